Background: an optimization exercise with open tools, aiming at small area and a short achievable clock period. Do not read the settings as production practice. RTL that was checked went through simulation tests only; none was proved equivalent to the original. The runs stand in the order in which they began. Some may have run side by side, so a run need not build on the results above it, and the first need not be the original design. Not every run is shown, and edits may drop behaviour that the tests do not exercise. For runs 1 to 7, 14, 30, 31 and 35, only the layout was checked, not whether the RTL still works. In runs 29 to 35 the design's own scripts or RTL, not TritonCTS, make the clock network. No driver is modelled on the clock port, so clock power and skew are understated where the tree is cut down; a real chip needs a root buffer or a tree. Power figures rest on the tool's default switching activity, not on a simulated workload.

### flow/config.mk
export PLATFORM = sky130hd
export DESIGN_NAME = edge_detection_top
export DESIGN_NICKNAME = edge_detection_top
export VERILOG_FILES = /design/flow/design.v
export SDC_FILE = /design/flow/constraint.sdc
export NUM_CORES = 4
export LEC_CHECK = 0
export CAP_MARGIN = 35
export CORE_MARGIN = 2
export CORE_UTILIZATION = 40
export SLEW_MARGIN = 30
### flow/run.sh
#!/bin/bash
# synth_recipe.tcl (not shown) runs the flow's synth.tcl, then flattens the netlist and writes it again
# the make line also repeats each setting of config.mk as NAME=value (left out here)
make -C /OpenROAD-flow-scripts/flow DESIGN_CONFIG=/design/flow/config.mk WORK_HOME=/design/flow/orfs CLKGATE_MAP_FILE= SYNTH_SCRIPT=/design/flow/synth_recipe.tcl finish
### flow/design.v
module image_buffer #(
    parameter IMAGE_WIDTH = 128
)(
    input  wire        clk,
    input  wire        reset,
    input  wire [7:0]  pixel_in,
    input  wire        pixel_valid,
    output wire [71:0] pixel_window,  
    output wire        window_valid
);
    reg [8*IMAGE_WIDTH-1:0] line_buffer_1;
    reg [8*IMAGE_WIDTH-1:0] line_buffer_2;
    reg [7:0] win [0:8];
    reg [15:0] x_count, y_count;
    reg window_valid_reg;
    reg [7:0] lb1_rd, lb2_rd;
    always @(*) begin
        lb1_rd = 8'h00;
        lb2_rd = 8'h00;
        for (integer k=0; k<IMAGE_WIDTH; k=k+1) begin
            lb1_rd = lb1_rd | ({8{x_count == k}} & line_buffer_1[8*k +: 8]);
            lb2_rd = lb2_rd | ({8{x_count == k}} & line_buffer_2[8*k +: 8]);
        end
    end
    genvar g;
    generate
        for (g=0; g<9; g=g+1) begin : g_win
            assign pixel_window[8*g +: 8] = win[g];
        end
    endgenerate
    assign window_valid = window_valid_reg;
    generate
        for (g=0; g<IMAGE_WIDTH; g=g+1) begin : g_col
            always @(posedge clk or posedge reset) begin
                if (reset) begin
                    line_buffer_1[8*g +: 8] <= 8'h00;
                    line_buffer_2[8*g +: 8] <= 8'h00;
                end else if (pixel_valid && x_count == g) begin
                    line_buffer_2[8*g +: 8] <= line_buffer_1[8*g +: 8];
                    line_buffer_1[8*g +: 8] <= pixel_in;
                end
            end
        end
    endgenerate
    always @(posedge clk or posedge reset) begin
        if (reset) begin
            x_count <= 0;
            y_count <= 0;
            window_valid_reg <= 1'b0;
            for (integer i=0; i<9; i=i+1) begin
                win[i] <= 8'h00;
            end
        end else if (pixel_valid) begin
            win[0] <= win[1]; win[1] <= win[2]; win[2] <= lb2_rd;
            win[3] <= win[4]; win[4] <= win[5]; win[5] <= lb1_rd;
            win[6] <= win[7]; win[7] <= win[8]; win[8] <= pixel_in;
            x_count <= x_count + 1;
            if (x_count == IMAGE_WIDTH - 1) begin
                x_count <= 0;
                if (y_count < 2)
                    y_count <= y_count + 1;
            end
            if (y_count >= 2 && x_count >= 2) begin
                window_valid_reg <= 1'b1;
            end else begin
                window_valid_reg <= 1'b0;
            end
        end else begin
            window_valid_reg <= 1'b0;
        end
    end
endmodule
module sobel_core (
    input  wire        clk,
    input  wire        reset,
    input  wire [71:0] pixel_window,  
    input  wire        window_valid,
    output reg  [7:0]  edge_magnitude,
    output reg         magnitude_valid
);
    wire signed [15:0] Gx, Gy;
    wire signed [15:0] Gx_abs, Gy_abs;
    assign Gx = ( $signed({1'b0, pixel_window[16 +: 8]}) + 
                 ($signed({1'b0, pixel_window[40 +: 8]}) * 2) + 
                  $signed({1'b0, pixel_window[64 +: 8]}) ) -
                ( $signed({1'b0, pixel_window[0 +: 8]}) + 
                 ($signed({1'b0, pixel_window[24 +: 8]}) * 2) + 
                  $signed({1'b0, pixel_window[48 +: 8]}) );
    assign Gy = ( $signed({1'b0, pixel_window[48 +: 8]}) + 
                 ($signed({1'b0, pixel_window[56 +: 8]}) * 2) + 
                  $signed({1'b0, pixel_window[64 +: 8]}) ) -
                ( $signed({1'b0, pixel_window[0 +: 8]}) + 
                 ($signed({1'b0, pixel_window[8 +: 8]}) * 2) + 
                  $signed({1'b0, pixel_window[16 +: 8]}) );
    assign Gx_abs = (Gx < 0) ? -Gx : Gx;
    assign Gy_abs = (Gy < 0) ? -Gy : Gy;
    always @(posedge clk or posedge reset) begin
        if (reset) begin
            edge_magnitude <= 8'h00;
            magnitude_valid <= 1'b0;
        end else begin
            if (window_valid) begin
                if ((Gx_abs + Gy_abs) > 255) begin
                    edge_magnitude <= 8'hff;
                end else begin
                    edge_magnitude <= (Gx_abs + Gy_abs);
                end
                magnitude_valid <= 1'b1;
            end else begin
                magnitude_valid <= 1'b0;
            end
        end
    end
endmodule
module edge_detection_top #(
    parameter IMAGE_WIDTH = 128
)(
    input  wire        clk,
    input  wire        reset,
    input  wire [7:0]  image_data,
    input  wire        data_valid,
    output wire [7:0]  edge_output,
    output wire        edge_valid
);
    wire [71:0] sobel_window;
    wire       window_valid_sig;
    image_buffer #(
        .IMAGE_WIDTH(IMAGE_WIDTH)
    ) image_buffer_inst (
        .clk(clk),
        .reset(reset),
        .pixel_in(image_data),
        .pixel_valid(data_valid),
        .pixel_window(sobel_window),
        .window_valid(window_valid_sig)
    );
    sobel_core sobel_core_inst (
        .clk(clk),
        .reset(reset),
        .pixel_window(sobel_window),
        .window_valid(window_valid_sig),
        .edge_magnitude(edge_output),
        .magnitude_valid(edge_valid)
    );
endmodule
### flow/constraint.sdc
create_clock -name core_clock -period 7.5 [get_ports {clk}]
set_input_delay 1.5000 -clock core_clock [delete_from_list [all_inputs] [get_ports {clk}]]
set_output_delay 1.5000 -clock core_clock [all_outputs]
set_load 0.01 [all_outputs]
==> results.py, run 1 <==
metrics = {
    "layout": {
        "synthToLayoutAreaGrowth_pct": 17.62,
        "drive_gt1_frac": 0.4304,
        "layout_commonest_cell": "dfrtp_1",
        "nets": 7715,
        "final_design_area_no_fill_um2": 115400,
        "final_cell_mix": "dfrtp_1, mux2_2, buf_4, a22o_1, a221oi_1",
        "instances_no_fill": 11146,
        "largestRegisters": "image_buffer_inst.line_buffer_1: 1024 flops, image_buffer_inst.line_buffer_2: 1024 flops, image_buffer_inst.win: 72 flops",
        "post-route-util": 0.4737,
    },
    "logic_synthesis": {
        "ys_seq_area_frac": 0.5513,
        "yosysWarnings": 3,
        "ys_types": 82,
        "avgSynthCellArea_um2": 13.47,
        "synth-edff-count": 0,
        "synth_flop_cell": "dfrtp_1",
        "ys_seq_elements": 2162,
        "ys_async_sr_fraction": 1.000,
        "syn_area_um2": 98130,
        "synthCells": 7287,
    },
    "critical_path": {
        "reg2reg_from": "image_buffer_inst.win[6][1]$_DFFE_PP0P_",
        "rr_worst_depth": 31,
        "crit_buf_inv": 4,
        "path_depth": 31,
        "path_class": "reg -> reg",
        "worstPathRequired_ps": 8250,
        "cp_top_family": "adder cells",
        "slowest_stage": "fa_1",
        "reg2reg_to": "sobel_core_inst.edge_magnitude[3]$_DFFE_PP0P_",
        "max_stage_delay_ps": 460,
        "reg2reg_slack_ps": 550,
        "cp_common_cell": "a21oi_1",
        "cp-start-kind": "flop",
        "worstPathMaxFanout": 8,
        "cp-end-kind": "flop",
        "cp.arrival_ps": 7700,
    },
    "placement": {
        "placed_area_um2": 106400,
        "io_buffers": 19,
        "hpwl_mm": 503.3,
        "dpl.cell_count": 10518,
        "routabilityCongestion": 1.159,
    },
    "routing": {
        "antenna_left": 0,
        "routed_wl_mm": 696.5,
        "vias_per_cell": 7.746,
        "drc": 0,
        "drt_iter0_drc": 15156,
        "vias": 86338,
        "wl_per_cell_um": 62.49,
        "drt-pass1-iter-count": 10,
    },
    "floorplan": {
        "die_w_um": 499.3,
        "initial_core_util": 0.4027,
        "dieArea_um2": 249300,
        "placementRows": 181,
        "core-area_um2": 243700,
        "pin_count": 20,
        "die_h_um": 499.3,
    },
    "power": {
        "switchingPower_uw": 27170,
        "switching_share": 0.4369,
        "leakagePower_uw": 0.05477,
        "power_uw": 62190,
        "power.density_nw_per_um2": 538.8,
        "seqPwrFrac": 0.242,
        "internal-power_uw": 35020,
        "ir_drop_uv": 2634,
        "p_comb_frac": 0.558,
        "p_clk_frac": 0.200,
    },
    "status": {
        "status": "complete, no violations",
    },
    "sta": {
        "slew_headroom": 0.1555,
        "fmax_mhz": 143.8,
        "period_needed_ps": 6953,
        "fin_skew_ps": 100.7,
        "finalCritPeriodShare": 0.9270,
        "worst_pin_slew_ps": 1267,
        "final-setup-viol-count": 0,
        "drv_slew": 0,
        "finalHoldViolCount": 0,
    },
    "clock_tree": {
        "clk_pin_slew_ps": 60,
        "numCtsBuffers": 239,
        "tritoncts": "done",
        "clock_latency_ps": 970,
        "cts-root-buf": "clkbuf_16",
        "clock_sinks": 2162,
        "clockBufferDepth": 3,
        "ctsHtreeMaxLevel": 4,
        "cts_hold_buffers": 0,
    },
    "worst_hold_path": {
        "hold_class": "reg -> reg",
        "hold_depth": 0,
        "hold_end": "image_buffer_inst.y_count[8]$_DFFE_PP0P_",
        "hold_start": "image_buffer_inst.y_count[8]$_DFFE_PP0P_",
    },
    "grt": {
        "grt_usage": 0.5499,
        "grt_max_degree": 161,
        "antenna_found_initial": 160,
        "grt_pass1_wl_mm": 875.3,
        "grt-ovfl-total": 0,
        "grt_pass1_vias": 77942,
    },
    "flow_run": {
        "maxCapViolCount": 0,
    },
}
## Yosys cell counts, types with 7 or more instances
cell	n	share of area
dfrtp_1	2162	0.55
mux2_2	2081	0.24
clkbuf_1	394	0.015
a22o_1	305	0.027
a221oi_1	296	0.026
nand2_1	264	0.010
a22oi_1	255	0.020
nor3_1	179	0.0091
nand4_1	127	0.0081
nor2_1	116	0.0044
nand3_1	108	0.0055
buf_2	90	0.0046
ha_1	82	0.010
nor4_1	69	0.0044
a21oi_1	66	0.0034
inv_1	66	0.0025
xnor2_1	58	0.0052
o21ai_0	50	0.0026
a222oi_1	41	0.0042
fa_1	37	0.0075
nor4_2	32	0.0041
a32oi_1	28	0.0025
xor2_1	26	0.0023
a31oi_1	24	0.0015
buf_1	22	0.00084
a32o_1	21	0.0021
a221o_1	16	0.0016
nor4_4	16	0.0035
buf_4	15	0.0011
a21o_1	14	0.0011
o21bai_1	13	0.00099
and3_1	12	0.00076
nor2b_1	12	0.00076
and2_1	11	0.00070
buf_6	11	0.0013
nand2b_1	11	0.00070
a211oi_1	10	0.00076
or4_1	10	0.00076
mux2i_1	8	0.00082
o31ai_1	7	0.00054
## kinds of logic after synthesis
kind of cell    synth area share
xor+xnor                0.007497
other cells           0.00003821
simple gates             0.05957
compound gates           0.09825
buf+inv                  0.02559
mux                       0.2397
fa+ha+maj                0.01800
flops                     0.5513
## repair_timing
item	CTS	global route
endpoints found under the hold margin	0	0
endpoints found under the setup margin	0	8
gates resized for setup	0	4
buffers inserted	0	0
## per-layer routing
metal  up-vias  GRT usage  wire (µm)
li1      28537          -          -
met1     44872     0.6005     235600
met2      9444     0.7005     262500
met3      3419     0.3458     109700
met4        66     0.5430      87370
met5         -    0.04959       1352
## area by class of cell
type,count,area (µm²)
fill,21493,128300
sequential,2162,54110
multi-input combinational,4529,43050
clock buffer,349,6965
timing repair buffer,587,5505
tap,3202,4006
clock inverter,90,1134
antenna,161,402.9
inverter,66,251.5
## worst max path at each step
stage	from	to	slack (ps)
after detailed placement	image_buffer_inst.win[0][1]$_DFFE_PP0P_	sobel_core_inst.edge_magnitude[3]$_DFFE_PP0P_	500
final	image_buffer_inst.win[6][1]$_DFFE_PP0P_	sobel_core_inst.edge_magnitude[3]$_DFFE_PP0P_	550
after floorplan	reset	image_buffer_inst.line_buffer_1[0]$_DFFE_PP0P_	-24030
after global placement	image_buffer_inst.win[0][1]$_DFFE_PP0P_	sobel_core_inst.edge_magnitude[5]$_DFFE_PP0P_	270
after CTS	image_buffer_inst.win[0][1]$_DFFE_PP0P_	sobel_core_inst.edge_magnitude[3]$_DFFE_PP0P_	440
after global routing	image_buffer_inst.win[0][1]$_DFFE_PP0P_	sobel_core_inst.edge_magnitude[3]$_DFFE_PP0P_	-10
## power groups by stage
stage / combinational, µW / sequential (µW) / clock, µW
2_1_floorplan: 21500 / 14000 / 0
3_3_place_gp: 33800 / 15000 / 0
3_5_place_dp: 33500 / 15100 / 0
4_1_cts: 33700 / 14900 / 12300
5_1_grt: 36900 / 15000 / 12900
6_report: 34700 / 15100 / 12400
## per-stage QoR
stage / setup slack (ps) / hold slack (ps) / setup TNS [ps]
3_3_place_gp: 267.0 / 364.9 / 0
5_1_grt: -12.34 / 386.3 / -14.64
6_report: 547.2 / 375.0 / 0
3_5_place_dp: 495.8 / 367.9 / 0
2_1_floorplan: -24030 / 429.4 / -
4_1_cts: 439.6 / 380.2 / 0
==> inputs of run 2 (changes only) <==
==> flow/design.v (replaced) <==
module image_buffer #(
    parameter IMAGE_WIDTH = 128
)(
    input  wire        clk,
    input  wire        reset,
    input  wire [7:0]  pixel_in,
    input  wire        pixel_valid,
    output wire [23:0] column,
    output wire        column_valid,   
    output wire        column_window   
);
    localparam N = 2 * IMAGE_WIDTH;
    reg  [7:0]     pix_r;
    reg            pix_v;
    reg  [8*N-1:0] chain;    
    reg  [6:0]     x_count;
    reg  [1:0]     y_count;  
    always @(posedge clk)
        pix_r <= pixel_in;
    always @(posedge clk or posedge reset) begin
        if (reset)
            pix_v <= 1'b0;
        else
            pix_v <= pixel_valid;
    end
    always @(posedge clk) begin
        if (pix_v)
            chain <= {chain[8*N-9:0], pix_r};
    end
    always @(posedge clk or posedge reset) begin
        if (reset) begin
            x_count <= 7'd0;
            y_count <= 2'd0;
        end else if (pix_v) begin
            x_count <= x_count + 7'd1;
            if (x_count == 7'd127 && !y_count[1])
                y_count <= y_count + 2'd1;
        end
    end
    assign column        = {pix_r, chain[8*(IMAGE_WIDTH-1) +: 8], chain[8*(N-1) +: 8]};
    assign column_valid  = pix_v;
    assign column_window = pix_v && y_count[1] && (x_count[6:1] != 6'd0);
endmodule
module sobel_core (
    input  wire        clk,
    input  wire        reset,
    input  wire [23:0] column,         
    input  wire        column_valid,
    input  wire        column_window,
    output reg  [7:0]  edge_magnitude,
    output reg         magnitude_valid
);
    wire [7:0] c = column[23:16];
    wire [7:0] b = column[15:8];
    wire [7:0] a = column[7:0];
    reg        [9:0] u1;
    reg signed [8:0] d1;
    reg              v1, w1;
    always @(posedge clk) begin
        u1 <= {2'b00, a} + {1'b0, b, 1'b0} + {2'b00, c};
        d1 <= $signed({1'b0, c}) - $signed({1'b0, a});
    end
    reg        [9:0]  uh0, uh1;
    reg signed [8:0]  dh0, dh1;
    reg signed [10:0] gx2, gy2;
    reg               w2;
    always @(posedge clk) begin
        if (v1) begin
            uh0 <= u1;  uh1 <= uh0;
            dh0 <= d1;  dh1 <= dh0;
        end
        gx2 <= $signed({1'b0, u1}) - $signed({1'b0, uh1});
        gy2 <= d1 + (dh0 <<< 1) + dh1;
    end
    wire [10:0] ax = gx2[10] ? -gx2 : gx2;
    wire [10:0] ay = gy2[10] ? -gy2 : gy2;
    reg  [11:0] s3;
    reg         w3;
    always @(posedge clk)
        s3 <= {1'b0, ax} + {1'b0, ay};
    always @(posedge clk)
        edge_magnitude <= (s3[11:8] != 4'd0) ? 8'hff : s3[7:0];
    always @(posedge clk or posedge reset) begin
        if (reset) begin
            v1 <= 1'b0; w1 <= 1'b0; w2 <= 1'b0; w3 <= 1'b0;
            magnitude_valid <= 1'b0;
        end else begin
            v1 <= column_valid;
            w1 <= column_window;
            w2 <= w1;
            w3 <= w2;
            magnitude_valid <= w3;
        end
    end
endmodule
module edge_detection_top #(
    parameter IMAGE_WIDTH = 128
)(
    input  wire        clk,
    input  wire        reset,
    input  wire [7:0]  image_data,
    input  wire        data_valid,
    output wire [7:0]  edge_output,
    output wire        edge_valid
);
    wire [23:0] column;
    wire        column_valid, column_window;
    image_buffer #(
        .IMAGE_WIDTH(IMAGE_WIDTH)
    ) image_buffer_inst (
        .clk(clk),
        .reset(reset),
        .pixel_in(image_data),
        .pixel_valid(data_valid),
        .column(column),
        .column_valid(column_valid),
        .column_window(column_window)
    );
    sobel_core sobel_core_inst (
        .clk(clk),
        .reset(reset),
        .column(column),
        .column_valid(column_valid),
        .column_window(column_window),
        .edge_magnitude(edge_output),
        .magnitude_valid(edge_valid)
    );
endmodule
==> run 2 against run 1 <==
Highest routed layer is now met4. Critical endpoint is now edge_output[1]. Sequential share of layout area up 37 points. Worst setup slack better by 3800 ps. Count of clock-buffer cells in the layout down 102. Critical path depth down 30.
==> results.py, run 2 <==
metrics = {
    "layout": {
        "layout_commonest_cell": "edfxtp_1",
        "drive_gt1_frac": 0.1140,
        "largestRegisters": "image_buffer_inst.chain: 2048 flops, sobel_core_inst.gy2: 11 flops, sobel_core_inst.s3: 11 flops",
        "synthToLayoutAreaGrowth_pct": 14.90,
        "top_register": "image_buffer_inst.chain",
        "final_cell_mix": "edfxtp_1, clkbuf_16, dfxtp_1, ha_1, xnor2_1",
        "nets": 2847,
        "fillers": 13231,
        "largest_reg_flops": 2048,
    },
    "critical_path": {
        "worstPathRequired_ps": 6000,
        "cp_top_family": "buffers and inverters",
        "cp-start-kind": "flop",
        "worstPathMaxFanout": 1,
        "slowest_stage": "clkdlybuf4s50_1",
        "path_class": "reg -> out",
        "max_stage_delay_ps": 530,
        "crit_buf_inv": 1,
        "critical_path.startpoint": "sobel_core_inst.edge_magnitude[1]$_SDFF_PP1_",
        "reg2reg_from": "image_buffer_inst.pix_v$_DFF_PP0_",
        "cp-end-kind": "output pin",
        "crit_chain": "clkdlybuf4s50_1",
        "cp.arrival_ps": 1640,
    },
    "routing": {
        "drt-pass1-iter-count": 5,
        "antenna_left": 0,
        "wl_per_cell_um": 15.99,
        "routed_wl_mm": 82.23,
        "wl_met1_mm": 42.91,
        "drt_iter0_drc": 2332,
        "vias": 23040,
        "drc": 0,
        "wl_met3_mm": 3.722,
        "wl_met2_mm": 33.20,
        "highest_layer": "met4",
        "vias_per_cell": 4.479,
    },
    "power": {
        "power_uw": 26460,
        "switchingPower_uw": 5717,
        "power.density_nw_per_um2": 343.3,
        "p_comb_frac": 0.068,
        "p_clk_frac": 0.382,
        "leakagePower_uw": 0.02600,
        "seqPwrFrac": 0.550,
        "switching_share": 0.2161,
        "internal-power_uw": 20740,
        "ir_drop_uv": 284.7,
    },
    "sta": {
        "finalHoldViolCount": 0,
        "worst_pin_slew_ps": 991.8,
        "drv_slew": 0,
        "fmax_mhz": 318.6,
        "grt_setup_unrepaired": "false",
        "slew_headroom": 0.3388,
        "fin_skew_ps": 37.72,
        "finalCritPeriodShare": 0.4185,
        "period_needed_ps": 3139,
        "worst_slack_ps": 4361,
        "final-setup-viol-count": 0,
        "setup_tns_ps": 0,
    },
    "grt": {
        "grt_max_degree": 199,
        "grt_pass1_vias": 22732,
        "grt_usage": 0.09519,
        "antenna_found_initial": 3,
        "grt-ovfl-total": 0,
        "grt_pass1_wl_mm": 129.0,
    },
    "floorplan": {
        "pin_count": 20,
        "dieArea_um2": 171000,
        "core-area_um2": 166800,
        "placementRows": 150,
        "initial_core_util": 0.4021,
        "die_h_um": 413.5,
        "die_w_um": 413.5,
    },
    "logic_synthesis": {
        "synth.top_cell.area_share": 0.9328,
        "synthCells": 2522,
        "avgSynthCellArea_um2": 26.60,
        "synth.most_common_cell": "edfxtp_1",
        "synth-edff-count": 2084,
        "ys_types": 49,
        "synth_commonest_cells": "edfxtp_1, dfxtp_1, ha_1",
        "ys_seq_elements": 2165,
        "synth_flop_cell": "edfxtp_1",
        "synth_top_cell_by_area": "edfxtp_1",
        "yosys-top-cells-area": "edfxtp_1, dfxtp_1, ha_1",
        "ys_seq_area_frac": 0.9581,
        "yosysWarnings": 2,
        "syn_area_um2": 67090,
        "ys_async_sr_fraction": 0.006928,
    },
    "clock_tree": {
        "clock_sinks": 2165,
        "clockBufferDepth": 3,
        "ctsHtreeMaxLevel": 4,
        "clock_latency_ps": 810,
        "cts_hold_buffers": 0,
        "tritoncts": "done",
        "clk_pin_slew_ps": 60,
        "cts_resized": 0,
        "numCtsBuffers": 201,
        "cts-root-buf": "clkbuf_16",
        "postCtsSetupBuffers": 0,
    },
    "placement": {
        "routabilityCongestion": 0.7946,
        "io_buffers": 19,
        "hpwl_mm": 37.54,
        "post-place-ws_ps": 4690,
    },
    "worst_hold_path": {
        "hold_start": "sobel_core_inst.w3$_DFF_PP0_",
        "hold_class": "reg -> reg",
    },
    "status": {
        "status": "complete, no violations",
    },
    "flow_run": {
        "maxCapViolCount": 0,
    },
}
[run 2: cell count changes in the layout (fill, tap and decap cells not counted), moves of 123 or more]
cell / delta
nand2_1: -158
buf_4: -452
nor3_1: -130
nand4_1: -123
a22o_1: -305
dfrtp_1: -2145
a22oi_1: -252
mux2_2: -2080
edfxtp_1: +2084
diode_2: -160
a221oi_1: -280
[run 2: cell families (layout without fill, tap and decap cells)]
kind of cell	Yosys count	in the layout	share of synthesized area
buffers and inverters	46	463	0.002574
and+or+nand+nor	89	89	0.006956
DFF	2165	2165	0.9581
xor gates and xnor gates	57	57	0.007441
AOI/OAI and AO/OA	93	93	0.009213
muxes	1	1	0.0001678
other	0	1	0
adders and majority gates	71	71	0.01559
[run 2: cell type report]
cell class	count	area, µm²	area share
antenna	1	2.502	0.00003246
clock buffer	247	5253	0.06814
clock inverter	130	1464	0.01899
inverter	44	165.2	0.002143
multi-input combinational	311	2641	0.03427
sequential	2165	64280	0.8339
tap	2204	2758	0.03577
timing repair buffer	42	520.5	0.006752
[run 2: power by group through the flow]
stage	registers, µW	clock network, µW	logic (µW)
2_1_floorplan	15000	0	1150
3_3_place_gp	14800	0	1670
3_5_place_dp	14800	0	1770
4_1_cts	14600	10500	1780
5_1_grt	14600	10900	1980
6_report	14500	10100	1800
[run 2: worst paths after layout]
| path | depth (start not counted) | slack [ps] | endpoint |
|---|---|---|---|
| setup / recovery | 1 | 4360 | edge_output[1] |
| hold / removal | 0 | 350 | sobel_core_inst.magnitude_valid$_DFF_PP0_ |
| setup reg to reg | 3 | 4560 | image_buffer_inst.chain[1028]$_DFFE_PP_ |
| hold reg to reg | 0 | 350 | sobel_core_inst.magnitude_valid$_DFF_PP0_ |
| max in group asynchronous | 2 | 5960 | image_buffer_inst.pix_v$_DFF_PP0_ |
| min in group asynchronous | 2 | 1060 | sobel_core_inst.w1$_DFF_PP0_ |
[run 2: metal layers]
metal  track usage  vias to the layer above
met3       0.02582                      218
met2        0.1205                      429
met4       0.03781                        0
met5             0                        -
met1        0.1532                    11835
li1              -                    10558
[run 2: per-stage QoR]
step / cells / util / instance area [µm²] / hold WS [ps]
6_report: 5144 / 0.4620 / 77080 / 347.6
5_1_grt: 5143 / 0.4620 / 77080 / 362.3
4_1_cts: 5141 / 0.4617 / 77030 / 350.8
3_5_place_dp: 4764 / 0.4214 / 70320 / 337.8
3_3_place_gp: 4763 / 0.4213 / 70300 / 344.9
2_1_floorplan: 2522 / - / 67090 / 331.2
==> inputs of run 3 (changes only) <==
--- a/flow/config.mk
+++ b/flow/config.mk
@@ -8,4 +8,5 @@
 export CAP_MARGIN = 35
 export CORE_MARGIN = 2
-export CORE_UTILIZATION = 40
+export CORE_UTILIZATION = 65
+export SETUP_SLACK_MARGIN = 5
 export SLEW_MARGIN = 30
==> run 3 against run 2 <==
Routed wire length shrank 3.2%. Non-clock buffer count is 27 higher. First-iteration DRC count decreased by 6.9%. Via count shrank 0.72%. Fmax is 15% higher. Flip-flop and latch count did not move.
==> results.py, run 3 <==
metrics = {
    "logic_synthesis": {
        "synth_commonest_cells": "edfxtp_1, dfxtp_1, ha_1",
        "yosys-top-cells-area": "edfxtp_1, dfxtp_1, ha_1",
        "synth-edff-count": 2084,
        "ys_seq_area_frac": 0.9581,
        "synth_flop_cell": "edfxtp_1",
        "ys_async_sr_fraction": 0.006928,
        "yosysWarnings": 2,
        "synthCells": 2522,
        "synth_top_cell_by_area": "edfxtp_1",
        "synth.top_cell.area_share": 0.9328,
        "synth.most_common_cell": "edfxtp_1",
        "syn_area_um2": 67090,
        "avgSynthCellArea_um2": 26.60,
        "ys_types": 49,
        "ys_seq_elements": 2165,
    },
    "critical_path": {
        "slowest_stage": "dfrtp_1",
        "crit_buf_inv": 1,
        "path_class": "reg -> out",
        "crit_chain": "buf_2",
        "max_stage_delay_ps": 350,
        "reg2reg_slack_ps": 4780,
        "cp_top_family": "flip-flops",
        "rr_worst_depth": 12,
        "cp-start-kind": "flop",
        "reg2reg_to": "sobel_core_inst.s3[9]$_DFF_P_",
        "cp.arrival_ps": 1240,
        "reg2reg_from": "sobel_core_inst.gy2[0]$_DFF_P_",
        "cp-end-kind": "output pin",
        "worstPathRequired_ps": 6000,
        "worstPathMaxFanout": 1,
    },
    "placement": {
        "routabilityCongestion": 0.7881,
        "io_buffers": 19,
        "hpwl_mm": 35.98,
    },
    "routing": {
        "drt-pass1-iter-count": 5,
        "wl_per_cell_um": 18.40,
        "vias_per_cell": 5.290,
        "drc": 0,
        "antenna_left": 0,
        "vias": 22874,
        "routed_wl_mm": 79.57,
        "drt_iter0_drc": 2171,
    },
    "sta": {
        "period_needed_ps": 2741,
        "fin_skew_ps": 19.23,
        "finalCritPeriodShare": 0.3655,
        "setup_tns_ps": 0,
        "drv_slew": 0,
        "slew_headroom": 0.4053,
        "worst_pin_slew_ps": 892.0,
        "finalHoldViolCount": 0,
        "final-setup-viol-count": 0,
        "fmax_mhz": 364.8,
        "grt_setup_unrepaired": "true",
    },
    "power": {
        "leakagePower_uw": 0.02606,
        "ir_drop_uv": 237.6,
        "power.density_nw_per_um2": 347.5,
    },
    "worst_hold_path": {
        "hold_class": "reg -> reg",
        "hold_start": "sobel_core_inst.w1$_DFF_PP0_",
        "hold_end": "sobel_core_inst.w2$_DFF_PP0_",
        "hold_depth": 0,
    },
    "grt": {
        "grt-ovfl-total": 0,
        "grt_pass1_vias": 22424,
        "grt_usage": 0.1510,
        "grt_max_degree": 215,
        "antenna_found_initial": 4,
        "grt_pass1_wl_mm": 124.4,
    },
    "floorplan": {
        "core-area_um2": 102000,
        "die_w_um": 325.3,
        "pin_count": 20,
        "initial_core_util": 0.6575,
        "dieArea_um2": 105800,
        "die_h_um": 325.3,
        "placementRows": 117,
    },
    "clock_tree": {
        "ctsHtreeMaxLevel": 4,
        "cts-root-buf": "clkbuf_16",
        "clockBufferDepth": 3,
        "clock_sinks": 2165,
        "numCtsBuffers": 193,
        "clk_pin_slew_ps": 60,
        "cts_hold_buffers": 0,
        "clock_latency_ps": 770,
        "tritoncts": "done",
    },
    "layout": {
        "largest_reg_flops": 2048,
        "synthToLayoutAreaGrowth_pct": 13.65,
        "fillers": 5486,
        "num_antenna_cells": 0,
        "final_cell_mix": "edfxtp_1, clkbuf_16, dfxtp_1, ha_1, xnor2_1",
        "layout_commonest_cell": "edfxtp_1",
        "largestRegisters": "image_buffer_inst.chain: 2048 flops, sobel_core_inst.gy2: 11 flops, sobel_core_inst.s3: 11 flops",
        "top_register": "image_buffer_inst.chain",
        "drive_gt1_frac": 0.1357,
        "post-route-util": 0.7473,
        "nets": 2866,
    },
    "status": {
        "status": "complete, no violations",
    },
    "flow_run": {
        "maxCapViolCount": 0,
    },
}
[run 3: cell types whose count changed in the layout (fill, tap and decap cells not counted), moves of 8 or more]
cell / before / now
dfxtp_1: 66 / 54
dfxtp_2: 0 / 11
buf_4: 11 / 24
clkdlybuf4s50_1: 19 / 10
clkinv_1: 35 / 43
buf_6: 0 / 15
[run 3: where the power goes]
group	switching [µW]	internal [µW]
clock network	4060	5600
registers	352	14200
logic	1250	1030
total	5660	20800
[run 3: stage by stage]
step | power (µW) | hold slack [ps] | instances | worst slack, ps | cell area (µm²)
6_report | 26490 | 348.7 | 4324 | 4759 | 76250
3_5_place_dp | 16500 | 336.2 | 3929 | 4477 | 69270
4_1_cts | 26490 | 349.6 | 4312 | 4695 | 75840
2_1_floorplan | 16200 | 331.2 | 2522 | -8331 | 67090
3_3_place_gp | 16400 | 339.1 | 3929 | 4593 | 69270
5_1_grt | 27570 | 355.8 | 4324 | 4694 | 76250
[run 3: final cells by class]
class                   count  area, µm²  area share
inverters                  44      167.7    0.002199
flip-flops and latches   2165      64300      0.8433
repair buffers             69      824.5     0.01081
well taps                1368       1712     0.02245
clock buffers             246       5195     0.06813
multi-input cells         311       2887     0.03786
clock inverters           121       1164     0.01526
[run 3: per-layer routing]
metal | vias to the layer above | global-route usage | wire length, µm
met5 | - | 0 | 0
met4 | 0 | 0.05988 | 1972
met1 | 11693 | 0.2644 | 42160
met2 | 418 | 0.1844 | 31980
li1 | 10595 | - | -
met3 | 168 | 0.03445 | 3461
[run 3: repair_timing]
item / CTS / global route
gates resized for setup: 68 / 50
setup buffers: 16 / 8
setup endpoints to repair: 1188 / 835
cloned: 0 / 2
pin swaps: 18 / 28
endpoints found under the hold margin: 0 / 0
[run 3: cell families after synthesis]
kind of cell | Yosys count | synth area share
buffers and inverters | 46 | 0.002574
adder cells (fa/ha/maj) | 71 | 0.01559
multiplexers | 1 | 0.0001678
AO/OA/AOI/OAI | 93 | 0.009213
XOR/XNOR | 57 | 0.007441
AND/OR/NAND/NOR | 89 | 0.006956
flip-flops | 2165 | 0.9581
[run 3: worst max path at each step]
stage	from	end	slack, ps	depth (start not counted)
3_5_place_dp	image_buffer_inst.pix_v$_DFF_PP0_	image_buffer_inst.chain[363]$_DFFE_PP_	4480	2
2_1_floorplan	image_buffer_inst.pix_v$_DFF_PP0_	image_buffer_inst.y_count[0]$_DFFE_PP0P_	-8330	5
3_3_place_gp	image_buffer_inst.pix_v$_DFF_PP0_	image_buffer_inst.chain[363]$_DFFE_PP_	4590	2
4_1_cts	sobel_core_inst.magnitude_valid$_DFF_PP0_	edge_valid	4690	1
5_1_grt	sobel_core_inst.magnitude_valid$_DFF_PP0_	edge_valid	4690	1
6_report	sobel_core_inst.magnitude_valid$_DFF_PP0_	edge_valid	4760	1
==> inputs of run 4 (changes only) <==
--- a/flow/config.mk
+++ b/flow/config.mk
@@ -8,5 +8,5 @@
 export CAP_MARGIN = 35
 export CORE_MARGIN = 2
-export CORE_UTILIZATION = 65
+export CORE_UTILIZATION = 40
 export SETUP_SLACK_MARGIN = 5
 export SLEW_MARGIN = 30
==> run 4 against run 3 <==
Register-to-register slack about the same. Final area up 1.9%. Still clean on timing, DRC and antenna. Clock power up 5%. Largest cell class unchanged. Global-route usage down 5.5 points. Highest routed layer unchanged. Non-clock buffer count down 1. Sequential power about the same. Utilization down 28 points. Worst setup slack worse by 35 ps. Combinational power down 2%. Clock skew up 18 ps.
==> results.py, run 4 <==
metrics = {
    "status": {
        "status": "complete, no violations",
    },
    "routing": {
        "wl_met1_mm": 43.69,
        "routed_wl_mm": 84.13,
        "drt-pass1-iter-count": 5,
        "drc": 0,
        "highest_layer": "met4",
        "vias": 23255,
        "antenna_left": 0,
        "drt_iter0_drc": 2364,
        "wl_per_cell_um": 16.28,
        "wl_met3_mm": 3.642,
        "wl_met2_mm": 34.31,
        "vias_per_cell": 4.499,
    },
    "layout": {
        "instances_no_fill": 5169,
        "nets": 2873,
        "synthToLayoutAreaGrowth_pct": 15.81,
        "num_antenna_cells": 0,
        "layout_commonest_cell": "edfxtp_1",
        "final_cell_mix": "edfxtp_1, clkbuf_16, dfxtp_1, ha_1, xnor2_1",
        "largestRegisters": "image_buffer_inst.chain: 2048 flops, sobel_core_inst.gy2: 11 flops, sobel_core_inst.s3: 11 flops",
        "drive_gt1_frac": 0.1433,
        "top_register": "image_buffer_inst.chain",
        "largest_reg_flops": 2048,
    },
    "critical_path": {
        "cp-end-kind": "output pin",
        "worstPathMaxFanout": 1,
        "slowest_stage": "dfrtp_1",
        "path_class": "reg -> out",
        "crit_chain": "buf_2",
        "cp.arrival_ps": 1280,
        "crit_buf_inv": 1,
        "cp_top_family": "flip-flops",
        "cp-start-kind": "flop",
        "max_stage_delay_ps": 350,
        "worstPathRequired_ps": 6000,
    },
    "logic_synthesis": {
        "synth_simple_gate_area_frac": 0.006956,
        "ys_async_sr_fraction": 0.006928,
        "synth_top_cell_by_area": "edfxtp_1",
        "synth-edff-count": 2084,
        "synth_flop_cell": "edfxtp_1",
        "synth_compound_area_frac": 0.009213,
        "yosysWarnings": 2,
        "synthAdderAreaFrac": 0.01559,
        "synthCells": 2522,
        "yosys-top-cells-area": "edfxtp_1, dfxtp_1, ha_1",
        "synthMuxAreaShare": 0.0001678,
        "ys_seq_elements": 2165,
        "synth.top_cell.area_share": 0.9328,
        "syn_area_um2": 67090,
        "ys_seq_area_frac": 0.9581,
        "ys_types": 49,
        "synth_top_family_by_area": "adder cells",
        "avgSynthCellArea_um2": 26.60,
        "synth.most_common_cell": "edfxtp_1",
        "synth_commonest_cells": "edfxtp_1, dfxtp_1, ha_1",
        "synthXorXnorAreaFrac": 0.007441,
    },
    "grt": {
        "grt_pass1_vias": 22896,
        "grt_max_degree": 180,
        "grt-ovfl-total": 0,
        "antenna_found_initial": 3,
        "grt_usage": 0.09623,
        "grt_pass1_wl_mm": 130.4,
    },
    "sta": {
        "hold_slack_ps": 347.6,
        "grt_setup_unrepaired": "true",
        "setup_tns_ps": 0,
        "period_needed_ps": 2776,
        "fin_skew_ps": 37.42,
        "slew_headroom": 0.3361,
        "fmax_mhz": 360.2,
        "worst_pin_slew_ps": 995.9,
        "finalCritPeriodShare": 0.3701,
        "finalHoldViolCount": 0,
        "drv_slew": 0,
        "final-setup-viol-count": 0,
    },
    "clock_tree": {
        "tritoncts": "done",
        "clk_pin_slew_ps": 50,
        "clock_latency_ps": 810,
        "ctsHtreeMaxLevel": 4,
        "cts_hold_buffers": 0,
        "clock_sinks": 2165,
        "cts-root-buf": "clkbuf_16",
        "clockBufferDepth": 3,
        "numCtsBuffers": 201,
    },
    "floorplan": {
        "die_w_um": 413.5,
        "dieArea_um2": 171000,
        "core-area_um2": 166800,
        "pin_count": 20,
        "initial_core_util": 0.4021,
        "die_h_um": 413.5,
        "placementRows": 150,
    },
    "placement": {
        "io_buffers": 19,
        "dpl.cell_count": 4764,
        "hpwl_mm": 37.54,
        "routabilityCongestion": 0.7946,
    },
    "power": {
        "power.density_nw_per_um2": 346.5,
        "power_uw": 26920,
        "leakagePower_uw": 0.02625,
        "ir_drop_uv": 285.8,
    },
    "flow_run": {
        "maxCapViolCount": 0,
    },
    "worst_hold_path": {
        "hold_class": "reg -> reg",
    },
}
run 4: repair_timing:
action / 4_1_cts / 5_1_grt
pin swaps: 21 / 25
cloned: 1 / 5
setup buffers: 13 / 8
resized for setup: 69 / 50
endpoints found under the setup margin: 1171 / 853
run 4: worst paths after layout:
path | startpoint | endpoint | slack, ps | cells past startpoint
max | sobel_core_inst.magnitude_valid$_DFF_PP0_ | edge_valid | 4720 | 1
min | sobel_core_inst.w3$_DFF_PP0_ | sobel_core_inst.magnitude_valid$_DFF_PP0_ | 350 | 0
max reg2reg | sobel_core_inst.gy2[0]$_DFF_P_ | sobel_core_inst.s3[9]$_DFF_P_ | 4770 | 12
min reg2reg | sobel_core_inst.w3$_DFF_PP0_ | sobel_core_inst.magnitude_valid$_DFF_PP0_ | 350 | 0
max in group asynchronous | reset | image_buffer_inst.pix_v$_DFF_PP0_ | 5970 | 2
min in group asynchronous | reset | sobel_core_inst.w1$_DFF_PP0_ | 1060 | 2
run 4: through the flow:
stage,setup WS [ps],util,area [µm²]
floorplan,-8331,-,67090
global placement,4764,0.4213,70300
detailed placement,4690,0.4214,70320
CTS,4632,0.4632,77280
global route,4645,0.4657,77700
finish,4724,0.4657,77700
run 4: routing by layer:
| metal | track usage | up-vias |
|---|---|---|
| met2 | 0.1220 | 394 |
| met3 | 0.02601 | 222 |
| met1 | 0.1544 | 12017 |
| li1 | - | 10622 |
| met4 | 0.03900 | 0 |
| met5 | 0 | - |
run 4: final cells by class:
cell class	count	area, µm²
multi-input cells	311	2878
repair buffers	68	882.1
clock buffers	247	5253
inverters	44	170.2
flip-flops and latches	2165	64300
well taps	2204	2758
fillers	13156	89150
clock inverters	130	1464
run 4: cells by family after synthesis:
logic type                 after synthesis
DFF                                   2165
AOI/OAI and AO/OA                       93
and+or+nand+nor                         89
adders and majority gates               71
xor gates and xnor gates                57
buffers and inverters                   46
muxes                                    1
run 4: report_power, final:
group	switching [µW]	internal (µW)	leakage, µW
combinational	1250	985	0.00185
sequential	373	14200	0.0211
clock	4300	5820	0.00326
==> inputs of run 5 (changes only) <==
--- a/flow/design.v
+++ b/flow/design.v
@@ -73,15 +73,25 @@
         gy2 <= d1 + (dh0 <<< 1) + dh1;
     end
-    wire [10:0] ax = gx2[10] ? -gx2 : gx2;
-    wire [10:0] ay = gy2[10] ? -gy2 : gy2;
-    reg  [11:0] s3;
+    wire [10:0] gx_neg = -gx2;
+    wire [10:0] gy_neg = -gy2;
+    reg  [9:0]  ax3, ay3;
     reg         w3;
+    always @(posedge clk) begin
+        ax3 <= gx2[10] ? gx_neg[9:0] : gx2[9:0];
+        ay3 <= gy2[10] ? gy_neg[9:0] : gy2[9:0];
+    end
+    wire [10:0] sum = {1'b0, ax3} + {1'b0, ay3};
+    reg  [7:0]  s4;
+    reg         big4;
+    reg         w4;
+    always @(posedge clk) begin
+        s4   <= sum[7:0];
+        big4 <= sum[10:8] != 3'd0;
+    end
     always @(posedge clk)
-        s3 <= {1'b0, ax} + {1'b0, ay};
-    always @(posedge clk)
-        edge_magnitude <= (s3[11:8] != 4'd0) ? 8'hff : s3[7:0];
+        edge_magnitude <= s4 | {8{big4}};
     always @(posedge clk or posedge reset) begin
         if (reset) begin
-            v1 <= 1'b0; w1 <= 1'b0; w2 <= 1'b0; w3 <= 1'b0;
+            v1 <= 1'b0; w1 <= 1'b0; w2 <= 1'b0; w3 <= 1'b0; w4 <= 1'b0;
             magnitude_valid <= 1'b0;
         end else begin
@@ -90,5 +100,6 @@
             w2 <= w1;
             w3 <= w2;
-            magnitude_valid <= w3;
+            w4 <= w3;
+            magnitude_valid <= w4;
         end
     end
--- a/flow/config.mk
+++ b/flow/config.mk
@@ -8,5 +8,5 @@
 export CAP_MARGIN = 35
 export CORE_MARGIN = 2
-export CORE_UTILIZATION = 40
+export CORE_UTILIZATION = 65
 export SETUP_SLACK_MARGIN = 5
 export SLEW_MARGIN = 30
==> run 5 against run 4 <==
Largest cell class unchanged. Worst hold slack improved by 13 ps. Synthesized cell count is 0.32% higher. Combinational power decreased by 42%. Flip-flop and latch count increased by 17. Non-clock buffer count decreased by 16.
==> results.py, run 5 <==
metrics = {
    "status": {
        "status": "complete, no violations",
    },
    "worst_hold_path": {
        "hold_class": "reg -> reg",
        "hold_start": "sobel_core_inst.w2$_DFF_PP0_",
    },
    "logic_synthesis": {
        "synthCells": 2530,
        "avgSynthCellArea_um2": 26.63,
        "synth.top_cell.area_share": 0.9290,
        "synth.most_common_cell": "edfxtp_1",
        "yosys-top-cells-area": "edfxtp_1, dfxtp_1, ha_1",
        "ys_async_sr_fraction": 0.007333,
        "yosysWarnings": 2,
        "synth_commonest_cells": "edfxtp_1, dfxtp_1, ha_1",
        "synth-edff-count": 2084,
        "synth_flop_cell": "edfxtp_1",
        "ys_types": 49,
        "ys_seq_area_frac": 0.9593,
        "ys_seq_elements": 2182,
        "syn_area_um2": 67360,
        "synth_top_cell_by_area": "edfxtp_1",
    },
    "floorplan": {
        "die_w_um": 325.9,
        "initial_core_util": 0.6527,
        "pin_count": 20,
        "core-area_um2": 103200,
        "die_h_um": 325.9,
        "placementRows": 118,
        "dieArea_um2": 106200,
    },
    "routing": {
        "vias": 22836,
        "wl_per_cell_um": 18.77,
        "drt-pass1-iter-count": 5,
        "drt_iter0_drc": 2133,
        "routed_wl_mm": 81.00,
        "drc": 0,
        "antenna_left": 0,
        "vias_per_cell": 5.291,
    },
    "critical_path": {
        "cp.arrival_ps": 1260,
        "cp-end-kind": "output pin",
        "critical_path.startpoint": "sobel_core_inst.magnitude_valid$_DFF_PP0_",
        "cp-start-kind": "flop",
        "slowest_stage": "dfrtp_1",
        "worstPathRequired_ps": 6000,
        "crit_buf_inv": 1,
        "cp_top_family": "flip-flops",
        "reg2reg_from": "sobel_core_inst.dh1[1]$_DFFE_PP_",
        "crit_chain": "buf_2",
        "worstPathMaxFanout": 1,
        "path_class": "reg -> out",
        "max_stage_delay_ps": 360,
    },
    "placement": {
        "routabilityCongestion": 0.7643,
        "hpwl_mm": 36.95,
        "io_buffers": 19,
        "placed_area_um2": 69550,
    },
    "grt": {
        "grt_usage": 0.1539,
        "antenna_found_initial": 4,
        "grt-ovfl-total": 0,
        "grt_pass1_vias": 22327,
        "grt_max_degree": 212,
        "grt_pass1_wl_mm": 125.6,
    },
    "flow_run": {
        "maxCapViolCount": 0,
    },
    "layout": {
        "multi_input_area_um2": 2605,
        "largestRegisters": "image_buffer_inst.chain: 2048 flops, sobel_core_inst.gy2: 11 flops",
        "synthToLayoutAreaGrowth_pct": 12.88,
        "fillers": 5586,
        "final-seq-area_um2": 64630,
        "layout_commonest_cell": "edfxtp_1",
        "final_cell_mix": "edfxtp_1, clkbuf_16, dfxtp_1, ha_1, xnor2_1",
        "top_register": "image_buffer_inst.chain",
        "largest_reg_flops": 2048,
        "drive_gt1_frac": 0.1165,
        "nets": 2859,
        "final_design_area_no_fill_um2": 76040,
    },
    "sta": {
        "drv_slew": 0,
        "slew_headroom": 0.5320,
        "final-setup-viol-count": 0,
        "finalHoldViolCount": 0,
        "period_needed_ps": 2759,
        "fin_skew_ps": 17.33,
        "grt_setup_unrepaired": "true",
        "worst_pin_slew_ps": 702.0,
        "fmax_mhz": 362.4,
        "setup_tns_ps": 0,
        "finalCritPeriodShare": 0.3679,
    },
    "clock_tree": {
        "ctsHtreeMaxLevel": 4,
        "clockBufferDepth": 3,
        "clock_latency_ps": 770,
        "clock_sinks": 2182,
        "clk_pin_slew_ps": 60,
        "numCtsBuffers": 197,
        "cts-root-buf": "clkbuf_16",
        "tritoncts": "done",
    },
    "power": {
        "power.density_nw_per_um2": 335.7,
        "ir_drop_uv": 252.8,
        "leakagePower_uw": 0.02595,
    },
}
-- run 5: per-layer routing --
layer	vias up	track usage	part of all wire
li1	10577	-	-
met1	11753	0.2637	0.52
met2	375	0.1951	0.41
met3	131	0.03702	0.044
met4	0	0.05630	0.022
met5	-	0	0
-- run 5: layout make-up --
type	count	share of cell area
Antenna cell	1	0.00003291
Clock buffer	249	0.06973
Tap cell	1380	0.02271
Clock inverter	107	0.01232
Multi-Input combinational cell	306	0.03426
Timing Repair Buffer	52	0.009115
Inverter	39	0.001925
Sequential cell	2182	0.8499
-- run 5: final timing paths --
kind / endpoint / slack (ps) / depth (start not counted)
setup reg to reg: sobel_core_inst.gy2[9]$_DFF_P_ / 5110 / 9
max in group asynchronous: image_buffer_inst.pix_v$_DFF_PP0_ / 5940 / 2
setup / recovery: edge_valid / 4740 / 1
hold / removal: sobel_core_inst.w3$_DFF_PP0_ / 360 / 0
min in group asynchronous: image_buffer_inst.x_count[3]$_DFFE_PP0P_ / 1110 / 2
hold reg to reg: sobel_core_inst.w3$_DFF_PP0_ / 360 / 0
-- run 5: what timing repair did --
item | in CTS | in global routing
endpoints found under the setup margin | 1210 | 386
hold buffers | 0 | 0
buffers inserted | 2 | 2
resized for setup | 49 | 10
gates cloned | 3 | 1
pin swaps | 1 | 2
-- run 5: power by group --
part           leakage [µW]  total [µW]  internal [µW]  switching [µW]
registers            0.0213       14700          14300             352
clock network       0.00304        9560           5530            4030
logic               0.00162        1300            514             787
-- run 5: metrics by stage --
step,total power (µW),std cells,hold slack [ps],util,setup slack [ps]
floorplan,15960,2530,331.2,-,-7546
global placement,16140,3950,339.4,0.6740,4670
detailed placement,16180,3950,338.6,0.6740,4533
CTS,25850,4311,360.8,0.7358,4654
global route,26560,4315,368.4,0.7368,4657
finish,25530,4316,360.2,0.7368,4741
-- run 5: logic make-up (layout without fill, tap and decap cells) --
family	after synthesis	count (layout)	share of synthesized area
other	0	1	0
AOI/OAI and AO/OA	69	69	0.007430
and+or+nand+nor	110	110	0.008098
adders and majority gates	70	70	0.01534
buffers and inverters	42	447	0.002340
DFF	2182	2182	0.9593
muxes	2	2	0.0003343
xor gates and xnor gates	55	55	0.007151
==> inputs of run 6 (changes only) <==
--- a/flow/config.mk
+++ b/flow/config.mk
@@ -9,4 +9,6 @@
 export CORE_MARGIN = 2
 export CORE_UTILIZATION = 65
+export CTS_CLUSTER_DIAMETER = 100
+export CTS_CLUSTER_SIZE = 30
 export SETUP_SLACK_MARGIN = 5
 export SLEW_MARGIN = 30
==> run 6 against run 5 <==
Still clean on timing, DRC and antenna. Worst hold slack better by 4.2 ps. Power down 17%. Worst setup slack better by 69 ps. Clock power down 45%. Clock skew up 9.2 ps. Utilization down 3.9 points. Count of clock-buffer cells in the layout down 137. Via count down 3.8%. Sequential share of layout area up 4.7 points. Combinational power about the same. Highest routed layer unchanged.
==> results.py, run 6 <==
metrics = {
    "status": {
        "status": "complete, no violations",
    },
    "layout": {
        "nets": 2745,
        "drive_gt1_frac": 0.05714,
        "fillers": 5996,
        "largest_reg_flops": 2048,
        "num_antenna_cells": 0,
        "largestRegisters": "image_buffer_inst.chain: 2048 flops, sobel_core_inst.gy2: 11 flops",
        "synthToLayoutAreaGrowth_pct": 6.976,
        "layout_commonest_cell": "edfxtp_1",
        "top_register": "image_buffer_inst.chain",
        "final_cell_mix": "edfxtp_1, clkbuf_16, dfxtp_1, ha_1, xnor2_1",
    },
    "clock_tree": {
        "clockBufferDepth": 3,
        "clk_pin_slew_ps": 110,
        "clock_latency_ps": 680,
        "ctsHtreeMaxLevel": 3,
        "numCtsBuffers": 82,
        "clock_sinks": 2182,
        "cts_hold_buffers": 0,
        "tritoncts": "done",
        "cts-root-buf": "clkbuf_16",
    },
    "flow_run": {
        "maxCapViolCount": 0,
    },
    "logic_synthesis": {
        "avgSynthCellArea_um2": 26.63,
        "ys_async_sr_fraction": 0.007333,
        "synth_flop_cell": "edfxtp_1",
        "synthCells": 2530,
        "synth.most_common_cell": "edfxtp_1",
        "ys_seq_area_frac": 0.9593,
        "yosysWarnings": 2,
        "ys_types": 49,
        "ys_seq_elements": 2182,
        "synth_commonest_cells": "edfxtp_1, dfxtp_1, ha_1",
        "synth_top_cell_by_area": "edfxtp_1",
        "yosys-top-cells-area": "edfxtp_1, dfxtp_1, ha_1",
        "syn_area_um2": 67360,
        "synth.top_cell.area_share": 0.9290,
        "synth-edff-count": 2084,
    },
    "floorplan": {
        "dieArea_um2": 106200,
        "initial_core_util": 0.6527,
        "pin_count": 20,
        "die_h_um": 325.9,
        "die_w_um": 325.9,
        "core-area_um2": 103200,
        "placementRows": 118,
    },
    "critical_path": {
        "cp-end-kind": "output pin",
        "slowest_stage": "dfrtp_1",
        "path_class": "reg -> out",
        "cp.arrival_ps": 1190,
        "reg2reg_from": "sobel_core_inst.dh1[1]$_DFFE_PP_",
        "cp-start-kind": "flop",
        "reg2reg_slack_ps": 5120,
        "cp_top_family": "flip-flops",
        "crit_buf_inv": 1,
        "crit_chain": "buf_2",
        "max_stage_delay_ps": 380,
        "worstPathMaxFanout": 1,
        "path_depth": 1,
        "worstPathRequired_ps": 6000,
        "reg2reg_to": "sobel_core_inst.gy2[9]$_DFF_P_",
        "rr_worst_depth": 9,
    },
    "grt": {
        "grt_pass1_wl_mm": 118.9,
        "grt_max_degree": 212,
        "grt_pass1_vias": 20850,
        "grt_usage": 0.1442,
        "antenna_found_initial": 4,
        "grt-ovfl-total": 0,
    },
    "sta": {
        "finalCritPeriodShare": 0.3588,
        "grt_setup_unrepaired": "true",
        "worst_slack_ps": 4809,
        "drv_slew": 0,
        "finalHoldViolCount": 0,
        "worst_pin_slew_ps": 806.7,
        "hold_slack_ps": 364.5,
        "final-setup-viol-count": 0,
        "period_needed_ps": 2691,
        "fin_skew_ps": 26.55,
        "setup_tns_ps": 0,
        "slew_headroom": 0.4622,
        "fmax_mhz": 371.6,
    },
    "power": {
        "p_clk_frac": 0.248,
        "leakagePower_uw": 0.02401,
        "power_uw": 21200,
        "switchingPower_uw": 4288,
        "p_comb_frac": 0.061,
        "internal-power_uw": 16910,
        "power.density_nw_per_um2": 294.2,
        "ir_drop_uv": 229.4,
        "seqPwrFrac": 0.690,
        "switching_share": 0.2023,
    },
    "worst_hold_path": {
        "hold_start": "sobel_core_inst.w3$_DFF_PP0_",
        "hold_class": "reg -> reg",
        "hold_end": "sobel_core_inst.w4$_DFF_PP0_",
        "hold_depth": 0,
    },
    "placement": {
        "post-place-ws_ps": 4533,
        "hpwl_mm": 36.95,
        "routabilityCongestion": 0.7643,
        "io_buffers": 19,
    },
    "routing": {
        "antenna_left": 0,
        "drc": 0,
        "drt_iter0_drc": 2240,
        "routed_wl_mm": 76.80,
        "drt-pass1-iter-count": 5,
        "wl_per_cell_um": 18.85,
        "vias_per_cell": 5.393,
        "vias": 21977,
    },
}
==> run 6: cell counts after synthesis <==
Identical to the previous run, type by type.
==> run 6: repair_timing <==
action | CTS | global route
gates resized for setup | 50 | 3
buffers inserted | 3 | 2
cloned | 3 | 0
endpoints found under the setup margin | 1210 | 13
pin swaps | 1 | 2
hold endpoints to repair | 0 | 0
==> run 6: logic make-up (layout without fill, tap and decap cells) <==
logic type / Yosys count / after routing / share of synthesized area
buf+inv: 42 / 207 / 0.002340
mux: 2 / 2 / 0.0003343
compound gates: 69 / 69 / 0.007430
xor+xnor: 55 / 55 / 0.007151
flops: 2182 / 2182 / 0.9593
fa+ha+maj: 70 / 70 / 0.01534
simple gates: 110 / 110 / 0.008098
==> run 6: layout make-up <==
class                      count  area (µm²)  area share
multi-input combinational    306        2605     0.03615
clock buffer                 112        2228     0.03092
sequential                  2182       64630      0.8968
inverter                      39       146.4    0.002031
tap                         1380        1727     0.02396
timing repair buffer          53       701.9    0.009740
clock inverter                 3       26.28   0.0003646
==> run 6: how the worst max path moves through the flow <==
stage / endpoint / slack (ps) / from
final: edge_valid / 4810 / sobel_core_inst.magnitude_valid$_DFF_PP0_
after global routing: edge_valid / 4720 / sobel_core_inst.magnitude_valid$_DFF_PP0_
after detailed placement: image_buffer_inst.chain[184]$_DFFE_PP_ / 4530 / image_buffer_inst.pix_v$_DFF_PP0_
after global placement: image_buffer_inst.chain[1160]$_DFFE_PP_ / 4670 / image_buffer_inst.pix_v$_DFF_PP0_
after CTS: edge_valid / 4740 / sobel_core_inst.magnitude_valid$_DFF_PP0_
after floorplan: sobel_core_inst.v1$_DFF_PP0_ / -7550 / image_buffer_inst.pix_v$_DFF_PP0_
==> run 6: power by group through the flow <==
stage	registers (µW)	clock network [µW]	logic (µW)
6_report	14600	5260	1300
5_1_grt	14700	5920	1450
2_1_floorplan	15200	0	783
3_3_place_gp	14900	0	1230
4_1_cts	14700	5520	1290
3_5_place_dp	14900	0	1270
==> run 6: routing by layer <==
layer / up-vias / GRT usage / wire (µm)
met5: - / 0 / 0
met4: 0 / 0.04077 / 1399
met3: 86 / 0.02387 / 2848
met2: 255 / 0.1871 / 31580
met1: 11440 / 0.2564 / 40980
li1: 10196 / - / -
==> run 6: per-stage QoR <==
| stage | utilization | std cells | cell area (µm²) |
|---|---|---|---|
| floorplan | - | 2530 | 67370 |
| global placement | 0.6740 | 3950 | 69550 |
| detailed placement | 0.6740 | 3950 | 69550 |
| CTS | 0.6974 | 4071 | 71980 |
| global route | 0.6983 | 4075 | 72060 |
| finish | 0.6983 | 4075 | 72060 |
==> inputs of run 7 (changes only) <==
--- a/flow/design.v
+++ b/flow/design.v
@@ -11,20 +11,10 @@
 );
     localparam N = 2 * IMAGE_WIDTH;
-    reg  [7:0]     pix_r;
-    reg            pix_v;
     reg  [8*N-1:0] chain;    
     reg  [6:0]     x_count;
     reg  [1:0]     y_count;  
-    always @(posedge clk)
-        pix_r <= pixel_in;
-    always @(posedge clk or posedge reset) begin
-        if (reset)
-            pix_v <= 1'b0;
-        else
-            pix_v <= pixel_valid;
-    end
     always @(posedge clk) begin
-        if (pix_v)
-            chain <= {chain[8*N-9:0], pix_r};
+        if (pixel_valid)
+            chain <= {chain[8*N-9:0], pixel_in};
     end
     always @(posedge clk or posedge reset) begin
@@ -32,5 +22,5 @@
             x_count <= 7'd0;
             y_count <= 2'd0;
-        end else if (pix_v) begin
+        end else if (pixel_valid) begin
             x_count <= x_count + 7'd1;
             if (x_count == 7'd127 && !y_count[1])
@@ -38,7 +28,7 @@
         end
     end
-    assign column        = {pix_r, chain[8*(IMAGE_WIDTH-1) +: 8], chain[8*(N-1) +: 8]};
-    assign column_valid  = pix_v;
-    assign column_window = pix_v && y_count[1] && (x_count[6:1] != 6'd0);
+    assign column        = {pixel_in, chain[8*(IMAGE_WIDTH-1) +: 8], chain[8*(N-1) +: 8]};
+    assign column_valid  = pixel_valid;
+    assign column_window = pixel_valid && y_count[1] && (x_count[6:1] != 6'd0);
 endmodule
 module sobel_core (
@@ -73,26 +63,21 @@
         gy2 <= d1 + (dh0 <<< 1) + dh1;
     end
-    wire [10:0] gx_neg = -gx2;
-    wire [10:0] gy_neg = -gy2;
-    reg  [9:0]  ax3, ay3;
+    wire        sx = gx2[10];
+    wire        sy = gy2[10];
+    wire [9:0]  ox = gx2[9:0] ^ {10{sx}};
+    wire [9:0]  oy = gy2[9:0] ^ {10{sy}};
+    wire [10:0] sum = {1'b0, ox} + {1'b0, oy} + {10'd0, sx} + {10'd0, sy};
+    reg  [7:0]  s3;
+    reg         big3;
     reg         w3;
     always @(posedge clk) begin
-        ax3 <= gx2[10] ? gx_neg[9:0] : gx2[9:0];
-        ay3 <= gy2[10] ? gy_neg[9:0] : gy2[9:0];
-    end
-    wire [10:0] sum = {1'b0, ax3} + {1'b0, ay3};
-    reg  [7:0]  s4;
-    reg         big4;
-    reg         w4;
-    always @(posedge clk) begin
-        s4   <= sum[7:0];
-        big4 <= sum[10:8] != 3'd0;
+        s3   <= sum[7:0];
+        big3 <= sum[10:8] != 3'd0;
     end
     always @(posedge clk)
-        edge_magnitude <= s4 | {8{big4}};
+        edge_magnitude <= s3 | {8{big3}};
     always @(posedge clk or posedge reset) begin
         if (reset) begin
-            v1 <= 1'b0; w1 <= 1'b0; w2 <= 1'b0; w3 <= 1'b0; w4 <= 1'b0;
-            magnitude_valid <= 1'b0;
+            v1 <= 1'b0; w1 <= 1'b0; w2 <= 1'b0; w3 <= 1'b0;
         end else begin
             v1 <= column_valid;
@@ -100,8 +85,8 @@
             w2 <= w1;
             w3 <= w2;
-            w4 <= w3;
-            magnitude_valid <= w4;
         end
     end
+    always @(posedge clk)
+        magnitude_valid <= w3;
 endmodule
 module edge_detection_top #(
==> run 7 against run 6 <==
Combinational power is 87% higher. Fmax is 0.96% lower. Non-clock buffer count is 8 higher. First-iteration DRC count is 1.7% lower. Count of clock-buffer cells in the layout is 29 higher. Final area is 0.29% lower. Flip-flop and latch count is 28 lower. Power is 4.6% higher. Via count is 1.2% lower. Utilization is 0.80 points higher. Synthesized cell count is 1.8% lower. Largest power group unchanged.
==> results.py, run 7 <==
metrics = {
    "layout": {
        "synthToLayoutAreaGrowth_pct": 7.652,
        "drive_gt1_frac": 0.07930,
        "largest_reg_flops": 2048,
        "nets": 2714,
        "top_register": "image_buffer_inst.chain",
        "largestRegisters": "image_buffer_inst.chain: 2048 flops, sobel_core_inst.gy2: 11 flops",
        "final_cell_mix": "edfxtp_1, clkbuf_16, clkbuf_1, dfxtp_1, ha_1",
        "layout_commonest_cell": "edfxtp_1",
    },
    "placement": {
        "routabilityCongestion": 0.7302,
        "hpwl_mm": 36.11,
        "post-place-ws_ps": 3423,
        "io_buffers": 19,
    },
    "routing": {
        "drt_iter0_drc": 2203,
        "vias_per_cell": 5.357,
        "wl_per_cell_um": 18.87,
        "routed_wl_mm": 76.52,
        "drc": 0,
        "vias": 21722,
        "drt-pass1-iter-count": 5,
        "antenna_left": 0,
    },
    "sta": {
        "worst_slack_ps": 4783,
        "grt_setup_unrepaired": "true",
        "period_needed_ps": 2717,
        "finalCritPeriodShare": 0.3622,
        "hold_slack_ps": 351.9,
        "fin_skew_ps": 16.83,
        "finalHoldViolCount": 0,
        "drv_slew": 0,
        "fmax_mhz": 368.1,
        "slew_headroom": 0.3402,
        "setup_tns_ps": 0,
        "final-setup-viol-count": 0,
        "worst_pin_slew_ps": 989.7,
    },
    "clock_tree": {
        "clock_sinks": 2154,
        "tritoncts": "done",
        "clk_pin_slew_ps": 110,
        "cts_hold_buffers": 0,
        "ctsHtreeMaxLevel": 3,
        "clock_latency_ps": 690,
        "numCtsBuffers": 81,
        "cts-root-buf": "clkbuf_16",
        "clockBufferDepth": 3,
    },
    "floorplan": {
        "dieArea_um2": 105300,
        "die_w_um": 324.5,
        "initial_core_util": 0.6561,
        "core-area_um2": 101700,
        "placementRows": 117,
        "die_h_um": 324.5,
        "pin_count": 20,
    },
    "logic_synthesis": {
        "yosysWarnings": 2,
        "synth_commonest_cells": "edfxtp_1, dfxtp_1, ha_1",
        "synth.top_cell.area_share": 0.9375,
        "ys_seq_area_frac": 0.9595,
        "ys_types": 49,
        "ys_async_sr_fraction": 0.006035,
        "synth_top_cell_by_area": "edfxtp_1",
        "avgSynthCellArea_um2": 26.87,
        "synthCells": 2484,
        "syn_area_um2": 66750,
        "synth.most_common_cell": "edfxtp_1",
        "ys_seq_elements": 2154,
        "synth-edff-count": 2084,
        "yosys-top-cells-area": "edfxtp_1, dfxtp_1, ha_1",
        "synth_flop_cell": "edfxtp_1",
    },
    "critical_path": {
        "worstPathRequired_ps": 8090,
        "path_class": "in -> reg",
        "cp-end-kind": "flop",
        "cp-start-kind": "input pin",
        "reg2reg_slack_ps": 5070,
        "rr_worst_depth": 10,
        "cp.arrival_ps": 3300,
        "reg2reg_from": "sobel_core_inst.gx2[10]$_DFF_P_",
        "reg2reg_to": "sobel_core_inst.big3$_DFF_P_",
        "worstPathMaxFanout": 3,
    },
    "grt": {
        "antenna_found_initial": 0,
        "grt_usage": 0.1440,
        "grt_max_degree": 187,
        "grt_pass1_vias": 20644,
        "grt-ovfl-total": 0,
        "grt_pass1_wl_mm": 118.3,
    },
    "status": {
        "status": "complete, no violations",
    },
    "worst_hold_path": {
        "hold_start": "sobel_core_inst.w3$_DFF_PP0_",
        "hold_class": "reg -> reg",
        "hold_end": "sobel_core_inst.magnitude_valid$_DFF_P_",
        "hold_depth": 0,
    },
    "power": {
        "leakagePower_uw": 0.02395,
        "ir_drop_uv": 293.7,
        "power.density_nw_per_um2": 308.7,
    },
    "flow_run": {
        "maxCapViolCount": 0,
    },
}
-- run 7: cell types whose count changed after synthesis, sizes merged, moves of 9 or more --
cell,previous run,this run
a21oi,10,19
dfxtp,82,57
nand2,22,13
nand3,12,2
xnor2,44,26
xor2,11,30
-- run 7: metal layers --
| layer | global-route usage | wire length (µm) |
|---|---|---|
| met1 | 0.2617 | 41560 |
| met2 | 0.1808 | 30880 |
| met3 | 0.02577 | 2478 |
| met4 | 0.03794 | 1609 |
| met5 | 0 | 0 |
-- run 7: critical path, cell delays in order --
cell	delay, ps
buf_12	110
fa_1	480
ha_2	190
inv_2	40
fa_2	330
nor2b_1	120
o21ai_1	70
nand2b_1	110
a21o_1	140
a21oi_2	80
xnor2_1	120
-- run 7: final cells by class --
class | count | area [µm²]
sequential | 2154 | 64060
inverter | 42 | 165.2
fill | 5927 | 29880
multi-input combinational | 285 | 2783
clock inverter | 3 | 18.77
tap | 1368 | 1712
antenna | 1 | 2.502
timing repair buffer | 61 | 735.7
clock buffer | 141 | 2380
-- run 7: how the worst max path moves through the flow --
stage                     slack, ps  cells past startpoint                             to                                       from
after global routing           4750                     11  sobel_core_inst.u1[7]$_DFF_P_                              image_data[1]
after global placement         3460                     11  sobel_core_inst.u1[7]$_DFF_P_                              image_data[1]
final                          4780                     11  sobel_core_inst.u1[7]$_DFF_P_                              image_data[1]
after floorplan                4290                     10  sobel_core_inst.u1[7]$_DFF_P_                              image_data[1]
after detailed placement       3420                     11  sobel_core_inst.u1[9]$_DFF_P_                              image_data[1]
after CTS                      4790                      1                 edge_output[7]  sobel_core_inst.edge_magnitude[7]$_DFF_P_
-- run 7: repair_timing --
action / 4_1_cts / 5_1_grt
setup endpoints to repair: 1111 / 291
gates cloned: 1 / 1
hold endpoints to repair: 0 / 0
pin swaps: 19 / 28
gates resized for setup: 95 / 34
buffers inserted: 8 / 10
-- run 7: cell families (layout without fill, tap and decap cells) --
group / Yosys count / in the layout / share of synthesized area
multiplexers: 3 / 3 / 0.0004686
XOR/XNOR: 56 / 56 / 0.007348
buffers and inverters: 45 / 247 / 0.002531
adder cells (fa/ha/maj): 78 / 78 / 0.01698
flip-flops: 2154 / 2154 / 0.9595
other: 0 / 1 / 0
AO/OA/AOI/OAI: 74 / 74 / 0.007498
AND/OR/NAND/NOR: 74 / 74 / 0.005661
-- run 7: power breakdown --
group,internal [µW],switching (µW),leakage [µW]
registers,14100,294,0.0210
clock network,2200,3150,0.00114
logic,1140,1290,0.00177
total,17400,4740,0.0240
-- run 7: stage by stage --
stage | power (µW) | area [µm²] | std cells | util
6_report | 22180 | 71860 | 4055 | 0.7063
5_1_grt | 23150 | 71850 | 4054 | 0.7062
4_1_cts | 22150 | 71640 | 4043 | 0.7041
3_5_place_dp | 16610 | 69050 | 3890 | 0.6786
3_3_place_gp | 16500 | 69020 | 3889 | 0.6784
2_1_floorplan | 15910 | 66820 | 2484 | -
==> inputs of run 8 (changes only) <==
--- a/flow/design.v
+++ b/flow/design.v
@@ -11,10 +11,20 @@
 );
     localparam N = 2 * IMAGE_WIDTH;
+    reg  [7:0]     pix_r;
+    reg            pix_v;
     reg  [8*N-1:0] chain;    
     reg  [6:0]     x_count;
     reg  [1:0]     y_count;  
+    always @(posedge clk)
+        pix_r <= pixel_in;
+    always @(posedge clk or posedge reset) begin
+        if (reset)
+            pix_v <= 1'b0;
+        else
+            pix_v <= pixel_valid;
+    end
     always @(posedge clk) begin
-        if (pixel_valid)
-            chain <= {chain[8*N-9:0], pixel_in};
+        if (pix_v)
+            chain <= {chain[8*N-9:0], pix_r};
     end
     always @(posedge clk or posedge reset) begin
@@ -22,5 +32,5 @@
             x_count <= 7'd0;
             y_count <= 2'd0;
-        end else if (pixel_valid) begin
+        end else if (pix_v) begin
             x_count <= x_count + 7'd1;
             if (x_count == 7'd127 && !y_count[1])
@@ -28,7 +38,7 @@
         end
     end
-    assign column        = {pixel_in, chain[8*(IMAGE_WIDTH-1) +: 8], chain[8*(N-1) +: 8]};
-    assign column_valid  = pixel_valid;
-    assign column_window = pixel_valid && y_count[1] && (x_count[6:1] != 6'd0);
+    assign column        = {pix_r, chain[8*(IMAGE_WIDTH-1) +: 8], chain[8*(N-1) +: 8]};
+    assign column_valid  = pix_v;
+    assign column_window = pix_v && y_count[1] && (x_count[6:1] != 6'd0);
 endmodule
 module sobel_core (
--- a/flow/config.mk
+++ b/flow/config.mk
@@ -8,7 +8,7 @@
 export CAP_MARGIN = 35
 export CORE_MARGIN = 2
-export CORE_UTILIZATION = 65
-export CTS_CLUSTER_DIAMETER = 100
-export CTS_CLUSTER_SIZE = 30
+export CORE_UTILIZATION = 80
+export CTS_CLUSTER_DIAMETER = 70
+export CTS_CLUSTER_SIZE = 36
 export SETUP_SLACK_MARGIN = 5
 export SLEW_MARGIN = 30
==> run 8 against run 7 <==
The run now fails in 3_5_place_dp. Synthesized cell count increased by 0.36%. Synthesized area is 0.28% higher.
==> results.py, run 8 <==
metrics = {
    "status": {
        "status": "did not finish",
        "error": "[ERROR DPL-0033] detailed placement checks failed during check placement.",
        "failing_step": "3_5_place_dp",
    },
    "logic_synthesis": {
        "synth-edff-count": 2084,
        "synthCells": 2493,
        "syn_area_um2": 66930,
        "avgSynthCellArea_um2": 26.85,
        "ys_seq_area_frac": 0.9596,
        "synth_flop_cell": "edfxtp_1",
        "ys_async_sr_fraction": 0.006472,
        "synth_top_cell_by_area": "edfxtp_1",
        "synth.top_cell.area_share": 0.9349,
        "synth_commonest_cells": "edfxtp_1, dfxtp_1, ha_1",
        "synth.most_common_cell": "edfxtp_1",
        "yosysWarnings": 2,
        "ys_types": 49,
        "yosys-top-cells-area": "edfxtp_1, dfxtp_1, ha_1",
        "ys_seq_elements": 2163,
    },
    "placement": {
        "routabilityCongestion": 0.7582,
        "io_buffers": 19,
        "hpwl_mm": 47.85,
    },
    "floorplan": {
        "die_w_um": 293.3,
        "pin_count": 20,
        "initial_core_util": 0.8036,
        "die_h_um": 293.3,
        "placementRows": 106,
    },
}
## run 8: cell count changes after synthesis, sizes merged
cell,before,now
dfxtp,57,65
dfrtp,13,14
## run 8: cells by family after synthesis
group	count (synthesis)	share of synthesized area
compound gates	74	0.007478
simple gates	74	0.005646
fa+ha+maj	78	0.01694
buf+inv	45	0.002524
xor+xnor	56	0.007328
mux	3	0.0004673
flops	2163	0.9596
## run 8: power by group through the flow
stage | Combinational [µW] | Clock (µW) | Sequential, µW
floorplan | 1370 | 0 | 15000
global placement | 1830 | 0 | 14700
## run 8: metrics by stage
| step | hold WS, ps | std cells | area (µm²) | setup WS (ps) |
|---|---|---|---|---|
| floorplan | 324.2 | 2493 | 66940 | -8458 |
| global placement | 337.8 | 3611 | 68720 | 4562 |
## run 8: worst max path at each step
stage / endpoint / slack, ps / cells past startpoint
after floorplan: image_buffer_inst.y_count[0]$_DFFE_PP0P_ / -8460 / 5
after global placement: image_buffer_inst.chain[536]$_DFFE_PP_ / 4560 / 2
==> inputs of run 9 (changes only) <==
--- a/flow/config.mk
+++ b/flow/config.mk
@@ -9,6 +9,6 @@
 export CORE_MARGIN = 2
 export CORE_UTILIZATION = 80
-export CTS_CLUSTER_DIAMETER = 70
-export CTS_CLUSTER_SIZE = 36
+export CTS_CLUSTER_DIAMETER = 100
+export CTS_CLUSTER_SIZE = 30
 export SETUP_SLACK_MARGIN = 5
 export SLEW_MARGIN = 30
==> run 9 against run 8 <==
The run again fails in 3_5_place_dp. Synthesized area did not move. Synthesized cell count is the same.
==> results.py, run 9 <==
metrics = {
    "placement": {
        "hpwl_mm": 47.85,
        "routabilityCongestion": 0.7582,
        "io_buffers": 19,
    },
    "logic_synthesis": {
        "yosysWarnings": 2,
        "synth.most_common_cell": "edfxtp_1",
        "synth_commonest_cells": "edfxtp_1, dfxtp_1, ha_1",
        "ys_types": 49,
        "synth_top_cell_by_area": "edfxtp_1",
        "syn_area_um2": 66930,
        "synth.top_cell.area_share": 0.9349,
        "synth_flop_cell": "edfxtp_1",
        "avgSynthCellArea_um2": 26.85,
        "ys_seq_area_frac": 0.9596,
        "ys_async_sr_fraction": 0.006472,
        "synth-edff-count": 2084,
        "yosys-top-cells-area": "edfxtp_1, dfxtp_1, ha_1",
        "ys_seq_elements": 2163,
        "synthCells": 2493,
    },
    "status": {
        "failing_step": "3_5_place_dp",
        "status": "did not finish",
        "error": "[ERROR DPL-0033] detailed placement checks failed during check placement.",
    },
    "floorplan": {
        "initial_core_util": 0.8036,
        "pin_count": 20,
        "die_w_um": 293.3,
        "placementRows": 106,
        "die_h_um": 293.3,
    },
}
## run 9: cell counts after synthesis
Identical to the previous run, type by type.
## run 9: power by group through the flow
stage	clock network (µW)	registers [µW]	logic, µW
3_3_place_gp	0	14700	1830
2_1_floorplan	0	15000	1370
## run 9: worst min path at each step
| stage | start | endpoint | slack, ps | depth (start not counted) |
|---|---|---|---|---|
| floorplan | sobel_core_inst.w3$_DFF_PP0_ | sobel_core_inst.magnitude_valid$_DFF_P_ | 320 | 0 |
| global placement | sobel_core_inst.w3$_DFF_PP0_ | sobel_core_inst.magnitude_valid$_DFF_P_ | 340 | 0 |
## run 9: kinds of logic after synthesis
| logic type | after synthesis | share of synthesized area |
|---|---|---|
| adders and majority gates | 78 | 0.01694 |
| and+or+nand+nor | 74 | 0.005646 |
| muxes | 3 | 0.0004673 |
| DFF | 2163 | 0.9596 |
| AOI/OAI and AO/OA | 74 | 0.007478 |
| buffers and inverters | 45 | 0.002524 |
| xor gates and xnor gates | 56 | 0.007328 |
## run 9: stage by stage
step / instances / area [µm²] / hold WS [ps] / setup slack [ps] / power [µW]
after floorplan: 2493 / 66940 / 324.2 / -8458 / 16380
after global placement: 3611 / 68720 / 337.8 / 4562 / 16550
==> inputs of run 10 (changes only) <==
--- a/flow/config.mk
+++ b/flow/config.mk
@@ -8,5 +8,5 @@
 export CAP_MARGIN = 35
 export CORE_MARGIN = 2
-export CORE_UTILIZATION = 80
+export CORE_UTILIZATION = 72
 export CTS_CLUSTER_DIAMETER = 100
 export CTS_CLUSTER_SIZE = 30
==> run 10 against run 9 <==
The run now finishes clean. Synthesized area did not move. Synthesized cell count is the same.
==> results.py, run 10 <==
metrics = {
    "status": {
        "status": "complete, no violations",
    },
    "routing": {
        "routed_wl_mm": 74.74,
        "vias_per_cell": 5.512,
        "drc": 0,
        "drt_iter0_drc": 2336,
        "antenna_left": 0,
        "wl_per_cell_um": 19.03,
        "vias": 21644,
        "drt-pass1-iter-count": 5,
    },
    "worst_hold_path": {
        "hold_class": "reg -> reg",
    },
    "layout": {
        "largestRegisters": "image_buffer_inst.chain: 2048 flops, sobel_core_inst.gy2: 11 flops",
        "largest_reg_flops": 2048,
        "final-seq-area_um2": 64250,
        "synthToLayoutAreaGrowth_pct": 7.214,
        "post-route-util": 0.7805,
        "fillers": 4634,
        "multi_input_area_um2": 2656,
        "top_register": "image_buffer_inst.chain",
        "layout_commonest_cell": "edfxtp_1",
        "drive_gt1_frac": 0.06483,
        "final_cell_mix": "edfxtp_1, clkbuf_16, dfxtp_1, clkbuf_1, ha_1",
        "num_antenna_cells": 0,
        "nets": 2714,
    },
    "sta": {
        "period_needed_ps": 2610,
        "drv_slew": 0,
        "fin_skew_ps": 24.46,
        "grt_setup_unrepaired": "true",
        "slew_headroom": 0.3799,
        "setup_tns_ps": 0,
        "finalHoldViolCount": 0,
        "worst_pin_slew_ps": 930.1,
        "final-setup-viol-count": 0,
        "finalCritPeriodShare": 0.3480,
        "fmax_mhz": 383.1,
    },
    "critical_path": {
        "path_class": "reg -> out",
        "worstPathRequired_ps": 6000,
        "crit_buf_inv": 1,
        "crit_chain": "buf_2",
        "slowest_stage": "dfxtp_1",
        "max_stage_delay_ps": 320,
        "cp_top_family": "flip-flops",
        "worstPathMaxFanout": 1,
        "cp.arrival_ps": 1110,
        "cp-start-kind": "flop",
        "cp-end-kind": "output pin",
    },
    "clock_tree": {
        "clk_pin_slew_ps": 100,
        "tritoncts": "done",
        "clockBufferDepth": 3,
        "ctsHtreeMaxLevel": 3,
        "cts_hold_buffers": 0,
        "clock_latency_ps": 670,
        "clock_sinks": 2163,
        "numCtsBuffers": 82,
        "cts-root-buf": "clkbuf_16",
    },
    "logic_synthesis": {
        "synth_commonest_cells": "edfxtp_1, dfxtp_1, ha_1",
        "ys_seq_area_frac": 0.9596,
        "synth.top_cell.area_share": 0.9349,
        "synth_top_cell_by_area": "edfxtp_1",
        "synthCells": 2493,
        "synth.most_common_cell": "edfxtp_1",
        "syn_area_um2": 66930,
        "yosysWarnings": 2,
        "avgSynthCellArea_um2": 26.85,
        "yosys-top-cells-area": "edfxtp_1, dfxtp_1, ha_1",
        "ys_types": 49,
        "synth-edff-count": 2084,
        "ys_seq_elements": 2163,
        "ys_async_sr_fraction": 0.006472,
        "synth_flop_cell": "edfxtp_1",
    },
    "floorplan": {
        "die_h_um": 308.9,
        "dieArea_um2": 95420,
        "pin_count": 20,
        "initial_core_util": 0.7280,
        "core-area_um2": 91940,
        "placementRows": 111,
        "die_w_um": 308.9,
    },
    "grt": {
        "grt-ovfl-total": 0,
        "grt_pass1_vias": 20294,
        "grt_usage": 0.1558,
        "grt_pass1_wl_mm": 113.6,
        "grt_max_degree": 202,
        "antenna_found_initial": 4,
    },
    "placement": {
        "routabilityCongestion": 0.7752,
        "hpwl_mm": 35.56,
        "io_buffers": 19,
    },
    "power": {
        "ir_drop_uv": 278.9,
        "power.density_nw_per_um2": 307.5,
        "leakagePower_uw": 0.02397,
    },
    "flow_run": {
        "maxCapViolCount": 0,
    },
}
==> run 10: metrics by stage <==
stage | setup slack (ps) | area [µm²] | power (µW) | hold WS, ps | cells
final | 4890 | 71760 | 22060 | 354.3 | 3927
after detailed placement | 4412 | 68960 | 16670 | 334.0 | 3770
after CTS | 4836 | 71480 | 22230 | 355.5 | 3918
after global routing | 4820 | 71760 | 22950 | 373.3 | 3927
after global placement | 4588 | 68940 | 16550 | 330.0 | 3769
after floorplan | -8458 | 66940 | 16380 | 324.2 | 2493
==> run 10: layout make-up <==
| type | instances | share of cell area |
|---|---|---|
| Multi-Input combinational cell | 285 | 0.03702 |
| Sequential cell | 2163 | 0.8953 |
| Clock buffer | 139 | 0.03246 |
| Clock inverter | 4 | 0.0007497 |
| Tap cell | 1243 | 0.02167 |
| Timing Repair Buffer | 51 | 0.01060 |
| Inverter | 42 | 0.002197 |
==> run 10: logic make-up (layout without fill, tap and decap cells) <==
family | after synthesis | count (layout) | share of synthesized area
flip-flops | 2163 | 2163 | 0.9596
adder cells (fa/ha/maj) | 78 | 78 | 0.01694
AO/OA/AOI/OAI | 74 | 74 | 0.007478
AND/OR/NAND/NOR | 74 | 74 | 0.005646
XOR/XNOR | 56 | 56 | 0.007328
buffers and inverters | 45 | 236 | 0.002524
multiplexers | 3 | 3 | 0.0004673
==> run 10: where the power goes <==
group          switching, µW  internal (µW)  total, µW
combinational           1260           1050       2310
clock                   3140           2170       5310
sequential               298          14200      14400
==> run 10: what timing repair did <==
item | 4_1_cts | 5_1_grt
pin swaps | 3 | 3
buffers inserted | 5 | 2
resized for setup | 59 | 20
setup endpoints to repair | 1144 | 852
cloned | 0 | 5
==> run 10: final timing paths <==
check,cells past startpoint,from,slack (ps),end
worst max-delay path,1,sobel_core_inst.edge_magnitude[2]$_DFF_P_,4890,edge_output[2]
worst min-delay path,0,sobel_core_inst.w3$_DFF_PP0_,350,sobel_core_inst.magnitude_valid$_DFF_P_
worst max register to register,9,sobel_core_inst.gy2[10]$_DFF_P_,4950,sobel_core_inst.big3$_DFF_P_
worst min register to register,0,sobel_core_inst.w3$_DFF_PP0_,350,sobel_core_inst.magnitude_valid$_DFF_P_
max in group asynchronous,2,reset,5950,image_buffer_inst.pix_v$_DFF_PP0_
min in group asynchronous,2,reset,1160,image_buffer_inst.y_count[1]$_DFFE_PP0P_
==> run 10: routing by layer <==
metal | up-vias | part of all wire | track usage
met5 | - | 0 | 0
met4 | 0 | 0.020 | 0.03951
met3 | 98 | 0.037 | 0.02761
met2 | 312 | 0.42 | 0.2061
met1 | 11152 | 0.52 | 0.2766
li1 | 10082 | - | -
==> inputs of run 11 (changes only) <==
--- a/flow/config.mk
+++ b/flow/config.mk
@@ -9,6 +9,6 @@
 export CORE_MARGIN = 2
 export CORE_UTILIZATION = 72
-export CTS_CLUSTER_DIAMETER = 100
-export CTS_CLUSTER_SIZE = 30
+export CTS_CLUSTER_DIAMETER = 70
+export CTS_CLUSTER_SIZE = 36
 export SETUP_SLACK_MARGIN = 5
 export SLEW_MARGIN = 30
==> run 11 against run 10 <==
Still clean on timing, DRC and antenna. Worst hold slack improved by 8.0 ps. Combinational power increased by 12%. Count of clock-buffer cells in the layout decreased by 36. Sequential power about the same. Global-route usage increased by 0.19 points. Synthesized cell count unchanged. Routed wire length increased by 1.8%. First-iteration DRC count increased by 0.21%. Sequential share of layout area decreased by 0.40 points. Critical endpoint is now edge_output[4]. Largest cell class unchanged. Largest power group unchanged.
==> results.py, run 11 <==
metrics = {
    "critical_path": {
        "path_class": "reg -> out",
        "max_stage_delay_ps": 330,
        "worstPathRequired_ps": 6000,
        "crit_chain": "buf_2",
        "worstPathMaxFanout": 1,
        "rr_worst_depth": 11,
        "reg2reg_slack_ps": 4970,
        "slowest_stage": "dfxtp_2",
        "cp.arrival_ps": 1130,
        "cp-start-kind": "flop",
        "cp_top_family": "flip-flops",
        "reg2reg_from": "sobel_core_inst.gy2[10]$_DFF_P_",
        "crit_buf_inv": 1,
        "reg2reg_to": "sobel_core_inst.s3[7]$_DFF_P_",
        "cp-end-kind": "output pin",
    },
    "sta": {
        "setup_tns_ps": 0,
        "fin_skew_ps": 29.81,
        "grt_setup_unrepaired": "true",
        "finalHoldViolCount": 0,
        "worst_pin_slew_ps": 1049,
        "drv_slew": 0,
        "final-setup-viol-count": 0,
        "worst_slack_ps": 4874,
        "fmax_mhz": 380.8,
        "finalCritPeriodShare": 0.3501,
        "period_needed_ps": 2626,
        "slew_headroom": 0.3007,
    },
    "layout": {
        "drive_gt1_frac": 0.08088,
        "synthToLayoutAreaGrowth_pct": 7.690,
        "multi_input_area_um2": 2751,
        "largestRegisters": "image_buffer_inst.chain: 2048 flops, sobel_core_inst.gy2: 11 flops",
        "layout_commonest_cell": "edfxtp_1",
        "final_design_area_no_fill_um2": 72080,
        "largest_reg_flops": 2048,
        "final_cell_mix": "edfxtp_1, clkbuf_16, dfxtp_1, ha_1, inv_1",
        "final-seq-area_um2": 64250,
        "fillers": 4566,
        "top_register": "image_buffer_inst.chain",
        "nets": 2715,
    },
    "power": {
        "internal-power_uw": 17570,
        "power.density_nw_per_um2": 313.4,
        "leakagePower_uw": 0.02413,
        "power_uw": 22590,
        "ir_drop_uv": 312.4,
        "seqPwrFrac": 0.640,
        "switching_share": 0.2225,
        "p_clk_frac": 0.246,
        "p_comb_frac": 0.114,
        "switchingPower_uw": 5026,
    },
    "logic_synthesis": {
        "synth.most_common_cell": "edfxtp_1",
        "avgSynthCellArea_um2": 26.85,
        "synthCells": 2493,
        "ys_seq_elements": 2163,
        "syn_area_um2": 66930,
        "synth-edff-count": 2084,
        "yosysWarnings": 2,
        "ys_seq_area_frac": 0.9596,
        "ys_async_sr_fraction": 0.006472,
        "synth.top_cell.area_share": 0.9349,
        "ys_types": 49,
        "synth_commonest_cells": "edfxtp_1, dfxtp_1, ha_1",
        "synth_flop_cell": "edfxtp_1",
        "synth_top_cell_by_area": "edfxtp_1",
        "yosys-top-cells-area": "edfxtp_1, dfxtp_1, ha_1",
    },
    "clock_tree": {
        "tritoncts": "done",
        "clock_sinks": 2163,
        "cts-root-buf": "clkbuf_16",
        "clockBufferDepth": 3,
        "clk_pin_slew_ps": 110,
        "cts_hold_buffers": 0,
        "numCtsBuffers": 78,
        "ctsHtreeMaxLevel": 3,
        "clock_latency_ps": 680,
    },
    "floorplan": {
        "initial_core_util": 0.7280,
        "core-area_um2": 91940,
        "die_w_um": 308.9,
        "placementRows": 111,
        "die_h_um": 308.9,
        "dieArea_um2": 95420,
        "pin_count": 20,
    },
    "routing": {
        "drt-pass1-iter-count": 5,
        "vias": 21659,
        "vias_per_cell": 5.515,
        "routed_wl_mm": 76.10,
        "antenna_left": 0,
        "wl_per_cell_um": 19.38,
        "drt_iter0_drc": 2341,
        "drc": 0,
    },
    "placement": {
        "placed_area_um2": 68960,
        "io_buffers": 19,
        "hpwl_mm": 35.56,
        "routabilityCongestion": 0.7752,
        "post-place-ws_ps": 4412,
    },
    "flow_run": {
        "maxCapViolCount": 0,
    },
    "worst_hold_path": {
        "hold_end": "sobel_core_inst.magnitude_valid$_DFF_P_",
        "hold_depth": 0,
        "hold_start": "sobel_core_inst.w3$_DFF_PP0_",
        "hold_class": "reg -> reg",
    },
    "grt": {
        "antenna_found_initial": 3,
        "grt_usage": 0.1576,
        "grt-ovfl-total": 0,
        "grt_max_degree": 202,
        "grt_pass1_vias": 20369,
        "grt_pass1_wl_mm": 114.6,
    },
    "status": {
        "status": "complete, no violations",
    },
}
[run 11: cell types whose count changed in the layout (fill, tap and decap cells not counted), moves of 4 or more]
| cell | previous run | this run |
|---|---|---|
| clkbuf_1 | 54 | 18 |
| clkinv_2 | 0 | 5 |
| inv_16 | 0 | 4 |
| inv_8 | 0 | 4 |
| inv_12 | 0 | 7 |
| buf_4 | 8 | 14 |
| inv_6 | 2 | 6 |
[run 11: power groups by stage]
stage,Sequential [µW],Clock (µW),Combinational [µW]
3_5_place_dp,14700,0,1950
6_report,14500,5550,2580
2_1_floorplan,15000,0,1370
4_1_cts,14500,5780,2200
5_1_grt,14500,6110,2810
3_3_place_gp,14700,0,1830
[run 11: worst reg2reg max path: cells and delay by family (launching register included)]
kind                     cells  cell delay (ps)
AND/OR/NAND/NOR              2              280
XOR/XNOR                     1              160
buffers and inverters        3              460
flip-flops                   1              390
multiplexers                 1              200
adder cells (fa/ha/maj)      1              200
AO/OA/AOI/OAI                3              770
[run 11: layout make-up]
| class | count | area share |
|---|---|---|
| flip-flops and latches | 2163 | 0.8913 |
| clock buffers | 103 | 0.02998 |
| repair buffers | 56 | 0.01068 |
| inverters | 42 | 0.002187 |
| multi-input cells | 285 | 0.03817 |
| diodes | 1 | 0.00003472 |
| well taps | 1243 | 0.02158 |
| clock inverters | 34 | 0.006041 |
[run 11: how the worst max path moves through the flow]
stage | start | to | slack, ps | depth (start not counted)
floorplan | image_buffer_inst.pix_v$_DFF_PP0_ | image_buffer_inst.y_count[0]$_DFFE_PP0P_ | -8460 | 5
global placement | image_buffer_inst.pix_v$_DFF_PP0_ | image_buffer_inst.chain[1856]$_DFFE_PP_ | 4590 | 2
detailed placement | image_buffer_inst.pix_v$_DFF_PP0_ | image_buffer_inst.chain[488]$_DFFE_PP_ | 4410 | 2
CTS | sobel_core_inst.edge_magnitude[4]$_DFF_P_ | edge_output[4] | 4810 | 1
global route | sobel_core_inst.edge_magnitude[2]$_DFF_P_ | edge_output[2] | 4800 | 1
finish | sobel_core_inst.edge_magnitude[4]$_DFF_P_ | edge_output[4] | 4870 | 1
[run 11: what timing repair did]
action                                  CTS  global route
setup endpoints to repair              1144           920
gates cloned                              0             5
resized for setup                        61            34
buffers inserted                          6             7
pin swaps                                 1            19
endpoints found under the hold margin     0             0
[run 11: stage by stage]
step | instances | util | hold slack (ps)
after global routing | 3926 | 0.7840 | 373.2
final | 3927 | 0.7840 | 362.3
after global placement | 3769 | 0.7498 | 330.0
after floorplan | 2493 | - | 324.2
after CTS | 3913 | 0.7798 | 361.3
after detailed placement | 3770 | 0.7500 | 334.0
[run 11: layer usage]
layer  track usage  vias to the layer above  part of all wire
met5             0                        -                 0
met4       0.04233                        0             0.022
li1              -                    10106                 -
met1        0.2743                    11129              0.51
met2        0.2142                      323              0.43
met3       0.02624                      101             0.037
[run 11: logic make-up (layout without fill, tap and decap cells)]
kind of cell / after synthesis / count (layout) / share of synthesized area
flops: 2163 / 2163 / 0.9596
compound gates: 74 / 74 / 0.007478
fa+ha+maj: 78 / 78 / 0.01694
simple gates: 74 / 74 / 0.005646
mux: 3 / 3 / 0.0004673
buf+inv: 45 / 235 / 0.002524
other cells: 0 / 1 / 0
xor+xnor: 56 / 56 / 0.007328
==> inputs of run 12 (changes only) <==
--- a/flow/config.mk
+++ b/flow/config.mk
@@ -8,7 +8,7 @@
 export CAP_MARGIN = 35
 export CORE_MARGIN = 2
-export CORE_UTILIZATION = 72
-export CTS_CLUSTER_DIAMETER = 70
-export CTS_CLUSTER_SIZE = 36
+export CORE_UTILIZATION = 65
+export CTS_CLUSTER_DIAMETER = 100
+export CTS_CLUSTER_SIZE = 30
 export SETUP_SLACK_MARGIN = 5
 export SLEW_MARGIN = 30
==> run 12 against run 11 <==
Sequential power is essentially flat. Sequential share of layout area shrank 0.15 points. Routed wire length shrank 0.33%. Register-to-register slack gained 20 ps. Via count grew 0.81%.
==> results.py, run 12 <==
metrics = {
    "clock_tree": {
        "tritoncts": "done",
        "ctsHtreeMaxLevel": 3,
        "clock_latency_ps": 670,
        "cts-root-buf": "clkbuf_16",
        "clockBufferDepth": 3,
        "numCtsBuffers": 82,
        "clk_pin_slew_ps": 100,
        "clock_sinks": 2163,
    },
    "grt": {
        "grt_usage": 0.1424,
        "grt_pass1_wl_mm": 117.9,
        "grt_pass1_vias": 20913,
        "antenna_found_initial": 3,
        "grt_max_degree": 183,
        "grt-ovfl-total": 0,
    },
    "logic_synthesis": {
        "synth_commonest_cells": "edfxtp_1, dfxtp_1, ha_1",
        "synth.most_common_cell": "edfxtp_1",
        "ys_types": 49,
        "synth.top_cell.area_share": 0.9349,
        "synthCells": 2493,
        "avgSynthCellArea_um2": 26.85,
        "synth_top_cell_by_area": "edfxtp_1",
        "syn_area_um2": 66930,
        "yosysWarnings": 2,
        "synth-edff-count": 2084,
        "ys_async_sr_fraction": 0.006472,
        "synth_flop_cell": "edfxtp_1",
        "ys_seq_area_frac": 0.9596,
        "yosys-top-cells-area": "edfxtp_1, dfxtp_1, ha_1",
        "ys_seq_elements": 2163,
    },
    "power": {
        "switchingPower_uw": 4862,
        "seqPwrFrac": 0.642,
        "p_clk_frac": 0.237,
        "p_comb_frac": 0.121,
        "internal-power_uw": 17660,
        "ir_drop_uv": 256.2,
        "power.density_nw_per_um2": 311.9,
        "switching_share": 0.2159,
        "leakagePower_uw": 0.02412,
    },
    "layout": {
        "final_design_area_no_fill_um2": 72210,
        "post-route-util": 0.7087,
        "instances_no_fill": 4060,
        "synthToLayoutAreaGrowth_pct": 7.875,
        "layout_commonest_cell": "edfxtp_1",
        "largestRegisters": "image_buffer_inst.chain: 2048 flops, sobel_core_inst.gy2: 11 flops",
        "top_register": "image_buffer_inst.chain",
        "drive_gt1_frac": 0.07652,
        "fillers": 5903,
        "nets": 2732,
        "num_antenna_cells": 0,
        "largest_reg_flops": 2048,
        "final_cell_mix": "edfxtp_1, clkbuf_16, dfxtp_1, ha_1, clkbuf_1",
    },
    "placement": {
        "routabilityCongestion": 0.7572,
        "placed_area_um2": 69100,
        "io_buffers": 19,
        "hpwl_mm": 35.87,
        "post-place-ws_ps": 4429,
        "dpl.cell_count": 3897,
    },
    "status": {
        "status": "complete, no violations",
    },
    "routing": {
        "routed_wl_mm": 75.85,
        "drc": 0,
        "vias": 21835,
        "drt-pass1-iter-count": 5,
        "wl_per_cell_um": 18.68,
        "vias_per_cell": 5.378,
        "drt_iter0_drc": 2052,
        "antenna_left": 0,
    },
    "critical_path": {
        "cp-end-kind": "output pin",
        "worstPathRequired_ps": 6000,
        "worstPathMaxFanout": 1,
        "max_stage_delay_ps": 340,
        "cp-start-kind": "flop",
        "path_class": "reg -> out",
        "cp.arrival_ps": 1120,
        "cp_top_family": "flip-flops",
        "slowest_stage": "dfxtp_2",
        "crit_buf_inv": 1,
        "crit_chain": "buf_6",
    },
    "worst_hold_path": {
        "hold_class": "reg -> reg",
    },
    "flow_run": {
        "maxCapViolCount": 0,
    },
    "sta": {
        "worst_slack_ps": 4884,
        "slew_headroom": 0.3343,
        "grt_setup_unrepaired": "true",
        "setup_tns_ps": 0,
        "fin_skew_ps": 29.38,
        "period_needed_ps": 2616,
        "finalHoldViolCount": 0,
        "drv_slew": 0,
        "worst_pin_slew_ps": 998.5,
        "finalCritPeriodShare": 0.3487,
        "fmax_mhz": 382.3,
        "final-setup-viol-count": 0,
    },
    "floorplan": {
        "initial_core_util": 0.6569,
        "die_w_um": 324.9,
        "dieArea_um2": 105600,
        "pin_count": 20,
        "placementRows": 117,
        "die_h_um": 324.9,
        "core-area_um2": 101900,
    },
}
[run 12: cell count changes in the layout (fill, tap and decap cells not counted), moves of 5 or more]
cell / delta
clkbuf_1: +26
buf_4: +11
buf_6: +7
inv_12: -7
buf_2: -5
clkinv_2: -5
inv_6: -5
[run 12: layout make-up]
type                            count  area [µm²]  area share
Multi-Input combinational cell    285        2771     0.03838
Inverter                           42       157.7    0.002183
Tap cell                         1368        1712     0.02371
Clock inverter                      2       38.79   0.0005372
Timing Repair Buffer               69       930.9     0.01289
Clock buffer                      131        2342     0.03244
Sequential cell                  2163       64250      0.8899
[run 12: per-stage QoR]
step,hold WS [ps],total power [µW]
after floorplan,324.2,16380
after global placement,336.0,16580
after detailed placement,334.7,16700
after CTS,358.9,22320
after global routing,380.1,23510
final,357.5,22520
[run 12: power by group through the flow]
stage / registers, µW / logic [µW] / clock network [µW]
detailed placement: 14700 / 1970 / 0
finish: 14500 / 2730 / 5340
global placement: 14700 / 1860 / 0
CTS: 14500 / 2250 / 5600
global route: 14500 / 2970 / 5990
floorplan: 15000 / 1370 / 0
[run 12: logic make-up (layout without fill, tap and decap cells)]
family                     count (synthesis)  after routing  share of synthesized area
AOI/OAI and AO/OA                         74             74                   0.007478
DFF                                     2163           2163                     0.9596
muxes                                      3              3                  0.0004673
adders and majority gates                 78             78                    0.01694
and+or+nand+nor                           74             74                   0.005646
xor gates and xnor gates                  56             56                   0.007328
buffers and inverters                     45            244                   0.002524
[run 12: timing repair]
action,in CTS,in global routing
pin swaps,8,25
cloned,3,3
gates resized for setup,75,39
endpoints found under the hold margin,0,0
endpoints found under the setup margin,1324,635
hold buffers,0,0
buffers inserted,8,16
[run 12: per-layer routing]
| metal | vias up | wire (µm) | track usage |
|---|---|---|---|
| met5 | - | 0 | 0 |
| met4 | 0 | 1689 | 0.03784 |
| met3 | 113 | 2141 | 0.02348 |
| met1 | 11368 | 41200 | 0.2564 |
| met2 | 229 | 30830 | 0.1828 |
| li1 | 10125 | - | - |
[run 12: path summary, 6_finish.rpt]
kind,start,endpoint,slack (ps),cells past startpoint
setup / recovery,sobel_core_inst.edge_magnitude[4]$_DFF_P_,edge_output[4],4880,1
hold / removal,sobel_core_inst.w1$_DFF_PP0_,sobel_core_inst.w2$_DFF_PP0_,360,0
setup reg to reg,sobel_core_inst.gx2[10]$_DFF_P_,sobel_core_inst.big3$_DFF_P_,4990,10
hold reg to reg,sobel_core_inst.w1$_DFF_PP0_,sobel_core_inst.w2$_DFF_PP0_,360,0
max in group asynchronous,reset,image_buffer_inst.pix_v$_DFF_PP0_,5920,2
min in group asynchronous,reset,image_buffer_inst.x_count[5]$_DFFE_PP0P_,1180,2
==> inputs of run 13 (changes only) <==
==> flow/flow/run.sh (new file) <==
#!/bin/bash
# The standard layout, with clock tree synthesis told not to add dummy
# load cells. Each tool's output goes to ORFS's own logs; make's output to
# make.log here.
set -euo pipefail
export CTS_ARGS="-sink_clustering_enable -repair_clock_nets -dont_use_dummy_load -sink_clustering_size 30 -sink_clustering_max_diameter 100"
bash standard.sh > make.log 2>&1
==> flow/standard.sh (new file) <==
#!/bin/bash
# synth_recipe.tcl (not shown) runs the flow's synth.tcl, then flattens the netlist and writes it again
# the make line also repeats each setting of config.mk as NAME=value (left out here)
make -C /OpenROAD-flow-scripts/flow DESIGN_CONFIG=/design/flow/config.mk WORK_HOME=/design/flow/orfs CLKGATE_MAP_FILE= SYNTH_SCRIPT=/design/flow/synth_recipe.tcl "${@:-finish}"
removed: flow/run.sh
==> run 13 against run 12 <==
Global-route usage is 0.14 points lower. Critical path type unchanged. Count of clock-buffer cells in the layout is 49 lower. Fmax is 0.20% higher. Die area unchanged. Still clean on timing, DRC and antenna. Clock power decreased by 5.6%. First-iteration DRC count up 5.5%.
==> results.py, run 13 <==
metrics = {
    "clock_tree": {
        "cts_hold_buffers": 0,
        "clock_latency_ps": 670,
        "cts-root-buf": "clkbuf_16",
        "clockBufferDepth": 3,
        "ctsHtreeMaxLevel": 3,
        "clock_sinks": 2163,
        "clk_pin_slew_ps": 100,
        "tritoncts": "done",
        "numCtsBuffers": 82,
    },
    "grt": {
        "grt_max_degree": 213,
        "grt-ovfl-total": 0,
        "antenna_found_initial": 5,
        "grt_usage": 0.1411,
        "grt_pass1_wl_mm": 116.9,
        "grt_pass1_vias": 20773,
    },
    "critical_path": {
        "cp.arrival_ps": 1110,
        "worstPathRequired_ps": 6000,
        "cp-start-kind": "flop",
        "worstPathMaxFanout": 1,
        "crit_buf_inv": 1,
        "slowest_stage": "dfxtp_2",
        "crit_chain": "buf_6",
        "cp_top_family": "flip-flops",
        "path_class": "reg -> out",
        "cp-end-kind": "output pin",
        "max_stage_delay_ps": 340,
    },
    "floorplan": {
        "dieArea_um2": 105600,
        "pin_count": 20,
        "core-area_um2": 101900,
        "die_w_um": 324.9,
        "initial_core_util": 0.6569,
        "placementRows": 117,
        "die_h_um": 324.9,
    },
    "layout": {
        "top_register": "image_buffer_inst.chain",
        "final-seq-area_um2": 64250,
        "nets": 2727,
        "largest_reg_flops": 2048,
        "layout_commonest_cell": "edfxtp_1",
        "synthToLayoutAreaGrowth_pct": 7.176,
        "post-route-util": 0.7041,
        "drive_gt1_frac": 0.07284,
        "fillers": 5924,
        "multi_input_area_um2": 2748,
        "final_cell_mix": "edfxtp_1, clkbuf_16, dfxtp_1, ha_1, inv_1",
        "largestRegisters": "image_buffer_inst.chain: 2048 flops, sobel_core_inst.gy2: 11 flops",
        "num_antenna_cells": 0,
    },
    "power": {
        "ir_drop_uv": 263.0,
        "power.density_nw_per_um2": 309.1,
        "leakagePower_uw": 0.02392,
    },
    "sta": {
        "fmax_mhz": 383.1,
        "grt_setup_unrepaired": "true",
        "worst_pin_slew_ps": 1106,
        "fin_skew_ps": 62.78,
        "drv_slew": 0,
        "period_needed_ps": 2610,
        "final-setup-viol-count": 0,
        "slew_headroom": 0.2628,
        "worst_slack_ps": 4890,
        "setup_tns_ps": 0,
        "finalCritPeriodShare": 0.3481,
        "finalHoldViolCount": 0,
    },
    "routing": {
        "routed_wl_mm": 74.95,
        "drt-pass1-iter-count": 5,
        "drc": 0,
        "vias_per_cell": 5.427,
        "vias": 21729,
        "drt_iter0_drc": 2164,
        "wl_per_cell_um": 18.72,
        "antenna_left": 0,
    },
    "status": {
        "status": "complete, no violations",
    },
    "logic_synthesis": {
        "synth_flop_cell": "edfxtp_1",
        "synth_top_cell_by_area": "edfxtp_1",
        "synth_commonest_cells": "edfxtp_1, dfxtp_1, ha_1",
        "yosysWarnings": 2,
        "synthCells": 2493,
        "avgSynthCellArea_um2": 26.85,
        "ys_async_sr_fraction": 0.006472,
        "yosys-top-cells-area": "edfxtp_1, dfxtp_1, ha_1",
        "ys_seq_elements": 2163,
        "ys_types": 49,
        "synth-edff-count": 2084,
        "synth.most_common_cell": "edfxtp_1",
        "synth.top_cell.area_share": 0.9349,
        "ys_seq_area_frac": 0.9596,
        "syn_area_um2": 66930,
    },
    "flow_run": {
        "maxCapViolCount": 0,
    },
    "placement": {
        "io_buffers": 19,
        "post-place-ws_ps": 4429,
        "hpwl_mm": 35.87,
        "routabilityCongestion": 0.7572,
    },
    "worst_hold_path": {
        "hold_class": "reg -> reg",
    },
}
run 13: cell counts after synthesis:
No cell type changed its count.
run 13: path summary, 6_finish.rpt:
kind / start / slack (ps) / endpoint / cells after the start
setup / recovery: sobel_core_inst.edge_magnitude[4]$_DFF_P_ / 4890 / edge_output[4] / 1
hold / removal: image_buffer_inst.chain[206]$_DFFE_PP_ / 350 / image_buffer_inst.chain[214]$_DFFE_PP_ / 0
setup reg to reg: sobel_core_inst.gx2[10]$_DFF_P_ / 4990 / sobel_core_inst.big3$_DFF_P_ / 10
hold reg to reg: image_buffer_inst.chain[206]$_DFFE_PP_ / 350 / image_buffer_inst.chain[214]$_DFFE_PP_ / 0
max in group asynchronous: reset / 5900 / image_buffer_inst.pix_v$_DFF_PP0_ / 2
min in group asynchronous: reset / 1200 / image_buffer_inst.x_count[5]$_DFFE_PP0P_ / 2
run 13: what timing repair did:
item / in CTS / in global routing
setup buffers: 7 / 13
gates cloned: 1 / 2
endpoints found under the setup margin: 1324 / 1025
resized for setup: 69 / 32
pin swaps: 6 / 22
run 13: metrics by stage:
stage / hold WS, ps / total power [µW] / cells / area [µm²]
floorplan: 324.2 / 16380 / 2493 / 66940
global placement: 336.0 / 16580 / 3896 / 69070
detailed placement: 334.7 / 16700 / 3897 / 69100
CTS: 340.9 / 21990 / 3987 / 71340
global route: 335.6 / 23140 / 4004 / 71740
finish: 345.7 / 22170 / 4004 / 71740
run 13: layout make-up:
cell class              count  area share
clock buffers              82     0.02860
inverters                  42    0.002198
multi-input cells         285     0.03830
flip-flops and latches   2163      0.8957
well taps                1368     0.02386
repair buffers             64     0.01137
run 13: report_power, final:
group | switching [µW] | internal (µW) | total (µW)
Sequential | 300 | 14200 | 14500
Combinational | 1400 | 1280 | 2680
Clock | 3060 | 1980 | 5040
Total | 4760 | 17400 | 22200
run 13: logic make-up (layout without fill, tap and decap cells):
kind of cell	Yosys count	count (layout)	share of synthesized area
xor+xnor	56	56	0.007328
fa+ha+maj	78	78	0.01694
compound gates	74	74	0.007478
mux	3	3	0.0004673
buf+inv	45	188	0.002524
simple gates	74	74	0.005646
flops	2163	2163	0.9596
run 13: layer usage:
metal	GRT usage	vias to the layer above	part of all wire
met2	0.1793	234	0.40
met5	0	-	0
li1	-	10064	-
met1	0.2554	11308	0.54
met4	0.03824	0	0.025
met3	0.02311	123	0.028
==> inputs of run 14 (changes only) <==
--- a/flow/design.v
+++ b/flow/design.v
@@ -78,25 +78,17 @@
     wire [9:0]  oy = gy2[9:0] ^ {10{sy}};
     wire [10:0] sum = {1'b0, ox} + {1'b0, oy} + {10'd0, sx} + {10'd0, sy};
-    reg  [7:0]  s3;
-    reg         big3;
-    reg         w3;
-    always @(posedge clk) begin
-        s3   <= sum[7:0];
-        big3 <= sum[10:8] != 3'd0;
-    end
     always @(posedge clk)
-        edge_magnitude <= s3 | {8{big3}};
+        edge_magnitude <= sum[7:0] | {8{sum[10:8] != 3'd0}};
     always @(posedge clk or posedge reset) begin
         if (reset) begin
-            v1 <= 1'b0; w1 <= 1'b0; w2 <= 1'b0; w3 <= 1'b0;
+            v1 <= 1'b0; w1 <= 1'b0; w2 <= 1'b0;
         end else begin
             v1 <= column_valid;
             w1 <= column_window;
             w2 <= w1;
-            w3 <= w2;
         end
     end
     always @(posedge clk)
-        magnitude_valid <= w3;
+        magnitude_valid <= w2;
 endmodule
 module edge_detection_top #(
==> flow/run.sh (new file) <==
#!/bin/bash
# synth_recipe.tcl (not shown) runs the flow's synth.tcl, then flattens the netlist and writes it again
# the make line also repeats each setting of config.mk as NAME=value (left out here)
make -C /OpenROAD-flow-scripts/flow DESIGN_CONFIG=/design/flow/config.mk WORK_HOME=/design/flow/orfs CLKGATE_MAP_FILE= SYNTH_SCRIPT=/design/flow/synth_recipe.tcl finish
removed: flow/flow/run.sh
removed: flow/standard.sh
==> run 14 against run 13 <==
Register-to-register slack lost 100 ps. Utilization grew 0.17 points. Sequential power is essentially flat. Power grew 1.6%. Final cell count grew 1.4%. Worst setup slack lost 4.6 ps. Largest power group unchanged. Highest routed layer unchanged.
==> results.py, run 14 <==
metrics = {
    "status": {
        "status": "complete, no violations",
    },
    "grt": {
        "antenna_found_initial": 0,
        "grt-ovfl-total": 0,
        "grt_pass1_vias": 20464,
        "grt_usage": 0.1396,
        "grt_pass1_wl_mm": 116.2,
        "grt_max_degree": 217,
    },
    "critical_path": {
        "slowest_stage": "dfxtp_4",
        "max_stage_delay_ps": 390,
        "crit_chain": "buf_4 > xor2_2 > ha_1 > ha_4 > o21ai_4 > nor4_4 > o211ai_1 > o41a_1 > nand4_4 > or2_1",
        "crit_buf_inv": 1,
        "worstPathMaxFanout": 8,
        "path_class": "reg -> reg",
        "cp_top_family": "compound AO/OA/AOI/OAI gates",
        "cp.arrival_ps": 3170,
        "critical_path.startpoint": "sobel_core_inst.gy2[10]$_DFF_P_",
        "worstPathRequired_ps": 8060,
        "cp-end-kind": "flop",
        "cp-start-kind": "flop",
        "reg2reg_from": "sobel_core_inst.gy2[10]$_DFF_P_",
    },
    "logic_synthesis": {
        "synth_top_family_by_area": "adder cells",
        "ys_seq_elements": 2153,
        "ys_async_sr_fraction": 0.006038,
        "avgSynthCellArea_um2": 26.73,
        "syn_area_um2": 66780,
        "synthCells": 2498,
        "synthAdderAreaFrac": 0.01697,
        "synth.most_common_cell": "edfxtp_1",
        "ys_seq_area_frac": 0.9587,
        "synth-edff-count": 2084,
        "synth_simple_gate_area_frac": 0.006670,
        "synth_compound_area_frac": 0.007082,
        "yosys-top-cells-area": "edfxtp_1, dfxtp_1, ha_1",
        "synth_flop_cell": "edfxtp_1",
        "synthXorXnorAreaFrac": 0.007082,
        "synth.top_cell.area_share": 0.9371,
        "ys_types": 51,
        "synthMuxAreaShare": 0.0006370,
        "yosysWarnings": 2,
        "synth_commonest_cells": "edfxtp_1, ha_1, dfxtp_1",
        "synth_top_cell_by_area": "edfxtp_1",
    },
    "sta": {
        "period_needed_ps": 2615,
        "slew_headroom": 0.5491,
        "hold_slack_ps": 360.9,
        "finalCritPeriodShare": 0.3487,
        "setup_tns_ps": 0,
        "worst_pin_slew_ps": 676.3,
        "fin_skew_ps": 22.38,
        "final-setup-viol-count": 0,
        "grt_setup_unrepaired": "true",
        "fmax_mhz": 382.4,
        "drv_slew": 0,
        "finalHoldViolCount": 0,
    },
    "placement": {
        "routabilityCongestion": 0.7795,
        "hpwl_mm": 33.75,
        "io_buffers": 19,
    },
    "clock_tree": {
        "clockBufferDepth": 3,
        "cts-root-buf": "clkbuf_16",
        "cts_hold_buffers": 0,
        "tritoncts": "done",
        "clk_pin_slew_ps": 110,
        "numCtsBuffers": 81,
        "ctsHtreeMaxLevel": 3,
        "clock_latency_ps": 680,
        "clock_sinks": 2153,
    },
    "layout": {
        "synthToLayoutAreaGrowth_pct": 7.678,
        "top_register": "image_buffer_inst.chain",
        "layout_commonest_cell": "edfxtp_1",
        "largestRegisters": "image_buffer_inst.chain: 2048 flops, sobel_core_inst.gy2: 11 flops",
        "post-route-util": 0.7058,
        "drive_gt1_frac": 0.07244,
        "largest_reg_flops": 2048,
        "num_antenna_cells": 0,
        "fillers": 5986,
        "nets": 2730,
        "final_cell_mix": "edfxtp_1, clkbuf_16, ha_1, clkbuf_1, dfxtp_1",
        "final-seq-area_um2": 64050,
        "multi_input_area_um2": 2801,
    },
    "routing": {
        "wl_met2_mm": 29.24,
        "vias_per_cell": 5.339,
        "wl_met1_mm": 40.11,
        "drt_iter0_drc": 2152,
        "wl_per_cell_um": 18.11,
        "wl_met3_mm": 2.416,
        "antenna_left": 0,
        "vias": 21678,
        "drc": 0,
        "highest_layer": "met4",
        "routed_wl_mm": 73.52,
        "drt-pass1-iter-count": 4,
    },
    "floorplan": {
        "die_h_um": 324.5,
        "pin_count": 20,
        "placementRows": 117,
        "initial_core_util": 0.6554,
        "dieArea_um2": 105300,
        "core-area_um2": 101900,
        "die_w_um": 324.5,
    },
    "worst_hold_path": {
        "hold_start": "sobel_core_inst.w1$_DFF_PP0_",
        "hold_class": "reg -> reg",
    },
    "power": {
        "leakagePower_uw": 0.02399,
        "power.density_nw_per_um2": 313.3,
        "ir_drop_uv": 298.0,
    },
    "flow_run": {
        "maxCapViolCount": 0,
    },
}
[run 14: changes by cell type after synthesis, sizes merged, moves of 3 or more]
| cell | delta |
|---|---|
| inv | +5 |
| nor2 | +4 |
| o21a | -3 |
| a21oi | +3 |
| dfxtp | -9 |
| nand2b | +8 |
| nand2 | +6 |
| or2 | -5 |
[run 14: logic make-up (layout without fill, tap and decap cells)]
group,after synthesis,count (layout)
and+or+nand+nor,88,88
xor gates and xnor gates,54,54
DFF,2153,2153
AOI/OAI and AO/OA,71,71
adders and majority gates,78,78
muxes,4,4
buffers and inverters,50,244
[run 14: power breakdown]
part	internal [µW]	leakage, µW	switching (µW)
Clock	2160	0.00113	3130
Combinational	1270	0.00183	1610
Sequential	14100	0.0210	284
Total	17500	0.0240	5030
[run 14: layer usage]
layer | track usage | up-vias
met5 | 0 | -
met4 | 0.03774 | 0
met3 | 0.02491 | 115
met2 | 0.1728 | 274
met1 | 0.2558 | 11193
li1 | - | 10096
[run 14: cell type report]
cell class	instances	area share
Tap cell	1368	0.02380
Multi-Input combinational cell	295	0.03896
Inverter	47	0.002453
Clock inverter	2	0.0003480
Clock buffer	132	0.03233
Sequential cell	2153	0.8907
Timing Repair Buffer	63	0.01141
[run 14: per-stage QoR]
stage	instances	worst slack (ps)	instance area (µm²)	power, µW
floorplan	2498	-8458	66790	16410
global placement	3903	4604	68920	16610
detailed placement	3906	4505	69000	16710
CTS	4053	4811	71650	22520
global route	4060	4814	71910	23500
finish	4060	4885	71910	22530
[run 14: worst register-to-register path, stage by stage, from the launching register on]
cell	delay [ps]
dfxtp_4	390
buf_4	150
xor2_2	180
ha_1	330
ha_4	260
o21ai_4	190
nor4_4	80
o211ai_1	250
o41a_1	280
nand4_4	140
or2_1	260
[run 14: final timing paths]
check | to | slack (ps) | depth (start not counted)
worst max register to register | sobel_core_inst.edge_magnitude[0]$_DFF_P_ | 4890 | 10
max in group asynchronous | image_buffer_inst.pix_v$_DFF_PP0_ | 5960 | 2
worst max-delay path | sobel_core_inst.edge_magnitude[0]$_DFF_P_ | 4890 | 10
min in group asynchronous | image_buffer_inst.x_count[2]$_DFFE_PP0P_ | 1160 | 2
worst min register to register | sobel_core_inst.w2$_DFF_PP0_ | 360 | 0
worst min-delay path | sobel_core_inst.w2$_DFF_PP0_ | 360 | 0
[run 14: what timing repair did]
| action | 4_1_cts | 5_1_grt |
|---|---|---|
| resized for setup | 76 | 26 |
| cloned | 1 | 0 |
| setup buffers | 12 | 3 |
| pin swaps | 15 | 22 |
| endpoints found under the setup margin | 649 | 142 |
==> inputs of run 15 (changes only) <==
--- a/flow/design.v
+++ b/flow/design.v
@@ -78,17 +78,25 @@
     wire [9:0]  oy = gy2[9:0] ^ {10{sy}};
     wire [10:0] sum = {1'b0, ox} + {1'b0, oy} + {10'd0, sx} + {10'd0, sy};
+    reg  [7:0]  s3;
+    reg         big3;
+    reg         w3;
+    always @(posedge clk) begin
+        s3   <= sum[7:0];
+        big3 <= sum[10:8] != 3'd0;
+    end
     always @(posedge clk)
-        edge_magnitude <= sum[7:0] | {8{sum[10:8] != 3'd0}};
+        edge_magnitude <= s3 | {8{big3}};
     always @(posedge clk or posedge reset) begin
         if (reset) begin
-            v1 <= 1'b0; w1 <= 1'b0; w2 <= 1'b0;
+            v1 <= 1'b0; w1 <= 1'b0; w2 <= 1'b0; w3 <= 1'b0;
         end else begin
             v1 <= column_valid;
             w1 <= column_window;
             w2 <= w1;
+            w3 <= w2;
         end
     end
     always @(posedge clk)
-        magnitude_valid <= w2;
+        magnitude_valid <= w3;
 endmodule
 module edge_detection_top #(
==> flow/flow/run.sh (new file) <==
#!/bin/bash
# The standard layout, with clock tree synthesis told not to add dummy
# load cells. Each tool's output goes to ORFS's own logs; make's output to
# make.log here.
set -euo pipefail
export CTS_ARGS="-sink_clustering_enable -repair_clock_nets -dont_use_dummy_load -sink_clustering_size 20 -sink_clustering_max_diameter 60 -buf_list {sky130_fd_sc_hd__clkbuf_8 sky130_fd_sc_hd__clkbuf_16} -root_buf sky130_fd_sc_hd__clkbuf_16 -tree_buf sky130_fd_sc_hd__clkbuf_16 -sink_clustering_buffer sky130_fd_sc_hd__clkbuf_8"
bash standard.sh > make.log 2>&1
==> flow/standard.sh (new file) <==
#!/bin/bash
# synth_recipe.tcl (not shown) runs the flow's synth.tcl, then flattens the netlist and writes it again
# the make line also repeats each setting of config.mk as NAME=value (left out here)
make -C /OpenROAD-flow-scripts/flow DESIGN_CONFIG=/design/flow/config.mk WORK_HOME=/design/flow/orfs CLKGATE_MAP_FILE= SYNTH_SCRIPT=/design/flow/synth_recipe.tcl "${@:-finish}"
removed: flow/run.sh
==> run 15 against run 14 <==
Still clean on timing, DRC and antenna. Worst hold slack got worse by 2.3 ps. Synthesized cell count is 0.20% lower. Combinational power shrank 13%. Sequential share of layout area rose by 0.57 points. Via count rose by 0.94%. Routed wire length increased by 4.5%. Die area increased by 0.23%. Worst setup slack got worse by 38 ps. Critical endpoint is now edge_output[5].
==> results.py, run 15 <==
metrics = {
    "grt": {
        "grt_pass1_vias": 21381,
        "grt_usage": 0.1467,
        "grt_pass1_wl_mm": 120.0,
        "grt_max_degree": 183,
        "antenna_found_initial": 2,
        "grt-ovfl-total": 0,
    },
    "routing": {
        "antenna_left": 0,
        "drt_iter0_drc": 2252,
        "drc": 0,
        "vias": 21881,
        "vias_per_cell": 5.401,
        "routed_wl_mm": 76.82,
        "drt-pass1-iter-count": 5,
        "wl_per_cell_um": 18.96,
    },
    "sta": {
        "worst_pin_slew_ps": 1022,
        "finalCritPeriodShare": 0.3537,
        "fmax_mhz": 376.9,
        "setup_tns_ps": 0,
        "slew_headroom": 0.3190,
        "period_needed_ps": 2653,
        "worst_slack_ps": 4847,
        "finalHoldViolCount": 0,
        "grt_setup_unrepaired": "true",
        "final-setup-viol-count": 0,
        "drv_slew": 0,
        "fin_skew_ps": 33.21,
    },
    "floorplan": {
        "die_h_um": 324.9,
        "placementRows": 117,
        "initial_core_util": 0.6569,
        "dieArea_um2": 105600,
        "pin_count": 20,
        "die_w_um": 324.9,
        "core-area_um2": 101900,
    },
    "layout": {
        "largest_reg_flops": 2048,
        "num_antenna_cells": 0,
        "largestRegisters": "image_buffer_inst.chain: 2048 flops, sobel_core_inst.gy2: 11 flops",
        "synthToLayoutAreaGrowth_pct": 7.087,
        "nets": 2774,
        "layout_commonest_cell": "edfxtp_1",
        "top_register": "image_buffer_inst.chain",
        "final_cell_mix": "edfxtp_1, clkbuf_8, dfxtp_1, ha_1, inv_1",
        "drive_gt1_frac": 0.08796,
        "instances_no_fill": 4051,
    },
    "critical_path": {
        "slowest_stage": "dfxtp_2",
        "reg2reg_to": "sobel_core_inst.big3$_DFF_P_",
        "cp-end-kind": "output pin",
        "critPathCapture": "edge_output[5]",
        "worstPathMaxFanout": 1,
        "crit_buf_inv": 1,
        "cp_top_family": "flip-flops",
        "cp-start-kind": "flop",
        "reg2reg_slack_ps": 4980,
        "max_stage_delay_ps": 340,
        "critical_path.startpoint": "sobel_core_inst.edge_magnitude[5]$_DFF_P_",
        "worstPathRequired_ps": 6000,
        "path_class": "reg -> out",
        "cp.arrival_ps": 1150,
        "path_depth": 1,
        "crit_chain": "buf_6",
        "rr_worst_depth": 10,
        "reg2reg_from": "sobel_core_inst.gy2[10]$_DFF_P_",
    },
    "logic_synthesis": {
        "yosys-top-cells-area": "edfxtp_1, dfxtp_1, ha_1",
        "ys_types": 49,
        "yosysWarnings": 2,
        "synth-edff-count": 2084,
        "synth_commonest_cells": "edfxtp_1, dfxtp_1, ha_1",
        "avgSynthCellArea_um2": 26.85,
        "ys_seq_area_frac": 0.9596,
        "syn_area_um2": 66930,
        "synth.top_cell.area_share": 0.9349,
        "synth_top_cell_by_area": "edfxtp_1",
        "synth.most_common_cell": "edfxtp_1",
        "synthCells": 2493,
        "ys_async_sr_fraction": 0.006472,
        "synth_flop_cell": "edfxtp_1",
        "ys_seq_elements": 2163,
    },
    "clock_tree": {
        "tritoncts": "done",
        "clock_sinks": 2163,
        "clk_pin_slew_ps": 110,
        "cts-root-buf": "clkbuf_16",
        "clockBufferDepth": 3,
        "ctsHtreeMaxLevel": 4,
        "clock_latency_ps": 710,
        "numCtsBuffers": 132,
        "cts_hold_buffers": 0,
    },
    "power": {
        "power.density_nw_per_um2": 305.1,
        "switchingPower_uw": 4740,
        "leakagePower_uw": 0.02397,
        "internal-power_uw": 17130,
        "ir_drop_uv": 259.2,
        "seqPwrFrac": 0.661,
        "p_comb_frac": 0.114,
        "switching_share": 0.2168,
        "p_clk_frac": 0.225,
        "power_uw": 21870,
    },
    "placement": {
        "routabilityCongestion": 0.7572,
        "dpl.cell_count": 3897,
        "io_buffers": 19,
        "hpwl_mm": 35.87,
        "post-place-ws_ps": 4429,
    },
    "flow_run": {
        "maxCapViolCount": 0,
    },
    "worst_hold_path": {
        "hold_class": "reg -> reg",
        "hold_depth": 0,
    },
    "status": {
        "status": "complete, no violations",
    },
}
==> run 15: changes by cell type after synthesis, sizes merged, moves of 4 or more <==
cell / delta
nand2: -6
nand2b: -8
inv: -5
dfxtp: +9
nor2: -4
or2: +5
==> run 15: worst min path at each step <==
stage / start / to
after CTS: sobel_core_inst.w1$_DFF_PP0_ / sobel_core_inst.w2$_DFF_PP0_
after floorplan: sobel_core_inst.w3$_DFF_PP0_ / sobel_core_inst.magnitude_valid$_DFF_P_
after global routing: sobel_core_inst.w1$_DFF_PP0_ / sobel_core_inst.w2$_DFF_PP0_
final: sobel_core_inst.w1$_DFF_PP0_ / sobel_core_inst.w2$_DFF_PP0_
after detailed placement: sobel_core_inst.w1$_DFF_PP0_ / sobel_core_inst.w2$_DFF_PP0_
after global placement: sobel_core_inst.w3$_DFF_PP0_ / sobel_core_inst.magnitude_valid$_DFF_P_
==> run 15: cell type report <==
class / instances / area, µm²
clock buffers: 132 / 2008
fillers: 5920 / 30210
inverters: 42 / 157.7
multi-input cells: 285 / 2684
flip-flops and latches: 2163 / 64250
well taps: 1368 / 1712
repair buffers: 61 / 863.3
==> run 15: cells by family after synthesis <==
logic type               after synthesis  synth area share
AND/OR/NAND/NOR                       74          0.005646
multiplexers                           3         0.0004673
adder cells (fa/ha/maj)               78           0.01694
AO/OA/AOI/OAI                         74          0.007478
buffers and inverters                 45          0.002524
flip-flops                          2163            0.9596
XOR/XNOR                              56          0.007328
==> run 15: power groups by stage <==
stage                     logic, µW  clock network [µW]  registers (µW)
after floorplan                1370                   0           15000
after CTS                      2210                5200           14500
after global routing           2750                5610           14500
after detailed placement       1970                   0           14700
after global placement         1860                   0           14700
final                          2500                4920           14400
==> run 15: routing by layer <==
metal | share of wire | GRT usage | wire [µm] | up-vias
met5 | 0 | 0 | 0 | -
met4 | 0.025 | 0.05435 | 1884 | 0
met3 | 0.033 | 0.02683 | 2538 | 131
met2 | 0.40 | 0.1846 | 31000 | 297
met1 | 0.54 | 0.2587 | 41390 | 11315
li1 | - | - | - | 10138
==> run 15: repair_timing <==
action / CTS / global route
endpoints found under the setup margin: 1326 / 467
pin swaps: 9 / 20
gates resized for setup: 73 / 28
cloned: 4 / 2
buffers inserted: 8 / 8
==> run 15: per-stage QoR <==
stage                     hold WS [ps]    util  cell area (µm²)
after CTS                        360.8  0.7011            71430
after floorplan                  324.2       -            66940
final                            358.6  0.7035            71680
after global placement           336.0  0.6779            69070
after detailed placement         334.7  0.6782            69100
after global routing             382.1  0.7035            71680
==> inputs of run 16 (changes only) <==
==> flow/flow/run.sh (replaced) <==
#!/bin/bash
# The standard layout, with clock tree synthesis told not to add dummy
# load cells. Each tool's output goes to ORFS's own logs; make's output to
# make.log here.
set -euo pipefail
export CTS_ARGS="-sink_clustering_enable -repair_clock_nets -dont_use_dummy_load -sink_clustering_size 36 -sink_clustering_max_diameter 80"
bash standard.sh > make.log 2>&1
==> run 16 against run 15 <==
Count of clock-buffer cells in the layout shrank 62. Final area shrank 0.52%. Still clean. Largest power group unchanged. Fmax grew 1.9%. Synthesized area is the same.
==> results.py, run 16 <==
metrics = {
    "grt": {
        "antenna_found_initial": 3,
        "grt-ovfl-total": 0,
        "grt_pass1_vias": 20598,
        "grt_usage": 0.1412,
        "grt_max_degree": 183,
        "grt_pass1_wl_mm": 116.8,
    },
    "critical_path": {
        "worstPathMaxFanout": 1,
        "slowest_stage": "dfxtp_2",
        "crit_chain": "buf_6",
        "max_stage_delay_ps": 340,
        "reg2reg_from": "sobel_core_inst.gy2[10]$_DFF_P_",
        "cp-end-kind": "output pin",
        "crit_buf_inv": 1,
        "cp-start-kind": "flop",
        "path_class": "reg -> out",
        "critical_path.startpoint": "sobel_core_inst.edge_magnitude[5]$_DFF_P_",
        "worstPathRequired_ps": 6000,
        "rr_worst_depth": 10,
        "cp_top_family": "flip-flops",
        "path_depth": 1,
        "cp.arrival_ps": 1100,
    },
    "placement": {
        "routabilityCongestion": 0.7572,
        "hpwl_mm": 35.87,
        "io_buffers": 19,
    },
    "sta": {
        "finalHoldViolCount": 0,
        "setup_tns_ps": 0,
        "fin_skew_ps": 48.97,
        "hold_slack_ps": 367.4,
        "fmax_mhz": 384.0,
        "period_needed_ps": 2604,
        "slew_headroom": 0.3055,
        "drv_slew": 0,
        "finalCritPeriodShare": 0.3472,
        "worst_pin_slew_ps": 1042,
        "grt_setup_unrepaired": "true",
        "final-setup-viol-count": 0,
    },
    "routing": {
        "vias": 21477,
        "routed_wl_mm": 74.78,
        "wl_per_cell_um": 18.78,
        "vias_per_cell": 5.395,
        "drt-pass1-iter-count": 5,
        "drc": 0,
        "drt_iter0_drc": 2194,
        "antenna_left": 0,
    },
    "logic_synthesis": {
        "synthAdderAreaFrac": 0.01694,
        "ys_types": 49,
        "ys_seq_area_frac": 0.9596,
        "synthCells": 2493,
        "synth_top_family_by_area": "adder cells",
        "ys_seq_elements": 2163,
        "syn_area_um2": 66930,
        "synth_flop_cell": "edfxtp_1",
        "synth.most_common_cell": "edfxtp_1",
        "synthMuxAreaShare": 0.0004673,
        "synth_commonest_cells": "edfxtp_1, dfxtp_1, ha_1",
        "synthXorXnorAreaFrac": 0.007328,
        "yosysWarnings": 2,
        "synth_top_cell_by_area": "edfxtp_1",
        "synth-edff-count": 2084,
        "yosys-top-cells-area": "edfxtp_1, dfxtp_1, ha_1",
        "synth_simple_gate_area_frac": 0.005645,
        "synth.top_cell.area_share": 0.9349,
        "ys_async_sr_fraction": 0.006472,
        "synth_compound_area_frac": 0.007477,
        "avgSynthCellArea_um2": 26.85,
    },
    "worst_hold_path": {
        "hold_class": "reg -> reg",
        "hold_start": "sobel_core_inst.w1$_DFF_PP0_",
        "hold_depth": 0,
    },
    "floorplan": {
        "pin_count": 20,
        "core-area_um2": 101900,
        "die_h_um": 324.9,
        "die_w_um": 324.9,
        "placementRows": 117,
        "initial_core_util": 0.6569,
        "dieArea_um2": 105600,
    },
    "layout": {
        "synthToLayoutAreaGrowth_pct": 6.528,
        "layout_commonest_cell": "edfxtp_1",
        "num_antenna_cells": 0,
        "largestRegisters": "image_buffer_inst.chain: 2048 flops, sobel_core_inst.gy2: 11 flops",
        "multi_input_area_um2": 2638,
        "final-seq-area_um2": 64250,
        "drive_gt1_frac": 0.06123,
        "fillers": 5980,
        "largest_reg_flops": 2048,
        "nets": 2704,
        "top_register": "image_buffer_inst.chain",
        "final_cell_mix": "edfxtp_1, clkbuf_16, dfxtp_1, ha_1, inv_1",
    },
    "power": {
        "ir_drop_uv": 228.8,
        "leakagePower_uw": 0.02374,
        "power.density_nw_per_um2": 300.2,
        "power_uw": 21400,
    },
    "clock_tree": {
        "ctsHtreeMaxLevel": 3,
        "tritoncts": "done",
        "clock_latency_ps": 680,
        "cts-root-buf": "clkbuf_16",
        "clk_pin_slew_ps": 110,
        "clock_sinks": 2163,
        "numCtsBuffers": 70,
        "clockBufferDepth": 3,
    },
    "status": {
        "status": "complete, no violations",
    },
    "flow_run": {
        "maxCapViolCount": 0,
    },
}
-- run 16: worst paths after layout --
| check | endpoint | slack [ps] |
|---|---|---|
| worst max register to register | sobel_core_inst.big3$_DFF_P_ | 4920 |
| max in group asynchronous | image_buffer_inst.pix_v$_DFF_PP0_ | 5900 |
| min in group asynchronous | image_buffer_inst.pix_v$_DFF_PP0_ | 1210 |
| worst max-delay path | edge_output[5] | 4900 |
| worst min-delay path | sobel_core_inst.w2$_DFF_PP0_ | 370 |
| worst min register to register | sobel_core_inst.w2$_DFF_PP0_ | 370 |
-- run 16: timing repair --
action / CTS / global route
hold buffers: 0 / 0
cloned: 3 / 3
pin swaps: 5 / 3
setup buffers: 5 / 3
resized for setup: 75 / 17
endpoints found under the setup margin: 1325 / 622
-- run 16: area by class of cell --
type / instances / area share
multi-input cells: 285 / 0.03699
inverters: 42 / 0.002211
clock buffers: 70 / 0.02457
repair buffers: 53 / 0.01111
flip-flops and latches: 2163 / 0.9011
well taps: 1368 / 0.02401
-- run 16: per-stage QoR --
step / setup slack [ps] / cells / instance area [µm²] / utilization
2_1_floorplan: -8458 / 2493 / 66940 / -
3_3_place_gp: 4548 / 3896 / 69070 / 0.6779
3_5_place_dp: 4429 / 3897 / 69100 / 0.6782
4_1_cts: 4827 / 3975 / 71120 / 0.6980
5_1_grt: 4821 / 3981 / 71300 / 0.6998
6_report: 4896 / 3981 / 71300 / 0.6998
-- run 16: where the power goes --
group          switching [µW]  total, µW  internal (µW)
Sequential                298      14400          14200
Clock                    2990       4700           1710
Combinational            1260       2260            999
Total                    4550      21400          16900
-- run 16: routing by layer --
| layer | track usage | wire length (µm) | share of wire | vias up |
|---|---|---|---|---|
| met5 | 0 | 0 | 0 | - |
| met3 | 0.02299 | 1874 | 0.025 | 94 |
| met1 | 0.2572 | 40990 | 0.55 | 11189 |
| li1 | - | - | - | 10006 |
| met4 | 0.03543 | 1670 | 0.022 | 0 |
| met2 | 0.1794 | 30240 | 0.40 | 188 |
-- run 16: cell families (layout without fill, tap and decap cells) --
family / count (synthesis) / in the layout
DFF: 2163 / 2163
adders and majority gates: 78 / 78
AOI/OAI and AO/OA: 74 / 74
and+or+nand+nor: 74 / 74
xor gates and xnor gates: 56 / 56
buffers and inverters: 45 / 165
muxes: 3 / 3
==> inputs of run 17 (changes only) <==
==> flow/flow/run.sh (replaced) <==
#!/bin/bash
# The standard layout, with clock tree synthesis told not to add dummy
# load cells. Each tool's output goes to ORFS's own logs; make's output to
# make.log here.
set -euo pipefail
export CTS_ARGS="-sink_clustering_enable -repair_clock_nets -dont_use_dummy_load -sink_clustering_size 30 -sink_clustering_max_diameter 100"
bash standard.sh > make.log 2>&1
--- a/flow/config.mk
+++ b/flow/config.mk
@@ -6,4 +6,5 @@
 export NUM_CORES = 4
 export LEC_CHECK = 0
+export ABC_AREA = 1
 export CAP_MARGIN = 35
 export CORE_MARGIN = 2
==> run 17 against run 16 <==
Global-route usage is 0.31 points higher. Worst hold slack worse by 11 ps. Via count increased by 2.6%. Final cell count is 2.8% higher. Fmax decreased by 0.43%. Sequential share of layout area is 0.49 points lower. Critical path type unchanged. Routed wire length up 2.3%. Flip-flop and latch count unchanged. Still clean. Synthesized area grew 0.37%. Clock skew increased by 7.6 ps.
==> results.py, run 17 <==
metrics = {
    "sta": {
        "slew_headroom": 0.4465,
        "fmax_mhz": 382.3,
        "final-setup-viol-count": 0,
        "worst_pin_slew_ps": 830.2,
        "drv_slew": 0,
        "grt_setup_unrepaired": "true",
        "setup_tns_ps": 0,
        "fin_skew_ps": 56.56,
        "finalCritPeriodShare": 0.3487,
        "finalHoldViolCount": 0,
        "period_needed_ps": 2616,
        "worst_slack_ps": 4884,
    },
    "clock_tree": {
        "clock_latency_ps": 670,
        "cts_hold_buffers": 0,
        "clk_pin_slew_ps": 100,
        "clock_sinks": 2163,
        "clockBufferDepth": 3,
        "ctsHtreeMaxLevel": 3,
        "tritoncts": "done",
        "cts-root-buf": "clkbuf_16",
        "numCtsBuffers": 82,
    },
    "layout": {
        "fillers": 6055,
        "top_register": "image_buffer_inst.chain",
        "drive_gt1_frac": 0.05507,
        "num_antenna_cells": 0,
        "final_cell_mix": "edfxtp_1, nand2_1, clkbuf_16, inv_1",
        "largest_reg_flops": 2048,
        "largestRegisters": "image_buffer_inst.chain: 2048 flops, sobel_core_inst.gy2: 11 flops",
        "layout_commonest_cell": "edfxtp_1",
        "synthToLayoutAreaGrowth_pct": 6.697,
        "nets": 2815,
    },
    "floorplan": {
        "pin_count": 20,
        "initial_core_util": 0.6575,
        "dieArea_um2": 105900,
        "core-area_um2": 102200,
        "die_h_um": 325.5,
        "placementRows": 117,
        "die_w_um": 325.5,
    },
    "logic_synthesis": {
        "synth.most_common_cell": "edfxtp_1",
        "avgSynthCellArea_um2": 25.89,
        "syn_area_um2": 67180,
        "ys_seq_area_frac": 0.9561,
        "synth.top_cell.area_share": 0.9315,
        "ys_seq_elements": 2163,
        "ys_async_sr_fraction": 0.006472,
        "yosysWarnings": 2,
        "synth-edff-count": 2084,
        "yosys-top-cells-area": "edfxtp_1, dfxtp_1, ha_1",
        "synthCells": 2595,
        "ys_types": 32,
        "synth_flop_cell": "edfxtp_1",
        "synth_top_cell_by_area": "edfxtp_1",
        "synth_commonest_cells": "edfxtp_1, nand2_1, inv_1",
    },
    "critical_path": {
        "cp.arrival_ps": 1120,
        "crit_buf_inv": 1,
        "cp_top_family": "flip-flops",
        "worstPathRequired_ps": 6000,
        "worstPathMaxFanout": 1,
        "cp-end-kind": "output pin",
        "crit_chain": "buf_6",
        "path_class": "reg -> out",
        "cp-start-kind": "flop",
        "max_stage_delay_ps": 330,
        "slowest_stage": "dfxtp_2",
    },
    "power": {
        "internal-power_uw": 16880,
        "p_clk_frac": 0.234,
        "switchingPower_uw": 4684,
        "ir_drop_uv": 239.2,
        "power.density_nw_per_um2": 300.8,
        "switching_share": 0.2172,
        "seqPwrFrac": 0.671,
        "leakagePower_uw": 0.02418,
        "p_comb_frac": 0.095,
    },
    "routing": {
        "vias_per_cell": 5.384,
        "drt_iter0_drc": 2507,
        "drc": 0,
        "wl_per_cell_um": 18.70,
        "antenna_left": 0,
        "vias": 22033,
        "routed_wl_mm": 76.53,
        "drt-pass1-iter-count": 7,
    },
    "placement": {
        "hpwl_mm": 36.79,
        "io_buffers": 19,
        "post-place-ws_ps": 4640,
        "routabilityCongestion": 0.8020,
    },
    "grt": {
        "grt_pass1_wl_mm": 119.6,
        "met2_usage": 0.1887,
        "antenna_found_initial": 1,
        "grt_usage": 0.1443,
        "grt_pass1_vias": 21154,
        "use_met1": 0.2544,
        "use_met3": 0.02579,
        "grt_max_degree": 198,
        "grt-ovfl-total": 0,
        "top_usage_layer": "met1",
    },
    "worst_hold_path": {
        "hold_class": "reg -> reg",
    },
    "status": {
        "status": "complete, no violations",
    },
    "flow_run": {
        "maxCapViolCount": 0,
    },
}
-- run 17: power groups by stage --
stage / logic, µW / registers [µW] / clock network [µW]
after global routing: 2320 / 14600 / 5680
after global placement: 1900 / 14700 / 0
after CTS: 1990 / 14500 / 5310
after floorplan: 1370 / 15000 / 0
after detailed placement: 1980 / 14700 / 0
final: 2050 / 14500 / 5050
-- run 17: metal layers --
metal | wire length (µm) | share of wire | up-vias
li1 | - | - | 10281
met1 | 40670 | 0.53 | 11358
met2 | 31710 | 0.41 | 277
met3 | 2427 | 0.032 | 117
met4 | 1726 | 0.023 | 0
met5 | 0 | 0 | -
-- run 17: what timing repair did --
action                                   CTS  global route
cloned                                     1             4
resized for setup                         48            11
buffers inserted                           1             2
hold endpoints to repair                   0             0
endpoints found under the setup margin  1243           875
-- run 17: layout make-up --
cell class,count,area (µm²),share of cell area
inverters,75,281.5,0.003927
flip-flops and latches,2163,64250,0.8962
repair buffers,50,728.2,0.01016
multi-input cells,354,2664,0.03716
well taps,1368,1712,0.02388
clock buffers,82,2052,0.02863
-- run 17: worst paths after layout --
path / start / end / slack (ps) / depth (start not counted)
setup / recovery: sobel_core_inst.edge_magnitude[6]$_DFF_P_ / edge_output[6] / 4880 / 1
setup reg to reg: sobel_core_inst.gy2[10]$_DFF_P_ / sobel_core_inst.big3$_DFF_P_ / 5120 / 11
max in group asynchronous: reset / image_buffer_inst.pix_v$_DFF_PP0_ / 5790 / 2
min in group asynchronous: reset / sobel_core_inst.v1$_DFF_PP0_ / 1230 / 2
hold / removal: image_buffer_inst.chain[115]$_DFFE_PP_ / image_buffer_inst.chain[123]$_DFFE_PP_ / 360 / 0
hold reg to reg: image_buffer_inst.chain[115]$_DFFE_PP_ / image_buffer_inst.chain[123]$_DFFE_PP_ / 360 / 0
-- run 17: through the flow --
step | instances | total power (µW) | instance area (µm²) | utilization | hold slack (ps)
after floorplan | 2595 | 16380 | 67190 | - | 324.2
after global placement | 4000 | 16630 | 69350 | 0.6787 | 337.3
after detailed placement | 4001 | 16720 | 69370 | 0.6789 | 340.3
after CTS | 4085 | 21800 | 71480 | 0.6996 | 352.8
after global routing | 4092 | 22560 | 71680 | 0.7015 | 354.4
final | 4092 | 21560 | 71680 | 0.7015 | 356.8
-- run 17: cells by family after synthesis --
family | synth area share
adder cells (fa/ha/maj) | 0.01687
buffers and inverters | 0.004395
AND/OR/NAND/NOR | 0.01073
XOR/XNOR | 0.006909
flip-flops | 0.9561
AO/OA/AOI/OAI | 0.005028
==> inputs of run 18 (changes only) <==
--- a/flow/design.v
+++ b/flow/design.v
@@ -61,21 +61,23 @@
         d1 <= $signed({1'b0, c}) - $signed({1'b0, a});
     end
-    reg        [9:0]  uh0, uh1;
-    reg signed [8:0]  dh0, dh1;
-    reg signed [10:0] gx2, gy2;
+    reg        [9:0]  uh0, uh1;    
+    reg signed [8:0]  dh0;         
+    reg signed [10:0] eh0;         
+    wire signed [10:0] gx = $signed({1'b0, u1}) - $signed({1'b0, uh1});
+    wire signed [10:0] gy = d1 + eh0;
+    reg        [9:0]  ox2, oy2;
+    reg               sx2, sy2;
     reg               w2;
     always @(posedge clk) begin
         if (v1) begin
             uh0 <= u1;  uh1 <= uh0;
-            dh0 <= d1;  dh1 <= dh0;
+            dh0 <= d1;  eh0 <= (d1 <<< 1) + dh0;
         end
-        gx2 <= $signed({1'b0, u1}) - $signed({1'b0, uh1});
-        gy2 <= d1 + (dh0 <<< 1) + dh1;
+        ox2 <= gx[9:0] ^ {10{gx[10]}};
+        oy2 <= gy[9:0] ^ {10{gy[10]}};
+        sx2 <= gx[10];
+        sy2 <= gy[10];
     end
-    wire        sx = gx2[10];
-    wire        sy = gy2[10];
-    wire [9:0]  ox = gx2[9:0] ^ {10{sx}};
-    wire [9:0]  oy = gy2[9:0] ^ {10{sy}};
-    wire [10:0] sum = {1'b0, ox} + {1'b0, oy} + {10'd0, sx} + {10'd0, sy};
+    wire [10:0] sum = {1'b0, ox2} + {1'b0, oy2} + {10'd0, sx2} + {10'd0, sy2};
     reg  [7:0]  s3;
     reg         big3;
==> flow/flow/run.sh (replaced) <==
#!/bin/bash
# The standard layout, with clock tree synthesis told not to add dummy
# load cells. Each tool's output goes to ORFS's own logs; make's output to
# make.log here.
set -euo pipefail
export CTS_ARGS="-sink_clustering_enable -repair_clock_nets -dont_use_dummy_load -sink_clustering_size 30 -sink_clustering_max_diameter 80"
bash standard.sh > make.log 2>&1
--- a/flow/config.mk
+++ b/flow/config.mk
@@ -6,5 +6,4 @@
 export NUM_CORES = 4
 export LEC_CHECK = 0
-export ABC_AREA = 1
 export CAP_MARGIN = 35
 export CORE_MARGIN = 2
==> run 18 against run 17 <==
Power down 1.1%. Final area rose by 0.31%. First-iteration DRC count down 6.6%. Flip-flop and latch count up 3. Via count down 1.0%. Global-route usage shrank 0.31 points. Synthesized area up 0.20%. Worst setup slack improved by 6.8 ps. Critical path type unchanged.
==> results.py, run 18 <==
metrics = {
    "status": {
        "status": "complete, no violations",
    },
    "routing": {
        "drc": 0,
        "antenna_left": 0,
        "drt_iter0_drc": 2342,
        "vias_per_cell": 5.393,
        "wl_per_cell_um": 18.65,
        "drt-pass1-iter-count": 5,
        "vias": 21803,
        "routed_wl_mm": 75.40,
    },
    "placement": {
        "hpwl_mm": 36.59,
        "io_buffers": 19,
        "routabilityCongestion": 0.7484,
    },
    "layout": {
        "nets": 2756,
        "largestRegisters": "image_buffer_inst.chain: 2048 flops, sobel_core_inst.eh0: 11 flops",
        "final_cell_mix": "edfxtp_1, clkbuf_16, ha_1, dfxtp_1, inv_1",
        "top_register": "image_buffer_inst.chain",
        "layout_commonest_cell": "edfxtp_1",
        "num_antenna_cells": 0,
        "drive_gt1_frac": 0.06309,
        "largest_reg_flops": 2048,
        "synthToLayoutAreaGrowth_pct": 6.814,
    },
    "clock_tree": {
        "clockBufferDepth": 3,
        "clock_sinks": 2166,
        "ctsHtreeMaxLevel": 3,
        "cts-root-buf": "clkbuf_16",
        "numCtsBuffers": 82,
        "clk_pin_slew_ps": 100,
        "clock_latency_ps": 680,
        "tritoncts": "done",
    },
    "power": {
        "ir_drop_uv": 228.3,
        "p_clk_frac": 0.237,
        "p_comb_frac": 0.084,
        "switching_share": 0.2038,
        "leakagePower_uw": 0.02403,
        "seqPwrFrac": 0.679,
        "switchingPower_uw": 4345,
        "power.density_nw_per_um2": 296.5,
        "internal-power_uw": 16970,
    },
    "logic_synthesis": {
        "syn_area_um2": 67320,
        "synth-edff-count": 2086,
        "synth.most_common_cell": "edfxtp_1",
        "ys_types": 52,
        "synth_commonest_cells": "edfxtp_1, dfxtp_1, ha_1",
        "synth_flop_cell": "edfxtp_1",
        "avgSynthCellArea_um2": 26.60,
        "yosys-top-cells-area": "edfxtp_1, dfxtp_1, ha_1",
        "yosysWarnings": 2,
        "ys_seq_area_frac": 0.9554,
        "ys_async_sr_fraction": 0.006464,
        "ys_seq_elements": 2166,
        "synthCells": 2531,
        "synth.top_cell.area_share": 0.9305,
        "synth_top_cell_by_area": "edfxtp_1",
    },
    "floorplan": {
        "core-area_um2": 103100,
        "initial_core_util": 0.6532,
        "pin_count": 20,
        "placementRows": 118,
        "die_h_um": 325.8,
        "die_w_um": 325.8,
        "dieArea_um2": 106200,
    },
    "sta": {
        "grt_setup_unrepaired": "true",
        "fmax_mhz": 383.3,
        "fin_skew_ps": 36.13,
        "period_needed_ps": 2609,
        "hold_slack_ps": 366.3,
        "finalHoldViolCount": 0,
        "drv_slew": 0,
        "final-setup-viol-count": 0,
        "slew_headroom": 0.3831,
        "finalCritPeriodShare": 0.3478,
        "worst_pin_slew_ps": 925.4,
        "setup_tns_ps": 0,
    },
    "critical_path": {
        "worstPathRequired_ps": 6000,
        "path_depth": 1,
        "cp.arrival_ps": 1110,
        "crit_buf_inv": 1,
        "cp-start-kind": "flop",
        "max_stage_delay_ps": 320,
        "path_class": "reg -> out",
        "rr_worst_depth": 8,
        "cp-end-kind": "output pin",
        "slowest_stage": "dfxtp_1",
        "worstPathMaxFanout": 1,
        "cp_top_family": "flip-flops",
        "crit_chain": "buf_2",
    },
    "grt": {
        "grt_pass1_wl_mm": 116.7,
        "antenna_found_initial": 2,
        "grt_pass1_vias": 20653,
        "grt_max_degree": 206,
        "grt_usage": 0.1412,
        "grt-ovfl-total": 0,
    },
    "flow_run": {
        "maxCapViolCount": 0,
    },
    "worst_hold_path": {
        "hold_class": "reg -> reg",
        "hold_depth": 0,
    },
}
==> run 18: cell types whose count changed after synthesis, sizes merged, moves of 6 or more <==
cell   previous run  this run
nand2            93        18
xor2             48        21
fa               21        14
a21o              2        13
xnor2             5        43
nand3            27         3
inv              75        40
nor2b             0        12
ha               57        66
o21a              1         7
==> run 18: area by class of cell <==
cell class                 count  area, µm²
fill                        6074      31150
multi-input combinational    323       2918
sequential                  2166      64320
inverter                      41      155.1
clock buffer                  82       2052
timing repair buffer          51      732.0
tap                         1380       1727
==> run 18: what timing repair did <==
| item | CTS | global route |
|---|---|---|
| resized for setup | 50 | 21 |
| gates cloned | 1 | 3 |
| hold buffers | 0 | 0 |
| setup buffers | 4 | 4 |
| pin swaps | 3 | 7 |
| endpoints found under the setup margin | 375 | 773 |
==> run 18: kinds of logic (layout without fill, tap and decap cells) <==
| family | after synthesis | after routing | synth area share |
|---|---|---|---|
| flops | 2166 | 2166 | 0.9554 |
| buf+inv | 42 | 174 | 0.002528 |
| compound gates | 94 | 94 | 0.009572 |
| xor+xnor | 64 | 64 | 0.009609 |
| simple gates | 82 | 82 | 0.006040 |
| fa+ha+maj | 80 | 80 | 0.01643 |
| mux | 3 | 3 | 0.0004647 |
==> run 18: path summary, 6_finish.rpt <==
kind / startpoint / end / slack (ps)
worst max-delay path: sobel_core_inst.edge_magnitude[1]$_DFF_P_ / edge_output[1] / 4890
worst min-delay path: sobel_core_inst.w2$_DFF_PP0_ / sobel_core_inst.w3$_DFF_PP0_ / 370
worst max register to register: sobel_core_inst.oy2[7]$_DFF_P_ / sobel_core_inst.big3$_DFF_P_ / 5070
worst min register to register: sobel_core_inst.w2$_DFF_PP0_ / sobel_core_inst.w3$_DFF_PP0_ / 370
max in group asynchronous: reset / image_buffer_inst.pix_v$_DFF_PP0_ / 5900
min in group asynchronous: reset / image_buffer_inst.x_count[2]$_DFFE_PP0P_ / 1180
==> run 18: per-layer routing <==
metal  wire length (µm)  up-vias  share of wire  GRT usage
met5                  0        -              0          0
met4               1350        0          0.018    0.03827
met3               2622       84          0.035    0.02332
met2              31100      227           0.41     0.1813
met1              40330    11315           0.53     0.2539
li1                   -    10177              -          -
==> run 18: power groups by stage <==
stage          combinational, µW  sequential, µW  clock [µW]
2_1_floorplan               1160           15100           0
3_3_place_gp                1580           14800           0
3_5_place_dp                1640           14800           0
4_1_cts                     1700           14500        5320
5_1_grt                     2000           14600        5670
6_report                    1790           14500        5050
==> run 18: per-stage QoR <==
| stage | util | setup slack (ps) | total power [µW] | instances | cell area, µm² |
|---|---|---|---|---|---|
| 2_1_floorplan | - | -8458 | 16210 | 2531 | 67320 |
| 3_3_place_gp | 0.6742 | 4481 | 16330 | 3947 | 69480 |
| 3_5_place_dp | 0.6746 | 4540 | 16400 | 3948 | 69520 |
| 4_1_cts | 0.6954 | 4821 | 21540 | 4035 | 71660 |
| 5_1_grt | 0.6977 | 4821 | 22250 | 4043 | 71900 |
| 6_report | 0.6977 | 4891 | 21320 | 4043 | 71900 |
==> inputs of run 19 (changes only) <==
==> flow/flow/run.sh (replaced) <==
#!/bin/bash
# The standard layout, except for the clock tree: CTS builds the leaf
# clusters without dummy loads, then flow/post_cts.tcl drives the leaf buffers
# from four root buffers on the clock port (two buffer levels instead of
# three). make's output goes to make.log here; each ORFS step keeps its own
# log under orfs/logs.
set -euo pipefail
HERE=$(cd "$(dirname "${BASH_SOURCE[0]}")" && pwd)
export CTS_ARGS="-sink_clustering_enable -repair_clock_nets -dont_use_dummy_load -sink_clustering_size 30 -sink_clustering_max_diameter 80"
export POST_CTS_TCL="$HERE/post_cts.tcl"
bash standard.sh > make.log 2>&1
==> flow/flow/post_cts.tcl (new file) <==
# Run by ORFS's CTS step after its clock tree and timing repair (POST_CTS_TCL):
# replace the tree above the leaf buffers with four root buffers fed by the
# clock port, then legalise the new buffers.
source [file join [file dirname [info script]] retree.tcl]
retree 4
detailed_placement
check_placement -verbose
estimate_parasitics -placement
report_clock_latency
==> flow/flow/retree.tcl (new file) <==
# Rebuild the clock tree above the leaf buffers: the clock port drives
# NROOT clkbuf_16 buffers, each driving the leaf buffers nearest to it.
proc retree { nroot } {
  set block [ord::get_db_block]
  set clkport [$block findBTerm clk]
  set clknet [$clkport getNet]
  # walk the tree: buffers whose output net has a flip-flop clock pin are leaves
  set leaves {}
  set upper {}
  set todo [list $clknet]
  while {[llength $todo]} {
    set net [lindex $todo 0]; set todo [lrange $todo 1 end]
    foreach it [$net getITerms] {
      if {![$it isInputSignal]} continue
      set inst [$it getInst]
      set m [[$inst getMaster] getName]
      if {[string match "*clkbuf*" $m] || [string match "*clkinv*" $m]} {
        if {[string match "*clkinv*" $m]} { error "inverter in clock tree" }
        set out [[$inst findITerm X] getNet]
        set isleaf 0
        foreach it2 [$out getITerms] {
          if {[$it2 isInputSignal] && [[$it2 getMTerm] getName] eq "CLK"} { set isleaf 1 }
        }
        if {$isleaf} { lappend leaves $inst } else { lappend upper $inst; lappend todo $out }
      } elseif {[[$it getMTerm] getName] ne "CLK"} {
        error "clock net drives [$inst getName]/[[$it getMTerm] getName]"
      }
    }
  }
  puts "retree: [llength $leaves] leaves, [llength $upper] upper buffers"
  # remove the upper buffers and their output nets
  foreach inst $upper {
    set out [[$inst findITerm X] getNet]
    foreach it [$out getITerms] { $it disconnect }
    odb::dbNet_destroy $out
    foreach it [$inst getITerms] { $it disconnect }
    odb::dbInst_destroy $inst
  }
  # k-means of the leaves into nroot groups
  set pts {}
  foreach l $leaves { set b [$l getBBox]; lappend pts [list [expr {([$b xMin]+[$b xMax])/2.0}] [expr {([$b yMin]+[$b yMax])/2.0}]] }
  set n [llength $pts]
  set cs {}
  for {set k 0} {$k < $nroot} {incr k} { lappend cs [lindex $pts [expr {int(($k + 0.5) * $n / $nroot)}]] }
  # seed along a sorted order for determinism
  set sorted [lsort -real -index 0 $pts]
  set cs {}
  for {set k 0} {$k < $nroot} {incr k} { lappend cs [lindex $sorted [expr {int(($k + 0.5) * $n / $nroot)}]] }
  for {set iter 0} {$iter < 50} {incr iter} {
    set asg {}
    foreach p $pts {
      set best 0; set bd 1e30
      for {set k 0} {$k < $nroot} {incr k} {
        set c [lindex $cs $k]
        set d [expr {abs([lindex $p 0]-[lindex $c 0]) + abs([lindex $p 1]-[lindex $c 1])}]
        if {$d < $bd} { set bd $d; set best $k }
      }
      lappend asg $best
    }
    set ncs {}
    for {set k 0} {$k < $nroot} {incr k} {
      set sx 0; set sy 0; set cnt 0
      foreach p $pts a $asg { if {$a == $k} { set sx [expr {$sx + [lindex $p 0]}]; set sy [expr {$sy + [lindex $p 1]}]; incr cnt } }
      if {$cnt} { lappend ncs [list [expr {$sx/$cnt}] [expr {$sy/$cnt}]] } else { lappend ncs [lindex $cs $k] }
    }
    set cs $ncs
  }
  set master [[ord::get_db] findMaster sky130_fd_sc_hd__clkbuf_16]
  for {set k 0} {$k < $nroot} {incr k} {
    set inst [odb::dbInst_create $block $master "clkroot_$k"]
    set net [odb::dbNet_create $block "clknet_root_$k"]
    $net setSigType CLOCK
    [$inst findITerm A] connect $clknet
    [$inst findITerm X] connect $net
    set c [lindex $cs $k]
    $inst setLocation [expr {int([lindex $c 0])}] [expr {int([lindex $c 1])}]
    $inst setPlacementStatus PLACED
    set cnt 0
    foreach l $leaves a $asg { if {$a == $k} { [$l findITerm A] disconnect; [$l findITerm A] connect $net; incr cnt } }
    puts "retree: root $k at [lindex $c 0] [lindex $c 1] drives $cnt leaves"
  }
}
==> run 19 against run 18 <==
Still clean on timing, DRC and antenna. Die area did not move. Final area fell by 0.18%. Worst hold slack got worse by 6.6 ps. Fmax rose by 5.9%. Clock skew rose by 33 ps. Sequential share of layout area rose by 0.16 points. Flip-flop and latch count did not move. Clock power fell by 4.2%. Largest power group unchanged. Highest routed layer unchanged.
==> results.py, run 19 <==
metrics = {
    "logic_synthesis": {
        "synth_top_cell_by_area": "edfxtp_1",
        "yosys-top-cells-area": "edfxtp_1, dfxtp_1, ha_1",
        "syn_area_um2": 67320,
        "synth.top_cell.area_share": 0.9305,
        "ys_types": 52,
        "synthCells": 2531,
        "synth.most_common_cell": "edfxtp_1",
        "ys_async_sr_fraction": 0.006464,
        "ys_seq_area_frac": 0.9554,
        "synth-edff-count": 2086,
        "yosysWarnings": 2,
        "avgSynthCellArea_um2": 26.60,
        "synth_commonest_cells": "edfxtp_1, dfxtp_1, ha_1",
        "synth_flop_cell": "edfxtp_1",
        "ys_seq_elements": 2166,
    },
    "routing": {
        "drt-pass1-iter-count": 5,
        "vias_per_cell": 5.387,
        "antenna_left": 0,
        "vias": 21762,
        "wl_per_cell_um": 18.69,
        "drc": 0,
        "drt_iter0_drc": 2319,
        "routed_wl_mm": 75.49,
    },
    "critical_path": {
        "crit_chain": "buf_2",
        "crit_buf_inv": 1,
        "max_stage_delay_ps": 320,
        "cp_top_family": "flip-flops",
        "worstPathRequired_ps": 6000,
        "rr_worst_depth": 2,
        "cp-end-kind": "output pin",
        "reg2reg_from": "image_buffer_inst.pix_v$_DFF_PP0_",
        "reg2reg_to": "image_buffer_inst.chain[1860]$_DFFE_PP_",
        "critical_path.startpoint": "sobel_core_inst.edge_magnitude[1]$_DFF_P_",
        "path_depth": 1,
        "path_class": "reg -> out",
        "cp.arrival_ps": 960,
        "cp-start-kind": "flop",
        "slowest_stage": "dfxtp_1",
        "critPathCapture": "edge_output[1]",
        "reg2reg_slack_ps": 5130,
        "worstPathMaxFanout": 1,
    },
    "placement": {
        "routabilityCongestion": 0.7484,
        "io_buffers": 19,
        "dpl.cell_count": 3948,
        "hpwl_mm": 36.59,
    },
    "worst_hold_path": {
        "hold_class": "reg -> reg",
        "hold_start": "sobel_core_inst.w3$_DFF_PP0_",
    },
    "clock_tree": {
        "clock_sinks": 2166,
        "clk_pin_slew_ps": 100,
        "clock_latency_ps": 520,
    },
    "power": {
        "internal-power_uw": 16820,
        "power_uw": 21090,
        "leakagePower_uw": 0.02397,
        "switching_share": 0.2025,
        "power.density_nw_per_um2": 293.8,
        "ir_drop_uv": 253.9,
        "switchingPower_uw": 4270,
        "seqPwrFrac": 0.687,
        "p_comb_frac": 0.084,
        "p_clk_frac": 0.229,
    },
    "sta": {
        "final-setup-viol-count": 0,
        "fin_skew_ps": 69.55,
        "slew_headroom": 0.3800,
        "setup_tns_ps": 0,
        "finalCritPeriodShare": 0.3286,
        "grt_setup_unrepaired": "true",
        "finalHoldViolCount": 0,
        "fmax_mhz": 405.8,
        "worst_pin_slew_ps": 930.0,
        "period_needed_ps": 2464,
        "drv_slew": 0,
    },
    "floorplan": {
        "core-area_um2": 103100,
        "die_h_um": 325.8,
        "placementRows": 118,
        "initial_core_util": 0.6532,
        "die_w_um": 325.8,
        "dieArea_um2": 106200,
        "pin_count": 20,
    },
    "layout": {
        "final_cell_mix": "edfxtp_1, clkbuf_16, ha_1, dfxtp_1, inv_1",
        "largestRegisters": "image_buffer_inst.chain: 2048 flops, sobel_core_inst.eh0: 11 flops",
        "largest_reg_flops": 2048,
        "nets": 2752,
        "drive_gt1_frac": 0.06168,
        "top_register": "image_buffer_inst.chain",
        "instances_no_fill": 4040,
        "layout_commonest_cell": "edfxtp_1",
        "synthToLayoutAreaGrowth_pct": 6.617,
    },
    "grt": {
        "grt_pass1_wl_mm": 116.5,
        "grt_usage": 0.1397,
        "antenna_found_initial": 3,
        "grt_pass1_vias": 20614,
        "grt-ovfl-total": 0,
        "grt_max_degree": 206,
    },
    "status": {
        "status": "complete, no violations",
    },
    "flow_run": {
        "maxCapViolCount": 0,
    },
}
run 19: how the worst min path moves through the flow:
stage	endpoint	depth (start not counted)	slack, ps
after floorplan	sobel_core_inst.magnitude_valid$_DFF_P_	0	320
after global placement	sobel_core_inst.magnitude_valid$_DFF_P_	0	330
after detailed placement	sobel_core_inst.w3$_DFF_PP0_	0	340
after global routing	sobel_core_inst.magnitude_valid$_DFF_P_	0	360
final	sobel_core_inst.magnitude_valid$_DFF_P_	0	360
run 19: cells by family (layout without fill, tap and decap cells):
family / after synthesis / in the layout / synth area share
flip-flops: 2166 / 2166 / 0.9554
AO/OA/AOI/OAI: 94 / 94 / 0.009572
AND/OR/NAND/NOR: 82 / 82 / 0.006040
adder cells (fa/ha/maj): 80 / 80 / 0.01643
XOR/XNOR: 64 / 64 / 0.009609
buffers and inverters: 42 / 170 / 0.002528
multiplexers: 3 / 3 / 0.0004647
other: 0 / 1 / 0
run 19: through the flow:
step	setup WS, ps	hold WS [ps]	utilization	area, µm²
6_report	5036	359.7	0.6964	71770
5_1_grt	4946	359.6	0.6964	71770
3_5_place_dp	4540	342.6	0.6746	69520
3_3_place_gp	4481	329.6	0.6742	69480
2_1_floorplan	-8458	324.2	-	67320
run 19: layout make-up, clock buffers not listed:
type                       instances  area [µm²]
sequential                      2166       64320
fill                            6086       31280
multi-input combinational        323        2902
tap                             1380        1727
timing repair buffer              52       739.5
inverter                          41       155.1
buffer                             4       100.1
antenna                            1       2.502
run 19: power groups by stage:
stage / Sequential (µW) / Combinational, µW / Clock [µW]
detailed placement: 14800 / 1640 / 0
finish: 14500 / 1770 / 4840
global placement: 14800 / 1580 / 0
global route: 14600 / 1980 / 5450
floorplan: 15100 / 1160 / 0
run 19: routing by layer:
metal / global-route usage / up-vias / share of wire
met5: 0 / - / 0
met4: 0.02525 / 0 / 0.015
met3: 0.02442 / 74 / 0.038
met2: 0.1813 / 241 / 0.41
met1: 0.2539 / 11281 / 0.54
li1: - / 10166 / -
==> inputs of run 20 (changes only) <==
--- a/flow/flow/run.sh
+++ b/flow/flow/run.sh
@@ -7,5 +7,5 @@
 set -euo pipefail
 HERE=$(cd "$(dirname "${BASH_SOURCE[0]}")" && pwd)
-export CTS_ARGS="-sink_clustering_enable -repair_clock_nets -dont_use_dummy_load -sink_clustering_size 30 -sink_clustering_max_diameter 80"
+export CTS_ARGS="-sink_clustering_enable -repair_clock_nets -dont_use_dummy_load -sink_clustering_size 33 -sink_clustering_max_diameter 80"
 export POST_CTS_TCL="$HERE/post_cts.tcl"
 bash standard.sh > make.log 2>&1
==> run 20 against run 19 <==
Still clean. Flip-flop and latch count did not move. Final cell count fell by 0.27%. Final area fell by 0.33%. First-iteration DRC count down 6.4%. Synthesized area is the same. Die area unchanged. Sequential share of layout area is 0.30 points higher. Utilization fell by 0.23 points. Sequential power barely moved. Largest cell class unchanged.
==> results.py, run 20 <==
metrics = {
    "worst_hold_path": {
        "hold_end": "sobel_core_inst.w3$_DFF_PP0_",
        "hold_class": "reg -> reg",
        "hold_depth": 0,
        "hold_start": "sobel_core_inst.w2$_DFF_PP0_",
    },
    "logic_synthesis": {
        "avgSynthCellArea_um2": 26.60,
        "synth.top_cell.area_share": 0.9305,
        "yosys-top-cells-area": "edfxtp_1, dfxtp_1, ha_1",
        "synth-edff-count": 2086,
        "yosysWarnings": 2,
        "synthXorXnorAreaFrac": 0.009609,
        "syn_area_um2": 67320,
        "synthAdderAreaFrac": 0.01643,
        "ys_seq_elements": 2166,
        "synthMuxAreaShare": 0.0004647,
        "synth_top_cell_by_area": "edfxtp_1",
        "synth_top_family_by_area": "adder cells",
        "synth.most_common_cell": "edfxtp_1",
        "synth_commonest_cells": "edfxtp_1, dfxtp_1, ha_1",
        "ys_seq_area_frac": 0.9554,
        "ys_async_sr_fraction": 0.006464,
        "synth_simple_gate_area_frac": 0.006041,
        "ys_types": 52,
        "synth_flop_cell": "edfxtp_1",
        "synthCells": 2531,
        "synth_compound_area_frac": 0.009572,
    },
    "grt": {
        "grt_pass1_wl_mm": 116.0,
        "antenna_found_initial": 3,
        "grt_pass1_vias": 20597,
        "grt_max_degree": 206,
        "grt_usage": 0.1391,
        "grt-ovfl-total": 0,
    },
    "sta": {
        "final-setup-viol-count": 0,
        "hold_slack_ps": 366.4,
        "grt_setup_unrepaired": "true",
        "fmax_mhz": 404.4,
        "slew_headroom": 0.3710,
        "worst_pin_slew_ps": 943.5,
        "worst_slack_ps": 5027,
        "finalCritPeriodShare": 0.3297,
        "finalHoldViolCount": 0,
        "setup_tns_ps": 0,
        "fin_skew_ps": 54.97,
        "drv_slew": 0,
        "period_needed_ps": 2473,
    },
    "critical_path": {
        "reg2reg_from": "sobel_core_inst.sy2$_DFF_P_",
        "rr_worst_depth": 10,
        "path_class": "reg -> out",
        "cp-start-kind": "flop",
        "cp.arrival_ps": 970,
        "crit_buf_inv": 1,
        "slowest_stage": "dfxtp_1",
        "critical_path.startpoint": "sobel_core_inst.edge_magnitude[1]$_DFF_P_",
        "reg2reg_slack_ps": 5060,
        "worstPathRequired_ps": 6000,
        "cp-end-kind": "output pin",
        "reg2reg_to": "sobel_core_inst.big3$_DFF_P_",
        "max_stage_delay_ps": 330,
        "crit_chain": "buf_2",
        "cp_top_family": "flip-flops",
        "worstPathMaxFanout": 1,
    },
    "layout": {
        "synthToLayoutAreaGrowth_pct": 6.262,
        "num_antenna_cells": 0,
        "largestRegisters": "image_buffer_inst.chain: 2048 flops, sobel_core_inst.eh0: 11 flops",
        "largest_reg_flops": 2048,
        "final_cell_mix": "edfxtp_1, clkbuf_16, ha_1, dfxtp_1, inv_1",
        "drive_gt1_frac": 0.05738,
        "layout_commonest_cell": "edfxtp_1",
        "fillers": 6127,
        "instances_no_fill": 4029,
        "nets": 2742,
        "top_register": "image_buffer_inst.chain",
    },
    "floorplan": {
        "die_w_um": 325.8,
        "placementRows": 118,
        "initial_core_util": 0.6532,
        "die_h_um": 325.8,
        "core-area_um2": 103100,
        "pin_count": 20,
        "dieArea_um2": 106200,
    },
    "clock_tree": {
        "clk_pin_slew_ps": 110,
        "clock_latency_ps": 530,
        "clock_sinks": 2166,
    },
    "power": {
        "power_uw": 20870,
        "seqPwrFrac": 0.694,
        "p_comb_frac": 0.082,
        "p_clk_frac": 0.224,
        "leakagePower_uw": 0.02386,
        "internal-power_uw": 16650,
        "switching_share": 0.2021,
        "ir_drop_uv": 223.6,
        "power.density_nw_per_um2": 291.7,
        "switchingPower_uw": 4217,
    },
    "flow_run": {
        "maxCapViolCount": 0,
    },
    "status": {
        "status": "complete, no violations",
    },
    "routing": {
        "routed_wl_mm": 74.75,
        "vias": 21795,
        "vias_per_cell": 5.410,
        "drc": 0,
        "drt-pass1-iter-count": 5,
        "antenna_left": 0,
        "drt_iter0_drc": 2171,
        "wl_per_cell_um": 18.55,
    },
    "placement": {
        "hpwl_mm": 36.59,
        "io_buffers": 19,
        "post-place-ws_ps": 4540,
        "dpl.cell_count": 3948,
        "routabilityCongestion": 0.7484,
    },
}
[run 20: cell type report, clock buffers not listed]
type | instances | area, µm² | area share
multi-input combinational | 324 | 2910 | 0.04068
tap | 1380 | 1727 | 0.02414
sequential | 2166 | 64320 | 0.8992
inverter | 41 | 155.1 | 0.002169
timing repair buffer | 47 | 643.1 | 0.008991
buffer | 4 | 100.1 | 0.001399
[run 20: power by group through the flow]
stage,Sequential (µW),Clock [µW],Combinational [µW]
after floorplan,15100,0,1160
after global routing,14600,5260,1910
after detailed placement,14800,0,1640
final,14500,4670,1710
after global placement,14800,0,1580
[run 20: worst max path at each step]
stage                                                    end  slack (ps)  cells after the start
finish                                        edge_output[1]        5030                      1
global route                    sobel_core_inst.big3$_DFF_P_        4920                     10
detailed placement   image_buffer_inst.chain[1853]$_DFFE_PP_        4540                      3
global placement     image_buffer_inst.chain[1903]$_DFFE_PP_        4480                      2
floorplan           image_buffer_inst.y_count[0]$_DFFE_PP0P_       -8460                      5
[run 20: metrics by stage]
stage          utilization  instance area [µm²]
2_1_floorplan            -                67320
3_3_place_gp        0.6742                69480
3_5_place_dp        0.6746                69520
5_1_grt             0.6941                71530
6_report            0.6941                71530
[run 20: cells by family (layout without fill, tap and decap cells)]
logic type               after synthesis  after routing
buffers and inverters                 42            159
flip-flops                          2166           2166
AND/OR/NAND/NOR                       82             82
AO/OA/AOI/OAI                         94             94
adder cells (fa/ha/maj)               80             80
multiplexers                           3              3
XOR/XNOR                              64             65
[run 20: per-layer routing]
layer  wire (µm)  track usage  up-vias
li1            -            -    10153
met1       40120       0.2525    11308
met2       30870       0.1818      241
met3        2490      0.02143       93
met4        1269      0.02835        0
met5           0            0        -
==> inputs of run 21 (changes only) <==
==> flow/flow/run.sh (replaced) <==
#!/bin/bash
# The standard layout, except for the clock tree: CTS builds the leaf
# clusters without dummy loads, then flow/post_cts.tcl drives the leaf buffers
# from four buf_16 root buffers on the clock port, and makes the leaves buf_12 (two buffer levels instead of
# three). make's output goes to make.log here; each ORFS step keeps its own
# log under orfs/logs.
set -euo pipefail
HERE=$(cd "$(dirname "${BASH_SOURCE[0]}")" && pwd)
export CTS_ARGS="-sink_clustering_enable -repair_clock_nets -dont_use_dummy_load -sink_clustering_size 30 -sink_clustering_max_diameter 80"
export POST_CTS_TCL="$HERE/post_cts.tcl"
bash standard.sh > make.log 2>&1
==> flow/flow/post_cts.tcl (replaced) <==
# Run by ORFS's CTS step after its clock tree and timing repair (POST_CTS_TCL):
# replace the tree above the leaf buffers with four root buffers fed by the
# clock port, make the leaf buffers buf_12, then legalise.
source [file join [file dirname [info script]] retree.tcl]
retree 4 sky130_fd_sc_hd__buf_16
swap_leaves sky130_fd_sc_hd__buf_12
detailed_placement
check_placement -verbose
estimate_parasitics -placement
report_clock_latency
--- a/flow/flow/retree.tcl
+++ b/flow/flow/retree.tcl
@@ -1,5 +1,5 @@
 # Rebuild the clock tree above the leaf buffers: the clock port drives
-# NROOT clkbuf_16 buffers, each driving the leaf buffers nearest to it.
-proc retree { nroot } {
+# nroot buffers of type rootcell, each driving the leaf buffers nearest to it.
+proc retree { nroot rootcell } {
   set block [ord::get_db_block]
   set clkport [$block findBTerm clk]
@@ -41,7 +41,5 @@
   foreach l $leaves { set b [$l getBBox]; lappend pts [list [expr {([$b xMin]+[$b xMax])/2.0}] [expr {([$b yMin]+[$b yMax])/2.0}]] }
   set n [llength $pts]
-  set cs {}
-  for {set k 0} {$k < $nroot} {incr k} { lappend cs [lindex $pts [expr {int(($k + 0.5) * $n / $nroot)}]] }
-  # seed along a sorted order for determinism
+  # seed along x order
   set sorted [lsort -real -index 0 $pts]
   set cs {}
@@ -66,5 +64,5 @@
     set cs $ncs
   }
-  set master [[ord::get_db] findMaster sky130_fd_sc_hd__clkbuf_16]
+  set master [[ord::get_db] findMaster $rootcell]
   for {set k 0} {$k < $nroot} {incr k} {
     set inst [odb::dbInst_create $block $master "clkroot_$k"]
@@ -81,2 +79,9 @@
   }
 }
+# Give every leaf buffer of the tree the cell type cell.
+proc swap_leaves { cell } {
+  set master [[ord::get_db] findMaster $cell]
+  foreach inst [[ord::get_db_block] getInsts] {
+    if {[string match "clkbuf_leaf_*" [$inst getName]]} { $inst swapMaster $master }
+  }
+}
==> run 21 against run 20 <==
Synthesized cell count stayed put. Global-route usage hardly changed. Via count is 0.28% lower. Register-to-register slack better by 80 ps. First-iteration DRC count is 9.2% higher. Clock skew is 11 ps higher. Utilization is 0.11 points lower. Largest cell class unchanged. Critical path depth stayed put. Flip-flop and latch count stayed put. Synthesized area stayed put.
==> results.py, run 21 <==
metrics = {
    "status": {
        "status": "complete, no violations",
    },
    "sta": {
        "setup_tns_ps": 0,
        "drv_slew": 0,
        "hold_slack_ps": 364.1,
        "fmax_mhz": 413.0,
        "worst_slack_ps": 5078,
        "final-setup-viol-count": 0,
        "grt_setup_unrepaired": "true",
        "fin_skew_ps": 65.62,
        "worst_pin_slew_ps": 913.8,
        "period_needed_ps": 2422,
        "finalCritPeriodShare": 0.3229,
        "finalHoldViolCount": 0,
        "slew_headroom": 0.3908,
    },
    "logic_synthesis": {
        "synth_flop_cell": "edfxtp_1",
        "ys_async_sr_fraction": 0.006464,
        "synth-edff-count": 2086,
        "yosys-top-cells-area": "edfxtp_1, dfxtp_1, ha_1",
        "avgSynthCellArea_um2": 26.60,
        "synth_top_cell_by_area": "edfxtp_1",
        "synth_commonest_cells": "edfxtp_1, dfxtp_1, ha_1",
        "synth.top_cell.area_share": 0.9305,
        "syn_area_um2": 67320,
        "ys_seq_area_frac": 0.9554,
        "yosysWarnings": 2,
        "synth.most_common_cell": "edfxtp_1",
        "ys_seq_elements": 2166,
        "synthCells": 2531,
        "ys_types": 52,
    },
    "floorplan": {
        "pin_count": 20,
        "core-area_um2": 103100,
        "dieArea_um2": 106200,
        "die_h_um": 325.8,
        "placementRows": 118,
        "initial_core_util": 0.6532,
        "die_w_um": 325.8,
    },
    "routing": {
        "wl_per_cell_um": 18.58,
        "vias": 21733,
        "antenna_left": 0,
        "routed_wl_mm": 75.06,
        "drc": 0,
        "drt-pass1-iter-count": 4,
        "vias_per_cell": 5.379,
        "drt_iter0_drc": 2370,
    },
    "placement": {
        "io_buffers": 19,
        "post-place-ws_ps": 4540,
        "hpwl_mm": 36.59,
        "routabilityCongestion": 0.7484,
    },
    "critical_path": {
        "critical_path.startpoint": "sobel_core_inst.edge_magnitude[1]$_DFF_P_",
        "crit_buf_inv": 1,
        "worstPathRequired_ps": 6000,
        "worstPathMaxFanout": 1,
        "rr_worst_depth": 10,
        "critPathCapture": "edge_output[1]",
        "cp.arrival_ps": 920,
        "reg2reg_slack_ps": 5140,
        "path_class": "reg -> out",
        "path_depth": 1,
        "max_stage_delay_ps": 330,
        "reg2reg_from": "sobel_core_inst.sy2$_DFF_P_",
        "cp-start-kind": "flop",
        "cp-end-kind": "output pin",
        "reg2reg_to": "sobel_core_inst.big3$_DFF_P_",
        "crit_chain": "buf_2",
        "slowest_stage": "dfxtp_1",
        "cp_top_family": "flip-flops",
    },
    "power": {
        "seqPwrFrac": 0.692,
        "p_comb_frac": 0.084,
        "switchingPower_uw": 4306,
        "leakagePower_uw": 0.02376,
        "ir_drop_uv": 268.7,
        "switching_share": 0.2058,
        "power.density_nw_per_um2": 292.9,
        "internal-power_uw": 16610,
        "p_clk_frac": 0.223,
    },
    "layout": {
        "largestRegisters": "image_buffer_inst.chain: 2048 flops, sobel_core_inst.eh0: 11 flops",
        "largest_reg_flops": 2048,
        "drive_gt1_frac": 0.06168,
        "synthToLayoutAreaGrowth_pct": 6.089,
        "top_register": "image_buffer_inst.chain",
        "nets": 2752,
        "layout_commonest_cell": "edfxtp_1",
        "final_cell_mix": "edfxtp_1, buf_12, ha_1, dfxtp_1, inv_1",
        "post-route-util": 0.6930,
        "fillers": 6140,
    },
    "clock_tree": {
        "clock_sinks": 2166,
        "clock_latency_ps": 480,
        "clk_pin_slew_ps": 110,
    },
    "grt": {
        "grt_pass1_vias": 20613,
        "grt-ovfl-total": 0,
        "grt_max_degree": 206,
        "antenna_found_initial": 3,
        "grt_usage": 0.1396,
        "grt_pass1_wl_mm": 116.5,
    },
    "flow_run": {
        "maxCapViolCount": 0,
    },
    "worst_hold_path": {
        "hold_class": "reg -> reg",
    },
}
## run 21: stage by stage
stage | cell area (µm²) | total power [µW] | instances
6_report | 71420 | 20920 | 4040
5_1_grt | 71410 | 21840 | 4039
3_5_place_dp | 69520 | 16400 | 3948
2_1_floorplan | 67320 | 16210 | 2531
3_3_place_gp | 69480 | 16330 | 3947
## run 21: cell families after synthesis
kind of cell | share of synthesized area
flops | 0.9554
compound gates | 0.009572
simple gates | 0.006040
fa+ha+maj | 0.01643
xor+xnor | 0.009609
buf+inv | 0.002528
mux | 0.0004647
## run 21: power by group through the flow
stage                     Sequential [µW]  Combinational (µW)  Clock [µW]
after floorplan                     15100                1160           0
after global placement              14800                1580           0
after detailed placement            14800                1640           0
after global routing                14600                1980        5280
final                               14500                1770        4670
## run 21: worst min-delay path by stage
stage / start / end / slack (ps) / cells past startpoint
2_1_floorplan: sobel_core_inst.w3$_DFF_PP0_ / sobel_core_inst.magnitude_valid$_DFF_P_ / 320 / 0
6_report: sobel_core_inst.w3$_DFF_PP0_ / sobel_core_inst.magnitude_valid$_DFF_P_ / 360 / 0
3_3_place_gp: sobel_core_inst.w3$_DFF_PP0_ / sobel_core_inst.magnitude_valid$_DFF_P_ / 330 / 0
5_1_grt: sobel_core_inst.w3$_DFF_PP0_ / sobel_core_inst.magnitude_valid$_DFF_P_ / 370 / 0
3_5_place_dp: sobel_core_inst.w2$_DFF_PP0_ / sobel_core_inst.w3$_DFF_PP0_ / 340 / 0
## run 21: layout make-up, clock buffers not listed
class	instances	area [µm²]	share of cell area
antenna	1	2.502	0.00003504
inverter	41	155.1	0.002172
sequential	2166	64320	0.9006
multi-input combinational	323	2902	0.04063
tap	1380	1727	0.02418
timing repair buffer	52	739.5	0.01035
buffer	4	110.1	0.001542
## run 21: routing by layer
metal,global-route usage,part of all wire,up-vias
met5,0,0,-
met4,0.02565,0.015,0
met3,0.02375,0.037,76
met2,0.1811,0.42,255
met1,0.2542,0.53,11235
li1,-,-,10167
==> inputs of run 22 (changes only) <==
==> flow/flow/run.sh (replaced) <==
#!/bin/bash
# The standard layout, except for the clock tree: CTS builds the leaf
# clusters without dummy loads, then flow/post_cts.tcl drives the leaf buffers
# from four buf_16 root buffers on the clock port, and makes the leaves buf_12 (two buffer levels instead of
# three). Ports are buffered with buf_2. make's output goes to make.log here; each ORFS step keeps its own
# log under orfs/logs.
set -euo pipefail
HERE=$(cd "$(dirname "${BASH_SOURCE[0]}")" && pwd)
export CTS_ARGS="-sink_clustering_enable -repair_clock_nets -dont_use_dummy_load -sink_clustering_size 33 -sink_clustering_max_diameter 80"
export BUFFER_PORTS_ARGS="-buffer_cell sky130_fd_sc_hd__buf_2"
export POST_CTS_TCL="$HERE/post_cts.tcl"
bash standard.sh > make.log 2>&1
==> run 22 against run 21 <==
Still clean on timing, DRC and antenna. Final cell count decreased by 0.17%. Register-to-register slack got worse by 40 ps. Flip-flop and latch count unchanged. Critical endpoint is now edge_valid. Largest power group unchanged. Highest routed layer unchanged.
==> results.py, run 22 <==
metrics = {
    "status": {
        "status": "complete, no violations",
    },
    "logic_synthesis": {
        "ys_seq_area_frac": 0.9554,
        "synthXorXnorAreaFrac": 0.009609,
        "synthMuxAreaShare": 0.0004647,
        "synth_commonest_cells": "edfxtp_1, dfxtp_1, ha_1",
        "yosysWarnings": 2,
        "synth-edff-count": 2086,
        "yosys-top-cells-area": "edfxtp_1, dfxtp_1, ha_1",
        "ys_seq_elements": 2166,
        "synth.top_cell.area_share": 0.9305,
        "syn_area_um2": 67320,
        "synthCells": 2531,
        "avgSynthCellArea_um2": 26.60,
        "synth_simple_gate_area_frac": 0.006041,
        "synth.most_common_cell": "edfxtp_1",
        "synth_top_cell_by_area": "edfxtp_1",
        "synthAdderAreaFrac": 0.01643,
        "ys_async_sr_fraction": 0.006464,
        "synth_compound_area_frac": 0.009572,
        "ys_types": 52,
        "synth_flop_cell": "edfxtp_1",
        "synth_top_family_by_area": "adder cells",
    },
    "critical_path": {
        "slowest_stage": "dfxtp_2",
        "worstPathRequired_ps": 6000,
        "path_class": "reg -> out",
        "worstPathMaxFanout": 1,
        "cp-start-kind": "flop",
        "reg2reg_from": "sobel_core_inst.eh0[0]$_DFFE_PP_",
        "critical_path.startpoint": "sobel_core_inst.magnitude_valid$_DFF_P_",
        "max_stage_delay_ps": 350,
        "cp.arrival_ps": 930,
        "cp-end-kind": "output pin",
        "crit_buf_inv": 1,
        "cp_top_family": "flip-flops",
        "crit_chain": "buf_6",
    },
    "sta": {
        "fin_skew_ps": 45.58,
        "finalCritPeriodShare": 0.3243,
        "slew_headroom": 0.4237,
        "finalHoldViolCount": 0,
        "final-setup-viol-count": 0,
        "drv_slew": 0,
        "worst_slack_ps": 5068,
        "worst_pin_slew_ps": 864.4,
        "setup_tns_ps": 0,
        "fmax_mhz": 411.2,
        "grt_setup_unrepaired": "false",
        "period_needed_ps": 2432,
    },
    "power": {
        "ir_drop_uv": 289.5,
        "power_uw": 20720,
        "leakagePower_uw": 0.02375,
        "power.density_nw_per_um2": 290.6,
    },
    "floorplan": {
        "die_h_um": 325.8,
        "pin_count": 20,
        "initial_core_util": 0.6532,
        "die_w_um": 325.8,
        "dieArea_um2": 106200,
        "core-area_um2": 103100,
        "placementRows": 118,
    },
    "routing": {
        "drc": 0,
        "wl_per_cell_um": 18.72,
        "vias": 21791,
        "vias_per_cell": 5.403,
        "drt_iter0_drc": 2151,
        "routed_wl_mm": 75.50,
        "antenna_left": 0,
        "drt-pass1-iter-count": 5,
    },
    "layout": {
        "largest_reg_flops": 2048,
        "top_register": "image_buffer_inst.chain",
        "layout_commonest_cell": "edfxtp_1",
        "synthToLayoutAreaGrowth_pct": 5.957,
        "final_cell_mix": "edfxtp_1, buf_12, ha_1, dfxtp_1, inv_1",
        "fillers": 6214,
        "largestRegisters": "image_buffer_inst.chain: 2048 flops, sobel_core_inst.eh0: 11 flops",
        "post-route-util": 0.6921,
        "final-seq-area_um2": 64330,
        "final_design_area_no_fill_um2": 71330,
        "multi_input_area_um2": 2903,
        "nets": 2744,
        "drive_gt1_frac": 0.06375,
    },
    "flow_run": {
        "maxCapViolCount": 0,
    },
    "clock_tree": {
        "clock_latency_ps": 490,
        "clock_sinks": 2166,
        "clk_pin_slew_ps": 120,
    },
    "grt": {
        "grt_max_degree": 178,
        "antenna_found_initial": 0,
        "grt-ovfl-total": 0,
        "grt_usage": 0.1415,
        "grt_pass1_wl_mm": 118.4,
        "grt_pass1_vias": 20691,
    },
    "placement": {
        "placed_area_um2": 69460,
        "routabilityCongestion": 0.7334,
        "hpwl_mm": 36.63,
        "io_buffers": 19,
        "post-place-ws_ps": 4513,
    },
    "worst_hold_path": {
        "hold_class": "reg -> reg",
        "hold_start": "sobel_core_inst.w3$_DFF_PP0_",
    },
}
-- run 22: worst paths after layout --
path	endpoint	slack, ps	depth (start not counted)
setup / recovery	edge_valid	5070	1
hold / removal	sobel_core_inst.magnitude_valid$_DFF_P_	360	0
setup reg to reg	sobel_core_inst.oy2[0]$_DFF_P_	5100	9
hold reg to reg	sobel_core_inst.magnitude_valid$_DFF_P_	360	0
max in group asynchronous	image_buffer_inst.pix_v$_DFF_PP0_	5980	2
min in group asynchronous	sobel_core_inst.w2$_DFF_PP0_	1070	2
-- run 22: cells by family after synthesis --
kind of cell	after synthesis
flops	2166
fa+ha+maj	80
buf+inv	42
compound gates	94
xor+xnor	64
mux	3
simple gates	82
-- run 22: final cells by class, clock buffers not listed --
type | count | area share
sequential | 2166 | 0.9018
multi-input combinational | 323 | 0.04070
tap | 1380 | 0.02421
timing repair buffer | 51 | 0.01095
inverter | 41 | 0.002175
buffer | 4 | 0.001544
antenna | 2 | 0.00007017
-- run 22: where the power goes --
part           switching (µW)  total, µW  internal, µW
clock                    3020       4500          1480
combinational             951       1730           779
sequential                298      14500         14200
total                    4270      20700         16500
-- run 22: through the flow --
step	std cells	hold WS, ps
final	4033	361.4
after global routing	4031	365.9
after detailed placement	3948	340.9
after floorplan	2531	324.2
after global placement	3945	329.0
-- run 22: metal layers --
metal	track usage	wire length (µm)
met5	0	0
met4	0.02835	1389
met3	0.02180	2268
met2	0.1824	30700
met1	0.2594	41140
==> inputs of run 23 (changes only) <==
--- a/flow/flow/run.sh
+++ b/flow/flow/run.sh
@@ -7,5 +7,5 @@
 set -euo pipefail
 HERE=$(cd "$(dirname "${BASH_SOURCE[0]}")" && pwd)
-export CTS_ARGS="-sink_clustering_enable -repair_clock_nets -dont_use_dummy_load -sink_clustering_size 33 -sink_clustering_max_diameter 80"
+export CTS_ARGS="-sink_clustering_enable -repair_clock_nets -dont_use_dummy_load -sink_clustering_size 30 -sink_clustering_max_diameter 80"
 export BUFFER_PORTS_ARGS="-buffer_cell sky130_fd_sc_hd__buf_2"
 export POST_CTS_TCL="$HERE/post_cts.tcl"
--- a/flow/config.mk
+++ b/flow/config.mk
@@ -8,5 +8,5 @@
 export CAP_MARGIN = 35
 export CORE_MARGIN = 2
-export CORE_UTILIZATION = 65
+export CORE_UTILIZATION = 72
 export CTS_CLUSTER_DIAMETER = 100
 export CTS_CLUSTER_SIZE = 30
==> run 23 against run 22 <==
Fmax up 0.56%. Clock power rose by 3%. Still clean on timing, DRC and antenna. Combinational power barely moved. Critical endpoint is now sobel_core_inst.u1[8]$_DFF_P_. Worst hold slack better by 3.7 ps. First-iteration DRC count fell by 2.1%. Clock skew increased by 2.7 ps. Largest power group unchanged. Final cell count shrank 3.0%.
==> results.py, run 23 <==
metrics = {
    "sta": {
        "grt_setup_unrepaired": "true",
        "slew_headroom": 0.3810,
        "fin_skew_ps": 48.30,
        "drv_slew": 0,
        "period_needed_ps": 2419,
        "fmax_mhz": 413.5,
        "setup_tns_ps": 0,
        "worst_pin_slew_ps": 928.4,
        "finalCritPeriodShare": 0.3225,
        "finalHoldViolCount": 0,
        "final-setup-viol-count": 0,
    },
    "routing": {
        "drt-pass1-iter-count": 4,
        "antenna_left": 0,
        "vias_per_cell": 5.553,
        "routed_wl_mm": 74.36,
        "drt_iter0_drc": 2105,
        "wl_per_cell_um": 19.01,
        "vias": 21716,
        "drc": 0,
    },
    "logic_synthesis": {
        "ys_seq_elements": 2166,
        "yosys-top-cells-area": "edfxtp_1, dfxtp_1, ha_1",
        "synth.top_cell.area_share": 0.9305,
        "synth_flop_cell": "edfxtp_1",
        "syn_area_um2": 67320,
        "yosysWarnings": 2,
        "ys_async_sr_fraction": 0.006464,
        "synth-edff-count": 2086,
        "ys_types": 52,
        "ys_seq_area_frac": 0.9554,
        "synth_commonest_cells": "edfxtp_1, dfxtp_1, ha_1",
        "synth.most_common_cell": "edfxtp_1",
        "synth_top_cell_by_area": "edfxtp_1",
        "synthCells": 2531,
        "avgSynthCellArea_um2": 26.60,
    },
    "flow_run": {
        "maxCapViolCount": 0,
    },
    "critical_path": {
        "reg2reg_slack_ps": 5080,
        "critPathCapture": "sobel_core_inst.u1[8]$_DFF_P_",
        "cp-end-kind": "flop",
        "worstPathMaxFanout": 2,
        "rr_worst_depth": 8,
        "critical_path.startpoint": "image_buffer_inst.chain[1017]$_DFFE_PP_",
        "cp.arrival_ps": 2750,
        "cp-start-kind": "flop",
        "reg2reg_to": "sobel_core_inst.u1[8]$_DFF_P_",
        "max_stage_delay_ps": 580,
        "reg2reg_from": "image_buffer_inst.chain[1017]$_DFFE_PP_",
        "worstPathRequired_ps": 7830,
        "crit_chain": "fa_1 > ha_1 > a21o_1 > a21oi_2 > nor2b_1 > o21a_1 > o41ai_2 > xnor2_1",
        "slowest_stage": "fa_1",
        "path_class": "reg -> reg",
    },
    "layout": {
        "largestRegisters": "image_buffer_inst.chain: 2048 flops, sobel_core_inst.eh0: 11 flops",
        "synthToLayoutAreaGrowth_pct": 5.784,
        "drive_gt1_frac": 0.06511,
        "post-route-util": 0.7653,
        "top_register": "image_buffer_inst.chain",
        "final_cell_mix": "edfxtp_1, buf_12, ha_1, dfxtp_1, inv_1",
        "largest_reg_flops": 2048,
        "nets": 2750,
        "num_antenna_cells": 0,
        "instances_no_fill": 3911,
        "layout_commonest_cell": "edfxtp_1",
        "fillers": 4836,
    },
    "clock_tree": {
        "clk_pin_slew_ps": 120,
        "clock_latency_ps": 490,
        "clock_sinks": 2166,
    },
    "floorplan": {
        "dieArea_um2": 95960,
        "die_w_um": 309.8,
        "die_h_um": 309.8,
        "placementRows": 112,
        "pin_count": 20,
        "initial_core_util": 0.7235,
        "core-area_um2": 93050,
    },
    "status": {
        "status": "complete, no violations",
    },
    "placement": {
        "routabilityCongestion": 0.7595,
        "io_buffers": 19,
        "hpwl_mm": 35.66,
        "dpl.cell_count": 3820,
    },
    "grt": {
        "grt_pass1_wl_mm": 114.0,
        "grt_max_degree": 165,
        "grt_usage": 0.1547,
        "grt_pass1_vias": 20511,
        "grt-ovfl-total": 0,
        "antenna_found_initial": 0,
    },
    "power": {
        "ir_drop_uv": 245.1,
        "leakagePower_uw": 0.02378,
        "power.density_nw_per_um2": 292.6,
    },
    "worst_hold_path": {
        "hold_class": "reg -> reg",
    },
}
==> run 23: report_power, final <==
group          internal (µW)  total (µW)  switching (µW)  leakage (µW)
registers              14200       14500             293        0.0211
logic                    768        1710             944       0.00190
clock network           1620        4640            3010      0.000737
==> run 23: metal layers <==
layer | vias up | GRT usage | part of all wire
met5 | - | 0 | 0
met4 | 0 | 0.03269 | 0.019
met3 | 94 | 0.02329 | 0.034
met2 | 280 | 0.2105 | 0.42
met1 | 11167 | 0.2741 | 0.52
li1 | 10175 | - | -
==> run 23: final cells by class, clock buffers not listed <==
cell class	instances	area (µm²)	share of cell area
Inverter	41	155.1	0.002179
Sequential cell	2166	64320	0.9033
Timing Repair Buffer	50	705.7	0.009910
Tap cell	1254	1569	0.02203
Multi-Input combinational cell	323	2887	0.04053
Buffer	4	110.1	0.001546
==> run 23: per-stage QoR <==
stage	area (µm²)	setup slack, ps	power, µW	hold slack, ps
3_5_place_dp	69230	4440	16380	341.9
3_3_place_gp	69220	4600	16310	331.7
2_1_floorplan	67320	-8458	16210	324.2
5_1_grt	71210	4983	21690	369.0
6_report	71210	5081	20840	365.2
==> run 23: worst min-delay path by stage <==
stage | depth (start not counted) | start | end
floorplan | 0 | sobel_core_inst.w3$_DFF_PP0_ | sobel_core_inst.magnitude_valid$_DFF_P_
global placement | 0 | sobel_core_inst.w3$_DFF_PP0_ | sobel_core_inst.magnitude_valid$_DFF_P_
detailed placement | 0 | sobel_core_inst.w1$_DFF_PP0_ | sobel_core_inst.w2$_DFF_PP0_
global route | 0 | sobel_core_inst.w1$_DFF_PP0_ | sobel_core_inst.w2$_DFF_PP0_
finish | 0 | sobel_core_inst.w2$_DFF_PP0_ | sobel_core_inst.w3$_DFF_PP0_
==> run 23: cell families after synthesis <==
logic type | after synthesis | synth area share
compound gates | 94 | 0.009572
xor+xnor | 64 | 0.009609
fa+ha+maj | 80 | 0.01643
buf+inv | 42 | 0.002528
flops | 2166 | 0.9554
mux | 3 | 0.0004647
simple gates | 82 | 0.006040
==> run 23: worst max-delay path, delay by kind of cell, from the launching register on <==
kind | cells | cell delay, ps
fa+ha+maj | 2 | 810
simple gates | 1 | 60
flops | 1 | 440
compound gates | 4 | 840
xor+xnor | 1 | 120
==> inputs of run 24 (changes only) <==
==> flow/flow/run.sh (replaced) <==
#!/bin/bash
# The standard layout, except for the clock tree: CTS builds the leaf
# clusters without dummy loads, then flow/post_cts.tcl drives the leaf buffers
# from four buf_16 root buffers on the clock port, and makes the leaves buf_12 (two buffer levels instead of
# three). make's output goes to make.log here; each ORFS step keeps its own
# log under orfs/logs.
set -euo pipefail
HERE=$(cd "$(dirname "${BASH_SOURCE[0]}")" && pwd)
export CTS_ARGS="-sink_clustering_enable -repair_clock_nets -dont_use_dummy_load -sink_clustering_size 30 -sink_clustering_max_diameter 80"
export POST_CTS_TCL="$HERE/post_cts.tcl"
bash standard.sh > make.log 2>&1
==> run 24 against run 23 <==
Synthesized cell count unchanged. Combinational power rose by 6%. Routed wire length rose by 1.2%. Critical path depth grew 2. Critical path type unchanged. Largest cell class unchanged.
==> results.py, run 24 <==
metrics = {
    "critical_path": {
        "worstPathMaxFanout": 2,
        "cp_common_cell": "o211ai_1",
        "cp.arrival_ps": 2850,
        "worstPathRequired_ps": 7800,
        "cp-start-kind": "flop",
        "cp-end-kind": "flop",
        "rr_worst_depth": 10,
        "reg2reg_to": "sobel_core_inst.big3$_DFF_P_",
        "reg2reg_from": "sobel_core_inst.sy2$_DFF_P_",
        "reg2reg_slack_ps": 4950,
        "max_stage_delay_ps": 530,
        "slowest_stage": "fa_1",
        "crit_chain": "fa_1 > ha_2 > inv_1 > fa_2 > nor2b_2 > o211ai_1 > nand2_1 > a31oi_2 > o31ai_2 > o211ai_1",
        "path_class": "reg -> reg",
    },
    "sta": {
        "drv_slew": 0,
        "period_needed_ps": 2548,
        "setup_tns_ps": 0,
        "hold_slack_ps": 284.0,
        "final-setup-viol-count": 0,
        "worst_pin_slew_ps": 804.7,
        "grt_setup_unrepaired": "true",
        "fmax_mhz": 392.4,
        "fin_skew_ps": 167.7,
        "finalCritPeriodShare": 0.3398,
        "finalHoldViolCount": 0,
        "slew_headroom": 0.4636,
    },
    "logic_synthesis": {
        "synth.top_cell.area_share": 0.9305,
        "yosysWarnings": 2,
        "synthXorXnorAreaFrac": 0.009609,
        "synthMuxAreaShare": 0.0004647,
        "synth-edff-count": 2086,
        "synth_flop_cell": "edfxtp_1",
        "synthCells": 2531,
        "syn_area_um2": 67320,
        "avgSynthCellArea_um2": 26.60,
        "synth_simple_gate_area_frac": 0.006041,
        "ys_seq_elements": 2166,
        "synthAdderAreaFrac": 0.01643,
        "synth_top_family_by_area": "adder cells",
        "ys_types": 52,
        "ys_seq_area_frac": 0.9554,
        "synth_top_cell_by_area": "edfxtp_1",
        "synth.most_common_cell": "edfxtp_1",
        "synth_commonest_cells": "edfxtp_1, dfxtp_1, ha_1",
        "yosys-top-cells-area": "edfxtp_1, dfxtp_1, ha_1",
        "synth_compound_area_frac": 0.009572,
        "ys_async_sr_fraction": 0.006464,
    },
    "placement": {
        "hpwl_mm": 36.08,
        "routabilityCongestion": 0.7582,
        "io_buffers": 19,
        "dpl.cell_count": 3820,
    },
    "layout": {
        "top_register": "image_buffer_inst.chain",
        "drive_gt1_frac": 0.06677,
        "final_cell_mix": "edfxtp_1, buf_12, ha_1, dfxtp_1, inv_1",
        "largestRegisters": "image_buffer_inst.chain: 2048 flops, sobel_core_inst.eh0: 11 flops",
        "layout_commonest_cell": "edfxtp_1",
        "synthToLayoutAreaGrowth_pct": 6.076,
        "nets": 2759,
        "instances_no_fill": 3921,
        "post-route-util": 0.7674,
        "largest_reg_flops": 2048,
    },
    "floorplan": {
        "die_w_um": 309.8,
        "core-area_um2": 93050,
        "die_h_um": 309.8,
        "placementRows": 112,
        "pin_count": 20,
        "initial_core_util": 0.7235,
        "dieArea_um2": 95960,
    },
    "routing": {
        "drt_iter0_drc": 2105,
        "wl_per_cell_um": 19.19,
        "antenna_left": 0,
        "routed_wl_mm": 75.25,
        "vias_per_cell": 5.562,
        "drt-pass1-iter-count": 4,
        "vias": 21810,
        "drc": 0,
    },
    "grt": {
        "grt_pass1_vias": 20019,
        "grt_usage": 0.1531,
        "grt-ovfl-total": 0,
        "grt_pass1_wl_mm": 112.1,
        "grt_max_degree": 203,
        "antenna_found_initial": 4,
    },
    "power": {
        "leakagePower_uw": 0.02383,
        "power.density_nw_per_um2": 293.5,
        "ir_drop_uv": 328.0,
    },
    "status": {
        "status": "complete, no violations",
    },
    "clock_tree": {
        "clock_sinks": 2166,
        "clock_latency_ps": 580,
        "clk_pin_slew_ps": 110,
    },
    "flow_run": {
        "maxCapViolCount": 0,
    },
    "worst_hold_path": {
        "hold_start": "image_buffer_inst.chain[1410]$_DFFE_PP_",
        "hold_end": "image_buffer_inst.chain[1418]$_DFFE_PP_",
        "hold_class": "reg -> reg",
        "hold_depth": 0,
    },
}
run 24: kinds of logic after synthesis:
group | after synthesis
muxes | 3
adders and majority gates | 80
and+or+nand+nor | 82
xor gates and xnor gates | 64
AOI/OAI and AO/OA | 94
DFF | 2166
buffers and inverters | 42
run 24: critical path: cells and delay by family (launching register included):
kind / cells / cell delay, ps
buffers and inverters: 1 / 50
flip-flops: 1 / 340
AO/OA/AOI/OAI: 4 / 580
AND/OR/NAND/NOR: 2 / 250
adder cells (fa/ha/maj): 3 / 1060
run 24: power by group:
group	leakage [µW]	switching [µW]	internal [µW]	total [µW]
clock network	0.000737	3020	1620	4650
logic	0.00194	970	838	1810
registers	0.0211	305	14200	14500
run 24: how the worst max path moves through the flow:
stage	start	end	slack [ps]	depth (start not counted)
after global placement	image_buffer_inst.pix_v$_DFF_PP0_	image_buffer_inst.chain[425]$_DFFE_PP_	4680	2
after floorplan	image_buffer_inst.pix_v$_DFF_PP0_	image_buffer_inst.y_count[0]$_DFFE_PP0P_	-8460	5
after global routing	sobel_core_inst.sy2$_DFF_P_	sobel_core_inst.big3$_DFF_P_	4750	10
final	sobel_core_inst.sy2$_DFF_P_	sobel_core_inst.big3$_DFF_P_	4950	10
after detailed placement	image_buffer_inst.pix_v$_DFF_PP0_	image_buffer_inst.chain[473]$_DFFE_PP_	4570	2
run 24: per-stage QoR:
step / power (µW) / setup slack, ps / cell area [µm²]
2_1_floorplan: 16210 / -8458 / 67320
3_3_place_gp: 16340 / 4677 / 69320
3_5_place_dp: 16400 / 4575 / 69330
5_1_grt: 21810 / 4755 / 71400
6_report: 20960 / 4952 / 71410
run 24: layout make-up, clock buffers not listed:
type | count | area [µm²]
flip-flops and latches | 2166 | 64320
fillers | 4905 | 21640
multi-input cells | 323 | 2937
well taps | 1254 | 1569
repair buffers | 59 | 848.3
inverters | 41 | 155.1
plain buffers | 4 | 110.1
diodes | 1 | 2.502
run 24: per-layer routing:
layer	up-vias	GRT usage	wire length, µm
met5	-	0	0
met4	0	0.03539	1356
met3	84	0.02090	2663
met2	277	0.2047	31660
met1	11256	0.2757	39570
li1	10193	-	-
==> inputs of run 25 (changes only) <==
==> flow/flow/run.sh (replaced) <==
#!/bin/bash
# The standard layout, except for the clock tree: CTS builds the leaf
# clusters without dummy loads, then flow/post_cts.tcl drives the leaf buffers
# from four buf_16 root buffers on the clock port, and makes the leaves buf_12 (two buffer levels instead of
# three). Ports are buffered with buf_2. make's output goes to make.log here; each ORFS step keeps its own
# log under orfs/logs.
set -euo pipefail
HERE=$(cd "$(dirname "${BASH_SOURCE[0]}")" && pwd)
export CTS_ARGS="-sink_clustering_enable -repair_clock_nets -dont_use_dummy_load -sink_clustering_size 30 -sink_clustering_max_diameter 80"
export BUFFER_PORTS_ARGS="-buffer_cell sky130_fd_sc_hd__buf_2"
export POST_CTS_TCL="$HERE/post_cts.tcl"
bash standard.sh > make.log 2>&1
--- a/flow/flow/retree.tcl
+++ b/flow/flow/retree.tcl
@@ -1,4 +1,5 @@
 # Rebuild the clock tree above the leaf buffers: the clock port drives
-# nroot buffers of type rootcell, each driving the leaf buffers nearest to it.
+# nroot buffers of type rootcell, each driving an equal share of the leaf
+# buffers, split by position.
 proc retree { nroot rootcell } {
   set block [ord::get_db_block]
@@ -37,30 +38,33 @@
     odb::dbInst_destroy $inst
   }
-  # k-means of the leaves into nroot groups
+  # split the leaves into nroot (1, 2 or 4) groups of equal size: halves by x,
+  # then each half into halves by y
   set pts {}
-  foreach l $leaves { set b [$l getBBox]; lappend pts [list [expr {([$b xMin]+[$b xMax])/2.0}] [expr {([$b yMin]+[$b yMax])/2.0}]] }
-  set n [llength $pts]
-  # seed along x order
-  set sorted [lsort -real -index 0 $pts]
+  set i 0
+  foreach l $leaves {
+    set b [$l getBBox]
+    lappend pts [list $i [expr {([$b xMin]+[$b xMax])/2.0}] [expr {([$b yMin]+[$b yMax])/2.0}]]
+    incr i
+  }
+  set groups [list $pts]
+  set axis 1
+  while {[llength $groups] < $nroot} {
+    set next {}
+    foreach g $groups {
+      set g [lsort -real -index $axis $g]
+      set h [expr {[llength $g] / 2}]
+      lappend next [lrange $g 0 [expr {$h - 1}]] [lrange $g $h end]
+    }
+    set groups $next
+    set axis [expr {3 - $axis}]
+  }
+  set asg [lrepeat [llength $leaves] 0]
   set cs {}
-  for {set k 0} {$k < $nroot} {incr k} { lappend cs [lindex $sorted [expr {int(($k + 0.5) * $n / $nroot)}]] }
-  for {set iter 0} {$iter < 50} {incr iter} {
-    set asg {}
-    foreach p $pts {
-      set best 0; set bd 1e30
-      for {set k 0} {$k < $nroot} {incr k} {
-        set c [lindex $cs $k]
-        set d [expr {abs([lindex $p 0]-[lindex $c 0]) + abs([lindex $p 1]-[lindex $c 1])}]
-        if {$d < $bd} { set bd $d; set best $k }
-      }
-      lappend asg $best
-    }
-    set ncs {}
-    for {set k 0} {$k < $nroot} {incr k} {
-      set sx 0; set sy 0; set cnt 0
-      foreach p $pts a $asg { if {$a == $k} { set sx [expr {$sx + [lindex $p 0]}]; set sy [expr {$sy + [lindex $p 1]}]; incr cnt } }
-      if {$cnt} { lappend ncs [list [expr {$sx/$cnt}] [expr {$sy/$cnt}]] } else { lappend ncs [lindex $cs $k] }
-    }
-    set cs $ncs
+  set k 0
+  foreach g $groups {
+    set sx 0; set sy 0
+    foreach p $g { lset asg [lindex $p 0] $k; set sx [expr {$sx + [lindex $p 1]}]; set sy [expr {$sy + [lindex $p 2]}] }
+    lappend cs [list [expr {$sx / [llength $g]}] [expr {$sy / [llength $g]}]]
+    incr k
   }
   set master [[ord::get_db] findMaster $rootcell]
--- a/flow/config.mk
+++ b/flow/config.mk
@@ -8,5 +8,5 @@
 export CAP_MARGIN = 35
 export CORE_MARGIN = 2
-export CORE_UTILIZATION = 72
+export CORE_UTILIZATION = 65
 export CTS_CLUSTER_DIAMETER = 100
 export CTS_CLUSTER_SIZE = 30
==> run 25 against run 24 <==
Utilization down 7.4 points. Worst setup slack improved by 100 ps. Critical endpoint is now edge_output[0]. Critical path type is now reg -> out. Largest cell class unchanged. Routed wire length is 0.82% higher. Synthesized cell count unchanged.
==> results.py, run 25 <==
metrics = {
    "sta": {
        "period_needed_ps": 2444,
        "slew_headroom": 0.5339,
        "finalCritPeriodShare": 0.3258,
        "setup_tns_ps": 0,
        "final-setup-viol-count": 0,
        "worst_pin_slew_ps": 699.2,
        "finalHoldViolCount": 0,
        "drv_slew": 0,
        "fin_skew_ps": 31.71,
        "grt_setup_unrepaired": "true",
        "hold_slack_ps": 345.2,
        "fmax_mhz": 409.2,
    },
    "layout": {
        "nets": 2752,
        "synthToLayoutAreaGrowth_pct": 6.215,
        "layout_commonest_cell": "edfxtp_1",
        "post-route-util": 0.6938,
        "drive_gt1_frac": 0.06581,
        "largestRegisters": "image_buffer_inst.chain: 2048 flops, sobel_core_inst.eh0: 11 flops",
        "final_cell_mix": "edfxtp_1, buf_12, ha_1, dfxtp_1, inv_1",
        "top_register": "image_buffer_inst.chain",
        "largest_reg_flops": 2048,
    },
    "grt": {
        "grt_pass1_wl_mm": 118.8,
        "grt_pass1_vias": 20762,
        "grt-ovfl-total": 0,
        "antenna_found_initial": 1,
        "grt_max_degree": 135,
        "grt_usage": 0.1424,
    },
    "logic_synthesis": {
        "ys_async_sr_fraction": 0.006464,
        "yosysWarnings": 2,
        "synth.most_common_cell": "edfxtp_1",
        "ys_seq_elements": 2166,
        "synth_top_cell_by_area": "edfxtp_1",
        "syn_area_um2": 67320,
        "yosys-top-cells-area": "edfxtp_1, dfxtp_1, ha_1",
        "synthCells": 2531,
        "synth-edff-count": 2086,
        "synth_flop_cell": "edfxtp_1",
        "avgSynthCellArea_um2": 26.60,
        "synth.top_cell.area_share": 0.9305,
        "ys_types": 52,
        "ys_seq_area_frac": 0.9554,
        "synth_commonest_cells": "edfxtp_1, dfxtp_1, ha_1",
    },
    "routing": {
        "drt_iter0_drc": 2361,
        "drt-pass1-iter-count": 5,
        "vias_per_cell": 5.406,
        "antenna_left": 0,
        "wl_per_cell_um": 18.76,
        "routed_wl_mm": 75.86,
        "vias": 21855,
        "drc": 0,
    },
    "placement": {
        "routabilityCongestion": 0.7334,
        "hpwl_mm": 36.63,
        "io_buffers": 19,
    },
    "floorplan": {
        "pin_count": 20,
        "initial_core_util": 0.6532,
        "placementRows": 118,
        "die_w_um": 325.8,
        "die_h_um": 325.8,
        "dieArea_um2": 106200,
        "core-area_um2": 103100,
    },
    "clock_tree": {
        "clk_pin_slew_ps": 110,
        "clock_sinks": 2166,
        "clock_latency_ps": 470,
    },
    "power": {
        "leakagePower_uw": 0.02384,
        "power.density_nw_per_um2": 292.5,
        "ir_drop_uv": 217.2,
    },
    "critical_path": {
        "max_stage_delay_ps": 340,
        "path_class": "reg -> out",
        "crit_buf_inv": 1,
        "slowest_stage": "dfxtp_2",
        "crit_chain": "buf_6",
        "worstPathMaxFanout": 1,
        "cp_top_family": "flip-flops",
        "worstPathRequired_ps": 6000,
        "cp.arrival_ps": 940,
        "cp-end-kind": "output pin",
        "reg2reg_slack_ps": 5110,
        "cp-start-kind": "flop",
    },
    "flow_run": {
        "maxCapViolCount": 0,
    },
    "status": {
        "status": "complete, no violations",
    },
    "worst_hold_path": {
        "hold_class": "reg -> reg",
    },
}
## run 25: cell counts after synthesis
Identical to the previous run, type by type.
## run 25: power breakdown
group          total [µW]  switching, µW  internal, µW
Clock                4690           3060          1620
Sequential          14500            299         14200
Combinational        1730            949           784
## run 25: kinds of logic after synthesis
group / synth area share
XOR/XNOR: 0.009609
adder cells (fa/ha/maj): 0.01643
buffers and inverters: 0.002528
AO/OA/AOI/OAI: 0.009572
multiplexers: 0.0004647
AND/OR/NAND/NOR: 0.006040
flip-flops: 0.9554
## run 25: worst reg2reg max path, stage by stage (launching register included)
cell and delay [ps]:
edfxtp_1 450, fa_1 500, ha_1 310, a21o_1 180
a21oi_1 210, nor2b_1 80, o21a_1 200, o41ai_2 240
xnor2_1 150
## run 25: cell type report, clock buffers not listed
type	count	area (µm²)
Sequential cell	2166	64330
Fill cell	6199	31550
Multi-Input combinational cell	323	2897
Tap cell	1380	1727
Timing Repair Buffer	52	815.8
Inverter	41	155.1
Buffer	4	110.1
Antenna cell	4	10.01
## run 25: metal layers
layer	wire, µm	track usage	vias up
met3	2441	0.02247	93
met1	40930	0.2593	11350
met2	31080	0.1842	231
met4	1412	0.02965	0
met5	0	0	-
li1	-	-	10181
## run 25: worst paths after layout
| kind | cells past startpoint | start | to |
|---|---|---|---|
| setup reg to reg | 8 | image_buffer_inst.chain[1017]$_DFFE_PP_ | sobel_core_inst.u1[8]$_DFF_P_ |
| hold reg to reg | 0 | sobel_core_inst.w3$_DFF_PP0_ | sobel_core_inst.magnitude_valid$_DFF_P_ |
| min in group asynchronous | 2 | reset | sobel_core_inst.w2$_DFF_PP0_ |
| max in group asynchronous | 2 | reset | image_buffer_inst.pix_v$_DFF_PP0_ |
| hold / removal | 0 | sobel_core_inst.w3$_DFF_PP0_ | sobel_core_inst.magnitude_valid$_DFF_P_ |
| setup / recovery | 1 | sobel_core_inst.edge_magnitude[0]$_DFF_P_ | edge_output[0] |
## run 25: stage by stage
step,area (µm²),worst slack (ps),power (µW),instances
floorplan,67320,-8458,16210,2531
global placement,69370,4573,16330,3945
detailed placement,69460,4513,16390,3948
global route,71490,4960,21820,4039
finish,71500,5057,20910,4043
==> inputs of run 26 (changes only) <==
==> flow/flow/post_cts.tcl (replaced) <==
# Run by ORFS's CTS step after its clock tree and timing repair (POST_CTS_TCL):
# replace the tree above the leaf buffers with four root buffers fed by the
# clock port, make the leaf buffers buf_12, legalise, then repair setup timing
# once more against the new clock tree, aiming 0.25 ns beyond the standard
# margin.
source [file join [file dirname [info script]] retree.tcl]
retree 4 sky130_fd_sc_hd__buf_16
swap_leaves sky130_fd_sc_hd__buf_12
detailed_placement
check_placement -verbose
estimate_parasitics -placement
report_clock_latency
set ::env(SETUP_SLACK_MARGIN) [expr {$::env(SETUP_SLACK_MARGIN) + 0.25}]
repair_timing_helper -setup
set ::env(SETUP_SLACK_MARGIN) [expr {$::env(SETUP_SLACK_MARGIN) - 0.25}]
detailed_placement
check_placement -verbose
==> run 26 against run 25 <==
Fmax about the same. Via count about the same. Still clean on timing, DRC and antenna. Power up 0.20%. Highest routed layer unchanged. Routed wire length is 0.72% higher. Worst setup slack barely moved. Largest power group unchanged. Critical path depth stayed put. Worst hold slack got worse by 0.71 ps. Combinational power increased by 2%. First-iteration DRC count is 3.4% lower. Critical path type unchanged. Flip-flop and latch count is the same. Die area stayed put. Final cell count increased by 0.17%.
==> results.py, run 26 <==
metrics = {
    "status": {
        "status": "complete, no violations",
    },
    "logic_synthesis": {
        "ys_seq_elements": 2166,
        "syn_area_um2": 67320,
        "synth-edff-count": 2086,
        "yosys-top-cells-area": "edfxtp_1, dfxtp_1, ha_1",
        "yosysWarnings": 2,
        "ys_seq_area_frac": 0.9554,
        "synth_commonest_cells": "edfxtp_1, dfxtp_1, ha_1",
        "synth.top_cell.area_share": 0.9305,
        "synth_top_cell_by_area": "edfxtp_1",
        "ys_types": 52,
        "synth.most_common_cell": "edfxtp_1",
        "synth_flop_cell": "edfxtp_1",
        "synthCells": 2531,
        "ys_async_sr_fraction": 0.006464,
        "avgSynthCellArea_um2": 26.60,
    },
    "grt": {
        "grt_pass1_vias": 20859,
        "grt-ovfl-total": 0,
        "grt_usage": 0.1435,
        "grt_pass1_wl_mm": 119.6,
        "antenna_found_initial": 1,
        "grt_max_degree": 135,
    },
    "layout": {
        "multi_input_area_um2": 2918,
        "layout_commonest_cell": "edfxtp_1",
        "top_register": "image_buffer_inst.chain",
        "fillers": 6188,
        "largest_reg_flops": 2048,
        "largestRegisters": "image_buffer_inst.chain: 2048 flops, sobel_core_inst.eh0: 11 flops",
        "final-seq-area_um2": 64330,
        "synthToLayoutAreaGrowth_pct": 6.409,
        "post-route-util": 0.6951,
        "drive_gt1_frac": 0.07159,
        "final_cell_mix": "edfxtp_1, buf_12, ha_1, dfxtp_1, inv_1",
        "nets": 2761,
    },
    "sta": {
        "setup_tns_ps": 0,
        "period_needed_ps": 2443,
        "final-setup-viol-count": 0,
        "fin_skew_ps": 31.14,
        "slew_headroom": 0.5334,
        "hold_slack_ps": 344.5,
        "finalCritPeriodShare": 0.3258,
        "worst_pin_slew_ps": 700.0,
        "drv_slew": 0,
        "finalHoldViolCount": 0,
        "worst_slack_ps": 5057,
        "grt_setup_unrepaired": "true",
        "fmax_mhz": 409.3,
    },
    "critical_path": {
        "cp.arrival_ps": 940,
        "worstPathMaxFanout": 1,
        "cp_top_family": "flip-flops",
        "reg2reg_from": "image_buffer_inst.chain[1017]$_DFFE_PP_",
        "reg2reg_to": "sobel_core_inst.u1[8]$_DFF_P_",
        "crit_buf_inv": 1,
        "slowest_stage": "dfxtp_2",
        "cp-start-kind": "flop",
        "path_class": "reg -> out",
        "rr_worst_depth": 8,
        "crit_chain": "buf_6",
        "reg2reg_slack_ps": 5150,
        "worstPathRequired_ps": 6000,
        "cp-end-kind": "output pin",
        "max_stage_delay_ps": 340,
    },
    "clock_tree": {
        "clock_sinks": 2166,
        "clock_latency_ps": 470,
        "clk_pin_slew_ps": 110,
    },
    "power": {
        "power.density_nw_per_um2": 292.5,
        "leakagePower_uw": 0.02390,
        "ir_drop_uv": 217.2,
        "power_uw": 20960,
    },
    "floorplan": {
        "dieArea_um2": 106200,
        "die_h_um": 325.8,
        "pin_count": 20,
        "die_w_um": 325.8,
        "initial_core_util": 0.6532,
        "placementRows": 118,
        "core-area_um2": 103100,
    },
    "worst_hold_path": {
        "hold_start": "sobel_core_inst.w3$_DFF_PP0_",
        "hold_end": "sobel_core_inst.magnitude_valid$_DFF_P_",
        "hold_class": "reg -> reg",
        "hold_depth": 0,
    },
    "routing": {
        "vias": 21870,
        "drt_iter0_drc": 2281,
        "drt-pass1-iter-count": 5,
        "drc": 0,
        "vias_per_cell": 5.400,
        "antenna_left": 0,
        "routed_wl_mm": 76.41,
        "wl_per_cell_um": 18.87,
    },
    "placement": {
        "hpwl_mm": 36.63,
        "routabilityCongestion": 0.7334,
        "io_buffers": 19,
        "post-place-ws_ps": 4513,
    },
    "flow_run": {
        "maxCapViolCount": 0,
    },
}
[run 26: changes by cell type in the layout (fill, tap and decap cells not counted), moves of 2 or more]
cell / previous run / this run
buf_4: 7 / 13
ha_1: 65 / 62
buf_6: 11 / 13
diode_2: 4 / 2
fa_1: 12 / 10
fa_2: 2 / 4
ha_2: 1 / 3
[run 26: where the power goes]
part	internal [µW]	switching (µW)	total [µW]
logic	816	959	1770
registers	14200	299	14500
clock network	1630	3060	4690
[run 26: final cells by class, clock buffers not listed]
class / instances / share of cell area
Sequential cell: 2166 / 0.8980
Antenna cell: 2 / 0.00006987
Multi-Input combinational cell: 323 / 0.04073
Inverter: 41 / 0.002166
Timing Repair Buffer: 61 / 0.01298
Tap cell: 1380 / 0.02410
Buffer: 4 / 0.001537
[run 26: logic make-up (layout without fill, tap and decap cells)]
kind of cell,count (synthesis),after routing,synth area share
AOI/OAI and AO/OA,94,94,0.009572
xor gates and xnor gates,64,64,0.009609
adders and majority gates,80,80,0.01643
buffers and inverters,42,179,0.002528
DFF,2166,2166,0.9554
muxes,3,3,0.0004647
other,0,2,0
and+or+nand+nor,82,82,0.006040
[run 26: metrics by stage]
stage / cell area (µm²) / instances
after floorplan: 67320 / 2531
after global routing: 71630 / 4048
final: 71630 / 4050
after detailed placement: 69460 / 3948
after global placement: 69370 / 3945
[run 26: routing by layer]
metal  wire [µm]  vias to the layer above  GRT usage  part of all wire
met3        2412                       91    0.02235             0.032
met1       41450                    11363     0.2617              0.54
met4        1401                        0    0.02945             0.018
met2       31140                      221     0.1857              0.41
met5           0                        -          0                 0
li1            -                    10195          -                 -
[run 26: worst max-delay path by stage]
| stage | startpoint | end | slack [ps] | depth (start not counted) |
|---|---|---|---|---|
| final | sobel_core_inst.edge_magnitude[0]$_DFF_P_ | edge_output[0] | 5060 | 1 |
| after global routing | sobel_core_inst.magnitude_valid$_DFF_P_ | edge_valid | 5000 | 1 |
| after detailed placement | image_buffer_inst.pix_v$_DFF_PP0_ | image_buffer_inst.chain[1474]$_DFFE_PP_ | 4510 | 2 |
| after global placement | image_buffer_inst.pix_v$_DFF_PP0_ | image_buffer_inst.chain[1872]$_DFFE_PP_ | 4570 | 2 |
| after floorplan | image_buffer_inst.pix_v$_DFF_PP0_ | image_buffer_inst.y_count[0]$_DFFE_PP0P_ | -8460 | 5 |
==> inputs of run 27 (changes only) <==
==> flow/flow/post_cts.tcl (replaced) <==
# Run by ORFS's CTS step after its clock tree and timing repair (POST_CTS_TCL):
# replace the tree above the leaf buffers with four root buffers fed by the
# clock port, make the leaf buffers buf_12, then legalise.
source [file join [file dirname [info script]] retree.tcl]
retree 4 sky130_fd_sc_hd__buf_16
swap_leaves sky130_fd_sc_hd__buf_12
detailed_placement
check_placement -verbose
estimate_parasitics -placement
report_clock_latency
--- a/flow/config.mk
+++ b/flow/config.mk
@@ -8,5 +8,5 @@
 export CAP_MARGIN = 35
 export CORE_MARGIN = 2
-export CORE_UTILIZATION = 65
+export CORE_UTILIZATION = 70
 export CTS_CLUSTER_DIAMETER = 100
 export CTS_CLUSTER_SIZE = 30
==> run 27 against run 26 <==
Clock skew is 10 ps higher. Largest cell class unchanged. Utilization is 5.4 points higher. Combinational power fell by 3%. Worst hold slack gained 27 ps. Power is 0.19% lower. Die area shrank 7.1%. Worst setup slack got worse by 14 ps. Clock power about the same. Synthesized cell count did not move.
==> results.py, run 27 <==
metrics = {
    "critical_path": {
        "max_stage_delay_ps": 370,
        "path_class": "reg -> out",
        "crit_chain": "buf_6",
        "reg2reg_from": "image_buffer_inst.chain[2042]$_DFFE_PP_",
        "cp-start-kind": "flop",
        "worstPathRequired_ps": 6000,
        "critical_path.startpoint": "sobel_core_inst.edge_magnitude[2]$_DFF_P_",
        "slowest_stage": "dfxtp_2",
        "crit_buf_inv": 1,
        "worstPathMaxFanout": 1,
        "cp_top_family": "flip-flops",
        "cp-end-kind": "output pin",
        "cp.arrival_ps": 960,
    },
    "logic_synthesis": {
        "synth-edff-count": 2086,
        "synth_flop_cell": "edfxtp_1",
        "synth.top_cell.area_share": 0.9305,
        "avgSynthCellArea_um2": 26.60,
        "ys_types": 52,
        "synth.most_common_cell": "edfxtp_1",
        "ys_seq_area_frac": 0.9554,
        "ys_seq_elements": 2166,
        "ys_async_sr_fraction": 0.006464,
        "synth_top_cell_by_area": "edfxtp_1",
        "yosys-top-cells-area": "edfxtp_1, dfxtp_1, ha_1",
        "synthCells": 2531,
        "syn_area_um2": 67320,
        "synth_commonest_cells": "edfxtp_1, dfxtp_1, ha_1",
        "yosysWarnings": 2,
    },
    "placement": {
        "post-place-ws_ps": 4648,
        "io_buffers": 19,
        "hpwl_mm": 37.43,
        "placed_area_um2": 69290,
        "routabilityCongestion": 0.7573,
    },
    "worst_hold_path": {
        "hold_class": "reg -> reg",
        "hold_start": "sobel_core_inst.w3$_DFF_PP0_",
    },
    "power": {
        "leakagePower_uw": 0.02376,
        "power.density_nw_per_um2": 293.6,
        "power_uw": 20920,
        "ir_drop_uv": 276.6,
    },
    "floorplan": {
        "initial_core_util": 0.7075,
        "core-area_um2": 95150,
        "die_w_um": 314.1,
        "dieArea_um2": 98670,
        "pin_count": 20,
        "placementRows": 113,
        "die_h_um": 314.1,
    },
    "flow_run": {
        "maxCapViolCount": 0,
    },
    "routing": {
        "routed_wl_mm": 77.74,
        "wl_per_cell_um": 19.81,
        "vias_per_cell": 5.587,
        "drt-pass1-iter-count": 7,
        "drt_iter0_drc": 2300,
        "drc": 0,
        "antenna_left": 0,
        "vias": 21924,
    },
    "sta": {
        "fin_skew_ps": 41.28,
        "setup_tns_ps": 0,
        "fmax_mhz": 407.0,
        "final-setup-viol-count": 0,
        "finalCritPeriodShare": 0.3276,
        "worst_slack_ps": 5043,
        "period_needed_ps": 2457,
        "worst_pin_slew_ps": 815.2,
        "drv_slew": 0,
        "hold_slack_ps": 371.1,
        "grt_setup_unrepaired": "true",
        "finalHoldViolCount": 0,
        "slew_headroom": 0.4565,
    },
    "grt": {
        "grt-ovfl-total": 0,
        "grt_pass1_wl_mm": 118.3,
        "grt_max_degree": 217,
        "grt_pass1_vias": 20723,
        "antenna_found_initial": 9,
        "grt_usage": 0.1553,
    },
    "layout": {
        "final_design_area_no_fill_um2": 71240,
        "nets": 2750,
        "layout_commonest_cell": "edfxtp_1",
        "largestRegisters": "image_buffer_inst.chain: 2048 flops, sobel_core_inst.eh0: 11 flops",
        "top_register": "image_buffer_inst.chain",
        "final-seq-area_um2": 64320,
        "drive_gt1_frac": 0.06436,
        "largest_reg_flops": 2048,
        "fillers": 5019,
        "synthToLayoutAreaGrowth_pct": 5.823,
        "final_cell_mix": "edfxtp_1, buf_12, ha_1, dfxtp_1, inv_1",
        "multi_input_area_um2": 2924,
    },
    "status": {
        "status": "complete, no violations",
    },
    "clock_tree": {
        "clock_latency_ps": 490,
        "clk_pin_slew_ps": 110,
        "clock_sinks": 2166,
    },
}
==> run 27: final cells by class, clock buffers not listed <==
type,instances,share of cell area
tap,1265,0.02222
sequential,2166,0.9029
multi-input combinational,324,0.04105
inverter,41,0.002178
antenna,2,0.00007026
buffer,4,0.001546
timing repair buffer,49,0.009502
==> run 27: where the power goes <==
group	leakage (µW)	switching, µW	internal, µW
Sequential	0.0211	307	14200
Clock	0.000737	3060	1630
Combinational	0.00188	968	754
==> run 27: per-stage QoR <==
| stage | util | cells |
|---|---|---|
| finish | 0.7487 | 3924 |
| detailed placement | 0.7282 | 3832 |
| global route | 0.7486 | 3922 |
| global placement | 0.7279 | 3831 |
| floorplan | - | 2531 |
==> run 27: path summary, 6_finish.rpt <==
check	end	slack (ps)	cells after the start
setup / recovery	edge_output[2]	5040	1
hold / removal	sobel_core_inst.magnitude_valid$_DFF_P_	370	0
setup reg to reg	sobel_core_inst.u1[8]$_DFF_P_	5070	8
hold reg to reg	sobel_core_inst.magnitude_valid$_DFF_P_	370	0
max in group asynchronous	image_buffer_inst.pix_v$_DFF_PP0_	6060	2
min in group asynchronous	sobel_core_inst.w3$_DFF_PP0_	1040	2
==> run 27: cells by family after synthesis <==
family,synth area share
adder cells (fa/ha/maj),0.01643
flip-flops,0.9554
XOR/XNOR,0.009609
AND/OR/NAND/NOR,0.006040
buffers and inverters,0.002528
AO/OA/AOI/OAI,0.009572
multiplexers,0.0004647
==> run 27: routing by layer <==
| metal | vias to the layer above | part of all wire | GRT usage |
|---|---|---|---|
| li1 | 10163 | - | - |
| met1 | 11356 | 0.52 | 0.2770 |
| met2 | 312 | 0.42 | 0.2107 |
| met3 | 93 | 0.036 | 0.01983 |
| met4 | 0 | 0.019 | 0.03676 |
| met5 | - | 0 | 0 |
==> inputs of run 28 (changes only) <==
==> flow/flow/run.sh (replaced) <==
#!/bin/bash
# The standard layout, except for the clock tree: CTS builds the leaf
# clusters without dummy loads, then flow/post_cts.tcl drives the leaf buffers
# from four buf_16 root buffers on the clock port, and makes the leaves buf_12 (two buffer levels instead of
# three). make's output goes to make.log here; each ORFS step keeps its own
# log under orfs/logs.
set -euo pipefail
HERE=$(cd "$(dirname "${BASH_SOURCE[0]}")" && pwd)
export CTS_ARGS="-sink_clustering_enable -repair_clock_nets -dont_use_dummy_load -sink_clustering_size 30 -sink_clustering_max_diameter 80"
export POST_CTS_TCL="$HERE/post_cts.tcl"
bash standard.sh > make.log 2>&1
==> flow/flow/retree.tcl: back to that of run 21 <==
--- a/flow/config.mk
+++ b/flow/config.mk
@@ -6,9 +6,9 @@
 export NUM_CORES = 4
 export LEC_CHECK = 0
-export CAP_MARGIN = 35
+export CAP_MARGIN = 15
 export CORE_MARGIN = 2
-export CORE_UTILIZATION = 70
+export CORE_UTILIZATION = 65
 export CTS_CLUSTER_DIAMETER = 100
 export CTS_CLUSTER_SIZE = 30
 export SETUP_SLACK_MARGIN = 5
-export SLEW_MARGIN = 30
+export SLEW_MARGIN = 15
==> run 28 against run 27 <==
Fmax is 1.3% higher. Routed wire length is 3.2% lower. Final area increased by 0.22%. Critical endpoint is now edge_output[1]. Largest cell class unchanged.
==> results.py, run 28 <==
metrics = {
    "layout": {
        "final_cell_mix": "edfxtp_1, buf_12, ha_1, dfxtp_1, inv_1",
        "largestRegisters": "image_buffer_inst.chain: 2048 flops, sobel_core_inst.eh0: 11 flops",
        "drive_gt1_frac": 0.06175,
        "fillers": 6179,
        "synthToLayoutAreaGrowth_pct": 6.054,
        "final-seq-area_um2": 64320,
        "nets": 2749,
        "top_register": "image_buffer_inst.chain",
        "layout_commonest_cell": "edfxtp_1",
        "largest_reg_flops": 2048,
        "multi_input_area_um2": 2912,
    },
    "grt": {
        "grt_pass1_vias": 20715,
        "grt_max_degree": 213,
        "grt-ovfl-total": 0,
        "grt_pass1_wl_mm": 117.3,
        "antenna_found_initial": 4,
        "grt_usage": 0.1408,
    },
    "critical_path": {
        "max_stage_delay_ps": 330,
        "worstPathMaxFanout": 1,
        "cp.arrival_ps": 930,
        "cp_top_family": "flip-flops",
        "cp-end-kind": "output pin",
        "crit_chain": "buf_2",
        "cp-start-kind": "flop",
        "slowest_stage": "dfxtp_1",
        "path_class": "reg -> out",
        "worstPathRequired_ps": 6000,
        "crit_buf_inv": 1,
    },
    "logic_synthesis": {
        "synth_top_cell_by_area": "edfxtp_1",
        "syn_area_um2": 67320,
        "yosysWarnings": 2,
        "synth.most_common_cell": "edfxtp_1",
        "synthCells": 2531,
        "yosys-top-cells-area": "edfxtp_1, dfxtp_1, ha_1",
        "ys_seq_elements": 2166,
        "ys_types": 52,
        "synth_commonest_cells": "edfxtp_1, dfxtp_1, ha_1",
        "ys_async_sr_fraction": 0.006464,
        "avgSynthCellArea_um2": 26.60,
        "synth-edff-count": 2086,
        "synth_flop_cell": "edfxtp_1",
        "ys_seq_area_frac": 0.9554,
        "synth.top_cell.area_share": 0.9305,
    },
    "routing": {
        "drc": 0,
        "vias_per_cell": 5.406,
        "vias": 21825,
        "drt_iter0_drc": 2239,
        "drt-pass1-iter-count": 5,
        "antenna_left": 0,
        "wl_per_cell_um": 18.64,
        "routed_wl_mm": 75.24,
    },
    "floorplan": {
        "die_h_um": 325.8,
        "pin_count": 20,
        "dieArea_um2": 106200,
        "core-area_um2": 103100,
        "initial_core_util": 0.6532,
        "placementRows": 118,
        "die_w_um": 325.8,
    },
    "sta": {
        "drv_slew": 0,
        "fin_skew_ps": 41.78,
        "grt_setup_unrepaired": "true",
        "worst_slack_ps": 5075,
        "slew_headroom": 0.2780,
        "finalCritPeriodShare": 0.3234,
        "setup_tns_ps": 0,
        "fmax_mhz": 412.3,
        "finalHoldViolCount": 0,
        "period_needed_ps": 2425,
        "worst_pin_slew_ps": 1083,
        "final-setup-viol-count": 0,
    },
    "power": {
        "ir_drop_uv": 252.0,
        "switchingPower_uw": 4307,
        "leakagePower_uw": 0.02375,
        "internal-power_uw": 16590,
        "p_clk_frac": 0.224,
        "p_comb_frac": 0.083,
        "power_uw": 20890,
        "seqPwrFrac": 0.693,
        "power.density_nw_per_um2": 292.6,
        "switching_share": 0.2062,
    },
    "placement": {
        "post-place-ws_ps": 4367,
        "hpwl_mm": 36.40,
        "io_buffers": 19,
        "routabilityCongestion": 0.7484,
    },
    "worst_hold_path": {
        "hold_class": "reg -> reg",
    },
    "clock_tree": {
        "clk_pin_slew_ps": 100,
        "clock_sinks": 2166,
        "clock_latency_ps": 480,
    },
    "flow_run": {
        "maxCapViolCount": 0,
    },
    "status": {
        "status": "complete, no violations",
    },
}
-- run 28: layout make-up, clock buffers not listed --
type / instances / area share
buffer: 4 / 0.001542
antenna: 1 / 0.00003505
inverter: 41 / 0.002173
timing repair buffer: 49 / 0.009867
tap: 1380 / 0.02419
multi-input combinational: 323 / 0.04078
sequential: 2166 / 0.9009
-- run 28: per-layer routing --
metal / vias to the layer above / global-route usage / share of wire
met5: - / 0 / 0
met4: 0 / 0.03015 / 0.020
li1: 10172 / - / -
met1: 11298 / 0.2535 / 0.53
met3: 104 / 0.02314 / 0.034
met2: 251 / 0.1840 / 0.41
-- run 28: cell families after synthesis --
group                      count (synthesis)  synth area share
adders and majority gates                 80           0.01643
AOI/OAI and AO/OA                         94          0.009572
DFF                                     2166            0.9554
and+or+nand+nor                           82          0.006040
muxes                                      3         0.0004647
xor gates and xnor gates                  64          0.009609
buffers and inverters                     42          0.002528
-- run 28: final timing paths --
| path | from | end | slack (ps) | cells after the start |
|---|---|---|---|---|
| worst min register to register | sobel_core_inst.w2$_DFF_PP0_ | sobel_core_inst.w3$_DFF_PP0_ | 370 | 0 |
| worst max-delay path | sobel_core_inst.edge_magnitude[1]$_DFF_P_ | edge_output[1] | 5070 | 1 |
| min in group asynchronous | reset | image_buffer_inst.x_count[0]$_DFFE_PP0P_ | 1380 | 2 |
| max in group asynchronous | reset | image_buffer_inst.pix_v$_DFF_PP0_ | 5700 | 2 |
| worst min-delay path | sobel_core_inst.w2$_DFF_PP0_ | sobel_core_inst.w3$_DFF_PP0_ | 370 | 0 |
| worst max register to register | image_buffer_inst.pix_v$_DFF_PP0_ | image_buffer_inst.chain[1770]$_DFFE_PP_ | 5100 | 2 |
-- run 28: stage by stage --
| stage | area [µm²] | hold WS (ps) | std cells | util |
|---|---|---|---|---|
| 2_1_floorplan | 67320 | 324.2 | 2531 | - |
| 3_3_place_gp | 69480 | 329.6 | 3947 | 0.6742 |
| 3_5_place_dp | 69480 | 342.6 | 3947 | 0.6742 |
| 5_1_grt | 71390 | 380.4 | 4036 | 0.6927 |
| 6_report | 71390 | 365.1 | 4037 | 0.6928 |
-- run 28: power by group through the flow --
stage / Clock (µW) / Combinational [µW] / Sequential (µW)
2_1_floorplan: 0 / 1160 / 15100
3_3_place_gp: 0 / 1580 / 14800
3_5_place_dp: 0 / 1630 / 14800
5_1_grt: 5280 / 1950 / 14600
6_report: 4670 / 1740 / 14500
==> inputs of run 29 (changes only) <==
==> flow/flow/run.sh (replaced) <==
#!/bin/bash
# The standard layout, except for the clock tree: CTS builds the leaf
# clusters without dummy loads, then flow/post_cts.tcl drives the leaves from
# four inverting roots on the clock port and makes the leaves inverting
# buffers (two levels instead of three). Ports are buffered with buf_2.
# make's output goes to make.log here; each ORFS step keeps its own log under
# orfs/logs.
set -euo pipefail
HERE=$(cd "$(dirname "${BASH_SOURCE[0]}")" && pwd)
export CTS_ARGS="-sink_clustering_enable -repair_clock_nets -dont_use_dummy_load -sink_clustering_size 22 -sink_clustering_max_diameter 60"
export BUFFER_PORTS_ARGS="-buffer_cell sky130_fd_sc_hd__buf_2"
export POST_CTS_TCL="$HERE/post_cts.tcl"
bash standard.sh > make.log 2>&1
==> flow/flow/post_cts.tcl (replaced) <==
# Run by ORFS's CTS step after its clock tree and timing repair (POST_CTS_TCL):
# replace the tree above the leaf buffers with four inv_16 roots fed by the
# clock port, make the leaves bufinv_8 (inverting, so each flip-flop still
# sees the clock through an even number of inversions), legalise, then repair
# setup timing once more against the new tree, aiming 0.25 ns beyond the
# standard margin.
source [file join [file dirname [info script]] retree.tcl]
retree 4 sky130_fd_sc_hd__inv_16
replace_leaves sky130_fd_sc_hd__bufinv_8
detailed_placement
check_placement -verbose
estimate_parasitics -placement
report_clock_latency
set ::env(SETUP_SLACK_MARGIN) [expr {$::env(SETUP_SLACK_MARGIN) + 0.25}]
repair_timing_helper -setup
set ::env(SETUP_SLACK_MARGIN) [expr {$::env(SETUP_SLACK_MARGIN) - 0.25}]
detailed_placement
check_placement -verbose
==> flow/flow/retree.tcl (replaced) <==
# Rebuild the clock tree above the leaf buffers: the clock port drives
# nroot buffers of type rootcell, each driving an equal share of the leaf
# buffers, split by position.
proc retree { nroot rootcell } {
  set block [ord::get_db_block]
  set clkport [$block findBTerm clk]
  set clknet [$clkport getNet]
  # walk the tree: buffers whose output net has a flip-flop clock pin are leaves
  set leaves {}
  set upper {}
  set todo [list $clknet]
  while {[llength $todo]} {
    set net [lindex $todo 0]; set todo [lrange $todo 1 end]
    foreach it [$net getITerms] {
      if {![$it isInputSignal]} continue
      set inst [$it getInst]
      set m [[$inst getMaster] getName]
      if {[string match "*clkbuf*" $m] || [string match "*clkinv*" $m]} {
        if {[string match "*clkinv*" $m]} { error "inverter in clock tree" }
        set out [[$inst findITerm [out_pin $inst]] getNet]
        set isleaf 0
        foreach it2 [$out getITerms] {
          if {[$it2 isInputSignal] && [[$it2 getMTerm] getName] eq "CLK"} { set isleaf 1 }
        }
        if {$isleaf} { lappend leaves $inst } else { lappend upper $inst; lappend todo $out }
      } elseif {[[$it getMTerm] getName] ne "CLK"} {
        error "clock net drives [$inst getName]/[[$it getMTerm] getName]"
      }
    }
  }
  puts "retree: [llength $leaves] leaves, [llength $upper] upper buffers"
  # remove the upper buffers and their output nets
  foreach inst $upper {
    set out [[$inst findITerm [out_pin $inst]] getNet]
    foreach it [$out getITerms] { $it disconnect }
    odb::dbNet_destroy $out
    foreach it [$inst getITerms] { $it disconnect }
    odb::dbInst_destroy $inst
  }
  # split the leaves into nroot (1, 2 or 4) groups of equal size: halves by x,
  # then each half into halves by y
  set pts {}
  set i 0
  foreach l $leaves {
    set b [$l getBBox]
    lappend pts [list $i [expr {([$b xMin]+[$b xMax])/2.0}] [expr {([$b yMin]+[$b yMax])/2.0}]]
    incr i
  }
  set groups [list $pts]
  set axis 1
  while {[llength $groups] < $nroot} {
    set next {}
    foreach g $groups {
      set g [lsort -real -index $axis $g]
      set h [expr {[llength $g] / 2}]
      lappend next [lrange $g 0 [expr {$h - 1}]] [lrange $g $h end]
    }
    set groups $next
    set axis [expr {3 - $axis}]
  }
  set asg [lrepeat [llength $leaves] 0]
  set cs {}
  set k 0
  foreach g $groups {
    set sx 0; set sy 0
    foreach p $g { lset asg [lindex $p 0] $k; set sx [expr {$sx + [lindex $p 1]}]; set sy [expr {$sy + [lindex $p 2]}] }
    lappend cs [list [expr {$sx / [llength $g]}] [expr {$sy / [llength $g]}]]
    incr k
  }
  set master [[ord::get_db] findMaster $rootcell]
  for {set k 0} {$k < $nroot} {incr k} {
    set inst [odb::dbInst_create $block $master "clkroot_$k"]
    set net [odb::dbNet_create $block "clknet_root_$k"]
    $net setSigType CLOCK
    [$inst findITerm A] connect $clknet
    [$inst findITerm [out_pin $inst]] connect $net
    set c [lindex $cs $k]
    $inst setLocation [expr {int([lindex $c 0])}] [expr {int([lindex $c 1])}]
    $inst setPlacementStatus PLACED
    set cnt 0
    foreach l $leaves a $asg { if {$a == $k} { [$l findITerm A] disconnect; [$l findITerm A] connect $net; incr cnt } }
    puts "retree: root $k at [lindex $c 0] [lindex $c 1] drives $cnt leaves"
  }
}
# The output pin of a buffer (X) or inverter (Y).
proc out_pin { inst } {
  if {[$inst findITerm X] ne "NULL"} { return X }
  return Y
}

# Replace every leaf buffer of the tree by a new instance of cell (a buffer
# or an inverter) at the same place, on the same nets.
proc replace_leaves { cell } {
  set block [ord::get_db_block]
  set master [[ord::get_db] findMaster $cell]
  foreach inst [$block getInsts] {
    if {![string match "clkbuf_leaf_*" [$inst getName]]} continue
    set in [[$inst findITerm A] getNet]
    set out [[$inst findITerm [out_pin $inst]] getNet]
    set name [$inst getName]
    set loc [$inst getLocation]
    odb::dbInst_destroy $inst
    set new [odb::dbInst_create $block $master $name]
    [$new findITerm A] connect $in
    [$new findITerm [out_pin $new]] connect $out
    $new setLocation [lindex $loc 0] [lindex $loc 1]
    $new setPlacementStatus PLACED
  }
}
--- a/flow/config.mk
+++ b/flow/config.mk
@@ -6,5 +6,5 @@
 export NUM_CORES = 4
 export LEC_CHECK = 0
-export CAP_MARGIN = 15
+export CAP_MARGIN = 35
 export CORE_MARGIN = 2
 export CORE_UTILIZATION = 65
@@ -12,3 +12,3 @@
 export CTS_CLUSTER_SIZE = 30
 export SETUP_SLACK_MARGIN = 5
-export SLEW_MARGIN = 15
+export SLEW_MARGIN = 30
==> run 29 against run 28 <==
Still clean on timing, DRC and antenna. Sequential power about the same. Flip-flop and latch count did not move. Final area is 1.2% higher. Clock skew rose by 14 ps. Worst hold slack lost 28 ps. Sequential share of layout area down 1.1 points. Routed wire length up 3.5%. Final cell count rose by 1.4%. Critical path type is now reg -> reg.
==> results.py, run 29 <==
metrics = {
    "status": {
        "status": "complete, no violations",
    },
    "layout": {
        "post-route-util": 0.7010,
        "top_register": "image_buffer_inst.chain",
        "final_design_area_no_fill_um2": 72250,
        "synthToLayoutAreaGrowth_pct": 7.321,
        "drive_gt1_frac": 0.08803,
        "final_cell_mix": "edfxtp_1, bufinv_8, ha_1, dfxtp_1, inv_1",
        "num_antenna_cells": 0,
        "fillers": 6186,
        "layout_commonest_cell": "edfxtp_1",
        "nets": 2808,
        "largest_reg_flops": 2048,
        "largestRegisters": "image_buffer_inst.chain: 2048 flops, sobel_core_inst.eh0: 11 flops",
    },
    "floorplan": {
        "initial_core_util": 0.6532,
        "placementRows": 118,
        "core-area_um2": 103100,
        "pin_count": 20,
        "die_w_um": 325.8,
        "dieArea_um2": 106200,
        "die_h_um": 325.8,
    },
    "grt": {
        "met2_usage": 0.1880,
        "top_usage_layer": "met1",
        "grt_pass1_vias": 21504,
        "use_met3": 0.02460,
        "grt_usage": 0.1473,
        "use_met1": 0.2672,
        "grt-ovfl-total": 0,
        "antenna_found_initial": 0,
        "grt_pass1_wl_mm": 122.6,
        "grt_max_degree": 135,
    },
    "critical_path": {
        "path_depth": 8,
        "cp.arrival_ps": 2540,
        "cp-end-kind": "flop",
        "slowest_stage": "fa_1",
        "reg2reg_from": "image_buffer_inst.chain[2042]$_DFFE_PP_",
        "cp-start-kind": "flop",
        "worstPathRequired_ps": 7720,
        "worstPathMaxFanout": 2,
        "crit_chain": "fa_1 > ha_1 > a21o_1 > a21oi_2 > nor2b_1 > o21a_1 > o41ai_2 > xnor2_1",
        "rr_worst_depth": 8,
        "crit_buf_inv": 0,
        "path_class": "reg -> reg",
        "critical_path.startpoint": "image_buffer_inst.chain[2042]$_DFFE_PP_",
        "critPathCapture": "sobel_core_inst.u1[8]$_DFF_P_",
        "cp_top_family": "adder cells",
        "max_stage_delay_ps": 510,
        "reg2reg_slack_ps": 5170,
        "reg2reg_to": "sobel_core_inst.u1[8]$_DFF_P_",
    },
    "logic_synthesis": {
        "synth-edff-count": 2086,
        "yosysWarnings": 2,
        "syn_area_um2": 67320,
        "avgSynthCellArea_um2": 26.60,
        "synthCells": 2531,
        "synth.top_cell.area_share": 0.9305,
        "ys_types": 52,
        "synth_commonest_cells": "edfxtp_1, dfxtp_1, ha_1",
        "synth.most_common_cell": "edfxtp_1",
        "synthXorXnorAreaFrac": 0.009609,
        "synthMuxAreaShare": 0.0004647,
        "synth_simple_gate_area_frac": 0.006041,
        "synth_flop_cell": "edfxtp_1",
        "ys_seq_elements": 2166,
        "ys_seq_area_frac": 0.9554,
        "synth_top_family_by_area": "adder cells",
        "synthAdderAreaFrac": 0.01643,
        "yosys-top-cells-area": "edfxtp_1, dfxtp_1, ha_1",
        "synth_compound_area_frac": 0.009572,
        "synth_top_cell_by_area": "edfxtp_1",
        "ys_async_sr_fraction": 0.006464,
    },
    "power": {
        "ir_drop_uv": 221.6,
        "leakagePower_uw": 0.02474,
        "power.density_nw_per_um2": 298.1,
    },
    "worst_hold_path": {
        "hold_class": "reg -> reg",
    },
    "routing": {
        "drt-pass1-iter-count": 5,
        "drc": 0,
        "wl_per_cell_um": 19.01,
        "routed_wl_mm": 77.84,
        "drt_iter0_drc": 2044,
        "vias": 22127,
        "antenna_left": 0,
        "vias_per_cell": 5.403,
    },
    "sta": {
        "setup_tns_ps": 0,
        "period_needed_ps": 2328,
        "worst_pin_slew_ps": 679.9,
        "grt_setup_unrepaired": "false",
        "fin_skew_ps": 55.80,
        "fmax_mhz": 429.5,
        "finalCritPeriodShare": 0.3104,
        "finalHoldViolCount": 0,
        "drv_slew": 0,
        "final-setup-viol-count": 0,
        "slew_headroom": 0.5467,
    },
    "placement": {
        "placed_area_um2": 69460,
        "routabilityCongestion": 0.7334,
        "io_buffers": 19,
        "hpwl_mm": 36.63,
    },
    "clock_tree": {
        "clk_pin_slew_ps": 100,
        "clock_sinks": 2166,
        "clock_latency_ps": 330,
    },
    "flow_run": {
        "maxCapViolCount": 0,
    },
}
## run 29: final cells by class
| class | instances | area (µm²) | share of cell area |
|---|---|---|---|
| Tap cell | 1380 | 1727 | 0.02390 |
| Multi-Input combinational cell | 323 | 2908 | 0.04025 |
| Timing Repair Buffer | 62 | 965.9 | 0.01337 |
| Sequential cell | 2166 | 64330 | 0.8904 |
| Inverter | 164 | 2320 | 0.03211 |
## run 29: power by group
group / leakage [µW] / switching, µW / internal [µW]
sequential: 0.0211 / 300 / 14200
combinational: 0.00204 / 957 / 818
clock: 0.00156 / 2940 / 2320
## run 29: stage by stage
stage	std cells	hold WS (ps)	total power (µW)	setup WS, ps
after floorplan	2531	324.2	16210	-8458
after global placement	3945	329.0	16330	4573
after detailed placement	3948	340.9	16390	4513
after global routing	4095	353.9	22510	5009
final	4095	337.0	21540	5172
## run 29: layer usage
| layer | vias up | routed length (µm) |
|---|---|---|
| met5 | - | 0 |
| met3 | 116 | 2532 |
| li1 | 10296 | - |
| met4 | 0 | 1660 |
| met2 | 257 | 31690 |
| met1 | 11458 | 41960 |
## run 29: worst min path at each step
stage / start / endpoint / slack [ps] / depth (start not counted)
floorplan: sobel_core_inst.w3$_DFF_PP0_ / sobel_core_inst.magnitude_valid$_DFF_P_ / 320 / 0
global placement: sobel_core_inst.w3$_DFF_PP0_ / sobel_core_inst.magnitude_valid$_DFF_P_ / 330 / 0
detailed placement: sobel_core_inst.w2$_DFF_PP0_ / sobel_core_inst.w3$_DFF_PP0_ / 340 / 0
global route: image_buffer_inst.chain[119]$_DFFE_PP_ / image_buffer_inst.chain[127]$_DFFE_PP_ / 350 / 0
finish: sobel_core_inst.w2$_DFF_PP0_ / sobel_core_inst.w3$_DFF_PP0_ / 340 / 0
## run 29: cells by family after synthesis
logic type	Yosys count
xor gates and xnor gates	64
AOI/OAI and AO/OA	94
and+or+nand+nor	82
muxes	3
adders and majority gates	80
buffers and inverters	42
DFF	2166
==> inputs of run 30 (changes only) <==
--- a/flow/design.v
+++ b/flow/design.v
@@ -7,4 +7,5 @@
     input  wire        pixel_valid,
     output wire [23:0] column,
+    output wire [9:0]  column_ab,      
     output wire        column_valid,   
     output wire        column_window   
@@ -13,9 +14,13 @@
     reg  [7:0]     pix_r;
     reg            pix_v;
+    reg            shift;    
     reg  [8*N-1:0] chain;    
+    reg  [9:0]     ab_r;     
     reg  [6:0]     x_count;
     reg  [1:0]     y_count;  
-    always @(posedge clk)
+    always @(posedge clk) begin
         pix_r <= pixel_in;
+        shift <= pixel_valid;
+    end
     always @(posedge clk or posedge reset) begin
         if (reset)
@@ -25,6 +30,8 @@
     end
     always @(posedge clk) begin
-        if (pix_v)
+        if (shift) begin
             chain <= {chain[8*N-9:0], pix_r};
+            ab_r  <= {2'b00, chain[8*(N-2) +: 8]} + {1'b0, chain[8*(IMAGE_WIDTH-2) +: 8], 1'b0};
+        end
     end
     always @(posedge clk or posedge reset) begin
@@ -39,4 +46,5 @@
     end
     assign column        = {pix_r, chain[8*(IMAGE_WIDTH-1) +: 8], chain[8*(N-1) +: 8]};
+    assign column_ab     = ab_r;
     assign column_valid  = pix_v;
     assign column_window = pix_v && y_count[1] && (x_count[6:1] != 6'd0);
@@ -46,4 +54,5 @@
     input  wire        reset,
     input  wire [23:0] column,         
+    input  wire [9:0]  column_ab,      
     input  wire        column_valid,
     input  wire        column_window,
@@ -52,5 +61,4 @@
 );
     wire [7:0] c = column[23:16];
-    wire [7:0] b = column[15:8];
     wire [7:0] a = column[7:0];
     reg        [9:0] u1;
@@ -58,5 +66,5 @@
     reg              v1, w1;
     always @(posedge clk) begin
-        u1 <= {2'b00, a} + {1'b0, b, 1'b0} + {2'b00, c};
+        u1 <= column_ab + {2'b00, c};
         d1 <= $signed({1'b0, c}) - $signed({1'b0, a});
     end
@@ -79,14 +87,10 @@
         sy2 <= gy[10];
     end
-    wire [10:0] sum = {1'b0, ox2} + {1'b0, oy2} + {10'd0, sx2} + {10'd0, sy2};
-    reg  [7:0]  s3;
-    reg         big3;
+    reg  [10:0] s3;
     reg         w3;
-    always @(posedge clk) begin
-        s3   <= sum[7:0];
-        big3 <= sum[10:8] != 3'd0;
-    end
     always @(posedge clk)
-        edge_magnitude <= s3 | {8{big3}};
+        s3 <= {1'b0, ox2} + {1'b0, oy2} + {10'd0, sx2} + {10'd0, sy2};
+    always @(posedge clk)
+        edge_magnitude <= s3[7:0] | {8{s3[10:8] != 3'd0}};
     always @(posedge clk or posedge reset) begin
         if (reset) begin
@@ -113,4 +117,5 @@
 );
     wire [23:0] column;
+    wire [9:0]  column_ab;
     wire        column_valid, column_window;
     image_buffer #(
@@ -122,4 +127,5 @@
         .pixel_valid(data_valid),
         .column(column),
+        .column_ab(column_ab),
         .column_valid(column_valid),
         .column_window(column_window)
@@ -129,4 +135,5 @@
         .reset(reset),
         .column(column),
+        .column_ab(column_ab),
         .column_valid(column_valid),
         .column_window(column_window),
==> run 30 against run 29 <==
Still clean on timing, DRC and antenna. Largest power group unchanged. Flip-flop and latch count up 12. Die area up 0.78%. Synthesized cell count up 2.6%. Fmax down 12%. Critical path type unchanged.
==> results.py, run 30 <==
metrics = {
    "status": {
        "status": "complete, no violations",
    },
    "floorplan": {
        "die_h_um": 327.1,
        "dieArea_um2": 107000,
        "placementRows": 118,
        "die_w_um": 327.1,
        "pin_count": 20,
        "core-area_um2": 103500,
        "initial_core_util": 0.6555,
    },
    "placement": {
        "placed_area_um2": 69910,
        "routabilityCongestion": 0.7656,
        "io_buffers": 19,
        "hpwl_mm": 37.79,
    },
    "sta": {
        "grt_setup_unrepaired": "true",
        "fmax_mhz": 380.0,
        "slew_headroom": 0.4198,
        "setup_tns_ps": 0,
        "drv_slew": 0,
        "fin_skew_ps": 41.54,
        "hold_slack_ps": 358.7,
        "final-setup-viol-count": 0,
        "worst_pin_slew_ps": 870.4,
        "period_needed_ps": 2631,
        "finalCritPeriodShare": 0.3508,
        "finalHoldViolCount": 0,
    },
    "layout": {
        "layout_commonest_cell": "edfxtp_1",
        "final_cell_mix": "edfxtp_1, bufinv_8, ha_1, dfxtp_1, inv_1",
        "synthToLayoutAreaGrowth_pct": 7.253,
        "multi_input_area_um2": 3277,
        "nets": 2872,
        "largestRegisters": "image_buffer_inst.chain: 2047 flops, sobel_core_inst.eh0: 11 flops, sobel_core_inst.s3: 11 flops",
        "drive_gt1_frac": 0.08744,
        "top_register": "image_buffer_inst.chain",
        "final_design_area_no_fill_um2": 72770,
        "largest_reg_flops": 2047,
        "fillers": 5988,
        "post-route-util": 0.7031,
        "final-seq-area_um2": 64660,
    },
    "worst_hold_path": {
        "hold_class": "reg -> reg",
        "hold_start": "sobel_core_inst.w3$_DFF_PP0_",
    },
    "logic_synthesis": {
        "ys_types": 59,
        "synth_top_cell_by_area": "edfxtp_1",
        "ys_async_sr_fraction": 0.006428,
        "avgSynthCellArea_um2": 26.13,
        "yosysWarnings": 2,
        "syn_area_um2": 67850,
        "synthCells": 2596,
        "ys_seq_elements": 2178,
        "synth-edff-count": 2095,
        "synth_flop_cell": "edfxtp_1",
        "synth.top_cell.area_share": 0.9273,
        "synth_commonest_cells": "edfxtp_1, ha_1, dfxtp_1",
        "yosys-top-cells-area": "edfxtp_1, dfxtp_1, ha_1",
        "ys_seq_area_frac": 0.9528,
        "synth.most_common_cell": "edfxtp_1",
    },
    "power": {
        "ir_drop_uv": 301.7,
        "power_uw": 21710,
        "leakagePower_uw": 0.02491,
        "power.density_nw_per_um2": 298.4,
    },
    "routing": {
        "drc": 0,
        "routed_wl_mm": 80.10,
        "vias_per_cell": 5.460,
        "wl_per_cell_um": 19.25,
        "drt-pass1-iter-count": 5,
        "vias": 22725,
        "drt_iter0_drc": 2176,
        "antenna_left": 0,
    },
    "critical_path": {
        "cp-start-kind": "flop",
        "worstPathMaxFanout": 2,
        "path_class": "reg -> reg",
        "critical_path.startpoint": "sobel_core_inst.sy2$_DFF_P_",
        "cp-end-kind": "flop",
        "reg2reg_from": "sobel_core_inst.sy2$_DFF_P_",
        "cp.arrival_ps": 2910,
        "worstPathRequired_ps": 7780,
    },
    "clock_tree": {
        "clock_sinks": 2178,
        "clock_latency_ps": 340,
        "clk_pin_slew_ps": 120,
    },
    "grt": {
        "grt_pass1_wl_mm": 126.6,
        "grt_usage": 0.1512,
        "grt-ovfl-total": 0,
        "antenna_found_initial": 1,
        "grt_pass1_vias": 22426,
        "grt_max_degree": 196,
    },
    "flow_run": {
        "maxCapViolCount": 0,
    },
}
==> run 30: cell count changes after synthesis, moves of 8 or more <==
cell      previous run  this run
edfxtp_1          2086      2095
a21oi_1             25        33
nand2b_1             3        12
o21ai_1             12         0
nand2_1             18        26
o21ai_0              6        22
xnor2_2              9         0
xnor2_1             33        45
==> run 30: critical path: stages, from the launching register on <==
cell	delay (ps)
dfxtp_2	350
fa_2	480
ha_4	180
fa_2	340
a21o_1	200
a21oi_2	180
o21bai_2	120
a2111oi_4	340
o31ai_1	100
a21oi_1	170
xnor2_1	130
==> run 30: cell families after synthesis <==
kind of cell / Yosys count / synth area share
buffers and inverters: 48 / 0.002877
muxes: 1 / 0.0001660
AOI/OAI and AO/OA: 113 / 0.01121
DFF: 2178 / 0.9528
xor gates and xnor gates: 71 / 0.009276
and+or+nand+nor: 105 / 0.008041
adders and majority gates: 80 / 0.01564
==> run 30: power breakdown <==
group          internal (µW)  switching, µW
Sequential             14300            299
Clock                   2230           2960
Combinational            890           1050
==> run 30: path summary, 6_finish.rpt <==
kind	to	slack (ps)	depth (start not counted)
hold reg to reg	sobel_core_inst.magnitude_valid$_DFF_P_	360	0
min in group asynchronous	sobel_core_inst.w3$_DFF_PP0_	1170	2
max in group asynchronous	image_buffer_inst.x_count[3]$_DFFE_PP0P_	5980	2
setup / recovery	sobel_core_inst.s3[10]$_DFF_P_	4870	10
setup reg to reg	sobel_core_inst.s3[10]$_DFF_P_	4870	10
hold / removal	sobel_core_inst.magnitude_valid$_DFF_P_	360	0
==> run 30: area by class of cell <==
type,count,share of cell area
inverter,163,0.03086
tap,1380,0.02373
antenna,3,0.0001032
sequential,2178,0.8885
timing repair buffer,67,0.01173
multi-input combinational,371,0.04503
==> run 30: layer usage <==
layer / routed length (µm) / track usage / vias to the layer above / part of all wire
met4: 1675 / 0.03879 / 2 / 0.021
li1: - / - / 10555 / -
met2: 33700 / 0.2052 / 275 / 0.42
met3: 2397 / 0.02035 / 121 / 0.030
met1: 42310 / 0.2648 / 11772 / 0.53
met5: 13 / 0 / - / 0.00016
==> run 30: stage by stage <==
step | std cells | worst slack (ps)
2_1_floorplan | 2596 | -7366
3_3_place_gp | 4012 | 4633
6_report | 4162 | 4869
3_5_place_dp | 4013 | 4503
5_1_grt | 4159 | 4739
==> inputs of run 31 (changes only) <==
--- a/flow/design.v
+++ b/flow/design.v
@@ -87,10 +87,14 @@
         sy2 <= gy[10];
     end
-    reg  [10:0] s3;
+    wire [10:0] sum = {1'b0, ox2} + {1'b0, oy2} + {10'd0, sx2} + {10'd0, sy2};
+    reg  [7:0]  s3;
+    reg         big3;
     reg         w3;
+    always @(posedge clk) begin
+        s3   <= sum[7:0];
+        big3 <= sum[10:8] != 3'd0;
+    end
     always @(posedge clk)
-        s3 <= {1'b0, ox2} + {1'b0, oy2} + {10'd0, sx2} + {10'd0, sy2};
-    always @(posedge clk)
-        edge_magnitude <= s3[7:0] | {8{s3[10:8] != 3'd0}};
+        edge_magnitude <= s3 | {8{big3}};
     always @(posedge clk or posedge reset) begin
         if (reset) begin
==> run 31 against run 30 <==
Global-route usage decreased by 0.35 points. Highest routed layer is now met4. Final area down 0.38%. Power down 1.0%. Clock skew up 6.5 ps. Combinational power decreased by 14%. Die area shrank 0.21%. Via count decreased by 0.87%. Routed wire length is 1.6% lower. Still clean. Clock power increased by 2%.
==> results.py, run 31 <==
metrics = {
    "grt": {
        "grt_max_degree": 201,
        "grt-ovfl-total": 0,
        "grt_pass1_vias": 22037,
        "grt_usage": 0.1476,
        "antenna_found_initial": 4,
        "grt_pass1_wl_mm": 123.6,
    },
    "floorplan": {
        "die_w_um": 326.7,
        "core-area_um2": 103300,
        "placementRows": 118,
        "initial_core_util": 0.6550,
        "dieArea_um2": 106700,
        "pin_count": 20,
        "die_h_um": 326.7,
    },
    "layout": {
        "layout_commonest_cell": "edfxtp_1",
        "drive_gt1_frac": 0.07943,
        "post-route-util": 0.7014,
        "largestRegisters": "image_buffer_inst.chain: 2047 flops, sobel_core_inst.eh0: 11 flops",
        "final_cell_mix": "edfxtp_1, bufinv_8, ha_1, dfxtp_1, xnor2_1",
        "nets": 2850,
        "synthToLayoutAreaGrowth_pct": 7.079,
        "largest_reg_flops": 2047,
        "fillers": 6122,
        "top_register": "image_buffer_inst.chain",
    },
    "routing": {
        "routed_wl_mm": 78.80,
        "vias": 22528,
        "wl_per_cell_um": 19.04,
        "drt_iter0_drc": 2202,
        "drt-pass1-iter-count": 5,
        "antenna_left": 0,
        "vias_per_cell": 5.444,
        "drc": 0,
    },
    "power": {
        "ir_drop_uv": 183.7,
        "power.density_nw_per_um2": 296.5,
        "leakagePower_uw": 0.02479,
    },
    "logic_synthesis": {
        "ys_seq_area_frac": 0.9543,
        "avgSynthCellArea_um2": 26.22,
        "ys_types": 55,
        "synthCells": 2582,
        "synth_commonest_cells": "edfxtp_1, ha_1, dfxtp_1",
        "synth.top_cell.area_share": 0.9293,
        "syn_area_um2": 67700,
        "synth_flop_cell": "edfxtp_1",
        "yosysWarnings": 2,
        "yosys-top-cells-area": "edfxtp_1, dfxtp_1, ha_1",
        "ys_async_sr_fraction": 0.006434,
        "synth_top_cell_by_area": "edfxtp_1",
        "ys_seq_elements": 2176,
        "synth.most_common_cell": "edfxtp_1",
        "synth-edff-count": 2095,
    },
    "placement": {
        "hpwl_mm": 37.43,
        "io_buffers": 19,
        "routabilityCongestion": 0.7488,
    },
    "flow_run": {
        "maxCapViolCount": 0,
    },
    "worst_hold_path": {
        "hold_class": "reg -> reg",
    },
    "sta": {
        "worst_pin_slew_ps": 807.5,
        "finalHoldViolCount": 0,
        "setup_tns_ps": 0,
        "period_needed_ps": 2403,
        "fin_skew_ps": 48.00,
        "slew_headroom": 0.4617,
        "final-setup-viol-count": 0,
        "finalCritPeriodShare": 0.3204,
        "drv_slew": 0,
        "grt_setup_unrepaired": "false",
        "fmax_mhz": 416.1,
    },
    "status": {
        "status": "complete, no violations",
    },
    "critical_path": {
        "cp-end-kind": "flop",
        "worstPathMaxFanout": 11,
        "worstPathRequired_ps": 7740,
        "cp.arrival_ps": 2640,
        "path_class": "reg -> reg",
        "cp-start-kind": "flop",
    },
    "clock_tree": {
        "clock_latency_ps": 340,
        "clk_pin_slew_ps": 110,
        "clock_sinks": 2176,
    },
}
## run 31: cell count changes after synthesis, sizes merged, moves of 4 or more
cell    previous run  this run
o21ai             23        28
or2                2        13
o21a               3         7
nand3              7         3
nand2b            12         7
o21bai             6         2
a21oi             36        24
nor2              24        28
## run 31: critical path: stages, from the launching register on
cell	delay (ps)
edfxtp_1	400
ha_2	230
fa_2	370
a21oi_2	190
o21ai_1	100
a31o_1	310
and4_4	220
a211oi_4	190
buf_12	180
xor2_2	140
## run 31: kinds of logic after synthesis
logic type                 Yosys count  share of synthesized area
buffers and inverters               45                   0.002624
xor gates and xnor gates            72                   0.009426
AOI/OAI and AO/OA                  106                    0.01041
muxes                                2                  0.0003142
DFF                               2176                     0.9543
adders and majority gates           80                    0.01567
and+or+nand+nor                    101                   0.007300
## run 31: worst paths after layout
path / startpoint / end / slack (ps) / depth (start not counted)
min: sobel_core_inst.w2$_DFF_PP0_ / sobel_core_inst.w3$_DFF_PP0_ / 370 / 0
max: sobel_core_inst.eh0[0]$_DFFE_PP_ / sobel_core_inst.oy2[1]$_DFF_P_ / 5100 / 9
min in group asynchronous: reset / image_buffer_inst.x_count[2]$_DFFE_PP0P_ / 1170 / 2
max in group asynchronous: reset / image_buffer_inst.pix_v$_DFF_PP0_ / 5990 / 2
max reg2reg: sobel_core_inst.eh0[0]$_DFFE_PP_ / sobel_core_inst.oy2[1]$_DFF_P_ / 5100 / 9
min reg2reg: sobel_core_inst.w2$_DFF_PP0_ / sobel_core_inst.w3$_DFF_PP0_ / 370 / 0
## run 31: routing by layer
layer / wire length [µm] / track usage / part of all wire / vias to the layer above
li1: - / - / - / 10471
met1: 41400 / 0.2577 / 0.53 / 11634
met2: 33030 / 0.1997 / 0.42 / 290
met3: 2651 / 0.02289 / 0.034 / 133
met4: 1713 / 0.03670 / 0.022 / 0
met5: 0 / 0 / 0 / -
## run 31: where the power goes
group | internal (µW) | total, µW | switching [µW]
Clock | 2320 | 5280 | 2960
Combinational | 727 | 1660 | 931
Sequential | 14300 | 14600 | 297
Total | 17300 | 21500 | 4190
## run 31: metrics by stage
step | std cells | cell area, µm² | setup WS, ps | hold slack (ps) | power [µW]
2_1_floorplan | 2582 | 67700 | -7366 | 324.2 | 16140
3_3_place_gp | 3998 | 69760 | 4345 | 333.5 | 16230
3_5_place_dp | 4000 | 69820 | 4590 | 338.8 | 16300
6_report | 4138 | 72490 | 5097 | 365.3 | 21490
5_1_grt | 4137 | 72490 | 5006 | 383.0 | 22440
## run 31: final cells by class
class / instances / area (µm²) / share of cell area
diodes: 1 / 2.502 / 0.00003452
inverters: 166 / 2326 / 0.03209
multi-input cells: 361 / 3009 / 0.04151
flip-flops and latches: 2176 / 64620 / 0.8914
well taps: 1380 / 1727 / 0.02382
repair buffers: 54 / 809.5 / 0.01117
==> inputs of run 32 (changes only) <==
--- a/flow/design.v
+++ b/flow/design.v
@@ -72,8 +72,5 @@
     reg signed [8:0]  dh0;         
     reg signed [10:0] eh0;         
-    wire signed [10:0] gx = $signed({1'b0, u1}) - $signed({1'b0, uh1});
-    wire signed [10:0] gy = d1 + eh0;
-    reg        [9:0]  ox2, oy2;
-    reg               sx2, sy2;
+    reg signed [10:0] gx2, gy2;
     reg               w2;
     always @(posedge clk) begin
@@ -82,22 +79,24 @@
             dh0 <= d1;  eh0 <= (d1 <<< 1) + dh0;
         end
-        ox2 <= gx[9:0] ^ {10{gx[10]}};
-        oy2 <= gy[9:0] ^ {10{gy[10]}};
-        sx2 <= gx[10];
-        sy2 <= gy[10];
+        gx2 <= $signed({1'b0, u1}) - $signed({1'b0, uh1});
+        gy2 <= d1 + eh0;
     end
-    wire [10:0] sum = {1'b0, ox2} + {1'b0, oy2} + {10'd0, sx2} + {10'd0, sy2};
-    reg  [7:0]  s3;
-    reg         big3;
+    wire [10:0] gx_neg = -gx2;
+    wire [10:0] gy_neg = -gy2;
+    reg  [9:0]  ax3, ay3;
     reg         w3;
     always @(posedge clk) begin
-        s3   <= sum[7:0];
-        big3 <= sum[10:8] != 3'd0;
+        ax3 <= gx2[10] ? gx_neg[9:0] : gx2[9:0];
+        ay3 <= gy2[10] ? gy_neg[9:0] : gy2[9:0];
     end
+    reg  [10:0] s4;
+    reg         w4;
     always @(posedge clk)
-        edge_magnitude <= s3 | {8{big3}};
+        s4 <= {1'b0, ax3} + {1'b0, ay3};
+    always @(posedge clk)
+        edge_magnitude <= s4[7:0] | {8{s4[10:8] != 3'd0}};
     always @(posedge clk or posedge reset) begin
         if (reset) begin
-            v1 <= 1'b0; w1 <= 1'b0; w2 <= 1'b0; w3 <= 1'b0;
+            v1 <= 1'b0; w1 <= 1'b0; w2 <= 1'b0; w3 <= 1'b0; w4 <= 1'b0;
         end else begin
             v1 <= column_valid;
@@ -105,8 +104,9 @@
             w2 <= w1;
             w3 <= w2;
+            w4 <= w3;
         end
     end
     always @(posedge clk)
-        magnitude_valid <= w3;
+        magnitude_valid <= w4;
 endmodule
 module edge_detection_top #(
==> run 32 against run 31 <==
Flip-flop and latch count increased by 20. First-iteration DRC count increased by 4.2%. Sequential power about the same. Clock skew increased by 16 ps. Still clean on timing, DRC and antenna. Combinational power decreased by about 20%. Routed wire length increased by 3.0%. Clock power increased by 3%. Power increased by 0.11%. Critical endpoint is now edge_output[1]. Synthesized cell count increased by 1.5%. Critical path depth decreased by 8.
==> results.py, run 32 <==
metrics = {
    "critical_path": {
        "path_class": "reg -> out",
        "path_depth": 1,
        "slowest_stage": "dfxtp_1",
        "cp.arrival_ps": 790,
        "cp-start-kind": "flop",
        "max_stage_delay_ps": 330,
        "worstPathRequired_ps": 6000,
        "cp_top_family": "flip-flops",
        "crit_chain": "buf_2",
        "cp-end-kind": "output pin",
        "crit_buf_inv": 1,
        "worstPathMaxFanout": 1,
        "rr_worst_depth": 2,
    },
    "grt": {
        "grt-ovfl-total": 0,
        "antenna_found_initial": 6,
        "grt_max_degree": 216,
        "grt_usage": 0.1503,
        "grt_pass1_wl_mm": 125.9,
        "grt_pass1_vias": 22010,
    },
    "sta": {
        "period_needed_ps": 2286,
        "worst_slack_ps": 5214,
        "setup_tns_ps": 0,
        "final-setup-viol-count": 0,
        "fmax_mhz": 437.4,
        "drv_slew": 0,
        "hold_slack_ps": 359.6,
        "worst_pin_slew_ps": 731.5,
        "finalHoldViolCount": 0,
        "fin_skew_ps": 64.04,
        "slew_headroom": 0.5123,
        "finalCritPeriodShare": 0.3048,
        "grt_setup_unrepaired": "false",
    },
    "logic_synthesis": {
        "syn_area_um2": 68130,
        "synth_flop_cell": "edfxtp_1",
        "synth.most_common_cell": "edfxtp_1",
        "yosysWarnings": 2,
        "synth.top_cell.area_share": 0.9234,
        "synth_commonest_cells": "edfxtp_1, dfxtp_1, ha_1",
        "yosys-top-cells-area": "edfxtp_1, dfxtp_1, ha_1",
        "synth-edff-count": 2095,
        "synth_top_cell_by_area": "edfxtp_1",
        "synthCells": 2621,
        "ys_seq_area_frac": 0.9542,
        "ys_async_sr_fraction": 0.006831,
        "ys_types": 45,
        "avgSynthCellArea_um2": 25.99,
        "ys_seq_elements": 2196,
    },
    "routing": {
        "drc": 0,
        "drt-pass1-iter-count": 5,
        "drt_iter0_drc": 2295,
        "vias_per_cell": 5.462,
        "wl_per_cell_um": 19.43,
        "routed_wl_mm": 81.15,
        "antenna_left": 0,
        "vias": 22813,
    },
    "power": {
        "ir_drop_uv": 283.2,
        "switching_share": 0.1919,
        "switchingPower_uw": 4130,
        "seqPwrFrac": 0.686,
        "leakagePower_uw": 0.02492,
        "power.density_nw_per_um2": 295.4,
        "internal-power_uw": 17390,
        "p_comb_frac": 0.061,
        "p_clk_frac": 0.252,
    },
    "clock_tree": {
        "clock_latency_ps": 330,
        "clock_sinks": 2196,
        "clk_pin_slew_ps": 110,
    },
    "worst_hold_path": {
        "hold_depth": 0,
        "hold_class": "reg -> reg",
    },
    "floorplan": {
        "core-area_um2": 103800,
        "initial_core_util": 0.6564,
        "placementRows": 118,
        "dieArea_um2": 107400,
        "pin_count": 20,
        "die_h_um": 327.7,
        "die_w_um": 327.7,
    },
    "placement": {
        "io_buffers": 19,
        "placed_area_um2": 70230,
        "routabilityCongestion": 0.7765,
        "post-place-ws_ps": 4700,
        "hpwl_mm": 38.96,
    },
    "layout": {
        "largest_reg_flops": 2047,
        "post-route-util": 0.7016,
        "layout_commonest_cell": "edfxtp_1",
        "top_register": "image_buffer_inst.chain",
        "fillers": 6021,
        "largestRegisters": "image_buffer_inst.chain: 2047 flops, sobel_core_inst.gy2: 11 flops",
        "nets": 2880,
        "final_design_area_no_fill_um2": 72820,
        "synthToLayoutAreaGrowth_pct": 6.895,
        "drive_gt1_frac": 0.06867,
        "final_cell_mix": "edfxtp_1, bufinv_8, dfxtp_1, ha_1, xnor2_1",
    },
    "flow_run": {
        "maxCapViolCount": 0,
    },
    "status": {
        "status": "complete, no violations",
    },
}
## run 32: changes by cell type in the layout (fill, tap and decap cells not counted), sizes merged, moves of 4 or more
cell    previous run  this run
o21bai             2         8
buf               50        44
a21oi             24        33
nand2             25        29
and3               2         9
bufinv           119       125
ha                72        64
nand3              3         8
o31ai              1         6
or2               13         3
nand2b             7        12
dfxtp             67        86
## run 32: through the flow
stage / power (µW) / std cells
5_1_grt: 22450 / 4176
2_1_floorplan: 16160 / 2621
6_report: 21520 / 4177
3_3_place_gp: 16250 / 4037
3_5_place_dp: 16320 / 4038
## run 32: area by class of cell
class,count,area [µm²],area share
multi-input cells,382,2965,0.04072
inverters,170,2424,0.03328
well taps,1380,1727,0.02371
repair buffers,48,688.2,0.009450
flip-flops and latches,2196,65020,0.8928
diodes,1,2.502,0.00003436
## run 32: power by group through the flow
| stage | combinational [µW] | clock (µW) | sequential (µW) |
|---|---|---|---|
| after detailed placement | 1290 | 0 | 15000 |
| final | 1320 | 5430 | 14800 |
| after global placement | 1230 | 0 | 15000 |
| after floorplan | 842 | 0 | 15300 |
| after global routing | 1480 | 6120 | 14900 |
## run 32: routing by layer
| metal | part of all wire | vias up | wire [µm] | track usage |
|---|---|---|---|---|
| met4 | 0.020 | 0 | 1648 | 0.04039 |
| li1 | - | 10626 | - | - |
| met1 | 0.53 | 11767 | 42920 | 0.2658 |
| met3 | 0.033 | 111 | 2682 | 0.02126 |
| met5 | 0 | - | 0 | 0 |
| met2 | 0.42 | 309 | 33900 | 0.1997 |
## run 32: cells by family after synthesis
logic type / count (synthesis) / share of synthesized area
flip-flops: 2196 / 0.9542
AO/OA/AOI/OAI: 121 / 0.01172
AND/OR/NAND/NOR: 118 / 0.008577
XOR/XNOR: 71 / 0.009128
adder cells (fa/ha/maj): 71 / 0.01381
buffers and inverters: 43 / 0.002369
multiplexers: 1 / 0.0001653
## run 32: path summary, 6_finish.rpt
kind | from | end | slack, ps
min | sobel_core_inst.w4$_DFF_PP0_ | sobel_core_inst.magnitude_valid$_DFF_P_ | 360
max reg2reg | image_buffer_inst.shift$_DFF_P_ | image_buffer_inst.ab_r[1]$_DFFE_PP_ | 5250
max | sobel_core_inst.edge_magnitude[1]$_DFF_P_ | edge_output[1] | 5210
min reg2reg | sobel_core_inst.w4$_DFF_PP0_ | sobel_core_inst.magnitude_valid$_DFF_P_ | 360
min in group asynchronous | reset | sobel_core_inst.w2$_DFF_PP0_ | 1240
max in group asynchronous | reset | image_buffer_inst.y_count[0]$_DFFE_PP0P_ | 5840
==> inputs of run 33 (changes only) <==
==> flow/flow/post_cts.tcl (replaced) <==
# Run by ORFS's CTS step after its clock tree and timing repair (POST_CTS_TCL):
# replace the tree above the leaf buffers with four inv_16 roots fed by the
# clock port, make the leaves bufinv_8 (inverting, so each flip-flop still
# sees the clock through an even number of inversions), then legalise.
source [file join [file dirname [info script]] retree.tcl]
retree 4 sky130_fd_sc_hd__inv_16
replace_leaves sky130_fd_sc_hd__bufinv_8
detailed_placement
check_placement -verbose
estimate_parasitics -placement
report_clock_latency
==> run 33 against run 32 <==
Synthesized area is the same. Critical path type is now reg -> reg. Clock power barely moved. Fmax shrank 2.8%. Die area unchanged. Still clean. Critical path depth is 1 higher.
==> results.py, run 33 <==
metrics = {
    "status": {
        "status": "complete, no violations",
    },
    "flow_run": {
        "maxCapViolCount": 0,
    },
    "routing": {
        "routed_wl_mm": 80.98,
        "vias_per_cell": 5.460,
        "drt-pass1-iter-count": 5,
        "wl_per_cell_um": 19.40,
        "drt_iter0_drc": 2286,
        "antenna_left": 0,
        "drc": 0,
        "vias": 22795,
    },
    "logic_synthesis": {
        "synth_flop_cell": "edfxtp_1",
        "synth_top_cell_by_area": "edfxtp_1",
        "synth.top_cell.area_share": 0.9234,
        "ys_seq_elements": 2196,
        "ys_async_sr_fraction": 0.006831,
        "ys_types": 45,
        "syn_area_um2": 68130,
        "yosys-top-cells-area": "edfxtp_1, dfxtp_1, ha_1",
        "synth-edff-count": 2095,
        "synth.most_common_cell": "edfxtp_1",
        "ys_seq_area_frac": 0.9542,
        "synth_commonest_cells": "edfxtp_1, dfxtp_1, ha_1",
        "yosysWarnings": 2,
        "avgSynthCellArea_um2": 25.99,
        "synthCells": 2621,
    },
    "power": {
        "power.density_nw_per_um2": 295.7,
        "switchingPower_uw": 4134,
        "switching_share": 0.1921,
        "internal-power_uw": 17380,
        "ir_drop_uv": 283.7,
        "p_clk_frac": 0.253,
        "leakagePower_uw": 0.02488,
        "seqPwrFrac": 0.686,
        "p_comb_frac": 0.061,
    },
    "worst_hold_path": {
        "hold_depth": 0,
        "hold_class": "reg -> reg",
        "hold_start": "sobel_core_inst.w4$_DFF_PP0_",
        "hold_end": "sobel_core_inst.magnitude_valid$_DFF_P_",
    },
    "placement": {
        "io_buffers": 19,
        "hpwl_mm": 38.96,
        "routabilityCongestion": 0.7765,
    },
    "critical_path": {
        "crit_chain": "buf_4 > buf_16",
        "cp-start-kind": "flop",
        "reg2reg_to": "image_buffer_inst.chain[1250]$_DFFE_PP_",
        "path_class": "reg -> reg",
        "max_stage_delay_ps": 630,
        "cp.arrival_ps": 2290,
        "slowest_stage": "dfxtp_4",
        "cp_top_family": "buffers and inverters",
        "cp-end-kind": "flop",
        "reg2reg_from": "image_buffer_inst.shift$_DFF_P_",
        "rr_worst_depth": 2,
        "reg2reg_slack_ps": 5150,
        "worstPathMaxFanout": 191,
        "crit_buf_inv": 2,
        "worstPathRequired_ps": 7440,
    },
    "grt": {
        "grt-ovfl-total": 0,
        "grt_pass1_wl_mm": 124.6,
        "antenna_found_initial": 3,
        "grt_usage": 0.1483,
        "grt_pass1_vias": 21875,
        "grt_max_degree": 216,
    },
    "layout": {
        "layout_commonest_cell": "edfxtp_1",
        "fillers": 6022,
        "largestRegisters": "image_buffer_inst.chain: 2047 flops, sobel_core_inst.gy2: 11 flops",
        "final_cell_mix": "edfxtp_1, bufinv_8, dfxtp_1, ha_1, xnor2_1",
        "largest_reg_flops": 2047,
        "num_antenna_cells": 0,
        "nets": 2879,
        "drive_gt1_frac": 0.06798,
        "top_register": "image_buffer_inst.chain",
        "synthToLayoutAreaGrowth_pct": 6.812,
    },
    "sta": {
        "grt_setup_unrepaired": "true",
        "finalHoldViolCount": 0,
        "hold_slack_ps": 356.8,
        "drv_slew": 0,
        "setup_tns_ps": 0,
        "fin_skew_ps": 66.13,
        "worst_pin_slew_ps": 920.2,
        "slew_headroom": 0.3865,
        "fmax_mhz": 425.0,
        "finalCritPeriodShare": 0.3137,
        "period_needed_ps": 2353,
        "final-setup-viol-count": 0,
    },
    "floorplan": {
        "die_w_um": 327.7,
        "die_h_um": 327.7,
        "pin_count": 20,
        "core-area_um2": 103800,
        "placementRows": 118,
        "dieArea_um2": 107400,
        "initial_core_util": 0.6564,
    },
    "clock_tree": {
        "clock_sinks": 2196,
        "clock_latency_ps": 330,
        "clk_pin_slew_ps": 110,
    },
}
[run 33: cell types whose count changed in the layout (fill, tap and decap cells not counted), moves of 2 or more]
cell	before	now
bufbuf_16	3	0
buf_4	8	10
buf_6	6	4
clkbuf_16	1	3
[run 33: layout make-up]
| type | instances | area, µm² | share of cell area |
|---|---|---|---|
| sequential | 2196 | 65020 | 0.8935 |
| multi-input combinational | 382 | 2962 | 0.04070 |
| inverter | 170 | 2424 | 0.03331 |
| tap | 1380 | 1727 | 0.02373 |
| timing repair buffer | 47 | 638.1 | 0.008769 |
[run 33: how the worst max path moves through the flow]
stage	from	end	slack [ps]	cells after the start
3_3_place_gp	image_buffer_inst.shift$_DFF_P_	image_buffer_inst.chain[48]$_DFFE_PP_	4820	2
5_1_grt	image_buffer_inst.shift$_DFF_P_	image_buffer_inst.chain[1706]$_DFFE_PP_	4960	2
6_report	image_buffer_inst.shift$_DFF_P_	image_buffer_inst.chain[1250]$_DFFE_PP_	5150	2
2_1_floorplan	image_buffer_inst.shift$_DFF_P_	image_buffer_inst.ab_r[0]$_DFFE_PP_	-7370	0
3_5_place_dp	image_buffer_inst.shift$_DFF_P_	image_buffer_inst.chain[48]$_DFFE_PP_	4700	2
[run 33: cell families after synthesis]
family	Yosys count	synth area share
AOI/OAI and AO/OA	121	0.01172
xor gates and xnor gates	71	0.009128
adders and majority gates	71	0.01381
buffers and inverters	43	0.002369
DFF	2196	0.9542
muxes	1	0.0001653
and+or+nand+nor	118	0.008577
[run 33: per-stage QoR]
| step | total power, µW | util | std cells | cell area [µm²] | worst slack (ps) |
|---|---|---|---|---|---|
| global route | 22450 | 0.7011 | 4175 | 72770 | 4961 |
| global placement | 16250 | 0.6763 | 4037 | 70200 | 4824 |
| floorplan | 16160 | - | 2621 | 68130 | -7366 |
| finish | 21520 | 0.7011 | 4175 | 72770 | 5147 |
| detailed placement | 16320 | 0.6766 | 4038 | 70230 | 4700 |
[run 33: routing by layer]
metal | global-route usage | share of wire
met1 | 0.2637 | 0.53
met2 | 0.1952 | 0.42
met3 | 0.02126 | 0.030
met4 | 0.04039 | 0.020
met5 | 0 | 0
[run 33: power groups by stage]
stage / combinational (µW) / sequential [µW] / clock, µW
finish: 1310 / 14800 / 5440
global route: 1480 / 14900 / 6120
detailed placement: 1290 / 15000 / 0
global placement: 1230 / 15000 / 0
floorplan: 842 / 15300 / 0
==> inputs of run 34 (changes only) <==
--- a/flow/design.v
+++ b/flow/design.v
@@ -84,16 +84,25 @@
     wire [10:0] gx_neg = -gx2;
     wire [10:0] gy_neg = -gy2;
-    reg  [9:0]  ax3, ay3;
+    wire [9:0]  ax = gx2[10] ? gx_neg[9:0] : gx2[9:0];
+    wire [9:0]  ay = gy2[10] ? gy_neg[9:0] : gy2[9:0];
+    reg  [7:0]  ax3, ay3;
+    reg         bx3, by3;
     reg         w3;
     always @(posedge clk) begin
-        ax3 <= gx2[10] ? gx_neg[9:0] : gx2[9:0];
-        ay3 <= gy2[10] ? gy_neg[9:0] : gy2[9:0];
+        ax3 <= ax[7:0];
+        ay3 <= ay[7:0];
+        bx3 <= ax[9:8] != 2'd0;
+        by3 <= ay[9:8] != 2'd0;
     end
-    reg  [10:0] s4;
+    wire [8:0]  sum = {1'b0, ax3} + {1'b0, ay3};
+    reg  [7:0]  s4;
+    reg         big4;
     reg         w4;
+    always @(posedge clk) begin
+        s4   <= sum[7:0];
+        big4 <= bx3 | by3 | sum[8];
+    end
     always @(posedge clk)
-        s4 <= {1'b0, ax3} + {1'b0, ay3};
-    always @(posedge clk)
-        edge_magnitude <= s4[7:0] | {8{s4[10:8] != 3'd0}};
+        edge_magnitude <= s4 | {8{big4}};
     always @(posedge clk or posedge reset) begin
         if (reset) begin
==> flow/flow/post_cts.tcl (replaced) <==
# Run by ORFS's CTS step after its clock tree and timing repair (POST_CTS_TCL):
# replace the tree above the leaf buffers with four inv_16 roots fed by the
# clock port, make the leaves bufinv_8 (inverting, so each flip-flop still
# sees the clock through an even number of inversions), legalise, then repair
# setup timing once more against the new tree, aiming 0.25 ns beyond the
# standard margin.
source [file join [file dirname [info script]] retree.tcl]
retree 4 sky130_fd_sc_hd__inv_16
replace_leaves sky130_fd_sc_hd__bufinv_8
detailed_placement
check_placement -verbose
estimate_parasitics -placement
report_clock_latency
set ::env(SETUP_SLACK_MARGIN) [expr {$::env(SETUP_SLACK_MARGIN) + 0.25}]
repair_timing_helper -setup
set ::env(SETUP_SLACK_MARGIN) [expr {$::env(SETUP_SLACK_MARGIN) - 0.25}]
detailed_placement
check_placement -verbose
==> run 34 against run 33 <==
Still clean. Synthesized cell count is 0.19% lower. Worst setup slack gained 74 ps. Die area is 0.18% lower. Register-to-register slack improved by 170 ps. Clock power decreased by 3%.
==> results.py, run 34 <==
metrics = {
    "layout": {
        "final_cell_mix": "edfxtp_1, bufinv_8, dfxtp_1, ha_1, xnor2_1",
        "post-route-util": 0.6996,
        "drive_gt1_frac": 0.06799,
        "largest_reg_flops": 2047,
        "top_register": "image_buffer_inst.chain",
        "synthToLayoutAreaGrowth_pct": 6.633,
        "layout_commonest_cell": "edfxtp_1",
        "num_antenna_cells": 0,
        "largestRegisters": "image_buffer_inst.chain: 2047 flops, sobel_core_inst.gy2: 11 flops",
        "instances_no_fill": 4160,
        "nets": 2862,
    },
    "floorplan": {
        "placementRows": 118,
        "die_h_um": 327.4,
        "pin_count": 20,
        "dieArea_um2": 107200,
        "die_w_um": 327.4,
        "core-area_um2": 103600,
        "initial_core_util": 0.6561,
    },
    "logic_synthesis": {
        "ys_async_sr_fraction": 0.006843,
        "synth-edff-count": 2095,
        "ys_seq_area_frac": 0.9548,
        "synth_commonest_cells": "edfxtp_1, dfxtp_1, ha_1",
        "ys_seq_elements": 2192,
        "ys_types": 45,
        "synth.top_cell.area_share": 0.9252,
        "synth.most_common_cell": "edfxtp_1",
        "synth_flop_cell": "edfxtp_1",
        "yosys-top-cells-area": "edfxtp_1, dfxtp_1, ha_1",
        "syn_area_um2": 68000,
        "synthCells": 2616,
        "synth_top_cell_by_area": "edfxtp_1",
        "yosysWarnings": 2,
        "avgSynthCellArea_um2": 25.99,
    },
    "routing": {
        "drt-pass1-iter-count": 5,
        "routed_wl_mm": 77.87,
        "vias_per_cell": 5.437,
        "drt_iter0_drc": 2224,
        "antenna_left": 0,
        "drc": 0,
        "vias": 22616,
        "wl_per_cell_um": 18.72,
    },
    "sta": {
        "slew_headroom": 0.3201,
        "setup_tns_ps": 0,
        "finalHoldViolCount": 0,
        "finalCritPeriodShare": 0.3038,
        "grt_setup_unrepaired": "false",
        "fmax_mhz": 438.9,
        "worst_pin_slew_ps": 1020,
        "hold_slack_ps": 344.6,
        "drv_slew": 0,
        "period_needed_ps": 2278,
        "final-setup-viol-count": 0,
        "fin_skew_ps": 58.71,
    },
    "critical_path": {
        "critical_path.startpoint": "sobel_core_inst.edge_magnitude[3]$_DFF_P_",
        "crit_chain": "buf_6",
        "cp-start-kind": "flop",
        "worstPathRequired_ps": 6000,
        "path_class": "reg -> out",
        "slowest_stage": "dfxtp_2",
        "crit_buf_inv": 1,
        "max_stage_delay_ps": 340,
        "cp.arrival_ps": 780,
        "cp_top_family": "flip-flops",
        "cp-end-kind": "output pin",
        "worstPathMaxFanout": 1,
        "reg2reg_from": "image_buffer_inst.pix_r[1]$_DFF_P_",
    },
    "placement": {
        "dpl.cell_count": 4031,
        "io_buffers": 19,
        "hpwl_mm": 37.45,
        "routabilityCongestion": 0.7743,
    },
    "flow_run": {
        "maxCapViolCount": 0,
    },
    "power": {
        "power.density_nw_per_um2": 291.6,
        "leakagePower_uw": 0.02475,
        "ir_drop_uv": 189.1,
    },
    "status": {
        "status": "complete, no violations",
    },
    "worst_hold_path": {
        "hold_class": "reg -> reg",
        "hold_start": "image_buffer_inst.chain[1932]$_DFFE_PP_",
    },
    "grt": {
        "grt_max_degree": 201,
        "antenna_found_initial": 4,
        "grt_usage": 0.1460,
        "grt-ovfl-total": 0,
        "grt_pass1_vias": 21836,
        "grt_pass1_wl_mm": 122.7,
    },
    "clock_tree": {
        "clk_pin_slew_ps": 110,
        "clock_sinks": 2192,
        "clock_latency_ps": 330,
    },
}
==> run 34: where the power goes <==
part / total, µW / leakage [µW] / internal, µW / switching (µW)
Combinational: 1160 / 0.00182 / 476 / 686
Clock: 5270 / 0.00154 / 2300 / 2970
Sequential: 14700 / 0.0214 / 14400 / 342
==> run 34: routing by layer <==
| metal | up-vias | track usage | routed length, µm |
|---|---|---|---|
| met5 | - | 0 | 0 |
| li1 | 10591 | - | - |
| met3 | 129 | 0.02628 | 3056 |
| met2 | 309 | 0.1954 | 32670 |
| met1 | 11587 | 0.2540 | 40490 |
| met4 | 0 | 0.03600 | 1650 |
==> run 34: area by class of cell <==
cell class	instances	area [µm²]
flip-flops and latches	2192	64930
fillers	6171	31130
multi-input cells	377	2895
inverters	167	2316
well taps	1380	1727
repair buffers	44	638.1
==> run 34: cells by family after synthesis <==
logic type | count (synthesis) | synth area share
XOR/XNOR | 65 | 0.008372
buffers and inverters | 47 | 0.002594
AND/OR/NAND/NOR | 125 | 0.009586
AO/OA/AOI/OAI | 116 | 0.01084
multiplexers | 2 | 0.0003128
adder cells (fa/ha/maj) | 69 | 0.01347
flip-flops | 2192 | 0.9548
==> run 34: final timing paths <==
path	to	slack, ps	cells after the start
setup / recovery	edge_output[3]	5220	1
hold / removal	image_buffer_inst.chain[1940]$_DFFE_PP_	340	0
setup reg to reg	sobel_core_inst.d1[8]$_DFF_P_	5320	7
hold reg to reg	image_buffer_inst.chain[1940]$_DFFE_PP_	340	0
max in group asynchronous	image_buffer_inst.x_count[4]$_DFFE_PP0P_	5880	2
min in group asynchronous	sobel_core_inst.w3$_DFF_PP0_	1230	2
==> run 34: stage by stage <==
stage,worst slack [ps],area (µm²),power [µW]
6_report,5222,72510,21140
5_1_grt,5160,72510,22080
3_5_place_dp,4757,70090,16120
3_3_place_gp,4728,70070,16060
2_1_floorplan,-7366,68000,16010
==> inputs of run 35 (changes only) <==
--- a/flow/design.v
+++ b/flow/design.v
@@ -96,16 +96,9 @@
     end
     wire [8:0]  sum = {1'b0, ax3} + {1'b0, ay3};
-    reg  [7:0]  s4;
-    reg         big4;
-    reg         w4;
-    always @(posedge clk) begin
-        s4   <= sum[7:0];
-        big4 <= bx3 | by3 | sum[8];
-    end
     always @(posedge clk)
-        edge_magnitude <= s4 | {8{big4}};
+        edge_magnitude <= sum[7:0] | {8{bx3 | by3 | sum[8]}};
     always @(posedge clk or posedge reset) begin
         if (reset) begin
-            v1 <= 1'b0; w1 <= 1'b0; w2 <= 1'b0; w3 <= 1'b0; w4 <= 1'b0;
+            v1 <= 1'b0; w1 <= 1'b0; w2 <= 1'b0; w3 <= 1'b0;
         end else begin
             v1 <= column_valid;
@@ -113,9 +106,8 @@
             w2 <= w1;
             w3 <= w2;
-            w4 <= w3;
         end
     end
     always @(posedge clk)
-        magnitude_valid <= w4;
+        magnitude_valid <= w3;
 endmodule
 module edge_detection_top #(
==> run 35 against run 34 <==
Still clean. Via count grew 0.13%. Clock power hardly changed. Flip-flop and latch count shrank 9. Worst setup slack got worse by 6.2 ps. Synthesized cell count decreased by 0.19%. Register-to-register slack got worse by 60 ps. Critical path depth unchanged. Synthesized area fell by 0.24%. Sequential power hardly changed. Sequential share of layout area about the same. Clock skew up 1.9 ps. Routed wire length up 1.5%.
==> results.py, run 35 <==
metrics = {
    "status": {
        "status": "complete, no violations",
    },
    "sta": {
        "slew_headroom": 0.4317,
        "setup_tns_ps": 0,
        "grt_setup_unrepaired": "false",
        "fin_skew_ps": 60.58,
        "finalCritPeriodShare": 0.3046,
        "finalHoldViolCount": 0,
        "hold_slack_ps": 348.3,
        "period_needed_ps": 2285,
        "drv_slew": 0,
        "worst_pin_slew_ps": 852.4,
        "fmax_mhz": 437.7,
        "final-setup-viol-count": 0,
        "worst_slack_ps": 5215,
    },
    "layout": {
        "final_cell_mix": "edfxtp_1, bufinv_8, dfxtp_1, ha_1, inv_1",
        "layout_commonest_cell": "edfxtp_1",
        "drive_gt1_frac": 0.06772,
        "largestRegisters": "image_buffer_inst.chain: 2047 flops, sobel_core_inst.gy2: 11 flops",
        "top_register": "image_buffer_inst.chain",
        "synthToLayoutAreaGrowth_pct": 6.544,
        "post-route-util": 0.6983,
        "largest_reg_flops": 2047,
        "nets": 2858,
    },
    "power": {
        "power.density_nw_per_um2": 291.5,
        "power_uw": 21070,
        "ir_drop_uv": 217.6,
        "leakagePower_uw": 0.02462,
    },
    "clock_tree": {
        "clock_sinks": 2183,
        "clock_latency_ps": 340,
        "clk_pin_slew_ps": 100,
    },
    "logic_synthesis": {
        "synth_commonest_cells": "edfxtp_1, dfxtp_1, ha_1",
        "ys_seq_elements": 2183,
        "synth-edff-count": 2095,
        "ys_seq_area_frac": 0.9544,
        "ys_async_sr_fraction": 0.006413,
        "synth.most_common_cell": "edfxtp_1",
        "syn_area_um2": 67840,
        "synth_top_cell_by_area": "edfxtp_1",
        "avgSynthCellArea_um2": 25.98,
        "synth_flop_cell": "edfxtp_1",
        "synthCells": 2611,
        "ys_types": 52,
        "yosysWarnings": 2,
        "yosys-top-cells-area": "edfxtp_1, dfxtp_1, ha_1",
        "synth.top_cell.area_share": 0.9274,
    },
    "grt": {
        "grt_pass1_wl_mm": 123.1,
        "grt_max_degree": 177,
        "grt_usage": 0.1473,
        "grt-ovfl-total": 0,
        "grt_pass1_vias": 21959,
        "antenna_found_initial": 5,
    },
    "placement": {
        "post-place-ws_ps": 4546,
        "hpwl_mm": 38.73,
        "routabilityCongestion": 0.7555,
        "io_buffers": 19,
    },
    "routing": {
        "drt-pass1-iter-count": 6,
        "highest_layer": "met4",
        "routed_wl_mm": 79.00,
        "wl_met1_mm": 40.59,
        "drt_iter0_drc": 2231,
        "vias_per_cell": 5.447,
        "wl_per_cell_um": 19.00,
        "antenna_left": 0,
        "vias": 22645,
        "drc": 0,
        "wl_met3_mm": 3.121,
        "wl_met2_mm": 33.54,
    },
    "worst_hold_path": {
        "hold_depth": 0,
        "hold_class": "reg -> reg",
    },
    "critical_path": {
        "worstPathRequired_ps": 6000,
        "path_depth": 1,
        "cp-end-kind": "output pin",
        "slowest_stage": "dfxtp_1",
        "rr_worst_depth": 7,
        "crit_buf_inv": 1,
        "cp-start-kind": "flop",
        "max_stage_delay_ps": 330,
        "cp_top_family": "flip-flops",
        "cp.arrival_ps": 780,
        "worstPathMaxFanout": 1,
        "path_class": "reg -> out",
        "crit_chain": "buf_2",
    },
    "flow_run": {
        "maxCapViolCount": 0,
    },
    "floorplan": {
        "pin_count": 20,
        "core-area_um2": 103500,
        "die_w_um": 327.1,
        "dieArea_um2": 107000,
        "placementRows": 118,
        "die_h_um": 327.1,
        "initial_core_util": 0.6554,
    },
}
==> run 35: logic make-up (layout without fill, tap and decap cells) <==
kind of cell,after synthesis,after routing,synth area share
DFF,2183,2183,0.9544
AOI/OAI and AO/OA,124,124,0.01195
and+or+nand+nor,124,124,0.009278
adders and majority gates,69,69,0.01350
xor gates and xnor gates,60,60,0.007747
buffers and inverters,48,213,0.002656
muxes,3,3,0.0004611
other,0,1,0
==> run 35: through the flow <==
step | area, µm² | cells
2_1_floorplan | 67840 | 2611
3_3_place_gp | 69910 | 4028
3_5_place_dp | 69910 | 4028
5_1_grt | 72270 | 4156
6_report | 72270 | 4157
==> run 35: power by group <==
part | leakage (µW) | switching (µW) | internal (µW) | total (µW)
sequential | 0.0213 | 339 | 14300 | 14600
combinational | 0.00176 | 686 | 463 | 1150
clock | 0.00156 | 2970 | 2320 | 5290
==> run 35: area by class of cell <==
cell class	count	area, µm²
Tap cell	1380	1727
Antenna cell	1	2.502
Inverter	168	2333
Fill cell	6155	31220
Timing Repair Buffer	45	544.3
Multi-Input combinational cell	380	2917
Sequential cell	2183	64750
==> run 35: routing by layer <==
layer,vias up,global-route usage
met2,342,0.1986
met4,0,0.04218
met5,-,0
met3,126,0.02222
li1,10579,-
met1,11598,0.2557
==> run 35: final timing paths <==
kind                                                            from                                        to  slack, ps
setup / recovery           sobel_core_inst.edge_magnitude[0]$_DFF_P_                            edge_output[0]       5220
hold / removal                          sobel_core_inst.w3$_DFF_PP0_   sobel_core_inst.magnitude_valid$_DFF_P_        350
setup reg to reg                 image_buffer_inst.ab_r[0]$_DFFE_PP_             sobel_core_inst.d1[8]$_DFF_P_       5260
hold reg to reg                         sobel_core_inst.w3$_DFF_PP0_   sobel_core_inst.magnitude_valid$_DFF_P_        350
max in group asynchronous                                      reset  image_buffer_inst.x_count[6]$_DFFE_PP0P_       5970
min in group asynchronous                                      reset  image_buffer_inst.x_count[2]$_DFFE_PP0P_       1160

separate check: timing with driven ports:
In the flow no input, the clock included, has a driving cell. The finished layouts below were timed again as built, in two steps.
Step 1 sets driving cells, clkbuf_16 on the clock port and buf_2 on the other inputs (assumed; they add their load-dependent delay and slew).
Step 2 times the ports against the registers' clock, not the clock port: input delays grow and output delays shrink by t, the midpoint of the rising clock arrivals with the driver on.
Three values: no drivers, after step 1, after step 2; two values: the first two.
run | t, ns | setup slack, ns | worst hold slack (ns)
run 1 | 1.026 | 0.547 / 0.547 / 0.547 | 0.375 / 0.375 / 0.375
run 2 | 0.869 | 4.361 / 4.287 / 4.559 | 0.348 / 0.348 / 0.348
run 3 | 0.831 | 4.759 / 4.693 / 4.777 | 0.349 / 0.349 / 0.349
run 4 | 0.869 | 4.724 / 4.651 / 4.772 | 0.348 / 0.348 / 0.348
run 5 | 0.825 | 4.741 / 4.677 / 5.115 | 0.360 / 0.360 / 0.360
run 6 | 0.728 | 4.809 / 4.744 / 5.116 | 0.364 / 0.364 / 0.364
run 7 | 0.741 | 4.783 / 4.735 / 3.994 | 0.352 / 0.352 / 0.352
run 10 | 0.725 | 4.890 / 4.825 / 4.946 | 0.354 / 0.354 / 0.354
run 11 | 0.740 | 4.874 / 4.809 / 4.974 | 0.362 / 0.362 / 0.362
run 12 | 0.728 | 4.884 / 4.818 / 4.990 | 0.357 / 0.357 / 0.357
run 13 | 0.709 | 4.890 / 4.822 / 4.994 | 0.346 / 0.346 / 0.346
run 14 | 0.736 | 4.885 / 4.821 / 4.885 | 0.361 / 0.361 / 0.361
run 15 | 0.766 | 4.847 / 4.780 / 4.983 | 0.359 / 0.359 / 0.359
run 16 | 0.720 | 4.896 / 4.830 / 4.925 | 0.367 / 0.367 / 0.367
run 17 | 0.717 | 4.884 / 4.815 / 5.115 | 0.357 / 0.357 / 0.357
run 18 | 0.726 | 4.891 / 4.827 / 5.066 | 0.366 / 0.366 / 0.366
run 19 | 0.639 | 5.036 / 4.894 / 5.125 | 0.360 / 0.360 / 0.360
run 20 | 0.646 | 5.027 / 4.879 / 5.061 | 0.366 / 0.366 / 0.366
run 21 | 0.610 | 5.078 / 4.921 / 5.140 | 0.364 / 0.364 / 0.364
run 22 | 0.621 | 5.068 / 4.912 / 5.100 | 0.361 / 0.361 / 0.361
run 23 | 0.623 | 5.081 / 4.926 / 5.081 | 0.365 / 0.365 / 0.365
run 24 | 0.649 | 4.952 / 4.812 / 4.951 | 0.284 / 0.283 / 0.283
run 25 | 0.631 | 5.057 / 4.891 / 5.115 | 0.345 / 0.345 / 0.345
run 26 | 0.631 | 5.057 / 4.892 / 5.152 | 0.344 / 0.344 / 0.344
run 27 | 0.629 | 5.043 / 4.883 / 5.072 | 0.371 / 0.371 / 0.371
run 28 | 0.633 | 5.075 / 4.910 / 5.101 | 0.365 / 0.365 / 0.365
run 29 | 0.556 | 5.172 / 4.965 / 5.172 | 0.337 / 0.338 / 0.338
run 30 | 0.565 | 4.869 / 4.869 / 4.869 | 0.359 / 0.359 / 0.359
run 31 | 0.558 | 5.097 / 4.924 / 5.097 | 0.365 / 0.365 / 0.365
run 32 | 0.551 | 5.214 / 4.964 / 5.255 | 0.360 / 0.360 / 0.360
run 33 | 0.550 | 5.147 / 4.965 / 5.147 | 0.357 / 0.357 / 0.357
run 34 | 0.551 | 5.222 / 4.974 / 5.315 | 0.345 / 0.345 / 0.345
run 35 | 0.555 | 5.215 / 4.975 / 5.257 | 0.348 / 0.348 / 0.348
After both steps every run listed still meets setup and hold. The setup slack of run 7, which loses most, moves by -0.048 ns with the drivers and by -0.789 ns with both steps. The worst setup slack also covers recovery checks on asynchronous resets.
